This is an optimization exercise on Yosys and OpenROAD, whose aim is small area and a short achievable clock period, not a production implementation. At most, simulation tests tie the RTL to the original design; equivalence was not proved. Order is by start time. A run may have started before the one above it ended, and the first run may already hold edits. The series may have gaps, and a smaller design here may also do less where the tests do not look. For runs 2 to 19, 23, 25, 27, 29, 31 to 33, 40, 53 and 60 to 62, only the layout was checked, not whether the RTL still works. Power is estimated from default activity; no workload was simulated.

==> design/flow/design.v <==
`timescale 1ns / 1ps
module FP16_mcl(
    input [15:0] data1,
    input [15:0] data2,
    input rst,
    input input_valid,
    input clk,
    output reg [15:0] datanew,
    output reg output_update
    );
    reg sign_1;           
    reg sign_2;
    reg [6:0]exp1;
    reg [6:0]exp2;
    reg [11:0]rm1;
    reg [11:0]rm2;
    reg overflow1;
    reg check_over;
    reg cal_over;        
    reg overflow2;
    reg [21:0]rmcache;
    reg [6:0]expcache;
    reg sign;
    reg carry1_over;     
    reg overflow3;
    reg [21:0]rmcache2;
    reg [6:0]expcache2;
    reg sign2;
    reg round_over;       
    reg overflow4;
    reg sign3;
    reg [6:0]expcache3;
    reg [11:0]rmcache3;
    reg carry2_over;     
    reg overflow5;
    reg [11:0]rmcache4;
    reg [6:0]expcache4;
    reg sign4;    
    always@(posedge clk or posedge rst) begin
        if(rst) begin
            sign_1 <= 1'b0;
            sign_2 <= 1'b0;
            exp1 <= 7'd0;
            exp2 <= 7'd0;
            rm1 <= 12'd0;
            rm2 <= 12'd0;
            overflow1 <= 1'b0;
            check_over <= 1'b0;
        end
        else if(input_valid)    begin
            check_over <= 1'b1;
            sign_1 <= data1[15];
            sign_2 <= data2[15];
            exp1 <= {2'b00,data1[14:10]};
            exp2 <= {2'b00,data2[14:10]};
            if((&data1[14:10]) || (&data2[14:10]))  begin    
                overflow1 <= 1'b1;
                rm1 <= rm1;
                rm2 <= rm2;
            end
            else if((~(|data1[14:0])) || (~(|data2[14:0]))) begin    
                overflow1 <= 1'b0;
                rm1 <= 12'd0;
                rm2 <= rm2;
                exp1 <= 7'd0;
                exp2 <= 7'd0;
            end
            else    begin
                overflow1 <= 1'b0;
                rm1 <= {2'b01,data1[9:0]};
                rm2 <= {2'b01,data2[9:0]};
            end
        end
        else begin
            sign_1 <= sign_1;
            sign_2 <= sign_2;
            exp1 <= exp1;
            exp2 <= exp2;
            rm1 <= rm1;
            rm2 <= rm2;
            overflow1 <= overflow1;
            check_over <= 1'b0;
        end
    end
    always@(posedge clk or posedge rst) begin
        if(rst) begin
            cal_over <= 1'b0;
            overflow2 <= 1'b0;
            rmcache <= 22'd0;
            expcache <= 7'd0;
            sign <= 1'b0;
        end
        else if(check_over) begin
            cal_over <= 1'b1;
            overflow2 <= overflow1;
            sign <= sign_1 ^ sign_2;
            if(overflow1)   begin
                rmcache <= rmcache;
                expcache <= expcache;
            end
            else    begin
                rmcache <= rm1 * rm2;
                expcache <= exp1 + exp2 - 7'd15;
            end
        end
        else    begin
            cal_over <= 1'b0;
            overflow2 <= overflow2;
            rmcache <= rmcache;
            expcache <= expcache;
            sign <= sign;
        end
    end
    always @(posedge clk or posedge rst)    begin
        if(rst) begin
            carry1_over <= 1'b0;
            overflow3 <= 1'b0;
            sign2 <= 1'b0;
            expcache2 <= 7'd0;
            rmcache2 <= 22'd0;
        end
        else if(cal_over)   begin
            carry1_over <=1'b1;
            sign2 <= sign;
            if(overflow2)   begin
                overflow3 <= overflow2;
                rmcache2 <= rmcache2;
                expcache2 <= expcache2;
            end
            else    begin
                if(rmcache[21]) begin
                    rmcache2 <= {1'b0, rmcache[21:2], rmcache[1] | rmcache[0]};
                    if(expcache == 7'd30)   begin
                        overflow3 <= 1'b1;
                        expcache2 <= expcache2;
                    end   
                    else begin
                        overflow3 <= overflow2 ;
                        expcache2 <= expcache + 7'd1;
                    end
                end
                else    begin
                    rmcache2 <= rmcache;
                    expcache2 <= expcache;
                    overflow3 <= overflow2;
                end
            end
        end
        else    begin
            carry1_over <= 1'b0;
            overflow3 <= overflow2;
            rmcache2 <= rmcache2;
            sign2 <= sign2;
            expcache2 <= expcache2;
        end
    end
    always@(posedge clk or posedge rst) begin
        if(rst) begin
            round_over <= 1'b0;
            overflow4 <= 1'b0;
            sign3 <= 1'b0;
            expcache3 <= 7'd0;
            rmcache3 <= 12'd0;
        end
        else if(carry1_over)    begin
            round_over <= 1'b1;
            overflow4 <= overflow3;
            sign3 <= sign2;
            if(overflow3)   begin
                expcache3 <= expcache3;
                rmcache3 <= rmcache3;
            end
            else    begin
                expcache3 <= expcache2;
                if(rmcache2[9] && (rmcache2[10] || (|rmcache2[8:0])))
                    rmcache3 <= rmcache2[21:10] + 12'd1;
                else
                    rmcache3 <= rmcache2[21:10];
            end
        end
        else    begin
            round_over <= 1'b0;
            overflow4 <= overflow4;
            sign3 <= sign3;
            expcache3 <= expcache3;
            rmcache3 <= rmcache3;
        end
    end
    always@(posedge clk or posedge rst) begin
        if(rst) begin
            carry2_over <= 1'b0;
            overflow5 <= 1'b0;
            sign4 <= 1'b0;
            expcache4 <= 7'd0;
            rmcache4 <= 12'd0;
        end
        else if(round_over)   begin
            carry2_over <=1'b1;
            sign4 <= sign3;
            if(overflow4)   begin
                overflow5 <= overflow4;
                rmcache4 <= rmcache4;
                expcache4 <= expcache4;
            end
            else    begin
                if(rmcache3[11]) begin
                    rmcache4 <= rmcache3 >> 1;
                    if((expcache3 >= 7'd30) && ~expcache3[6])  begin
                        overflow5 <= 1'b1;
                        expcache4 <= expcache4;
                    end
                    else begin
                        overflow5 <= overflow4;
                        expcache4 <= expcache3 + 7'd1;
                    end
                end
                else    begin
                    rmcache4 <= rmcache3;
                    expcache4 <= expcache3;
                    overflow5 <= overflow4;
                end
            end
        end
        else    begin
            carry2_over <= 1'b0;
            overflow5 <= overflow5;
            rmcache4 <= rmcache4;
            sign4 <= sign4;
            expcache4 <= expcache4;
        end
    end
    always@(posedge clk or posedge rst) begin
        if(rst) begin
            datanew <= 16'd0;
            output_update <= 1'b0;
        end
        else if(carry2_over)    begin
            output_update <= 1'b1;
            if(((expcache4 > 7'd30) && ~expcache4[6]) || overflow5)
                datanew <= {sign4,15'h7fff};
            else if(expcache4[6] || ~(|expcache4))
                datanew <= 16'h0000;
            else
                datanew <= {sign4,expcache4[4:0],rmcache4[9:0]};
        end
        else begin
            datanew <= datanew;
            output_update <= 1'b0;
        end
    end
endmodule
==> design/flow/run.sh <==
#!/bin/bash
# synth_recipe.tcl (not shown) runs the flow's synth.tcl, then flattens the netlist and writes it again
# the make line also repeats each setting of config.mk as NAME=value (left out here)
make -C /OpenROAD-flow-scripts/flow DESIGN_CONFIG=/design/flow/config.mk WORK_HOME=/design/flow/orfs CLKGATE_MAP_FILE= SYNTH_SCRIPT=/design/flow/synth_recipe.tcl finish
==> design/flow/config.mk <==
export PLATFORM = sky130hd
export DESIGN_NAME = FP16_mcl
export DESIGN_NICKNAME = FP16_mcl
export VERILOG_FILES = /design/flow/design.v
export SDC_FILE = /design/flow/constraint.sdc
export NUM_CORES = 4
export LEC_CHECK = 0
export CAP_MARGIN = 20
export CORE_MARGIN = 2
export CORE_UTILIZATION = 40
export SLEW_MARGIN = 20
==> design/flow/constraint.sdc <==
create_clock -name core_clock -period 5.5 [get_ports {clk}]
set_input_delay 1.1000 -clock core_clock [delete_from_list [all_inputs] [get_ports {clk}]]
set_output_delay 1.1000 -clock core_clock [all_outputs]
set_load 0.01 [all_outputs]
==> results of run 1 <==
[cell usage after synthesis (all sizes together)]
library cell    n
nand2         183
dfrtp         158
inv           127
o21ai          94
fa             81
ha             74
and2           69
a21oi          53
clkbuf         46
nor2           35
mux2i          31
mux2           24
nand4          21
xor2           21
xnor2          18
a21o           14
buf            12
a22o           10
nor4            9
nand2b          8
nand3           8
and3            7
a31oi           5
o211ai          4
a31o            3
nor3            3
o2111ai         3
or2             3
a211oi          2
nand3b          2
nor2b           2
nor4b           2
o21a            2
o21bai          2
or3             2
a2111o          1
a211o           1
a21boi          1
and2b           1
o2bb2ai         1
o311ai          1
o31ai           1
[final timing paths]
path | start | end | slack (ps) | depth (start not counted)
max | rm1[1]$_DFFE_PP0P_ | rmcache[18]$_DFFE_PP0P_ | 310 | 15
min | cal_over$_DFF_PP0_ | carry1_over$_DFF_PP0_ | 430 | 0
max reg2reg | rm1[1]$_DFFE_PP0P_ | rmcache[18]$_DFFE_PP0P_ | 310 | 15
min reg2reg | cal_over$_DFF_PP0_ | carry1_over$_DFF_PP0_ | 430 | 0
max in group asynchronous | rst | rmcache[1]$_DFFE_PP0P_ | 3290 | 3
min in group asynchronous | rst | rm2[0]$_DFFE_PP0P_ | 1220 | 2
[cells by family (layout without fill, tap and decap cells)]
family | after synthesis | count (layout) | synth area share, %
AOI/OAI and AO/OA | 198 | 198 | 10.6
xor gates and xnor gates | 39 | 39 | 3.11
DFF | 158 | 158 | 36.0
buffers and inverters | 185 | 219 | 6.48
and+or+nand+nor | 355 | 355 | 15.3
muxes | 55 | 55 | 5.29
adders and majority gates | 155 | 155 | 23.2
[state kept, by name, indices dropped and copies added, names as in the netlist, 10 cells and up]
| signal | flops |
|---|---|
| rm1 | 11 |
| rmcache2 | 21 |
| rmcache3 | 12 |
| rmcache4 | 10 |
| datanew | 16 |
| rm2 | 11 |
| rmcache | 22 |
[layer usage]
metal | routed length, um | share of wire (%) | track usage [%] | vias to the layer above
met4 | 397 | 1.9 | 5.09 | 0
met3 | 496 | 2.3 | 2.89 | 20
li1 | - | - | - | 3806
met5 | 0 | 0 | 0 | -
met2 | 9830 | 46 | 26.0 | 102
met1 | 10500 | 49 | 21.8 | 3475
[critical path, stage by stage (launching register included)]
cell       delay [ps]
dfrtp_1           540
and2_1            240
fa_1              500
fa_1              520
fa_1              530
fa_1              540
inv_1              50
fa_1              530
inv_1              40
ha_1              370
a21o_1            200
a31o_2            250
o2bb2ai_1         130
a211oi_1          340
xor2_1            180
o21ai_0            80
[power by group]
group	total (mW)	internal (mW)	switching (mW)
Sequential	1.88	1.54	0.336
Clock	1.20	0.666	0.532
Combinational	3.94	1.73	2.21
[layout make-up]
type	instances	area, um^2
Multi-Input combinational cell	802	6310
Inverter	127	482
Tap cell	341	427
Clock buffer	19	453
Clock inverter	13	144
Sequential cell	158	3950
Timing Repair Buffer	60	578
Fill cell	2569	14600
[metrics by stage]
stage | setup WS (ps) | hold WS (ps) | util (%) | cell area [um^2]
detailed placement | 381 | 422 | 43.6 | 11700
global placement | 467 | 424 | 43.6 | 11700
finish | 311 | 433 | 45.8 | 12300
floorplan | 137 | 403 | - | 11000
global route | 53.3 | 453 | 45.8 | 12300
CTS | 352 | 437 | 45.8 | 12300
==> impl_results.md, run 1 <==
- Hold Crit Class: flip-flop to flip-flop
- Netlist cell types: 50
- Post-Synthesis Cell Area: 11000 um^2
- Row cnt: 60
- Register area share after synthesis: 36.0%
- Fin. Hold Viols: 0
- Post-Syn Nets: 1335
- Final TNS setup: 0 ps
- DR iter-0 viols: 375
- Clock latency on the worst-skew pair: 420 ps
- Tcrit/Tclk final: 94.3%
- Initial antenna violation count: 0
- # Post-CTS Setup Buffers: 0
- Max-slew headroom: 27.1%
- Worst Skew: 10.3 ps
- CTS tree: done
- Placed cell count: 1488
- CP Launch Type: flip-flop
- Area of the die: 28800 um^2
- Tot GR Track Use: 16.0%
- Final Instance Count excl. Fillers: 1520
- Via/cell ratio: 4.87
- Power, Total: 7.02 mW
- CP max FO: 12
- Die height: 170 um
- Layout cells sized above 1: 6.79%
- Hpwl dp: 15900 um
- Drt first pass iters: 4
- Area delta synth->final: 12.5%
- GPL Wtd Cong: 0.838
- Worst Setup Path Type: flip-flop to flip-flop
- Syn avg cell area: 9.58 um^2
- Synth warn: 1
- Endpoint class of the critical path: flip-flop
- Commonest non-fill, non-tap cells in the layout: 183 x nand2_1, 158 x dfrtp_1, 126 x inv_1
- Register bit total from synthesis: 158
- Unrepaired setup endpoints after global routing: false
- First-pass GRT wire length: 37500 um
- Number of clock sinks: 158
- Min Tclk post-route: 5190 ps
- Top-area cell type share of the netlist area: 36.0%
- Grt total ovfl: 0
- Port bufs: 51
- TritonCTS buffer count: 17
- WL final: 21200 um
- DRC Markers: 0
- # diodes: 0
- Post-route ant nets: 0
- Cell accounting for the most synthesized area: dfrtp_1
- Nets: 1356
- Synth top area cells: dfrtp_1 36%, fa_1 15%, ha_1 8.4%
- CTS hold repair buffers: 0
- Total number of vias: 7403
- Largest net degree at the start of global routing: 98
- Die width: 170 um
- Commonest non-fill, non-tap cell in the layout: nand2_1
- CTS resizes: 0
- Clock transition at path regs: 70 ps
- Max-cap violations: 0
- Leak pwr: 5.75 nW
- Longest Clk Path Bufs: 2
- H-tree Lvls: 4
- CTS Root Cell: clkbuf_16
- Final Max Slew Viols: 0
- Critical path arrival: 5480 ps
- Worst EP required: 5790 ps
- Worst Tran Pin Value: 1090 ps
- Maximum vdd drop: 426 uV
- Cells after Synth: 1145
- Power density over cell area: 569 nW/um^2
- Status: timing/DRC/antenna clean
- F_max: 0.193 GHz
- Endpoints failing setup: 0
- Core area: 27000 um^2
- Initial Util: 40.7%
- WL/cell: 14.0 um
- Vias in the first global route: 7488
- Num ports: 52
==> run 2, diff against run 1 <==
==> design/flow/design.v (replaced) <==
module FP16_mcl(
    input [15:0] data1,
    input [15:0] data2,
    input rst,
    input input_valid,
    input clk,
    output reg [15:0] datanew,
    output reg output_update
    );
    wire        s    = data1[15] ^ data2[15];
    wire        inf  = (&data1[14:10]) | (&data2[14:10]);
    wire        zero = ~(|data1[14:0]) | ~(|data2[14:0]);
    wire [5:0]  esum = data1[14:10] + data2[14:10];
    wire [21:0] p    = {1'b1, data1[9:0]} * {1'b1, data2[9:0]};
    wire        h    = p[21];
    wire [10:0] sig  = h ? p[21:11] : p[20:10];
    wire        rb   = h ? p[10] : p[9];
    wire        st   = h ? (|p[9:0]) : (|p[8:0]);
    wire        up   = rb & (sig[0] | st);
    wire [11:0] sr   = {1'b0, sig} + {11'd0, up};
    wire [6:0]  ef   = {1'b0, esum} + {6'd0, h} + {6'd0, sr[11]};
    wire        sat  = inf | (ef >= 7'd46);
    wire        flz  = zero | (ef <= 7'd15);
    wire [4:0]  eo   = ef[4:0] + 5'd17;
    wire [15:0] res  = sat ? {s, 15'h7fff} : flz ? 16'h0000 : {s, eo, sr[9:0]};
    always @(posedge clk or posedge rst)
        if (rst) output_update <= 1'b0;
        else     output_update <= input_valid;
    always @(posedge clk)
        datanew <= res;
endmodule
==> impl_results.md, run 2 <==
- Commonest non-fill, non-tap cells in the layout: 169 x buf_4, 106 x inv_1, 74 x fa_1
- Setup WS post-layout: -2660 ps
- Worst Setup Path Type: input port to flip-flop
- Post-synth EDFFs: 0
- Initial antenna violation count: 0
- CP Launch Type: input port
- Most frequent cells after synthesis: 124 x inv_1, 82 x fa_1, 81 x nand2_1
- Port bufs: 51
- Worst Tran Pin Value: 443 ps
- Die width: 121 um
- Tcrit/Tclk final: 148%
- # diodes: 0
- TritonCTS buffer count: 3
- Cell accounting for the most synthesized area: fa_1
- Unrepaired setup endpoints after global routing: true
- Register bit total from synthesis: 17
- H-tree Lvls: 1
- Final Max Slew Viols: 0
- Fin. Hold Viols: 0
- Area of the die: 14700 um^2
- Total number of vias: 5203
- Register area share after synthesis: 6.27%
- Max-slew headroom: 70.2%
- SO Viols: negative setup slack
- F_max: 0.123 GHz
- DR iter-0 viols: 220
- Layout cells sized above 1: 36.6%
- CP max FO: 5
- Die height: 121 um
- Grt total ovfl: 0
- Commonest non-fill, non-tap cell in the layout: buf_4
- Crit path buffers/inverters: 10
- CTS tree: done
- Num ports: 52
- Syn avg cell area: 8.40 um^2
- Largest regs: datanew x16, output_update x1
- Synth top area cells: fa_1 30%, ha_1 16%, inv_1 8.4%
- WL final: 15300 um
- Most common cell in the synthesized netlist: inv_1
- CTS Root Cell: clkbuf_16
- Ys async rst share: 5.88%
- Fill count: 1170
- Area delta synth->final: 47.8%
- Hpwl dp: 12400 um
- CTS hold repair buffers: 0
- Drt first pass iters: 4
- Hold Crit Class: input port to async pin
- Tot GR Track Use: 21.4%
- Netlist cell types: 62
- Nets: 1058
- First-pass GRT wire length: 25500 um
- Crit-path leading delay family: adder cells
- Max reg flops: 16
- Largest net degree at the start of global routing: 16
- Primary FF master, synth: dfxtp_1
- Endpoint class of the critical path: flip-flop
- Initial Util: 41.3%
- Vias in the first global route: 5571
- Fin area: 8140 um^2
- Critical-path top delay cell: fa_2
- GPL Wtd Cong: 0.889
- Slowest Stage Delay on Critical Path: 540 ps
- Largest Register: datanew
- Cells after Synth: 656
- Endpoints failing setup: 16
- Max-cap violations: 0
- Post-Syn Nets: 844
- Min Tclk post-route: 8160 ps
- Row cnt: 42
- Longest Clk Path Bufs: 2
- Area after DPL: 7440 um^2
- Status: finished with violations
- Post-Synthesis Cell Area: 5510 um^2
- DRC Markers: 0
- Worst EP required: 5670 ps
- Critical path arrival: 8320 ps
- Core area: 13300 um^2
- Number of clock sinks: 17
- Synth warn: 1
- Top-area cell type share of the netlist area: 29.8%
- Via/cell ratio: 4.98
- Clock transition at path regs: 50 ps
- Post-route ant nets: 0
- WL/cell: 14.7 um
## run 2: cell families after synthesis
family | share of synthesized area (%)
xor gates and xnor gates | 6.61
adders and majority gates | 45.9
and+or+nand+nor | 18.1
DFF | 6.27
muxes | 0.931
AOI/OAI and AO/OA | 11.8
buffers and inverters | 10.4
## run 2: path summary, 6_finish.rpt
path | startpoint | to | slack [ps] | depth (start not counted)
min in group core_clock | input_valid | output_update$_DFF_PP0_ | 1290 | 1
max | data2[4] | datanew[5]$_SDFF_PP1_ | -2660 | 34
min | rst | output_update$_DFF_PP0_ | 980 | 2
max in group asynchronous | rst | output_update$_DFF_PP0_ | 4430 | 2
## run 2: final cells by class
class	count	area, um^2	area share, %
Timing Repair Buffer	237	1980	24.3
Inverter	124	468	5.75
Sequential cell	17	345	4.24
Clock buffer	4	78.8	0.968
Multi-Input combinational cell	487	5050	62.0
Tap cell	176	220	2.70
## run 2: per-stage QoR
step                TNS (ps)  worst slack, ps  util (%)  std cells  hold WS, ps
global route          -47070            -2970      61.0       1045         1020
floorplan             -43360            -2820         -        656          829
global placement      -53150            -3420      55.8       1004         1240
finish                -41580            -2660      61.0       1045          980
detailed placement    -53480            -3510      55.8       1004         1240
CTS                   -40810            -2600      60.3       1045          979
## run 2: per-layer routing
layer  GRT usage [%]  up-vias  share of wire, %
met2            39.4       82                52
li1                -     2513                 -
met5               0        -                 0
met1            28.0     2594                43
met4            2.30        0              0.89
met3            1.97       14               3.5
## run 2: repair_timing
item                       in CTS  in global routing
cloned                          3                  0
resized for setup             121                 61
pin swaps                      56                 53
setup endpoints to repair      16                 16
buffers inserted               34                  5
Power of run 2 is left out: the tool's default activity adds up to more than one toggle a clock period on the data nets, which glitch-free logic cannot reach.
==> run 3, diff against run 2 <==
==> design/flow/design.v (replaced) <==
module FP16_mcl(
    input [15:0] data1,
    input [15:0] data2,
    input rst,
    input input_valid,
    input clk,
    output reg [15:0] datanew,
    output reg output_update
    );
    reg        v1;
    reg        s1, inf1, zero1;
    reg [5:0]  esum1;
    reg [21:0] p;
    always @(posedge clk or posedge rst)
        if (rst) begin
            v1 <= 1'b0;
            output_update <= 1'b0;
        end else begin
            v1 <= input_valid;
            output_update <= v1;
        end
    always @(posedge clk) begin
        s1    <= data1[15] ^ data2[15];
        inf1  <= (&data1[14:10]) | (&data2[14:10]);
        zero1 <= ~(|data1[14:0]) | ~(|data2[14:0]);
        esum1 <= data1[14:10] + data2[14:10];
        p     <= {1'b1, data1[9:0]} * {1'b1, data2[9:0]};
    end
    wire        h    = p[21];
    wire [10:0] sig  = h ? p[21:11] : p[20:10];
    wire        rb   = h ? p[10] : p[9];
    wire        st   = h ? (|p[9:0]) : (|p[8:0]);
    wire        up   = rb & (sig[0] | st);
    wire [11:0] sr   = {1'b0, sig} + {11'd0, up};
    wire [6:0]  ef   = {1'b0, esum1} + {6'd0, h} + {6'd0, sr[11]};
    wire        sat  = inf1 | (ef >= 7'd46);
    wire        flz  = zero1 | (ef <= 7'd15);
    wire [4:0]  eo   = ef[4:0] + 5'd17;
    wire [15:0] res  = sat ? {s1, 15'h7fff} : flz ? 16'h0000 : {s1, eo, sr[9:0]};
    always @(posedge clk)
        datanew <= res;
endmodule
==> impl_results.md, run 3 <==
- Status: timing/DRC/antenna clean
- Hold_ws: 350 ps
- Largest family of logic cells by synthesized area: adder cells
- Register area share after synthesis: 16.2%
- Hpwl dp: 12200 um
- Top-area cell type share of the netlist area: 26.8%
- Slowest Stage Delay on Critical Path: 550 ps
- Vias in the first global route: 5196
- Endpoint class of the critical path: flip-flop
- Longest Clk Path Bufs: 2
- Grt total ovfl: 0
- Commonest non-fill, non-tap cell in the layout: inv_1
- Sequential cell area: 991 um^2
- Synth warn: 1
- Area of the die: 16300 um^2
- Most common cell in the synthesized netlist: inv_1
- F_max: 0.186 GHz
- Compound-cell area share of the yosys netlist: 9.02%
- Simple logic cell fraction of the synthesized area: 15.5%
- Post-Synthesis Cell Area: 6110 um^2
- Worst EP required: 5680 ps
- Power density over cell area: 571 nW/um^2
- CP Cell Sequence: buf_2 -> and2_4 -> fa_1 -> inv_1 -> fa_1 -> inv_2 -> fa_2 -> fa_1 -> inv_2 -> fa_1 -> inv_2 -> ha_4 -> a21o_1 -> a221o_1 -> a31o_4 -> a2bb2oi_4 -> a41oi_2 -> o31ai_1
- Ys async rst share: 4.08%
- Drt first pass iters: 4
- CP Launch Type: input port
- Number of clock sinks: 49
- Cell accounting for the most synthesized area: fa_1
- Xor/xnor share of the synthesized area: 5.42%
- Fill count: 1409
- Critical Path Sink: p[18]$_DFF_P_
- Commonest non-fill, non-tap cells in the layout: 135 x inv_1, 80 x fa_1, 80 x buf_4
- Critical path arrival: 5560 ps
- DR iter-0 viols: 303
- Fin area: 7640 um^2
- Clock latency on the worst-skew pair: 290 ps
- Core area: 15100 um^2
- Tcrit/Tclk final: 97.8%
- WL final: 14200 um
- Max-slew headroom: 52.1%
- CP most frequent cell: fa_1
- CTS Root Cell: clkbuf_16
- Cells after Synth: 704
- Initial Util: 40.5%
- CTS tree: done
- GPL Wtd Cong: 0.916
- Nets: 998
- Port bufs: 51
- Synth Area in Adders: 40.8%
- Leak pwr: 3.78 nW
- DRC Markers: 0
- Worst R2R End: datanew[5]$_SDFF_PP1_
- Layout cells sized above 1: 18.1%
- Worst R2R Path Depth: 11
- Mux contribution to synthesized area: 2.19%
- Min Tclk post-route: 5380 ps
- Largest regs: p x22, datanew x16, esum1 x6
- Total number of vias: 4913
- Post-Syn Nets: 889
- Hold Crit Class: flip-flop to flip-flop
- Row cnt: 45
- # diodes: 0
- Post-synth EDFFs: 0
- Netlist cell types: 50
- Register bit total from synthesis: 49
- Initial antenna violation count: 0
- Worst Tran Pin Value: 711 ps
- Primary FF master, synth: dfxtp_1
- Largest Register: p
- Setup slack, reg-to-reg: 1720 ps
- Crit-path leading delay family: adder cells
- Syn avg cell area: 8.69 um^2
- Critical-path top delay cell: fa_1
- Most frequent cells after synthesis: 143 x inv_1, 82 x fa_1, 77 x nand2_1
- First-pass GRT wire length: 24300 um
- Area delta synth->final: 25.0%
- Via/cell ratio: 4.90
- TritonCTS buffer count: 5
- Die height: 128 um
- WL/cell: 14.1 um
- Final Max Slew Viols: 0
- Crit path buffers/inverters: 5
- Maximum vdd drop: 346 uV
- Multi-input gate area: 4600 um^2
- Crit path from: data2[8]
- Critical R2R Launch: p[21]$_DFF_P_
- Post-route ant nets: 0
- Max reg flops: 22
- Worst Skew: 6.20 ps
- Worst Setup Path Type: input port to flip-flop
- Num ports: 52
- Endpoints failing setup: 0
- Hold Path End: output_update$_DFF_PP0_
- Synth top area cells: fa_1 27%, dfxtp_1 15%, ha_1 14%
- Clock transition at path regs: 60 ps
- Die width: 128 um
- Cells on Worst Hold Path: 0
- CP max FO: 5
- Min-delay src: v1$_DFF_PP0_
- Max-cap violations: 0
- H-tree Lvls: 2
- Largest net degree at the start of global routing: 17
- Cell depth of the worst setup path: 18
- Area after DPL: 7400 um^2
- CTS hold repair buffers: 0
- Fin. Hold Viols: 0
- Tot GR Track Use: 18.4%
run 3: metal layers:
layer / wire (um) / global-route usage (%) / share of wire (%) / up-vias
li1: - / - / - / 2435
met1: 6220 / 23.2 / 44 / 2333
met2: 6870 / 31.9 / 48 / 113
met3: 613 / 2.64 / 4.3 / 32
met4: 473 / 7.05 / 3.3 / 0
met5: 0 / 0 / 0 / -
run 3: cell type report:
| cell class | count | share of cell area (%) |
|---|---|---|
| multi-input combinational | 482 | 60.2 |
| timing repair buffer | 132 | 14.2 |
| sequential | 49 | 13.0 |
| inverter | 143 | 7.06 |
| tap | 188 | 3.08 |
| clock buffer | 5 | 1.64 |
| clock inverter | 3 | 0.900 |
run 3: through the flow:
step | util (%) | total power, mW | setup slack [ps] | instances | setup TNS, ps
final | 50.7 | 4.36 | 124 | 1002 | 0
after global routing | 50.7 | 4.87 | -12.8 | 1002 | -12.8
after CTS | 50.5 | 4.25 | 1.27 | 1000 | 0
after detailed placement | 49.0 | 3.82 | -651 | 992 | -7200
after global placement | 49.0 | 3.75 | -619 | 992 | -6450
after floorplan | - | 2.71 | -14.2 | 704 | -14.2
run 3: kinds of logic after synthesis:
kind of cell | after synthesis
buffers and inverters | 173
adders and majority gates | 150
DFF | 49
AOI/OAI and AO/OA | 89
muxes | 13
and+or+nand+nor | 193
xor gates and xnor gates | 37
run 3: what timing repair did:
action / 4_1_cts / 5_1_grt
buffers inserted: 0 / 2
gates cloned: 0 / 1
pin swaps: 3 / 15
setup endpoints to repair: 12 / 12
gates resized for setup: 43 / 58
run 3: worst register-to-register path, delay by kind of cell, from the launching register on:
family                   cells  cell delay, ps
flip-flops                   1             500
AO/OA/AOI/OAI                3            1130
AND/OR/NAND/NOR              5            1190
adder cells (fa/ha/maj)      2             700
XOR/XNOR                     1             200
run 3: power breakdown:
group | switching (mW) | internal, mW | total, mW
clock | 0.132 | 0.262 | 0.394
sequential | 0.102 | 0.533 | 0.635
combinational | 1.64 | 1.70 | 3.33
==> run 4, diff against run 3 <==
--- a/design/flow/design.v
+++ b/design/flow/design.v
@@ -11,5 +11,5 @@
     reg        s1, inf1, zero1;
     reg [5:0]  esum1;
-    reg [21:0] p;
+    reg [9:0]  f1, f2;
     always @(posedge clk or posedge rst)
         if (rst) begin
@@ -25,6 +25,8 @@
         zero1 <= ~(|data1[14:0]) | ~(|data2[14:0]);
         esum1 <= data1[14:10] + data2[14:10];
-        p     <= {1'b1, data1[9:0]} * {1'b1, data2[9:0]};
+        f1    <= data1[9:0];
+        f2    <= data2[9:0];
     end
+    wire [21:0] p    = {1'b1, f1} * {1'b1, f2};
     wire        h    = p[21];
     wire [10:0] sig  = h ? p[21:11] : p[20:10];
==> impl_results.md, run 4 <==
- Cell accounting for the most synthesized area: fa_1
- Netlist cell types: 57
- Most frequent cells after synthesis: 131 x inv_1, 82 x fa_1, 77 x nand2_1
- Via/cell ratio: 4.97
- Grt total ovfl: 0
- Hold_ws: 356 ps
- Drt first pass iters: 4
- Crit path from: f1[5]$_DFF_P_
- Port bufs: 51
- TritonCTS buffer count: 5
- Critical Path Sink: datanew[7]$_SDFF_PP1_
- Post-Syn Nets: 868
- Tot GR Track Use: 20.3%
- Worst R2R Path Depth: 29
- Top-area cell type share of the netlist area: 27.3%
- Min-delay src: v1$_DFF_PP0_
- DRC Markers: 0
- Post-synth EDFFs: 0
- H-tree Lvls: 2
- Initial Util: 41.2%
- Synth top area cells: fa_1 27%, dfxtp_1 15%, ha_1 14%
- Vias in the first global route: 5789
- Max-cap violations: 0
- Worst Setup Path Type: flip-flop to flip-flop
- Worst R2R End: datanew[7]$_SDFF_PP1_
- Post-Synthesis Cell Area: 6010 um^2
- Fin. Hold Viols: 0
- Post-route ant nets: 0
- Tcrit/Tclk final: 127%
- Die height: 127 um
- Initial antenna violation count: 0
- Synth warn: 1
- Unrepaired setup endpoints after global routing: true
- Die width: 127 um
- WL final: 15200 um
- Met3 Track Usage GR: 3.04%
- Endpoints failing setup: 16
- Primary FF master, synth: dfxtp_1
- Clock transition at path regs: 70 ps
- Busiest layer in global routing: met2
- Fill count: 1277
- # diodes: 0
- Endpoint class of the critical path: flip-flop
- CTS Root Cell: clkbuf_16
- Slowest Stage Delay on Critical Path: 550 ps
- Largest regs: datanew x16, f1 x10, f2 x10
- SO Viols: negative setup slack
- Total number of vias: 5239
- Setup WS post-layout: -1490 ps
- Hold Crit Class: flip-flop to flip-flop
- CP max FO: 8
- GPL Wtd Cong: 0.944
- Register area share after synthesis: 15.8%
- Crit-path leading delay family: adder cells
- Critical-path top delay cell: fa_1
- Cells after Synth: 683
- Largest net degree at the start of global routing: 17
- GR Util met2: 37.5%
- Area delta synth->final: 42.8%
- Max-slew headroom: 46.8%
- DR iter-0 viols: 168
- Number of clock sinks: 47
- Commonest non-fill, non-tap cell in the layout: buf_4
- Ys async rst share: 4.26%
- F_max: 0.143 GHz
- Worst Skew: 9.72 ps
- Clock latency on the worst-skew pair: 300 ps
- Met1 Usage GRT: 24.4%
- Nets: 1055
- Cell depth of the worst setup path: 29
- Critical R2R Launch: f1[5]$_DFF_P_
- Longest Clk Path Bufs: 2
- WL/cell: 14.4 um
- CTS tree: done
- Commonest non-fill, non-tap cells in the layout: 138 x buf_4, 119 x inv_1, 76 x fa_1
- Most common cell in the synthesized netlist: inv_1
- Hold Path End: output_update$_DFF_PP0_
- Critical path arrival: 7200 ps
- Layout cells sized above 1: 32.5%
- CTS hold repair buffers: 0
- Min Tclk post-route: 6990 ps
- Setup slack, reg-to-reg: -1490 ps
- Core area: 14600 um^2
- Max reg flops: 16
- Worst EP required: 5710 ps
- CP Launch Type: flip-flop
- Num ports: 52
- Hpwl dp: 12700 um
- Status: finished with violations
- Largest Register: datanew
- First-pass GRT wire length: 26300 um
- Worst Tran Pin Value: 790 ps
- Cells on Worst Hold Path: 0
- Register bit total from synthesis: 47
- Syn avg cell area: 8.80 um^2
- Crit path buffers/inverters: 7
- Area of the die: 16000 um^2
- Final Max Slew Viols: 0
- Row cnt: 44
- CP most frequent cell: fa_1
run 4: through the flow:
| stage | cell area (um^2) | TNS [ps] | setup slack, ps | util, % | instances |
|---|---|---|---|---|---|
| floorplan | 6360 | -21830 | -1430 | - | 683 |
| global placement | 7900 | -24940 | -1640 | 54.2 | 1027 |
| detailed placement | 7900 | -26040 | -1770 | 54.2 | 1027 |
| CTS | 8340 | -22530 | -1530 | 57.1 | 1050 |
| global route | 8590 | -26480 | -1780 | 58.9 | 1055 |
| finish | 8590 | -22110 | -1490 | 58.9 | 1055 |
run 4: routing by layer:
metal  vias to the layer above  wire length [um]
li1                       2551                 -
met5                         -                 0
met2                        94              7930
met1                      2573              6280
met3                        21               609
met4                         0               344
run 4: layout make-up:
type	count	area [um^2]	share of cell area (%)
multi-input cells	483	4960	57.8
repair buffers	201	1730	20.2
flip-flops and latches	47	987	11.5
inverters	132	495	5.77
well taps	184	230	2.68
clock buffers	6	139	1.62
clock inverters	2	38.8	0.452
run 4: what timing repair did:
| item | in CTS | in global routing |
|---|---|---|
| buffers inserted | 15 | 5 |
| endpoints found under the setup margin | 16 | 16 |
| resized for setup | 50 | 55 |
| gates cloned | 0 | 1 |
| pin swaps | 37 | 27 |
run 4: logic make-up (layout without fill, tap and decap cells):
kind of cell / Yosys count / count (layout) / share of synthesized area (%)
AND/OR/NAND/NOR: 201 / 201 / 17.0
AO/OA/AOI/OAI: 94 / 94 / 10.3
buffers and inverters: 153 / 341 / 9.86
flip-flops: 47 / 47 / 15.8
adder cells (fa/ha/maj): 150 / 150 / 41.4
multiplexers: 3 / 3 / 0.499
XOR/XNOR: 35 / 35 / 5.10
Power of run 4 is not shown: the default activity estimate is doubtful for this run.
==> run 5, diff against run 4 <==
--- a/design/flow/design.v
+++ b/design/flow/design.v
@@ -11,5 +11,5 @@
     reg        s1, inf1, zero1;
     reg [5:0]  esum1;
-    reg [9:0]  f1, f2;
+    reg [21:0] p;
     always @(posedge clk or posedge rst)
         if (rst) begin
@@ -25,8 +25,6 @@
         zero1 <= ~(|data1[14:0]) | ~(|data2[14:0]);
         esum1 <= data1[14:10] + data2[14:10];
-        f1    <= data1[9:0];
-        f2    <= data2[9:0];
+        p     <= {1'b1, data1[9:0]} * {1'b1, data2[9:0]};
     end
-    wire [21:0] p    = {1'b1, f1} * {1'b1, f2};
     wire        h    = p[21];
     wire [10:0] sig  = h ? p[21:11] : p[20:10];
--- a/design/flow/config.mk
+++ b/design/flow/config.mk
@@ -9,3 +9,4 @@
 export CORE_MARGIN = 2
 export CORE_UTILIZATION = 40
+export GPL_TIMING_DRIVEN = 0
 export SLEW_MARGIN = 20
==> impl_results.md, run 5 <==
- Status: timing/DRC/antenna clean
- Setup slack, reg-to-reg: 1730 ps
- Power density over cell area: 561 nW/um^2
- Cell accounting for the most synthesized area: fa_1
- CTS Root Cell: clkbuf_16
- Critical-path top delay cell: fa_1
- Critical R2R Launch: p[21]$_DFF_P_
- Row cnt: 45
- Crit-path leading delay family: adder cells
- Largest net degree at the start of global routing: 15
- Register area share after synthesis: 16.2%
- Nets: 983
- Layout cells sized above 1: 18.3%
- Final TNS setup: 0 ps
- F_max: 0.186 GHz
- Min-delay src: v1$_DFF_PP0_
- Clock transition at path regs: 60 ps
- Xor/xnor share of the synthesized area: 5.42%
- WL/cell: 14.3 um
- First-pass GRT wire length: 23700 um
- Multi-input gate area: 4720 um^2
- Ys async rst share: 4.08%
- H-tree Lvls: 2
- Core area: 15100 um^2
- Vias in the first global route: 5086
- Largest Register: p
- Setup WS post-layout: 136 ps
- CP most frequent cell: fa_1
- CTS tree: done
- Hold_ws: 349 ps
- Commonest non-fill, non-tap cell in the layout: inv_1
- Drt first pass iters: 4
- DRC Markers: 0
- Worst EP required: 5670 ps
- Compound-cell area share of the yosys netlist: 9.02%
- Worst Skew: 2.60 ps
- Post-Synthesis Cell Area: 6110 um^2
- Area delta synth->final: 26.4%
- # Post-CTS Setup Buffers: 32
- Post-synth EDFFs: 0
- Largest regs: p x22, datanew x16, esum1 x6
- Most frequent cells after synthesis: 143 x inv_1, 82 x fa_1, 77 x nand2_1
- Area of the die: 16300 um^2
- DR iter-0 viols: 195
- Most common cell in the synthesized netlist: inv_1
- Die width: 128 um
- Synth top area cells: fa_1 27%, dfxtp_1 15%, ha_1 14%
- CP max FO: 8
- Critical path arrival: 5530 ps
- Worst Setup Path Type: input port to flip-flop
- Register bit total from synthesis: 49
- Power, Total: 4.34 mW
- Crit path from: data2[4]
- Hpwl dp: 11300 um
- Endpoint class of the critical path: flip-flop
- Max reg flops: 22
- Hold Crit Class: flip-flop to flip-flop
- CTS resizes: 82
- # diodes: 0
- Min Tclk post-route: 5360 ps
- Simple logic cell fraction of the synthesized area: 15.5%
- Endpoints failing setup: 0
- Fin. Hold Viols: 0
- Commonest non-fill, non-tap cells in the layout: 130 x inv_1, 80 x fa_1, 70 x nand2_1
- Synth Area in Adders: 40.8%
- Port bufs: 47
- Via/cell ratio: 4.97
- Tcrit/Tclk final: 97.5%
- Worst Tran Pin Value: 583 ps
- Netlist cell types: 50
- Cells after Synth: 704
- CP Cell Sequence: buf_6 -> clkbuf_16 -> nand2_4 -> fa_1 -> inv_2 -> fa_1 -> inv_2 -> fa_1 -> inv_2 -> fa_1 -> inv_1 -> fa_1 -> inv_2 -> ha_4 -> and3_4 -> a221o_1 -> a31o_4 -> a2bb2oi_4 -> a41oi_2 -> o31ai_2
- Synth warn: 1
- Syn avg cell area: 8.69 um^2
- GPL Wtd Cong: 0.914
- Post-Syn Nets: 889
- Primary FF master, synth: dfxtp_1
- Number of clock sinks: 49
- Leak pwr: 3.73 nW
- Grt total ovfl: 0
- Longest Clk Path Bufs: 2
- Sequential cell area: 991 um^2
- Post-route ant nets: 0
- Tot GR Track Use: 18.0%
- Largest family of logic cells by synthesized area: adder cells
- Num ports: 52
- Total number of vias: 4902
- Crit path buffers/inverters: 7
- Slowest Stage Delay on Critical Path: 540 ps
- Max-slew headroom: 60.8%
- Mux contribution to synthesized area: 2.19%
- Die height: 128 um
- Maximum vdd drop: 329 uV
- Initial antenna violation count: 0
- Top-area cell type share of the netlist area: 26.8%
- Max-cap violations: 0
- Initial Util: 40.5%
- WL final: 14100 um
- Place WS: -1070 ps
- CP Launch Type: input port
- CTS hold repair buffers: 0
- TritonCTS buffer count: 5
- Final Max Slew Viols: 0
- Fill count: 1409
- Clock latency on the worst-skew pair: 290 ps
## run 5: changes by cell type after synthesis, sizes merged, moves of 5 or more
cell	before	now
inv	132	143
a21oi	29	23
xor2	19	14
clkbuf	17	26
xnor2	16	23
nor3	13	5
o22ai	1	6
mux2i	3	10
## run 5: where the power goes
part | switching [mW] | internal, mW
Sequential | 0.0857 | 0.533
Clock | 0.120 | 0.178
Combinational | 1.76 | 1.66
## run 5: per-layer routing
| layer | wire length [um] | vias up | global-route usage, % |
|---|---|---|---|
| met2 | 7090 | 99 | 32.8 |
| met4 | 311 | 0 | 5.62 |
| met1 | 6270 | 2372 | 22.4 |
| met3 | 413 | 25 | 1.84 |
| met5 | 0 | - | 0 |
| li1 | - | 2406 | - |
## run 5: path summary, 6_finish.rpt
path	end	cells after the start
worst min-delay path	output_update$_DFF_PP0_	0
worst min register to register	output_update$_DFF_PP0_	0
max in group asynchronous	v1$_DFF_PP0_	2
min in group asynchronous	output_update$_DFF_PP0_	2
worst max-delay path	p[18]$_DFF_P_	20
worst max register to register	datanew[12]$_SDFF_PP1_	12
## run 5: kinds of logic (layout without fill, tap and decap cells)
logic type                 Yosys count  after routing
buffers and inverters              173            267
adders and majority gates          150            150
and+or+nand+nor                    193            193
muxes                               13             13
AOI/OAI and AO/OA                   89             89
xor gates and xnor gates            37             37
DFF                                 49             49
## run 5: cell type report
type                    count  area share [%]
clock buffers               6            1.80
flip-flops and latches     49            12.8
repair buffers             95            10.8
inverters                 143            7.01
clock inverters             1          0.0972
multi-input cells         482            61.1
plain buffers              22            3.30
well taps                 188            3.04
## run 5: per-stage QoR
stage | utilization, % | area (um^2) | instances
after detailed placement | 46.8 | 7060 | 939
after global routing | 51.2 | 7730 | 986
after CTS | 49.9 | 7520 | 975
after floorplan | - | 6350 | 704
final | 51.2 | 7730 | 986
after global placement | 46.8 | 7060 | 939
==> run 6, diff against run 5 <==
--- a/design/flow/config.mk
+++ b/design/flow/config.mk
@@ -8,5 +8,6 @@
 export CAP_MARGIN = 20
 export CORE_MARGIN = 2
-export CORE_UTILIZATION = 40
+export CORE_UTILIZATION = 60
+export CTS_BUF_LIST = sky130_fd_sc_hd__clkbuf_4 sky130_fd_sc_hd__clkbuf_8
 export GPL_TIMING_DRIVEN = 0
 export SLEW_MARGIN = 20
==> impl_results.md, run 6 <==
- DR iter-0 viols: 210
- Max-cap violations: 0
- Area after DPL: 6990 um^2
- Primary FF master, synth: dfxtp_1
- Clock transition at path regs: 80 ps
- WL/cell: 14.8 um
- Met3 routed WL: 705 um
- DRC Markers: 0
- Post-route ant nets: 0
- Crit path buffers/inverters: 7
- Post-Synthesis Cell Area: 6110 um^2
- CP max FO: 6
- CP Launch Type: input port
- Leak pwr: 3.58 nW
- Nets: 964
- Fin area: 7350 um^2
- CP most frequent cell: fa_1
- Area of the die: 11000 um^2
- Area delta synth->final: 20.3%
- Register area share after synthesis: 16.2%
- Worst R2R End: datanew[4]$_SDFF_PP1_
- Met1 Routed Length: 5790 um
- # diodes: 0
- Grt total ovfl: 0
- Slowest Stage Delay on Critical Path: 530 ps
- H-tree Lvls: 2
- Drt first pass iters: 5
- Critical-path top delay cell: fa_1
- Min-delay src: v1$_DFF_PP0_
- Worst Tran Pin Value: 589 ps
- Row cnt: 36
- Hold_ws: 370 ps
- Most frequent cells after synthesis: 143 x inv_1, 82 x fa_1, 77 x nand2_1
- Status: timing/DRC/antenna clean
- Synth warn: 1
- Maximum vdd drop: 288 uV
- Power density over cell area: 538 nW/um^2
- Clock latency on the worst-skew pair: 290 ps
- Crit-path leading delay family: adder cells
- Metal2 WL: 6700 um
- Worst Skew: 6.34 ps
- Cells on Worst Hold Path: 0
- DR top layer: met4
- Tot GR Track Use: 26.4%
- TritonCTS buffer count: 5
- Unrepaired setup endpoints after global routing: true
- Critical R2R Launch: p[21]$_DFF_P_
- Critical path arrival: 5580 ps
- Most common cell in the synthesized netlist: inv_1
- Cells after Synth: 704
- Port bufs: 47
- Layout cells sized above 1: 14.7%
- Die width: 105 um
- Ys async rst share: 4.08%
- Met3 Track Usage GR: 2.99%
- Hold Crit Class: flip-flop to flip-flop
- Endpoints failing setup: 0
- Longest Clk Path Bufs: 2
- Synth top area cells: fa_1 27%, dfxtp_1 15%, ha_1 14%
- Min Tclk post-route: 5400 ps
- F_max: 0.185 GHz
- Commonest non-fill, non-tap cells in the layout: 134 x inv_1, 79 x fa_1, 72 x nand2_1
- Via/cell ratio: 5.35
- Tcrit/Tclk final: 98.2%
- Initial Util: 62.3%
- Final Max Slew Viols: 0
- Num ports: 52
- Hpwl dp: 11100 um
- Largest net degree at the start of global routing: 16
- Top-area cell type share of the netlist area: 26.8%
- Vias in the first global route: 4971
- Endpoint class of the critical path: flip-flop
- Setup slack, reg-to-reg: 1770 ps
- Total number of vias: 4880
- Worst Setup Path Type: input port to flip-flop
- Busiest layer in global routing: met2
- Power, Total: 3.96 mW
- Commonest non-fill, non-tap cell in the layout: inv_1
- CTS tree: done
- Final TNS setup: 0 ps
- Largest Register: p
- Cell depth of the worst setup path: 20
- Post-Syn Nets: 889
- CP Cell Sequence: buf_2 -> clkbuf_16 -> nand2_2 -> fa_1 -> inv_1 -> fa_1 -> inv_1 -> fa_1 -> inv_1 -> fa_1 -> inv_1 -> fa_1 -> inv_2 -> ha_4 -> and3_4 -> a221o_1 -> a31o_4 -> a2bb2oi_4 -> a41oi_2 -> o31ai_2
- Fin. Hold Viols: 0
- Register bit total from synthesis: 49
- Cell accounting for the most synthesized area: fa_1
- CTS Root Cell: clkbuf_8
- Max-slew headroom: 60.4%
- Post-synth EDFFs: 0
- Largest regs: p x22, datanew x16, esum1 x6
- Syn avg cell area: 8.69 um^2
- Number of clock sinks: 49
- Max reg flops: 22
- Core area: 9820 um^2
- Netlist cell types: 50
- GPL Wtd Cong: 0.901
- CTS hold repair buffers: 0
- Worst EP required: 5680 ps
- WL final: 13500 um
- Die height: 105 um
- Initial antenna violation count: 0
- Worst R2R Path Depth: 12
- Hold Path End: output_update$_DFF_PP0_
- GR Util met2: 45.7%
- First-pass GRT wire length: 23500 um
- Met1 Usage GRT: 34.6%
run 6: cell counts after synthesis:
No cell type changed its count.
run 6: logic make-up after synthesis:
logic type | Yosys count | share of synthesized area, %
flops | 49 | 16.2
mux | 13 | 2.19
buf+inv | 173 | 10.9
compound gates | 89 | 9.02
xor+xnor | 37 | 5.42
simple gates | 193 | 15.5
fa+ha+maj | 150 | 40.8
run 6: worst max path at each step:
stage / from / end / slack, ps
floorplan: data1[7] / p[18]$_DFF_P_ / -10
global placement: data1[0] / p[18]$_DFF_P_ / -1000
detailed placement: data1[0] / p[18]$_DFF_P_ / -1040
CTS: data2[9] / p[18]$_DFF_P_ / -30
global route: data1[5] / p[19]$_DFF_P_ / -40
finish: data2[4] / p[18]$_DFF_P_ / 100
run 6: per-stage QoR:
stage | cells | setup slack (ps) | util [%]
floorplan | 704 | -14.2 | -
global placement | 884 | -1000 | 71.2
detailed placement | 884 | -1040 | 71.2
CTS | 904 | -31.5 | 73.9
global route | 913 | -37.5 | 74.9
finish | 913 | 101 | 74.9
run 6: final cells by class:
| type | count | area (um^2) |
|---|---|---|
| Sequential cell | 49 | 991 |
| Timing Repair Buffer | 76 | 653 |
| Buffer | 22 | 255 |
| Tap cell | 133 | 166 |
| Multi-Input combinational cell | 482 | 4650 |
| Inverter | 143 | 539 |
| Clock buffer | 6 | 82.6 |
| Fill cell | 745 | 2470 |
| Clock inverter | 2 | 13.8 |
run 6: timing repair:
action	4_1_cts	5_1_grt
cloned	1	1
endpoints found under the setup margin	13	9
buffers inserted	14	13
pin swaps	8	23
gates resized for setup	61	59
run 6: where the power goes:
| part | switching, mW | internal, mW | leakage, nW |
|---|---|---|---|
| logic | 1.65 | 1.48 | 3.11 |
| clock network | 0.107 | 0.102 | 0.0512 |
| registers | 0.0879 | 0.532 | 0.419 |
--- run 7: outline of the changes from run 6 ---
design/flow/design.v: 42 -> 580 lines; modules unchanged: 0
  FP16_mcl: edited, 42 -> 580 lines, shown in part
==> module FP16_mcl, changes in run 7, first 39 of 599 lines <==
@@ -8,35 +8,573 @@
     output reg output_update
     );
-    reg        v1;
-    reg        s1, inf1, zero1;
-    reg [5:0]  esum1;
-    reg [21:0] p;
+    wire bm5_0;
+    wire bm5_1;
+    wire bm5_10;
+    wire bm5_11;
+    wire bm5_2;
+    wire bm5_3;
+    wire bm5_4;
+    wire bm5_5;
+    wire bm5_6;
+    wire bm5_7;
+    wire bm5_8;
+    wire bm5_9;
+    wire bp0_0;
+    wire bp0_1;
+    wire bp0_10;
+    wire bp0_11;
+    wire bp0_2;
+    wire bp0_3;
+    wire bp0_4;
+    wire bp0_5;
+    wire bp0_6;
+    wire bp0_7;
+    wire bp0_8;
+    wire bp0_9;
+    wire bp1_0;
+    wire bp1_1;
+    wire bp1_10;
+    wire bp1_11;
+    wire bp1_2;
+    wire bp1_3;
+    wire bp1_4;
+    wire bp1_5;
--- a/design/flow/config.mk
+++ b/design/flow/config.mk
@@ -8,6 +8,4 @@
 export CAP_MARGIN = 20
 export CORE_MARGIN = 2
-export CORE_UTILIZATION = 60
-export CTS_BUF_LIST = sky130_fd_sc_hd__clkbuf_4 sky130_fd_sc_hd__clkbuf_8
-export GPL_TIMING_DRIVEN = 0
+export CORE_UTILIZATION = 40
 export SLEW_MARGIN = 20
==> impl_results.md, run 7 <==
- Status: timing/DRC/antenna clean
- Post-Syn Nets: 756
- Sequential cell area share: 20.1%
- Worst Tran Pin Value: 727 ps
- Worst R2R Path Depth: 23
- Largest Register: datanew
- Initial Util: 40.7%
- Critical-path top delay cell: fa_1
- Multi-input combinational area share: 59.7%
- Register area share after synthesis: 23.7%
- CP max FO: 5
- Die height: 125 um
- Placed cell count: 844
- Area after DPL: 6560 um^2
- Leak pwr: 2.92 nW
- CP Launch Type: flip-flop
- Multi-input gate count: 472
- DRC Markers: 0
- Row cnt: 44
- Grt total ovfl: 0
- WL final: 13700 um
- Buffers outside the clock class: 68
- Critical R2R Launch: hs_3_2_6_r1$_DFF_P_
- Endpoint class of the critical path: flip-flop
- Reg power frac: 18.1%
- Worst Setup Path Type: flip-flop to flip-flop
- Net Sw Frac: 45.3%
- Final Instance Count excl. Fillers: 863
- Worst R2R End: datanew[14]$_SDFF_PP1_
- Fin. Hold Viols: 0
- Worst Skew: 7.78 ps
- Clock transition at path regs: 50 ps
- CTS hold repair buffers: 0
- Worst EP required: 5710 ps
- Initial antenna violation count: 0
- DR iter-0 viols: 239
- Endpoints failing setup: 0
- Clock latency on the worst-skew pair: 340 ps
- Die width: 125 um
- Nets: 796
- Final TNS setup: 0 ps
- F_max: 0.197 GHz
- Comb pwr share: 67.6%
- Place WS: 272 ps
- Buffering overhead: 9.22%
- Via/cell ratio: 5.45
- Hpwl dp: 10600 um
- Power, Total: 4.30 mW
- Primary FF master, synth: dfxtp_1
- Cells after Synth: 635
- Tot GR Track Use: 18.3%
- WL/cell: 15.8 um
- Top-area cell type share of the netlist area: 22.8%
- Cell accounting for the most synthesized area: dfxtp_1
- Max-cap violations: 0
- CTS Root Cell: clkbuf_16
- Number of clock sinks: 69
- Hold_ws: 356 ps
- Slowest Stage Delay on Critical Path: 460 ps
- Largest net degree at the start of global routing: 22
- Ys async rst share: 2.90%
- Area of the die: 15700 um^2
- Maximum vdd drop: 271 uV
- Num ports: 52
- Tap cells: 184
- Core area: 14400 um^2
- Crit path buffers/inverters: 1
- # diodes: 0
- Final clock-cell share: 4.68%
- Critical path arrival: 5290 ps
- Port bufs: 51
- Power density over cell area: 622 nW/um^2
- Commonest non-fill, non-tap cells in the layout: 67 x dfxtp_1, 53 x inv_1, 51 x clkdlybuf4s50_1
- Max-slew headroom: 51.1%
- Hold Crit Class: flip-flop to flip-flop
- Most common cell in the synthesized netlist: dfxtp_1
- Critical Path Sink: datanew[14]$_SDFF_PP1_
- Crit path from: hs_3_2_6_r1$_DFF_P_
- CTS tree: done
- Layout clock buffers: 10
- Area delta synth->final: 17.8%
- Net Sw Power: 1.95 mW
- CP most frequent cell: a21o_1
- Max reg flops: 16
- Cell depth of the worst setup path: 23
- Final Util: 48.0%
- TritonCTS buffer count: 9
- Final Max Slew Viols: 0
- Layout cells sized above 1: 7.81%
- Post-route ant nets: 0
- Int Pwr: 2.35 mW
- Netlist cell types: 65
- CP Cell Sequence: ha_1 -> a41o_1 -> a21o_1 -> a21o_1 -> a21o_1 -> a21oi_1 -> nor2b_1 -> o21ai_0 -> nand2b_1 -> fa_1 -> a21o_1 -> a21oi_1 -> xnor2_1 -> ha_1 -> nand3_1 -> nor2_1 -> nand2b_1 -> o31ai_4 -> inv_1 -> fa_1 -> nor2_1 -> mux2i_1 -> o211ai_1
- Longest Clk Path Bufs: 2
- Invs w/o clock: 55
- Vias in the first global route: 4729
- Post-synth EDFFs: 0
- Sequential cell area: 1390 um^2
- First-pass GRT wire length: 23700 um
- Setup slack, reg-to-reg: 420 ps
- Synth warn: 1
- Commonest non-fill, non-tap cell in the layout: dfxtp_1
run 7: changes by cell type after synthesis, moves of 29 or more:
cell     change
ha_1        -29
and2_1      -40
fa_1        -35
inv_1       -90
a22oi_1     +38
nand2_1     -46
run 7: layer usage:
layer	up-vias	share of wire [%]	GRT usage, %
li1	2310	-	-
met1	2242	47	24.2
met2	131	47	30.2
met3	19	4.5	3.21
met4	0	1.9	6.73
met5	-	0	0
run 7: worst min path at each step:
| stage | startpoint | end | slack, ps | depth (start not counted) |
|---|---|---|---|---|
| global route | vld$_DFF_PP0_ | output_update$_DFF_PP0_ | 370 | 0 |
| CTS | vld$_DFF_PP0_ | output_update$_DFF_PP0_ | 370 | 0 |
| global placement | vld$_DFF_PP0_ | output_update$_DFF_PP0_ | 340 | 0 |
| finish | vld$_DFF_PP0_ | output_update$_DFF_PP0_ | 360 | 0 |
| floorplan | vld$_DFF_PP0_ | output_update$_DFF_PP0_ | 330 | 0 |
| detailed placement | vld$_DFF_PP0_ | output_update$_DFF_PP0_ | 350 | 0 |
run 7: cells by family (layout without fill, tap and decap cells):
| group | count (synthesis) | after routing | share of synthesized area [%] |
|---|---|---|---|
| AOI/OAI and AO/OA | 160 | 160 | 19.9 |
| and+or+nand+nor | 136 | 136 | 11.9 |
| buffers and inverters | 94 | 138 | 6.24 |
| adders and majority gates | 86 | 86 | 24.3 |
| DFF | 69 | 69 | 23.7 |
| xor gates and xnor gates | 67 | 67 | 9.99 |
| muxes | 23 | 23 | 4.04 |
run 7: power groups by stage:
stage | logic [mW] | registers, mW | clock network [mW]
2_1_floorplan | 2.12 | 0.805 | 0
3_5_place_dp | 2.82 | 0.788 | 0
3_3_place_gp | 2.75 | 0.784 | 0
4_1_cts | 2.84 | 0.780 | 0.634
6_report | 2.91 | 0.777 | 0.618
5_1_grt | 3.29 | 0.799 | 0.656
run 7: what timing repair did:
action	CTS	global route
gates resized for setup	0	1
endpoints found under the setup margin	0	3
buffers inserted	0	4
==> run 8: too many edits to list; what changed since run 7 <==
design/flow/design.v: 580 -> 648 lines; modules unchanged: 0
  FP16_mcl: edited, 580 -> 648 lines, not shown
==> impl_results.md, run 8 <==
- Status: timing/DRC/antenna clean
- Max reg flops: 16
- Largest Register: datanew
- Ys async rst share: 2.88%
- Worst Tran Pin Value: 870 ps
- Initial Util: 41.3%
- Largest regs: datanew x16, vld x2
- Endpoint class of the critical path: flip-flop
- Netlist cell types: 61
- Worst Skew: 7.21 ps
- DR iter-0 viols: 380
- Fill count: 1560
- Unrepaired setup endpoints after global routing: false
- Critical R2R Launch: hs_3_2_6_r2$_DFF_P_
- Synth warn: 1
- Core area: 16000 um^2
- Row cnt: 46
- DRC Markers: 0
- CP most frequent cell: o21ai_0
- Min-delay src: sg0_r1$_DFF_P_
- Die width: 132 um
- Most common cell in the synthesized netlist: dfxtp_1
- Via/cell ratio: 5.28
- Endpoints failing setup: 0
- Drt first pass iters: 5
- Min Tclk post-route: 5020 ps
- Commonest non-fill, non-tap cells in the layout: 101 x dfxtp_1, 55 x inv_1, 51 x clkdlybuf4s50_1
- CTS Root Cell: clkbuf_16
- CTS resizes: 0
- Mux contribution to synthesized area: 1.93%
- Initial antenna violation count: 0
- # diodes: 0
- Worst EP required: 5780 ps
- F_max: 0.199 GHz
- Top-area cell type share of the netlist area: 30.6%
- WL/cell: 14.9 um
- Fin. Hold Viols: 0
- Nets: 821
- H-tree Lvls: 3
- Final Max Slew Viols: 0
- WL final: 13700 um
- Compound-cell area share of the yosys netlist: 16.8%
- Slowest Stage Delay on Critical Path: 460 ps
- CTS tree: done
- Register area share after synthesis: 31.8%
- Die height: 132 um
- Area of the die: 17500 um^2
- Hpwl dp: 10500 um
- Xor/xnor share of the synthesized area: 11.3%
- Number of clock sinks: 104
- Crit path buffers/inverters: 1
- Most frequent cells after synthesis: 101 x dfxtp_1, 55 x inv_1, 51 x xnor2_1
- Post-route ant nets: 0
- Simple logic cell fraction of the synthesized area: 11.0%
- Register bit total from synthesis: 104
- Post-synth EDFFs: 0
- Crit-path leading delay family: compound AO/OA/AOI/OAI gates
- Max-slew headroom: 41.9%
- Synth Area in Adders: 21.6%
- Total number of vias: 4860
- Critical-path top delay cell: fa_1
- Area delta synth->final: 15.0%
- GPL Wtd Cong: 0.867
- CP max FO: 5
- First-pass GRT wire length: 23200 um
- TritonCTS buffer count: 9
- Syn avg cell area: 9.94 um^2
- CTS hold repair buffers: 0
- Crit path from: hs_3_2_6_r2$_DFF_P_
- Critical path arrival: 5300 ps
- # Post-CTS Setup Buffers: 0
- Vias in the first global route: 4840
- Largest family of logic cells by synthesized area: adder cells
- Cells after Synth: 664
- Tcrit/Tclk final: 91.3%
- CP Cell Sequence: ha_1 -> a41o_1 -> a21oi_1 -> nor2b_1 -> o21ai_0 -> nand2b_1 -> a21oi_1 -> nor2b_1 -> o21ai_0 -> nand2b_1 -> fa_1 -> a211oi_4 -> nor2_1 -> xnor2_2 -> inv_1 -> ha_1 -> nand3_1 -> or3_4 -> nor3_4 -> a31oi_4 -> fa_1 -> o21ai_0 -> o31ai_1 -> a31oi_1
- Sequential cell area: 2100 um^2
- Largest net degree at the start of global routing: 26
- Post-Synthesis Cell Area: 6600 um^2
- Hold Crit Class: flip-flop to flip-flop
- Multi-input gate area: 4160 um^2
- CP Launch Type: flip-flop
- Longest Clk Path Bufs: 2
- Clock transition at path regs: 70 ps
- Synth top area cells: dfxtp_1 31%, fa_1 14%, ha_1 7.4%
- Primary FF master, synth: dfxtp_1
- Num ports: 52
- Grt total ovfl: 0
- Port bufs: 51
- Layout cells sized above 1: 7.52%
- Tot GR Track Use: 16.2%
- Clock latency on the worst-skew pair: 350 ps
- Max-cap violations: 0
- Cell accounting for the most synthesized area: dfxtp_1
- Commonest non-fill, non-tap cell in the layout: dfxtp_1
- Final TNS setup: 0 ps
- Worst Setup Path Type: flip-flop to flip-flop
- Post-Syn Nets: 785
[run 8: cell count changes in the layout (fill, tap and decap cells not counted), moves of 10 or more]
cell and delta:
dfxtp_1 +34, xor2_1 +10, a21oi_2 +10, nand2_1 -11
mux2i_1 -11, nor2_1 -16
[run 8: cells by family after synthesis]
kind of cell    count (synthesis)
compound gates                155
fa+ha+maj                      86
simple gates                  131
xor+xnor                       85
buf+inv                        91
mux                            12
flops                         104
[run 8: metrics by stage]
| step | area (um^2) | hold WS (ps) | setup slack [ps] | cells | util (%) |
|---|---|---|---|---|---|
| 2_1_floorplan | 6600 | 310 | 856 | 664 | - |
| 3_3_place_gp | 7250 | 311 | 390 | 899 | 45.3 |
| 3_5_place_dp | 7250 | 312 | 253 | 899 | 45.3 |
| 4_1_cts | 7520 | 328 | 217 | 915 | 47.0 |
| 5_1_grt | 7590 | 333 | 12.4 | 921 | 47.4 |
| 6_report | 7590 | 327 | 479 | 921 | 47.4 |
[run 8: cell type report]
cell class / count / share of cell area (%)
well taps: 216 / 3.56
clock inverters: 6 / 0.577
inverters: 56 / 2.77
multi-input cells: 469 / 54.8
repair buffers: 60 / 7.61
clock buffers: 10 / 3.02
flip-flops and latches: 104 / 27.6
[run 8: path summary, 6_finish.rpt]
path,endpoint,slack (ps),cells past startpoint
max,datanew[14]$_SDFF_PP1_,480,24
min in group asynchronous,output_update$_DFF_PP0_,920,2
max in group asynchronous,vld[0]$_DFF_PP0_,4460,2
min reg2reg,sg0_r2$_DFF_P_,330,0
max reg2reg,datanew[14]$_SDFF_PP1_,480,24
min,sg0_r2$_DFF_P_,330,0
[run 8: layer usage]
| layer | vias to the layer above | track usage, % | routed length, um |
|---|---|---|---|
| li1 | 2382 | - | - |
| met1 | 2341 | 21.6 | 6440 |
| met2 | 121 | 26.5 | 6510 |
| met3 | 16 | 3.07 | 548 |
| met4 | 0 | 5.85 | 224 |
| met5 | - | 0 | 0 |
Power of run 8 is not shown: the default activity estimate is doubtful for this run.
==> run 9, diff against run 8 <==
==> design/flow/design.v: back to that of run 7 <==
--- a/design/flow/config.mk
+++ b/design/flow/config.mk
@@ -6,6 +6,9 @@
 export NUM_CORES = 4
 export LEC_CHECK = 0
+export ABC_CLOCK_PERIOD_IN_PS = 3500
 export CAP_MARGIN = 20
 export CORE_MARGIN = 2
-export CORE_UTILIZATION = 40
+export CORE_UTILIZATION = 60
+export CTS_BUF_LIST = sky130_fd_sc_hd__clkbuf_4 sky130_fd_sc_hd__clkbuf_8
+export SETUP_SLACK_MARGIN = 2.0
 export SLEW_MARGIN = 20
==> impl_results.md, run 9 <==
- CP max FO: 3
- Primary FF master, synth: dfxtp_1
- Min Tclk post-route: 4450 ps
- Max-slew headroom: 53.8%
- Number of clock sinks: 69
- Layout cells sized above 1: 23.5%
- Syn avg cell area: 9.25 um^2
- Post-synth EDFFs: 0
- Clock latency on the worst-skew pair: 350 ps
- Cell accounting for the most synthesized area: dfxtp_1
- Commonest non-fill, non-tap cell in the layout: dfxtp_1
- Total number of vias: 5063
- Max reg flops: 16
- Drt first pass iters: 6
- Crit-path leading delay family: compound AO/OA/AOI/OAI gates
- Register area share after synthesis: 23.7%
- Post-route ant nets: 0
- Register bit total from synthesis: 69
- Longest Clk Path Bufs: 2
- Synth warn: 1
- Die height: 103 um
- Critical-path top delay cell: o31ai_4
- Cells after Synth: 635
- Place WS: 537 ps
- Post-Synthesis Cell Area: 5880 um^2
- CTS tree: done
- WL final: 14800 um
- F_max: 0.225 GHz
- Hpwl dp: 10200 um
- Status: timing/DRC/antenna clean
- WL/cell: 17.3 um
- Row cnt: 36
- Cell depth of the worst setup path: 23
- Tot GR Track Use: 28.5%
- Worst Tran Pin Value: 687 ps
- CP Launch Type: flip-flop
- # Post-CTS Setup Buffers: 36
- H-tree Lvls: 3
- Power density over cell area: 624 nW/um^2
- Via/cell ratio: 5.94
- First-pass GRT wire length: 23600 um
- Port bufs: 51
- Initial antenna violation count: 0
- TritonCTS buffer count: 9
- Worst R2R Path Depth: 23
- Worst EP required: 5760 ps
- Most frequent cells after synthesis: 67 x dfxtp_1, 53 x inv_1, 47 x fa_1
- CP most frequent cell: a21o_1
- Post-Syn Nets: 756
- Max-cap violations: 0
- Most common cell in the synthesized netlist: dfxtp_1
- CTS hold repair buffers: 0
- Grt total ovfl: 0
- CP Cell Sequence: ha_4 -> a41o_1 -> a21o_1 -> a21o_1 -> a21o_1 -> a21oi_2 -> nor2b_1 -> o21ai_1 -> nand2b_1 -> fa_2 -> a21o_1 -> nand4_1 -> a21oi_1 -> o41ai_2 -> xor2_2 -> o31ai_4 -> buf_6 -> ha_4 -> a21oi_2 -> nor2b_2 -> nand2_2 -> nor2_1 -> nor4_1
- Netlist cell types: 65
- Setup WS post-layout: 1050 ps
- Largest net degree at the start of global routing: 20
- Fin. Hold Viols: 0
- Core area: 9640 um^2
- Worst Skew: 15.9 ps
- Clock transition at path regs: 80 ps
- Synth top area cells: dfxtp_1 23%, fa_1 16%, ha_1 8.3%
- Maximum vdd drop: 341 uV
- Area delta synth->final: 27.3%
- Top-area cell type share of the netlist area: 22.8%
- Die width: 103 um
- Critical path arrival: 4710 ps
- Worst Setup Path Type: flip-flop to flip-flop
- Cells on Worst Hold Path: 0
- DR iter-0 viols: 229
- Endpoints failing setup: 0
- DRC Markers: 0
- Largest Register: datanew
- Vias in the first global route: 4933
- Tcrit/Tclk final: 80.8%
- # diodes: 0
- Endpoint class of the critical path: flip-flop
- CTS resizes: 74
- Hold Crit Class: flip-flop to flip-flop
- Commonest non-fill, non-tap cells in the layout: 65 x dfxtp_1, 47 x inv_1, 46 x buf_4
- Leak pwr: 3.19 nW
- Slowest Stage Delay on Critical Path: 400 ps
- Unrepaired setup endpoints after global routing: true
- Nets: 835
- Initial Util: 61.0%
- Final Max Slew Viols: 0
- Ys async rst share: 2.90%
- GPL Wtd Cong: 0.902
- Final TNS setup: 0 ps
- Crit path buffers/inverters: 1
- Area of the die: 10600 um^2
- CTS Root Cell: clkbuf_8
- Num ports: 52
-- run 9: final cells by class --
cell class                      count  area (um^2)
Fill cell                         680         2160
Multi-Input combinational cell    472         4550
Sequential cell                    69         1390
Clock inverter                      4         32.5
Clock buffer                       12          153
Timing Repair Buffer              107          966
Inverter                           55          223
Tap cell                          133          166
-- run 9: per-stage QoR --
step / cell area, um^2 / hold WS (ps) / power [mW] / utilization (%) / std cells
after global routing: 7480 / 373 / 5.07 / 77.6 / 852
final: 7480 / 363 / 4.66 / 77.6 / 852
after detailed placement: 6600 / 342 / 3.61 / 68.4 / 791
after CTS: 7270 / 369 / 4.33 / 75.4 / 844
after global placement: 6600 / 339 / 3.52 / 68.4 / 791
after floorplan: 6080 / 331 / 2.98 / - / 635
-- run 9: where the power goes --
part	internal, mW	switching (mW)	total, mW
registers	0.709	0.0733	0.782
clock network	0.189	0.201	0.389
logic	1.59	1.90	3.49
-- run 9: routing by layer --
metal  global-route usage [%]  wire length (um)
met4                     14.0               497
met2                     46.6              7150
met3                     3.93               753
met1                     37.3              6360
met5                        0                 0
-- run 9: cell families after synthesis --
| family | after synthesis | synth area share (%) |
|---|---|---|
| buffers and inverters | 94 | 6.24 |
| XOR/XNOR | 67 | 9.99 |
| AND/OR/NAND/NOR | 136 | 11.9 |
| adder cells (fa/ha/maj) | 86 | 24.3 |
| flip-flops | 69 | 23.7 |
| AO/OA/AOI/OAI | 160 | 19.9 |
| multiplexers | 23 | 4.04 |
-- run 9: path summary, 6_finish.rpt --
kind                                 start  slack [ps]                      end
setup / recovery           neg1_r1$_DFF_P_        1050   datanew[13]$_SDFF_PP1_
hold / removal               vld$_DFF_PP0_         360  output_update$_DFF_PP0_
setup reg to reg           neg1_r1$_DFF_P_        1050   datanew[13]$_SDFF_PP1_
hold reg to reg              vld$_DFF_PP0_         360  output_update$_DFF_PP0_
max in group asynchronous              rst        4500  output_update$_DFF_PP0_
min in group asynchronous              rst         890            vld$_DFF_PP0_
==> run 10, diff against run 9 <==
==> design/flow/design.v: back to that of run 8 <==
--- a/design/flow/config.mk
+++ b/design/flow/config.mk
@@ -6,9 +6,9 @@
 export NUM_CORES = 4
 export LEC_CHECK = 0
-export ABC_CLOCK_PERIOD_IN_PS = 3500
+export ABC_CLOCK_PERIOD_IN_PS = 3000
 export CAP_MARGIN = 20
 export CORE_MARGIN = 2
 export CORE_UTILIZATION = 60
 export CTS_BUF_LIST = sky130_fd_sc_hd__clkbuf_4 sky130_fd_sc_hd__clkbuf_8
-export SETUP_SLACK_MARGIN = 2.0
+export SETUP_SLACK_MARGIN = 2.5
 export SLEW_MARGIN = 20
==> impl_results.md, run 10 <==
- Worst R2R End: datanew[13]$_SDFF_PP1_
- Final Max Slew Viols: 0
- Tcrit/Tclk final: 81.2%
- Post-Syn Nets: 785
- Post-synth EDFFs: 0
- Tot GR Track Use: 26.7%
- Post-route ant nets: 0
- Drt first pass iters: 5
- Most common cell in the synthesized netlist: dfxtp_1
- Compound-cell area share of the yosys netlist: 16.8%
- WL final: 15000 um
- Cell accounting for the most synthesized area: dfxtp_1
- Worst Setup Path Type: flip-flop to flip-flop
- CTS tree: done
- Worst R2R Path Depth: 26
- Max-slew headroom: 43.1%
- Post-Synthesis Cell Area: 6600 um^2
- Final TNS setup: 0 ps
- First-pass GRT wire length: 24600 um
- Worst EP required: 5760 ps
- Commonest non-fill, non-tap cells in the layout: 97 x dfxtp_1, 52 x inv_1, 51 x clkdlybuf4s50_1
- Worst Skew: 12.0 ps
- Largest regs: datanew x16, vld x2
- Top-area cell type share of the netlist area: 30.6%
- Vias in the first global route: 5226
- Primary FF master, synth: dfxtp_1
- WL/cell: 17.4 um
- CP max FO: 4
- Crit-path leading delay family: adder cells
- DRC Markers: 0
- Total number of vias: 5150
- Xor/xnor share of the synthesized area: 11.3%
- Longest Clk Path Bufs: 2
- Synth warn: 1
- Synth top area cells: dfxtp_1 31%, fa_1 14%, ha_1 7.4%
- Via/cell ratio: 5.98
- Min-delay src: es0_2_r1$_SDFF_PP1_
- Nets: 837
- Most frequent cells after synthesis: 101 x dfxtp_1, 55 x inv_1, 51 x xnor2_1
- GPL Wtd Cong: 0.937
- Status: timing/DRC/antenna clean
- Largest Register: datanew
- Setup slack, reg-to-reg: 1030 ps
- Largest net degree at the start of global routing: 19
- Endpoints failing setup: 0
- CTS hold repair buffers: 0
- Simple logic cell fraction of the synthesized area: 11.0%
- Syn avg cell area: 9.94 um^2
- Max-cap violations: 0
- Synth Area in Adders: 21.6%
- Worst Tran Pin Value: 852 ps
- Critical R2R Launch: hs_3_2_6_r2$_DFF_P_
- # diodes: 0
- Critical-path top delay cell: fa_2
- Min Tclk post-route: 4470 ps
- Mux contribution to synthesized area: 1.93%
- Hold Crit Class: flip-flop to flip-flop
- Critical path arrival: 4730 ps
- Fin. Hold Viols: 0
- Hold Path End: es0_2_r2$_DFF_P_
- Register area share after synthesis: 31.8%
- Cells after Synth: 664
- Area delta synth->final: 19.2%
- Largest family of logic cells by synthesized area: adder cells
- DR iter-0 viols: 339
- Num ports: 52
- Clock latency on the worst-skew pair: 380 ps
- F_max: 0.224 GHz
- Die width: 109 um
- Grt total ovfl: 0
- Row cnt: 38
- Port bufs: 51
- Area of the die: 11900 um^2
- Clock transition at path regs: 100 ps
- Unrepaired setup endpoints after global routing: true
- Die height: 109 um
- Ys async rst share: 2.88%
- Fill count: 789
- Slowest Stage Delay on Critical Path: 400 ps
- H-tree Lvls: 3
- Register bit total from synthesis: 104
- Initial Util: 61.2%
- Cells on Worst Hold Path: 0
- Commonest non-fill, non-tap cell in the layout: dfxtp_1
- Core area: 10800 um^2
- Max reg flops: 16
- TritonCTS buffer count: 9
- Netlist cell types: 61
- Crit path buffers/inverters: 3
- Initial antenna violation count: 0
- Layout cells sized above 1: 15.8%
- Crit path from: hs_3_2_6_r2$_DFF_P_
- CP Launch Type: flip-flop
- Number of clock sinks: 104
- CTS Root Cell: clkbuf_8
- Endpoint class of the critical path: flip-flop
- Hpwl dp: 10800 um
==> run 10: timing repair <==
action	4_1_cts	5_1_grt
gates cloned	1	0
buffers inserted	20	3
resized for setup	27	24
hold endpoints to repair	0	0
endpoints found under the setup margin	22	28
pin swaps	25	20
==> run 10: cell families after synthesis <==
group,Yosys count
compound gates,155
simple gates,131
flops,104
buf+inv,91
fa+ha+maj,86
xor+xnor,85
mux,12
==> run 10: worst max path at each step <==
stage          depth (start not counted)                      to
6_report                              26  datanew[13]$_SDFF_PP1_
5_1_grt                               25  datanew[13]$_SDFF_PP1_
4_1_cts                               26  datanew[10]$_SDFF_PP1_
3_5_place_dp                          22     datanew[15]$_DFF_P_
3_3_place_gp                          22     datanew[15]$_DFF_P_
2_1_floorplan                         23  datanew[11]$_SDFF_PP1_
==> run 10: metrics by stage <==
stage	setup WS, ps	cells	util (%)	area [um^2]	hold slack [ps]
finish	1030	861	72.9	7870	333
global route	694	861	72.9	7870	342
CTS	1050	858	71.6	7730	336
detailed placement	630	821	66.6	7190	313
global placement	788	821	66.6	7190	311
floorplan	1200	664	-	6650	310
==> run 10: metal layers <==
metal / vias up / global-route usage [%] / wire length, um / part of all wire, %
met4: 0 / 8.52 / 268 / 1.8
met2: 191 / 45.2 / 7320 / 49
met5: - / 0 / 0 / 0
met3: 27 / 5.80 / 894 / 6.0
li1: 2408 / - / - / -
met1: 2524 / 34.0 / 6480 / 43
==> run 10: area by class of cell <==
cell class	count	area [um^2]	area share, %
Multi-Input combinational cell	469	4440	56.5
Sequential cell	104	2100	26.7
Timing Repair Buffer	76	756	9.61
Inverter	56	210	2.67
Tap cell	140	175	2.23
Clock buffer	10	131	1.67
Clock inverter	6	50.0	0.636
Power of run 10 is not shown: the default activity estimate is doubtful for this run.
--- run 11: outline of the changes from run 10 ---
design/flow/design.v: 648 -> 933 lines; modules unchanged: 0
  FP16_mcl: edited, 648 -> 933 lines, shown in part
==> module FP16_mcl, changes in run 11, first 67 of 507 lines <==
@@ -8,4 +8,82 @@
     output reg output_update
     );
+    wire G1;
+    wire G10;
+    wire G11;
+    wire G12;
+    wire G13;
+    wire G14;
+    wire G15;
+    wire G16;
+    wire G17;
+    wire G18;
+    wire G19;
+    wire G2;
+    wire G20;
+    wire G21;
+    wire G22;
+    wire G23;
+    wire G24;
+    wire G25;
+    wire G26;
+    wire G27;
+    wire G28;
+    wire G29;
+    wire G3;
+    wire G30;
+    wire G31;
+    wire G32;
+    wire G33;
+    wire G34;
+    wire G35;
+    wire G36;
+    wire G37;
+    wire G38;
+    wire G39;
+    wire G4;
+    wire G40;
+    wire G41;
+    wire G42;
+    wire G43;
+    wire G44;
+    wire G45;
+    wire G5;
+    wire G6;
+    wire G7;
+    wire G8;
+    wire G9;
+    wire P1;
+    wire P10;
+    wire P11;
+    wire P12;
+    wire P13;
+    wire P14;
+    wire P15;
+    wire P16;
+    wire P17;
+    wire P18;
+    wire P19;
+    wire P2;
+    wire P20;
+    wire P21;
+    wire P22;
+    wire P23;
+    wire P24;
+    wire P25;
+    wire P26;
==> impl_results.md, run 11 <==
- # diodes: 0
- Die width: 110 um
- Top-area cell type share of the netlist area: 30.2%
- Setup WS post-layout: 1660 ps
- Max-slew headroom: 48.8%
- Fin. Hold Viols: 0
- Hpwl dp: 10800 um
- Slowest Stage Delay on Critical Path: 490 ps
- Commonest non-fill, non-tap cells in the layout: 94 x dfxtp_1, 51 x clkdlybuf4s50_1, 49 x inv_1
- Cell accounting for the most synthesized area: dfxtp_1
- Synth warn: 1
- DRC Markers: 0
- Place WS: 1260 ps
- Clock transition at path regs: 120 ps
- Worst EP required: 5800 ps
- Worst Setup Path Type: flip-flop to flip-flop
- Post-synth EDFFs: 0
- Total number of vias: 5173
- Largest regs: datanew x16, vld x2
- Final Max Slew Viols: 0
- Crit-path leading delay family: adder cells
- CTS Root Cell: clkbuf_8
- H-tree Lvls: 3
- Critical-path top delay cell: fa_2
- F_max: 0.261 GHz
- TritonCTS buffer count: 9
- Clock latency on the worst-skew pair: 400 ps
- Post-Synthesis Cell Area: 6700 um^2
- Initial Util: 61.5%
- GPL Wtd Cong: 0.850
- Hold_ws: 337 ps
- Unrepaired setup endpoints after global routing: true
- Critical path arrival: 4140 ps
- Commonest non-fill, non-tap cell in the layout: dfxtp_1
- Fill count: 761
- DR iter-0 viols: 306
- Synth top area cells: dfxtp_1 30%, fa_1 14%, ha_1 8.6%
- CP max FO: 7
- Initial antenna violation count: 0
- Die height: 110 um
- Final TNS setup: 0 ps
- Port bufs: 51
- Number of clock sinks: 104
- Post-Syn Nets: 802
- Worst Skew: 21.5 ps
- Most frequent cells after synthesis: 101 x dfxtp_1, 53 x inv_1, 47 x xnor2_1
- Post-route ant nets: 0
- Ys async rst share: 2.88%
- Most common cell in the synthesized netlist: dfxtp_1
- Syn avg cell area: 9.93 um^2
- Area of the die: 12000 um^2
- WL final: 15100 um
- Core area: 10900 um^2
- Max reg flops: 16
- Endpoints failing setup: 0
- First-pass GRT wire length: 24000 um
- Min Tclk post-route: 3840 ps
- Register area share after synthesis: 31.3%
- Area delta synth->final: 22.7%
- Largest net degree at the start of global routing: 23
- CP Launch Type: flip-flop
- WL/cell: 17.0 um
- Layout cells sized above 1: 18.4%
- Worst Tran Pin Value: 767 ps
- Cells after Synth: 675
- Crit path buffers/inverters: 4
- Max-cap violations: 0
- Status: timing/DRC/antenna clean
- Hold Crit Class: flip-flop to flip-flop
- Num ports: 52
- Longest Clk Path Bufs: 2
- Primary FF master, synth: dfxtp_1
- Endpoint class of the critical path: flip-flop
- CTS tree: done
- Nets: 870
- Grt total ovfl: 0
- Vias in the first global route: 5147
- Drt first pass iters: 5
- Largest Register: datanew
- Via/cell ratio: 5.83
- Row cnt: 38
- Register bit total from synthesis: 104
- Netlist cell types: 67
- Tcrit/Tclk final: 69.8%
- CTS hold repair buffers: 0
- CP Cell Sequence: ha_4 -> a21oi_4 -> o21ai_4 -> a221o_2 -> inv_2 -> fa_2 -> a21oi_2 -> buf_4 -> nor2b_4 -> and4b_1 -> nand4_4 -> o21ai_4 -> inv_2 -> buf_6 -> fa_2 -> nor2_4 -> xor2_1 -> o21ai_1
- Tot GR Track Use: 25.7%
==> run 11: final timing paths <==
check / cells after the start / slack (ps) / start / end
worst max register to register: 18 / 1660 / fc_3_6_29_r2$_DFF_P_ / datanew[14]$_SDFF_PP1_
min in group asynchronous: 2 / 880 / rst / vld[0]$_DFF_PP0_
worst min-delay path: 0 / 340 / es0_5_r1$_SDFF_PP1_ / es0_5_r2$_DFF_P_
max in group asynchronous: 2 / 4500 / rst / output_update$_DFF_PP0_
worst min register to register: 0 / 340 / es0_5_r1$_SDFF_PP1_ / es0_5_r2$_DFF_P_
worst max-delay path: 18 / 1660 / fc_3_6_29_r2$_DFF_P_ / datanew[14]$_SDFF_PP1_
==> run 11: area by class of cell <==
class	instances	area [um^2]	share of cell area [%]
inverter	55	211	2.57
tap	140	175	2.13
sequential	104	2110	25.6
clock buffer	9	124	1.51
multi-input combinational	483	4640	56.5
clock inverter	7	62.6	0.761
timing repair buffer	90	898	10.9
==> run 11: metal layers <==
metal | GRT usage (%) | vias up | wire length (um)
met2 | 44.1 | 170 | 7400
met1 | 32.3 | 2499 | 6690
met4 | 9.22 | 0 | 355
li1 | - | 2476 | -
met5 | 0 | - | 0
met3 | 5.04 | 28 | 684
==> run 11: kinds of logic (layout without fill, tap and decap cells) <==
group	count (synthesis)	count (layout)	synth area share (%)
compound gates	152	152	15.4
xor+xnor	85	85	11.1
fa+ha+maj	92	92	22.3
buf+inv	88	161	5.38
flops	104	104	31.3
mux	21	21	3.29
simple gates	133	133	11.2
==> run 11: timing repair <==
item	4_1_cts	5_1_grt
pin swaps	25	20
buffers inserted	27	8
endpoints found under the setup margin	22	26
gates cloned	0	2
gates resized for setup	28	38
==> run 11: through the flow <==
stage	instance area, um^2	util, %	std cells
2_1_floorplan	6790	-	675
3_3_place_gp	7340	67.5	835
3_5_place_dp	7340	67.5	835
4_1_cts	7910	72.7	878
5_1_grt	8220	75.5	888
6_report	8220	75.5	888
Power of run 11 is not shown: the default activity estimate is doubtful for this run.
--- run 12: outline of the changes from run 11 ---
design/flow/design.v: 933 -> 865 lines; modules unchanged: 0
  FP16_mcl: edited, 933 -> 865 lines, not shown
--- a/design/flow/config.mk
+++ b/design/flow/config.mk
@@ -6,9 +6,9 @@
 export NUM_CORES = 4
 export LEC_CHECK = 0
-export ABC_CLOCK_PERIOD_IN_PS = 3000
+export ABC_CLOCK_PERIOD_IN_PS = 3500
 export CAP_MARGIN = 20
 export CORE_MARGIN = 2
 export CORE_UTILIZATION = 60
 export CTS_BUF_LIST = sky130_fd_sc_hd__clkbuf_4 sky130_fd_sc_hd__clkbuf_8
-export SETUP_SLACK_MARGIN = 2.5
+export SETUP_SLACK_MARGIN = 2.0
 export SLEW_MARGIN = 20
==> impl_results.md, run 12 <==
- Status: timing/DRC/antenna clean
- WL final: 15500 um
- TritonCTS buffer count: 9
- Largest net degree at the start of global routing: 23
- Worst Skew: 10.6 ps
- Total number of vias: 5159
- Cells on Worst Hold Path: 0
- Area after DPL: 6800 um^2
- Crit path from: fs_3_7_30_r1$_DFF_P_
- Port bufs: 51
- Final Max Slew Viols: 0
- Max reg flops: 16
- Worst Setup Path Type: flip-flop to flip-flop
- Max-slew headroom: 52.4%
- Die height: 104 um
- CTS tree: done
- Via/cell ratio: 5.91
- Endpoint class of the critical path: flip-flop
- Post-Syn Nets: 775
- Hold Crit Class: flip-flop to flip-flop
- Tot GR Track Use: 28.5%
- CP Launch Type: flip-flop
- Longest Clk Path Bufs: 2
- Critical path arrival: 4120 ps
- Syn avg cell area: 9.32 um^2
- WL/cell: 17.8 um
- Placed cell count: 805
- GPL Wtd Cong: 0.885
- Endpoints failing setup: 0
- Die width: 104 um
- H-tree Lvls: 3
- Register area share after synthesis: 23.0%
- Unrepaired setup endpoints after global routing: true
- Final Instance Count excl. Fillers: 873
- CP max FO: 4
- Netlist cell types: 64
- Final Util: 79.1%
- Worst R2R End: datanew[14]$_SDFF_PP1_
- Number of clock sinks: 69
- Clock latency on the worst-skew pair: 370 ps
- Ys async rst share: 2.90%
- Area delta synth->final: 28.0%
- Hold Path End: output_update$_DFF_PP0_
- # diodes: 0
- Row cnt: 36
- Register bit total from synthesis: 69
- Synth top area cells: dfxtp_1 22%, fa_1 15%, ha_1 9.5%
- Initial antenna violation count: 0
- Top-area cell type share of the netlist area: 22.2%
- Primary FF master, synth: dfxtp_1
- Drt first pass iters: 4
- Post-Synthesis Cell Area: 6040 um^2
- Min Tclk post-route: 3820 ps
- Initial Util: 61.8%
- Largest Register: datanew
- Hpwl dp: 10700 um
- Max-cap violations: 0
- Post-route ant nets: 0
- Setup slack, reg-to-reg: 1680 ps
- Commonest non-fill, non-tap cell in the layout: dfxtp_1
- Worst Tran Pin Value: 712 ps
- Final TNS setup: 0 ps
- Fin. Hold Viols: 0
- Area of the die: 10900 um^2
- Fin area: 7730 um^2
- DR iter-0 viols: 235
- Grt total ovfl: 0
- Most common cell in the synthesized netlist: dfxtp_1
- Min-delay src: vld$_DFF_PP0_
- Post-synth EDFFs: 0
- Num ports: 52
- Critical R2R Launch: fs_3_7_30_r1$_DFF_P_
- Tcrit/Tclk final: 69.5%
- Commonest non-fill, non-tap cells in the layout: 62 x dfxtp_1, 53 x buf_4, 44 x inv_1, 44 x fa_1, 40 x xnor2_1
- Cell accounting for the most synthesized area: dfxtp_1
- First-pass GRT wire length: 24800 um
- Vias in the first global route: 5067
- Nets: 863
- Worst R2R Path Depth: 20
- DRC Markers: 0
- Core area: 9770 um^2
- Cells after Synth: 648
- F_max: 0.262 GHz
- Worst EP required: 5800 ps
- Critical Path Sink: datanew[14]$_SDFF_PP1_
- CTS Root Cell: clkbuf_8
- Layout cells sized above 1: 27.4%
- Synth warn: 1
- Most frequent cells after synthesis: 67 x dfxtp_1, 50 x inv_1, 46 x fa_1, 46 x ha_1, 46 x xnor2_1
- Clock transition at path regs: 70 ps
## run 12: worst max-delay path, cell delays in order (launching register included)
cell and delay, ps:
dfxtp_2 330, ha_4 250, and4_4 200, and2_4 130, a221o_2 380, inv_2 100, fa_2 260, xor2_4 180
inv_2 70, ha_4 170, nand2_2 50, mux2i_1 70, and4_1 220, a41o_4 290, inv_6 80, ha_4 130
inv_2 40, fa_2 410, nor3b_2 240, a21oi_2 50, nand3_1 100
## run 12: area by class of cell
class                           instances  area (um^2)
Fill cell                             642         2040
Multi-Input combinational cell        488         4780
Clock buffer                            9          124
Inverter                               55          226
Clock inverter                          6         65.1
Timing Repair Buffer                  113          975
Sequential cell                        69         1400
Tap cell                              133          166
## run 12: what timing repair did
action | 4_1_cts | 5_1_grt
buffers inserted | 36 | 14
gates resized for setup | 70 | 71
pin swaps | 24 | 36
setup endpoints to repair | 41 | 33
cloned | 2 | 1
hold buffers | 0 | 0
## run 12: per-layer routing
layer / wire (um) / vias up / global-route usage (%)
met2: 7690 / 218 / 49.1
met1: 6210 / 2461 / 34.5
li1: - / 2437 / -
met3: 1150 / 43 / 7.02
met4: 469 / 0 / 10.0
met5: 0 / - / 0
## run 12: cell families after synthesis
kind of cell / after synthesis / share of synthesized area (%)
DFF: 69 / 23.0
and+or+nand+nor: 135 / 11.7
AOI/OAI and AO/OA: 156 / 18.4
xor gates and xnor gates: 75 / 11.1
muxes: 29 / 4.97
adders and majority gates: 92 / 24.8
buffers and inverters: 92 / 6.01
## run 12: metrics by stage
step	hold WS, ps	setup WS, ps
finish	363	1680
global route	383	1560
CTS	372	1760
detailed placement	348	846
global placement	343	951
floorplan	331	1830
Power of run 12 is not shown: the default activity estimate is doubtful for this run.
--- run 13: outline of the changes from run 12 ---
design/flow/design.v: 865 -> 944 lines; modules unchanged: 0
  FP16_mcl: edited, 865 -> 944 lines, shown in part
==> module FP16_mcl, changes in run 13, first 34 of 379 lines <==
@@ -48,4 +48,6 @@
     wire G44;
     wire G45;
+    wire G46;
+    wire G47;
     wire G5;
     wire G6;
@@ -77,7 +79,4 @@
     wire P3;
     wire P30;
-    wire P31;
-    wire P32;
-    wire P33;
     wire P4;
     wire P5;
@@ -275,4 +274,25 @@
     wire hc_3_2_6;
     wire hc_3_3_7;
+    wire hrc12;
+    wire hrc13;
+    wire hrc14;
+    wire hrc15;
+    wire hrc16;
+    wire hrc17;
+    wire hrc18;
+    wire hrc19;
+    wire hrc20;
+    wire hrc21;
+    wire hrs11;
+    wire hrs12;
+    wire hrs13;
+    wire hrs14;
+    wire hrs15;
+    wire hrs16;
--- a/design/flow/config.mk
+++ b/design/flow/config.mk
@@ -6,9 +6,9 @@
 export NUM_CORES = 4
 export LEC_CHECK = 0
-export ABC_CLOCK_PERIOD_IN_PS = 3500
+export ABC_CLOCK_PERIOD_IN_PS = 3000
 export CAP_MARGIN = 20
 export CORE_MARGIN = 2
 export CORE_UTILIZATION = 60
 export CTS_BUF_LIST = sky130_fd_sc_hd__clkbuf_4 sky130_fd_sc_hd__clkbuf_8
-export SETUP_SLACK_MARGIN = 2.0
+export SETUP_SLACK_MARGIN = 2.5
 export SLEW_MARGIN = 20
==> impl_results.md, run 13 <==
- Max reg flops: 16
- Grt total ovfl: 0
- Min Tclk post-route: 4060 ps
- H-tree Lvls: 3
- Int Pwr: 2.49 mW
- F_max: 0.247 GHz
- Compound-cell area share of the yosys netlist: 15.2%
- Core area: 9110 um^2
- Post-synth EDFFs: 0
- DR iter-0 viols: 279
- Final Util: 79.8%
- Leak pwr: 3.13 nW
- Power, Total: 4.36 mW
- CP Launch Type: flip-flop
- Register bit total from synthesis: 69
- Critical path arrival: 4280 ps
- Hold Crit Class: flip-flop to flip-flop
- Mux contribution to synthesized area: 3.25%
- Clock transition at path regs: 90 ps
- Most common cell in the synthesized netlist: dfxtp_1
- Longest Clk Path Bufs: 2
- TritonCTS buffer count: 9
- Synth Area in Adders: 28.6%
- Nets: 782
- Commonest non-fill, non-tap cell in the layout: dfxtp_1
- Reg power frac: 18.1%
- Top-area cell type share of the netlist area: 24.1%
- Most frequent cells after synthesis: 67 x dfxtp_1, 56 x inv_1, 49 x fa_1, 49 x ha_1, 42 x xor2_1
- Final TNS setup: 0 ps
- Fill count: 592
- Simple logic cell fraction of the synthesized area: 7.09%
- First-pass GRT wire length: 23800 um
- Tot GR Track Use: 30.9%
- Busiest layer in global routing: met2
- CP max FO: 4
- GPL Wtd Cong: 0.879
- Post-route ant nets: 0
- CP Cell Sequence: ha_4 -> a41o_1 -> a21oi_2 -> nor2_1 -> o22a_1 -> a21oi_2 -> xor2_2 -> inv_1 -> ha_2 -> inv_2 -> fa_2 -> nor2b_4 -> o21bai_4 -> a21boi_2 -> o41a_4 -> xnor2_4 -> inv_8 -> ha_4 -> buf_4 -> a21oi_1 -> nor2b_1 -> xnor2_1 -> o21ai_0
- Worst EP required: 5730 ps
- Netlist cell types: 55
- Slowest Stage Delay on Critical Path: 400 ps
- Synth top area cells: dfxtp_1 24%, fa_1 18%, ha_1 11%
- Place WS: 866 ps
- Fin area: 7270 um^2
- # diodes: 0
- Die width: 100 um
- Total number of vias: 4549
- GR Util met2: 52.8%
- Register area share after synthesis: 25.0%
- Clk pwr share: 9.9%
- Max-cap violations: 0
- Port bufs: 51
- Net Sw Power: 1.87 mW
- Largest family of logic cells by synthesized area: adder cells
- Area after DPL: 6320 um^2
- Tcrit/Tclk final: 73.7%
- Worst Tran Pin Value: 650 ps
- Initial antenna violation count: 0
- Area of the die: 10100 um^2
- Largest Register: datanew
- Maximum vdd drop: 453 uV
- CTS Root Cell: clkbuf_8
- Primary FF master, synth: dfxtp_1
- Cell accounting for the most synthesized area: dfxtp_1
- Num ports: 52
- Xor/xnor share of the synthesized area: 13.9%
- CTS tree: done
- Hpwl dp: 10000 um
- Drt first pass iters: 5
- Post-Syn Nets: 704
- Ys async rst share: 2.90%
- Initial Util: 61.2%
- Largest net degree at the start of global routing: 25
- Post-Synthesis Cell Area: 5570 um^2
- Crit path buffers/inverters: 4
- Status: timing/DRC/antenna clean
- Number of clock sinks: 69
- Unrepaired setup endpoints after global routing: true
- Crit-path leading delay family: compound AO/OA/AOI/OAI gates
- Endpoint class of the critical path: flip-flop
- Critical-path top delay cell: o41a_4
- WL final: 14800 um
- WL/cell: 19.4 um
- Sequential cell area: 1390 um^2
- Worst Skew: 18.7 ps
- Row cnt: 35
- Die height: 100 um
- Vias in the first global route: 4795
- Via/cell ratio: 5.95
- Worst Setup Path Type: flip-flop to flip-flop
- Met1 Usage GRT: 39.6%
- Met3 Track Usage GR: 5.36%
- Synth warn: 1
- Multi-input gate area: 4290 um^2
- Setup WS post-layout: 1440 ps
- DRC Markers: 0
- Max-slew headroom: 56.7%
- Commonest non-fill, non-tap cells in the layout: 66 x dfxtp_1, 44 x inv_1, 41 x ha_1
- Clock latency on the worst-skew pair: 350 ps
- Fin. Hold Viols: 0
- Power density over cell area: 600 nW/um^2
- Layout cells sized above 1: 30.1%
[run 13: kinds of logic (layout without fill, tap and decap cells)]
family / after synthesis / after routing
mux: 17 / 17
flops: 69 / 69
compound gates: 127 / 128
simple gates: 82 / 82
xor+xnor: 84 / 84
fa+ha+maj: 98 / 98
buf+inv: 94 / 176
[run 13: repair_timing]
item / 4_1_cts / 5_1_grt
pin swaps: 50 / 29
endpoints found under the setup margin: 53 / 49
resized for setup: 167 / 24
cloned: 4 / 0
setup buffers: 34 / 5
hold buffers: 0 / 0
[run 13: metal layers]
metal	vias to the layer above	part of all wire [%]
li1	2089	-
met4	0	2.7
met5	-	0
met3	33	6.8
met1	2236	41
met2	191	50
[run 13: final cells by class]
type                    count  share of cell area [%]
repair buffers            101                    13.8
flip-flops and latches     69                    19.2
inverters                  59                    3.27
multi-input cells         409                    59.0
clock inverters             5                   0.827
clock buffers              11                    2.00
well taps                 111                    1.91
[run 13: power groups by stage]
stage / Combinational, mW / Clock, mW / Sequential, mW
final: 3.14 / 0.432 / 0.788
after floorplan: 1.99 / 0 / 0.810
after global placement: 2.58 / 0 / 0.788
after detailed placement: 2.64 / 0 / 0.798
after CTS: 2.97 / 0.438 / 0.790
after global routing: 3.48 / 0.452 / 0.804
[run 13: final timing paths]
check                                         start                 endpoint  slack (ps)  cells past startpoint
worst max-delay path            hs_3_2_6_r1$_DFF_P_   datanew[13]$_SDFF_PP1_        1440                     23
worst min-delay path                  vld$_DFF_PP0_  output_update$_DFF_PP0_         360                      0
worst max register to register  hs_3_2_6_r1$_DFF_P_   datanew[13]$_SDFF_PP1_        1440                     23
worst min register to register        vld$_DFF_PP0_  output_update$_DFF_PP0_         360                      0
max in group asynchronous                       rst            vld$_DFF_PP0_        4490                      2
min in group asynchronous                       rst  output_update$_DFF_PP0_         900                      2
[run 13: stage by stage]
step	hold slack, ps	instances
floorplan	331	571
global placement	332	706
detailed placement	340	706
CTS	359	760
global route	367	765
finish	358	765
==> run 14, diff against run 13 <==
--- a/design/flow/design.v
+++ b/design/flow/design.v
@@ -442,4 +442,25 @@
     reg fc_3_20_43_r1;
     reg bp0_1_r1;
+    reg hrs12_r1;
+    reg hrc12_r1;
+    reg hrs13_r1;
+    reg hrc13_r1;
+    reg hrs14_r1;
+    reg hrc14_r1;
+    reg hrs15_r1;
+    reg hrc15_r1;
+    reg hrs16_r1;
+    reg hrc16_r1;
+    reg hrs17_r1;
+    reg hrc17_r1;
+    reg hrs18_r1;
+    reg hrc18_r1;
+    reg hrs19_r1;
+    reg hrc19_r1;
+    reg hrs20_r1;
+    reg hrc20_r1;
+    reg hrs21_r1;
+    reg hrc21_r1;
+    reg hrs11_r1;
     reg z9_0_r1;
     reg es0_5_r1;
@@ -759,45 +780,45 @@
     assign l9 = p9 ^ G15;
     assign l10 = p10 ^ G16;
-    assign hrs11 = fs_3_11_34_r1 ^ fc_3_10_33_r1;
-    assign hrc12 = fs_3_11_34_r1 & fc_3_10_33_r1;
-    assign hrs12 = fs_3_12_35_r1 ^ fc_3_11_34_r1;
-    assign hrc13 = fs_3_12_35_r1 & fc_3_11_34_r1;
-    assign hrs13 = fs_3_13_36_r1 ^ fc_3_12_35_r1;
-    assign hrc14 = fs_3_13_36_r1 & fc_3_12_35_r1;
-    assign hrs14 = fs_3_14_37_r1 ^ fc_3_13_36_r1;
-    assign hrc15 = fs_3_14_37_r1 & fc_3_13_36_r1;
-    assign hrs15 = fs_3_15_38_r1 ^ fc_3_14_37_r1;
-    assign hrc16 = fs_3_15_38_r1 & fc_3_14_37_r1;
-    assign hrs16 = fs_3_16_39_r1 ^ fc_3_15_38_r1;
-    assign hrc17 = fs_3_16_39_r1 & fc_3_15_38_r1;
-    assign hrs17 = fs_3_17_40_r1 ^ fc_3_16_39_r1;
-    assign hrc18 = fs_3_17_40_r1 & fc_3_16_39_r1;
-    assign hrs18 = fs_3_18_41_r1 ^ fc_3_17_40_r1;
-    assign hrc19 = fs_3_18_41_r1 & fc_3_17_40_r1;
-    assign hrs19 = fs_3_19_42_r1 ^ fc_3_18_41_r1;
-    assign hrc20 = fs_3_19_42_r1 & fc_3_18_41_r1;
-    assign hrs20 = fs_3_20_43_r1 ^ fc_3_19_42_r1;
-    assign hrc21 = fs_3_20_43_r1 & fc_3_19_42_r1;
-    assign hrs21 = n_bm5_11_c21_r1 ^ fc_3_20_43_r1;
-    assign ug12 = hrs12 & hrc12;
-    assign up12 = hrs12 ^ hrc12;
-    assign ug13 = hrs13 & hrc13;
-    assign up13 = hrs13 ^ hrc13;
-    assign ug14 = hrs14 & hrc14;
-    assign up14 = hrs14 ^ hrc14;
-    assign ug15 = hrs15 & hrc15;
-    assign up15 = hrs15 ^ hrc15;
-    assign ug16 = hrs16 & hrc16;
-    assign up16 = hrs16 ^ hrc16;
-    assign ug17 = hrs17 & hrc17;
-    assign up17 = hrs17 ^ hrc17;
-    assign ug18 = hrs18 & hrc18;
-    assign up18 = hrs18 ^ hrc18;
-    assign ug19 = hrs19 & hrc19;
-    assign up19 = hrs19 ^ hrc19;
-    assign ug20 = hrs20 & hrc20;
-    assign up20 = hrs20 ^ hrc20;
-    assign ug21 = hrs21 & hrc21;
-    assign up21 = hrs21 ^ hrc21;
+    assign hrs11 = fs_3_11_34 ^ fc_3_10_33;
+    assign hrc12 = fs_3_11_34 & fc_3_10_33;
+    assign hrs12 = fs_3_12_35 ^ fc_3_11_34;
+    assign hrc13 = fs_3_12_35 & fc_3_11_34;
+    assign hrs13 = fs_3_13_36 ^ fc_3_12_35;
+    assign hrc14 = fs_3_13_36 & fc_3_12_35;
+    assign hrs14 = fs_3_14_37 ^ fc_3_13_36;
+    assign hrc15 = fs_3_14_37 & fc_3_13_36;
+    assign hrs15 = fs_3_15_38 ^ fc_3_14_37;
+    assign hrc16 = fs_3_15_38 & fc_3_14_37;
+    assign hrs16 = fs_3_16_39 ^ fc_3_15_38;
+    assign hrc17 = fs_3_16_39 & fc_3_15_38;
+    assign hrs17 = fs_3_17_40 ^ fc_3_16_39;
+    assign hrc18 = fs_3_17_40 & fc_3_16_39;
+    assign hrs18 = fs_3_18_41 ^ fc_3_17_40;
+    assign hrc19 = fs_3_18_41 & fc_3_17_40;
+    assign hrs19 = fs_3_19_42 ^ fc_3_18_41;
+    assign hrc20 = fs_3_19_42 & fc_3_18_41;
+    assign hrs20 = fs_3_20_43 ^ fc_3_19_42;
+    assign hrc21 = fs_3_20_43 & fc_3_19_42;
+    assign hrs21 = n_bm5_11_c21 ^ fc_3_20_43;
+    assign ug12 = hrs12_r1 & hrc12_r1;
+    assign up12 = hrs12_r1 ^ hrc12_r1;
+    assign ug13 = hrs13_r1 & hrc13_r1;
+    assign up13 = hrs13_r1 ^ hrc13_r1;
+    assign ug14 = hrs14_r1 & hrc14_r1;
+    assign up14 = hrs14_r1 ^ hrc14_r1;
+    assign ug15 = hrs15_r1 & hrc15_r1;
+    assign up15 = hrs15_r1 ^ hrc15_r1;
+    assign ug16 = hrs16_r1 & hrc16_r1;
+    assign up16 = hrs16_r1 ^ hrc16_r1;
+    assign ug17 = hrs17_r1 & hrc17_r1;
+    assign up17 = hrs17_r1 ^ hrc17_r1;
+    assign ug18 = hrs18_r1 & hrc18_r1;
+    assign up18 = hrs18_r1 ^ hrc18_r1;
+    assign ug19 = hrs19_r1 & hrc19_r1;
+    assign up19 = hrs19_r1 ^ hrc19_r1;
+    assign ug20 = hrs20_r1 & hrc20_r1;
+    assign up20 = hrs20_r1 ^ hrc20_r1;
+    assign ug21 = hrs21_r1 & hrc21_r1;
+    assign up21 = hrs21_r1 ^ hrc21_r1;
     assign G18 = ug13 | (up13 & ug12);
     assign P18 = up13 & up12;
@@ -828,6 +849,6 @@
     assign r0 = l10 & l9;
     assign q0_10 = l10 ^ l9;
-    assign q0_c12 = (G17 & r0) | ((G17 ^ r0) & hrs11);
-    assign q0_11 = hrs11 ^ G17 ^ r0;
+    assign q0_c12 = (G17 & r0) | ((G17 ^ r0) & hrs11_r1);
+    assign q0_11 = hrs11_r1 ^ G17 ^ r0;
     assign q0_12 = up12 ^ q0_c12;
     assign G31 = ug12 | (up12 & q0_c12);
@@ -849,6 +870,6 @@
     assign G39 = G30 | (P30 & q0_c12);
     assign q0_21 = up21 ^ G39;
-    assign q1_c12 = (G17 & l10) | ((G17 ^ l10) & hrs11);
-    assign q1_11 = hrs11 ^ G17 ^ l10;
+    assign q1_c12 = (G17 & l10) | ((G17 ^ l10) & hrs11_r1);
+    assign q1_11 = hrs11_r1 ^ G17 ^ l10;
     assign q1_12 = up12 ^ q1_c12;
     assign G40 = ug12 | (up12 & q1_c12);
@@ -932,4 +953,25 @@
         fc_3_20_43_r1 <= fc_3_20_43;
         bp0_1_r1 <= bp0_1;
+        hrs12_r1 <= hrs12;
+        hrc12_r1 <= hrc12;
+        hrs13_r1 <= hrs13;
+        hrc13_r1 <= hrc13;
+        hrs14_r1 <= hrs14;
+        hrc14_r1 <= hrc14;
+        hrs15_r1 <= hrs15;
+        hrc15_r1 <= hrc15;
+        hrs16_r1 <= hrs16;
+        hrc16_r1 <= hrc16;
+        hrs17_r1 <= hrs17;
+        hrc17_r1 <= hrc17;
+        hrs18_r1 <= hrs18;
+        hrc18_r1 <= hrc18;
+        hrs19_r1 <= hrs19;
+        hrc19_r1 <= hrc19;
+        hrs20_r1 <= hrs20;
+        hrc20_r1 <= hrc20;
+        hrs21_r1 <= hrs21;
+        hrc21_r1 <= hrc21;
+        hrs11_r1 <= hrs11;
         z9_0_r1 <= z9_0;
         es0_5_r1 <= es0[5];
==> impl_results.md, run 14 <==
- Status: timing/DRC/antenna clean
- Sequential cell area share: 16.6%
- Setup WS post-layout: 944 ps
- CP max FO: 10
- Met1 Routed Length: 7170 um
- Tot GR Track Use: 36.4%
- TritonCTS buffer count: 9
- Primary FF master, synth: dfxtp_1
- Power density over cell area: 611 nW/um^2
- Port bufs: 51
- Min Tclk post-route: 4560 ps
- Invs w/o clock: 57
- H-tree Lvls: 3
- Row cnt: 35
- WL/cell: 24.9 um
- Seq Cell Count: 68
- Total number of vias: 5598
- Post-synth EDFFs: 0
- Area delta synth->final: 46.9%
- GPL Wtd Cong: 0.862
- Fin. Hold Viols: 0
- CTS Root Cell: clkbuf_8
- Buffers outside the clock class: 175
- Critical-path top delay cell: fa_2
- Post-Synthesis Cell Area: 5650 um^2
- Syn avg cell area: 9.46 um^2
- Sequential cell area: 1380 um^2
- Num ports: 52
- Final clock-cell share: 2.65%
- Net Sw Frac: 44.4%
- Net Sw Power: 2.25 mW
- Worst Skew: 4.92 ps
- Most frequent cells after synthesis: 66 x dfxtp_1, 56 x inv_1, 49 x fa_1, 49 x ha_1, 47 x xor2_1
- Worst EP required: 5720 ps
- CTS hold repair buffers: 0
- Slowest Stage Delay on Critical Path: 420 ps
- Unrepaired setup endpoints after global routing: true
- Max-slew headroom: 55.9%
- Register area share after synthesis: 24.3%
- Comb pwr share: 74.8%
- Initial antenna violation count: 0
- Metal2 WL: 10600 um
- Multi-input gate area: 4680 um^2
- Reg power frac: 15.7%
- Commonest non-fill, non-tap cells in the layout: 86 x buf_4, 63 x dfxtp_1, 39 x xor2_1
- Clk pwr share: 9.5%
- DRC Markers: 0
- Place WS: 789 ps
- Die width: 101 um
- Top class by area: multi-input combinational cells
- CP Cell Sequence: ha_1 -> a21oi_2 -> o21ai_1 -> and2_4 -> o31a_1 -> buf_4 -> o21ai_4 -> nand2b_1 -> fa_2 -> a21o_4 -> a221oi_4 -> buf_4 -> nor4_4 -> nor3_4 -> buf_6 -> inv_4 -> fa_2 -> nor2b_2 -> xor2_1 -> o21ai_1
- Post-Syn Nets: 730
- Grt total ovfl: 0
- Multi-input gate count: 433
- Leak pwr: 3.57 nW
- Final Max Slew Viols: 0
- Multi-input combinational area share: 56.4%
- Crit-path leading delay family: compound AO/OA/AOI/OAI gates
- Synth top area cells: dfxtp_1 23%, fa_1 17%, ha_1 11%
- Hold Crit Class: flip-flop to flip-flop
- Crit path buffers/inverters: 4
- Core area: 9200 um^2
- Initial Util: 61.4%
- Worst Tran Pin Value: 662 ps
- Tcrit/Tclk final: 82.8%
- CTS tree: done
- Hpwl dp: 9250 um
- Area of the die: 10200 um^2
- Vias in the first global route: 5493
- DR top layer: met4
- Ys async rst share: 2.94%
- Cells after Synth: 597
- Clock transition at path regs: 80 ps
- F_max: 0.220 GHz
- WL final: 21400 um
- Max-cap violations: 0
- Met3 routed WL: 1850 um
- Worst Setup Path Type: flip-flop to flip-flop
- Largest Register: datanew
- Clock latency on the worst-skew pair: 360 ps
- Synth warn: 1
- Layout clock buffers: 10
- Fill count: 369
- Final TNS setup: 0 ps
- Endpoint class of the critical path: flip-flop
- Buffering overhead: 20.1%
- Drt first pass iters: 5
- Maximum vdd drop: 315 uV
- Endpoints failing setup: 0
- Commonest non-fill, non-tap cell in the layout: buf_4
- Top-area cell type share of the netlist area: 23.4%
- Via/cell ratio: 6.51
- Int Pwr: 2.82 mW
- Max reg flops: 16
- Register bit total from synthesis: 68
- Die height: 101 um
- Longest Clk Path Bufs: 2
- Tap cells: 111
- CP Launch Type: flip-flop
- # diodes: 0
- Most common cell in the synthesized netlist: dfxtp_1
- Number of clock sinks: 68
run 14: power groups by stage:
stage	clock, mW	combinational, mW	sequential (mW)
floorplan	0	1.65	0.800
global placement	0	2.13	0.783
detailed placement	0	2.19	0.787
CTS	0.470	2.96	0.780
global route	0.502	4.01	0.807
finish	0.483	3.79	0.797
run 14: per-stage QoR:
stage | hold slack, ps | power [mW] | cells | instance area, um^2 | util (%)
finish | 367 | 5.07 | 860 | 8300 | 90.2
global route | 372 | 5.32 | 860 | 8300 | 90.2
CTS | 369 | 4.21 | 843 | 7900 | 85.9
detailed placement | 350 | 2.98 | 731 | 6450 | 70.2
global placement | 343 | 2.91 | 731 | 6450 | 70.2
floorplan | 331 | 2.45 | 597 | 6020 | -
run 14: cell families after synthesis:
kind of cell             after synthesis  share of synthesized area [%]
buffers and inverters                 96                           6.64
adder cells (fa/ha/maj)               98                           28.2
XOR/XNOR                              78                           12.2
multiplexers                          14                           2.52
AO/OA/AOI/OAI                        136                           16.2
AND/OR/NAND/NOR                      107                           9.94
flip-flops                            68                           24.3
run 14: timing repair:
item	4_1_cts	5_1_grt
setup buffers	93	17
endpoints found under the setup margin	54	48
cloned	3	0
resized for setup	184	61
pin swaps	85	59
run 14: routing by layer:
metal	GRT usage, %	vias to the layer above
met5	0	-
met4	20.4	0
met3	7.07	157
met2	63.8	431
met1	41.4	2691
li1	-	2319
run 14: worst paths after layout:
path | end | from | slack, ps | cells past startpoint
worst max-delay path | datanew[14]$_SDFF_PP1_ | fs_3_5_28_r1$_DFF_P_ | 940 | 20
worst min-delay path | output_update$_DFF_PP0_ | vld$_DFF_PP0_ | 370 | 0
worst max register to register | datanew[14]$_SDFF_PP1_ | fs_3_5_28_r1$_DFF_P_ | 940 | 20
worst min register to register | output_update$_DFF_PP0_ | vld$_DFF_PP0_ | 370 | 0
max in group asynchronous | output_update$_DFF_PP0_ | rst | 4510 | 2
min in group asynchronous | vld$_DFF_PP0_ | rst | 890 | 2
==> run 15: too many edits to list; what changed since run 14 <==
design/flow/design.v: 986 -> 970 lines; modules unchanged: 0
  FP16_mcl: edited, 986 -> 970 lines, shown in part
==> module FP16_mcl, changes in run 15, first 57 of 430 lines <==
@@ -46,8 +46,4 @@
     wire G42;
     wire G43;
-    wire G44;
-    wire G45;
-    wire G46;
-    wire G47;
     wire G5;
     wire G6;
@@ -74,9 +70,5 @@
     wire P25;
     wire P26;
-    wire P27;
-    wire P28;
-    wire P29;
     wire P3;
-    wire P30;
     wire P4;
     wire P5;
@@ -157,4 +149,11 @@
     wire bp4_8;
     wire bp4_9;
+    wire c10_k1;
+    wire c11_k0;
+    wire c11_k1;
+    wire c12_0_k0;
+    wire c12_0_k1;
+    wire c12_1_k0;
+    wire c12_1_k1;
     wire fc_1_10_2;
     wire fc_1_10_3;
@@ -303,6 +302,8 @@
     wire hs_3_2_6;
     wire hs_3_3_7;
-    wire l10;
-    wire l9;
+    wire l10_k0;
+    wire l10_k1;
+    wire l9_k0;
+    wire l9_k1;
     wire n_bm5_11_c21;
     wire n_bm5_2_c12;
@@ -347,4 +348,6 @@
     wire p8;
     wire p9;
+    wire pl10;
+    wire pl9;
     wire q0_10;
     wire q0_11;
@@ -360,4 +363,10 @@
     wire q0_21;
     wire q0_c12;
+    wire q10_k0;
+    wire q10_k1;
+    wire q11_0_k0;
+    wire q11_0_k1;
+    wire q11_1_k0;
==> impl_results.md, run 15 <==
- Die height: 105 um
- Critical-path top delay cell: fa_2
- Register bit total from synthesis: 69
- Netlist cell types: 65
- CP Cell Sequence: buf_12 -> buf_4 -> nand2_2 -> o21ai_4 -> buf_6 -> buf_12 -> a22oi_1 -> xnor2_1 -> fa_1 -> fa_1 -> inv_1 -> fa_2
- Xor/xnor share of the synthesized area: 12.3%
- Port bufs: 51
- Compound-cell area share of the yosys netlist: 18.1%
- Unrepaired setup endpoints after global routing: true
- Fin area: 7890 um^2
- Primary FF master, synth: dfxtp_1
- Mux contribution to synthesized area: 4.29%
- Net Sw Power: 2.17 mW
- Worst R2R Path Depth: 13
- Power, Total: 4.67 mW
- Net Sw Frac: 46.3%
- Layout cells sized above 1: 25.9%
- Final Instance Count excl. Fillers: 880
- Synth warn: 1
- Post-Syn Nets: 803
- WL final: 16900 um
- Hold Path End: output_update$_DFF_PP0_
- Critical R2R Launch: fs_3_9_32_r1$_DFF_P_
- Fin. Hold Viols: 0
- Total number of vias: 5247
- Tcrit/Tclk final: 62.8%
- Cell accounting for the most synthesized area: dfxtp_1
- Core area: 10100 um^2
- Worst R2R End: datanew[11]$_DFF_P_
- Comb power: 3.50 mW
- Min-delay src: vld$_DFF_PP0_
- Drt first pass iters: 7
- Maximum vdd drop: 416 uV
- Worst Skew: 13.8 ps
- Number of clock sinks: 69
- Endpoint class of the critical path: flip-flop
- Commonest non-fill, non-tap cells in the layout: 66 x dfxtp_1, 59 x inv_1, 46 x ha_1
- Area of the die: 11100 um^2
- Post-Synthesis Cell Area: 6180 um^2
- Status: timing/DRC/antenna clean
- Worst Tran Pin Value: 823 ps
- Grt total ovfl: 0
- Area after DPL: 6850 um^2
- Area delta synth->final: 27.6%
- CTS tree: done
- P_clk: 0.377 mW
- Row cnt: 37
- Post-synth EDFFs: 0
- Max reg flops: 16
- Endpoints failing setup: 0
- Register area share after synthesis: 22.5%
- Vias in the first global route: 5359
- Via/cell ratio: 5.96
- Tot GR Track Use: 30.5%
- Setup slack, reg-to-reg: 2370 ps
- Num ports: 52
- Most common cell in the synthesized netlist: inv_1
- CTS Root Cell: clkbuf_8
- Slowest Stage Delay on Critical Path: 520 ps
- Hold_ws: 360 ps
- Nets: 878
- Setup WS post-layout: 2050 ps
- Cells after Synth: 664
- Final Max Slew Viols: 0
- Reg power frac: 17.0%
- Fill count: 657
- Top-area cell type share of the netlist area: 21.7%
- Worst EP required: 5810 ps
- Simple logic cell fraction of the synthesized area: 8.49%
- Ys async rst share: 2.90%
- Main power group: combinational logic
- Int Pwr: 2.51 mW
- Crit path from: data2[7]
- TritonCTS buffer count: 9
- Placed cell count: 821
- Cells on Worst Hold Path: 0
- F_max: 0.290 GHz
- Die width: 105 um
- Final TNS setup: 0 ps
- CP Launch Type: input port
- First-pass GRT wire length: 26800 um
- Worst Setup Path Type: input port to flip-flop
- Initial antenna violation count: 0
- Commonest non-fill, non-tap cell in the layout: dfxtp_1
- Critical path arrival: 3760 ps
- # diodes: 0
- Max-cap violations: 0
- Most frequent cells after synthesis: 68 x inv_1, 67 x dfxtp_1, 52 x fa_1, 52 x ha_1, 46 x xnor2_1
- DR iter-0 viols: 299
- Largest family of logic cells by synthesized area: adder cells
- Clk pwr share: 8.1%
- GPL Wtd Cong: 0.911
- Longest Clk Path Bufs: 2
- Hpwl dp: 11300 um
- Place WS: 776 ps
- H-tree Lvls: 3
- Final Util: 77.8%
- Initial Util: 60.9%
- Power density over cell area: 592 nW/um^2
- Clock transition at path regs: 80 ps
- Total sequential power: 0.794 mW
- Post-route ant nets: 0
run 15: cell count changes after synthesis, sizes merged, moves of 4 or more:
cell | before | now
nor2 | 14 | 32
or3 | 5 | 1
nor2b | 12 | 2
mux2i | 12 | 22
inv | 57 | 71
o21ai | 30 | 38
xnor2 | 31 | 47
o31ai | 5 | 11
xor2 | 47 | 37
run 15: cell type report:
class / count / area, um^2 / area share [%]
Clock buffer: 10 / 131 / 1.67
Clock inverter: 6 / 40.0 / 0.508
Inverter: 71 / 284 / 3.60
Multi-Input combinational cell: 487 / 4830 / 61.3
Sequential cell: 69 / 1390 / 17.7
Tap cell: 136 / 170 / 2.16
Timing Repair Buffer: 101 / 1040 / 13.2
run 15: worst max-delay path by stage:
| stage | to | slack, ps |
|---|---|---|
| floorplan | fs_3_13_36_r1$_DFF_P_ | 1930 |
| global placement | fs_3_12_35_r1$_DFF_P_ | 900 |
| detailed placement | fs_3_10_33_r1$_DFF_P_ | 780 |
| CTS | fs_3_11_34_r1$_DFF_P_ | 2200 |
| global route | fs_3_12_35_r1$_DFF_P_ | 2050 |
| finish | fs_3_12_35_r1$_DFF_P_ | 2050 |
run 15: critical path: cells and delay by family:
| family | cells | cell delay [ps] |
|---|---|---|
| compound gates | 2 | 300 |
| simple gates | 1 | 90 |
| fa+ha+maj | 3 | 1510 |
| buf+inv | 5 | 580 |
| xor+xnor | 1 | 180 |
run 15: layer usage:
layer / up-vias / track usage (%) / share of wire (%)
li1: 2422 / - / -
met1: 2490 / 36.4 / 38
met2: 262 / 53.9 / 50
met3: 73 / 4.08 / 7.0
met4: 0 / 15.0 / 4.5
met5: - / 0 / 0
run 15: timing repair:
action | in CTS | in global routing
hold buffers | 0 | 0
pin swaps | 64 | 21
gates cloned | 4 | 0
gates resized for setup | 177 | 28
setup buffers | 35 | 4
endpoints found under the setup margin | 54 | 42
==> run 16, diff against run 15 <==
--- a/design/flow/design.v
+++ b/design/flow/design.v
@@ -452,4 +452,25 @@
     reg fc_3_20_43_r1;
     reg bp0_1_r1;
+    reg hrs12_r1;
+    reg hrc12_r1;
+    reg hrs13_r1;
+    reg hrc13_r1;
+    reg hrs14_r1;
+    reg hrc14_r1;
+    reg hrs15_r1;
+    reg hrc15_r1;
+    reg hrs16_r1;
+    reg hrc16_r1;
+    reg hrs17_r1;
+    reg hrc17_r1;
+    reg hrs18_r1;
+    reg hrc18_r1;
+    reg hrs19_r1;
+    reg hrc19_r1;
+    reg hrs20_r1;
+    reg hrc20_r1;
+    reg hrs21_r1;
+    reg hrc21_r1;
+    reg hrs11_r1;
     reg z9_0_r1;
     reg es0_5_r1;
@@ -759,45 +780,45 @@
     assign G13 = g8 | (p8 & G12);
     assign P13 = p8 & P12;
-    assign hrs11 = fs_3_11_34_r1 ^ fc_3_10_33_r1;
-    assign hrc12 = fs_3_11_34_r1 & fc_3_10_33_r1;
-    assign hrs12 = fs_3_12_35_r1 ^ fc_3_11_34_r1;
-    assign hrc13 = fs_3_12_35_r1 & fc_3_11_34_r1;
-    assign hrs13 = fs_3_13_36_r1 ^ fc_3_12_35_r1;
-    assign hrc14 = fs_3_13_36_r1 & fc_3_12_35_r1;
-    assign hrs14 = fs_3_14_37_r1 ^ fc_3_13_36_r1;
-    assign hrc15 = fs_3_14_37_r1 & fc_3_13_36_r1;
-    assign hrs15 = fs_3_15_38_r1 ^ fc_3_14_37_r1;
-    assign hrc16 = fs_3_15_38_r1 & fc_3_14_37_r1;
-    assign hrs16 = fs_3_16_39_r1 ^ fc_3_15_38_r1;
-    assign hrc17 = fs_3_16_39_r1 & fc_3_15_38_r1;
-    assign hrs17 = fs_3_17_40_r1 ^ fc_3_16_39_r1;
-    assign hrc18 = fs_3_17_40_r1 & fc_3_16_39_r1;
-    assign hrs18 = fs_3_18_41_r1 ^ fc_3_17_40_r1;
-    assign hrc19 = fs_3_18_41_r1 & fc_3_17_40_r1;
-    assign hrs19 = fs_3_19_42_r1 ^ fc_3_18_41_r1;
-    assign hrc20 = fs_3_19_42_r1 & fc_3_18_41_r1;
-    assign hrs20 = fs_3_20_43_r1 ^ fc_3_19_42_r1;
-    assign hrc21 = fs_3_20_43_r1 & fc_3_19_42_r1;
-    assign hrs21 = n_bm5_11_c21_r1 ^ fc_3_20_43_r1;
-    assign ug12 = hrs12 & hrc12;
-    assign up12 = hrs12 ^ hrc12;
-    assign ug13 = hrs13 & hrc13;
-    assign up13 = hrs13 ^ hrc13;
-    assign ug14 = hrs14 & hrc14;
-    assign up14 = hrs14 ^ hrc14;
-    assign ug15 = hrs15 & hrc15;
-    assign up15 = hrs15 ^ hrc15;
-    assign ug16 = hrs16 & hrc16;
-    assign up16 = hrs16 ^ hrc16;
-    assign ug17 = hrs17 & hrc17;
-    assign up17 = hrs17 ^ hrc17;
-    assign ug18 = hrs18 & hrc18;
-    assign up18 = hrs18 ^ hrc18;
-    assign ug19 = hrs19 & hrc19;
-    assign up19 = hrs19 ^ hrc19;
-    assign ug20 = hrs20 & hrc20;
-    assign up20 = hrs20 ^ hrc20;
-    assign ug21 = hrs21 & hrc21;
-    assign up21 = hrs21 ^ hrc21;
+    assign hrs11 = fs_3_11_34 ^ fc_3_10_33;
+    assign hrc12 = fs_3_11_34 & fc_3_10_33;
+    assign hrs12 = fs_3_12_35 ^ fc_3_11_34;
+    assign hrc13 = fs_3_12_35 & fc_3_11_34;
+    assign hrs13 = fs_3_13_36 ^ fc_3_12_35;
+    assign hrc14 = fs_3_13_36 & fc_3_12_35;
+    assign hrs14 = fs_3_14_37 ^ fc_3_13_36;
+    assign hrc15 = fs_3_14_37 & fc_3_13_36;
+    assign hrs15 = fs_3_15_38 ^ fc_3_14_37;
+    assign hrc16 = fs_3_15_38 & fc_3_14_37;
+    assign hrs16 = fs_3_16_39 ^ fc_3_15_38;
+    assign hrc17 = fs_3_16_39 & fc_3_15_38;
+    assign hrs17 = fs_3_17_40 ^ fc_3_16_39;
+    assign hrc18 = fs_3_17_40 & fc_3_16_39;
+    assign hrs18 = fs_3_18_41 ^ fc_3_17_40;
+    assign hrc19 = fs_3_18_41 & fc_3_17_40;
+    assign hrs19 = fs_3_19_42 ^ fc_3_18_41;
+    assign hrc20 = fs_3_19_42 & fc_3_18_41;
+    assign hrs20 = fs_3_20_43 ^ fc_3_19_42;
+    assign hrc21 = fs_3_20_43 & fc_3_19_42;
+    assign hrs21 = n_bm5_11_c21 ^ fc_3_20_43;
+    assign ug12 = hrs12_r1 & hrc12_r1;
+    assign up12 = hrs12_r1 ^ hrc12_r1;
+    assign ug13 = hrs13_r1 & hrc13_r1;
+    assign up13 = hrs13_r1 ^ hrc13_r1;
+    assign ug14 = hrs14_r1 & hrc14_r1;
+    assign up14 = hrs14_r1 ^ hrc14_r1;
+    assign ug15 = hrs15_r1 & hrc15_r1;
+    assign up15 = hrs15_r1 ^ hrc15_r1;
+    assign ug16 = hrs16_r1 & hrc16_r1;
+    assign up16 = hrs16_r1 ^ hrc16_r1;
+    assign ug17 = hrs17_r1 & hrc17_r1;
+    assign up17 = hrs17_r1 ^ hrc17_r1;
+    assign ug18 = hrs18_r1 & hrc18_r1;
+    assign up18 = hrs18_r1 ^ hrc18_r1;
+    assign ug19 = hrs19_r1 & hrc19_r1;
+    assign up19 = hrs19_r1 ^ hrc19_r1;
+    assign ug20 = hrs20_r1 & hrc20_r1;
+    assign up20 = hrs20_r1 ^ hrc20_r1;
+    assign ug21 = hrs21_r1 & hrc21_r1;
+    assign up21 = hrs21_r1 ^ hrc21_r1;
     assign G14 = ug13 | (up13 & ug12);
     assign P14 = up13 & up12;
@@ -830,8 +851,8 @@
     assign c11_k0 = g10 | (p10 & g9);
     assign r0_k0 = l10_k0 & l9_k0;
-    assign c12_0_k0 = (hrs11 & c11_k0) | (hrs11 & r0_k0) | (c11_k0 & r0_k0);
-    assign q11_0_k0 = hrs11 ^ c11_k0 ^ r0_k0;
-    assign c12_1_k0 = (hrs11 & c11_k0) | (hrs11 & l10_k0) | (c11_k0 & l10_k0);
-    assign q11_1_k0 = hrs11 ^ c11_k0 ^ l10_k0;
+    assign c12_0_k0 = (hrs11_r1 & c11_k0) | (hrs11_r1 & r0_k0) | (c11_k0 & r0_k0);
+    assign q11_0_k0 = hrs11_r1 ^ c11_k0 ^ r0_k0;
+    assign c12_1_k0 = (hrs11_r1 & c11_k0) | (hrs11_r1 & l10_k0) | (c11_k0 & l10_k0);
+    assign q11_1_k0 = hrs11_r1 ^ c11_k0 ^ l10_k0;
     assign q10_k0 = l10_k0 ^ l9_k0;
     assign l9_k1 = ~p9;
@@ -840,8 +861,8 @@
     assign c11_k1 = g10 | (p10 & c10_k1);
     assign r0_k1 = l10_k1 & l9_k1;
-    assign c12_0_k1 = (hrs11 & c11_k1) | (hrs11 & r0_k1) | (c11_k1 & r0_k1);
-    assign q11_0_k1 = hrs11 ^ c11_k1 ^ r0_k1;
-    assign c12_1_k1 = (hrs11 & c11_k1) | (hrs11 & l10_k1) | (c11_k1 & l10_k1);
-    assign q11_1_k1 = hrs11 ^ c11_k1 ^ l10_k1;
+    assign c12_0_k1 = (hrs11_r1 & c11_k1) | (hrs11_r1 & r0_k1) | (c11_k1 & r0_k1);
+    assign q11_0_k1 = hrs11_r1 ^ c11_k1 ^ r0_k1;
+    assign c12_1_k1 = (hrs11_r1 & c11_k1) | (hrs11_r1 & l10_k1) | (c11_k1 & l10_k1);
+    assign q11_1_k1 = hrs11_r1 ^ c11_k1 ^ l10_k1;
     assign q10_k1 = l10_k1 ^ l9_k1;
     assign pl9 = G13 ? l9_k1 : l9_k0;
@@ -958,4 +979,25 @@
         fc_3_20_43_r1 <= fc_3_20_43;
         bp0_1_r1 <= bp0_1;
+        hrs12_r1 <= hrs12;
+        hrc12_r1 <= hrc12;
+        hrs13_r1 <= hrs13;
+        hrc13_r1 <= hrc13;
+        hrs14_r1 <= hrs14;
+        hrc14_r1 <= hrc14;
+        hrs15_r1 <= hrs15;
+        hrc15_r1 <= hrc15;
+        hrs16_r1 <= hrs16;
+        hrc16_r1 <= hrc16;
+        hrs17_r1 <= hrs17;
+        hrc17_r1 <= hrc17;
+        hrs18_r1 <= hrs18;
+        hrc18_r1 <= hrc18;
+        hrs19_r1 <= hrs19;
+        hrc19_r1 <= hrc19;
+        hrs20_r1 <= hrs20;
+        hrc20_r1 <= hrc20;
+        hrs21_r1 <= hrs21;
+        hrc21_r1 <= hrc21;
+        hrs11_r1 <= hrs11;
         z9_0_r1 <= z9_0;
         es0_5_r1 <= es0[5];
==> impl_results.md, run 16 <==
- F_max: 0.275 GHz
- Placed cell count: 799
- Cells after Synth: 649
- Worst EP required: 5750 ps
- Leak pwr: 3.41 nW
- Drt first pass iters: 4
- Slowest Stage Delay on Critical Path: 590 ps
- CP Launch Type: input port
- Total number of vias: 5101
- Longest Clk Path Bufs: 2
- Area of the die: 10800 um^2
- Final Max Slew Viols: 0
- Critical R2R Launch: fc_3_8_31_r1$_DFF_P_
- Worst R2R Path Depth: 14
- Grt total ovfl: 0
- Status: timing/DRC/antenna clean
- CP most frequent cell: fa_2
- Tcrit/Tclk final: 66.1%
- Fin. Hold Viols: 0
- Post-synth EDFFs: 0
- Power, Total: 4.37 mW
- Hpwl dp: 9780 um
- CTS tree: done
- Place WS: 497 ps
- Unrepaired setup endpoints after global routing: true
- Critical path arrival: 3890 ps
- Final TNS setup: 0 ps
- Clock transition at path regs: 80 ps
- Netlist cell types: 57
- Commonest non-fill, non-tap cell in the layout: dfxtp_1
- Initial Util: 61.5%
- Worst Setup Path Type: input port to flip-flop
- Power density over cell area: 538 nW/um^2
- DR iter-0 viols: 276
- Register area share after synthesis: 22.8%
- Ys async rst share: 2.94%
- Maximum vdd drop: 334 uV
- GPL Wtd Cong: 0.911
- CP max FO: 5
- Crit-path leading delay family: adder cells
- Fin area: 8120 um^2
- Initial antenna violation count: 0
- Largest net degree at the start of global routing: 17
- WL final: 15300 um
- Port bufs: 51
- Final Instance Count excl. Fillers: 876
- Clock latency on the worst-skew pair: 360 ps
- CTS hold repair buffers: 0
- Fill count: 587
- Num ports: 52
- Endpoints failing setup: 0
- Register bit total from synthesis: 68
- Row cnt: 36
- Worst Skew: 13.1 ps
- Vias in the first global route: 5130
- Critical-path top delay cell: fa_1
- Max-slew headroom: 32.5%
- Min-delay src: vld$_DFF_PP0_
- Layout cells sized above 1: 33.5%
- Nets: 877
- CTS Root Cell: clkbuf_8
- Crit path buffers/inverters: 4
- Setup slack, reg-to-reg: 2150 ps
- Post-route ant nets: 0
- CP Cell Sequence: buf_8 -> buf_6 -> nand3b_1 -> o21ai_4 -> buf_12 -> a22oi_2 -> xor2_2 -> fa_1 -> fa_2 -> fa_2 -> inv_2 -> ha_4
- Tot GR Track Use: 28.6%
- Synth top area cells: dfxtp_1 22%, fa_1 17%, ha_1 11%
- # diodes: 0
- Cell depth of the worst setup path: 12
- H-tree Lvls: 3
- TritonCTS buffer count: 9
- First-pass GRT wire length: 24800 um
- Synth warn: 1
- Die height: 104 um
- Syn avg cell area: 9.27 um^2
- Commonest non-fill, non-tap cells in the layout: 64 x dfxtp_1, 46 x inv_1, 35 x xor2_1, 35 x buf_4, 34 x ha_1
- Cells on Worst Hold Path: 0
- Largest Register: datanew
- Post-Synthesis Cell Area: 6020 um^2
- Most common cell in the synthesized netlist: inv_1
- Number of clock sinks: 68
- Hold_ws: 353 ps
- Min Tclk post-route: 3640 ps
- Post-Syn Nets: 788
- Top-area cell type share of the netlist area: 22.0%
- Worst R2R End: datanew[11]$_DFF_P_
- Max-cap violations: 0
- Via/cell ratio: 5.82
- Area delta synth->final: 34.9%
- Setup WS post-layout: 1860 ps
- Cell accounting for the most synthesized area: dfxtp_1
- Final Util: 83.1%
- WL/cell: 17.5 um
- Primary FF master, synth: dfxtp_1
- DRC Markers: 0
- Most frequent cells after synthesis: 67 x inv_1, 66 x dfxtp_1, 52 x fa_1, 52 x ha_1, 39 x xor2_1
- Worst Tran Pin Value: 1000 ps
- Hold Crit Class: flip-flop to flip-flop
- Endpoint class of the critical path: flip-flop
- Hold Path End: output_update$_DFF_PP0_
- Area after DPL: 6750 um^2
- Max reg flops: 16
- Core area: 9770 um^2
- Die width: 104 um
run 16: cells by family (layout without fill, tap and decap cells):
logic type	count (synthesis)	in the layout	synth area share, %
simple gates	122	123	10.5
fa+ha+maj	104	104	28.1
xor+xnor	73	73	10.6
buf+inv	112	205	7.47
flops	68	68	22.8
mux	20	20	3.47
compound gates	150	150	17.0
run 16: timing repair:
item                                   in CTS  in global routing
setup endpoints to repair                  55                 51
resized for setup                         197                 40
endpoints found under the hold margin       0                  0
buffers inserted                           47                 10
gates cloned                                4                  0
pin swaps                                  75                 37
run 16: final cells by class:
class / instances / area [um^2] / share of cell area, %
clock buffers: 9 / 124 / 1.53
clock inverters: 7 / 60.1 / 0.740
inverters: 68 / 260 / 3.21
multi-input cells: 470 / 4850 / 59.8
flip-flops and latches: 68 / 1370 / 16.9
well taps: 133 / 166 / 2.05
repair buffers: 121 / 1280 / 15.8
run 16: metal layers:
| metal | part of all wire, % | track usage, % | up-vias |
|---|---|---|---|
| met1 | 42 | 35.8 | 2486 |
| met3 | 5.5 | 5.58 | 39 |
| met5 | 0 | 0 | - |
| li1 | - | - | 2380 |
| met2 | 50 | 49.3 | 196 |
| met4 | 2.5 | 9.85 | 0 |
run 16: where the power goes:
part           internal (mW)  switching, mW  total (mW)
clock network          0.169          0.215       0.384
registers              0.708         0.0788       0.787
logic                   1.54           1.66        3.20
total                   2.42           1.95        4.37
run 16: worst max-delay path by stage:
stage,start,endpoint,slack (ps)
floorplan,data2[9],hrs14_r1$_DFF_P_,1720
global placement,data2[7],hrs16_r1$_DFF_P_,550
detailed placement,data2[7],hrs11_r1$_DFF_P_,500
CTS,data2[9],hrs11_r1$_DFF_P_,1930
global route,data2[9],hrs13_r1$_DFF_P_,1790
finish,data2[9],hrs14_r1$_DFF_P_,1860
==> run 17, diff against run 16 <==
==> design/flow/design.v: back to that of run 15 <==
--- a/design/flow/config.mk
+++ b/design/flow/config.mk
@@ -6,9 +6,9 @@
 export NUM_CORES = 4
 export LEC_CHECK = 0
-export ABC_CLOCK_PERIOD_IN_PS = 3000
+export ABC_CLOCK_PERIOD_IN_PS = 4000
 export CAP_MARGIN = 20
 export CORE_MARGIN = 2
 export CORE_UTILIZATION = 60
 export CTS_BUF_LIST = sky130_fd_sc_hd__clkbuf_4 sky130_fd_sc_hd__clkbuf_8
-export SETUP_SLACK_MARGIN = 2.5
+export SETUP_SLACK_MARGIN = 1.5
 export SLEW_MARGIN = 20
==> impl_results.md, run 17 <==
- Status: timing/DRC/antenna clean
- Area delta synth->final: 15.2%
- Nets: 842
- # diodes: 0
- Synth warn: 1
- CP max FO: 11
- Netlist cell types: 65
- Drt first pass iters: 5
- Post-synth EDFFs: 0
- Slowest Stage Delay on Critical Path: 550 ps
- WL/cell: 16.7 um
- Unrepaired setup endpoints after global routing: false
- Post-Synthesis Cell Area: 6180 um^2
- Worst R2R Path Depth: 12
- Via/cell ratio: 5.72
- CP most frequent cell: fa_1
- Tot GR Track Use: 26.6%
- Hpwl dp: 11000 um
- Tcrit/Tclk final: 70.3%
- Critical-path top delay cell: fa_1
- Ys async rst share: 2.90%
- Leak pwr: 3.20 nW
- DRC Markers: 0
- GPL Wtd Cong: 0.925
- Cell accounting for the most synthesized area: dfxtp_1
- Setup slack, reg-to-reg: 2260 ps
- Crit path buffers/inverters: 2
- Most frequent cells after synthesis: 68 x inv_1, 67 x dfxtp_1, 52 x fa_1, 52 x ha_1, 46 x xnor2_1
- Cells on Worst Hold Path: 0
- Clock transition at path regs: 70 ps
- Hold Crit Class: flip-flop to flip-flop
- Crit path from: data2[2]
- Total number of vias: 4824
- Post-Syn Nets: 803
- Endpoints failing setup: 0
- Post-route ant nets: 0
- Worst Tran Pin Value: 931 ps
- Hold Path End: output_update$_DFF_PP0_
- CTS Root Cell: clkbuf_8
- Commonest non-fill, non-tap cells in the layout: 67 x inv_1, 67 x dfxtp_1, 52 x fa_1
- DR iter-0 viols: 239
- Power density over cell area: 610 nW/um^2
- Critical R2R Launch: fs_3_9_32_r1$_DFF_P_
- CTS tree: done
- Layout cells sized above 1: 8.62%
- Max reg flops: 16
- Top-area cell type share of the netlist area: 21.7%
- Most common cell in the synthesized netlist: inv_1
- Min Tclk post-route: 3870 ps
- First-pass GRT wire length: 23500 um
- Min-delay src: vld$_DFF_PP0_
- Net Sw Frac: 45.2%
- Register bit total from synthesis: 69
- Cell depth of the worst setup path: 8
- Final Max Slew Viols: 0
- Area of the die: 11100 um^2
- Crit-path leading delay family: adder cells
- Worst EP required: 5730 ps
- Power, Total: 4.34 mW
- Row cnt: 37
- WL final: 14100 um
- Port bufs: 51
- Core area: 10100 um^2
- Cells after Synth: 664
- Final TNS setup: 0 ps
- Die width: 105 um
- Initial antenna violation count: 0
- Clock latency on the worst-skew pair: 360 ps
- Largest net degree at the start of global routing: 25
- TritonCTS buffer count: 9
- Number of clock sinks: 69
- Max-slew headroom: 37.2%
- Critical path arrival: 4100 ps
- H-tree Lvls: 3
- Die height: 105 um
- Maximum vdd drop: 335 uV
- Register area share after synthesis: 22.5%
- F_max: 0.259 GHz
- Max-cap violations: 0
- Area after DPL: 6770 um^2
- Num ports: 52
- Critical Path Sink: fs_3_9_32_r1$_DFF_P_
- Clk pwr share: 11.5%
- Int Pwr: 2.38 mW
- CP Cell Sequence: clkdlybuf4s50_1 -> ha_1 -> a22oi_1 -> xnor2_1 -> fa_1 -> fa_1 -> inv_1 -> fa_1
- Worst Setup Path Type: input port to flip-flop
- Worst R2R End: datanew[11]$_DFF_P_
- Synth top area cells: dfxtp_1 22%, fa_1 17%, ha_1 11%
- Primary FF master, synth: dfxtp_1
- Initial Util: 60.9%
- Worst Skew: 9.65 ps
- Syn avg cell area: 9.30 um^2
- CP Launch Type: input port
- Comb pwr share: 70.2%
- Vias in the first global route: 4825
- Net Sw Power: 1.96 mW
- Largest Register: datanew
- Fin. Hold Viols: 0
- Reg power frac: 18.3%
- Grt total ovfl: 0
- Endpoint class of the critical path: flip-flop
- Longest Clk Path Bufs: 2
- Fin area: 7120 um^2
-- run 17: area by class of cell --
class                      count  area, um^2
tap                          136         170
multi-input combinational    485        4380
fill                         783        3020
sequential                    69        1390
clock buffer                  10         131
timing repair buffer          67         659
clock inverter                 6         111
inverter                      71         269
-- run 17: layer usage --
layer / vias up / wire length (um) / global-route usage, % / share of wire (%)
met5: - / 0 / 0 / 0
met2: 171 / 6990 / 46.4 / 50
li1: 2342 / - / - / -
met4: 0 / 336 / 10.9 / 2.4
met1: 2284 / 6000 / 33.3 / 43
met3: 27 / 748 / 3.40 / 5.3
-- run 17: per-stage QoR --
stage / setup WS, ps / instances / util [%] / hold slack [ps]
after floorplan: 1580 / 664 / - / 331
after global placement: 1100 / 822 / 66.8 / 340
after detailed placement: 1050 / 822 / 66.8 / 349
after CTS: 1480 / 841 / 69.5 / 364
after global routing: 1500 / 844 / 70.2 / 370
final: 1630 / 844 / 70.2 / 358
-- run 17: kinds of logic after synthesis --
group	after synthesis	share of synthesized area, %
flops	69	22.5
xor+xnor	84	12.3
compound gates	161	18.1
buf+inv	110	6.91
fa+ha+maj	104	27.4
simple gates	110	8.49
mux	26	4.29
-- run 17: timing repair --
item	in CTS	in global routing
gates cloned	1	1
pin swaps	0	3
hold buffers	0	0
gates resized for setup	5	16
setup buffers	2	2
setup endpoints to repair	5	18
-- run 17: worst reg2reg max path, delay by kind of cell (launching register included) --
kind,cells,cell delay [ps]
simple gates,3,400
xor+xnor,1,250
compound gates,3,1050
flops,1,310
buf+inv,1,60
fa+ha+maj,4,1060
-- run 17: power by group through the flow --
stage,clock network (mW),registers (mW),logic (mW)
after floorplan,0,0.820,2.29
after global placement,0,0.801,2.98
after detailed placement,0,0.806,3.02
after CTS,0.511,0.796,3.05
after global routing,0.532,0.814,3.42
final,0.499,0.795,3.05
==> run 18, diff against run 17 <==
--- a/design/flow/config.mk
+++ b/design/flow/config.mk
@@ -6,9 +6,9 @@
 export NUM_CORES = 4
 export LEC_CHECK = 0
-export ABC_CLOCK_PERIOD_IN_PS = 4000
+export ABC_CLOCK_PERIOD_IN_PS = 3500
 export CAP_MARGIN = 20
 export CORE_MARGIN = 2
 export CORE_UTILIZATION = 60
 export CTS_BUF_LIST = sky130_fd_sc_hd__clkbuf_4 sky130_fd_sc_hd__clkbuf_8
-export SETUP_SLACK_MARGIN = 1.5
+export SETUP_SLACK_MARGIN = 2.0
 export SLEW_MARGIN = 20
==> impl_results.md, run 18 <==
- Vias in the first global route: 5076
- Core area: 10100 um^2
- Nets: 860
- H-tree Lvls: 3
- Hold_ws: 357 ps
- Commonest non-fill, non-tap cells in the layout: 67 x dfxtp_1, 62 x inv_1, 52 x fa_1
- Power, Total: 4.33 mW
- Clock transition at path regs: 80 ps
- Ys async rst share: 2.90%
- Critical path arrival: 3740 ps
- Post-synth EDFFs: 0
- Synth Area in Adders: 27.4%
- Primary FF master, synth: dfxtp_1
- Tcrit/Tclk final: 64.2%
- Critical-path top delay cell: fa_1
- Drt first pass iters: 5
- F_max: 0.283 GHz
- Hold Path End: output_update$_DFF_PP0_
- Fin area: 7360 um^2
- TritonCTS buffer count: 9
- Via/cell ratio: 5.74
- Commonest non-fill, non-tap cell in the layout: dfxtp_1
- Min Tclk post-route: 3530 ps
- Largest family of logic cells by synthesized area: adder cells
- Die width: 105 um
- Crit path from: data2[9]
- Register bit total from synthesis: 69
- Hpwl dp: 10900 um
- Worst Setup Path Type: input port to flip-flop
- CTS Root Cell: clkbuf_8
- Critical Path Sink: fs_3_13_36_r1$_DFF_P_
- Port bufs: 51
- Worst R2R End: datanew[15]$_DFF_P_
- CTS hold repair buffers: 0
- Max-slew headroom: 34.2%
- Worst R2R Path Depth: 12
- Initial Util: 60.9%
- Post-route ant nets: 0
- Final Instance Count excl. Fillers: 861
- Setup slack, reg-to-reg: 2270 ps
- Most common cell in the synthesized netlist: inv_1
- CTS tree: done
- Area after DPL: 6810 um^2
- # diodes: 0
- Xor/xnor share of the synthesized area: 12.3%
- Cells on Worst Hold Path: 0
- Netlist cell types: 65
- Num ports: 52
- Placed cell count: 821
- Max-cap violations: 0
- GPL Wtd Cong: 0.920
- Top-area cell type share of the netlist area: 21.7%
- Longest Clk Path Bufs: 2
- Clock latency on the worst-skew pair: 350 ps
- Fill count: 745
- Leak pwr: 3.28 nW
- Register area share after synthesis: 22.5%
- Number of clock sinks: 69
- Initial antenna violation count: 0
- WL final: 14600 um
- Grt total ovfl: 0
- Critical R2R Launch: fs_3_9_32_r1$_DFF_P_
- Row cnt: 37
- DR iter-0 viols: 231
- DRC Markers: 0
- Maximum vdd drop: 308 uV
- Total number of vias: 4938
- Synth warn: 1
- First-pass GRT wire length: 24800 um
- Fin. Hold Viols: 0
- Area delta synth->final: 19.1%
- Cells after Synth: 664
- CP max FO: 7
- CP Launch Type: input port
- Die height: 105 um
- Endpoint class of the critical path: flip-flop
- Worst Skew: 11.5 ps
- Hold Crit Class: flip-flop to flip-flop
- Post-Synthesis Cell Area: 6180 um^2
- Cell accounting for the most synthesized area: dfxtp_1
- Tot GR Track Use: 28.0%
- Worst Tran Pin Value: 980 ps
- CP most frequent cell: fa_1
- Power density over cell area: 589 nW/um^2
- Syn avg cell area: 9.30 um^2
- Layout cells sized above 1: 16.3%
- WL/cell: 17.0 um
- Unrepaired setup endpoints after global routing: true
- Post-Syn Nets: 803
- Endpoints failing setup: 0
- Largest net degree at the start of global routing: 25
- Simple logic cell fraction of the synthesized area: 8.49%
- Worst EP required: 5710 ps
- CP Cell Sequence: buf_6 -> buf_8 -> inv_8 -> or3_4 -> o21ai_4 -> buf_6 -> a22oi_2 -> xnor2_2 -> fa_1 -> inv_1 -> fa_1 -> inv_2 -> fa_1
- Final TNS setup: 0 ps
- Status: timing/DRC/antenna clean
- Mux contribution to synthesized area: 4.29%
- Area of the die: 11100 um^2
- Synth top area cells: dfxtp_1 22%, fa_1 17%, ha_1 11%
- Min-delay src: vld$_DFF_PP0_
- Compound-cell area share of the yosys netlist: 18.1%
- Final Max Slew Viols: 0
- Slowest Stage Delay on Critical Path: 500 ps
- Most frequent cells after synthesis: 68 x inv_1, 67 x dfxtp_1, 52 x fa_1, 52 x ha_1, 46 x xnor2_1
- Largest Register: datanew
- Max reg flops: 16
[run 18: metrics by stage]
step	utilization, %	setup WS, ps
floorplan	-	1930
global placement	67.2	987
detailed placement	67.2	893
CTS	71.4	1990
global route	72.6	1880
finish	72.6	1970
[run 18: per-layer routing]
| layer | share of wire, % | vias to the layer above | GRT usage, % | wire [um] |
|---|---|---|---|---|
| met5 | 0 | - | 0 | 0 |
| met4 | 3.3 | 0 | 12.5 | 487 |
| met3 | 6.3 | 35 | 4.70 | 924 |
| met2 | 48 | 182 | 46.7 | 7050 |
| met1 | 42 | 2352 | 35.6 | 6150 |
| li1 | - | 2369 | - | - |
[run 18: logic make-up after synthesis]
family,Yosys count
AOI/OAI and AO/OA,161
xor gates and xnor gates,84
adders and majority gates,104
buffers and inverters,110
DFF,69
muxes,26
and+or+nand+nor,110
[run 18: power by group]
group / switching, mW / internal (mW) / leakage, nW
clock network: 0.197 / 0.252 / 0.101
logic: 1.71 / 1.38 / 2.59
registers: 0.0749 / 0.720 / 0.587
total: 1.98 / 2.35 / 3.28
[run 18: layout make-up]
cell class                      count  area (um^2)  share of cell area [%]
Multi-Input combinational cell    485         4550                    61.8
Sequential cell                    69         1390                    18.9
Timing Repair Buffer               85          758                    10.3
Inverter                           71          279                    3.79
Tap cell                          136          170                    2.31
Clock buffer                        9          124                    1.68
Clock inverter                      6         88.8                    1.21
[run 18: what timing repair did]
item                                    in CTS  in global routing
gates cloned                                 2                  0
endpoints found under the setup margin      26                 19
gates resized for setup                     74                 43
buffers inserted                            12                 11
hold endpoints to repair                     0                  0
pin swaps                                   13                 31
[run 18: worst max-delay path, delay by kind of cell]
kind	cells	cell delay (ps)
compound gates	2	210
xor+xnor	1	200
fa+ha+maj	3	1450
buf+inv	6	450
simple gates	1	330
--- run 19: outline of the changes from run 18 ---
design/flow/design.v: 970 -> 1004 lines; modules unchanged: 0
  FP16_mcl: edited, 970 -> 1004 lines, not shown
--- a/design/flow/config.mk
+++ b/design/flow/config.mk
@@ -6,9 +6,9 @@
 export NUM_CORES = 4
 export LEC_CHECK = 0
-export ABC_CLOCK_PERIOD_IN_PS = 3500
+export ABC_CLOCK_PERIOD_IN_PS = 3300
 export CAP_MARGIN = 20
 export CORE_MARGIN = 2
 export CORE_UTILIZATION = 60
 export CTS_BUF_LIST = sky130_fd_sc_hd__clkbuf_4 sky130_fd_sc_hd__clkbuf_8
-export SETUP_SLACK_MARGIN = 2.0
+export SETUP_SLACK_MARGIN = 1.9
 export SLEW_MARGIN = 20
==> impl_results.md, run 19 <==
- Final Max Slew Viols: 0
- Metal2 WL: 6990 um
- Max reg flops: 16
- Met3 Track Usage GR: 7.45%
- Final TNS setup: 0 ps
- Top-area cell type share of the netlist area: 26.2%
- CP Launch Type: input port
- F_max: 0.284 GHz
- Fin. Hold Viols: 0
- Met3 routed WL: 1030 um
- Largest Register: datanew
- Nets: 830
- Grt total ovfl: 0
- Busiest layer in global routing: met2
- Netlist cell types: 63
- H-tree Lvls: 3
- CTS hold repair buffers: 0
- Cells after Synth: 651
- CP Cell Sequence: clkdlybuf4s50_1 -> ha_1 -> nand2b_1 -> inv_2 -> xnor2_1 -> fa_1 -> inv_1 -> fa_1 -> inv_1
- CP max FO: 10
- Crit path buffers/inverters: 4
- Register area share after synthesis: 26.9%
- Register bit total from synthesis: 86
- Worst R2R Path Depth: 12
- Worst Skew: 14.4 ps
- Largest net degree at the start of global routing: 21
- Via/cell ratio: 5.86
- Tot GR Track Use: 27.2%
- Cells on Worst Hold Path: 0
- Critical path arrival: 3790 ps
- Initial Util: 62.0%
- Die width: 107 um
- Unrepaired setup endpoints after global routing: true
- Row cnt: 37
- Hpwl dp: 11200 um
- TritonCTS buffer count: 9
- # Post-CTS Setup Buffers: 2
- # diodes: 0
- Longest Clk Path Bufs: 2
- Port bufs: 51
- Ys async rst share: 2.33%
- Initial antenna violation count: 0
- GR Util met2: 45.7%
- Critical-path top delay cell: fa_1
- Met1 Routed Length: 6090 um
- Total number of vias: 4871
- Num ports: 52
- Syn avg cell area: 9.87 um^2
- Min Tclk post-route: 3520 ps
- Worst Setup Path Type: input port to flip-flop
- Post-Syn Nets: 791
- CTS tree: done
- CTS resizes: 3
- Most frequent cells after synthesis: 84 x dfxtp_1, 71 x inv_1, 54 x xnor2_1
- CTS Root Cell: clkbuf_8
- Crit-path leading delay family: adder cells
- WL/cell: 17.7 um
- Primary FF master, synth: dfxtp_1
- Vias in the first global route: 4997
- Area of the die: 11600 um^2
- Most common cell in the synthesized netlist: dfxtp_1
- Endpoint class of the critical path: flip-flop
- Drt first pass iters: 6
- First-pass GRT wire length: 24200 um
- Worst Tran Pin Value: 909 ps
- Cell depth of the worst setup path: 9
- Commonest non-fill, non-tap cells in the layout: 84 x dfxtp_1, 69 x inv_1, 54 x xnor2_1
- Setup slack, reg-to-reg: 2000 ps
- Met1 Usage GRT: 32.7%
- Synth top area cells: dfxtp_1 26%, fa_1 17%, ha_1 10%
- Endpoints failing setup: 0
- Clock transition at path regs: 80 ps
- GPL Wtd Cong: 0.911
- Commonest non-fill, non-tap cell in the layout: dfxtp_1
- Tcrit/Tclk final: 64.0%
- Core area: 10400 um^2
- DR iter-0 viols: 230
- Max-cap violations: 0
- Slowest Stage Delay on Critical Path: 540 ps
- Synth warn: 1
- Post-synth EDFFs: 0
- WL final: 14700 um
- Hold Crit Class: flip-flop to flip-flop
- Layout cells sized above 1: 9.21%
- Clock latency on the worst-skew pair: 370 ps
- Die height: 107 um
- Post-route ant nets: 0
- Worst EP required: 5770 ps
- Area delta synth->final: 13.3%
- Max-slew headroom: 39.0%
- Post-Synthesis Cell Area: 6430 um^2
- Cell accounting for the most synthesized area: dfxtp_1
- DR top layer: met4
- Number of clock sinks: 86
- DRC Markers: 0
- Status: timing/DRC/antenna clean
-- run 19: changes by cell type after synthesis, moves of 6 or more --
cell | previous run | this run
nand2_1 | 37 | 11
xor2_1 | 36 | 12
o21ai_0 | 37 | 14
dfxtp_1 | 67 | 84
nor2_1 | 31 | 21
o31ai_1 | 11 | 1
o21ai_1 | 1 | 10
a22o_1 | 0 | 8
xnor2_1 | 46 | 54
buf_1 | 8 | 1
clkbuf_1 | 25 | 32
nand2b_1 | 4 | 11
a21oi_1 | 32 | 26
mux2i_1 | 22 | 28
-- run 19: worst paths after layout --
path	endpoint	startpoint
max	fs_2_16_24_r1$_DFF_P_	data2[5]
min in group asynchronous	vld$_DFF_PP0_	rst
max reg2reg	datanew[3]$_DFF_P_	fc_2_8_16_r1$_DFF_P_
min	output_update$_DFF_PP0_	vld$_DFF_PP0_
max in group asynchronous	output_update$_DFF_PP0_	rst
min reg2reg	output_update$_DFF_PP0_	vld$_DFF_PP0_
-- run 19: cell type report --
cell class	instances	area [um^2]
Clock inverter	5	35.0
Sequential cell	86	1730
Fill cell	858	3090
Tap cell	136	170
Multi-Input combinational cell	456	4330
Inverter	74	282
Timing Repair Buffer	63	596
Clock buffer	11	139
-- run 19: logic make-up after synthesis --
group | Yosys count | synth area share, %
AO/OA/AOI/OAI | 146 | 16.1
XOR/XNOR | 66 | 9.00
adder cells (fa/ha/maj) | 105 | 26.6
buffers and inverters | 109 | 6.54
flip-flops | 86 | 26.9
multiplexers | 36 | 5.76
AND/OR/NAND/NOR | 103 | 9.03
-- run 19: metrics by stage --
stage          hold WS, ps  area (um^2)  instances  utilization, %  setup slack (ps)
4_1_cts                364         7210        827            69.5              1910
5_1_grt                370         7280        831            70.2              1840
3_3_place_gp           342         7010        809            67.6              1510
3_5_place_dp           340         7010        809            67.6              1350
6_report               362         7280        831            70.2              1980
2_1_floorplan          331         6430        651               -              2050
Power of run 19 is not shown: the default activity estimate is doubtful for this run.
## Run 20: large edit since run 19, in outline
design/flow/design.v: 1004 -> 1038 lines; modules unchanged: 0
  FP16_mcl: edited, 1004 -> 1038 lines, not shown
--- a/design/flow/config.mk
+++ b/design/flow/config.mk
@@ -6,9 +6,9 @@
 export NUM_CORES = 4
 export LEC_CHECK = 0
-export ABC_CLOCK_PERIOD_IN_PS = 3300
+export ABC_CLOCK_PERIOD_IN_PS = 2900
 export CAP_MARGIN = 20
 export CORE_MARGIN = 2
 export CORE_UTILIZATION = 60
 export CTS_BUF_LIST = sky130_fd_sc_hd__clkbuf_4 sky130_fd_sc_hd__clkbuf_8
-export SETUP_SLACK_MARGIN = 1.9
+export SETUP_SLACK_MARGIN = 2.3
 export SLEW_MARGIN = 20
==> impl_results.md, run 20 <==
- Status: timing/DRC/antenna clean
- Hold Path End: sg0_r2$_DFF_P_
- Clock latency on the worst-skew pair: 390 ps
- Net Sw Frac: 42.7%
- Register bit total from synthesis: 104
- Initial antenna violation count: 0
- GPL Wtd Cong: 0.885
- Crit path from: fs_3_9_32_r2$_DFF_P_
- Critical R2R Launch: fs_3_9_32_r2$_DFF_P_
- Post-route ant nets: 0
- WL/cell: 15.9 um
- Via/cell ratio: 5.61
- Reg power frac: 24.5%
- CTS tree: done
- CP max FO: 4
- Clk pwr share: 11.5%
- DRC Markers: 0
- Largest Register: datanew
- Min Tclk post-route: 3140 ps
- Cell accounting for the most synthesized area: dfxtp_1
- Worst Skew: 11.3 ps
- Leak pwr: 3.28 nW
- Critical Path Sink: datanew[1]$_DFF_P_
- Power, Total: 4.59 mW
- Maximum vdd drop: 551 uV
- Net Sw Power: 1.96 mW
- Fin area: 7600 um^2
- Layout cells sized above 1: 6.85%
- DR iter-0 viols: 249
- Area delta synth->final: 13.3%
- Unrepaired setup endpoints after global routing: true
- Setup WS post-layout: 2360 ps
- Worst R2R End: datanew[1]$_DFF_P_
- Endpoint class of the critical path: flip-flop
- Tot GR Track Use: 24.1%
- Final Max Slew Viols: 0
- Post-Syn Nets: 799
- Syn avg cell area: 10.2 um^2
- Ys async rst share: 2.88%
- Worst Setup Path Type: flip-flop to flip-flop
- F_max: 0.318 GHz
- Setup slack, reg-to-reg: 2360 ps
- Cells on Worst Hold Path: 0
- Most frequent cells after synthesis: 101 x dfxtp_1, 71 x inv_1, 54 x xnor2_1
- Hpwl dp: 10400 um
- Post-Synthesis Cell Area: 6700 um^2
- Largest regs: datanew x16, vld x2
- Number of clock sinks: 104
- Drt first pass iters: 5
- Place WS: 2090 ps
- Primary FF master, synth: dfxtp_1
- Post-synth EDFFs: 0
- Top-area cell type share of the netlist area: 30.2%
- Max reg flops: 16
- Endpoints failing setup: 0
- Max-slew headroom: 31.6%
- H-tree Lvls: 3
- WL final: 13400 um
- Worst Tran Pin Value: 1020 ps
- Final TNS setup: 0 ps
- Total number of vias: 4717
- Row cnt: 38
- Initial Util: 61.6%
- CTS Root Cell: clkbuf_8
- Core area: 10900 um^2
- Clock transition at path regs: 100 ps
- Worst R2R Path Depth: 14
- First-pass GRT wire length: 22300 um
- Port bufs: 51
- TritonCTS buffer count: 9
- Critical path arrival: 3400 ps
- Comb pwr share: 64.0%
- CP Launch Type: flip-flop
- Area after DPL: 7270 um^2
- Longest Clk Path Bufs: 2
- Int Pwr: 2.63 mW
- Fin. Hold Viols: 0
- Nets: 835
- Final Instance Count excl. Fillers: 841
- Netlist cell types: 51
- Grt total ovfl: 0
- Commonest non-fill, non-tap cell in the layout: dfxtp_1
- Commonest non-fill, non-tap cells in the layout: 101 x dfxtp_1, 71 x inv_1, 54 x xnor2_1
- Worst EP required: 5760 ps
- Final Util: 69.8%
- Die width: 110 um
- Synth top area cells: dfxtp_1 30%, fa_1 16%, ha_1 9.7%
- Die height: 110 um
- Area of the die: 12000 um^2
- Min-delay src: sg0_r1$_DFF_P_
- Synth warn: 1
- Tcrit/Tclk final: 57.1%
- Power density over cell area: 604 nW/um^2
- Register area share after synthesis: 31.3%
- Most common cell in the synthesized netlist: dfxtp_1
- Hold_ws: 336 ps
- Max-cap violations: 0
- # diodes: 0
- Cells after Synth: 660
- Placed cell count: 820
- Num ports: 52
- Hold Crit Class: flip-flop to flip-flop
- Vias in the first global route: 4644
- Largest net degree at the start of global routing: 19
run 20: power by group through the flow:
| stage | clock network, mW | registers (mW) | logic [mW] |
|---|---|---|---|
| after global placement | 0 | 1.14 | 2.67 |
| after floorplan | 0 | 1.11 | 2.11 |
| after CTS | 0.540 | 1.12 | 2.84 |
| after detailed placement | 0 | 1.14 | 2.74 |
| after global routing | 0.570 | 1.15 | 3.31 |
| final | 0.529 | 1.12 | 2.93 |
run 20: cell families after synthesis:
family | Yosys count | share of synthesized area (%)
DFF | 104 | 31.3
AOI/OAI and AO/OA | 146 | 15.0
muxes | 31 | 4.96
and+or+nand+nor | 90 | 6.87
adders and majority gates | 104 | 25.2
buffers and inverters | 106 | 6.08
xor gates and xnor gates | 79 | 10.6
run 20: layer usage:
layer,wire (um),share of wire (%),global-route usage (%)
met2,6660,50,41.8
met1,5930,44,30.1
met3,633,4.7,5.28
met4,155,1.2,7.41
met5,0,0,0
run 20: critical path, stage by stage, from the launching register on:
cell	delay, ps
dfxtp_1	340
ha_2	190
fa_1	590
inv_1	70
fa_2	340
nor3b_1	140
o21ai_1	110
o32ai_2	110
buf_4	180
nor2_4	90
inv_1	60
fa_2	510
inv_1	40
o21ai_1	140
mux2i_1	100
run 20: repair_timing:
action                                  CTS  global route
hold buffers                              0             0
pin swaps                                 3             1
resized for setup                         1             9
endpoints found under the setup margin   15            13
buffers inserted                          2             2
endpoints found under the hold margin     0             0
gates cloned                              1             0
run 20: layout make-up:
class,instances,area [um^2]
Clock buffer,9,124
Timing Repair Buffer,57,568
Tap cell,140,175
Multi-Input combinational cell,451,4260
Clock inverter,7,101
Sequential cell,104,2100
Inverter,73,277
Fill cell,834,3290
==> run 21, diff against run 20 <==
--- a/design/flow/config.mk
+++ b/design/flow/config.mk
@@ -6,9 +6,9 @@
 export NUM_CORES = 4
 export LEC_CHECK = 0
-export ABC_CLOCK_PERIOD_IN_PS = 2900
+export ABC_CLOCK_PERIOD_IN_PS = 2700
 export CAP_MARGIN = 20
 export CORE_MARGIN = 2
 export CORE_UTILIZATION = 60
 export CTS_BUF_LIST = sky130_fd_sc_hd__clkbuf_4 sky130_fd_sc_hd__clkbuf_8
-export SETUP_SLACK_MARGIN = 2.3
+export SETUP_SLACK_MARGIN = 2.6
 export SLEW_MARGIN = 20
==> impl_results.md, run 21 <==
- Simple logic cell fraction of the synthesized area: 6.87%
- Area of the die: 12000 um^2
- Total number of vias: 4808
- Critical-path top delay cell: fa_1
- Post-Synthesis Cell Area: 6700 um^2
- CTS hold repair buffers: 0
- Status: timing/DRC/antenna clean
- Syn avg cell area: 10.2 um^2
- Worst Setup Path Type: flip-flop to flip-flop
- Min Tclk post-route: 2920 ps
- Power density over cell area: 625 nW/um^2
- Crit path buffers/inverters: 4
- Worst R2R End: datanew[7]$_DFF_P_
- Die height: 110 um
- F_max: 0.342 GHz
- CP max FO: 8
- Cells after Synth: 660
- Final Max Slew Viols: 0
- Leak pwr: 3.32 nW
- Unrepaired setup endpoints after global routing: true
- Synth Area in Adders: 25.2%
- Endpoints failing setup: 0
- Num ports: 52
- Fin. Hold Viols: 0
- Initial Util: 61.6%
- Netlist cell types: 51
- Post-Syn Nets: 799
- Crit-path leading delay family: adder cells
- Primary FF master, synth: dfxtp_1
- Critical path arrival: 3230 ps
- Final Util: 71.1%
- Hpwl dp: 10500 um
- Grt total ovfl: 0
- Most common cell in the synthesized netlist: dfxtp_1
- Nets: 847
- Largest regs: datanew x16, vld x2
- Clock transition at path regs: 100 ps
- Largest family of logic cells by synthesized area: adder cells
- Synth top area cells: dfxtp_1 30%, fa_1 16%, ha_1 9.7%
- Tot GR Track Use: 24.5%
- DRC Markers: 0
- Setup slack, reg-to-reg: 2580 ps
- Core area: 10900 um^2
- CP Cell Sequence: ha_2 -> fa_1 -> buf_4 -> ha_2 -> fa_2 -> mux2i_4 -> inv_4 -> a211oi_4 -> buf_6 -> xnor2_4 -> buf_12 -> mux2i_1
- Worst R2R Path Depth: 12
- Most frequent cells after synthesis: 101 x dfxtp_1, 71 x inv_1, 54 x xnor2_1
- WL final: 13700 um
- DR iter-0 viols: 231
- Metal2 WL: 6840 um
- Critical R2R Launch: fs_3_9_32_r2$_DFF_P_
- Top-area cell type share of the netlist area: 30.2%
- CP most frequent cell: ha_2
- Worst Skew: 10.0 ps
- Place WS: 2100 ps
- Initial antenna violation count: 0
- Hold Path End: sg0_r2$_DFF_P_
- Longest Clk Path Bufs: 2
- Endpoint class of the critical path: flip-flop
- Clock latency on the worst-skew pair: 380 ps
- CP Launch Type: flip-flop
- Layout cells sized above 1: 11.9%
- Tcrit/Tclk final: 53.2%
- Final TNS setup: 0 ps
- Met3 routed WL: 556 um
- Drt first pass iters: 5
- Worst EP required: 5800 ps
- Post-route ant nets: 0
- H-tree Lvls: 3
- Min-delay src: sg0_r1$_DFF_P_
- Commonest non-fill, non-tap cells in the layout: 93 x dfxtp_1, 67 x inv_1, 54 x xnor2_1
- TritonCTS buffer count: 9
- Max-slew headroom: 23.2%
- Synth warn: 1
- Largest net degree at the start of global routing: 19
- Number of clock sinks: 104
- Max reg flops: 16
- Row cnt: 38
- Port bufs: 51
- Max-cap violations: 0
- # diodes: 0
- CTS tree: done
- Maximum vdd drop: 501 uV
- First-pass GRT wire length: 22700 um
- Met1 Routed Length: 6090 um
- Xor/xnor share of the synthesized area: 10.6%
- WL/cell: 16.1 um
- Hold Crit Class: flip-flop to flip-flop
- Area delta synth->final: 15.5%
- CTS Root Cell: clkbuf_8
- Hold_ws: 339 ps
- Power, Total: 4.84 mW
- Compound-cell area share of the yosys netlist: 15.0%
- Register bit total from synthesis: 104
- Setup WS post-layout: 2580 ps
- Vias in the first global route: 4794
- Post-synth EDFFs: 0
- Cells on Worst Hold Path: 0
- Register area share after synthesis: 31.3%
- Die width: 110 um
- Fill count: 861
- Commonest non-fill, non-tap cell in the layout: dfxtp_1
- Mux contribution to synthesized area: 4.96%
- Cell accounting for the most synthesized area: dfxtp_1
- Slowest Stage Delay on Critical Path: 470 ps
- GPL Wtd Cong: 0.914
- Ys async rst share: 2.88%
- Via/cell ratio: 5.64
- Worst Tran Pin Value: 1140 ps
- Largest Register: datanew
- DR top layer: met4
[run 21: cell counts after synthesis]
Identical to the previous run, type by type.
[run 21: worst max path at each step]
stage / start / end / slack, ps / depth (start not counted)
6_report: fs_3_9_32_r2$_DFF_P_ / datanew[7]$_DFF_P_ / 2580 / 12
5_1_grt: fs_3_9_32_r2$_DFF_P_ / datanew[2]$_DFF_P_ / 2460 / 13
4_1_cts: fs_3_9_32_r2$_DFF_P_ / datanew[1]$_DFF_P_ / 2560 / 13
3_5_place_dp: data1[1] / es0_3_r1$_SDFF_PP1_ / 2100 / 6
3_3_place_gp: data1[1] / es0_4_r1$_SDFF_PP1_ / 2220 / 6
2_1_floorplan: fc_3_8_31_r2$_DFF_P_ / datanew[12]$_DFF_P_ / 2550 / 12
[run 21: what timing repair did]
item	CTS	global route
setup endpoints to repair	22	26
resized for setup	11	22
setup buffers	10	7
cloned	1	0
endpoints found under the hold margin	0	0
pin swaps	8	12
[run 21: report_power, final]
part           switching, mW  internal, mW
Clock                  0.271         0.178
Combinational           1.65          1.61
Sequential             0.131         0.998
Total                   2.06          2.78
[run 21: routing by layer]
metal | vias up | GRT usage, %
li1 | 2333 | -
met4 | 0 | 8.77
met1 | 2344 | 31.2
met3 | 12 | 3.62
met2 | 119 | 42.2
met5 | - | 0
[run 21: layout make-up]
cell class / instances / area [um^2] / share of cell area (%)
repair buffers: 69 / 677 / 8.74
clock inverters: 6 / 52.6 / 0.678
multi-input cells: 451 / 4330 / 55.9
inverters: 73 / 277 / 3.57
flip-flops and latches: 104 / 2110 / 27.2
well taps: 140 / 175 / 2.26
clock buffers: 10 / 131 / 1.70
[run 21: stage by stage]
step / instances / cell area, um^2
global route: 853 / 7750
CTS: 846 / 7620
detailed placement: 819 / 7290
finish: 853 / 7750
floorplan: 660 / 6730
global placement: 819 / 7290
==> run 22, diff against run 21 <==
==> design/flow/flow/run.sh (new file) <==
#!/bin/bash
# The standard layout, with the port buffers made from the smallest buffer cell.
bash standard.sh 'BUFFER_PORTS_ARGS=-buffer_cell sky130_fd_sc_hd__buf_1' finish > standard.log 2>&1
==> design/flow/standard.sh (new file) <==
#!/bin/bash
# synth_recipe.tcl (not shown) runs the flow's synth.tcl, then flattens the netlist and writes it again
# the make line also repeats each setting of config.mk as NAME=value (left out here)
make -C /OpenROAD-flow-scripts/flow DESIGN_CONFIG=/design/flow/config.mk WORK_HOME=/design/flow/orfs CLKGATE_MAP_FILE= SYNTH_SCRIPT=/design/flow/synth_recipe.tcl "${@:-finish}"
--- a/design/flow/config.mk
+++ b/design/flow/config.mk
@@ -6,9 +6,9 @@
 export NUM_CORES = 4
 export LEC_CHECK = 0
-export ABC_CLOCK_PERIOD_IN_PS = 2700
+export ABC_CLOCK_PERIOD_IN_PS = 2900
 export CAP_MARGIN = 20
 export CORE_MARGIN = 2
 export CORE_UTILIZATION = 60
 export CTS_BUF_LIST = sky130_fd_sc_hd__clkbuf_4 sky130_fd_sc_hd__clkbuf_8
-export SETUP_SLACK_MARGIN = 2.6
+export SETUP_SLACK_MARGIN = 2.3
 export SLEW_MARGIN = 20
removed: design/flow/run.sh
==> impl_results.md, run 22 <==
- Status: timing/DRC/antenna clean
- Worst Setup Path Type: flip-flop to flip-flop
- Synth warn: 1
- Commonest non-fill, non-tap cell in the layout: dfxtp_1
- Net Sw Frac: 43.9%
- Endpoints failing setup: 0
- Longest Clk Path Bufs: 2
- Post-Synthesis Cell Area: 6700 um^2
- WL final: 13700 um
- Metal2 WL: 6600 um
- Busiest layer in global routing: met2
- Final TNS setup: 0 ps
- Fin area: 7250 um^2
- Synth Area in Adders: 25.2%
- Max reg flops: 16
- Hold Crit Class: flip-flop to flip-flop
- Worst Skew: 16.6 ps
- TritonCTS buffer count: 9
- Mux contribution to synthesized area: 4.96%
- Simple logic cell fraction of the synthesized area: 6.87%
- CTS tree: done
- Drt first pass iters: 5
- GPL Wtd Cong: 0.895
- Most frequent cells after synthesis: 101 x dfxtp_1, 71 x inv_1, 54 x xnor2_1
- Register area share after synthesis: 31.3%
- Nets: 836
- Register bit total from synthesis: 104
- Tot GR Track Use: 24.7%
- Synth top area cells: dfxtp_1 30%, fa_1 16%, ha_1 9.7%
- Clock latency on the worst-skew pair: 400 ps
- F_max: 0.331 GHz
- Critical-path top delay cell: fa_1
- CP Launch Type: flip-flop
- Hold_ws: 337 ps
- Worst EP required: 5830 ps
- Grt total ovfl: 0
- # Post-CTS Setup Buffers: 3
- Fin. Hold Viols: 0
- Area after DPL: 6950 um^2
- Unrepaired setup endpoints after global routing: false
- DRC Markers: 0
- Most common cell in the synthesized netlist: dfxtp_1
- H-tree Lvls: 3
- Area delta synth->final: 8.17%
- Slowest Stage Delay on Critical Path: 540 ps
- Largest regs: datanew x16, vld x2
- Cell accounting for the most synthesized area: dfxtp_1
- Int Pwr: 2.52 mW
- Final Max Slew Viols: 0
- Maximum vdd drop: 436 uV
- Hpwl dp: 10300 um
- CTS Root Cell: clkbuf_8
- Power, Total: 4.49 mW
- Initial Util: 61.6%
- First-pass GRT wire length: 22600 um
- Leak pwr: 3.13 nW
- Total number of vias: 4681
- Clock transition at path regs: 110 ps
- Initial antenna violation count: 0
- Via/cell ratio: 5.56
- Port bufs: 51
- Min Tclk post-route: 3020 ps
- Final Util: 66.6%
- Met3 routed WL: 727 um
- Largest Register: datanew
- Ys async rst share: 2.88%
- Post-Syn Nets: 799
- Met3 Track Usage GR: 5.63%
- Primary FF master, synth: dfxtp_1
- CTS resizes: 2
- Area of the die: 12000 um^2
- Die height: 110 um
- Placed cell count: 819
- Compound-cell area share of the yosys netlist: 15.0%
- Final Instance Count excl. Fillers: 842
- Net Sw Power: 1.97 mW
- CTS hold repair buffers: 0
- CP Cell Sequence: inv_1 -> ha_1 -> fa_1 -> inv_1 -> ha_1 -> fa_1 -> mux2i_4 -> inv_4 -> a211oi_4 -> buf_4 -> xnor2_4 -> mux2i_1
- CP max FO: 8
- Worst Tran Pin Value: 1080 ps
- Largest net degree at the start of global routing: 18
- Netlist cell types: 51
- Core area: 10900 um^2
- DR iter-0 viols: 284
- Num ports: 52
- Post-route ant nets: 0
- Setup WS post-layout: 2480 ps
- # diodes: 0
- Critical path arrival: 3350 ps
- Vias in the first global route: 4598
- Syn avg cell area: 10.2 um^2
- Commonest non-fill, non-tap cells in the layout: 100 x dfxtp_1, 71 x inv_1, 54 x xnor2_1
- Row cnt: 38
- Layout cells sized above 1: 6.70%
- Die width: 110 um
- Power density over cell area: 619 nW/um^2
- Top-area cell type share of the netlist area: 30.2%
- Reg power frac: 25.0%
- Number of clock sinks: 104
- Endpoint class of the critical path: flip-flop
- Max-cap violations: 0
- Crit path buffers/inverters: 4
[run 22: cell types whose count changed in the layout (fill, tap and decap cells not counted), sizes merged]
cell	delta
clkinv	-1
clkinvlp	-1
clkdlybuf4s50	-51
bufinv	+1
buf	+40
clkbuf	+1
[run 22: logic make-up (layout without fill, tap and decap cells)]
kind of cell | after synthesis | in the layout
simple gates | 90 | 90
flops | 104 | 104
fa+ha+maj | 104 | 104
mux | 31 | 31
buf+inv | 106 | 147
compound gates | 146 | 146
xor+xnor | 79 | 80
[run 22: path summary, 6_finish.rpt]
| path | start | end | cells after the start | slack, ps |
|---|---|---|---|---|
| worst min-delay path | sg0_r1$_DFF_P_ | sg0_r2$_DFF_P_ | 0 | 340 |
| worst min register to register | sg0_r1$_DFF_P_ | sg0_r2$_DFF_P_ | 0 | 340 |
| min in group asynchronous | rst | vld[1]$_DFF_PP0_ | 2 | 520 |
| worst max register to register | fs_3_9_32_r2$_DFF_P_ | datanew[13]$_DFF_P_ | 12 | 2480 |
| worst max-delay path | fs_3_9_32_r2$_DFF_P_ | datanew[13]$_DFF_P_ | 12 | 2480 |
| max in group asynchronous | rst | vld[0]$_DFF_PP0_ | 2 | 4850 |
[run 22: power by group through the flow]
stage | clock network, mW | logic (mW) | registers, mW
CTS | 0.514 | 2.77 | 1.12
finish | 0.503 | 2.86 | 1.12
detailed placement | 0 | 2.66 | 1.14
floorplan | 0 | 2.11 | 1.11
global route | 0.539 | 3.26 | 1.15
global placement | 0 | 2.60 | 1.13
[run 22: area by class of cell]
class | count | area [um^2] | area share (%)
clock buffer | 11 | 145 | 2.00
clock inverter | 5 | 62.6 | 0.863
inverter | 73 | 277 | 3.81
multi-input combinational | 451 | 4250 | 58.6
sequential | 104 | 2100 | 28.9
tap | 140 | 175 | 2.42
timing repair buffer | 58 | 244 | 3.36
--- run 23: outline of the changes from run 22 ---
design/flow/design.v: 1038 -> 1176 lines; modules unchanged: 0
  FP16_mcl: edited, 1038 -> 1176 lines, not shown
--- a/design/flow/config.mk
+++ b/design/flow/config.mk
@@ -6,9 +6,9 @@
 export NUM_CORES = 4
 export LEC_CHECK = 0
-export ABC_CLOCK_PERIOD_IN_PS = 2900
+export ABC_CLOCK_PERIOD_IN_PS = 2400
 export CAP_MARGIN = 20
 export CORE_MARGIN = 2
 export CORE_UTILIZATION = 60
 export CTS_BUF_LIST = sky130_fd_sc_hd__clkbuf_4 sky130_fd_sc_hd__clkbuf_8
-export SETUP_SLACK_MARGIN = 2.3
+export SETUP_SLACK_MARGIN = 2.9
 export SLEW_MARGIN = 20
==> impl_results.md, run 23 <==
- Status: timing/DRC/antenna clean
- Placed cell count: 877
- Netlist cell types: 55
- Register bit total from synthesis: 167
- First-pass GRT wire length: 24400 um
- Slowest Stage Delay on Critical Path: 300 ps
- H-tree Lvls: 4
- GPL Wtd Cong: 0.860
- Compound-cell area share of the yosys netlist: 13.7%
- Num ports: 52
- P_clk: 0.957 mW
- Vias in the first global route: 5058
- Min Tclk post-route: 2530 ps
- Cell accounting for the most synthesized area: dfxtp_1
- DRC Markers: 0
- Primary FF master, synth: dfxtp_1
- Hold Crit Class: flip-flop to flip-flop
- Final Instance Count excl. Fillers: 928
- Crit-path leading delay family: simple AND/OR/NAND/NOR gates
- Area of the die: 13900 um^2
- Net Sw Frac: 35.3%
- Syn avg cell area: 11.3 um^2
- Via/cell ratio: 5.37
- Synth warn: 1
- F_max: 0.395 GHz
- Final TNS setup: 0 ps
- Post-Syn Nets: 826
- Tcrit/Tclk final: 46.1%
- Post-synth EDFFs: 0
- CTS tree: done
- Area delta synth->final: 13.4%
- Fill count: 983
- Int Pwr: 3.29 mW
- Power, Total: 5.09 mW
- Largest net degree at the start of global routing: 17
- Ys async rst share: 2.40%
- Endpoints failing setup: 0
- Fin. Hold Viols: 0
- Number of clock sinks: 167
- Largest regs: datanew x16, vld x3
- TritonCTS buffer count: 17
- CP max FO: 6
- Crit path buffers/inverters: 3
- Tot GR Track Use: 22.1%
- Main power group: combinational logic
- Largest family of logic cells by synthesized area: adder cells
- Layout cells sized above 1: 10.6%
- Post-Synthesis Cell Area: 7810 um^2
- Place WS: 2380 ps
- Final Util: 69.9%
- WL final: 14700 um
- Core area: 12700 um^2
- Xor/xnor share of the synthesized area: 9.87%
- Worst Tran Pin Value: 663 ps
- Endpoint class of the critical path: flip-flop
- Die width: 118 um
- CTS Root Cell: clkbuf_8
- Top-area cell type share of the netlist area: 41.8%
- Post-route ant nets: 0
- Worst Setup Path Type: flip-flop to flip-flop
- Worst Skew: 11.8 ps
- DR iter-0 viols: 246
- Die height: 118 um
- Hpwl dp: 10700 um
- Max-slew headroom: 55.3%
- Longest Clk Path Bufs: 2
- Nets: 881
- Mux contribution to synthesized area: 2.66%
- Synth top area cells: dfxtp_1 42%, fa_1 12%, ha_1 9.0%
- Reg power frac: 35.8%
- Grt total ovfl: 0
- Net Sw Power: 1.80 mW
- Row cnt: 41
- Total sequential power: 1.82 mW
- Cells after Synth: 688
- Drt first pass iters: 5
- CTS hold repair buffers: 0
- Port bufs: 51
- CP Launch Type: flip-flop
- Register area share after synthesis: 43.1%
- Synth Area in Adders: 21.0%
- Simple logic cell fraction of the synthesized area: 5.88%
- Most frequent cells after synthesis: 163 x dfxtp_1, 80 x xnor2_1, 56 x ha_1
- Most common cell in the synthesized netlist: dfxtp_1
- Maximum vdd drop: 221 uV
- Clock transition at path regs: 90 ps
- Clock latency on the worst-skew pair: 450 ps
- # diodes: 0
- Max reg flops: 16
- Final Max Slew Viols: 0
- Clk pwr share: 18.8%
- Largest Register: datanew
- Comb power: 2.31 mW
- Critical path arrival: 2910 ps
- Commonest non-fill, non-tap cells in the layout: 161 x dfxtp_1, 80 x xnor2_1, 53 x ha_1
- Worst EP required: 5880 ps
- Setup WS post-layout: 2970 ps
- Commonest non-fill, non-tap cell in the layout: dfxtp_1
- Initial antenna violation count: 0
- Total number of vias: 4983
- Initial Util: 61.6%
- Leak pwr: 3.72 nW
- WL/cell: 15.8 um
- Power density over cell area: 575 nW/um^2
- Comb pwr share: 45.4%
- Max-cap violations: 0
- Unrepaired setup endpoints after global routing: true
- CP Cell Sequence: or2_4 -> ha_4 -> or2_4 -> ha_4 -> o21ba_4 -> nand3_4 -> a211oi_4 -> buf_6 -> a311oi_4 -> buf_4 -> buf_12 -> nand2b_4 -> a21boi_1
- Critical-path top delay cell: dfxtp_1
run 23: layout make-up:
type | count | area [um^2] | share of cell area (%)
Timing Repair Buffer | 70 | 407 | 4.59
Clock inverter | 13 | 196 | 2.22
Sequential cell | 167 | 3370 | 38.0
Inverter | 36 | 135 | 1.53
Clock buffer | 19 | 255 | 2.88
Multi-Input combinational cell | 451 | 4280 | 48.3
Tap cell | 172 | 215 | 2.43
run 23: routing by layer:
metal | vias up | part of all wire [%] | track usage, %
met5 | - | 0 | 0
li1 | 2474 | - | -
met2 | 116 | 49 | 38.2
met1 | 2364 | 44 | 26.6
met3 | 29 | 4.0 | 5.18
met4 | 0 | 2.5 | 8.43
run 23: worst paths after layout:
check	from	cells past startpoint	slack, ps	to
min in group asynchronous	rst	2	480	vld[0]$_DFF_PP0_
min reg2reg	es0_4_r2$_DFF_P_	0	320	es0_4_r3$_DFF_P_
max in group asynchronous	rst	2	4880	output_update$_DFF_PP0_
max reg2reg	fs_3_9_32_r3$_DFF_P_	13	2970	datanew[15]$_DFF_P_
max	fs_3_9_32_r3$_DFF_P_	13	2970	datanew[15]$_DFF_P_
min	es0_4_r2$_DFF_P_	0	320	es0_4_r3$_DFF_P_
run 23: cells by family (layout without fill, tap and decap cells):
kind of cell | count (synthesis) | in the layout
flip-flops | 167 | 167
AO/OA/AOI/OAI | 156 | 157
adder cells (fa/ha/maj) | 103 | 103
XOR/XNOR | 88 | 88
AND/OR/NAND/NOR | 83 | 83
buffers and inverters | 71 | 138
multiplexers | 20 | 20
run 23: per-stage QoR:
stage               hold slack, ps  cell area [um^2]
floorplan                      310              7810
global placement               310              8060
detailed placement             312              8060
CTS                            327              8740
global route                   334              8850
finish                         324              8850
run 23: repair_timing:
item                                    CTS  global route
endpoints found under the setup margin   16            16
buffers inserted                          9             8
cloned                                    2             0
endpoints found under the hold margin     0             0
pin swaps                                 6             3
gates resized for setup                  16            10
==> run 24, diff against run 23 <==
==> design/flow/design.v: back to that of run 20 <==
--- a/design/flow/config.mk
+++ b/design/flow/config.mk
@@ -6,9 +6,9 @@
 export NUM_CORES = 4
 export LEC_CHECK = 0
-export ABC_CLOCK_PERIOD_IN_PS = 2400
+export ABC_CLOCK_PERIOD_IN_PS = 2700
 export CAP_MARGIN = 20
 export CORE_MARGIN = 2
 export CORE_UTILIZATION = 60
 export CTS_BUF_LIST = sky130_fd_sc_hd__clkbuf_4 sky130_fd_sc_hd__clkbuf_8
-export SETUP_SLACK_MARGIN = 2.9
+export SETUP_SLACK_MARGIN = 2.6
 export SLEW_MARGIN = 20
==> impl_results.md, run 24 <==
- Status: timing/DRC/antenna clean
- Largest Register: datanew
- Hold_ws: 342 ps
- Placed cell count: 819
- Largest regs: datanew x16, vld x2
- CP most frequent cell: buf_4
- Clock latency on the worst-skew pair: 390 ps
- Hold Crit Class: flip-flop to flip-flop
- CTS Root Cell: clkbuf_8
- Commonest non-fill, non-tap cells in the layout: 91 x dfxtp_1, 68 x inv_1, 54 x xnor2_1
- Slowest Stage Delay on Critical Path: 440 ps
- Drt first pass iters: 5
- GPL Wtd Cong: 0.885
- Synth warn: 1
- Area after DPL: 6970 um^2
- Cells after Synth: 660
- F_max: 0.342 GHz
- Final TNS setup: 0 ps
- Syn avg cell area: 10.2 um^2
- Max reg flops: 16
- Post-Syn Nets: 799
- Vias in the first global route: 4843
- Worst EP required: 5770 ps
- Place WS: 2320 ps
- H-tree Lvls: 3
- Tot GR Track Use: 25.2%
- Primary FF master, synth: dfxtp_1
- Register area share after synthesis: 31.3%
- Initial Util: 61.6%
- Area of the die: 12000 um^2
- Unrepaired setup endpoints after global routing: true
- Final Util: 68.7%
- Largest net degree at the start of global routing: 20
- Multi-input gate area: 4340 um^2
- Most frequent cells after synthesis: 101 x dfxtp_1, 71 x inv_1, 54 x xnor2_1
- Critical-path top delay cell: fa_2
- Hpwl dp: 10600 um
- Min Tclk post-route: 2920 ps
- Port bufs: 51
- Commonest non-fill, non-tap cell in the layout: dfxtp_1
- Post-synth EDFFs: 0
- Top-area cell type share of the netlist area: 30.2%
- Post-route ant nets: 0
- Fill count: 879
- Ys async rst share: 2.88%
- Die width: 110 um
- Clock transition at path regs: 110 ps
- Post-Synthesis Cell Area: 6700 um^2
- DRC Markers: 0
- Most common cell in the synthesized netlist: dfxtp_1
- First-pass GRT wire length: 23300 um
- CP max FO: 2
- Cell accounting for the most synthesized area: dfxtp_1
- CTS tree: done
- Worst Skew: 12.2 ps
- Met1 Routed Length: 6540 um
- Nets: 849
- Final Instance Count excl. Fillers: 855
- CP Launch Type: flip-flop
- Worst Tran Pin Value: 1060 ps
- DR top layer: met4
- Area delta synth->final: 11.6%
- TritonCTS buffer count: 9
- Initial antenna violation count: 0
- Worst Setup Path Type: flip-flop to flip-flop
- Sequential cell area: 2110 um^2
- Netlist cell types: 51
- Max-slew headroom: 29.0%
- Longest Clk Path Bufs: 2
- Core area: 10900 um^2
- Row cnt: 38
- Synth top area cells: dfxtp_1 30%, fa_1 16%, ha_1 9.7%
- Fin. Hold Viols: 0
- Total number of vias: 4824
- Endpoints failing setup: 0
- Max-cap violations: 0
- Setup WS post-layout: 2580 ps
- Via/cell ratio: 5.64
- WL final: 14100 um
- CP Cell Sequence: ha_4 -> fa_2 -> inv_2 -> fa_2 -> buf_4 -> inv_1 -> o32ai_4 -> nor2_2 -> buf_4 -> buf_4 -> buf_4 -> a2111o_1 -> o211ai_1 -> mux2i_1
- Grt total ovfl: 0
- Endpoint class of the critical path: flip-flop
- DR iter-0 viols: 223
- Metal2 WL: 6870 um
- Num ports: 52
- Met3 routed WL: 466 um
- Die height: 110 um
- WL/cell: 16.5 um
- Tcrit/Tclk final: 53.1%
- Fin area: 7480 um^2
- Final Max Slew Viols: 0
- Layout cells sized above 1: 11.9%
- # diodes: 0
- Number of clock sinks: 104
- Register bit total from synthesis: 104
- Critical path arrival: 3200 ps
## run 24: area by class of cell
cell class / count / area share, %
inverter: 73 / 3.70
timing repair buffer: 71 / 5.00
clock inverter: 7 / 1.19
clock buffer: 9 / 1.66
sequential: 104 / 28.2
multi-input combinational: 451 / 57.9
tap: 140 / 2.34
## run 24: path summary, 6_finish.rpt
path / start / endpoint / slack [ps] / cells after the start
max in group asynchronous: rst / vld[0]$_DFF_PP0_ / 4820 / 2
max: fs_3_9_32_r2$_DFF_P_ / datanew[7]$_DFF_P_ / 2580 / 14
min in group asynchronous: rst / vld[1]$_DFF_PP0_ / 530 / 2
min: sg0_r1$_DFF_P_ / sg0_r2$_DFF_P_ / 340 / 0
max reg2reg: fs_3_9_32_r2$_DFF_P_ / datanew[7]$_DFF_P_ / 2580 / 14
min reg2reg: sg0_r1$_DFF_P_ / sg0_r2$_DFF_P_ / 340 / 0
## run 24: metal layers
| layer | GRT usage, % | vias up |
|---|---|---|
| met5 | 0 | - |
| met4 | 10.3 | 0 |
| met1 | 33.2 | 2344 |
| li1 | - | 2339 |
| met2 | 41.9 | 119 |
| met3 | 3.56 | 22 |
## run 24: kinds of logic after synthesis
kind of cell | count (synthesis) | synth area share, %
AOI/OAI and AO/OA | 146 | 15.0
xor gates and xnor gates | 79 | 10.6
adders and majority gates | 104 | 25.2
buffers and inverters | 106 | 6.08
DFF | 104 | 31.3
muxes | 31 | 4.96
and+or+nand+nor | 90 | 6.87
## run 24: what timing repair did
action,in CTS,in global routing
setup endpoints to repair,16,29
hold buffers,0,0
buffers inserted,10,9
cloned,1,0
pin swaps,8,9
gates resized for setup,10,22
endpoints found under the hold margin,0,0
## run 24: worst max-delay path, delay by kind of cell, from the launching register on
| family | cells | cell delay, ps |
|---|---|---|
| buf+inv | 6 | 600 |
| mux | 1 | 110 |
| fa+ha+maj | 3 | 790 |
| compound gates | 3 | 840 |
| flops | 1 | 380 |
| simple gates | 1 | 80 |
Power of run 24 is not shown: the default activity estimate is doubtful for this run.
==> run 25, diff against run 24 <==
--- a/design/flow/design.v
+++ b/design/flow/design.v
@@ -77,4 +77,8 @@
     wire P8;
     wire P9;
+    wire all_k0;
+    wire all_k1;
+    wire any_k0;
+    wire any_k1;
     wire bm5_0;
     wire bm5_1;
@@ -150,10 +154,12 @@
     wire bp4_9;
     wire c10_k1;
-    wire c11_k0;
-    wire c11_k1;
     wire c12_0_k0;
     wire c12_0_k1;
     wire c12_1_k0;
     wire c12_1_k1;
+    wire ex1_k0;
+    wire ex1_k1;
+    wire ex2_k0;
+    wire ex2_k1;
     wire fc_1_10_2;
     wire fc_1_10_3;
@@ -302,4 +308,6 @@
     wire hs_3_2_6;
     wire hs_3_3_7;
+    wire k1_k0;
+    wire k1_k1;
     wire l10_k0;
     wire l10_k1;
@@ -380,6 +388,4 @@
     wire q1_20;
     wire q1_c12;
-    wire r0_k0;
-    wire r0_k1;
     wire sg0;
     wire two0;
@@ -861,21 +867,27 @@
     assign P26 = up20 & P25;
     assign l9_k0 = p9;
-    assign l10_k0 = p10 ^ g9;
-    assign c11_k0 = g10 | (p10 & g9);
-    assign r0_k0 = l10_k0 & l9_k0;
-    assign c12_0_k0 = (hrs11 & c11_k0) | (hrs11 & r0_k0) | (c11_k0 & r0_k0);
-    assign q11_0_k0 = hrs11 ^ c11_k0 ^ r0_k0;
-    assign c12_1_k0 = (hrs11 & c11_k0) | (hrs11 & l10_k0) | (c11_k0 & l10_k0);
-    assign q11_1_k0 = hrs11 ^ c11_k0 ^ l10_k0;
+    assign all_k0 = fs_3_10_33_r2 & fc_3_9_32_r2 & g9;
+    assign any_k0 = fs_3_10_33_r2 | fc_3_9_32_r2 | g9;
+    assign ex2_k0 = (fs_3_10_33_r2 & fc_3_9_32_r2 & ~g9) | (fs_3_10_33_r2 & ~fc_3_9_32_r2 & g9) | (~fs_3_10_33_r2 & fc_3_9_32_r2 & g9);
+    assign ex1_k0 = (fs_3_10_33_r2 & ~fc_3_9_32_r2 & ~g9) | (~fs_3_10_33_r2 & fc_3_9_32_r2 & ~g9) | (~fs_3_10_33_r2 & ~fc_3_9_32_r2 & g9);
+    assign l10_k0 = ex1_k0 | all_k0;
+    assign c12_1_k0 = all_k0 | (hrs11 & any_k0);
+    assign q11_1_k0 = hrs11 ^ (any_k0 & ~all_k0);
+    assign k1_k0 = ex2_k0 | (all_k0 & ~l9_k0) | (ex1_k0 & l9_k0);
+    assign c12_0_k0 = (all_k0 & l9_k0) | (k1_k0 & hrs11);
+    assign q11_0_k0 = hrs11 ^ k1_k0;
     assign q10_k0 = l10_k0 ^ l9_k0;
     assign l9_k1 = ~p9;
     assign c10_k1 = fs_3_9_32_r2 | fc_3_8_31_r2;
-    assign l10_k1 = p10 ^ c10_k1;
-    assign c11_k1 = g10 | (p10 & c10_k1);
-    assign r0_k1 = l10_k1 & l9_k1;
-    assign c12_0_k1 = (hrs11 & c11_k1) | (hrs11 & r0_k1) | (c11_k1 & r0_k1);
-    assign q11_0_k1 = hrs11 ^ c11_k1 ^ r0_k1;
-    assign c12_1_k1 = (hrs11 & c11_k1) | (hrs11 & l10_k1) | (c11_k1 & l10_k1);
-    assign q11_1_k1 = hrs11 ^ c11_k1 ^ l10_k1;
+    assign all_k1 = fs_3_10_33_r2 & fc_3_9_32_r2 & c10_k1;
+    assign any_k1 = fs_3_10_33_r2 | fc_3_9_32_r2 | c10_k1;
+    assign ex2_k1 = (fs_3_10_33_r2 & fc_3_9_32_r2 & ~c10_k1) | (fs_3_10_33_r2 & ~fc_3_9_32_r2 & c10_k1) | (~fs_3_10_33_r2 & fc_3_9_32_r2 & c10_k1);
+    assign ex1_k1 = (fs_3_10_33_r2 & ~fc_3_9_32_r2 & ~c10_k1) | (~fs_3_10_33_r2 & fc_3_9_32_r2 & ~c10_k1) | (~fs_3_10_33_r2 & ~fc_3_9_32_r2 & c10_k1);
+    assign l10_k1 = ex1_k1 | all_k1;
+    assign c12_1_k1 = all_k1 | (hrs11 & any_k1);
+    assign q11_1_k1 = hrs11 ^ (any_k1 & ~all_k1);
+    assign k1_k1 = ex2_k1 | (all_k1 & ~l9_k1) | (ex1_k1 & l9_k1);
+    assign c12_0_k1 = (all_k1 & l9_k1) | (k1_k1 & hrs11);
+    assign q11_0_k1 = hrs11 ^ k1_k1;
     assign q10_k1 = l10_k1 ^ l9_k1;
     assign pl9 = G13 ? l9_k1 : l9_k0;
--- a/design/flow/config.mk
+++ b/design/flow/config.mk
@@ -6,9 +6,9 @@
 export NUM_CORES = 4
 export LEC_CHECK = 0
-export ABC_CLOCK_PERIOD_IN_PS = 2700
+export ABC_AREA = 1
 export CAP_MARGIN = 20
 export CORE_MARGIN = 2
 export CORE_UTILIZATION = 60
 export CTS_BUF_LIST = sky130_fd_sc_hd__clkbuf_4 sky130_fd_sc_hd__clkbuf_8
-export SETUP_SLACK_MARGIN = 2.6
+export SETUP_SLACK_MARGIN = 2.7
 export SLEW_MARGIN = 20
==> impl_results.md, run 25 <==
- Status: timing/DRC/antenna clean
- Final Instance Count excl. Fillers: 1031
- WL/cell: 14.2 um
- CTS hold repair buffers: 0
- Total number of vias: 5510
- Min Tclk post-route: 2740 ps
- Initial antenna violation count: 0
- Commonest non-fill, non-tap cells in the layout: 165 x nand2_1, 107 x inv_1, 89 x dfxtp_1
- Syn avg cell area: 8.20 um^2
- Synth warn: 1
- Power density over cell area: 548 nW/um^2
- Met1 Usage GRT: 34.1%
- Netlist cell types: 35
- DRC Markers: 0
- DR top layer: met4
- Critical path arrival: 3070 ps
- Met1 Routed Length: 6790 um
- Tot GR Track Use: 25.5%
- Max-slew headroom: 50.7%
- Worst Skew: 15.1 ps
- First-pass GRT wire length: 23800 um
- Layout cells sized above 1: 9.65%
- Most common cell in the synthesized netlist: nand2_1
- Leak pwr: 3.65 nW
- Clock latency on the worst-skew pair: 390 ps
- Area of the die: 12100 um^2
- Port bufs: 51
- Placed cell count: 999
- Post-synth EDFFs: 0
- Max reg flops: 16
- Post-Syn Nets: 956
- Register bit total from synthesis: 104
- Area after DPL: 7060 um^2
- Post-Synthesis Cell Area: 6750 um^2
- Final TNS setup: 0 ps
- Endpoints failing setup: 0
- WL final: 14600 um
- Fin area: 7460 um^2
- Largest Register: datanew
- Longest Clk Path Bufs: 2
- Initial Util: 62.0%
- Max-cap violations: 0
- Die width: 110 um
- GR Util met2: 41.8%
- CP Launch Type: flip-flop
- Cell accounting for the most synthesized area: dfxtp_1
- Drt first pass iters: 7
- GPL Wtd Cong: 0.937
- Hold Crit Class: flip-flop to flip-flop
- Most frequent cells after synthesis: 166 x nand2_1, 108 x inv_1, 101 x dfxtp_1
- Endpoint class of the critical path: flip-flop
- Cells after Synth: 823
- Via/cell ratio: 5.34
- Nets: 1019
- Largest regs: datanew x16, vld x2
- Number of clock sinks: 104
- Fill count: 926
- Worst Setup Path Type: flip-flop to flip-flop
- Metal2 WL: 6630 um
- F_max: 0.365 GHz
- Worst EP required: 5830 ps
- Place WS: 2500 ps
- Unrepaired setup endpoints after global routing: false
- Clock transition at path regs: 100 ps
- Commonest non-fill, non-tap cell in the layout: nand2_1
- DR iter-0 viols: 404
- Primary FF master, synth: dfxtp_1
- # diodes: 0
- Setup WS post-layout: 2760 ps
- Area delta synth->final: 10.5%
- Met3 Track Usage GR: 5.17%
- Num ports: 52
- H-tree Lvls: 3
- Row cnt: 38
- Post-route ant nets: 0
- Busiest layer in global routing: met2
- Vias in the first global route: 5135
- Largest net degree at the start of global routing: 21
- CP max FO: 8
- Register area share after synthesis: 31.1%
- Hold_ws: 342 ps
- Worst Tran Pin Value: 739 ps
- Final Util: 68.5%
- Power, Total: 4.09 mW
- CTS tree: done
- CTS Root Cell: clkbuf_8
- Fin. Hold Viols: 0
- Core area: 10900 um^2
- Met3 routed WL: 869 um
- Maximum vdd drop: 349 uV
- Top-area cell type share of the netlist area: 30.0%
- TritonCTS buffer count: 9
- Grt total ovfl: 0
- Synth top area cells: dfxtp_1 30%, fa_1 14%, ha_1 9.6%
- Ys async rst share: 2.88%
- Hpwl dp: 11500 um
- Tcrit/Tclk final: 49.8%
- Final Max Slew Viols: 0
- Die height: 110 um
## run 25: cells by family after synthesis
| kind of cell | share of synthesized area (%) |
|---|---|
| buf+inv | 8.01 |
| flops | 31.1 |
| compound gates | 10.9 |
| fa+ha+maj | 23.3 |
| xor+xnor | 8.82 |
| simple gates | 17.9 |
## run 25: final timing paths
kind,from,endpoint,slack (ps),depth (start not counted)
worst max-delay path,one2_r1$_DFF_P_,fs_3_13_36_r2$_DFF_P_,2760,8
worst min-delay path,es0_3_r1$_SDFF_PP1_,es0_3_r2$_DFF_P_,340,0
worst max register to register,one2_r1$_DFF_P_,fs_3_13_36_r2$_DFF_P_,2760,8
worst min register to register,es0_3_r1$_SDFF_PP1_,es0_3_r2$_DFF_P_,340,0
max in group asynchronous,rst,vld[1]$_DFF_PP0_,4850,2
min in group asynchronous,rst,vld[0]$_DFF_PP0_,530,2
## run 25: final cells by class
cell class	count	area [um^2]	share of cell area, %
clock inverter	7	83.8	1.12
timing repair inverter	2	10.0	0.134
sequential	104	2110	28.3
inverter	126	526	7.04
clock buffer	9	124	1.66
timing repair buffer	66	304	4.08
tap	140	175	2.35
multi-input combinational	577	4120	55.3
## run 25: repair_timing
| item | 4_1_cts | 5_1_grt |
|---|---|---|
| hold endpoints to repair | 0 | 0 |
| cloned | 0 | 2 |
| resized for setup | 6 | 25 |
| setup buffers | 0 | 14 |
| pin swaps | 0 | 0 |
| endpoints found under the setup margin | 14 | 20 |
## run 25: where the power goes
part	switching (mW)	leakage [nW]	internal [mW]	total [mW]
Sequential	0.0984	0.886	0.990	1.09
Clock	0.276	0.103	0.219	0.495
Combinational	1.57	2.66	0.935	2.51
## run 25: critical path: stages, from the launching register on
cell        delay, ps
dfxtp_1           410
clkinvlp_4        210
o22ai_1           250
xor2_1            120
fa_1              510
inv_1              60
fa_1              550
inv_1              60
fa_1              520
==> run 26: too many edits to list; what changed since run 25 <==
design/flow/design.v: 1050 -> 1188 lines; modules unchanged: 0
  FP16_mcl: edited, 1050 -> 1188 lines, not shown
--- a/design/flow/config.mk
+++ b/design/flow/config.mk
@@ -11,4 +11,4 @@
 export CORE_UTILIZATION = 60
 export CTS_BUF_LIST = sky130_fd_sc_hd__clkbuf_4 sky130_fd_sc_hd__clkbuf_8
-export SETUP_SLACK_MARGIN = 2.7
+export SETUP_SLACK_MARGIN = 3.0
 export SLEW_MARGIN = 20
==> impl_results.md, run 26 <==
- Tot GR Track Use: 22.2%
- Status: timing/DRC/antenna clean
- Fin. Hold Viols: 0
- Sequential cell area share: 38.6%
- Commonest non-fill, non-tap cell in the layout: nand2_1
- Crit path buffers/inverters: 1
- Int Pwr: 2.76 mW
- # diodes: 0
- Critical R2R Launch: data2_9_r1$_DFF_P_
- Tap cells: 176
- F_max: 0.424 GHz
- Via/cell ratio: 4.99
- Cell accounting for the most synthesized area: dfxtp_1
- Row cnt: 42
- # Post-CTS Setup Buffers: 0
- Die width: 119 um
- Nets: 1052
- Clk pwr share: 19.2%
- Worst Skew: 11.6 ps
- Final TNS setup: 0 ps
- Grt total ovfl: 0
- Comb pwr share: 41.9%
- Post-Synthesis Cell Area: 7980 um^2
- Worst EP required: 5810 ps
- Initial antenna violation count: 0
- Layout cells sized above 1: 6.32%
- Core area: 13100 um^2
- Die height: 119 um
- Hold Path End: es0_5_r2$_DFF_P_
- Crit-path leading delay family: adder cells
- Max-slew headroom: 57.4%
- Multi-input gate area: 4090 um^2
- Largest Register: datanew
- Largest regs: datanew x16, vld x3
- Endpoints failing setup: 0
- TritonCTS buffer count: 17
- Num ports: 52
- Vias in the first global route: 5462
- CP most frequent cell: fa_1
- Worst R2R End: fs_2_13_21_r2$_DFF_P_
- Netlist cell types: 35
- Final Max Slew Viols: 0
- Ys async rst share: 2.40%
- Area delta synth->final: 9.32%
- CP Launch Type: flip-flop
- Multi-input gate count: 564
- Worst Tran Pin Value: 633 ps
- Synth top area cells: dfxtp_1 41%, fa_1 11%, ha_1 8.0%
- Worst Setup Path Type: flip-flop to flip-flop
- Synth warn: 1
- Syn avg cell area: 9.20 um^2
- Total sequential power: 1.76 mW
- First-pass GRT wire length: 25100 um
- CTS hold repair buffers: 0
- Register area share after synthesis: 42.2%
- CP Cell Sequence: o21ai_0 -> fa_1 -> inv_1 -> fa_1
- Critical-path top delay cell: dfxtp_1
- Cells after Synth: 867
- Maximum vdd drop: 255 uV
- DRC Markers: 0
- Hold Crit Class: flip-flop to flip-flop
- Min-delay src: es0_5_r1$_SDFF_PP1_
- Buffers outside the clock class: 51
- Invs w/o clock: 120
- Clock latency on the worst-skew pair: 440 ps
- Top class by area: multi-input combinational cells
- Drt first pass iters: 5
- Seq Cell Count: 167
- Total number of vias: 5543
- Area of the die: 14200 um^2
- Cells on Worst Hold Path: 0
- CTS tree: done
- Most common cell in the synthesized netlist: nand2_1
- Slowest Stage Delay on Critical Path: 720 ps
- Unrepaired setup endpoints after global routing: false
- Post-Syn Nets: 998
- Post-synth EDFFs: 0
- Multi-input combinational area share: 46.9%
- WL/cell: 13.3 um
- Net Sw Power: 1.77 mW
- Worst R2R Path Depth: 4
- Commonest non-fill, non-tap cells in the layout: 164 x nand2_1, 162 x dfxtp_1, 105 x inv_1
- Endpoint class of the critical path: flip-flop
- Power density over cell area: 520 nW/um^2
- DR iter-0 viols: 270
- Leak pwr: 4.20 nW
- Initial Util: 60.7%
- Register bit total from synthesis: 167
- Tcrit/Tclk final: 42.9%
- Setup slack, reg-to-reg: 3140 ps
- Placed cell count: 1078
- Max reg flops: 16
- Min Tclk post-route: 2360 ps
- Buffering overhead: 2.20%
- Primary FF master, synth: dfxtp_1
- Largest net degree at the start of global routing: 22
- P_clk: 0.872 mW
- Power, Total: 4.53 mW
- Sequential cell area: 3360 um^2
- Clock transition at path regs: 80 ps
- CTS Root Cell: clkbuf_8
- Layout clock buffers: 19
## run 26: cell count changes after synthesis, sizes merged, moves of 2 or more
cell / previous run / this run
xnor2: 5 / 7
nand4: 6 / 3
a21oi: 28 / 24
inv: 112 / 106
dfxtp: 101 / 163
nor2: 54 / 44
o211ai: 4 / 1
xor2: 63 / 67
o21ai: 40 / 44
o21bai: 0 / 2
## run 26: worst max-delay path by stage
stage               cells past startpoint  slack, ps               endpoint          startpoint
floorplan                               7       3190  fs_2_16_24_r2$_DFF_P_     neg3_r1$_DFF_P_
global placement                        7       3070    es0_4_r1$_SDFF_PP1_           data1[10]
detailed placement                      9       3010    es0_0_r1$_SDFF_PP1_            data1[1]
CTS                                     6       3120  fs_2_16_24_r2$_DFF_P_     neg3_r1$_DFF_P_
global route                            4       3030  fs_2_13_21_r2$_DFF_P_  data2_9_r1$_DFF_P_
finish                                  4       3140  fs_2_13_21_r2$_DFF_P_  data2_9_r1$_DFF_P_
## run 26: timing repair
action                     CTS  global route
hold endpoints to repair     0             0
setup endpoints to repair    0             2
resized for setup            0             1
## run 26: per-layer routing
layer	wire length (um)	part of all wire [%]	track usage, %	vias up
met5	0	0	0	-
met1	6900	47	27.9	2490
met2	6950	47	37.2	144
met4	293	2.0	8.46	0
met3	641	4.3	5.27	20
li1	-	-	-	2889
## run 26: metrics by stage
| step | worst slack [ps] | util [%] | hold slack (ps) | area [um^2] |
|---|---|---|---|---|
| 6_report | 3140 | 66.4 | 324 | 8720 |
| 5_1_grt | 3030 | 66.4 | 327 | 8720 |
| 4_1_cts | 3120 | 66.4 | 321 | 8720 |
| 3_5_place_dp | 3010 | 63.3 | 313 | 8310 |
| 3_3_place_gp | 3070 | 63.3 | 316 | 8310 |
| 2_1_floorplan | 3190 | - | 310 | 7980 |
## run 26: kinds of logic after synthesis
logic type | share of synthesized area (%)
flops | 42.2
buf+inv | 6.62
xor+xnor | 8.12
simple gates | 14.9
fa+ha+maj | 19.3
compound gates | 8.96
==> run 27, diff against run 26 <==
==> design/flow/design.v: back to that of run 25 <==
--- a/design/flow/config.mk
+++ b/design/flow/config.mk
@@ -11,4 +11,4 @@
 export CORE_UTILIZATION = 60
 export CTS_BUF_LIST = sky130_fd_sc_hd__clkbuf_4 sky130_fd_sc_hd__clkbuf_8
-export SETUP_SLACK_MARGIN = 3.0
+export SETUP_SLACK_MARGIN = 2.95
 export SLEW_MARGIN = 20
==> impl_results.md, run 27 <==
- Status: timing/DRC/antenna clean
- WL/cell: 14.7 um
- Multi-input gate area: 4360 um^2
- Hold Crit Class: flip-flop to flip-flop
- Int Pwr: 2.18 mW
- Number of clock sinks: 104
- Clk pwr share: 10.5%
- Largest Register: datanew
- Total number of vias: 5544
- Hpwl dp: 11500 um
- Min-delay src: es0_5_r1$_SDFF_PP1_
- TritonCTS buffer count: 9
- Critical path arrival: 2930 ps
- Endpoints failing setup: 0
- Setup slack, reg-to-reg: 2830 ps
- Netlist cell types: 35
- CP max FO: 8
- Post-synth EDFFs: 0
- Via/cell ratio: 5.38
- Fill count: 863
- Simple logic cell fraction of the synthesized area: 17.9%
- Most common cell in the synthesized netlist: nand2_1
- Final Util: 71.0%
- Clock transition at path regs: 100 ps
- Top-area cell type share of the netlist area: 30.0%
- Critical Path Sink: fs_3_8_31_r2$_DFF_P_
- Leak pwr: 3.72 nW
- Post-Syn Nets: 956
- First-pass GRT wire length: 24900 um
- Register area share after synthesis: 31.1%
- Port bufs: 51
- Met3 Track Usage GR: 5.23%
- Nets: 1018
- Reg power frac: 26.1%
- Endpoint class of the critical path: flip-flop
- Synth Area in Adders: 23.3%
- CTS hold repair buffers: 0
- Fin. Hold Viols: 0
- Unrepaired setup endpoints after global routing: true
- Tcrit/Tclk final: 48.5%
- Final Instance Count excl. Fillers: 1030
- Syn avg cell area: 8.20 um^2
- Worst Skew: 12.6 ps
- Busiest layer in global routing: met2
- Worst R2R Path Depth: 8
- Num ports: 52
- Sequential cell area: 2140 um^2
- Min Tclk post-route: 2670 ps
- Placed cell count: 998
- Initial Util: 62.0%
- Synth top area cells: dfxtp_1 30%, fa_1 14%, ha_1 9.6%
- GPL Wtd Cong: 0.997
- Longest Clk Path Bufs: 2
- WL final: 15200 um
- Die width: 110 um
- Post-route ant nets: 0
- CTS Root Cell: clkbuf_8
- Final TNS setup: 0 ps
- Power, Total: 4.18 mW
- Met1 Usage GRT: 34.6%
- Commonest non-fill, non-tap cells in the layout: 161 x nand2_1, 100 x inv_1, 82 x dfxtp_1
- Area after DPL: 7050 um^2
- DR iter-0 viols: 428
- Cells after Synth: 823
- Initial antenna violation count: 0
- H-tree Lvls: 3
- Comb pwr share: 63.4%
- Final Max Slew Viols: 0
- Ys async rst share: 2.88%
- Max reg flops: 16
- Worst Setup Path Type: flip-flop to flip-flop
- Commonest non-fill, non-tap cell in the layout: nand2_1
- Max-slew headroom: 61.7%
- Worst R2R End: fs_3_8_31_r2$_DFF_P_
- Largest family of logic cells by synthesized area: adder cells
- Net Sw Power: 2.00 mW
- Vias in the first global route: 5383
- Critical R2R Launch: data1_4_r1$_DFF_P_
- Maximum vdd drop: 430 uV
- Largest regs: datanew x16, vld x2
- Area of the die: 12100 um^2
- Post-Synthesis Cell Area: 6750 um^2
- Tot GR Track Use: 26.7%
- Mux contribution to synthesized area: 0%
- Worst Tran Pin Value: 568 ps
- Register bit total from synthesis: 104
- F_max: 0.375 GHz
- Max-cap violations: 0
- Largest net degree at the start of global routing: 21
- Layout cells sized above 1: 14.9%
- Area delta synth->final: 14.5%
- Primary FF master, synth: dfxtp_1
- Worst EP required: 5770 ps
- Cell accounting for the most synthesized area: dfxtp_1
- Most frequent cells after synthesis: 166 x nand2_1, 108 x inv_1, 101 x dfxtp_1
- Hold_ws: 336 ps
- CP Launch Type: flip-flop
- Die height: 110 um
- Clock latency on the worst-skew pair: 390 ps
- Drt first pass iters: 7
- Setup WS post-layout: 2830 ps
- GR Util met2: 42.6%
- Net Sw Frac: 47.9%
- # diodes: 0
- Compound-cell area share of the yosys netlist: 10.9%
- Place WS: 2580 ps
- Fin area: 7730 um^2
- CTS tree: done
- Cells on Worst Hold Path: 0
- Xor/xnor share of the synthesized area: 8.82%
- Row cnt: 38
- Core area: 10900 um^2
- Grt total ovfl: 0
- Crit path from: data1_4_r1$_DFF_P_
- Power density over cell area: 540 nW/um^2
- DRC Markers: 0
- Synth warn: 1
## run 27: changes by cell type after synthesis, sizes merged, moves of 3 or more
cell,previous run,this run
nand4,3,6
inv,106,112
o211ai,1,4
o21ai,44,40
a21oi,24,28
xor2,67,63
dfxtp,163,101
nor2,44,54
## run 27: how the worst min path moves through the flow
stage / to / slack, ps
3_3_place_gp: sg0_r2$_DFF_P_ / 310
2_1_floorplan: es0_0_r2$_DFF_P_ / 310
3_5_place_dp: es0_3_r2$_DFF_P_ / 310
6_report: es0_5_r2$_DFF_P_ / 340
4_1_cts: es0_5_r2$_DFF_P_ / 340
5_1_grt: es0_3_r2$_DFF_P_ / 340
## run 27: critical path: stages, from the launching register on
cell	delay, ps
dfxtp_2	360
clkinvlp_4	220
buf_4	220
o22ai_4	120
xor2_2	200
fa_1	440
inv_1	80
fa_1	440
fa_1	480
## run 27: final cells by class
type                    count  share of cell area [%]
clock buffers              11                    1.88
clock inverters             5                   0.437
inverters                 126                    6.85
multi-input cells         577                    56.4
flip-flops and latches    104                    27.7
well taps                 140                    2.27
repair buffers             66                    4.36
repair inverters            1                  0.0972
## run 27: metal layers
metal  share of wire, %  vias up
met1                 45     2542
li1                   -     2767
met3                5.6       42
met5                  0        -
met2                 46      193
met4                3.3        0
## run 27: power by group through the flow
| stage | sequential [mW] | combinational [mW] | clock [mW] |
|---|---|---|---|
| 6_report | 1.09 | 2.65 | 0.438 |
| 4_1_cts | 1.09 | 2.54 | 0.446 |
| 5_1_grt | 1.12 | 3.03 | 0.480 |
| 3_3_place_gp | 1.10 | 2.42 | 0 |
| 2_1_floorplan | 1.11 | 1.90 | 0 |
| 3_5_place_dp | 1.10 | 2.49 | 0 |
## run 27: timing repair
item | CTS | global route
gates resized for setup | 68 | 39
pin swaps | 14 | 19
cloned | 1 | 0
setup buffers | 10 | 5
setup endpoints to repair | 26 | 36
==> run 28, diff against run 27 <==
==> design/flow/design.v: back to that of run 26 <==
--- a/design/flow/config.mk
+++ b/design/flow/config.mk
@@ -11,4 +11,4 @@
 export CORE_UTILIZATION = 60
 export CTS_BUF_LIST = sky130_fd_sc_hd__clkbuf_4 sky130_fd_sc_hd__clkbuf_8
-export SETUP_SLACK_MARGIN = 2.95
+export SETUP_SLACK_MARGIN = 3.25
 export SLEW_MARGIN = 20
==> impl_results.md, run 28 <==
- Setup slack, reg-to-reg: 3310 ps
- CP Launch Type: flip-flop
- Tap cells: 176
- Cell accounting for the most synthesized area: dfxtp_1
- Crit-path leading delay family: adder cells
- Ys async rst share: 2.40%
- Largest regs: datanew x16, vld x3
- Top-area cell type share of the netlist area: 40.9%
- DRC Markers: 0
- Multi-input gate count: 564
- GPL Wtd Cong: 0.937
- Min Tclk post-route: 2190 ps
- Fin. Hold Viols: 0
- Post-Synthesis Cell Area: 7980 um^2
- Multi-input gate area: 4100 um^2
- # diodes: 0
- H-tree Lvls: 4
- Buffering overhead: 3.18%
- TritonCTS buffer count: 17
- Fill count: 1089
- Row cnt: 42
- Endpoint class of the critical path: flip-flop
- Tot GR Track Use: 22.6%
- Worst Tran Pin Value: 475 ps
- Post-route ant nets: 0
- Critical-path top delay cell: fa_1
- Post-Syn Nets: 998
- Largest Register: datanew
- Met3 routed WL: 750 um
- Area of the die: 14200 um^2
- Commonest non-fill, non-tap cell in the layout: nand2_1
- Post-synth EDFFs: 0
- Worst R2R Path Depth: 6
- DR iter-0 viols: 415
- Synth warn: 1
- DR top layer: met4
- Core area: 13100 um^2
- Register bit total from synthesis: 167
- Met1 Usage GRT: 28.6%
- Register area share after synthesis: 42.2%
- Clk pwr share: 18.4%
- F_max: 0.457 GHz
- Net Sw Power: 1.81 mW
- Met1 Routed Length: 7030 um
- Clock latency on the worst-skew pair: 470 ps
- Layout clock buffers: 17
- Layout cells sized above 1: 10.2%
- Power density over cell area: 511 nW/um^2
- Tcrit/Tclk final: 39.8%
- Maximum vdd drop: 241 uV
- WL/cell: 13.8 um
- Max reg flops: 16
- Vias in the first global route: 5443
- Worst EP required: 5900 ps
- Commonest non-fill, non-tap cells in the layout: 164 x nand2_1, 151 x dfxtp_1, 105 x inv_1
- Min-delay src: es0_3_r2$_DFF_P_
- Initial Util: 60.7%
- Syn avg cell area: 9.20 um^2
- Sequential cell area share: 38.2%
- Drt first pass iters: 5
- Netlist cell types: 35
- Comb power: 1.92 mW
- CP most frequent cell: fa_1
- Clock transition at path regs: 90 ps
- Hpwl dp: 11900 um
- Placed cell count: 1078
- Hold_ws: 331 ps
- Invs w/o clock: 121
- Cells after Synth: 867
- P_clk: 0.832 mW
- Hold Crit Class: flip-flop to flip-flop
- Fin area: 8850 um^2
- Synth top area cells: dfxtp_1 41%, fa_1 11%, ha_1 8.0%
- GR Util met2: 35.8%
- Crit path buffers/inverters: 2
- WL final: 15500 um
- Busiest layer in global routing: met2
- Largest net degree at the start of global routing: 22
- Final clock-cell share: 4.25%
- Via/cell ratio: 5.15
- Metal2 WL: 7070 um
- Slowest Stage Delay on Critical Path: 540 ps
- Number of clock sinks: 167
- Critical R2R Launch: two3_r1$_DFF_P_
- Endpoints failing setup: 0
- Max-slew headroom: 68.0%
- Worst R2R End: fs_2_13_21_r2$_DFF_P_
- Die width: 119 um
- Area after DPL: 8310 um^2
- Worst Skew: 18.5 ps
- Die height: 119 um
- Max-cap violations: 0
- Primary FF master, synth: dfxtp_1
- Worst Setup Path Type: flip-flop to flip-flop
- Int Pwr: 2.71 mW
- Total sequential power: 1.77 mW
- Status: timing/DRC/antenna clean
- CP Cell Sequence: clkinvlp_4 -> buf_4 -> o22ai_1 -> xor2_1 -> fa_1 -> fa_1
- Grt total ovfl: 0
- Final Instance Count excl. Fillers: 1123
- Main power group: combinational logic
- Initial antenna violation count: 0
[run 28: changes by cell type in the layout (fill, tap and decap cells not counted), sizes merged, moves of 6 or more]
cell and change:
clkbuf +6, clkinv -6, clkinvlp +6, dfxtp +62
nor2 -10
[run 28: through the flow]
stage / worst slack, ps / utilization [%] / total power, mW
2_1_floorplan: 3260 / - / 3.24
3_3_place_gp: 3080 / 63.3 / 3.64
3_5_place_dp: 3000 / 63.3 / 3.69
4_1_cts: 3210 / 66.2 / 4.54
5_1_grt: 3240 / 67.4 / 4.99
6_report: 3310 / 67.4 / 4.52
[run 28: how the worst max path moves through the flow]
stage                             from  slack [ps]                    end  cells past startpoint
global placement             data1[10]        3080    es0_4_r1$_SDFF_PP1_                      7
global route        data1_7_r1$_DFF_P_        3240  fs_2_15_23_r2$_DFF_P_                      6
finish                 two3_r1$_DFF_P_        3310  fs_2_13_21_r2$_DFF_P_                      6
floorplan              neg1_r1$_DFF_P_        3260   fs_2_8_16_r2$_DFF_P_                      6
detailed placement           data1[10]        3000    es0_4_r1$_SDFF_PP1_                      7
CTS                    one3_r1$_DFF_P_        3210  fs_2_15_23_r2$_DFF_P_                      6
[run 28: cell families after synthesis]
| logic type | after synthesis | synth area share (%) |
|---|---|---|
| simple gates | 273 | 14.9 |
| xor+xnor | 74 | 8.12 |
| compound gates | 121 | 8.96 |
| flops | 167 | 42.2 |
| buf+inv | 136 | 6.62 |
| fa+ha+maj | 96 | 19.3 |
[run 28: timing repair]
action,in CTS,in global routing
hold endpoints to repair,0,0
gates resized for setup,8,22
cloned,0,1
endpoints found under the setup margin,14,16
buffers inserted,0,12
[run 28: worst reg2reg max path: cells and delay by family (launching register included)]
family | cells | cell delay, ps
AOI/OAI and AO/OA | 1 | 170
xor gates and xnor gates | 1 | 210
adders and majority gates | 2 | 1000
buffers and inverters | 2 | 320
DFF | 1 | 440
## Run 29: large edit since run 28, in outline
design/flow/design.v: 1188 -> 1176 lines; modules unchanged: 0
  FP16_mcl: edited, 1188 -> 1176 lines, shown in part
==> module FP16_mcl, changes in run 29, first 40 of 270 lines <==
@@ -415,9 +415,8 @@
     wire up21;
     wire z9_0;
-    reg one0_r1;
+    reg data2_1_r1;
+    reg data2_0_r1;
     reg data1_0_r1;
-    reg neg0_r1;
     reg data1_1_r1;
-    reg two0_r1;
     reg data1_2_r1;
     reg data1_3_r1;
@@ -428,17 +427,12 @@
     reg data1_8_r1;
     reg data1_9_r1;
-    reg one1_r1;
-    reg neg1_r1;
-    reg two1_r1;
-    reg one2_r1;
-    reg neg2_r1;
-    reg two2_r1;
-    reg one3_r1;
-    reg neg3_r1;
-    reg two3_r1;
-    reg one4_r1;
-    reg neg4_r1;
-    reg two4_r1;
+    reg data2_3_r1;
+    reg data2_2_r1;
+    reg data2_5_r1;
+    reg data2_4_r1;
+    reg data2_7_r1;
+    reg data2_6_r1;
     reg data2_9_r1;
+    reg data2_8_r1;
     reg bp0_2_r2;
     reg bp1_0_r2;
@@ -598,84 +592,84 @@
     assign t2[10] = ~(|data2[9:0]);
     assign z9_0 = (t1[0] & t2[9]) | (t1[1] & t2[8]) | (t1[2] & t2[7]) | (t1[3] & t2[6]) | (t1[4] & t2[5]) | (t1[5] & t2[4]) | (t1[6] & t2[3]) | (t1[7] & t2[2]) | (t1[8] & t2[1]) | (t1[9] & t2[0]);
==> impl_results.md, run 29 <==
- Post-synth EDFFs: 0
- Setup WS post-layout: 3190 ps
- Cells on Worst Hold Path: 0
- Hold Path End: es0_2_r3$_DFF_P_
- Primary FF master, synth: dfxtp_1
- P_clk: 0.895 mW
- Cell accounting for the most synthesized area: dfxtp_1
- Net Sw Frac: 40.2%
- Synth Area in Adders: 19.8%
- Largest family of logic cells by synthesized area: adder cells
- Largest Register: datanew
- Layout cells sized above 1: 17.8%
- Final Util: 73.8%
- Area delta synth->final: 19.7%
- Status: timing/DRC/antenna clean
- Fin area: 9320 um^2
- Min-delay src: es0_2_r2$_DFF_P_
- Final TNS setup: 0 ps
- Endpoints failing setup: 0
- Initial Util: 61.7%
- Multi-input gate area: 4460 um^2
- Worst Skew: 13.9 ps
- Number of clock sinks: 161
- Max-cap violations: 0
- Post-Synthesis Cell Area: 7780 um^2
- Max-slew headroom: 59.4%
- Worst EP required: 5920 ps
- Register area share after synthesis: 41.7%
- Num ports: 52
- Top-area cell type share of the netlist area: 40.4%
- Port bufs: 51
- Die width: 118 um
- Tcrit/Tclk final: 42.0%
- Worst Setup Path Type: flip-flop to flip-flop
- Most frequent cells after synthesis: 162 x nand2_1, 157 x dfxtp_1, 100 x inv_1
- Compound-cell area share of the yosys netlist: 10.2%
- Slowest Stage Delay on Critical Path: 540 ps
- DRC Markers: 0
- Hpwl dp: 12000 um
- F_max: 0.433 GHz
- Sequential cell area: 3280 um^2
- DR iter-0 viols: 470
- Longest Clk Path Bufs: 2
- GPL Wtd Cong: 0.878
- Nets: 1066
- Endpoint class of the critical path: flip-flop
- Grt total ovfl: 0
- Fin. Hold Viols: 0
- H-tree Lvls: 4
- CP Launch Type: flip-flop
- Placed cell count: 1057
- Hold Crit Class: flip-flop to flip-flop
- Final Max Slew Viols: 0
- Critical R2R Launch: data2_3_r1$_DFF_P_
- Largest net degree at the start of global routing: 17
- Int Pwr: 2.76 mW
- Drt first pass iters: 5
- Vias in the first global route: 5872
- Synth warn: 1
- Largest regs: datanew x16, vld x3
- Crit-path leading delay family: adder cells
- Tot GR Track Use: 24.9%
- Die height: 118 um
- Row cnt: 41
- Comb power: 2.01 mW
- TritonCTS buffer count: 17
- Worst Tran Pin Value: 603 ps
- Unrepaired setup endpoints after global routing: true
- CP Cell Sequence: inv_4 -> o21ai_4 -> o21ai_4 -> o21ai_2 -> xor2_1 -> fa_1 -> fa_1
- Total number of vias: 6040
- Xor/xnor share of the synthesized area: 7.77%
- Final Instance Count excl. Fillers: 1120
- Setup slack, reg-to-reg: 3190 ps
- Commonest non-fill, non-tap cell in the layout: nand2_1
- Area after DPL: 8150 um^2
- Critical-path top delay cell: fa_1
- Clock latency on the worst-skew pair: 470 ps
- Area of the die: 13900 um^2
- Power, Total: 4.62 mW
- Clock transition at path regs: 90 ps
- Ys async rst share: 2.48%
- Total sequential power: 1.72 mW
- WL/cell: 15.5 um
- Worst R2R Path Depth: 7
- Core area: 12600 um^2
- Max reg flops: 16
- Post-Syn Nets: 980
- Commonest non-fill, non-tap cells in the layout: 160 x nand2_1, 144 x dfxtp_1, 90 x inv_1
- Clk pwr share: 19.4%
- Crit path buffers/inverters: 1
- Most common cell in the synthesized netlist: nand2_1
- Critical path arrival: 2720 ps
- Register bit total from synthesis: 161
- Post-route ant nets: 0
- Cells after Synth: 849
- Power density over cell area: 496 nW/um^2
- Synth top area cells: dfxtp_1 40%, fa_1 12%, ha_1 8.2%
- Hold_ws: 325 ps
- First-pass GRT wire length: 27600 um
- Fill count: 925
- Mux contribution to synthesized area: 0%
- Syn avg cell area: 9.17 um^2
run 29: cell count changes after synthesis, moves of 3 or more:
cell / before / now
buf_2: 0 / 3
clkinv_1: 14 / 10
dfxtp_1: 163 / 157
inv_1: 105 / 100
nand2_2: 7 / 4
nand3_1: 42 / 32
nor2_1: 39 / 42
o21ai_0: 37 / 47
xnor2_1: 7 / 10
xor2_1: 67 / 59
run 29: layout make-up:
cell class / count / area share [%]
Multi-Input combinational cell: 562 / 47.9
Sequential cell: 161 / 35.2
Inverter: 111 / 5.10
Timing Repair inverter: 1 / 0.0537
Clock buffer: 18 / 2.66
Clock inverter: 14 / 1.87
Tap cell: 172 / 2.31
Timing Repair Buffer: 81 / 4.98
run 29: routing by layer:
metal | up-vias | track usage [%] | part of all wire (%)
met3 | 53 | 6.78 | 6.1
li1 | 2916 | - | -
met5 | - | 0 | 0
met1 | 2821 | 30.5 | 42
met4 | 0 | 12.4 | 3.5
met2 | 250 | 40.5 | 49
run 29: what timing repair did:
item                       4_1_cts  5_1_grt
setup buffers                   20        7
setup endpoints to repair       34       24
pin swaps                       25       34
gates resized for setup         73       54
hold buffers                     0        0
gates cloned                     3        1
run 29: how the worst max path moves through the flow:
stage | from | end | slack (ps) | cells after the start
2_1_floorplan | data2_5_r1$_DFF_P_ | fs_2_13_21_r2$_DFF_P_ | 3250 | 8
3_3_place_gp | data2_9_r1$_DFF_P_ | fs_2_16_24_r2$_DFF_P_ | 2360 | 9
3_5_place_dp | data2_9_r1$_DFF_P_ | fs_2_16_24_r2$_DFF_P_ | 2250 | 9
4_1_cts | data2_5_r1$_DFF_P_ | fs_2_16_24_r2$_DFF_P_ | 3250 | 9
5_1_grt | data2_3_r1$_DFF_P_ | fs_2_14_22_r2$_DFF_P_ | 3120 | 7
6_report | data2_3_r1$_DFF_P_ | fs_2_14_22_r2$_DFF_P_ | 3190 | 7
==> run 30, diff against run 29 <==
==> design/flow/design.v: back to that of run 26 <==
--- a/design/flow/config.mk
+++ b/design/flow/config.mk
@@ -9,5 +9,5 @@
 export CAP_MARGIN = 20
 export CORE_MARGIN = 2
-export CORE_UTILIZATION = 60
+export CORE_UTILIZATION = 75
 export CTS_BUF_LIST = sky130_fd_sc_hd__clkbuf_4 sky130_fd_sc_hd__clkbuf_8
 export SETUP_SLACK_MARGIN = 3.25
==> impl_results.md, run 30 <==
- Status: timing/DRC/antenna clean
- Netlist cell types: 35
- Cells on Worst Hold Path: 0
- CTS hold repair buffers: 0
- Clk pwr share: 19.8%
- Setup WS post-layout: 3120 ps
- Initial Util: 77.3%
- CTS resizes: 14
- Max-cap violations: 0
- Hold_ws: 335 ps
- Layout cells sized above 1: 10.5%
- Vias in the first global route: 6442
- Max-slew headroom: 67.3%
- Min Tclk post-route: 2380 ps
- CP Launch Type: flip-flop
- Worst Setup Path Type: flip-flop to flip-flop
- Final Max Slew Viols: 0
- Initial antenna violation count: 0
- Min-delay src: es0_5_r2$_DFF_P_
- Int Pwr: 2.86 mW
- Ys async rst share: 2.40%
- Net Sw Power: 1.98 mW
- Commonest non-fill, non-tap cell in the layout: nand2_1
- Post-route ant nets: 0
- Final TNS setup: 0 ps
- Endpoint class of the critical path: flip-flop
- H-tree Lvls: 4
- Tot GR Track Use: 33.5%
- First-pass GRT wire length: 29400 um
- Critical R2R Launch: one3_r1$_DFF_P_
- Num ports: 52
- Area after DPL: 8260 um^2
- Worst R2R Path Depth: 6
- Power, Total: 4.83 mW
- CTS tree: done
- Number of clock sinks: 167
- Clock transition at path regs: 90 ps
- Hold Path End: es0_5_r3$_DFF_P_
- Worst R2R End: fs_2_15_23_r2$_DFF_P_
- Area delta synth->final: 11.1%
- Tcrit/Tclk final: 43.3%
- Final Util: 85.9%
- Largest net degree at the start of global routing: 22
- Register area share after synthesis: 42.2%
- Cell accounting for the most synthesized area: dfxtp_1
- Grt total ovfl: 0
- Syn avg cell area: 9.20 um^2
- Die height: 107 um
- TritonCTS buffer count: 17
- Max reg flops: 16
- Largest regs: datanew x16, vld x3
- Maximum vdd drop: 258 uV
- Largest Register: datanew
- Longest Clk Path Bufs: 2
- DR iter-0 viols: 502
- Row cnt: 37
- Die width: 107 um
- Port bufs: 51
- Final Instance Count excl. Fillers: 1082
- Power density over cell area: 545 nW/um^2
- Placed cell count: 1038
- Post-Synthesis Cell Area: 7980 um^2
- Hold Crit Class: flip-flop to flip-flop
- Fin area: 8860 um^2
- CTS Root Cell: clkbuf_8
- Worst Tran Pin Value: 485 ps
- Commonest non-fill, non-tap cells in the layout: 164 x nand2_1, 152 x dfxtp_1, 102 x inv_1
- Fin. Hold Viols: 0
- Most frequent cells after synthesis: 164 x nand2_1, 163 x dfxtp_1, 105 x inv_1
- Most common cell in the synthesized netlist: nand2_1
- Clock latency on the worst-skew pair: 480 ps
- # diodes: 0
- DRC Markers: 0
- Via/cell ratio: 5.84
- WL/cell: 17.4 um
- Post-Syn Nets: 998
- Register bit total from synthesis: 167
- Drt first pass iters: 6
- Cells after Synth: 867
- Area of the die: 11500 um^2
- Top-area cell type share of the netlist area: 40.9%
- Reg power frac: 36.9%
- Critical path arrival: 2750 ps
- Synth top area cells: dfxtp_1 41%, fa_1 11%, ha_1 8.0%
- Fill count: 519
- Hpwl dp: 13200 um
- F_max: 0.420 GHz
- Post-synth EDFFs: 0
- Worst Skew: 12.6 ps
- Setup slack, reg-to-reg: 3120 ps
- Leak pwr: 4.28 nW
- Total number of vias: 6321
- Core area: 10300 um^2
- Place WS: 2940 ps
- WL final: 18800 um
- CP max FO: 9
- Endpoints failing setup: 0
- GPL Wtd Cong: 0.955
- Synth warn: 1
- # Post-CTS Setup Buffers: 0
- Primary FF master, synth: dfxtp_1
- Net Sw Frac: 40.9%
- Worst EP required: 5870 ps
- Comb pwr share: 43.3%
- Unrepaired setup endpoints after global routing: true
- Nets: 1064
==> run 30: power groups by stage <==
stage | Combinational [mW] | Sequential (mW) | Clock, mW
2_1_floorplan | 1.47 | 1.77 | 0
3_3_place_gp | 1.83 | 1.78 | 0
3_5_place_dp | 1.99 | 1.80 | 0
4_1_cts | 2.04 | 1.78 | 0.959
5_1_grt | 2.36 | 1.82 | 1.01
6_report | 2.09 | 1.78 | 0.958
==> run 30: logic make-up after synthesis <==
logic type,share of synthesized area [%]
compound gates,8.96
xor+xnor,8.12
fa+ha+maj,19.3
buf+inv,6.62
flops,42.2
simple gates,14.9
==> run 30: worst max-delay path by stage <==
stage                               start               endpoint  slack, ps  cells after the start
after global placement          data1[10]    es0_4_r1$_SDFF_PP1_       3080                      7
after floorplan           neg1_r1$_DFF_P_   fs_2_8_16_r2$_DFF_P_       3260                      6
after CTS                 neg4_r1$_DFF_P_  fs_2_15_23_r2$_DFF_P_       3200                      5
after detailed placement        data1[10]    es0_4_r1$_SDFF_PP1_       2940                      7
final                     one3_r1$_DFF_P_  fs_2_15_23_r2$_DFF_P_       3120                      6
after global routing      one3_r1$_DFF_P_  fs_2_15_23_r2$_DFF_P_       3110                      6
==> run 30: layer usage <==
layer | vias to the layer above | GRT usage [%] | routed length (um)
met5 | - | 0 | 0
met4 | 0 | 17.1 | 916
met3 | 113 | 7.90 | 1320
met2 | 354 | 61.0 | 9600
met1 | 2933 | 36.0 | 6970
li1 | 2921 | - | -
==> run 30: layout make-up <==
cell class	count	area, um^2	area share (%)
clock buffers	19	249	2.81
repair buffers	61	267	3.01
clock inverters	13	193	2.17
multi-input cells	564	4110	46.3
well taps	136	170	1.92
repair inverters	2	10.0	0.113
flip-flops and latches	167	3380	38.1
inverters	120	492	5.55
==> run 30: critical path, stage by stage, from the launching register on <==
cell and delay, ps:
dfxtp_1 410, clkinv_2 180, o22ai_1 340, xor2_1 240, fa_1 480, fa_1 560
inv_1 70
--- run 31: outline of the changes from run 30 ---
design/flow/design.v: 1188 -> 1236 lines; modules unchanged: 0
  FP16_mcl: edited, 1188 -> 1236 lines, shown in part
==> module FP16_mcl, changes in run 31, first 35 of 741 lines <==
@@ -158,4 +158,10 @@
     wire c12_1_k0;
     wire c12_1_k1;
+    wire es0;
+    wire es1;
+    wire es2;
+    wire es3;
+    wire es4;
+    wire es5;
     wire ex1_k0;
     wire ex1_k1;
@@ -308,4 +314,5 @@
     wire hs_3_2_6;
     wire hs_3_3_7;
+    wire inf0;
     wire k1_k0;
     wire k1_k1;
@@ -415,4 +422,17 @@
     wire up21;
     wire z9_0;
+    wire zero0;
+    reg data1_10_r1;
+    reg data2_10_r1;
+    reg data1_11_r1;
+    reg data2_11_r1;
+    reg data1_12_r1;
+    reg data2_12_r1;
+    reg data1_13_r1;
+    reg data2_13_r1;
+    reg data1_14_r1;
+    reg data2_14_r1;
+    reg inf0_r1;
+    reg zero0_r1;
     reg one0_r1;
     reg data1_0_r1;
--- a/design/flow/config.mk
+++ b/design/flow/config.mk
@@ -9,6 +9,6 @@
 export CAP_MARGIN = 20
 export CORE_MARGIN = 2
-export CORE_UTILIZATION = 75
+export CORE_UTILIZATION = 60
 export CTS_BUF_LIST = sky130_fd_sc_hd__clkbuf_4 sky130_fd_sc_hd__clkbuf_8
-export SETUP_SLACK_MARGIN = 3.25
+export SETUP_SLACK_MARGIN = 3.4
 export SLEW_MARGIN = 20
==> impl_results.md, run 31 <==
- Nets: 1099
- Endpoint class of the critical path: output port
- Hpwl dp: 13100 um
- Cell accounting for the most synthesized area: dfxtp_1
- Most frequent cells after synthesis: 187 x dfxtp_1, 160 x nand2_1, 114 x inv_1
- Synth warn: 1
- Most common cell in the synthesized netlist: dfxtp_1
- Row cnt: 43
- Setup slack, reg-to-reg: 3470 ps
- Largest regs: datanew x16, vld x3
- Net Sw Power: 1.94 mW
- Vias in the first global route: 6007
- Die width: 123 um
- Longest Clk Path Bufs: 2
- Total number of vias: 6076
- CP max FO: 1
- Area of the die: 15100 um^2
- Maximum vdd drop: 236 uV
- Post-Synthesis Cell Area: 8480 um^2
- Clk pwr share: 17.3%
- Int Pwr: 2.93 mW
- Port bufs: 51
- Worst Skew: 14.7 ps
- Syn avg cell area: 9.36 um^2
- Unrepaired setup endpoints after global routing: true
- First-pass GRT wire length: 28100 um
- Worst EP required: 4400 ps
- F_max: 0.486 GHz
- Register bit total from synthesis: 191
- Crit-path leading delay family: flip-flops
- Slowest Stage Delay on Critical Path: 380 ps
- WL final: 17000 um
- DRC Markers: 0
- Num ports: 52
- Area delta synth->final: 10.8%
- Multi-input gate area: 4180 um^2
- Number of clock sinks: 191
- Worst Tran Pin Value: 833 ps
- Primary FF master, synth: dfxtp_1
- Tot GR Track Use: 24.1%
- Fill count: 1143
- Initial Util: 61.3%
- Crit path buffers/inverters: 1
- Hold Crit Class: flip-flop to flip-flop
- Final TNS setup: 0 ps
- Endpoints failing setup: 0
- Tcrit/Tclk final: 37.4%
- Max reg flops: 16
- Core area: 13800 um^2
- Netlist cell types: 39
- Commonest non-fill, non-tap cell in the layout: dfxtp_1
- Final Max Slew Viols: 0
- Initial antenna violation count: 0
- Drt first pass iters: 5
- Final Instance Count excl. Fillers: 1161
- CP Cell Sequence: buf_6
- Reg power frac: 40.7%
- Largest Register: datanew
- Post-Syn Nets: 1037
- Critical path arrival: 960 ps
- DR iter-0 viols: 346
- Power density over cell area: 519 nW/um^2
- Register area share after synthesis: 45.3%
- Post-synth EDFFs: 0
- Critical R2R Launch: fs_1_13_8_r2$_DFF_P_
- Max-cap violations: 0
- Cells on Worst Hold Path: 0
- Max-slew headroom: 44.4%
- Worst R2R Path Depth: 4
- Net Sw Frac: 39.8%
- TritonCTS buffer count: 17
- CTS Root Cell: clkbuf_8
- Hold_ws: 332 ps
- Largest net degree at the start of global routing: 22
- Grt total ovfl: 0
- Commonest non-fill, non-tap cells in the layout: 181 x dfxtp_1, 149 x nand2_1, 113 x inv_1
- Critical-path top delay cell: dfrtp_1
- GPL Wtd Cong: 0.882
- Clock transition at path regs: 90 ps
- Place WS: 3320 ps
- Via/cell ratio: 5.23
- Final Util: 67.9%
- Min-delay src: z9_0_r2$_DFF_P_
- Synth top area cells: dfxtp_1 44%, fa_1 11%, ha_1 7.5%
- Hold Path End: z9_0_r3$_DFF_P_
- Die height: 123 um
- Post-route ant nets: 0
- Setup WS post-layout: 3440 ps
- Status: timing/DRC/antenna clean
- CP Launch Type: flip-flop
- Placed cell count: 1119
- Fin area: 9390 um^2
- Leak pwr: 4.50 nW
- Min Tclk post-route: 2060 ps
- # diodes: 0
- Power, Total: 4.87 mW
- Fin. Hold Viols: 0
- Top-area cell type share of the netlist area: 44.1%
- WL/cell: 14.7 um
- Sequential cell area: 3860 um^2
- Clock latency on the worst-skew pair: 470 ps
- Comb pwr share: 42.0%
- Area after DPL: 8820 um^2
- Worst Setup Path Type: flip-flop to output port
- CTS tree: done
- Layout cells sized above 1: 9.48%
- Cells after Synth: 906
- Ys async rst share: 2.09%
- Worst R2R End: up13_r3$_DFF_P_
- H-tree Lvls: 4
==> run 31: layout make-up <==
type,instances,share of cell area [%]
Multi-Input combinational cell,569,44.5
Clock inverter,13,1.32
Timing Repair Buffer,61,3.01
Sequential cell,191,41.0
Clock buffer,19,2.65
Inverter,128,5.11
Tap cell,180,2.40
==> run 31: timing repair <==
item	in CTS	in global routing
pin swaps	0	15
endpoints found under the setup margin	13	20
hold buffers	0	0
gates resized for setup	5	38
buffers inserted	1	9
==> run 31: how the worst max path moves through the flow <==
stage / from / endpoint / slack (ps) / cells past startpoint
2_1_floorplan: fs_1_12_6_r2$_DFF_P_ / up12_r3$_DFF_P_ / 3540 / 4
3_3_place_gp: es5_r3$_DFF_P_ / datanew[10]$_DFF_P_ / 3330 / 6
3_5_place_dp: es5_r3$_DFF_P_ / datanew[10]$_DFF_P_ / 3320 / 6
4_1_cts: p3_r3$_DFF_P_ / datanew[2]$_DFF_P_ / 3400 / 17
5_1_grt: fs_3_10_33_r3$_DFF_P_ / datanew[3]$_DFF_P_ / 3370 / 15
6_report: output_update$_DFF_PP0_ / output_update / 3440 / 1
==> run 31: kinds of logic (layout without fill, tap and decap cells) <==
logic type / Yosys count / count (layout) / synth area share, %
simple gates: 287 / 287 / 14.7
flops: 191 / 191 / 45.3
buf+inv: 146 / 221 / 6.64
compound gates: 116 / 116 / 7.95
fa+ha+maj: 96 / 96 / 18.1
xor+xnor: 70 / 70 / 7.23
==> run 31: power groups by stage <==
stage                     combinational (mW)  clock [mW]  sequential [mW]
after floorplan                         1.39           0             1.96
after global placement                  1.81           0             1.98
after CTS                               1.92       0.866             1.96
after detailed placement                1.87           0             1.99
after global routing                    2.38       0.923             2.03
final                                   2.05       0.844             1.98
==> run 31: routing by layer <==
metal	part of all wire, %	global-route usage, %	vias up
li1	-	-	3023
met1	44	30.2	2805
met2	47	39.2	193
met3	4.5	5.26	55
met4	4.4	12.2	0
met5	0	0	-
==> run 32, diff against run 31 <==
--- a/design/flow/config.mk
+++ b/design/flow/config.mk
@@ -11,4 +11,4 @@
 export CORE_UTILIZATION = 60
 export CTS_BUF_LIST = sky130_fd_sc_hd__clkbuf_4 sky130_fd_sc_hd__clkbuf_8
-export SETUP_SLACK_MARGIN = 3.4
+export SETUP_SLACK_MARGIN = 3.25
 export SLEW_MARGIN = 20
==> impl_results.md, run 32 <==
- Status: timing/DRC/antenna clean
- Die width: 123 um
- Max-slew headroom: 44.7%
- Num ports: 52
- CTS resizes: 0
- Net Sw Frac: 39.6%
- Endpoints failing setup: 0
- Final TNS setup: 0 ps
- Synth warn: 1
- Power density over cell area: 512 nW/um^2
- Largest Register: datanew
- CTS tree: done
- Net Sw Power: 1.87 mW
- Most common cell in the synthesized netlist: dfxtp_1
- Layout cells sized above 1: 6.57%
- Commonest non-fill, non-tap cells in the layout: 187 x dfxtp_1, 156 x nand2_1, 114 x inv_1
- Grt total ovfl: 0
- # Post-CTS Setup Buffers: 0
- GPL Wtd Cong: 0.882
- Slowest Stage Delay on Critical Path: 350 ps
- CTS Root Cell: clkbuf_8
- Area delta synth->final: 8.87%
- F_max: 0.477 GHz
- Ys async rst share: 2.09%
- Cell accounting for the most synthesized area: dfxtp_1
- Primary FF master, synth: dfxtp_1
- Critical path arrival: 2450 ps
- Worst Setup Path Type: flip-flop to flip-flop
- WL final: 16700 um
- Leak pwr: 4.44 nW
- Crit path buffers/inverters: 2
- Unrepaired setup endpoints after global routing: true
- Critical R2R Launch: p3_r3$_DFF_P_
- Number of clock sinks: 191
- Max-cap violations: 0
- Synth top area cells: dfxtp_1 44%, fa_1 11%, ha_1 7.5%
- Cells after Synth: 906
- H-tree Lvls: 4
- Int Pwr: 2.85 mW
- Most frequent cells after synthesis: 187 x dfxtp_1, 160 x nand2_1, 114 x inv_1
- Port bufs: 51
- Core area: 13800 um^2
- Nets: 1092
- CTS hold repair buffers: 0
- Endpoint class of the critical path: flip-flop
- Critical-path top delay cell: dfxtp_1
- Reg power frac: 41.3%
- GR Util met2: 38.9%
- Vias in the first global route: 5940
- Met1 Routed Length: 7290 um
- Hold_ws: 333 ps
- DRC Markers: 0
- Initial Util: 61.3%
- Hpwl dp: 13100 um
- Tot GR Track Use: 23.9%
- Maximum vdd drop: 233 uV
- Max reg flops: 16
- Min Tclk post-route: 2100 ps
- Crit-path leading delay family: simple AND/OR/NAND/NOR gates
- Area of the die: 15100 um^2
- Via/cell ratio: 5.26
- WL/cell: 14.5 um
- Worst Skew: 13.2 ps
- Clk pwr share: 17.8%
- Met3 routed WL: 909 um
- Metal2 WL: 7830 um
- Crit path from: p3_r3$_DFF_P_
- Final Max Slew Viols: 0
- Clock latency on the worst-skew pair: 460 ps
- Comb pwr share: 40.8%
- # diodes: 0
- Largest regs: datanew x16, vld x3
- Largest net degree at the start of global routing: 22
- Total number of vias: 6065
- Post-route ant nets: 0
- CP most frequent cell: nand2_1
- Worst EP required: 5850 ps
- Top-area cell type share of the netlist area: 44.1%
- Met1 Usage GRT: 30.2%
- TritonCTS buffer count: 17
- Clock transition at path regs: 100 ps
- Commonest non-fill, non-tap cell in the layout: dfxtp_1
- CP Launch Type: flip-flop
- Post-Syn Nets: 1037
- Min-delay src: z9_0_r2$_DFF_P_
- Worst Tran Pin Value: 828 ps
- DR top layer: met4
- Busiest layer in global routing: met2
- Hold Crit Class: flip-flop to flip-flop
- Syn avg cell area: 9.36 um^2
- Row cnt: 43
- Met3 Track Usage GR: 5.21%
- Tcrit/Tclk final: 38.2%
- Post-Synthesis Cell Area: 8480 um^2
- CP max FO: 7
- Register bit total from synthesis: 191
- Initial antenna violation count: 0
- Fin. Hold Viols: 0
- First-pass GRT wire length: 27900 um
- Netlist cell types: 39
- Longest Clk Path Bufs: 2
- CP Cell Sequence: nand2_1 -> inv_1 -> nand2_1 -> nand2_1 -> nand2_1 -> nand2_1 -> nand2_1 -> nand2_4 -> nand3_4 -> nand2_2 -> inv_1 -> ha_1 -> nor2_1 -> xor2_1 -> o21ai_0 -> nand2_1 -> nand2_1
- Register area share after synthesis: 45.3%
- Post-synth EDFFs: 0
- Die height: 123 um
- DR iter-0 viols: 366
- Drt first pass iters: 5
## run 32: cell counts after synthesis
Identical to the previous run, type by type.
## run 32: worst paths after layout
check | endpoint | cells past startpoint | slack, ps
max | datanew[3]$_DFF_P_ | 17 | 3400
min | z9_0_r3$_DFF_P_ | 0 | 330
max reg2reg | datanew[3]$_DFF_P_ | 17 | 3400
min reg2reg | z9_0_r3$_DFF_P_ | 0 | 330
max in group asynchronous | vld[1]$_DFF_PP0_ | 2 | 4880
min in group asynchronous | output_update$_DFF_PP0_ | 2 | 480
## run 32: kinds of logic after synthesis
| logic type | share of synthesized area (%) |
|---|---|
| adders and majority gates | 18.1 |
| DFF | 45.3 |
| AOI/OAI and AO/OA | 7.95 |
| xor gates and xnor gates | 7.23 |
| buffers and inverters | 6.64 |
| and+or+nand+nor | 14.7 |
## run 32: layout make-up
class | instances | area (um^2)
fillers | 1161 | 4590
multi-input cells | 569 | 4100
flip-flops and latches | 191 | 3840
inverters | 128 | 480
clock buffers | 19 | 249
well taps | 180 | 225
repair buffers | 54 | 214
clock inverters | 13 | 124
## run 32: power groups by stage
stage          logic (mW)  clock network (mW)  registers [mW]
6_report             1.93               0.843            1.95
5_1_grt              2.26               0.923            2.00
3_5_place_dp         1.87                   0            1.99
4_1_cts              1.89               0.866            1.95
3_3_place_gp         1.81                   0            1.98
2_1_floorplan        1.39                   0            1.96
## run 32: through the flow
| step | utilization [%] | power [mW] | cells | setup WS, ps | cell area [um^2] |
|---|---|---|---|---|---|
| global placement | 63.8 | 3.78 | 1119 | 3330 | 8820 |
| detailed placement | 63.8 | 3.86 | 1119 | 3320 | 8820 |
| CTS | 66.5 | 4.72 | 1151 | 3310 | 9190 |
| finish | 66.8 | 4.72 | 1154 | 3400 | 9230 |
| floorplan | - | 3.34 | 906 | 3540 | 8480 |
| global route | 66.8 | 5.18 | 1154 | 3180 | 9230 |
==> run 33: too many edits to list; what changed since run 32 <==
design/flow/design.v: 1236 -> 1185 lines; modules unchanged: 0
  FP16_mcl: edited, 1236 -> 1185 lines, shown in part
==> module FP16_mcl as of run 33, first 48 of 1185 lines <==
module FP16_mcl(
    input [15:0] data1,
    input [15:0] data2,
    input rst,
    input input_valid,
    input clk,
    output reg [15:0] datanew,
    output reg output_update
    );
    wire G1;
    wire G10;
    wire G11;
    wire G12;
    wire G13;
    wire G14;
    wire G15;
    wire G16;
    wire G17;
    wire G18;
    wire G19;
    wire G20;
    wire G21;
    wire G22;
    wire G23;
    wire G24;
    wire G25;
    wire G26;
    wire G27;
    wire G28;
    wire G29;
    wire G3;
    wire G30;
    wire G31;
    wire G32;
    wire G33;
    wire G34;
    wire G35;
    wire G36;
    wire G37;
    wire G38;
    wire G39;
    wire G4;
    wire G40;
    wire G41;
    wire G42;
    wire G43;
    wire G5;
    wire G6;
--- a/design/flow/config.mk
+++ b/design/flow/config.mk
@@ -11,4 +11,4 @@
 export CORE_UTILIZATION = 60
 export CTS_BUF_LIST = sky130_fd_sc_hd__clkbuf_4 sky130_fd_sc_hd__clkbuf_8
-export SETUP_SLACK_MARGIN = 3.25
+export SETUP_SLACK_MARGIN = 3.4
 export SLEW_MARGIN = 20
==> impl_results.md, run 33 <==
- Register bit total from synthesis: 174
- Tcrit/Tclk final: 37.0%
- Final TNS setup: 0 ps
- Cell accounting for the most synthesized area: dfxtp_1
- Die height: 121 um
- GR Util met2: 38.0%
- DR iter-0 viols: 418
- Longest Clk Path Bufs: 2
- Num ports: 52
- Largest regs: datanew x16, vld x3
- Slowest Stage Delay on Critical Path: 370 ps
- Critical R2R Launch: fs_1_15_16_r2$_DFF_P_
- DRC Markers: 0
- Endpoints failing setup: 0
- Cell depth of the worst setup path: 1
- Post-Synthesis Cell Area: 8170 um^2
- Commonest non-fill, non-tap cell in the layout: dfxtp_1
- Most frequent cells after synthesis: 170 x dfxtp_1, 158 x nand2_1, 112 x inv_1
- Xor/xnor share of the synthesized area: 7.18%
- Leak pwr: 4.37 nW
- Primary FF master, synth: dfxtp_1
- Critical path arrival: 940 ps
- Post-Syn Nets: 1025
- WL/cell: 14.6 um
- Number of clock sinks: 174
- Final Max Slew Viols: 0
- Crit-path leading delay family: flip-flops
- CTS Root Cell: clkbuf_8
- Register area share after synthesis: 42.9%
- Commonest non-fill, non-tap cells in the layout: 163 x dfxtp_1, 148 x nand2_1, 109 x inv_1
- Initial antenna violation count: 0
- Vias in the first global route: 5826
- Cells after Synth: 890
- First-pass GRT wire length: 27600 um
- Critical Path Sink: output_update
- Initial Util: 61.5%
- Hpwl dp: 12500 um
- Min Tclk post-route: 2040 ps
- Fin. Hold Viols: 0
- H-tree Lvls: 4
- Area after DPL: 8510 um^2
- Simple logic cell fraction of the synthesized area: 14.6%
- Core area: 13300 um^2
- Worst Tran Pin Value: 527 ps
- # diodes: 0
- Top-area cell type share of the netlist area: 41.7%
- Crit path from: output_update$_DFF_PP0_
- Mux contribution to synthesized area: 0%
- Die width: 121 um
- Hold Crit Class: flip-flop to flip-flop
- Power, Total: 4.65 mW
- Row cnt: 42
- Crit path buffers/inverters: 1
- Final Util: 69.0%
- Critical-path top delay cell: dfrtp_1
- Unrepaired setup endpoints after global routing: true
- CP Launch Type: flip-flop
- Grt total ovfl: 0
- Area of the die: 14600 um^2
- Setup slack, reg-to-reg: 3470 ps
- Busiest layer in global routing: met2
- Total number of vias: 5964
- CP Cell Sequence: buf_1
- Clock latency on the worst-skew pair: 450 ps
- Clock transition at path regs: 90 ps
- Tot GR Track Use: 24.3%
- Placed cell count: 1099
- Area delta synth->final: 12.2%
- F_max: 0.491 GHz
- Final Instance Count excl. Fillers: 1146
- Largest Register: datanew
- WL final: 16800 um
- Syn avg cell area: 9.18 um^2
- Worst R2R Path Depth: 4
- Max reg flops: 16
- Netlist cell types: 41
- GPL Wtd Cong: 0.964
- Compound-cell area share of the yosys netlist: 9.17%
- Maximum vdd drop: 270 uV
- Met1 Usage GRT: 32.9%
- Worst Skew: 12.6 ps
- Drt first pass iters: 5
- Most common cell in the synthesized netlist: dfxtp_1
- Met3 Track Usage GR: 5.42%
- Largest family of logic cells by synthesized area: adder cells
- Synth top area cells: dfxtp_1 42%, fa_1 11%, ha_1 8.4%
- Synth Area in Adders: 19.4%
- Nets: 1092
- Port bufs: 51
- Power density over cell area: 507 nW/um^2
- Worst Setup Path Type: flip-flop to output port
- Status: timing/DRC/antenna clean
- Post-route ant nets: 0
- CTS tree: done
- Fin area: 9170 um^2
- CP max FO: 1
- Layout cells sized above 1: 11.3%
- Ys async rst share: 2.30%
- Place WS: 2810 ps
- Worst EP required: 4400 ps
- Max-slew headroom: 64.8%
- Hold_ws: 332 ps
- Largest net degree at the start of global routing: 23
- Via/cell ratio: 5.20
- Post-synth EDFFs: 0
- Max-cap violations: 0
- Fill count: 1065
- TritonCTS buffer count: 17
- Worst R2R End: up15_r3$_DFF_P_
- Synth warn: 1
- Setup WS post-layout: 3460 ps
- Endpoint class of the critical path: output port
## run 33: cell families after synthesis
| logic type | Yosys count |
|---|---|
| fa+ha+maj | 100 |
| flops | 174 |
| compound gates | 130 |
| xor+xnor | 67 |
| buf+inv | 141 |
| simple gates | 278 |
## run 33: what timing repair did
item                                    CTS  global route
endpoints found under the setup margin   56            41
gates cloned                              0             1
pin swaps                                 1            10
hold buffers                              0             0
resized for setup                        17            40
setup buffers                             3            11
## run 33: report_power, final
| group | internal [mW] | switching [mW] |
|---|---|---|
| registers | 1.63 | 0.206 |
| clock network | 0.385 | 0.464 |
| logic | 0.772 | 1.19 |
| total | 2.79 | 1.86 |
## run 33: worst min path at each step
stage / from / end / slack (ps) / depth (start not counted)
floorplan: bp0_1_r2$_DFF_P_ / bp0_1_r3$_DFF_P_ / 310 / 0
global placement: sg0_r1$_DFF_P_ / sg0_r2$_DFF_P_ / 310 / 0
detailed placement: es1_r2$_DFF_P_ / es1_r3$_DFF_P_ / 310 / 0
CTS: bp0_1_r2$_DFF_P_ / bp0_1_r3$_DFF_P_ / 330 / 0
global route: bp0_1_r2$_DFF_P_ / bp0_1_r3$_DFF_P_ / 340 / 0
finish: bp0_1_r2$_DFF_P_ / bp0_1_r3$_DFF_P_ / 330 / 0
## run 33: area by class of cell
class	instances	area, um^2	area share, %
Sequential cell	174	3520	38.4
Timing Repair inverter	1	3.75	0.0409
Clock inverter	13	126	1.38
Tap cell	176	220	2.40
Multi-Input combinational cell	575	4250	46.4
Timing Repair Buffer	67	312	3.40
Inverter	121	477	5.20
Clock buffer	19	255	2.78
## run 33: routing by layer
layer | share of wire (%) | wire length [um]
met3 | 5.4 | 911
met4 | 2.4 | 399
met1 | 47 | 7800
met2 | 46 | 7650
met5 | 0 | 0
## Run 34: large edit since run 33, in outline
design/flow/design.v: 1185 -> 1226 lines; modules unchanged: 0
  FP16_mcl: edited, 1185 -> 1226 lines, shown in part
==> module FP16_mcl, changes in run 34, first 48 of 393 lines <==
@@ -426,34 +426,42 @@
     wire z9_0;
     wire zero0;
-    reg data1_14_r1;
-    reg data1_13_r1;
-    reg data1_12_r1;
-    reg data1_11_r1;
     reg data1_10_r1;
-    reg data2_14_r1;
-    reg data2_13_r1;
-    reg data2_12_r1;
-    reg data2_11_r1;
     reg data2_10_r1;
-    reg data1_9_r1;
-    reg data1_8_r1;
-    reg data1_7_r1;
-    reg data1_6_r1;
-    reg data1_5_r1;
-    reg data1_4_r1;
-    reg data1_3_r1;
-    reg data1_2_r1;
-    reg data1_1_r1;
+    reg data1_11_r1;
+    reg data2_11_r1;
+    reg data1_12_r1;
+    reg data2_12_r1;
+    reg data1_13_r1;
+    reg data2_13_r1;
+    reg data1_14_r1;
+    reg data2_14_r1;
+    reg inf0_r1;
+    reg zero0_r1;
+    reg one0_r1;
     reg data1_0_r1;
+    reg neg0_r1;
+    reg data1_1_r1;
+    reg two0_r1;
+    reg data1_2_r1;
+    reg data1_3_r1;
+    reg data1_4_r1;
+    reg data1_5_r1;
+    reg data1_6_r1;
+    reg data1_7_r1;
+    reg data1_8_r1;
+    reg data1_9_r1;
+    reg one1_r1;
+    reg neg1_r1;
+    reg two1_r1;
==> impl_results.md, run 34 <==
- Status: timing/DRC/antenna clean
- Initial Util: 60.8%
- Post-Syn Nets: 1033
- Post-route ant nets: 0
- Die width: 122 um
- Total number of vias: 5929
- Final Util: 67.1%
- Tcrit/Tclk final: 37.1%
- Clock transition at path regs: 110 ps
- First-pass GRT wire length: 27200 um
- Endpoint class of the critical path: output port
- Crit path from: datanew[2]$_DFF_P_
- Area after DPL: 8680 um^2
- Core area: 13700 um^2
- Final Instance Count excl. Fillers: 1152
- Final Max Slew Viols: 0
- TritonCTS buffer count: 17
- Netlist cell types: 39
- Most common cell in the synthesized netlist: dfxtp_1
- Num ports: 52
- Port bufs: 51
- Commonest non-fill, non-tap cell in the layout: dfxtp_1
- Layout cells sized above 1: 7.72%
- Min-delay src: es3_r2$_DFF_P_
- Worst R2R Path Depth: 4
- Longest Clk Path Bufs: 2
- Crit path buffers/inverters: 1
- Register bit total from synthesis: 183
- Cells on Worst Hold Path: 0
- Setup WS post-layout: 3460 ps
- Number of clock sinks: 183
- Initial antenna violation count: 1
- Placed cell count: 1117
- Net Sw Frac: 39.8%
- Synth top area cells: dfxtp_1 43%, fa_1 11%, nand2_1 7.7%
- Most frequent cells after synthesis: 179 x dfxtp_1, 172 x nand2_1, 117 x inv_1
- Clk pwr share: 19.5%
- Worst Tran Pin Value: 851 ps
- Hold Path End: es3_r3$_DFF_P_
- Min Tclk post-route: 2040 ps
- Max-cap violations: 0
- Row cnt: 43
- Area delta synth->final: 10.4%
- Cell accounting for the most synthesized area: dfxtp_1
- Critical R2R Launch: fs_1_15_16_r2$_DFF_P_
- Unrepaired setup endpoints after global routing: true
- Post-Synthesis Cell Area: 8340 um^2
- CP Cell Sequence: buf_2
- Critical path arrival: 940 ps
- CP max FO: 1
- Int Pwr: 2.87 mW
- Fin area: 9210 um^2
- Worst Skew: 20.2 ps
- Setup slack, reg-to-reg: 3470 ps
- Maximum vdd drop: 284 uV
- WL/cell: 14.2 um
- DR iter-0 viols: 389
- CP Launch Type: flip-flop
- Commonest non-fill, non-tap cells in the layout: 175 x dfxtp_1, 168 x nand2_1, 117 x inv_1
- Largest Register: datanew
- F_max: 0.490 GHz
- Ys async rst share: 2.19%
- Synth warn: 1
- Tot GR Track Use: 23.6%
- Final TNS setup: 0 ps
- Leak pwr: 4.47 nW
- Crit-path leading delay family: flip-flops
- Slowest Stage Delay on Critical Path: 360 ps
- Via/cell ratio: 5.15
- Net Sw Power: 1.89 mW
- Die height: 122 um
- Largest net degree at the start of global routing: 22
- Hpwl dp: 12600 um
- Comb pwr share: 40.5%
- Register area share after synthesis: 44.2%
- Post-synth EDFFs: 0
- Power density over cell area: 517 nW/um^2
- Worst R2R End: up15_r3$_DFF_P_
- Critical Path Sink: datanew[2]
- Nets: 1089
- Area of the die: 14900 um^2
- Drt first pass iters: 5
- Primary FF master, synth: dfxtp_1
- Cell depth of the worst setup path: 1
- CTS tree: done
- Cells after Synth: 902
- Reg power frac: 40.0%
- Hold_ws: 339 ps
- Worst Setup Path Type: flip-flop to output port
- Largest regs: datanew x16, vld x3
- Max-slew headroom: 43.2%
- H-tree Lvls: 4
- WL final: 16400 um
- Fin. Hold Viols: 0
- Hold Crit Class: flip-flop to flip-flop
- Max reg flops: 16
- Grt total ovfl: 0
- Endpoints failing setup: 0
- Top-area cell type share of the netlist area: 43.0%
- Worst EP required: 4400 ps
- Power, Total: 4.76 mW
- Syn avg cell area: 9.24 um^2
- Place WS: 3130 ps
- Critical-path top delay cell: dfxtp_2
- CTS Root Cell: clkbuf_8
- Vias in the first global route: 5867
- CTS hold repair buffers: 0
- DRC Markers: 0
- GPL Wtd Cong: 0.932
- Clock latency on the worst-skew pair: 460 ps
-- run 34: changes by cell type after synthesis, moves of 6 or more --
cell | previous run | this run
nand2_1 | 158 | 172
dfxtp_1 | 170 | 179
xor2_1 | 59 | 66
nor2_1 | 50 | 41
nand3_1 | 42 | 50
clkinv_1 | 6 | 12
o21ai_0 | 51 | 29
-- run 34: repair_timing --
| item | 4_1_cts | 5_1_grt |
|---|---|---|
| buffers inserted | 0 | 2 |
| pin swaps | 0 | 4 |
| setup endpoints to repair | 12 | 21 |
| resized for setup | 4 | 22 |
-- run 34: final cells by class --
class | count | area, um^2
diodes | 1 | 2.50
clock buffers | 17 | 234
clock inverters | 15 | 189
fillers | 1155 | 4510
inverters | 129 | 484
multi-input cells | 573 | 4160
flip-flops and latches | 183 | 3690
well taps | 180 | 225
repair buffers | 54 | 221
-- run 34: logic make-up (layout without fill, tap and decap cells) --
| group | Yosys count | in the layout | synth area share [%] |
|---|---|---|---|
| adders and majority gates | 96 | 96 | 18.5 |
| and+or+nand+nor | 293 | 293 | 15.2 |
| other | 0 | 1 | 0 |
| xor gates and xnor gates | 70 | 70 | 7.35 |
| AOI/OAI and AO/OA | 114 | 114 | 8.06 |
| buffers and inverters | 146 | 215 | 6.75 |
| DFF | 183 | 183 | 44.2 |
-- run 34: power by group through the flow --
stage / Clock [mW] / Combinational [mW] / Sequential, mW
after detailed placement: 0 / 1.85 / 1.93
final: 0.926 / 1.93 / 1.90
after global placement: 0 / 1.79 / 1.92
after global routing: 1.01 / 2.29 / 1.95
after floorplan: 0 / 1.39 / 1.90
after CTS: 0.947 / 1.89 / 1.90
-- run 34: layer usage --
| layer | up-vias | track usage [%] | wire length, um |
|---|---|---|---|
| met4 | 0 | 10.9 | 498 |
| met2 | 169 | 39.6 | 7980 |
| met5 | - | 0 | 0 |
| li1 | 2994 | - | - |
| met1 | 2734 | 29.1 | 7170 |
| met3 | 32 | 5.10 | 710 |
==> run 35, diff against run 34 <==
--- a/design/flow/config.mk
+++ b/design/flow/config.mk
@@ -10,5 +10,7 @@
 export CORE_MARGIN = 2
 export CORE_UTILIZATION = 60
-export CTS_BUF_LIST = sky130_fd_sc_hd__clkbuf_4 sky130_fd_sc_hd__clkbuf_8
+export CTS_BUF_LIST = sky130_fd_sc_hd__clkbuf_8 sky130_fd_sc_hd__clkbuf_16
+export CTS_CLUSTER_DIAMETER = 60
+export CTS_CLUSTER_SIZE = 24
 export SETUP_SLACK_MARGIN = 3.4
 export SLEW_MARGIN = 20
==> impl_results.md, run 35 <==
- Status: timing/DRC/antenna clean
- TritonCTS buffer count: 17
- Met1 Usage GRT: 29.6%
- WL final: 16600 um
- Tcrit/Tclk final: 37.3%
- Min Tclk post-route: 2050 ps
- Commonest non-fill, non-tap cell in the layout: dfxtp_1
- Post-Syn Nets: 1033
- Slowest Stage Delay on Critical Path: 360 ps
- First-pass GRT wire length: 27700 um
- Post-Synthesis Cell Area: 8340 um^2
- Core area: 13700 um^2
- H-tree Lvls: 4
- Longest Clk Path Bufs: 2
- Layout cells sized above 1: 6.90%
- Busiest layer in global routing: met2
- Worst Skew: 11.5 ps
- Nets: 1089
- Initial antenna violation count: 0
- Ys async rst share: 2.19%
- GR Util met2: 40.5%
- Port bufs: 51
- Cells on Worst Hold Path: 0
- CP max FO: 1
- Worst Tran Pin Value: 871 ps
- Cells after Synth: 902
- Power density over cell area: 538 nW/um^2
- Max reg flops: 16
- Worst EP required: 4400 ps
- Crit-path leading delay family: flip-flops
- Clock transition at path regs: 70 ps
- Cell accounting for the most synthesized area: dfxtp_1
- Tot GR Track Use: 24.0%
- Primary FF master, synth: dfxtp_1
- DR top layer: met4
- Maximum vdd drop: 256 uV
- Synth top area cells: dfxtp_1 43%, fa_1 11%, nand2_1 7.7%
- Netlist cell types: 39
- Top-area cell type share of the netlist area: 43.0%
- Largest Register: datanew
- Final TNS setup: 0 ps
- CP Cell Sequence: buf_1
- CTS tree: done
- Drt first pass iters: 5
- Initial Util: 60.8%
- Worst Setup Path Type: flip-flop to output port
- WL/cell: 14.5 um
- Post-route ant nets: 0
- CP Launch Type: flip-flop
- # diodes: 0
- Hold Crit Class: flip-flop to flip-flop
- Met3 Track Usage GR: 4.87%
- Most frequent cells after synthesis: 179 x dfxtp_1, 172 x nand2_1, 117 x inv_1
- Commonest non-fill, non-tap cells in the layout: 176 x dfxtp_1, 169 x nand2_1, 117 x inv_1
- F_max: 0.487 GHz
- Synth warn: 1
- CTS hold repair buffers: 0
- Leak pwr: 4.53 nW
- Vias in the first global route: 5926
- Power, Total: 5.04 mW
- CTS Root Cell: clkbuf_16
- DRC Markers: 0
- Final Max Slew Viols: 0
- Final Util: 68.3%
- Die height: 122 um
- Fin. Hold Viols: 0
- Endpoint class of the critical path: output port
- Register bit total from synthesis: 183
- Endpoints failing setup: 0
- Cell depth of the worst setup path: 1
- Worst R2R Path Depth: 4
- Hpwl dp: 12600 um
- Met1 Routed Length: 7230 um
- Crit path buffers/inverters: 1
- Unrepaired setup endpoints after global routing: true
- GPL Wtd Cong: 0.932
- Row cnt: 43
- Area of the die: 14900 um^2
- Area delta synth->final: 12.5%
- Max-slew headroom: 41.9%
- Via/cell ratio: 5.24
- Syn avg cell area: 9.24 um^2
- Largest net degree at the start of global routing: 22
- Register area share after synthesis: 44.2%
- Critical path arrival: 950 ps
- Clock latency on the worst-skew pair: 430 ps
- Largest regs: datanew x16, vld x3
- Max-cap violations: 0
- Total number of vias: 6034
- Critical-path top delay cell: dfxtp_1
- Number of clock sinks: 183
- Most common cell in the synthesized netlist: dfxtp_1
- Grt total ovfl: 0
- Metal2 WL: 8150 um
- DR iter-0 viols: 453
- Met3 routed WL: 747 um
- Num ports: 52
- Die width: 122 um
- Post-synth EDFFs: 0
==> run 35: cell types whose count changed in the layout (fill, tap and decap cells not counted), sizes merged <==
cell and delta:
clkbuf -5, buf +5, diode -1
==> run 35: cell type report <==
cell class / instances / area, um^2
Clock buffer: 17 / 425
Clock inverter: 15 / 189
Fill cell: 1121 / 4340
Inverter: 129 / 484
Multi-Input combinational cell: 573 / 4150
Sequential cell: 183 / 3690
Tap cell: 180 / 225
Timing Repair Buffer: 54 / 214
==> run 35: power by group <==
| part | internal, mW | switching [mW] |
|---|---|---|
| Combinational | 0.764 | 1.15 |
| Sequential | 1.70 | 0.206 |
| Clock | 0.654 | 0.571 |
==> run 35: path summary, 6_finish.rpt <==
check | endpoint | slack (ps) | from
max in group asynchronous | vld[0]$_DFF_PP0_ | 4850 | rst
hold reg to reg | es3_r3$_DFF_P_ | 330 | es3_r2$_DFF_P_
min in group asynchronous | vld[1]$_DFF_PP0_ | 510 | rst
hold / removal | es3_r3$_DFF_P_ | 330 | es3_r2$_DFF_P_
setup / recovery | datanew[2] | 3450 | datanew[2]$_DFF_P_
setup reg to reg | up15_r3$_DFF_P_ | 3480 | fs_1_15_16_r2$_DFF_P_
==> run 35: stage by stage <==
stage               instances  hold WS (ps)  setup slack (ps)  cell area [um^2]
detailed placement       1117           312              3130              8680
global placement         1117           314              3270              8680
global route             1151           335              3320              9380
floorplan                 902           310              3470              8340
finish                   1151           331              3450              9380
CTS                      1149           330              3410              9310
==> run 35: repair_timing <==
action,4_1_cts,5_1_grt
buffers inserted,0,2
resized for setup,2,15
pin swaps,0,2
endpoints found under the setup margin,11,16
==> run 35: logic make-up after synthesis <==
| logic type | after synthesis | share of synthesized area [%] |
|---|---|---|
| AOI/OAI and AO/OA | 114 | 8.06 |
| xor gates and xnor gates | 70 | 7.35 |
| adders and majority gates | 96 | 18.5 |
| buffers and inverters | 146 | 6.75 |
| DFF | 183 | 44.2 |
| and+or+nand+nor | 293 | 15.2 |
==> run 36, diff against run 35 <==
--- a/design/flow/config.mk
+++ b/design/flow/config.mk
@@ -10,7 +10,6 @@
 export CORE_MARGIN = 2
 export CORE_UTILIZATION = 60
-export CTS_BUF_LIST = sky130_fd_sc_hd__clkbuf_8 sky130_fd_sc_hd__clkbuf_16
-export CTS_CLUSTER_DIAMETER = 60
-export CTS_CLUSTER_SIZE = 24
+export CTS_BUF_LIST = sky130_fd_sc_hd__clkbuf_4 sky130_fd_sc_hd__clkbuf_8
 export SETUP_SLACK_MARGIN = 3.4
 export SLEW_MARGIN = 20
+export TNS_END_PERCENT = 10
==> impl_results.md, run 36 <==
- CTS Root Cell: clkbuf_8
- Most common cell in the synthesized netlist: dfxtp_1
- Max reg flops: 16
- Number of clock sinks: 183
- Vias in the first global route: 5854
- First-pass GRT wire length: 27200 um
- Reg power frac: 40.3%
- Post-route ant nets: 0
- Die width: 122 um
- Port bufs: 51
- Area of the die: 14900 um^2
- Worst R2R Path Depth: 4
- Unrepaired setup endpoints after global routing: true
- Crit path buffers/inverters: 1
- Multi-input gate area: 4140 um^2
- Cell accounting for the most synthesized area: dfxtp_1
- WL final: 16300 um
- Hpwl dp: 12600 um
- Placed cell count: 1117
- Row cnt: 43
- DR iter-0 viols: 373
- Slowest Stage Delay on Critical Path: 380 ps
- Drt first pass iters: 6
- Power density over cell area: 515 nW/um^2
- Worst Tran Pin Value: 865 ps
- Ys async rst share: 2.19%
- Setup slack, reg-to-reg: 3470 ps
- Net Sw Frac: 39.8%
- Commonest non-fill, non-tap cell in the layout: dfxtp_1
- Synth warn: 1
- WL/cell: 14.2 um
- Worst EP required: 4400 ps
- Total number of vias: 5935
- Cell depth of the worst setup path: 1
- Final TNS setup: 0 ps
- Largest Register: datanew
- Register bit total from synthesis: 183
- Critical path arrival: 1010 ps
- Fin. Hold Viols: 0
- Largest regs: datanew x16, vld x3
- Final Max Slew Viols: 0
- Min-delay src: es3_r2$_DFF_P_
- Cells after Synth: 902
- CTS tree: done
- Sequential cell area: 3690 um^2
- Worst R2R End: up15_r3$_DFF_P_
- Core area: 13700 um^2
- Netlist cell types: 39
- Final Util: 66.8%
- Max-slew headroom: 42.2%
- GPL Wtd Cong: 0.932
- Layout cells sized above 1: 6.50%
- Largest net degree at the start of global routing: 22
- Nets: 1087
- Fill count: 1161
- H-tree Lvls: 4
- Hold Path End: es3_r3$_DFF_P_
- Final Instance Count excl. Fillers: 1150
- Worst Skew: 18.8 ps
- Critical R2R Launch: fs_1_15_16_r2$_DFF_P_
- Comb pwr share: 40.1%
- Critical-path top delay cell: dfxtp_1
- CP Launch Type: flip-flop
- Min Tclk post-route: 2110 ps
- Hold Crit Class: flip-flop to flip-flop
- Initial Util: 60.8%
- Num ports: 52
- Worst Setup Path Type: flip-flop to output port
- Power, Total: 4.72 mW
- Tcrit/Tclk final: 38.3%
- Post-Syn Nets: 1033
- Leak pwr: 4.43 nW
- Syn avg cell area: 9.24 um^2
- Via/cell ratio: 5.16
- Commonest non-fill, non-tap cells in the layout: 177 x dfxtp_1, 169 x nand2_1, 117 x inv_1
- TritonCTS buffer count: 17
- Synth top area cells: dfxtp_1 43%, fa_1 11%, nand2_1 7.7%
- Top-area cell type share of the netlist area: 43.0%
- Post-synth EDFFs: 0
- CTS hold repair buffers: 0
- Fin area: 9170 um^2
- Initial antenna violation count: 1
- Int Pwr: 2.84 mW
- Clock transition at path regs: 110 ps
- Clk pwr share: 19.6%
- DRC Markers: 0
- CP max FO: 1
- Die height: 122 um
- Grt total ovfl: 0
- Endpoints failing setup: 0
- Register area share after synthesis: 44.2%
- Status: timing/DRC/antenna clean
- CP Cell Sequence: buf_1
- # Post-CTS Setup Buffers: 0
- Area delta synth->final: 9.93%
- Tot GR Track Use: 23.6%
- Endpoint class of the critical path: output port
- Most frequent cells after synthesis: 179 x dfxtp_1, 172 x nand2_1, 117 x inv_1
- Max-cap violations: 0
- F_max: 0.475 GHz
- Crit-path leading delay family: flip-flops
- Area after DPL: 8680 um^2
- Clock latency on the worst-skew pair: 460 ps
- Primary FF master, synth: dfxtp_1
- Longest Clk Path Bufs: 2
- Maximum vdd drop: 284 uV
- Post-Synthesis Cell Area: 8340 um^2
- Net Sw Power: 1.88 mW
- Cells on Worst Hold Path: 0
run 36: final cells by class:
class | count | area share, %
Multi-Input combinational cell | 573 | 45.2
Clock inverter | 15 | 2.06
Clock buffer | 17 | 2.55
Inverter | 129 | 5.28
Sequential cell | 183 | 40.2
Timing Repair Buffer | 52 | 2.17
Antenna cell | 1 | 0.0273
Tap cell | 180 | 2.46
run 36: worst reg2reg max path, stage by stage (launching register included):
cell     delay, ps
dfxtp_1        330
fa_1           560
fa_1           430
ha_1           310
ha_1           290
run 36: timing repair:
item	CTS	global route
resized for setup	1	14
pin swaps	0	1
setup endpoints to repair	12	22
run 36: power by group through the flow:
stage               clock, mW  combinational, mW  sequential, mW
global route             1.01               2.25            1.95
global placement            0               1.79            1.92
CTS                     0.947               1.89            1.90
finish                  0.925               1.89            1.90
floorplan                   0               1.39            1.90
detailed placement          0               1.85            1.93
run 36: cells by family after synthesis:
| group | synth area share (%) |
|---|---|
| and+or+nand+nor | 15.2 |
| DFF | 44.2 |
| buffers and inverters | 6.75 |
| AOI/OAI and AO/OA | 8.06 |
| adders and majority gates | 18.5 |
| xor gates and xnor gates | 7.35 |
run 36: worst max path at each step:
stage / startpoint / endpoint
2_1_floorplan: data2[1] / z9_0_r1$_DFF_P_
3_3_place_gp: data2[1] / z9_0_r1$_DFF_P_
3_5_place_dp: data2[1] / z9_0_r1$_DFF_P_
4_1_cts: datanew[2]$_DFF_P_ / datanew[2]
5_1_grt: fc_3_9_34_r3$_DFF_P_ / datanew[3]$_DFF_P_
6_report: datanew[2]$_DFF_P_ / datanew[2]
run 36: routing by layer:
metal,vias up,GRT usage [%],wire length (um)
li1,2993,-,-
met4,0,10.9,448
met5,-,0,0
met1,2735,29.1,7120
met3,29,5.10,720
met2,178,39.5,8010
run 36: stage by stage:
stage	hold slack, ps	setup slack (ps)
global route	344	3320
finish	339	3390
global placement	314	3270
floorplan	310	3470
CTS	337	3340
detailed placement	312	3130
==> run 37, diff against run 36 <==
--- a/design/flow/config.mk
+++ b/design/flow/config.mk
@@ -11,5 +11,4 @@
 export CORE_UTILIZATION = 60
 export CTS_BUF_LIST = sky130_fd_sc_hd__clkbuf_4 sky130_fd_sc_hd__clkbuf_8
-export SETUP_SLACK_MARGIN = 3.4
+export SETUP_SLACK_MARGIN = 3.45
 export SLEW_MARGIN = 20
-export TNS_END_PERCENT = 10
==> impl_results.md, run 37 <==
- Status: timing/DRC/antenna clean
- Seq Cell Count: 183
- Largest regs: datanew x16, vld x3
- Commonest non-fill, non-tap cells in the layout: 165 x dfxtp_1, 164 x nand2_1, 115 x inv_1
- Nets: 1091
- Crit path buffers/inverters: 1
- CTS resizes: 19
- Area after DPL: 8680 um^2
- TritonCTS buffer count: 17
- Min Tclk post-route: 2040 ps
- Via/cell ratio: 5.16
- Post-route ant nets: 0
- Area delta synth->final: 11.8%
- Tcrit/Tclk final: 37.0%
- Die height: 122 um
- Drt first pass iters: 6
- Area of the die: 14900 um^2
- Initial antenna violation count: 1
- First-pass GRT wire length: 27200 um
- Fin area: 9320 um^2
- Synth warn: 1
- Clk pwr share: 19.0%
- Most frequent cells after synthesis: 179 x dfxtp_1, 172 x nand2_1, 117 x inv_1
- Post-Synthesis Cell Area: 8340 um^2
- Layout clock buffers: 17
- Hpwl dp: 12600 um
- Endpoint class of the critical path: output port
- Max-slew headroom: 41.7%
- Clock transition at path regs: 110 ps
- Largest Register: datanew
- Port bufs: 51
- Clock latency on the worst-skew pair: 460 ps
- # Post-CTS Setup Buffers: 0
- Layout cells sized above 1: 11.2%
- Primary FF master, synth: dfxtp_1
- Net Sw Power: 1.91 mW
- DR iter-0 viols: 422
- Cells after Synth: 902
- Netlist cell types: 39
- Cell accounting for the most synthesized area: dfxtp_1
- F_max: 0.491 GHz
- Row cnt: 43
- Tap cells: 180
- Worst Tran Pin Value: 873 ps
- Net Sw Frac: 39.5%
- Buffering overhead: 3.09%
- Ys async rst share: 2.19%
- # diodes: 1
- Vias in the first global route: 5867
- Num ports: 52
- Commonest non-fill, non-tap cell in the layout: dfxtp_1
- Multi-input combinational area share: 45.0%
- Largest net degree at the start of global routing: 22
- Post-synth EDFFs: 0
- Invs w/o clock: 129
- Grt total ovfl: 0
- Top class by area: multi-input combinational cells
- Core area: 13700 um^2
- Max-cap violations: 0
- Die width: 122 um
- Initial Util: 60.8%
- Slowest Stage Delay on Critical Path: 370 ps
- Most common cell in the synthesized netlist: dfxtp_1
- Fill count: 1145
- CTS tree: done
- Max reg flops: 16
- Final TNS setup: 0 ps
- Worst EP required: 4400 ps
- Sequential cell area: 3700 um^2
- Synth top area cells: dfxtp_1 43%, fa_1 11%, nand2_1 7.7%
- Unrepaired setup endpoints after global routing: true
- Post-Syn Nets: 1033
- Longest Clk Path Bufs: 2
- Total number of vias: 5955
- Sequential cell area share: 39.7%
- H-tree Lvls: 4
- CP Launch Type: flip-flop
- CTS Root Cell: clkbuf_8
- Critical path arrival: 940 ps
- Worst Skew: 19.9 ps
- Final Max Slew Viols: 0
- Comb pwr share: 41.4%
- Top-area cell type share of the netlist area: 43.0%
- Maximum vdd drop: 284 uV
- Power density over cell area: 520 nW/um^2
- DRC Markers: 0
- Register bit total from synthesis: 183
- Multi-input gate area: 4200 um^2
- Buffers outside the clock class: 56
- GPL Wtd Cong: 0.932
- CP Cell Sequence: clkbuf_2
- Tot GR Track Use: 23.6%
- WL final: 16300 um
- Place WS: 3130 ps
- WL/cell: 14.2 um
- Endpoints failing setup: 0
- Register area share after synthesis: 44.2%
- Multi-input gate count: 573
- Syn avg cell area: 9.24 um^2
- CTS hold repair buffers: 0
- Power, Total: 4.85 mW
- Worst Setup Path Type: flip-flop to output port
- Number of clock sinks: 183
- Setup WS post-layout: 3460 ps
- Final clock-cell share: 4.54%
- Crit-path leading delay family: flip-flops
- Reg power frac: 39.6%
- CP max FO: 1
- Int Pwr: 2.94 mW
- Hold Crit Class: flip-flop to flip-flop
- Fin. Hold Viols: 0
- Leak pwr: 4.53 nW
- Critical-path top delay cell: dfrtp_1
## run 37: changes by cell type in the layout (fill, tap and decap cells not counted), moves of 4 or more
cell     previous run  this run
buf_1              51        34
dfxtp_1           177       165
dfxtp_2             1        13
buf_2               0        10
buf_6               0         6
nand2_1           169       164
buf_4               1         5
## run 37: routing by layer
metal / global-route usage (%) / up-vias / share of wire [%]
li1: - / 2998 / -
met1: 29.1 / 2748 / 44
met2: 39.6 / 173 / 49
met3: 5.10 / 36 / 4.4
met4: 10.9 / 0 / 3.0
met5: 0 / - / 0
## run 37: cell families (layout without fill, tap and decap cells)
family | Yosys count | count (layout) | share of synthesized area, %
XOR/XNOR | 70 | 70 | 7.35
buffers and inverters | 146 | 217 | 6.75
AO/OA/AOI/OAI | 114 | 114 | 8.06
other | 0 | 1 | 0
adder cells (fa/ha/maj) | 96 | 96 | 18.5
flip-flops | 183 | 183 | 44.2
AND/OR/NAND/NOR | 293 | 293 | 15.2
## run 37: worst paths after layout
kind                                              start          endpoint  slack [ps]  cells past startpoint
min in group asynchronous                           rst  vld[1]$_DFF_PP0_         470                      2
worst min register to register           es3_r2$_DFF_P_    es3_r3$_DFF_P_         340                      0
max in group asynchronous                           rst  vld[2]$_DFF_PP0_        4880                      2
worst min-delay path                     es3_r2$_DFF_P_    es3_r3$_DFF_P_         340                      0
worst max-delay path            output_update$_DFF_PP0_     output_update        3460                      1
worst max register to register    fc_1_12_10_r2$_DFF_P_   up13_r3$_DFF_P_        3480                      4
## run 37: power groups by stage
stage	clock network (mW)	registers, mW	logic [mW]
floorplan	0	1.90	1.39
global placement	0	1.92	1.79
detailed placement	0	1.93	1.85
CTS	0.947	1.90	1.91
global route	1.01	1.96	2.37
finish	0.922	1.92	2.01
## run 37: metrics by stage
step	std cells	util (%)	hold slack, ps
floorplan	902	-	310
global placement	1117	63.3	314
finish	1154	67.9	338
global route	1153	67.9	344
detailed placement	1117	63.3	312
CTS	1149	66.6	337
==> run 38, diff against run 37 <==
--- a/design/flow/config.mk
+++ b/design/flow/config.mk
@@ -6,9 +6,9 @@
 export NUM_CORES = 4
 export LEC_CHECK = 0
-export ABC_AREA = 1
+export ABC_AREA = 0
 export CAP_MARGIN = 20
 export CORE_MARGIN = 2
 export CORE_UTILIZATION = 60
 export CTS_BUF_LIST = sky130_fd_sc_hd__clkbuf_4 sky130_fd_sc_hd__clkbuf_8
-export SETUP_SLACK_MARGIN = 3.45
+export SETUP_SLACK_MARGIN = 3.4
 export SLEW_MARGIN = 20
==> impl_results.md, run 38 <==
- Worst R2R End: datanew[2]$_DFF_P_
- H-tree Lvls: 4
- Worst Setup Path Type: flip-flop to flip-flop
- Largest net degree at the start of global routing: 17
- Min Tclk post-route: 2330 ps
- Longest Clk Path Bufs: 2
- Worst R2R Path Depth: 10
- Net Sw Frac: 36.9%
- Clk pwr share: 17.2%
- Largest Register: datanew
- Placed cell count: 953
- Comb pwr share: 43.4%
- Fin. Hold Viols: 0
- Simple logic cell fraction of the synthesized area: 7.71%
- Hpwl dp: 11700 um
- # diodes: 0
- Total number of vias: 5553
- DR iter-0 viols: 334
- Most frequent cells after synthesis: 179 x dfxtp_1, 64 x xnor2_1, 61 x inv_1
- Worst Tran Pin Value: 913 ps
- Endpoint class of the critical path: flip-flop
- F_max: 0.430 GHz
- Comb power: 2.22 mW
- Final Max Slew Viols: 0
- Core area: 13800 um^2
- Endpoints failing setup: 0
- Mux contribution to synthesized area: 3.05%
- Unrepaired setup endpoints after global routing: true
- Sequential cell area: 3690 um^2
- Maximum vdd drop: 194 uV
- Largest regs: datanew x16, vld x3
- Tot GR Track Use: 23.7%
- Cells after Synth: 763
- Commonest non-fill, non-tap cells in the layout: 173 x dfxtp_1, 64 x xnor2_1, 60 x inv_1
- CP max FO: 5
- Net Sw Power: 1.88 mW
- GPL Wtd Cong: 0.881
- Setup WS post-layout: 3170 ps
- Cell depth of the worst setup path: 10
- Synth Area in Adders: 18.5%
- DRC Markers: 0
- Max reg flops: 16
- Crit path from: g6_r3$_DFF_P_
- Initial Util: 60.8%
- Final Instance Count excl. Fillers: 1000
- Setup slack, reg-to-reg: 3170 ps
- Final Util: 68.1%
- Post-synth EDFFs: 0
- Primary FF master, synth: dfxtp_1
- Critical path arrival: 2700 ps
- Int Pwr: 3.22 mW
- Via/cell ratio: 5.55
- Largest family of logic cells by synthesized area: adder cells
- Number of clock sinks: 183
- Multi-input gate area: 4490 um^2
- Area after DPL: 8610 um^2
- Netlist cell types: 64
- Num ports: 52
- Critical-path top delay cell: or4_4
- Area of the die: 14900 um^2
- Total sequential power: 2.02 mW
- Worst Skew: 10.3 ps
- Post-route ant nets: 0
- First-pass GRT wire length: 27400 um
- Die height: 122 um
- Fill count: 1085
- Power density over cell area: 545 nW/um^2
- Layout cells sized above 1: 12.4%
- Commonest non-fill, non-tap cell in the layout: dfxtp_1
- WL/cell: 16.3 um
- Hold_ws: 332 ps
- WL final: 16300 um
- Worst EP required: 5870 ps
- Ys async rst share: 2.19%
- Synth top area cells: dfxtp_1 43%, fa_1 11%, ha_1 7.6%
- Status: timing/DRC/antenna clean
- Clock transition at path regs: 90 ps
- Reg power frac: 39.5%
- Clock latency on the worst-skew pair: 450 ps
- Post-Synthesis Cell Area: 8370 um^2
- TritonCTS buffer count: 17
- Vias in the first global route: 5699
- Xor/xnor share of the synthesized area: 8.79%
- CP Launch Type: flip-flop
- Final TNS setup: 0 ps
- Tcrit/Tclk final: 42.3%
- P_clk: 0.877 mW
- Port bufs: 51
- Synth warn: 1
- Row cnt: 43
- Post-Syn Nets: 894
- Grt total ovfl: 0
- Max-cap violations: 0
- Main power group: combinational logic
- Drt first pass iters: 5
- Nets: 938
- Area delta synth->final: 12.0%
- Die width: 122 um
- Most common cell in the synthesized netlist: dfxtp_1
- CTS Root Cell: clkbuf_8
- Initial antenna violation count: 0
- Register area share after synthesis: 44.0%
==> run 38: changes by cell type in the layout (fill, tap and decap cells not counted), moves of 10 or more <==
| cell | before | now |
|---|---|---|
| nor2_1 | 38 | 27 |
| nand2_1 | 164 | 17 |
| buf_2 | 10 | 0 |
| xor2_1 | 66 | 20 |
| xnor2_1 | 4 | 64 |
| a22oi_1 | 1 | 47 |
| buf_1 | 34 | 48 |
| o21bai_1 | 0 | 10 |
| inv_1 | 115 | 60 |
| nand3_1 | 48 | 6 |
| o22ai_1 | 45 | 0 |
| mux2i_1 | 0 | 12 |
| clkinv_1 | 12 | 0 |
==> run 38: layout make-up <==
cell class                      count  area share (%)
Tap cell                          180            2.40
Inverter                           61            2.44
Multi-Input combinational cell    478            47.8
Clock buffer                       20            2.80
Timing Repair Buffer               66            3.79
Clock inverter                     12            1.37
Sequential cell                   183            39.4
==> run 38: how the worst min path moves through the flow <==
| stage | slack, ps | startpoint | to | depth (start not counted) |
|---|---|---|---|---|
| after floorplan | 310 | bp0_1_r2$_DFF_P_ | bp0_1_r3$_DFF_P_ | 0 |
| after global placement | 310 | sg0_r1$_DFF_P_ | sg0_r2$_DFF_P_ | 0 |
| after detailed placement | 310 | bp0_1_r2$_DFF_P_ | bp0_1_r3$_DFF_P_ | 0 |
| after CTS | 330 | fs_1_2_0_r2$_DFF_P_ | fs_1_2_0_r3$_DFF_P_ | 0 |
| after global routing | 340 | bp0_1_r2$_DFF_P_ | bp0_1_r3$_DFF_P_ | 0 |
| final | 330 | fs_1_2_0_r2$_DFF_P_ | fs_1_2_0_r3$_DFF_P_ | 0 |
==> run 38: routing by layer <==
layer | global-route usage [%] | wire length [um] | vias up
met5 | 0 | 0 | -
met4 | 8.98 | 285 | 0
met3 | 5.20 | 730 | 31
met2 | 39.0 | 7820 | 172
met1 | 30.6 | 7420 | 2649
li1 | - | - | 2701
==> run 39, diff against run 38 <==
--- a/design/flow/config.mk
+++ b/design/flow/config.mk
@@ -6,9 +6,10 @@
 export NUM_CORES = 4
 export LEC_CHECK = 0
-export ABC_AREA = 0
+export ABC_AREA = 1
 export CAP_MARGIN = 20
 export CORE_MARGIN = 2
 export CORE_UTILIZATION = 60
-export CTS_BUF_LIST = sky130_fd_sc_hd__clkbuf_4 sky130_fd_sc_hd__clkbuf_8
+export CTS_BUF_LIST = sky130_fd_sc_hd__clkbuf_8
+export CTS_CLUSTER_SIZE = 24
 export SETUP_SLACK_MARGIN = 3.4
 export SLEW_MARGIN = 20
==> impl_results.md, run 39 <==
- Status: timing/DRC/antenna clean
- Commonest non-fill, non-tap cell in the layout: dfxtp_1
- Place WS: 3130 ps
- Initial antenna violation count: 1
- Most frequent cells after synthesis: 179 x dfxtp_1, 172 x nand2_1, 117 x inv_1
- Register bit total from synthesis: 183
- H-tree Lvls: 4
- DRC Markers: 0
- Worst Skew: 20.2 ps
- WL/cell: 14.2 um
- GPL Wtd Cong: 0.932
- Metal2 WL: 7980 um
- DR top layer: met4
- Comb pwr share: 40.5%
- CP max FO: 1
- Int Pwr: 2.87 mW
- Synth warn: 1
- Met3 routed WL: 710 um
- Tot GR Track Use: 23.6%
- Critical-path top delay cell: dfxtp_2
- Main power group: combinational logic
- CTS hold repair buffers: 0
- Total number of vias: 5929
- CP Cell Sequence: buf_2
- Fill count: 1155
- Leak pwr: 4.47 nW
- DR iter-0 viols: 389
- Nets: 1089
- Largest Register: datanew
- Commonest non-fill, non-tap cells in the layout: 175 x dfxtp_1, 168 x nand2_1, 117 x inv_1
- Fin. Hold Viols: 0
- Tcrit/Tclk final: 37.1%
- Synth top area cells: dfxtp_1 43%, fa_1 11%, nand2_1 7.7%
- Top-area cell type share of the netlist area: 43.0%
- TritonCTS buffer count: 17
- Max reg flops: 16
- F_max: 0.490 GHz
- First-pass GRT wire length: 27200 um
- Number of clock sinks: 183
- Drt first pass iters: 5
- Hold Crit Class: flip-flop to flip-flop
- Primary FF master, synth: dfxtp_1
- CP Launch Type: flip-flop
- Layout cells sized above 1: 7.72%
- Endpoints failing setup: 0
- Area delta synth->final: 10.4%
- Clock transition at path regs: 110 ps
- Hpwl dp: 12600 um
- Netlist cell types: 39
- Endpoint class of the critical path: output port
- Final Max Slew Viols: 0
- Clock latency on the worst-skew pair: 460 ps
- CTS resizes: 4
- Net Sw Frac: 39.8%
- Maximum vdd drop: 284 uV
- Reg power frac: 40.0%
- Die width: 122 um
- Worst Setup Path Type: flip-flop to output port
- Post-route ant nets: 0
- Met1 Usage GRT: 29.1%
- Power density over cell area: 517 nW/um^2
- Grt total ovfl: 0
- Via/cell ratio: 5.15
- Crit path buffers/inverters: 1
- Max-slew headroom: 43.2%
- Core area: 13700 um^2
- Crit-path leading delay family: flip-flops
- Critical path arrival: 940 ps
- Min Tclk post-route: 2040 ps
- Longest Clk Path Bufs: 2
- Met3 Track Usage GR: 5.10%
- # Post-CTS Setup Buffers: 0
- Comb power: 1.93 mW
- CTS tree: done
- Net Sw Power: 1.89 mW
- Most common cell in the synthesized netlist: dfxtp_1
- Port bufs: 51
- Post-Synthesis Cell Area: 8340 um^2
- Post-Syn Nets: 1033
- Ys async rst share: 2.19%
- Post-synth EDFFs: 0
- Busiest layer in global routing: met2
- Total sequential power: 1.90 mW
- Row cnt: 43
- Largest net degree at the start of global routing: 22
- Initial Util: 60.8%
- Syn avg cell area: 9.24 um^2
- WL final: 16400 um
- Register area share after synthesis: 44.2%
- Cell accounting for the most synthesized area: dfxtp_1
- Unrepaired setup endpoints after global routing: true
- Die height: 122 um
- Final TNS setup: 0 ps
- P_clk: 0.926 mW
- Area of the die: 14900 um^2
- Vias in the first global route: 5867
- GR Util met2: 39.6%
- Slowest Stage Delay on Critical Path: 360 ps
- Largest regs: datanew x16, vld x3
- Max-cap violations: 0
- Met1 Routed Length: 7170 um
- Cells after Synth: 902
- Setup slack, reg-to-reg: 3470 ps
- Worst Tran Pin Value: 851 ps
- Num ports: 52
- Clk pwr share: 19.5%
- CTS Root Cell: clkbuf_8
- Setup WS post-layout: 3460 ps
- Worst EP required: 4400 ps
## run 39: changes by cell type after synthesis, sizes merged, moves of 13 or more
cell    previous run  this run
nand2             17       179
xnor2             64         4
inv               61       117
a22oi             47         1
xor2              20        66
nand3              9        53
o22ai              1        45
nor2              27        46
clkbuf            29        12
mux2i             13         0
## run 39: worst paths after layout
| kind | start | endpoint | cells past startpoint |
|---|---|---|---|
| setup / recovery | datanew[2]$_DFF_P_ | datanew[2] | 1 |
| hold / removal | es3_r2$_DFF_P_ | es3_r3$_DFF_P_ | 0 |
| setup reg to reg | fs_1_15_16_r2$_DFF_P_ | up15_r3$_DFF_P_ | 4 |
| hold reg to reg | es3_r2$_DFF_P_ | es3_r3$_DFF_P_ | 0 |
| max in group asynchronous | rst | vld[2]$_DFF_PP0_ | 2 |
| min in group asynchronous | rst | vld[1]$_DFF_PP0_ | 2 |
## run 39: logic make-up after synthesis
logic type	share of synthesized area, %
buf+inv	6.75
xor+xnor	7.35
compound gates	8.06
fa+ha+maj	18.5
simple gates	15.2
flops	44.2
## run 39: area by class of cell
| cell class | count | area [um^2] | area share, % |
|---|---|---|---|
| diodes | 1 | 2.50 | 0.0272 |
| clock buffers | 17 | 234 | 2.54 |
| clock inverters | 15 | 189 | 2.05 |
| inverters | 129 | 484 | 5.26 |
| multi-input cells | 573 | 4160 | 45.2 |
| flip-flops and latches | 183 | 3690 | 40.1 |
| well taps | 180 | 225 | 2.45 |
| repair buffers | 54 | 221 | 2.41 |
## run 39: per-stage QoR
step | total power, mW | instances | util (%) | hold slack (ps) | instance area (um^2)
finish | 4.76 | 1152 | 67.1 | 339 | 9210
global route | 5.25 | 1151 | 67.1 | 344 | 9210
CTS | 4.74 | 1149 | 66.4 | 337 | 9120
detailed placement | 3.78 | 1117 | 63.3 | 312 | 8680
global placement | 3.71 | 1117 | 63.3 | 314 | 8680
floorplan | 3.29 | 902 | - | 310 | 8340
## Run 40: large edit since run 39, in outline
design/flow/design.v: 1226 -> 1159 lines; modules unchanged: 0
  FP16_mcl: edited, 1226 -> 1159 lines, shown in part
==> module FP16_mcl, changes in run 40, first 33 of 482 lines <==
@@ -54,5 +54,4 @@
     wire P11;
     wire P12;
-    wire P13;
     wire P14;
     wire P15;
@@ -426,42 +425,34 @@
     wire z9_0;
     wire zero0;
-    reg data1_10_r1;
-    reg data2_10_r1;
-    reg data1_11_r1;
-    reg data2_11_r1;
-    reg data1_12_r1;
-    reg data2_12_r1;
-    reg data1_13_r1;
-    reg data2_13_r1;
     reg data1_14_r1;
+    reg data1_13_r1;
+    reg data1_12_r1;
+    reg data1_11_r1;
+    reg data1_10_r1;
     reg data2_14_r1;
-    reg inf0_r1;
-    reg zero0_r1;
-    reg one0_r1;
-    reg data1_0_r1;
-    reg neg0_r1;
-    reg data1_1_r1;
-    reg two0_r1;
-    reg data1_2_r1;
-    reg data1_3_r1;
-    reg data1_4_r1;
--- a/design/flow/config.mk
+++ b/design/flow/config.mk
@@ -10,6 +10,5 @@
 export CORE_MARGIN = 2
 export CORE_UTILIZATION = 60
-export CTS_BUF_LIST = sky130_fd_sc_hd__clkbuf_8
-export CTS_CLUSTER_SIZE = 24
+export CTS_BUF_LIST = sky130_fd_sc_hd__clkbuf_4 sky130_fd_sc_hd__clkbuf_8
 export SETUP_SLACK_MARGIN = 3.4
 export SLEW_MARGIN = 20
==> impl_results.md, run 40 <==
- Critical R2R Launch: fs_1_12_10_r2$_DFF_P_
- Xor/xnor share of the synthesized area: 7.33%
- Ys async rst share: 2.45%
- Grt total ovfl: 0
- Largest regs: datanew x16, vld x3
- Slowest Stage Delay on Critical Path: 370 ps
- Power density over cell area: 503 nW/um^2
- Mux contribution to synthesized area: 0%
- Final TNS setup: 0 ps
- Min Tclk post-route: 2030 ps
- Power, Total: 4.48 mW
- Crit-path leading delay family: flip-flops
- Worst Tran Pin Value: 514 ps
- Largest net degree at the start of global routing: 23
- Hold_ws: 330 ps
- Initial Util: 61.0%
- Via/cell ratio: 5.23
- Int Pwr: 2.71 mW
- Final Max Slew Viols: 0
- Post-Synthesis Cell Area: 8010 um^2
- Max-slew headroom: 65.7%
- Critical path arrival: 930 ps
- Critical-path top delay cell: dfrtp_1
- TritonCTS buffer count: 17
- CTS tree: done
- Synth top area cells: dfxtp_1 40%, fa_1 11%, ha_1 8.6%
- DRC Markers: 0
- Vias in the first global route: 5700
- Net Sw Frac: 39.7%
- Area of the die: 14300 um^2
- Core area: 13100 um^2
- Crit path buffers/inverters: 1
- Hpwl dp: 11900 um
- Die width: 120 um
- Max reg flops: 16
- Longest Clk Path Bufs: 2
- GPL Wtd Cong: 0.881
- Cells after Synth: 885
- Crit path from: output_update$_DFF_PP0_
- Initial antenna violation count: 0
- Worst Setup Path Type: flip-flop to output port
- Largest family of logic cells by synthesized area: adder cells
- Register area share after synthesis: 41.0%
- Most frequent cells after synthesis: 175 x nand2_1, 159 x dfxtp_1, 115 x inv_1
- CP max FO: 1
- Layout cells sized above 1: 10.4%
- Comb pwr share: 42.1%
- Row cnt: 42
- CP Cell Sequence: buf_1
- Endpoints failing setup: 0
- Endpoint class of the critical path: output port
- CP Launch Type: flip-flop
- F_max: 0.492 GHz
- Commonest non-fill, non-tap cell in the layout: nand2_1
- Worst EP required: 4400 ps
- WL final: 15900 um
- Tot GR Track Use: 23.3%
- Leak pwr: 4.31 nW
- Max-cap violations: 0
- Post-Syn Nets: 1020
- Cell accounting for the most synthesized area: dfxtp_1
- Most common cell in the synthesized netlist: nand2_1
- Reg power frac: 38.4%
- Drt first pass iters: 6
- Netlist cell types: 42
- Primary FF master, synth: dfxtp_1
- Compound-cell area share of the yosys netlist: 9.13%
- Clock transition at path regs: 80 ps
- Place WS: 2750 ps
- Clk pwr share: 19.5%
- Post-synth EDFFs: 0
- Maximum vdd drop: 238 uV
- Area delta synth->final: 11.3%
- DR iter-0 viols: 439
- H-tree Lvls: 4
- Num ports: 52
- Nets: 1080
- Largest Register: datanew
- Top-area cell type share of the netlist area: 39.8%
- Die height: 120 um
- Clock latency on the worst-skew pair: 450 ps
- First-pass GRT wire length: 26400 um
- Min-delay src: es0_r2$_DFF_P_
- Tcrit/Tclk final: 37.0%
- Hold Crit Class: flip-flop to flip-flop
- Setup WS post-layout: 3470 ps
- Register bit total from synthesis: 163
- Post-route ant nets: 0
- Port bufs: 51
- Simple logic cell fraction of the synthesized area: 15.7%
- Setup slack, reg-to-reg: 3470 ps
- # diodes: 0
- CTS Root Cell: clkbuf_8
- Worst Skew: 10.7 ps
- Commonest non-fill, non-tap cells in the layout: 172 x nand2_1, 152 x dfxtp_1, 114 x inv_1
- CTS hold repair buffers: 0
- Status: timing/DRC/antenna clean
- Number of clock sinks: 163
- Synth warn: 1
- Syn avg cell area: 9.05 um^2
- Synth Area in Adders: 19.8%
- Net Sw Power: 1.78 mW
- Total number of vias: 5933
- WL/cell: 14.0 um
- Unrepaired setup endpoints after global routing: false
- Fin. Hold Viols: 0
-- run 40: final timing paths --
| check | end | cells past startpoint |
|---|---|---|
| max reg2reg | up12_r3$_DFF_P_ | 4 |
| min | es0_r3$_DFF_P_ | 0 |
| max | output_update | 1 |
| min in group asynchronous | vld[0]$_DFF_PP0_ | 2 |
| min reg2reg | es0_r3$_DFF_P_ | 0 |
| max in group asynchronous | output_update$_DFF_PP0_ | 2 |
-- run 40: final cells by class --
class                           instances  area [um^2]
Inverter                              123          477
Tap cell                              176          220
Sequential cell                       163         3300
Clock inverter                         13          150
Timing Repair inverter                  1         3.75
Fill cell                            1099         4230
Timing Repair Buffer                   62          274
Multi-Input combinational cell        577         4230
Clock buffer                           19          255
-- run 40: logic make-up after synthesis --
logic type | count (synthesis)
AOI/OAI and AO/OA | 123
adders and majority gates | 100
xor gates and xnor gates | 67
DFF | 163
and+or+nand+nor | 287
buffers and inverters | 145
-- run 40: per-layer routing --
layer | global-route usage [%] | routed length (um)
met5 | 0 | 0
met4 | 11.4 | 487
met3 | 4.33 | 797
met2 | 38.3 | 7620
met1 | 29.7 | 6990
-- run 40: timing repair --
item / in CTS / in global routing
resized for setup: 14 / 24
pin swaps: 0 / 8
endpoints found under the setup margin: 47 / 36
buffers inserted: 2 / 7
gates cloned: 0 / 1
hold endpoints to repair: 0 / 0
-- run 40: through the flow --
step                cells  util [%]  area, um^2
global placement     1092      63.4        8330
detailed placement   1092      63.4        8330
floorplan             885         -        8010
finish               1134      67.8        8910
CTS                  1126      66.9        8790
global route         1134      67.8        8910
-- run 40: power by group through the flow --
stage          combinational (mW)  sequential, mW  clock (mW)
2_1_floorplan                1.42            1.73           0
3_3_place_gp                 1.78            1.74           0
3_5_place_dp                 1.85            1.74           0
4_1_cts                      1.88            1.71       0.897
5_1_grt                      2.22            1.76       0.939
6_report                     1.89            1.72       0.873
## Run 41: large edit since run 40, in outline
design/flow/design.v: 1159 -> 1189 lines; modules unchanged: 0
  FP16_mcl: edited, 1159 -> 1189 lines, shown in part
==> module FP16_mcl, changes in run 41, first 22 of 239 lines <==
@@ -455,4 +455,19 @@
     reg data2_1_r1;
     reg data2_0_r1;
+    reg one0_r1;
+    reg neg0_r1;
+    reg two0_r1;
+    reg one1_r1;
+    reg neg1_r1;
+    reg two1_r1;
+    reg one2_r1;
+    reg neg2_r1;
+    reg two2_r1;
+    reg one3_r1;
+    reg neg3_r1;
+    reg two3_r1;
+    reg one4_r1;
+    reg neg4_r1;
+    reg two4_r1;
     reg bp0_3_r2;
     reg bp1_1_r2;
@@ -578,84 +593,84 @@
     assign sg0 = data1[15] ^ data2[15];
==> impl_results.md, run 41 <==
- Synth top area cells: dfxtp_1 42%, fa_1 11%, nand2_1 8.0%
- Layout cells sized above 1: 7.36%
- GR Util met2: 37.6%
- Multi-input gate count: 574
- Via/cell ratio: 5.21
- Top class by area: multi-input combinational cells
- Crit path from: output_update$_DFF_PP0_
- Unrepaired setup endpoints after global routing: false
- Post-synth EDFFs: 0
- Largest Register: datanew
- H-tree Lvls: 4
- Slowest Stage Delay on Critical Path: 370 ps
- Cell depth of the worst setup path: 1
- Fill count: 1104
- Row cnt: 42
- Register bit total from synthesis: 176
- Worst EP required: 4400 ps
- CTS Root Cell: clkbuf_8
- DRC Markers: 0
- GPL Wtd Cong: 0.893
- Cell accounting for the most synthesized area: dfxtp_1
- TritonCTS buffer count: 17
- Hpwl dp: 11900 um
- Crit-path leading delay family: flip-flops
- Layout clock buffers: 20
- Min Tclk post-route: 2040 ps
- Endpoints failing setup: 0
- Register area share after synthesis: 43.2%
- Multi-input gate area: 4170 um^2
- Total number of vias: 5867
- Clock transition at path regs: 80 ps
- # Post-CTS Setup Buffers: 0
- Buffering overhead: 2.13%
- Initial Util: 61.7%
- Met3 routed WL: 868 um
- Sequential cell area: 3550 um^2
- Grt total ovfl: 0
- Synth warn: 1
- Syn avg cell area: 9.21 um^2
- Multi-input combinational area share: 46.4%
- Vias in the first global route: 5757
- CP Launch Type: flip-flop
- Number of clock sinks: 176
- CTS tree: done
- Leak pwr: 4.34 nW
- Core area: 13300 um^2
- Final Max Slew Viols: 0
- Top-area cell type share of the netlist area: 42.0%
- Sequential cell area share: 39.4%
- Die height: 121 um
- Placed cell count: 1098
- Post-Synthesis Cell Area: 8210 um^2
- Hold_ws: 332 ps
- Drt first pass iters: 6
- Maximum vdd drop: 285 uV
- Critical Path Sink: output_update
- Port bufs: 51
- First-pass GRT wire length: 26700 um
- Seq Cell Count: 176
- Min-delay src: sg0_r2$_DFF_P_
- Met3 Track Usage GR: 4.51%
- Crit path buffers/inverters: 1
- Status: timing/DRC/antenna clean
- Max-slew headroom: 37.8%
- Worst R2R End: up16_r3$_DFF_P_
- Busiest layer in global routing: met2
- Num ports: 52
- Most frequent cells after synthesis: 174 x nand2_1, 172 x dfxtp_1, 108 x inv_1
- Setup WS post-layout: 3460 ps
- # diodes: 0
- Post-Syn Nets: 1022
- Invs w/o clock: 121
- Most common cell in the synthesized netlist: nand2_1
- Met1 Routed Length: 7030 um
- Clock latency on the worst-skew pair: 450 ps
- Nets: 1072
- Metal2 WL: 7340 um
- Fin. Hold Viols: 0
- Power, Total: 4.58 mW
- CP max FO: 1
- Worst R2R Path Depth: 4
- Die width: 121 um
- DR top layer: met4
- Hold Crit Class: flip-flop to flip-flop
- Post-route ant nets: 0
- Max-cap violations: 0
- Cells after Synth: 891
- Final Instance Count excl. Fillers: 1127
- Primary FF master, synth: dfxtp_1
- Critical path arrival: 940 ps
- Largest net degree at the start of global routing: 23
- Setup slack, reg-to-reg: 3480 ps
- Tap cells: 176
- CP Cell Sequence: buf_1
- Final clock-cell share: 4.48%
- Met1 Usage GRT: 30.1%
- Netlist cell types: 39
- Ys async rst share: 2.27%
- Power density over cell area: 509 nW/um^2
- F_max: 0.491 GHz
- DR iter-0 viols: 427
- Worst Skew: 6.90 ps
run 41: changes by cell type after synthesis, moves of 6 or more:
| cell | delta |
|---|---|
| clkinv_1 | +6 |
| o21ai_0 | -12 |
| xor2_1 | +6 |
| dfxtp_1 | +13 |
| inv_1 | -7 |
| a21oi_1 | +6 |
run 41: how the worst min path moves through the flow:
stage	endpoint	slack, ps	cells after the start
floorplan	es0_r3$_DFF_P_	310	0
global placement	sg0_r3$_DFF_P_	310	0
detailed placement	sg0_r3$_DFF_P_	310	0
CTS	sg0_r3$_DFF_P_	330	0
global route	z9_0_r3$_DFF_P_	340	0
finish	sg0_r3$_DFF_P_	330	0
run 41: through the flow:
step / cell area [um^2] / util [%]
2_1_floorplan: 8210 / -
3_3_place_gp: 8530 / 64.2
3_5_place_dp: 8530 / 64.2
4_1_cts: 8940 / 67.2
5_1_grt: 9000 / 67.7
6_report: 9000 / 67.7
run 41: worst reg2reg max path: stages, from the launching register on:
cell and delay, ps:
dfxtp_1 330, fa_1 560, fa_1 430, ha_1 310, ha_1 290
run 41: what timing repair did:
| action | 4_1_cts | 5_1_grt |
|---|---|---|
| endpoints found under the hold margin | 0 | 0 |
| resized for setup | 3 | 18 |
| hold buffers | 0 | 0 |
| pin swaps | 0 | 3 |
| cloned | 0 | 0 |
| setup endpoints to repair | 19 | 17 |
run 41: logic make-up after synthesis:
| family | Yosys count | share of synthesized area [%] |
|---|---|---|
| AO/OA/AOI/OAI | 119 | 8.61 |
| AND/OR/NAND/NOR | 288 | 15.2 |
| multiplexers | 1 | 0.137 |
| buffers and inverters | 141 | 6.63 |
| adder cells (fa/ha/maj) | 96 | 18.7 |
| flip-flops | 176 | 43.2 |
| XOR/XNOR | 70 | 7.47 |
run 41: where the power goes:
group | switching [mW] | internal (mW)
sequential | 0.209 | 1.62
clock | 0.436 | 0.472
combinational | 1.10 | 0.743
total | 1.74 | 2.84
==> run 42, diff against run 41 <==
--- a/design/flow/design.v
+++ b/design/flow/design.v
@@ -425,37 +425,29 @@
     wire z9_0;
     wire zero0;
-    reg data1_14_r1;
-    reg data1_13_r1;
-    reg data1_12_r1;
-    reg data1_11_r1;
     reg data1_10_r1;
-    reg data2_14_r1;
-    reg data2_13_r1;
-    reg data2_12_r1;
-    reg data2_11_r1;
     reg data2_10_r1;
-    reg data1_9_r1;
-    reg data1_8_r1;
-    reg data1_7_r1;
-    reg data1_6_r1;
-    reg data1_5_r1;
-    reg data1_4_r1;
-    reg data1_3_r1;
-    reg data1_2_r1;
-    reg data1_1_r1;
-    reg data1_0_r1;
-    reg data2_9_r1;
-    reg data2_8_r1;
-    reg data2_7_r1;
-    reg data2_6_r1;
-    reg data2_5_r1;
-    reg data2_4_r1;
-    reg data2_3_r1;
-    reg data2_2_r1;
-    reg data2_1_r1;
-    reg data2_0_r1;
+    reg data1_11_r1;
+    reg data2_11_r1;
+    reg data1_12_r1;
+    reg data2_12_r1;
+    reg data1_13_r1;
+    reg data2_13_r1;
+    reg data1_14_r1;
+    reg data2_14_r1;
+    reg inf0_r1;
+    reg zero0_r1;
     reg one0_r1;
+    reg data1_0_r1;
     reg neg0_r1;
+    reg data1_1_r1;
     reg two0_r1;
+    reg data1_2_r1;
+    reg data1_3_r1;
+    reg data1_4_r1;
+    reg data1_5_r1;
+    reg data1_6_r1;
+    reg data1_7_r1;
+    reg data1_8_r1;
+    reg data1_9_r1;
     reg one1_r1;
     reg neg1_r1;
@@ -470,4 +462,5 @@
     reg neg4_r1;
     reg two4_r1;
+    reg data2_9_r1;
     reg bp0_3_r2;
     reg bp1_1_r2;
@@ -566,4 +559,5 @@
     reg fc_3_8_33_r3;
     reg up21_r3;
+    reg z9_0_r1;
     reg z9_0_r2;
     reg z9_0_r3;
@@ -583,14 +577,14 @@
     reg sg0_r2;
     reg sg0_r3;
-    assign inf0 = (&{data1_14_r1, data1_13_r1, data1_12_r1, data1_11_r1, data1_10_r1}) | (&{data2_14_r1, data2_13_r1, data2_12_r1, data2_11_r1, data2_10_r1});
-    assign zero0 = ~(|{data1_14_r1, data1_13_r1, data1_12_r1, data1_11_r1, data1_10_r1, data1_9_r1, data1_8_r1, data1_7_r1, data1_6_r1, data1_5_r1, data1_4_r1, data1_3_r1, data1_2_r1, data1_1_r1, data1_0_r1}) | ~(|{data2_14_r1, data2_13_r1, data2_12_r1, data2_11_r1, data2_10_r1, data2_9_r1, data2_8_r1, data2_7_r1, data2_6_r1, data2_5_r1, data2_4_r1, data2_3_r1, data2_2_r1, data2_1_r1, data2_0_r1});
-    assign es0 = inf0 | (~zero0 & ((data1_10_r1 ^ data2_10_r1)));
-    assign es1 = inf0 | (~zero0 & ((data1_11_r1 ^ data2_11_r1) ^ (((data1_10_r1 & data2_10_r1)))));
-    assign es2 = inf0 | (~zero0 & ((data1_12_r1 ^ data2_12_r1) ^ (((data1_11_r1 ^ data2_11_r1) & (data1_10_r1 & data2_10_r1)) | ((data1_11_r1 & data2_11_r1)))));
-    assign es3 = inf0 | (~zero0 & ((data1_13_r1 ^ data2_13_r1) ^ (((data1_11_r1 ^ data2_11_r1) & (data1_12_r1 ^ data2_12_r1) & (data1_10_r1 & data2_10_r1)) | ((data1_12_r1 ^ data2_12_r1) & (data1_11_r1 & data2_11_r1)) | ((data1_12_r1 & data2_12_r1)))));
-    assign es4 = inf0 | (~zero0 & ((data1_14_r1 ^ data2_14_r1) ^ (((data1_11_r1 ^ data2_11_r1) & (data1_12_r1 ^ data2_12_r1) & (data1_13_r1 ^ data2_13_r1) & (data1_10_r1 & data2_10_r1)) | ((data1_12_r1 ^ data2_12_r1) & (data1_13_r1 ^ data2_13_r1) & (data1_11_r1 & data2_11_r1)) | ((data1_13_r1 ^ data2_13_r1) & (data1_12_r1 & data2_12_r1)) | ((data1_13_r1 & data2_13_r1)))));
-    assign es5 = inf0 | (~zero0 & ((((data1_11_r1 ^ data2_11_r1) & (data1_12_r1 ^ data2_12_r1) & (data1_13_r1 ^ data2_13_r1) & (data1_14_r1 ^ data2_14_r1) & (data1_10_r1 & data2_10_r1)) | ((data1_12_r1 ^ data2_12_r1) & (data1_13_r1 ^ data2_13_r1) & (data1_14_r1 ^ data2_14_r1) & (data1_11_r1 & data2_11_r1)) | ((data1_13_r1 ^ data2_13_r1) & (data1_14_r1 ^ data2_14_r1) & (data1_12_r1 & data2_12_r1)) | ((data1_14_r1 ^ data2_14_r1) & (data1_13_r1 & data2_13_r1)) | ((data1_14_r1 & data2_14_r1)))));
+    assign inf0 = (&{data1[14], data1[13], data1[12], data1[11], data1[10]}) | (&{data2[14], data2[13], data2[12], data2[11], data2[10]});
+    assign zero0 = ~(|{data1[14], data1[13], data1[12], data1[11], data1[10], data1[9], data1[8], data1[7], data1[6], data1[5], data1[4], data1[3], data1[2], data1[1], data1[0]}) | ~(|{data2[14], data2[13], data2[12], data2[11], data2[10], data2[9], data2[8], data2[7], data2[6], data2[5], data2[4], data2[3], data2[2], data2[1], data2[0]});
+    assign es0 = inf0_r1 | (~zero0_r1 & ((data1_10_r1 ^ data2_10_r1)));
+    assign es1 = inf0_r1 | (~zero0_r1 & ((data1_11_r1 ^ data2_11_r1) ^ (((data1_10_r1 & data2_10_r1)))));
+    assign es2 = inf0_r1 | (~zero0_r1 & ((data1_12_r1 ^ data2_12_r1) ^ (((data1_11_r1 ^ data2_11_r1) & (data1_10_r1 & data2_10_r1)) | ((data1_11_r1 & data2_11_r1)))));
+    assign es3 = inf0_r1 | (~zero0_r1 & ((data1_13_r1 ^ data2_13_r1) ^ (((data1_11_r1 ^ data2_11_r1) & (data1_12_r1 ^ data2_12_r1) & (data1_10_r1 & data2_10_r1)) | ((data1_12_r1 ^ data2_12_r1) & (data1_11_r1 & data2_11_r1)) | ((data1_12_r1 & data2_12_r1)))));
+    assign es4 = inf0_r1 | (~zero0_r1 & ((data1_14_r1 ^ data2_14_r1) ^ (((data1_11_r1 ^ data2_11_r1) & (data1_12_r1 ^ data2_12_r1) & (data1_13_r1 ^ data2_13_r1) & (data1_10_r1 & data2_10_r1)) | ((data1_12_r1 ^ data2_12_r1) & (data1_13_r1 ^ data2_13_r1) & (data1_11_r1 & data2_11_r1)) | ((data1_13_r1 ^ data2_13_r1) & (data1_12_r1 & data2_12_r1)) | ((data1_13_r1 & data2_13_r1)))));
+    assign es5 = inf0_r1 | (~zero0_r1 & ((((data1_11_r1 ^ data2_11_r1) & (data1_12_r1 ^ data2_12_r1) & (data1_13_r1 ^ data2_13_r1) & (data1_14_r1 ^ data2_14_r1) & (data1_10_r1 & data2_10_r1)) | ((data1_12_r1 ^ data2_12_r1) & (data1_13_r1 ^ data2_13_r1) & (data1_14_r1 ^ data2_14_r1) & (data1_11_r1 & data2_11_r1)) | ((data1_13_r1 ^ data2_13_r1) & (data1_14_r1 ^ data2_14_r1) & (data1_12_r1 & data2_12_r1)) | ((data1_14_r1 ^ data2_14_r1) & (data1_13_r1 & data2_13_r1)) | ((data1_14_r1 & data2_14_r1)))));
     assign sg0 = data1[15] ^ data2[15];
-    assign z9_0 = (1'b1 & ~(|{data2_8_r1, data2_7_r1, data2_6_r1, data2_5_r1, data2_4_r1, data2_3_r1, data2_2_r1, data2_1_r1, data2_0_r1})) | (~(|{data1_0_r1}) & ~(|{data2_7_r1, data2_6_r1, data2_5_r1, data2_4_r1, data2_3_r1, data2_2_r1, data2_1_r1, data2_0_r1})) | (~(|{data1_1_r1, data1_0_r1}) & ~(|{data2_6_r1, data2_5_r1, data2_4_r1, data2_3_r1, data2_2_r1, data2_1_r1, data2_0_r1})) | (~(|{data1_2_r1, data1_1_r1, data1_0_r1}) & ~(|{data2_5_r1, data2_4_r1, data2_3_r1, data2_2_r1, data2_1_r1, data2_0_r1})) | (~(|{data1_3_r1, data1_2_r1, data1_1_r1, data1_0_r1}) & ~(|{data2_4_r1, data2_3_r1, data2_2_r1, data2_1_r1, data2_0_r1})) | (~(|{data1_4_r1, data1_3_r1, data1_2_r1, data1_1_r1, data1_0_r1}) & ~(|{data2_3_r1, data2_2_r1, data2_1_r1, data2_0_r1})) | (~(|{data1_5_r1, data1_4_r1, data1_3_r1, data1_2_r1, data1_1_r1, data1_0_r1}) & ~(|{data2_2_r1, data2_1_r1, data2_0_r1})) | (~(|{data1_6_r1, data1_5_r1, data1_4_r1, data1_3_r1, data1_2_r1, data1_1_r1, data1_0_r1}) & ~(|{data2_1_r1, data2_0_r1})) | (~(|{data1_7_r1, data1_6_r1, data1_5_r1, data1_4_r1, data1_3_r1, data1_2_r1, data1_1_r1, data1_0_r1}) & ~(|{data2_0_r1})) | (~(|{data1_8_r1, data1_7_r1, data1_6_r1, data1_5_r1, data1_4_r1, data1_3_r1, data1_2_r1, data1_1_r1, data1_0_r1}) & 1'b1);
+    assign z9_0 = (1'b1 & ~(|{data2[8], data2[7], data2[6], data2[5], data2[4], data2[3], data2[2], data2[1], data2[0]})) | (~(|{data1[0]}) & ~(|{data2[7], data2[6], data2[5], data2[4], data2[3], data2[2], data2[1], data2[0]})) | (~(|{data1[1], data1[0]}) & ~(|{data2[6], data2[5], data2[4], data2[3], data2[2], data2[1], data2[0]})) | (~(|{data1[2], data1[1], data1[0]}) & ~(|{data2[5], data2[4], data2[3], data2[2], data2[1], data2[0]})) | (~(|{data1[3], data1[2], data1[1], data1[0]}) & ~(|{data2[4], data2[3], data2[2], data2[1], data2[0]})) | (~(|{data1[4], data1[3], data1[2], data1[1], data1[0]}) & ~(|{data2[3], data2[2], data2[1], data2[0]})) | (~(|{data1[5], data1[4], data1[3], data1[2], data1[1], data1[0]}) & ~(|{data2[2], data2[1], data2[0]})) | (~(|{data1[6], data1[5], data1[4], data1[3], data1[2], data1[1], data1[0]}) & ~(|{data2[1], data2[0]})) | (~(|{data1[7], data1[6], data1[5], data1[4], data1[3], data1[2], data1[1], data1[0]}) & ~(|{data2[0]})) | (~(|{data1[8], data1[7], data1[6], data1[5], data1[4], data1[3], data1[2], data1[1], data1[0]}) & 1'b1);
     assign neg0 = data2[1] & ~(data2[0] & 1'b0);
     assign one0 = data2[0] ^ 1'b0;
@@ -1027,37 +1021,29 @@
         end
     always @(posedge clk) begin
-        data1_14_r1 <= data1[14];
-        data1_13_r1 <= data1[13];
-        data1_12_r1 <= data1[12];
-        data1_11_r1 <= data1[11];
         data1_10_r1 <= data1[10];
-        data2_14_r1 <= data2[14];
-        data2_13_r1 <= data2[13];
-        data2_12_r1 <= data2[12];
-        data2_11_r1 <= data2[11];
         data2_10_r1 <= data2[10];
-        data1_9_r1 <= data1[9];
-        data1_8_r1 <= data1[8];
-        data1_7_r1 <= data1[7];
-        data1_6_r1 <= data1[6];
-        data1_5_r1 <= data1[5];
-        data1_4_r1 <= data1[4];
-        data1_3_r1 <= data1[3];
-        data1_2_r1 <= data1[2];
-        data1_1_r1 <= data1[1];
-        data1_0_r1 <= data1[0];
-        data2_9_r1 <= data2[9];
-        data2_8_r1 <= data2[8];
-        data2_7_r1 <= data2[7];
-        data2_6_r1 <= data2[6];
-        data2_5_r1 <= data2[5];
-        data2_4_r1 <= data2[4];
-        data2_3_r1 <= data2[3];
-        data2_2_r1 <= data2[2];
-        data2_1_r1 <= data2[1];
-        data2_0_r1 <= data2[0];
+        data1_11_r1 <= data1[11];
+        data2_11_r1 <= data2[11];
+        data1_12_r1 <= data1[12];
+        data2_12_r1 <= data2[12];
+        data1_13_r1 <= data1[13];
+        data2_13_r1 <= data2[13];
+        data1_14_r1 <= data1[14];
+        data2_14_r1 <= data2[14];
+        inf0_r1 <= inf0;
+        zero0_r1 <= zero0;
         one0_r1 <= one0;
+        data1_0_r1 <= data1[0];
         neg0_r1 <= neg0;
+        data1_1_r1 <= data1[1];
         two0_r1 <= two0;
+        data1_2_r1 <= data1[2];
+        data1_3_r1 <= data1[3];
+        data1_4_r1 <= data1[4];
+        data1_5_r1 <= data1[5];
+        data1_6_r1 <= data1[6];
+        data1_7_r1 <= data1[7];
+        data1_8_r1 <= data1[8];
+        data1_9_r1 <= data1[9];
         one1_r1 <= one1;
         neg1_r1 <= neg1;
@@ -1072,4 +1058,5 @@
         neg4_r1 <= neg4;
         two4_r1 <= two4;
+        data2_9_r1 <= data2[9];
         bp0_3_r2 <= bp0_3;
         bp1_1_r2 <= bp1_1;
@@ -1168,5 +1155,6 @@
         fc_3_8_33_r3 <= fc_3_8_33;
         up21_r3 <= up21;
-        z9_0_r2 <= z9_0;
+        z9_0_r1 <= z9_0;
+        z9_0_r2 <= z9_0_r1;
         z9_0_r3 <= z9_0_r2;
         es5_r2 <= es5;
==> impl_results.md, run 42 <==
- Status: timing/DRC/antenna clean
- Area delta synth->final: 9.32%
- Crit-path leading delay family: flip-flops
- Layout cells sized above 1: 7.57%
- GPL Wtd Cong: 0.908
- Clock transition at path regs: 100 ps
- Hold Path End: sg0_r3$_DFF_P_
- Final Instance Count excl. Fillers: 1114
- Setup WS post-layout: 3450 ps
- Largest Register: datanew
- CTS tree: done
- Ys async rst share: 2.33%
- Setup slack, reg-to-reg: 3470 ps
- Place WS: 3270 ps
- Number of clock sinks: 172
- Clock latency on the worst-skew pair: 460 ps
- Crit path from: output_update$_DFF_PP0_
- DRC Markers: 0
- Fin. Hold Viols: 0
- Initial Util: 61.4%
- Worst R2R Path Depth: 4
- Final Util: 67.1%
- Max-cap violations: 0
- Final TNS setup: 0 ps
- Cell accounting for the most synthesized area: dfxtp_1
- Cells after Synth: 871
- Hold_ws: 326 ps
- Area after DPL: 8470 um^2
- Worst Setup Path Type: flip-flop to output port
- Fin area: 8890 um^2
- Synth Area in Adders: 18.9%
- Mux contribution to synthesized area: 0%
- WL final: 15900 um
- Xor/xnor share of the synthesized area: 7.97%
- Worst Tran Pin Value: 859 ps
- Num ports: 52
- CTS hold repair buffers: 0
- DR iter-0 viols: 355
- Maximum vdd drop: 206 uV
- Register bit total from synthesis: 172
- F_max: 0.488 GHz
- Die width: 120 um
- Top-area cell type share of the netlist area: 41.3%
- WL/cell: 14.3 um
- Syn avg cell area: 9.34 um^2
- TritonCTS buffer count: 17
- CP Launch Type: flip-flop
- Synth top area cells: dfxtp_1 41%, fa_1 11%, ha_1 7.8%
- Longest Clk Path Bufs: 2
- Endpoints failing setup: 0
- Commonest non-fill, non-tap cells in the layout: 166 x dfxtp_1, 145 x nand2_1, 119 x inv_1
- Critical-path top delay cell: dfrtp_1
- Most common cell in the synthesized netlist: dfxtp_1
- Fill count: 1129
- Critical R2R Launch: fs_1_13_12_r2$_DFF_P_
- Min Tclk post-route: 2050 ps
- Post-synth EDFFs: 0
- Area of the die: 14500 um^2
- Largest net degree at the start of global routing: 22
- Tot GR Track Use: 23.1%
- Slowest Stage Delay on Critical Path: 370 ps
- Largest regs: datanew x16, vld x3
- Max-slew headroom: 42.7%
- Total number of vias: 5771
- Worst R2R End: up13_r3$_DFF_P_
- Via/cell ratio: 5.18
- Max reg flops: 16
- Commonest non-fill, non-tap cell in the layout: dfxtp_1
- Row cnt: 42
- Final Max Slew Viols: 0
- Worst EP required: 4400 ps
- Drt first pass iters: 6
- Power, Total: 4.52 mW
- Nets: 1056
- Min-delay src: sg0_r2$_DFF_P_
- Cells on Worst Hold Path: 0
- Primary FF master, synth: dfxtp_1
- Critical path arrival: 950 ps
- # diodes: 0
- H-tree Lvls: 4
- Synth warn: 1
- Netlist cell types: 43
- Worst Skew: 10.5 ps
- Endpoint class of the critical path: output port
- Most frequent cells after synthesis: 168 x dfxtp_1, 147 x nand2_1, 119 x inv_1
- Core area: 13200 um^2
- Compound-cell area share of the yosys netlist: 9.37%
- Crit path buffers/inverters: 1
- Placed cell count: 1081
- Post-Syn Nets: 1002
- Hold Crit Class: flip-flop to flip-flop
- Vias in the first global route: 5580
- CP Cell Sequence: clkbuf_2
- Die height: 120 um
- Post-route ant nets: 0
- Hpwl dp: 12300 um
- CP max FO: 1
- Tcrit/Tclk final: 37.3%
- Largest family of logic cells by synthesized area: adder cells
- Initial antenna violation count: 0
- Grt total ovfl: 0
- First-pass GRT wire length: 26200 um
- Leak pwr: 4.27 nW
- Port bufs: 51
- Simple logic cell fraction of the synthesized area: 14.0%
- Post-Synthesis Cell Area: 8130 um^2
- Register area share after synthesis: 42.6%
- Power density over cell area: 508 nW/um^2
- Unrepaired setup endpoints after global routing: true
- CTS Root Cell: clkbuf_8
-- run 42: cell types whose count changed after synthesis, moves of 6 or more --
cell     delta
o21ai_0     +8
nand2_1    -27
nor2_1      -9
a21oi_1     +6
inv_1      +11
-- run 42: cell families (layout without fill, tap and decap cells) --
logic type	after synthesis	after routing
adder cells (fa/ha/maj)	96	96
XOR/XNOR	74	74
flip-flops	172	172
AO/OA/AOI/OAI	130	130
buffers and inverters	149	216
AND/OR/NAND/NOR	250	250
-- run 42: cell type report --
class	count	area, um^2	area share (%)
sequential	172	3470	39.0
inverter	131	492	5.53
clock inverter	15	153	1.72
clock buffer	17	234	2.63
timing repair buffer	53	210	2.36
tap	176	220	2.48
multi-input combinational	550	4120	46.3
-- run 42: worst max-delay path by stage --
stage,to,slack [ps],cells after the start
after global placement,z9_0_r1$_DFF_P_,3310,10
after CTS,datanew[4],3410,1
after detailed placement,z9_0_r1$_DFF_P_,3270,10
after floorplan,up12_r3$_DFF_P_,3540,4
after global routing,datanew[3]$_DFF_P_,3300,14
final,output_update,3450,1
-- run 42: timing repair --
action	in CTS	in global routing
resized for setup	1	11
setup buffers	0	1
setup endpoints to repair	1	8
endpoints found under the hold margin	0	0
pin swaps	0	5
-- run 42: report_power, final --
group          leakage [nW]  total (mW)  switching, mW  internal [mW]
Combinational          2.61        1.88           1.14          0.744
Clock                 0.199       0.845          0.509          0.336
Sequential             1.46        1.79          0.204           1.59
-- run 42: metal layers --
layer | wire, um | up-vias | global-route usage, %
met5 | 0 | - | 0
met1 | 7500 | 2673 | 30.7
li1 | - | 2898 | -
met4 | 337 | 0 | 9.81
met3 | 753 | 31 | 4.81
met2 | 7320 | 169 | 36.8
==> run 43, diff against run 42 <==
--- a/design/flow/config.mk
+++ b/design/flow/config.mk
@@ -11,4 +11,4 @@
 export CORE_UTILIZATION = 60
 export CTS_BUF_LIST = sky130_fd_sc_hd__clkbuf_4 sky130_fd_sc_hd__clkbuf_8
-export SETUP_SLACK_MARGIN = 3.4
+export SETUP_SLACK_MARGIN = 3.5
 export SLEW_MARGIN = 20
==> impl_results.md, run 43 <==
- WL final: 16000 um
- Max reg flops: 16
- TritonCTS buffer count: 17
- Unrepaired setup endpoints after global routing: true
- Max-slew headroom: 43.4%
- Total number of vias: 5767
- WL/cell: 14.4 um
- Synth warn: 1
- Multi-input gate count: 550
- Vias in the first global route: 5623
- Fin area: 9000 um^2
- Commonest non-fill, non-tap cell in the layout: dfxtp_1
- DRC Markers: 0
- # diodes: 0
- Clock latency on the worst-skew pair: 470 ps
- Critical-path top delay cell: dfrtp_1
- CTS Root Cell: clkbuf_8
- Post-Synthesis Cell Area: 8130 um^2
- Busiest layer in global routing: met2
- Slowest Stage Delay on Critical Path: 370 ps
- Die height: 120 um
- Min-delay src: sg0_r2$_DFF_P_
- Largest Register: datanew
- CP Launch Type: flip-flop
- Fill count: 1113
- Buffering overhead: 2.96%
- Met3 Track Usage GR: 4.81%
- Die width: 120 um
- Min Tclk post-route: 2050 ps
- Syn avg cell area: 9.34 um^2
- Area delta synth->final: 10.6%
- First-pass GRT wire length: 26300 um
- Initial Util: 61.4%
- Core area: 13200 um^2
- Area after DPL: 8470 um^2
- Setup slack, reg-to-reg: 3510 ps
- Layout clock buffers: 17
- F_max: 0.487 GHz
- Top class by area: multi-input combinational cells
- CP Cell Sequence: clkbuf_2
- Leak pwr: 4.32 nW
- Fin. Hold Viols: 0
- Final TNS setup: 0 ps
- Tcrit/Tclk final: 37.3%
- Via/cell ratio: 5.17
- Register area share after synthesis: 42.6%
- Worst Tran Pin Value: 847 ps
- CTS hold repair buffers: 0
- Cells on Worst Hold Path: 0
- Worst Setup Path Type: flip-flop to output port
- Crit path buffers/inverters: 1
- Final clock-cell share: 4.30%
- Worst EP required: 4400 ps
- Final Max Slew Viols: 0
- CTS tree: done
- Worst R2R End: up13_r3$_DFF_P_
- Most common cell in the synthesized netlist: dfxtp_1
- Multi-input gate area: 4140 um^2
- Cells after Synth: 871
- Ys async rst share: 2.33%
- Register bit total from synthesis: 172
- Sequential cell area share: 38.8%
- Netlist cell types: 43
- Post-Syn Nets: 1002
- Seq Cell Count: 172
- Cell accounting for the most synthesized area: dfxtp_1
- Most frequent cells after synthesis: 168 x dfxtp_1, 147 x nand2_1, 119 x inv_1
- Grt total ovfl: 0
- Critical R2R Launch: fc_1_12_10_r2$_DFF_P_
- Invs w/o clock: 131
- GR Util met2: 36.9%
- Drt first pass iters: 5
- H-tree Lvls: 4
- Nets: 1057
- Maximum vdd drop: 207 uV
- Status: timing/DRC/antenna clean
- Met1 Usage GRT: 30.7%
- Hold Crit Class: flip-flop to flip-flop
- Layout cells sized above 1: 11.5%
- Largest net degree at the start of global routing: 22
- Endpoint class of the critical path: output port
- Buffers outside the clock class: 54
- DR iter-0 viols: 341
- Initial antenna violation count: 0
- Power, Total: 4.60 mW
- Endpoints failing setup: 0
- Power density over cell area: 512 nW/um^2
- Tap cells: 176
- CP max FO: 1
- Hold Path End: sg0_r3$_DFF_P_
- Multi-input combinational area share: 46.1%
- Critical path arrival: 950 ps
- Commonest non-fill, non-tap cells in the layout: 151 x dfxtp_1, 141 x nand2_1, 117 x inv_1
- Worst R2R Path Depth: 4
- Primary FF master, synth: dfxtp_1
- Max-cap violations: 0
- Worst Skew: 12.2 ps
- Num ports: 52
- Longest Clk Path Bufs: 2
- Synth top area cells: dfxtp_1 41%, fa_1 11%, ha_1 7.8%
- Post-synth EDFFs: 0
- Area of the die: 14500 um^2
- Clock transition at path regs: 100 ps
- Tot GR Track Use: 23.2%
- Row cnt: 42
- GPL Wtd Cong: 0.908
- Top-area cell type share of the netlist area: 41.3%
- Hpwl dp: 12300 um
- Sequential cell area: 3490 um^2
- Crit-path leading delay family: flip-flops
- Port bufs: 51
- Number of clock sinks: 172
- Largest regs: datanew x16, vld x3
- Post-route ant nets: 0
==> run 43: stage by stage <==
stage               hold WS [ps]  setup slack [ps]  utilization (%)  instances
finish                       326              3450             68.0       1115
global route                 349              3400             68.0       1115
CTS                          331              3410             67.3       1113
detailed placement           313              3270             63.9       1081
global placement             311              3310             63.9       1081
floorplan                    310              3540                -        871
==> run 43: power breakdown <==
part           switching (mW)  total, mW  internal [mW]  leakage (nW)
sequential              0.215       1.82           1.60          1.46
clock                   0.509      0.845          0.336         0.199
combinational            1.15       1.94          0.793          2.66
==> run 43: worst max-delay path by stage <==
| stage | startpoint | to | slack (ps) | cells after the start |
|---|---|---|---|---|
| floorplan | fs_1_12_10_r2$_DFF_P_ | up12_r3$_DFF_P_ | 3540 | 4 |
| global placement | data2[1] | z9_0_r1$_DFF_P_ | 3310 | 10 |
| detailed placement | data2[1] | z9_0_r1$_DFF_P_ | 3270 | 10 |
| CTS | output_update$_DFF_PP0_ | output_update | 3410 | 1 |
| global route | fs_3_10_35_r3$_DFF_P_ | datanew[3]$_DFF_P_ | 3400 | 16 |
| finish | output_update$_DFF_PP0_ | output_update | 3450 | 1 |
==> run 43: kinds of logic after synthesis <==
family / synth area share [%]
fa+ha+maj: 18.9
simple gates: 14.0
buf+inv: 7.12
compound gates: 9.37
flops: 42.6
xor+xnor: 7.97
==> run 43: per-layer routing <==
| metal | routed length (um) | part of all wire [%] |
|---|---|---|
| met5 | 0 | 0 |
| met1 | 7470 | 47 |
| met3 | 799 | 5.0 |
| met4 | 367 | 2.3 |
| met2 | 7380 | 46 |
==> run 43: timing repair <==
item	in CTS	in global routing
pin swaps	10	10
buffers inserted	0	2
resized for setup	31	30
setup endpoints to repair	24	38
==> run 44, diff against run 43 <==
--- a/design/flow/config.mk
+++ b/design/flow/config.mk
@@ -10,5 +10,5 @@
 export CORE_MARGIN = 2
 export CORE_UTILIZATION = 60
-export CTS_BUF_LIST = sky130_fd_sc_hd__clkbuf_4 sky130_fd_sc_hd__clkbuf_8
-export SETUP_SLACK_MARGIN = 3.5
+export CTS_BUF_LIST = sky130_fd_sc_hd__clkbuf_16
+export SETUP_SLACK_MARGIN = 3.45
 export SLEW_MARGIN = 20
==> impl_results.md, run 44 <==
- Synth Area in Adders: 18.9%
- Clock transition at path regs: 70 ps
- Syn avg cell area: 9.34 um^2
- Met1 Routed Length: 7260 um
- Min Tclk post-route: 2010 ps
- Reg power frac: 37.2%
- Netlist cell types: 43
- Total number of vias: 5809
- TritonCTS buffer count: 17
- Worst Skew: 12.4 ps
- Unrepaired setup endpoints after global routing: true
- CP max FO: 1
- Net Sw Power: 1.89 mW
- Hold Crit Class: flip-flop to flip-flop
- Initial antenna violation count: 0
- # diodes: 0
- DRC Markers: 0
- Row cnt: 42
- Crit path buffers/inverters: 0
- Mux contribution to synthesized area: 0%
- Grt total ovfl: 0
- Xor/xnor share of the synthesized area: 7.97%
- Top-area cell type share of the netlist area: 41.3%
- Placed cell count: 1081
- CTS Root Cell: clkbuf_16
- Hpwl dp: 12300 um
- Synth warn: 1
- Largest regs: datanew x16, vld x3
- Synth top area cells: dfxtp_1 41%, fa_1 11%, ha_1 7.8%
- Largest family of logic cells by synthesized area: adder cells
- Place WS: 3270 ps
- Via/cell ratio: 5.21
- Metal2 WL: 7470 um
- Vias in the first global route: 5592
- Area after DPL: 8470 um^2
- Fin area: 9090 um^2
- CTS hold repair buffers: 0
- Final TNS setup: 0 ps
- Max reg flops: 16
- Post-Syn Nets: 1002
- Comb pwr share: 39.2%
- Power density over cell area: 532 nW/um^2
- Worst EP required: 5810 ps
- Register area share after synthesis: 42.6%
- Post-synth EDFFs: 0
- Multi-input gate area: 4120 um^2
- Cells after Synth: 871
- Fin. Hold Viols: 0
- Sequential cell area: 3470 um^2
- H-tree Lvls: 4
- Largest Register: datanew
- Leak pwr: 4.35 nW
- Critical-path top delay cell: fa_1
- Area delta synth->final: 11.7%
- WL final: 16000 um
- Core area: 13200 um^2
- Net Sw Frac: 39.1%
- Commonest non-fill, non-tap cell in the layout: dfxtp_1
- Fill count: 1111
- WL/cell: 14.4 um
- Initial Util: 61.4%
- Final Max Slew Viols: 0
- CP Launch Type: flip-flop
- Nets: 1056
- Status: timing/DRC/antenna clean
- Crit-path leading delay family: adder cells
- Slowest Stage Delay on Critical Path: 570 ps
- Endpoint class of the critical path: flip-flop
- DR iter-0 viols: 323
- Max-cap violations: 0
- Register bit total from synthesis: 172
- Port bufs: 51
- Commonest non-fill, non-tap cells in the layout: 165 x dfxtp_1, 143 x nand2_1, 119 x inv_1
- Clk pwr share: 23.6%
- Power, Total: 4.84 mW
- Int Pwr: 2.94 mW
- Number of clock sinks: 172
- Critical path arrival: 2320 ps
- GPL Wtd Cong: 0.908
- Max-slew headroom: 43.9%
- Worst Setup Path Type: flip-flop to flip-flop
- Area of the die: 14500 um^2
- Post-Synthesis Cell Area: 8130 um^2
- Cell accounting for the most synthesized area: dfxtp_1
- First-pass GRT wire length: 26200 um
- Compound-cell area share of the yosys netlist: 9.37%
- Tot GR Track Use: 23.1%
- Most frequent cells after synthesis: 168 x dfxtp_1, 147 x nand2_1, 119 x inv_1
- Die width: 120 um
- Final Instance Count excl. Fillers: 1114
- Endpoints failing setup: 0
- Met3 routed WL: 912 um
- Largest net degree at the start of global routing: 22
- Num ports: 52
- Simple logic cell fraction of the synthesized area: 14.0%
- Primary FF master, synth: dfxtp_1
- Hold_ws: 321 ps
- Setup WS post-layout: 3490 ps
- Worst Tran Pin Value: 840 ps
- Ys async rst share: 2.33%
- Most common cell in the synthesized netlist: dfxtp_1
- Die height: 120 um
- Tcrit/Tclk final: 36.6%
- Maximum vdd drop: 266 uV
- Post-route ant nets: 0
- Layout cells sized above 1: 7.78%
- Final Util: 68.6%
- Drt first pass iters: 5
- F_max: 0.497 GHz
- Longest Clk Path Bufs: 2
- Clock latency on the worst-skew pair: 430 ps
- CP Cell Sequence: fa_1 -> fa_1 -> ha_1 -> ha_1
- DR top layer: met4
- CTS tree: done
-- run 44: cell type report --
class	instances	share of cell area, %
multi-input cells	550	45.4
flip-flops and latches	172	38.1
inverters	131	5.41
clock buffers	17	4.68
well taps	176	2.42
repair buffers	53	2.30
clock inverters	15	1.68
-- run 44: what timing repair did --
item | in CTS | in global routing
endpoints found under the setup margin | 2 | 17
setup buffers | 0 | 1
resized for setup | 2 | 12
pin swaps | 0 | 16
endpoints found under the hold margin | 0 | 0
-- run 44: logic make-up after synthesis --
kind of cell             after synthesis
AND/OR/NAND/NOR                      250
flip-flops                           172
buffers and inverters                149
AO/OA/AOI/OAI                        130
adder cells (fa/ha/maj)               96
XOR/XNOR                              74
-- run 44: worst paths after layout --
path / start / to / slack, ps / cells after the start
hold / removal: sg0_r2$_DFF_P_ / sg0_r3$_DFF_P_ / 320 / 0
max in group asynchronous: rst / vld[1]$_DFF_PP0_ / 4830 / 2
min in group asynchronous: rst / output_update$_DFF_PP0_ / 520 / 2
hold reg to reg: sg0_r2$_DFF_P_ / sg0_r3$_DFF_P_ / 320 / 0
setup reg to reg: fc_1_12_10_r2$_DFF_P_ / up13_r3$_DFF_P_ / 3490 / 4
setup / recovery: fc_1_12_10_r2$_DFF_P_ / up13_r3$_DFF_P_ / 3490 / 4
-- run 44: power groups by stage --
stage | clock network [mW] | logic (mW) | registers [mW]
after detailed placement | 0 | 1.86 | 1.82
after global placement | 0 | 1.80 | 1.81
final | 1.14 | 1.90 | 1.80
after CTS | 1.17 | 1.91 | 1.79
after floorplan | 0 | 1.41 | 1.79
after global routing | 1.21 | 2.21 | 1.83
-- run 44: per-layer routing --
layer  global-route usage, %  vias up
met5                       0        -
li1                        -     2902
met2                    37.3      215
met1                    30.6     2663
met4                    9.88        0
met3                    4.39       29
==> run 45, diff against run 44 <==
--- a/design/flow/config.mk
+++ b/design/flow/config.mk
@@ -9,6 +9,6 @@
 export CAP_MARGIN = 20
 export CORE_MARGIN = 2
-export CORE_UTILIZATION = 60
-export CTS_BUF_LIST = sky130_fd_sc_hd__clkbuf_16
+export CORE_UTILIZATION = 75
+export CTS_BUF_LIST = sky130_fd_sc_hd__clkbuf_4 sky130_fd_sc_hd__clkbuf_8
 export SETUP_SLACK_MARGIN = 3.45
 export SLEW_MARGIN = 20
==> impl_results.md, run 45 <==
- Status: timing/DRC/antenna clean
- Commonest non-fill, non-tap cell in the layout: dfxtp_1
- Cell accounting for the most synthesized area: dfxtp_1
- Max-cap violations: 0
- Maximum vdd drop: 337 uV
- Final Max Slew Viols: 0
- Most frequent cells after synthesis: 168 x dfxtp_1, 147 x nand2_1, 119 x inv_1
- Fill count: 645
- Setup WS post-layout: 3440 ps
- Commonest non-fill, non-tap cells in the layout: 157 x dfxtp_1, 143 x nand2_1, 117 x inv_1
- Cells after Synth: 871
- Min Tclk post-route: 2060 ps
- Tot GR Track Use: 32.2%
- Drt first pass iters: 5
- Endpoints failing setup: 0
- Hpwl dp: 12900 um
- F_max: 0.486 GHz
- Syn avg cell area: 9.34 um^2
- CP max FO: 1
- WL final: 17800 um
- Largest regs: datanew x16, vld x3
- Area delta synth->final: 10.0%
- Final TNS setup: 0 ps
- GPL Wtd Cong: 0.945
- Post-Syn Nets: 1002
- Most common cell in the synthesized netlist: dfxtp_1
- Fin area: 8950 um^2
- Met3 routed WL: 1120 um
- Post-route ant nets: 0
- Tcrit/Tclk final: 37.4%
- Hold_ws: 331 ps
- CP Launch Type: flip-flop
- Nets: 1058
- Initial antenna violation count: 0
- Ys async rst share: 2.33%
- Num ports: 52
- Number of clock sinks: 172
- H-tree Lvls: 4
- Worst Tran Pin Value: 869 ps
- Die width: 108 um
- Hold Crit Class: flip-flop to flip-flop
- Register area share after synthesis: 42.6%
- Power, Total: 4.80 mW
- Worst Skew: 13.5 ps
- Layout cells sized above 1: 10.7%
- Core area: 10700 um^2
- Metal2 WL: 9120 um
- Vias in the first global route: 6062
- Place WS: 3210 ps
- Grt total ovfl: 0
- Clock latency on the worst-skew pair: 460 ps
- Primary FF master, synth: dfxtp_1
- Longest Clk Path Bufs: 2
- CTS Root Cell: clkbuf_8
- Max reg flops: 16
- Critical R2R Launch: bm5_5_r2$_DFF_P_
- Leak pwr: 4.30 nW
- Die height: 108 um
- Unrepaired setup endpoints after global routing: true
- Register bit total from synthesis: 172
- Area after DPL: 8420 um^2
- Via/cell ratio: 5.70
- DR iter-0 viols: 448
- CTS hold repair buffers: 0
- Crit path from: bm5_5_r2$_DFF_P_
- Met1 Routed Length: 6840 um
- Endpoint class of the critical path: flip-flop
- CTS tree: done
- Post-synth EDFFs: 0
- Netlist cell types: 43
- First-pass GRT wire length: 28500 um
- Area of the die: 11700 um^2
- Max-slew headroom: 42.0%
- Worst Setup Path Type: flip-flop to flip-flop
- Top-area cell type share of the netlist area: 41.3%
- TritonCTS buffer count: 17
- Largest net degree at the start of global routing: 22
- Min-delay src: z9_0_r2$_DFF_P_
- DR top layer: met4
- Synth warn: 1
- Power density over cell area: 537 nW/um^2
- Fin. Hold Viols: 0
- Clock transition at path regs: 80 ps
- Initial Util: 76.0%
- Total number of vias: 6144
- Critical path arrival: 2400 ps
- Worst EP required: 5840 ps
- Synth top area cells: dfxtp_1 41%, fa_1 11%, ha_1 7.8%
- Row cnt: 38
- Post-Synthesis Cell Area: 8130 um^2
- WL/cell: 16.5 um
- Largest Register: datanew
- Port bufs: 51
- # diodes: 0
- DRC Markers: 0
[run 45: worst paths after layout]
path	to	slack, ps	cells after the start
max	up16_r3$_DFF_P_	3440	4
min in group asynchronous	vld[2]$_DFF_PP0_	480	2
max in group asynchronous	output_update$_DFF_PP0_	4880	2
min reg2reg	z9_0_r3$_DFF_P_	330	0
max reg2reg	up16_r3$_DFF_P_	3440	4
min	z9_0_r3$_DFF_P_	330	0
[run 45: layout make-up]
class                   instances  area (um^2)  share of cell area, %
clock buffers                  21          283                   3.16
clock inverters                 9          115                   1.29
inverters                     131          492                   5.49
multi-input cells             550         4150                   46.4
flip-flops and latches        172         3480                   38.9
well taps                     140          175                   1.96
repair buffers                 55          254                   2.84
[run 45: report_power, final]
part	switching [mW]	internal (mW)	leakage (nW)
registers	0.226	1.60	1.46
logic	1.25	0.844	2.65
clock network	0.444	0.440	0.186
total	1.92	2.89	4.30
[run 45: what timing repair did]
action	4_1_cts	5_1_grt
gates resized for setup	12	38
pin swaps	5	10
buffers inserted	0	3
endpoints found under the setup margin	11	28
hold endpoints to repair	0	0
[run 45: cell families (layout without fill, tap and decap cells)]
group / Yosys count / in the layout / synth area share (%)
compound gates: 130 / 130 / 9.37
xor+xnor: 74 / 74 / 7.97
fa+ha+maj: 96 / 96 / 18.9
buf+inv: 149 / 216 / 7.12
flops: 172 / 172 / 42.6
simple gates: 250 / 250 / 14.0
[run 45: worst max-delay path, cell delays in order, from the launching register on]
cell and delay, ps:
dfxtp_2 340, fa_2 580, fa_1 440, ha_1 300
ha_1 280
[run 45: metal layers]
layer  global-route usage [%]  up-vias
li1                         -     2901
met1                     35.7     2887
met2                     56.9      292
met3                     7.78       64
met4                     17.1        0
met5                        0        -
[run 45: per-stage QoR]
stage,cells,util (%)
floorplan,871,-
global placement,1045,78.7
detailed placement,1045,78.7
CTS,1075,82.7
global route,1078,83.7
finish,1078,83.7
==> run 46, diff against run 45 <==
==> design/flow/flow/run.sh (replaced) <==
#!/bin/bash
# The standard layout, with the port buffers made from the smallest buffer
# cell and a clock tree built without dummy loads.
bash standard.sh 'BUFFER_PORTS_ARGS=-buffer_cell sky130_fd_sc_hd__buf_1' \
  'CTS_ARGS=-sink_clustering_enable -repair_clock_nets -buf_list {sky130_fd_sc_hd__clkbuf_4 sky130_fd_sc_hd__clkbuf_8} -dont_use_dummy_load' \
  finish > standard.log 2>&1
--- a/design/flow/config.mk
+++ b/design/flow/config.mk
@@ -9,6 +9,6 @@
 export CAP_MARGIN = 20
 export CORE_MARGIN = 2
-export CORE_UTILIZATION = 75
+export CORE_UTILIZATION = 60
 export CTS_BUF_LIST = sky130_fd_sc_hd__clkbuf_4 sky130_fd_sc_hd__clkbuf_8
-export SETUP_SLACK_MARGIN = 3.45
+export SETUP_SLACK_MARGIN = 3.5
 export SLEW_MARGIN = 20
==> impl_results.md, run 46 <==
- Final Util: 66.6%
- CTS tree: done
- Worst EP required: 4400 ps
- Endpoints failing setup: 0
- Final Instance Count excl. Fillers: 1100
- Post-route ant nets: 0
- Cell accounting for the most synthesized area: dfxtp_1
- Initial Util: 61.4%
- Core area: 13200 um^2
- Place WS: 3270 ps
- Commonest non-fill, non-tap cell in the layout: dfxtp_1
- GPL Wtd Cong: 0.908
- CP max FO: 1
- Area delta synth->final: 8.51%
- Compound-cell area share of the yosys netlist: 9.37%
- Layout cells sized above 1: 9.74%
- Tot GR Track Use: 22.9%
- Number of clock sinks: 172
- Top-area cell type share of the netlist area: 41.3%
- # diodes: 0
- Simple logic cell fraction of the synthesized area: 14.0%
- Slowest Stage Delay on Critical Path: 360 ps
- Max-slew headroom: 44.7%
- Total number of vias: 5717
- Register area share after synthesis: 42.6%
- Power density over cell area: 497 nW/um^2
- Longest Clk Path Bufs: 2
- Setup WS post-layout: 3470 ps
- DR iter-0 viols: 316
- Max reg flops: 16
- Initial antenna violation count: 0
- Post-synth EDFFs: 0
- Ys async rst share: 2.33%
- First-pass GRT wire length: 25900 um
- Leak pwr: 4.25 nW
- Critical path arrival: 930 ps
- Fin area: 8830 um^2
- Status: timing/DRC/antenna clean
- Final TNS setup: 0 ps
- Register bit total from synthesis: 172
- Worst Skew: 30.8 ps
- Power, Total: 4.39 mW
- WL final: 15700 um
- Max-cap violations: 0
- Xor/xnor share of the synthesized area: 7.97%
- Hold_ws: 329 ps
- DRC Markers: 0
- Fill count: 1130
- CP Cell Sequence: clkbuf_2
- Crit-path leading delay family: flip-flops
- # Post-CTS Setup Buffers: 0
- Mux contribution to synthesized area: 0%
- Netlist cell types: 43
- Port bufs: 51
- Syn avg cell area: 9.34 um^2
- H-tree Lvls: 4
- Cells after Synth: 871
- Vias in the first global route: 5534
- Row cnt: 42
- Drt first pass iters: 7
- Synth Area in Adders: 18.9%
- Largest family of logic cells by synthesized area: adder cells
- Worst Tran Pin Value: 829 ps
- Commonest non-fill, non-tap cells in the layout: 154 x dfxtp_1, 141 x nand2_1, 117 x inv_1
- Tcrit/Tclk final: 36.9%
- Unrepaired setup endpoints after global routing: true
- Hold Crit Class: flip-flop to flip-flop
- Min Tclk post-route: 2030 ps
- Min-delay src: sg0_r1$_DFF_P_
- Largest regs: datanew x16, vld x3
- Clock latency on the worst-skew pair: 460 ps
- CP Launch Type: flip-flop
- Num ports: 52
- Clock transition at path regs: 80 ps
- TritonCTS buffer count: 17
- Placed cell count: 1081
- Die height: 120 um
- WL/cell: 14.3 um
- Hpwl dp: 12300 um
- Most frequent cells after synthesis: 168 x dfxtp_1, 147 x nand2_1, 119 x inv_1
- Critical-path top delay cell: dfrtp_1
- Via/cell ratio: 5.20
- CTS hold repair buffers: 0
- Largest Register: datanew
- Grt total ovfl: 0
- Die width: 120 um
- Maximum vdd drop: 212 uV
- Crit path buffers/inverters: 1
- Nets: 1057
- Primary FF master, synth: dfxtp_1
- Area of the die: 14500 um^2
- Synth top area cells: dfxtp_1 41%, fa_1 11%, ha_1 7.8%
- CTS resizes: 25
- CTS Root Cell: clkbuf_8
- Crit path from: output_update$_DFF_PP0_
- Area after DPL: 8470 um^2
- F_max: 0.493 GHz
- Most common cell in the synthesized netlist: dfxtp_1
- Largest net degree at the start of global routing: 22
- Synth warn: 1
- Worst Setup Path Type: flip-flop to output port
- Fin. Hold Viols: 0
- Endpoint class of the critical path: output port
- Post-Syn Nets: 1002
- Final Max Slew Viols: 0
- Post-Synthesis Cell Area: 8130 um^2
- Critical R2R Launch: fc_1_12_10_r2$_DFF_P_
-- run 46: cell count changes in the layout (fill, tap and decap cells not counted), sizes merged --
cell      previous run  this run
buf                 48        52
bufinv               2         0
clkbuf              28        19
clkinv              14        12
clkinvlp             5         0
-- run 46: layout make-up --
| type | instances | area, um^2 | share of cell area [%] |
|---|---|---|---|
| clock buffers | 17 | 234 | 2.65 |
| inverters | 131 | 492 | 5.57 |
| multi-input cells | 550 | 4130 | 46.8 |
| flip-flops and latches | 172 | 3480 | 39.5 |
| well taps | 176 | 220 | 2.50 |
| repair buffers | 54 | 267 | 3.02 |
-- run 46: routing by layer --
| layer | global-route usage [%] | vias to the layer above | routed length, um |
|---|---|---|---|
| li1 | - | 2886 | - |
| met1 | 30.6 | 2633 | 7380 |
| met2 | 35.8 | 161 | 7160 |
| met3 | 4.72 | 37 | 741 |
| met4 | 10.5 | 0 | 442 |
| met5 | 0 | - | 0 |
-- run 46: power by group --
part | switching, mW | leakage, nW | total, mW | internal, mW
sequential | 0.208 | 1.46 | 1.81 | 1.60
combinational | 1.14 | 2.66 | 1.93 | 0.789
clock | 0.372 | 0.122 | 0.645 | 0.273
total | 1.72 | 4.25 | 4.39 | 2.66
-- run 46: path summary, 6_finish.rpt --
kind | endpoint | slack (ps) | cells past startpoint
worst max-delay path | output_update | 3470 | 1
worst min-delay path | sg0_r2$_DFF_P_ | 330 | 0
worst max register to register | up13_r3$_DFF_P_ | 3500 | 4
worst min register to register | sg0_r2$_DFF_P_ | 330 | 0
max in group asynchronous | vld[2]$_DFF_PP0_ | 4860 | 2
min in group asynchronous | vld[0]$_DFF_PP0_ | 490 | 2
-- run 46: cells by family (layout without fill, tap and decap cells) --
| group | Yosys count | after routing |
|---|---|---|
| compound gates | 130 | 130 |
| xor+xnor | 74 | 74 |
| fa+ha+maj | 96 | 96 |
| buf+inv | 149 | 202 |
| flops | 172 | 172 |
| simple gates | 250 | 250 |
==> run 47, diff against run 46 <==
==> design/flow/flow/run.sh (replaced) <==
#!/bin/bash
# The standard layout, with the port buffers made from the smallest buffer cell.
bash standard.sh 'BUFFER_PORTS_ARGS=-buffer_cell sky130_fd_sc_hd__buf_1' finish > standard.log 2>&1
--- a/design/flow/config.mk
+++ b/design/flow/config.mk
@@ -11,4 +11,4 @@
 export CORE_UTILIZATION = 60
 export CTS_BUF_LIST = sky130_fd_sc_hd__clkbuf_4 sky130_fd_sc_hd__clkbuf_8
-export SETUP_SLACK_MARGIN = 3.5
+export SETUP_SLACK_MARGIN = 3.3
 export SLEW_MARGIN = 20
==> impl_results.md, run 47 <==
- Status: timing/DRC/antenna clean
- Max-cap violations: 0
- Setup WS post-layout: 3430 ps
- CP Cell Sequence: buf_1
- DRC Markers: 0
- Fill count: 1125
- CP max FO: 1
- Clock transition at path regs: 100 ps
- # Post-CTS Setup Buffers: 0
- WL/cell: 14.3 um
- Post-synth EDFFs: 0
- Post-Synthesis Cell Area: 8130 um^2
- CTS hold repair buffers: 0
- Crit-path leading delay family: flip-flops
- Vias in the first global route: 5580
- CTS resizes: 0
- WL final: 15900 um
- Cell accounting for the most synthesized area: dfxtp_1
- Worst Setup Path Type: flip-flop to output port
- Hold_ws: 326 ps
- Synth warn: 1
- Worst Skew: 11.5 ps
- Hpwl dp: 12300 um
- Largest Register: datanew
- Maximum vdd drop: 207 uV
- Nets: 1055
- Slowest Stage Delay on Critical Path: 330 ps
- # diodes: 0
- GPL Wtd Cong: 0.908
- Synth top area cells: dfxtp_1 41%, fa_1 11%, ha_1 7.8%
- Endpoints failing setup: 0
- Unrepaired setup endpoints after global routing: true
- Worst R2R Path Depth: 14
- Initial Util: 61.4%
- Critical-path top delay cell: dfxtp_1
- Max-slew headroom: 42.9%
- Min Tclk post-route: 2070 ps
- Most frequent cells after synthesis: 168 x dfxtp_1, 147 x nand2_1, 119 x inv_1
- Ys async rst share: 2.33%
- Final Util: 66.9%
- Final Instance Count excl. Fillers: 1113
- Area delta synth->final: 8.98%
- Crit path buffers/inverters: 1
- Cell depth of the worst setup path: 1
- Hold Crit Class: flip-flop to flip-flop
- Max reg flops: 16
- Fin. Hold Viols: 0
- CTS tree: done
- First-pass GRT wire length: 26200 um
- Total number of vias: 5756
- Area of the die: 14500 um^2
- Core area: 13200 um^2
- Tcrit/Tclk final: 37.6%
- Register bit total from synthesis: 172
- Leak pwr: 4.25 nW
- Area after DPL: 8470 um^2
- Die height: 120 um
- Fin area: 8860 um^2
- Worst Tran Pin Value: 856 ps
- Most common cell in the synthesized netlist: dfxtp_1
- Die width: 120 um
- F_max: 0.483 GHz
- CTS Root Cell: clkbuf_8
- Initial antenna violation count: 0
- Endpoint class of the critical path: output port
- Cells on Worst Hold Path: 0
- Via/cell ratio: 5.17
- Largest net degree at the start of global routing: 22
- Post-route ant nets: 0
- Top-area cell type share of the netlist area: 41.3%
- Critical path arrival: 970 ps
- Register area share after synthesis: 42.6%
- Longest Clk Path Bufs: 2
- Worst EP required: 4400 ps
- Grt total ovfl: 0
- Cells after Synth: 871
- Clock latency on the worst-skew pair: 460 ps
- Final Max Slew Viols: 0
- Num ports: 52
- Final TNS setup: 0 ps
- Placed cell count: 1081
- TritonCTS buffer count: 17
- DR iter-0 viols: 350
- Netlist cell types: 43
- Commonest non-fill, non-tap cell in the layout: dfxtp_1
- CP Launch Type: flip-flop
- Power density over cell area: 507 nW/um^2
- H-tree Lvls: 4
- Post-Syn Nets: 1002
- Row cnt: 42
- Tot GR Track Use: 23.1%
- Power, Total: 4.50 mW
- Layout cells sized above 1: 6.83%
- Port bufs: 51
- Largest regs: datanew x16, vld x3
- Commonest non-fill, non-tap cells in the layout: 167 x dfxtp_1, 146 x nand2_1, 119 x inv_1
- Number of clock sinks: 172
- Primary FF master, synth: dfxtp_1
- Syn avg cell area: 9.34 um^2
- Drt first pass iters: 6
- Place WS: 3270 ps
run 47: cell types whose count changed in the layout (fill, tap and decap cells not counted), moves of 4 or more:
cell,previous run,this run
buf_1,34,51
dfxtp_1,154,167
dfxtp_2,13,1
buf_2,10,0
inv_6,0,6
buf_6,5,0
nand2_1,141,146
nand2_2,11,6
clkinv_8,0,4
run 47: worst paths after layout:
path                                 startpoint                      end  slack [ps]
max in group asynchronous                   rst         vld[2]$_DFF_PP0_        4880
setup reg to reg           fc_3_9_34_r3$_DFF_P_       datanew[3]$_DFF_P_        3460
setup / recovery             datanew[0]$_DFF_P_               datanew[0]        3430
min in group asynchronous                   rst  output_update$_DFF_PP0_         470
hold reg to reg                  sg0_r2$_DFF_P_           sg0_r3$_DFF_P_         330
hold / removal                   sg0_r2$_DFF_P_           sg0_r3$_DFF_P_         330
run 47: final cells by class:
type                    count  area, um^2  share of cell area, %
clock buffers              17         234                   2.64
flip-flops and latches    172        3460                   39.1
multi-input cells         550        4100                   46.3
well taps                 176         220                   2.48
clock inverters            15         153                   1.72
inverters                 131         492                   5.55
repair buffers             52         199                   2.24
run 47: logic make-up (layout without fill, tap and decap cells):
kind of cell	after synthesis	count (layout)	synth area share, %
DFF	172	172	42.6
adders and majority gates	96	96	18.9
AOI/OAI and AO/OA	130	130	9.37
buffers and inverters	149	215	7.12
xor gates and xnor gates	74	74	7.97
and+or+nand+nor	250	250	14.0
run 47: power breakdown:
part	internal, mW	switching (mW)	leakage, nW	total (mW)
registers	1.59	0.201	1.46	1.79
logic	0.730	1.13	2.59	1.86
clock network	0.336	0.509	0.199	0.845
run 47: routing by layer:
metal / wire, um / up-vias / global-route usage [%] / part of all wire, %
li1: - / 2892 / - / -
met1: 7410 / 2651 / 30.7 / 47
met2: 7350 / 182 / 36.8 / 46
met3: 826 / 31 / 4.81 / 5.2
met4: 341 / 0 / 9.81 / 2.1
met5: 0 / - / 0 / 0
==> run 48, diff against run 47 <==
--- a/design/flow/config.mk
+++ b/design/flow/config.mk
@@ -11,4 +11,4 @@
 export CORE_UTILIZATION = 60
 export CTS_BUF_LIST = sky130_fd_sc_hd__clkbuf_4 sky130_fd_sc_hd__clkbuf_8
-export SETUP_SLACK_MARGIN = 3.3
+export SETUP_SLACK_MARGIN = 3.35
 export SLEW_MARGIN = 20
==> impl_results.md, run 48 <==
- Top-area cell type share of the netlist area: 41.3%
- Tot GR Track Use: 23.1%
- First-pass GRT wire length: 26200 um
- CP Cell Sequence: buf_1
- Total number of vias: 5768
- Primary FF master, synth: dfxtp_1
- Ys async rst share: 2.33%
- Initial antenna violation count: 0
- Number of clock sinks: 172
- Min Tclk post-route: 2070 ps
- F_max: 0.483 GHz
- Largest net degree at the start of global routing: 22
- Netlist cell types: 43
- WL/cell: 14.3 um
- Post-Synthesis Cell Area: 8130 um^2
- Cell accounting for the most synthesized area: dfxtp_1
- Endpoint class of the critical path: output port
- Area of the die: 14500 um^2
- Sequential cell area: 3470 um^2
- Crit path buffers/inverters: 1
- Endpoints failing setup: 0
- Largest regs: datanew x16, vld x3
- Grt total ovfl: 0
- Num ports: 52
- Register bit total from synthesis: 172
- Tcrit/Tclk final: 37.7%
- CTS tree: done
- Critical path arrival: 970 ps
- Leak pwr: 4.25 nW
- CP max FO: 1
- Die width: 120 um
- Power density over cell area: 507 nW/um^2
- Fill count: 1124
- # diodes: 0
- Register area share after synthesis: 42.6%
- WL final: 15900 um
- Post-route ant nets: 0
- H-tree Lvls: 4
- Port bufs: 51
- Unrepaired setup endpoints after global routing: true
- Final Max Slew Viols: 0
- Crit-path leading delay family: flip-flops
- Multi-input gate area: 4110 um^2
- Vias in the first global route: 5580
- Worst Tran Pin Value: 859 ps
- Row cnt: 42
- CTS resizes: 0
- Synth warn: 1
- Place WS: 3270 ps
- CTS hold repair buffers: 0
- Worst Skew: 11.6 ps
- Clock latency on the worst-skew pair: 470 ps
- GPL Wtd Cong: 0.908
- Layout cells sized above 1: 7.15%
- Via/cell ratio: 5.18
- CTS Root Cell: clkbuf_8
- Status: timing/DRC/antenna clean
- Commonest non-fill, non-tap cell in the layout: dfxtp_1
- Nets: 1055
- TritonCTS buffer count: 17
- Initial Util: 61.4%
- DR iter-0 viols: 366
- Fin. Hold Viols: 0
- Maximum vdd drop: 207 uV
- Hold Crit Class: flip-flop to flip-flop
- Max-cap violations: 0
- Core area: 13200 um^2
- Final TNS setup: 0 ps
- Post-synth EDFFs: 0
- Area delta synth->final: 9.12%
- Commonest non-fill, non-tap cells in the layout: 166 x dfxtp_1, 145 x nand2_1, 119 x inv_1
- Slowest Stage Delay on Critical Path: 330 ps
- CP Launch Type: flip-flop
- Hpwl dp: 12300 um
- DRC Markers: 0
- Power, Total: 4.50 mW
- Largest Register: datanew
- Setup WS post-layout: 3430 ps
- Post-Syn Nets: 1002
- Worst EP required: 4400 ps
- Drt first pass iters: 5
- Clock transition at path regs: 100 ps
- Critical-path top delay cell: dfxtp_1
- Longest Clk Path Bufs: 2
- Synth top area cells: dfxtp_1 41%, fa_1 11%, ha_1 7.8%
- Cells after Synth: 871
- Syn avg cell area: 9.34 um^2
- Max-slew headroom: 42.7%
- Die height: 120 um
- Worst Setup Path Type: flip-flop to output port
- Hold_ws: 326 ps
- Most common cell in the synthesized netlist: dfxtp_1
- Max reg flops: 16
- # Post-CTS Setup Buffers: 0
- Most frequent cells after synthesis: 168 x dfxtp_1, 147 x nand2_1, 119 x inv_1
run 48: path summary, 6_finish.rpt:
path / start / end / slack (ps) / cells past startpoint
worst max-delay path: datanew[0]$_DFF_P_ / datanew[0] / 3430 / 1
worst min-delay path: sg0_r2$_DFF_P_ / sg0_r3$_DFF_P_ / 330 / 0
worst max register to register: fs_1_15_16_r2$_DFF_P_ / up15_r3$_DFF_P_ / 3470 / 4
worst min register to register: sg0_r2$_DFF_P_ / sg0_r3$_DFF_P_ / 330 / 0
max in group asynchronous: rst / vld[2]$_DFF_PP0_ / 4880 / 2
min in group asynchronous: rst / output_update$_DFF_PP0_ / 470 / 2
run 48: power by group:
part	total (mW)	switching, mW	internal [mW]
combinational	1.87	1.13	0.732
sequential	1.79	0.203	1.59
clock	0.845	0.509	0.336
run 48: layer usage:
layer  GRT usage [%]  routed length [um]  up-vias
met5               0                   0        -
met2            36.8                7350      178
li1                -                   -     2892
met3            4.81                 793       31
met4            9.81                 342        0
met1            30.7                7450     2667
run 48: cells by family after synthesis:
family          share of synthesized area [%]
compound gates                           9.37
xor+xnor                                 7.97
fa+ha+maj                                18.9
buf+inv                                  7.12
flops                                    42.6
simple gates                             14.0
run 48: layout make-up:
type / instances / area share, %
Tap cell: 176 / 2.48
Sequential cell: 172 / 39.0
Timing Repair Buffer: 52 / 2.24
Clock inverter: 15 / 1.72
Inverter: 131 / 5.54
Clock buffer: 17 / 2.64
Multi-Input combinational cell: 550 / 46.3
run 48: per-stage QoR:
stage	std cells	instance area [um^2]	util, %
6_report	1113	8880	67.0
5_1_grt	1113	8880	67.0
4_1_cts	1113	8850	66.8
3_5_place_dp	1081	8470	63.9
3_3_place_gp	1081	8470	63.9
2_1_floorplan	871	8130	-
==> run 49, diff against run 48 <==
--- a/design/flow/config.mk
+++ b/design/flow/config.mk
@@ -11,4 +11,5 @@
 export CORE_UTILIZATION = 60
 export CTS_BUF_LIST = sky130_fd_sc_hd__clkbuf_4 sky130_fd_sc_hd__clkbuf_8
-export SETUP_SLACK_MARGIN = 3.35
+export PLACE_DENSITY = 0.92
+export SETUP_SLACK_MARGIN = 3.4
 export SLEW_MARGIN = 20
==> impl_results.md, run 49 <==
- Commonest non-fill, non-tap cells in the layout: 167 x dfxtp_1, 146 x nand2_1, 119 x inv_1
- Top-area cell type share of the netlist area: 41.3%
- Initial antenna violation count: 0
- Endpoint class of the critical path: flip-flop
- Register bit total from synthesis: 172
- H-tree Lvls: 4
- Cell accounting for the most synthesized area: dfxtp_1
- CTS tree: done
- Cells after Synth: 871
- Synth warn: 1
- DR iter-0 viols: 556
- Int Pwr: 2.88 mW
- Tot GR Track Use: 25.3%
- Slowest Stage Delay on Critical Path: 580 ps
- Worst Skew: 11.2 ps
- Area delta synth->final: 9.86%
- Longest Clk Path Bufs: 2
- Area of the die: 14500 um^2
- Power density over cell area: 532 nW/um^2
- Initial Util: 61.4%
- Commonest non-fill, non-tap cell in the layout: dfxtp_1
- Fin. Hold Viols: 0
- Endpoints failing setup: 0
- Worst Tran Pin Value: 846 ps
- DR top layer: met4
- P_clk: 0.964 mW
- Worst Setup Path Type: flip-flop to flip-flop
- Core area: 13200 um^2
- Crit path buffers/inverters: 0
- Final TNS setup: 0 ps
- F_max: 0.483 GHz
- # diodes: 0
- Primary FF master, synth: dfxtp_1
- WL/cell: 15.8 um
- DRC Markers: 0
- Register area share after synthesis: 42.6%
- GPL Wtd Cong: 0.960
- Ys async rst share: 2.33%
- Hpwl dp: 13100 um
- Grt total ovfl: 0
- Clock latency on the worst-skew pair: 480 ps
- CTS hold repair buffers: 0
- CTS Root Cell: clkbuf_8
- Via/cell ratio: 5.45
- Drt first pass iters: 6
- Comb power: 1.98 mW
- Unrepaired setup endpoints after global routing: true
- First-pass GRT wire length: 28300 um
- Status: timing/DRC/antenna clean
- Layout cells sized above 1: 7.48%
- Main power group: combinational logic
- Clock transition at path regs: 80 ps
- Largest Register: datanew
- Synth top area cells: dfxtp_1 41%, fa_1 11%, ha_1 7.8%
- Net Sw Frac: 39.3%
- Min Tclk post-route: 2070 ps
- Die width: 120 um
- Maximum vdd drop: 214 uV
- Met3 Track Usage GR: 6.46%
- Met3 routed WL: 1030 um
- Total number of vias: 6056
- Vias in the first global route: 5874
- Metal2 WL: 9000 um
- CTS resizes: 4
- Final Max Slew Viols: 0
- Crit-path leading delay family: adder cells
- Comb pwr share: 41.7%
- Worst EP required: 5870 ps
- Leak pwr: 4.27 nW
- Num ports: 52
- Tcrit/Tclk final: 37.6%
- Post-Syn Nets: 1002
- Most frequent cells after synthesis: 168 x dfxtp_1, 147 x nand2_1, 119 x inv_1
- Max-slew headroom: 43.5%
- Nets: 1054
- Met1 Usage GRT: 28.3%
- Hold Crit Class: flip-flop to flip-flop
- Largest regs: datanew x16, vld x3
- Max-cap violations: 0
- Number of clock sinks: 172
- Netlist cell types: 43
- Syn avg cell area: 9.34 um^2
- WL final: 17600 um
- Reg power frac: 38.0%
- Post-Synthesis Cell Area: 8130 um^2
- TritonCTS buffer count: 17
- Busiest layer in global routing: met2
- Row cnt: 42
- Port bufs: 51
- Die height: 120 um
- Total sequential power: 1.81 mW
- CP Launch Type: flip-flop
- CP Cell Sequence: fa_1 -> fa_1 -> ha_1 -> ha_1
- GR Util met2: 44.7%
- Post-route ant nets: 0
- Met1 Routed Length: 6900 um
- # Post-CTS Setup Buffers: 0
- Most common cell in the synthesized netlist: dfxtp_1
- Clk pwr share: 20.3%
- Critical path arrival: 2440 ps
- Net Sw Power: 1.87 mW
- Post-synth EDFFs: 0
- Largest net degree at the start of global routing: 22
- Power, Total: 4.75 mW
- CP max FO: 1
- Max reg flops: 16
- Critical-path top delay cell: fa_1
==> run 49: cell counts after synthesis <==
Identical to the previous run, type by type.
==> run 49: layout make-up <==
| type | count | area, um^2 |
|---|---|---|
| repair buffers | 51 | 199 |
| inverters | 131 | 492 |
| well taps | 176 | 220 |
| multi-input cells | 550 | 4120 |
| flip-flops and latches | 172 | 3460 |
| clock buffers | 18 | 248 |
| fillers | 963 | 4310 |
| clock inverters | 14 | 193 |
==> run 49: cell families (layout without fill, tap and decap cells) <==
family	after synthesis	count (layout)	share of synthesized area, %
DFF	172	172	42.6
xor gates and xnor gates	74	74	7.97
adders and majority gates	96	96	18.9
AOI/OAI and AO/OA	130	130	9.37
and+or+nand+nor	250	250	14.0
buffers and inverters	149	214	7.12
==> run 49: worst reg2reg max path, cell delays in order, from the launching register on <==
cell,delay (ps)
dfxtp_1,330
fa_1,580
fa_1,450
ha_1,320
ha_1,290
==> run 49: per-stage QoR <==
| step | hold WS [ps] | instance area [um^2] | cells | utilization [%] | setup slack, ps |
|---|---|---|---|---|---|
| floorplan | 310 | 8130 | 871 | - | 3540 |
| global placement | 311 | 8460 | 1080 | 63.9 | 3260 |
| detailed placement | 313 | 8460 | 1080 | 63.9 | 3180 |
| CTS | 330 | 8900 | 1112 | 67.2 | 3400 |
| global route | 337 | 8940 | 1112 | 67.5 | 3290 |
| finish | 332 | 8940 | 1112 | 67.5 | 3430 |
==> run 49: path summary, 6_finish.rpt <==
check                                      start                 endpoint  slack [ps]  cells after the start
max                        fs_1_13_12_r2$_DFF_P_          up13_r3$_DFF_P_        3430                      4
min                               sg0_r2$_DFF_P_           sg0_r3$_DFF_P_         330                      0
max reg2reg                fs_1_13_12_r2$_DFF_P_          up13_r3$_DFF_P_        3430                      4
min reg2reg                       sg0_r2$_DFF_P_           sg0_r3$_DFF_P_         330                      0
max in group asynchronous                    rst         vld[1]$_DFF_PP0_        4900                      2
min in group asynchronous                    rst  output_update$_DFF_PP0_         460                      2
==> run 50, diff against run 49 <==
--- a/design/flow/config.mk
+++ b/design/flow/config.mk
@@ -11,5 +11,5 @@
 export CORE_UTILIZATION = 60
 export CTS_BUF_LIST = sky130_fd_sc_hd__clkbuf_4 sky130_fd_sc_hd__clkbuf_8
-export PLACE_DENSITY = 0.92
+export PLACE_DENSITY = 0.8
 export SETUP_SLACK_MARGIN = 3.4
 export SLEW_MARGIN = 20
==> impl_results.md, run 50 <==
- Worst Skew: 11.0 ps
- CTS hold repair buffers: 0
- Worst Tran Pin Value: 851 ps
- Worst EP required: 5860 ps
- Slowest Stage Delay on Critical Path: 560 ps
- Net Sw Frac: 38.6%
- Final Instance Count excl. Fillers: 1114
- Placed cell count: 1081
- Area after DPL: 8470 um^2
- Maximum vdd drop: 204 uV
- Post-Synthesis Cell Area: 8130 um^2
- Ys async rst share: 2.33%
- Netlist cell types: 43
- Setup WS post-layout: 3460 ps
- Status: timing/DRC/antenna clean
- Most frequent cells after synthesis: 168 x dfxtp_1, 147 x nand2_1, 119 x inv_1
- Reg power frac: 37.9%
- H-tree Lvls: 4
- Busiest layer in global routing: met2
- Hpwl dp: 11900 um
- Int Pwr: 2.92 mW
- Number of clock sinks: 172
- Hold Crit Class: flip-flop to flip-flop
- Worst Setup Path Type: flip-flop to flip-flop
- Syn avg cell area: 9.34 um^2
- CP Cell Sequence: fa_1 -> fa_1 -> ha_1 -> ha_1
- Core area: 13200 um^2
- Critical path arrival: 2400 ps
- Post-synth EDFFs: 0
- Longest Clk Path Bufs: 2
- Leak pwr: 4.31 nW
- Nets: 1056
- Hold_ws: 332 ps
- Grt total ovfl: 0
- Largest Register: datanew
- TritonCTS buffer count: 17
- Cell accounting for the most synthesized area: dfxtp_1
- Fin. Hold Viols: 0
- Initial antenna violation count: 0
- Net Sw Power: 1.84 mW
- Met1 Usage GRT: 29.3%
- F_max: 0.490 GHz
- Clock latency on the worst-skew pair: 470 ps
- CTS tree: done
- Drt first pass iters: 6
- Synth warn: 1
- Fill count: 1020
- Num ports: 52
- Fin area: 8990 um^2
- Final Max Slew Viols: 0
- Comb pwr share: 40.3%
- Multi-input gate area: 4110 um^2
- CP max FO: 1
- Most common cell in the synthesized netlist: dfxtp_1
- Register area share after synthesis: 42.6%
- Crit path from: fs_1_15_16_r2$_DFF_P_
- Critical-path top delay cell: fa_1
- Layout cells sized above 1: 8.00%
- Post-route ant nets: 0
- Power density over cell area: 529 nW/um^2
- GPL Wtd Cong: 0.895
- Primary FF master, synth: dfxtp_1
- Unrepaired setup endpoints after global routing: true
- Final TNS setup: 0 ps
- Die width: 120 um
- WL final: 15900 um
- Area delta synth->final: 10.5%
- Final Util: 67.9%
- Sequential cell area: 3470 um^2
- WL/cell: 14.3 um
- Min Tclk post-route: 2040 ps
- Endpoint class of the critical path: flip-flop
- Clk pwr share: 21.8%
- Power, Total: 4.76 mW
- Initial Util: 61.4%
- Largest regs: datanew x16, vld x3
- DRC Markers: 0
- Met3 Track Usage GR: 4.39%
- Row cnt: 42
- Critical R2R Launch: fs_1_15_16_r2$_DFF_P_
- CP Launch Type: flip-flop
- Cells on Worst Hold Path: 0
- GR Util met2: 40.1%
- Post-Syn Nets: 1002
- Area of the die: 14500 um^2
- Vias in the first global route: 5633
- Endpoints failing setup: 0
- Tot GR Track Use: 23.5%
- Via/cell ratio: 5.27
- Tcrit/Tclk final: 37.1%
- Register bit total from synthesis: 172
- Clock transition at path regs: 90 ps
- CTS Root Cell: clkbuf_8
- Worst R2R End: up15_r3$_DFF_P_
- # diodes: 0
- Synth top area cells: dfxtp_1 41%, fa_1 11%, ha_1 7.8%
- Worst R2R Path Depth: 4
- Die height: 120 um
- Commonest non-fill, non-tap cell in the layout: dfxtp_1
- First-pass GRT wire length: 26700 um
- Port bufs: 51
- DR iter-0 viols: 541
- Largest net degree at the start of global routing: 22
- Total number of vias: 5874
- Max reg flops: 16
- Cells after Synth: 871
- Setup slack, reg-to-reg: 3460 ps
- Critical Path Sink: up15_r3$_DFF_P_
- Max-cap violations: 0
- Commonest non-fill, non-tap cells in the layout: 164 x dfxtp_1, 143 x nand2_1, 119 x inv_1
- Max-slew headroom: 43.2%
- Place WS: 3290 ps
- Top-area cell type share of the netlist area: 41.3%
==> run 50: cell count changes in the layout (fill, tap and decap cells not counted), sizes merged <==
cell and change:
bufinv +1, inv +2, clkinv +2, buf +4, clkbuf -2, clkinvlp -5
==> run 50: cell type report <==
class                   instances  area share (%)
multi-input cells             550            45.7
clock buffers                  18            2.76
flip-flops and latches        172            38.6
clock inverters                14            2.60
well taps                     176            2.45
inverters                     131            5.47
repair buffers                 53            2.34
==> run 50: how the worst min path moves through the flow <==
stage	startpoint	end	slack (ps)
floorplan	es0_r2$_DFF_P_	es0_r3$_DFF_P_	310
finish	es5_r2$_DFF_P_	es5_r3$_DFF_P_	330
global route	es5_r2$_DFF_P_	es5_r3$_DFF_P_	340
global placement	z9_0_r2$_DFF_P_	z9_0_r3$_DFF_P_	310
detailed placement	es5_r2$_DFF_P_	es5_r3$_DFF_P_	310
CTS	es5_r2$_DFF_P_	es5_r3$_DFF_P_	330
==> run 50: cell families after synthesis <==
family | Yosys count | share of synthesized area [%]
xor+xnor | 74 | 7.97
flops | 172 | 42.6
simple gates | 250 | 14.0
buf+inv | 149 | 7.12
compound gates | 130 | 9.37
fa+ha+maj | 96 | 18.9
==> run 50: timing repair <==
action,4_1_cts,5_1_grt
gates resized for setup,2,15
buffers inserted,0,1
pin swaps,0,2
endpoints found under the setup margin,2,5
==> run 50: power by group through the flow <==
stage,Sequential (mW),Combinational (mW),Clock (mW)
after global placement,1.81,1.76,0
after floorplan,1.79,1.41,0
after detailed placement,1.82,1.87,0
after CTS,1.79,1.92,1.06
final,1.80,1.92,1.04
after global routing,1.83,2.23,1.11
==> run 50: layer usage <==
layer,up-vias,part of all wire [%]
met2,212,50
li1,2897,-
met1,2729,43
met5,-,0
met4,0,2.1
met3,36,5.4
==> run 50: worst max-delay path, delay by kind of cell (launching register included) <==
kind | cells | cell delay [ps]
flip-flops | 1 | 330
adder cells (fa/ha/maj) | 4 | 1600
==> run 51, diff against run 50 <==
--- a/design/flow/config.mk
+++ b/design/flow/config.mk
@@ -11,5 +11,5 @@
 export CORE_UTILIZATION = 60
 export CTS_BUF_LIST = sky130_fd_sc_hd__clkbuf_4 sky130_fd_sc_hd__clkbuf_8
-export PLACE_DENSITY = 0.8
+export CTS_CLUSTER_DIAMETER = 20
 export SETUP_SLACK_MARGIN = 3.4
 export SLEW_MARGIN = 20
==> impl_results.md, run 51 <==
- Unrepaired setup endpoints after global routing: true
- Multi-input gate area: 4120 um^2
- Largest net degree at the start of global routing: 22
- Sequential cell area: 3470 um^2
- Hpwl dp: 12300 um
- DRC Markers: 0
- Port bufs: 51
- Clock transition at path regs: 100 ps
- Tap cells: 176
- Min-delay src: sg0_r2$_DFF_P_
- CP Cell Sequence: clkbuf_2
- Initial antenna violation count: 0
- Die width: 120 um
- Setup WS post-layout: 3450 ps
- CTS Root Cell: clkbuf_8
- Multi-input combinational area share: 46.3%
- Fin. Hold Viols: 0
- F_max: 0.488 GHz
- Grt total ovfl: 0
- Tot GR Track Use: 23.1%
- GPL Wtd Cong: 0.908
- Tcrit/Tclk final: 37.3%
- First-pass GRT wire length: 26200 um
- Area delta synth->final: 9.32%
- Leak pwr: 4.27 nW
- Endpoints failing setup: 0
- Place WS: 3270 ps
- Worst Tran Pin Value: 859 ps
- Slowest Stage Delay on Critical Path: 370 ps
- Invs w/o clock: 131
- Core area: 13200 um^2
- Total number of vias: 5771
- Worst Setup Path Type: flip-flop to output port
- Max reg flops: 16
- Crit-path leading delay family: flip-flops
- Sequential cell area share: 39.0%
- Largest regs: datanew x16, vld x3
- Initial Util: 61.4%
- Critical R2R Launch: fs_1_13_12_r2$_DFF_P_
- Final Max Slew Viols: 0
- H-tree Lvls: 4
- WL final: 15900 um
- Longest Clk Path Bufs: 2
- Seq Cell Count: 172
- TritonCTS buffer count: 17
- Clock latency on the worst-skew pair: 460 ps
- Register bit total from synthesis: 172
- Layout cells sized above 1: 7.57%
- Drt first pass iters: 6
- Worst Skew: 10.5 ps
- Min Tclk post-route: 2050 ps
- Final TNS setup: 0 ps
- Buffers outside the clock class: 53
- Power density over cell area: 508 nW/um^2
- Critical-path top delay cell: dfrtp_1
- Setup slack, reg-to-reg: 3470 ps
- WL/cell: 14.3 um
- Register area share after synthesis: 42.6%
- Top-area cell type share of the netlist area: 41.3%
- Top class by area: multi-input combinational cells
- Crit path from: output_update$_DFF_PP0_
- Vias in the first global route: 5580
- Most common cell in the synthesized netlist: dfxtp_1
- Power, Total: 4.52 mW
- DR iter-0 viols: 355
- Endpoint class of the critical path: output port
- Critical path arrival: 950 ps
- CTS tree: done
- Most frequent cells after synthesis: 168 x dfxtp_1, 147 x nand2_1, 119 x inv_1
- Post-Syn Nets: 1002
- Syn avg cell area: 9.34 um^2
- Via/cell ratio: 5.18
- Max-cap violations: 0
- Worst EP required: 4400 ps
- Commonest non-fill, non-tap cells in the layout: 166 x dfxtp_1, 145 x nand2_1, 119 x inv_1
- Die height: 120 um
- Multi-input gate count: 550
- CP max FO: 1
- Hold Crit Class: flip-flop to flip-flop
- Commonest non-fill, non-tap cell in the layout: dfxtp_1
- Primary FF master, synth: dfxtp_1
- Nets: 1056
- Ys async rst share: 2.33%
- Status: timing/DRC/antenna clean
- Crit path buffers/inverters: 1
- Final clock-cell share: 4.35%
- Netlist cell types: 43
- # diodes: 0
- Maximum vdd drop: 206 uV
- Cells on Worst Hold Path: 0
- Cell accounting for the most synthesized area: dfxtp_1
- Synth warn: 1
- CP Launch Type: flip-flop
- Max-slew headroom: 42.7%
- Post-Synthesis Cell Area: 8130 um^2
- Fill count: 1129
- Post-route ant nets: 0
- Largest Register: datanew
- Hold Path End: sg0_r3$_DFF_P_
- CTS hold repair buffers: 0
- Area of the die: 14500 um^2
- Buffering overhead: 2.36%
- Post-synth EDFFs: 0
- Cells after Synth: 871
- Num ports: 52
- Layout clock buffers: 17
- Worst R2R Path Depth: 4
- Worst R2R End: up13_r3$_DFF_P_
- Hold_ws: 326 ps
- Row cnt: 42
- Number of clock sinks: 172
- Final Util: 67.1%
- Synth top area cells: dfxtp_1 41%, fa_1 11%, ha_1 7.8%
[run 51: cell counts after synthesis]
Identical to the previous run, type by type.
[run 51: metrics by stage]
stage	instances	area, um^2
2_1_floorplan	871	8130
3_3_place_gp	1081	8470
3_5_place_dp	1081	8470
4_1_cts	1113	8850
5_1_grt	1114	8890
6_report	1114	8890
[run 51: worst register-to-register path: stages, from the launching register on]
cell and delay [ps]:
dfxtp_1 330, fa_1 570, fa_1 430, ha_1 320, ha_1 280
[run 51: cell families (layout without fill, tap and decap cells)]
logic type	Yosys count	count (layout)	synth area share [%]
simple gates	250	250	14.0
flops	172	172	42.6
buf+inv	149	216	7.12
compound gates	130	130	9.37
fa+ha+maj	96	96	18.9
xor+xnor	74	74	7.97
[run 51: report_power, final]
group          switching [mW]  leakage, nW  internal (mW)  total (mW)
sequential              0.204         1.46           1.59        1.79
clock                   0.509        0.199          0.336       0.845
combinational            1.14         2.61          0.744        1.88
[run 51: worst max path at each step]
| stage | end | slack, ps | cells past startpoint |
|---|---|---|---|
| floorplan | up12_r3$_DFF_P_ | 3540 | 4 |
| global placement | z9_0_r1$_DFF_P_ | 3310 | 10 |
| detailed placement | z9_0_r1$_DFF_P_ | 3270 | 10 |
| CTS | datanew[4] | 3410 | 1 |
| global route | datanew[3]$_DFF_P_ | 3300 | 14 |
| finish | output_update | 3450 | 1 |
[run 51: layer usage]
| layer | up-vias | routed length [um] | track usage (%) |
|---|---|---|---|
| met1 | 2673 | 7500 | 30.7 |
| met2 | 169 | 7320 | 36.8 |
| met4 | 0 | 337 | 9.81 |
| met5 | - | 0 | 0 |
| li1 | 2898 | - | - |
| met3 | 31 | 753 | 4.81 |
[run 51: what timing repair did]
action                                 4_1_cts  5_1_grt
resized for setup                            1       11
endpoints found under the hold margin        0        0
setup endpoints to repair                    1        8
pin swaps                                    0        5
buffers inserted                             0        1
==> run 52, diff against run 51 <==
--- a/design/flow/config.mk
+++ b/design/flow/config.mk
@@ -11,5 +11,5 @@
 export CORE_UTILIZATION = 60
 export CTS_BUF_LIST = sky130_fd_sc_hd__clkbuf_4 sky130_fd_sc_hd__clkbuf_8
-export CTS_CLUSTER_DIAMETER = 20
+export CTS_CLUSTER_DIAMETER = 100
 export SETUP_SLACK_MARGIN = 3.4
 export SLEW_MARGIN = 20
==> impl_results.md, run 52 <==
- Post-route ant nets: 0
- Post-Syn Nets: 1002
- Crit-path leading delay family: flip-flops
- Most common cell in the synthesized netlist: dfxtp_1
- Largest Register: datanew
- Tot GR Track Use: 23.1%
- Worst Setup Path Type: flip-flop to output port
- Fin. Hold Viols: 0
- Netlist cell types: 43
- GR Util met2: 36.8%
- Endpoints failing setup: 0
- Number of clock sinks: 172
- Grt total ovfl: 0
- Ys async rst share: 2.33%
- Worst Tran Pin Value: 859 ps
- GPL Wtd Cong: 0.908
- Initial Util: 61.4%
- Min Tclk post-route: 2050 ps
- Worst Skew: 10.5 ps
- Core area: 13200 um^2
- Via/cell ratio: 5.18
- Maximum vdd drop: 206 uV
- Worst EP required: 4400 ps
- Cells after Synth: 871
- Slowest Stage Delay on Critical Path: 370 ps
- Metal2 WL: 7320 um
- Critical-path top delay cell: dfrtp_1
- Largest regs: datanew x16, vld x3
- Area delta synth->final: 9.32%
- Status: timing/DRC/antenna clean
- DR top layer: met4
- Endpoint class of the critical path: output port
- Die width: 120 um
- Register bit total from synthesis: 172
- Post-Synthesis Cell Area: 8130 um^2
- Layout cells sized above 1: 7.57%
- Power density over cell area: 508 nW/um^2
- Nets: 1056
- Area of the die: 14500 um^2
- CTS hold repair buffers: 0
- WL/cell: 14.3 um
- Final TNS setup: 0 ps
- Total number of vias: 5771
- Met1 Usage GRT: 30.7%
- Primary FF master, synth: dfxtp_1
- Longest Clk Path Bufs: 2
- Syn avg cell area: 9.34 um^2
- Vias in the first global route: 5580
- CTS tree: done
- Power, Total: 4.52 mW
- Top-area cell type share of the netlist area: 41.3%
- Initial antenna violation count: 0
- Final Util: 67.1%
- Die height: 120 um
- Synth top area cells: dfxtp_1 41%, fa_1 11%, ha_1 7.8%
- Setup slack, reg-to-reg: 3470 ps
- Commonest non-fill, non-tap cells in the layout: 166 x dfxtp_1, 145 x nand2_1, 119 x inv_1
- Clock transition at path regs: 100 ps
- Final Max Slew Viols: 0
- Synth warn: 1
- First-pass GRT wire length: 26200 um
- Met3 routed WL: 753 um
- Critical path arrival: 950 ps
- Most frequent cells after synthesis: 168 x dfxtp_1, 147 x nand2_1, 119 x inv_1
- Drt first pass iters: 6
- Met3 Track Usage GR: 4.81%
- CP Launch Type: flip-flop
- Hold Crit Class: flip-flop to flip-flop
- Clock latency on the worst-skew pair: 460 ps
- Hold_ws: 326 ps
- Setup WS post-layout: 3450 ps
- Cell accounting for the most synthesized area: dfxtp_1
- Max-slew headroom: 42.7%
- TritonCTS buffer count: 17
- CP max FO: 1
- F_max: 0.488 GHz
- Hpwl dp: 12300 um
- Row cnt: 42
- Max-cap violations: 0
- DR iter-0 viols: 355
- Max reg flops: 16
- Fill count: 1129
- # diodes: 0
- Place WS: 3270 ps
- Port bufs: 51
- Commonest non-fill, non-tap cell in the layout: dfxtp_1
- Leak pwr: 4.27 nW
- Met1 Routed Length: 7500 um
- Tcrit/Tclk final: 37.3%
- H-tree Lvls: 4
- Largest net degree at the start of global routing: 22
- Post-synth EDFFs: 0
- WL final: 15900 um
- CTS Root Cell: clkbuf_8
- Unrepaired setup endpoints after global routing: true
- CP Cell Sequence: clkbuf_2
- DRC Markers: 0
- Register area share after synthesis: 42.6%
- Num ports: 52
- Crit path buffers/inverters: 1
- Busiest layer in global routing: met2
[run 52: where the power goes]
group / leakage [nW] / internal, mW / switching, mW
sequential: 1.46 / 1.59 / 0.204
clock: 0.199 / 0.336 / 0.509
combinational: 2.61 / 0.744 / 1.14
[run 52: repair_timing]
action / CTS / global route
setup endpoints to repair: 1 / 8
cloned: 0 / 0
setup buffers: 0 / 1
pin swaps: 0 / 5
gates resized for setup: 1 / 11
[run 52: cell families (layout without fill, tap and decap cells)]
group | count (synthesis) | after routing | share of synthesized area [%]
adder cells (fa/ha/maj) | 96 | 96 | 18.9
AO/OA/AOI/OAI | 130 | 130 | 9.37
XOR/XNOR | 74 | 74 | 7.97
flip-flops | 172 | 172 | 42.6
AND/OR/NAND/NOR | 250 | 250 | 14.0
buffers and inverters | 149 | 216 | 7.12
[run 52: metrics by stage]
| stage | instances | instance area, um^2 |
|---|---|---|
| floorplan | 871 | 8130 |
| detailed placement | 1081 | 8470 |
| CTS | 1113 | 8850 |
| global route | 1114 | 8890 |
| global placement | 1081 | 8470 |
| finish | 1114 | 8890 |
[run 52: area by class of cell]
cell class                      count  area [um^2]  share of cell area [%]
Tap cell                          176          220                    2.48
Sequential cell                   172         3470                    39.0
Timing Repair Buffer               53          210                    2.36
Multi-Input combinational cell    550         4120                    46.3
Clock inverter                     15          153                    1.72
Inverter                          131          492                    5.53
Clock buffer                       17          234                    2.63
[run 52: final timing paths]
kind	start	to	cells past startpoint
setup / recovery	output_update$_DFF_PP0_	output_update	1
hold / removal	sg0_r2$_DFF_P_	sg0_r3$_DFF_P_	0
setup reg to reg	fs_1_13_12_r2$_DFF_P_	up13_r3$_DFF_P_	4
hold reg to reg	sg0_r2$_DFF_P_	sg0_r3$_DFF_P_	0
max in group asynchronous	rst	vld[2]$_DFF_PP0_	2
min in group asynchronous	rst	output_update$_DFF_PP0_	2
==> run 53, diff against run 52 <==
--- a/design/flow/design.v
+++ b/design/flow/design.v
@@ -19,4 +19,5 @@
     wire G18;
     wire G19;
+    wire G2;
     wire G20;
     wire G21;
@@ -29,5 +30,4 @@
     wire G28;
     wire G29;
-    wire G3;
     wire G30;
     wire G31;
@@ -43,6 +43,4 @@
     wire G40;
     wire G41;
-    wire G42;
-    wire G43;
     wire G5;
     wire G6;
@@ -51,7 +49,6 @@
     wire G9;
     wire P1;
-    wire P10;
-    wire P11;
     wire P12;
+    wire P13;
     wire P14;
     wire P15;
@@ -60,5 +57,4 @@
     wire P18;
     wire P19;
-    wire P2;
     wire P20;
     wire P21;
@@ -66,13 +62,7 @@
     wire P23;
     wire P24;
-    wire P25;
-    wire P26;
     wire P3;
     wire P4;
-    wire P5;
-    wire P6;
     wire P7;
-    wire P8;
-    wire P9;
     wire all_k0;
     wire all_k1;
@@ -257,4 +247,5 @@
     wire fs_3_9_34;
     wire g0;
+    wire g0_0;
     wire g10;
     wire g11;
@@ -347,4 +338,5 @@
     wire one4;
     wire p0;
+    wire p0_0;
     wire p10;
     wire p11;
@@ -528,9 +520,9 @@
     reg bp0_0_r2;
     reg neg0_r2;
-    reg bp0_1_r2;
     reg fs_1_2_0_r2;
+    reg G1_r2;
     reg g8_r3;
     reg p8_r3;
-    reg G12_r3;
+    reg G10_r3;
     reg ug13_r3;
     reg up13_r3;
@@ -835,28 +827,20 @@
     assign g21 = hs_3_21_10 & hc_3_20_9;
     assign p21 = hs_3_21_10 ^ hc_3_20_9;
-    assign G1 = bp0_1_r2 & g0;
-    assign P1 = bp0_1_r2 & p0;
-    assign P2 = fs_2_3_20 & fs_1_2_0_r2;
-    assign G3 = g5 | (p5 & g4);
-    assign P3 = p5 & p4;
-    assign G4 = g7 | (p7 & g6);
-    assign P4 = p7 & p6;
-    assign G5 = fs_1_2_0_r2 & G1;
-    assign P5 = fs_1_2_0_r2 & P1;
-    assign G6 = P2 & G1;
-    assign P6 = P2 & P1;
-    assign G7 = g6 | (p6 & G3);
-    assign P7 = p6 & P3;
-    assign G8 = G4 | (P4 & G3);
-    assign P8 = P4 & P3;
-    assign G9 = g4 | (p4 & G6);
-    assign P9 = p4 & P6;
-    assign G10 = G3 | (P3 & G6);
-    assign P10 = P3 & P6;
-    assign G11 = G7 | (P7 & G6);
-    assign P11 = P7 & P6;
-    assign G12 = G8 | (P8 & G6);
-    assign P12 = P8 & P6;
-    assign G13 = g8_r3 | (p8_r3 & G12_r3);
+    assign g0_0 = bp0_0 & neg0_r1;
+    assign p0_0 = bp0_0 ^ neg0_r1;
+    assign G1 = bp0_1 & g0_0;
+    assign P1 = bp0_1 & p0_0;
+    assign G2 = fs_1_2_0_r2 & G1_r2;
+    assign P3 = p4 & fs_2_3_20;
+    assign G4 = g6 | (p6 & g5);
+    assign P4 = p6 & p5;
+    assign G5 = fs_2_3_20 & G2;
+    assign G6 = g4 | (P3 & G2);
+    assign G7 = g7 | (p7 & G4);
+    assign P7 = p7 & P4;
+    assign G8 = g5 | (p5 & G6);
+    assign G9 = G4 | (P4 & G6);
+    assign G10 = G7 | (P7 & G6);
+    assign G11 = g8_r3 | (p8_r3 & G10_r3);
     assign hrs11 = fs_3_11_36 ^ fc_3_10_35;
     assign hrc12 = fs_3_11_36 & fc_3_10_35;
@@ -900,30 +884,30 @@
     assign ug21 = hrs21 & hrc21;
     assign up21 = hrs21 ^ hrc21;
-    assign G14 = ug13_r3 | (up13_r3 & ug12_r3);
-    assign P14 = up13_r3 & up12_r3;
-    assign G15 = ug15_r3 | (up15_r3 & ug14_r3);
-    assign P15 = up15_r3 & up14_r3;
-    assign G16 = ug17_r3 | (up17_r3 & ug16_r3);
-    assign P16 = up17_r3 & up16_r3;
-    assign G17 = ug19_r3 | (up19_r3 & ug18_r3);
-    assign P17 = up19_r3 & up18_r3;
-    assign G18 = ug14_r3 | (up14_r3 & G14);
-    assign P18 = up14_r3 & P14;
+    assign G12 = ug13_r3 | (up13_r3 & ug12_r3);
+    assign P12 = up13_r3 & up12_r3;
+    assign G13 = ug15_r3 | (up15_r3 & ug14_r3);
+    assign P13 = up15_r3 & up14_r3;
+    assign G14 = ug17_r3 | (up17_r3 & ug16_r3);
+    assign P14 = up17_r3 & up16_r3;
+    assign G15 = ug19_r3 | (up19_r3 & ug18_r3);
+    assign P15 = up19_r3 & up18_r3;
+    assign G16 = ug14_r3 | (up14_r3 & G12);
+    assign P16 = up14_r3 & P12;
+    assign G17 = G13 | (P13 & G12);
+    assign P17 = P13 & P12;
+    assign G18 = ug18_r3 | (up18_r3 & G14);
+    assign P18 = up18_r3 & P14;
     assign G19 = G15 | (P15 & G14);
     assign P19 = P15 & P14;
-    assign G20 = ug18_r3 | (up18_r3 & G16);
-    assign P20 = up18_r3 & P16;
-    assign G21 = G17 | (P17 & G16);
-    assign P21 = P17 & P16;
-    assign G22 = ug16_r3 | (up16_r3 & G19);
-    assign P22 = up16_r3 & P19;
-    assign G23 = G16 | (P16 & G19);
-    assign P23 = P16 & P19;
-    assign G24 = G20 | (P20 & G19);
-    assign P24 = P20 & P19;
-    assign G25 = G21 | (P21 & G19);
-    assign P25 = P21 & P19;
-    assign G26 = ug20_r3 | (up20_r3 & G25);
-    assign P26 = up20_r3 & P25;
+    assign G20 = ug16_r3 | (up16_r3 & G17);
+    assign P20 = up16_r3 & P17;
+    assign G21 = G14 | (P14 & G17);
+    assign P21 = P14 & P17;
+    assign G22 = G18 | (P18 & G17);
+    assign P22 = P18 & P17;
+    assign G23 = G19 | (P19 & G17);
+    assign P23 = P19 & P17;
+    assign G24 = ug20_r3 | (up20_r3 & G23);
+    assign P24 = up20_r3 & P23;
     assign l9_k0 = p9_r3;
     assign all_k0 = fs_3_10_35_r3 & fc_3_9_34_r3 & g9_r3;
@@ -951,47 +935,47 @@
     assign q11_0_k1 = hrs11_r3 ^ k1_k1;
     assign q10_k1 = l10_k1 ^ l9_k1;
-    assign pl9 = G13 ? l9_k1 : l9_k0;
-    assign pl10 = G13 ? l10_k1 : l10_k0;
-    assign q0_10 = G13 ? q10_k1 : q10_k0;
-    assign q0_c12 = G13 ? c12_0_k1 : c12_0_k0;
-    assign q0_11 = G13 ? q11_0_k1 : q11_0_k0;
+    assign pl9 = G11 ? l9_k1 : l9_k0;
+    assign pl10 = G11 ? l10_k1 : l10_k0;
+    assign q0_10 = G11 ? q10_k1 : q10_k0;
+    assign q0_c12 = G11 ? c12_0_k1 : c12_0_k0;
+    assign q0_11 = G11 ? q11_0_k1 : q11_0_k0;
     assign q0_12 = up12_r3 ^ q0_c12;
-    assign G27 = ug12_r3 | (up12_r3 & q0_c12);
-    assign q0_13 = up13_r3 ^ G27;
-    assign G28 = G14 | (P14 & q0_c12);
-    assign q0_14 = up14_r3 ^ G28;
-    assign G29 = G18 | (P18 & q0_c12);
-    assign q0_15 = up15_r3 ^ G29;
-    assign G30 = G19 | (P19 & q0_c12);
-    assign q0_16 = up16_r3 ^ G30;
+    assign G25 = ug12_r3 | (up12_r3 & q0_c12);
+    assign q0_13 = up13_r3 ^ G25;
+    assign G26 = G12 | (P12 & q0_c12);
+    assign q0_14 = up14_r3 ^ G26;
+    assign G27 = G16 | (P16 & q0_c12);
+    assign q0_15 = up15_r3 ^ G27;
+    assign G28 = G17 | (P17 & q0_c12);
+    assign q0_16 = up16_r3 ^ G28;
+    assign G29 = G20 | (P20 & q0_c12);
+    assign q0_17 = up17_r3 ^ G29;
+    assign G30 = G21 | (P21 & q0_c12);
+    assign q0_18 = up18_r3 ^ G30;
     assign G31 = G22 | (P22 & q0_c12);
-    assign q0_17 = up17_r3 ^ G31;
+    assign q0_19 = up19_r3 ^ G31;
     assign G32 = G23 | (P23 & q0_c12);
-    assign q0_18 = up18_r3 ^ G32;
+    assign q0_20 = up20_r3 ^ G32;
     assign G33 = G24 | (P24 & q0_c12);
-    assign q0_19 = up19_r3 ^ G33;
-    assign G34 = G25 | (P25 & q0_c12);
-    assign q0_20 = up20_r3 ^ G34;
-    assign G35 = G26 | (P26 & q0_c12);
-    assign q0_21 = up21_r3 ^ G35;
-    assign q1_c12 = G13 ? c12_1_k1 : c12_1_k0;
-    assign q1_11 = G13 ? q11_1_k1 : q11_1_k0;
+    assign q0_21 = up21_r3 ^ G33;
+    assign q1_c12 = G11 ? c12_1_k1 : c12_1_k0;
+    assign q1_11 = G11 ? q11_1_k1 : q11_1_k0;
     assign q1_12 = up12_r3 ^ q1_c12;
-    assign G36 = ug12_r3 | (up12_r3 & q1_c12);
-    assign q1_13 = up13_r3 ^ G36;
-    assign G37 = G14 | (P14 & q1_c12);
-    assign q1_14 = up14_r3 ^ G37;
-    assign G38 = G18 | (P18 & q1_c12);
-    assign q1_15 = up15_r3 ^ G38;
-    assign G39 = G19 | (P19 & q1_c12);
-    assign q1_16 = up16_r3 ^ G39;
+    assign G34 = ug12_r3 | (up12_r3 & q1_c12);
+    assign q1_13 = up13_r3 ^ G34;
+    assign G35 = G12 | (P12 & q1_c12);
+    assign q1_14 = up14_r3 ^ G35;
+    assign G36 = G16 | (P16 & q1_c12);
+    assign q1_15 = up15_r3 ^ G36;
+    assign G37 = G17 | (P17 & q1_c12);
+    assign q1_16 = up16_r3 ^ G37;
+    assign G38 = G20 | (P20 & q1_c12);
+    assign q1_17 = up17_r3 ^ G38;
+    assign G39 = G21 | (P21 & q1_c12);
+    assign q1_18 = up18_r3 ^ G39;
     assign G40 = G22 | (P22 & q1_c12);
-    assign q1_17 = up17_r3 ^ G40;
+    assign q1_19 = up19_r3 ^ G40;
     assign G41 = G23 | (P23 & q1_c12);
-    assign q1_18 = up18_r3 ^ G41;
-    assign G42 = G24 | (P24 & q1_c12);
-    assign q1_19 = up19_r3 ^ G42;
-    assign G43 = G25 | (P25 & q1_c12);
-    assign q1_20 = up20_r3 ^ G43;
+    assign q1_20 = up20_r3 ^ G41;
     wire z9 = z9_0_r3;
     wire k = q0_21;
@@ -1124,9 +1108,9 @@
         bp0_0_r2 <= bp0_0;
         neg0_r2 <= neg0_r1;
-        bp0_1_r2 <= bp0_1;
         fs_1_2_0_r2 <= fs_1_2_0;
+        G1_r2 <= G1;
         g8_r3 <= g8;
         p8_r3 <= p8;
-        G12_r3 <= G12;
+        G10_r3 <= G10;
         ug13_r3 <= ug13;
         up13_r3 <= up13;
--- a/design/flow/config.mk
+++ b/design/flow/config.mk
@@ -11,5 +11,4 @@
 export CORE_UTILIZATION = 60
 export CTS_BUF_LIST = sky130_fd_sc_hd__clkbuf_4 sky130_fd_sc_hd__clkbuf_8
-export CTS_CLUSTER_DIAMETER = 100
 export SETUP_SLACK_MARGIN = 3.4
 export SLEW_MARGIN = 20
==> impl_results.md, run 53 <==
- Status: timing/DRC/antenna clean
- Fill count: 1080
- Post-Syn Nets: 988
- Maximum vdd drop: 216 uV
- Post-Synthesis Cell Area: 8050 um^2
- Drt first pass iters: 5
- Top-area cell type share of the netlist area: 41.3%
- Netlist cell types: 45
- CP Cell Sequence: clkbuf_2
- Area delta synth->final: 9.91%
- Grt total ovfl: 0
- Final Util: 67.1%
- Worst Skew: 19.9 ps
- CTS hold repair buffers: 0
- Most common cell in the synthesized netlist: dfxtp_1
- CP Launch Type: flip-flop
- Synth top area cells: dfxtp_1 41%, fa_1 11%, ha_1 7.9%
- Endpoint class of the critical path: output port
- Crit path from: output_update$_DFF_PP0_
- Largest net degree at the start of global routing: 22
- Min Tclk post-route: 2050 ps
- Hpwl dp: 12400 um
- Hold Crit Class: flip-flop to flip-flop
- Die width: 120 um
- Final Max Slew Viols: 0
- Leak pwr: 4.20 nW
- Cells after Synth: 857
- Worst R2R Path Depth: 4
- Power density over cell area: 518 nW/um^2
- DRC Markers: 0
- Setup slack, reg-to-reg: 3460 ps
- Critical path arrival: 950 ps
- Critical R2R Launch: fs_1_15_16_r2$_DFF_P_
- CTS tree: done
- Initial antenna violation count: 0
- Most frequent cells after synthesis: 166 x dfxtp_1, 134 x nand2_1, 108 x inv_1
- Post-route ant nets: 0
- Worst Setup Path Type: flip-flop to output port
- WL/cell: 14.6 um
- Worst EP required: 4400 ps
- Area of the die: 14400 um^2
- Ys async rst share: 2.35%
- Port bufs: 51
- Largest Register: datanew
- Endpoints failing setup: 0
- Total number of vias: 5698
- Initial Util: 61.0%
- Clock latency on the worst-skew pair: 460 ps
- Critical-path top delay cell: dfrtp_1
- Vias in the first global route: 5851
- Crit path buffers/inverters: 1
- Unrepaired setup endpoints after global routing: true
- Primary FF master, synth: dfxtp_1
- Layout cells sized above 1: 9.74%
- Final TNS setup: 0 ps
- Nets: 1042
- DR iter-0 viols: 364
- Cells on Worst Hold Path: 0
- H-tree Lvls: 4
- Synth warn: 1
- CP max FO: 1
- Tcrit/Tclk final: 37.4%
- Largest regs: datanew x16, vld x3
- Num ports: 52
- GPL Wtd Cong: 0.880
- Cell accounting for the most synthesized area: dfxtp_1
- CTS Root Cell: clkbuf_8
- Commonest non-fill, non-tap cells in the layout: 157 x dfxtp_1, 132 x nand2_1, 108 x inv_1
- Cell depth of the worst setup path: 1
- Commonest non-fill, non-tap cell in the layout: dfxtp_1
- # diodes: 0
- Longest Clk Path Bufs: 2
- Fin. Hold Viols: 0
- Register area share after synthesis: 42.5%
- Via/cell ratio: 5.18
- Worst Tran Pin Value: 823 ps
- Number of clock sinks: 170
- Max-cap violations: 0
- TritonCTS buffer count: 17
- Slowest Stage Delay on Critical Path: 380 ps
- Worst R2R End: up15_r3$_DFF_P_
- Min-delay src: sg0_r1$_DFF_P_
- Syn avg cell area: 9.39 um^2
- Die height: 120 um
- Core area: 13200 um^2
- Post-synth EDFFs: 0
- Register bit total from synthesis: 170
- # Post-CTS Setup Buffers: 0
- WL final: 16000 um
- Critical Path Sink: output_update
- Max-slew headroom: 45.1%
- Max reg flops: 16
- Clock transition at path regs: 100 ps
- First-pass GRT wire length: 27200 um
- Tot GR Track Use: 24.0%
- Crit-path leading delay family: flip-flops
- Row cnt: 42
- F_max: 0.487 GHz
## run 53: how the worst min path moves through the flow
stage	end
floorplan	es0_r3$_DFF_P_
global placement	es5_r3$_DFF_P_
detailed placement	es2_r3$_DFF_P_
CTS	es2_r3$_DFF_P_
global route	z9_0_r3$_DFF_P_
finish	sg0_r2$_DFF_P_
## run 53: area by class of cell
cell class,instances,area (um^2),area share (%)
Clock buffer,18,241,2.73
Clock inverter,14,151,1.71
Inverter,124,465,5.26
Multi-Input combinational cell,547,4140,46.8
Sequential cell,170,3440,38.8
Tap cell,176,220,2.49
Timing Repair Buffer,51,196,2.22
## run 53: cells by family (layout without fill, tap and decap cells)
kind of cell               after synthesis  in the layout  share of synthesized area, %
buffers and inverters                  140            207                          6.71
xor gates and xnor gates                70             70                          7.61
and+or+nand+nor                        253            253                          14.6
adders and majority gates               96             96                          19.1
DFF                                    170            170                          42.5
AOI/OAI and AO/OA                      128            128                          9.46
## run 53: report_power, final
part           internal [mW]  switching, mW  leakage, nW
registers               1.58          0.206         1.44
logic                  0.777           1.18         2.55
clock network          0.345          0.501        0.202
total                   2.70           1.88         4.20
## run 53: per-stage QoR
stage	area [um^2]	setup slack, ps	hold WS, ps	cells	total power [mW]
floorplan	8050	3500	310	857	3.20
global placement	8390	3420	312	1068	3.64
detailed placement	8390	3300	312	1068	3.71
CTS	8780	3400	334	1100	4.58
global route	8850	3390	340	1100	5.02
finish	8850	3450	337	1100	4.58
## run 53: what timing repair did
item                       4_1_cts  5_1_grt
pin swaps                        0        8
resized for setup                1       25
setup endpoints to repair        1       19
## run 53: per-layer routing
layer / GRT usage (%) / up-vias / wire length [um] / share of wire [%]
li1: - / 2872 / - / -
met1: 28.8 / 2643 / 7000 / 44
met2: 41.7 / 152 / 7930 / 50
met3: 5.94 / 31 / 694 / 4.3
met4: 9.12 / 0 / 390 / 2.4
met5: 0 / - / 0 / 0
==> run 54, diff against run 53 <==
--- a/design/flow/design.v
+++ b/design/flow/design.v
@@ -30,4 +30,5 @@
     wire G28;
     wire G29;
+    wire G3;
     wire G30;
     wire G31;
@@ -42,5 +43,4 @@
     wire G4;
     wire G40;
-    wire G41;
     wire G5;
     wire G6;
@@ -49,4 +49,5 @@
     wire G9;
     wire P1;
+    wire P11;
     wire P12;
     wire P13;
@@ -57,12 +58,11 @@
     wire P18;
     wire P19;
+    wire P2;
     wire P20;
     wire P21;
     wire P22;
     wire P23;
-    wire P24;
-    wire P3;
     wire P4;
-    wire P7;
+    wire P5;
     wire all_k0;
     wire all_k1;
@@ -520,9 +520,8 @@
     reg bp0_0_r2;
     reg neg0_r2;
-    reg fs_1_2_0_r2;
-    reg G1_r2;
+    reg G2_r2;
     reg g8_r3;
     reg p8_r3;
-    reg G10_r3;
+    reg G9_r3;
     reg ug13_r3;
     reg up13_r3;
@@ -831,16 +830,16 @@
     assign G1 = bp0_1 & g0_0;
     assign P1 = bp0_1 & p0_0;
-    assign G2 = fs_1_2_0_r2 & G1_r2;
-    assign P3 = p4 & fs_2_3_20;
-    assign G4 = g6 | (p6 & g5);
-    assign P4 = p6 & p5;
-    assign G5 = fs_2_3_20 & G2;
-    assign G6 = g4 | (P3 & G2);
-    assign G7 = g7 | (p7 & G4);
-    assign P7 = p7 & P4;
-    assign G8 = g5 | (p5 & G6);
-    assign G9 = G4 | (P4 & G6);
-    assign G10 = G7 | (P7 & G6);
-    assign G11 = g8_r3 | (p8_r3 & G10_r3);
+    assign G2 = fs_1_2_0 & G1;
+    assign P2 = fs_1_2_0 & P1;
+    assign G3 = fs_2_3_20 & G2_r2;
+    assign G4 = g5 | (p5 & g4);
+    assign P4 = p5 & p4;
+    assign G5 = g7 | (p7 & g6);
+    assign P5 = p7 & p6;
+    assign G6 = g4 | (p4 & G3);
+    assign G7 = G4 | (P4 & G3);
+    assign G8 = g6 | (p6 & G7);
+    assign G9 = G5 | (P5 & G7);
+    assign G10 = g8_r3 | (p8_r3 & G9_r3);
     assign hrs11 = fs_3_11_36 ^ fc_3_10_35;
     assign hrc12 = fs_3_11_36 & fc_3_10_35;
@@ -884,30 +883,30 @@
     assign ug21 = hrs21 & hrc21;
     assign up21 = hrs21 ^ hrc21;
-    assign G12 = ug13_r3 | (up13_r3 & ug12_r3);
-    assign P12 = up13_r3 & up12_r3;
-    assign G13 = ug15_r3 | (up15_r3 & ug14_r3);
-    assign P13 = up15_r3 & up14_r3;
-    assign G14 = ug17_r3 | (up17_r3 & ug16_r3);
-    assign P14 = up17_r3 & up16_r3;
-    assign G15 = ug19_r3 | (up19_r3 & ug18_r3);
-    assign P15 = up19_r3 & up18_r3;
-    assign G16 = ug14_r3 | (up14_r3 & G12);
-    assign P16 = up14_r3 & P12;
-    assign G17 = G13 | (P13 & G12);
-    assign P17 = P13 & P12;
-    assign G18 = ug18_r3 | (up18_r3 & G14);
-    assign P18 = up18_r3 & P14;
-    assign G19 = G15 | (P15 & G14);
-    assign P19 = P15 & P14;
-    assign G20 = ug16_r3 | (up16_r3 & G17);
-    assign P20 = up16_r3 & P17;
-    assign G21 = G14 | (P14 & G17);
-    assign P21 = P14 & P17;
-    assign G22 = G18 | (P18 & G17);
-    assign P22 = P18 & P17;
-    assign G23 = G19 | (P19 & G17);
-    assign P23 = P19 & P17;
-    assign G24 = ug20_r3 | (up20_r3 & G23);
-    assign P24 = up20_r3 & P23;
+    assign G11 = ug13_r3 | (up13_r3 & ug12_r3);
+    assign P11 = up13_r3 & up12_r3;
+    assign G12 = ug15_r3 | (up15_r3 & ug14_r3);
+    assign P12 = up15_r3 & up14_r3;
+    assign G13 = ug17_r3 | (up17_r3 & ug16_r3);
+    assign P13 = up17_r3 & up16_r3;
+    assign G14 = ug19_r3 | (up19_r3 & ug18_r3);
+    assign P14 = up19_r3 & up18_r3;
+    assign G15 = ug14_r3 | (up14_r3 & G11);
+    assign P15 = up14_r3 & P11;
+    assign G16 = G12 | (P12 & G11);
+    assign P16 = P12 & P11;
+    assign G17 = ug18_r3 | (up18_r3 & G13);
+    assign P17 = up18_r3 & P13;
+    assign G18 = G14 | (P14 & G13);
+    assign P18 = P14 & P13;
+    assign G19 = ug16_r3 | (up16_r3 & G16);
+    assign P19 = up16_r3 & P16;
+    assign G20 = G13 | (P13 & G16);
+    assign P20 = P13 & P16;
+    assign G21 = G17 | (P17 & G16);
+    assign P21 = P17 & P16;
+    assign G22 = G18 | (P18 & G16);
+    assign P22 = P18 & P16;
+    assign G23 = ug20_r3 | (up20_r3 & G22);
+    assign P23 = up20_r3 & P22;
     assign l9_k0 = p9_r3;
     assign all_k0 = fs_3_10_35_r3 & fc_3_9_34_r3 & g9_r3;
@@ -935,47 +934,47 @@
     assign q11_0_k1 = hrs11_r3 ^ k1_k1;
     assign q10_k1 = l10_k1 ^ l9_k1;
-    assign pl9 = G11 ? l9_k1 : l9_k0;
-    assign pl10 = G11 ? l10_k1 : l10_k0;
-    assign q0_10 = G11 ? q10_k1 : q10_k0;
-    assign q0_c12 = G11 ? c12_0_k1 : c12_0_k0;
-    assign q0_11 = G11 ? q11_0_k1 : q11_0_k0;
+    assign pl9 = G10 ? l9_k1 : l9_k0;
+    assign pl10 = G10 ? l10_k1 : l10_k0;
+    assign q0_10 = G10 ? q10_k1 : q10_k0;
+    assign q0_c12 = G10 ? c12_0_k1 : c12_0_k0;
+    assign q0_11 = G10 ? q11_0_k1 : q11_0_k0;
     assign q0_12 = up12_r3 ^ q0_c12;
-    assign G25 = ug12_r3 | (up12_r3 & q0_c12);
-    assign q0_13 = up13_r3 ^ G25;
-    assign G26 = G12 | (P12 & q0_c12);
-    assign q0_14 = up14_r3 ^ G26;
+    assign G24 = ug12_r3 | (up12_r3 & q0_c12);
+    assign q0_13 = up13_r3 ^ G24;
+    assign G25 = G11 | (P11 & q0_c12);
+    assign q0_14 = up14_r3 ^ G25;
+    assign G26 = G15 | (P15 & q0_c12);
+    assign q0_15 = up15_r3 ^ G26;
     assign G27 = G16 | (P16 & q0_c12);
-    assign q0_15 = up15_r3 ^ G27;
-    assign G28 = G17 | (P17 & q0_c12);
-    assign q0_16 = up16_r3 ^ G28;
+    assign q0_16 = up16_r3 ^ G27;
+    assign G28 = G19 | (P19 & q0_c12);
+    assign q0_17 = up17_r3 ^ G28;
     assign G29 = G20 | (P20 & q0_c12);
-    assign q0_17 = up17_r3 ^ G29;
+    assign q0_18 = up18_r3 ^ G29;
     assign G30 = G21 | (P21 & q0_c12);
-    assign q0_18 = up18_r3 ^ G30;
+    assign q0_19 = up19_r3 ^ G30;
     assign G31 = G22 | (P22 & q0_c12);
-    assign q0_19 = up19_r3 ^ G31;
+    assign q0_20 = up20_r3 ^ G31;
     assign G32 = G23 | (P23 & q0_c12);
-    assign q0_20 = up20_r3 ^ G32;
-    assign G33 = G24 | (P24 & q0_c12);
-    assign q0_21 = up21_r3 ^ G33;
-    assign q1_c12 = G11 ? c12_1_k1 : c12_1_k0;
-    assign q1_11 = G11 ? q11_1_k1 : q11_1_k0;
+    assign q0_21 = up21_r3 ^ G32;
+    assign q1_c12 = G10 ? c12_1_k1 : c12_1_k0;
+    assign q1_11 = G10 ? q11_1_k1 : q11_1_k0;
     assign q1_12 = up12_r3 ^ q1_c12;
-    assign G34 = ug12_r3 | (up12_r3 & q1_c12);
-    assign q1_13 = up13_r3 ^ G34;
-    assign G35 = G12 | (P12 & q1_c12);
-    assign q1_14 = up14_r3 ^ G35;
+    assign G33 = ug12_r3 | (up12_r3 & q1_c12);
+    assign q1_13 = up13_r3 ^ G33;
+    assign G34 = G11 | (P11 & q1_c12);
+    assign q1_14 = up14_r3 ^ G34;
+    assign G35 = G15 | (P15 & q1_c12);
+    assign q1_15 = up15_r3 ^ G35;
     assign G36 = G16 | (P16 & q1_c12);
-    assign q1_15 = up15_r3 ^ G36;
-    assign G37 = G17 | (P17 & q1_c12);
-    assign q1_16 = up16_r3 ^ G37;
+    assign q1_16 = up16_r3 ^ G36;
+    assign G37 = G19 | (P19 & q1_c12);
+    assign q1_17 = up17_r3 ^ G37;
     assign G38 = G20 | (P20 & q1_c12);
-    assign q1_17 = up17_r3 ^ G38;
+    assign q1_18 = up18_r3 ^ G38;
     assign G39 = G21 | (P21 & q1_c12);
-    assign q1_18 = up18_r3 ^ G39;
+    assign q1_19 = up19_r3 ^ G39;
     assign G40 = G22 | (P22 & q1_c12);
-    assign q1_19 = up19_r3 ^ G40;
-    assign G41 = G23 | (P23 & q1_c12);
-    assign q1_20 = up20_r3 ^ G41;
+    assign q1_20 = up20_r3 ^ G40;
     wire z9 = z9_0_r3;
     wire k = q0_21;
@@ -1108,9 +1107,8 @@
         bp0_0_r2 <= bp0_0;
         neg0_r2 <= neg0_r1;
-        fs_1_2_0_r2 <= fs_1_2_0;
-        G1_r2 <= G1;
+        G2_r2 <= G2;
         g8_r3 <= g8;
         p8_r3 <= p8;
-        G10_r3 <= G10;
+        G9_r3 <= G9;
         ug13_r3 <= ug13;
         up13_r3 <= up13;
==> impl_results.md, run 54 <==
- Via/cell ratio: 5.14
- Longest Clk Path Bufs: 2
- Tcrit/Tclk final: 36.9%
- Layout cells sized above 1: 7.00%
- Max-cap violations: 0
- DRC Markers: 0
- Max-slew headroom: 46.2%
- Vias in the first global route: 5717
- Most common cell in the synthesized netlist: dfxtp_1
- Initial antenna violation count: 0
- Min Tclk post-route: 2030 ps
- Nets: 1047
- DR iter-0 viols: 315
- Cells after Synth: 862
- GPL Wtd Cong: 0.891
- Worst Skew: 9.22 ps
- Fill count: 1110
- Met3 Track Usage GR: 3.94%
- Net Sw Frac: 39.0%
- Commonest non-fill, non-tap cells in the layout: 164 x dfxtp_1, 154 x nand2_1, 113 x inv_1
- Synth warn: 1
- Endpoint class of the critical path: output port
- Worst Setup Path Type: flip-flop to output port
- Total sequential power: 1.76 mW
- Post-synth EDFFs: 0
- Critical path arrival: 930 ps
- Busiest layer in global routing: met2
- Net Sw Power: 1.76 mW
- CP max FO: 1
- Worst Tran Pin Value: 805 ps
- Syn avg cell area: 9.31 um^2
- Met1 Routed Length: 6790 um
- First-pass GRT wire length: 26400 um
- Clock latency on the worst-skew pair: 450 ps
- Met3 routed WL: 590 um
- Fin. Hold Viols: 0
- TritonCTS buffer count: 17
- Grt total ovfl: 0
- # diodes: 0
- CTS Root Cell: clkbuf_8
- Maximum vdd drop: 206 uV
- Worst EP required: 4400 ps
- H-tree Lvls: 4
- Unrepaired setup endpoints after global routing: true
- CP Cell Sequence: buf_1
- Drt first pass iters: 4
- Final Max Slew Viols: 0
- Netlist cell types: 45
- Post-route ant nets: 0
- Die width: 120 um
- Tot GR Track Use: 23.2%
- Area delta synth->final: 9.48%
- Power density over cell area: 513 nW/um^2
- Hold Crit Class: flip-flop to flip-flop
- Met1 Usage GRT: 28.1%
- Endpoints failing setup: 0
- Final Util: 66.9%
- Critical-path top delay cell: dfrtp_1
- CP Launch Type: flip-flop
- Comb pwr share: 41.3%
- Hpwl dp: 12300 um
- Crit-path leading delay family: flip-flops
- Largest Register: datanew
- Die height: 120 um
- Register bit total from synthesis: 169
- Synth top area cells: dfxtp_1 41%, fa_1 11%, ha_1 8.0%
- F_max: 0.492 GHz
- Main power group: combinational logic
- Slowest Stage Delay on Critical Path: 360 ps
- WL/cell: 13.9 um
- P_clk: 0.890 mW
- Crit path buffers/inverters: 1
- Register area share after synthesis: 42.4%
- Largest regs: datanew x16, vld x3
- Num ports: 52
- Clk pwr share: 19.7%
- Post-Syn Nets: 993
- Total number of vias: 5677
- Clock transition at path regs: 90 ps
- DR top layer: met4
- Area of the die: 14300 um^2
- Top-area cell type share of the netlist area: 41.2%
- Largest net degree at the start of global routing: 22
- Comb power: 1.86 mW
- Post-Synthesis Cell Area: 8030 um^2
- Primary FF master, synth: dfxtp_1
- Reg power frac: 39.0%
- Ys async rst share: 2.37%
- Cell accounting for the most synthesized area: dfxtp_1
- Initial Util: 61.1%
- Row cnt: 42
- Status: timing/DRC/antenna clean
- Int Pwr: 2.75 mW
- Most frequent cells after synthesis: 165 x dfxtp_1, 155 x nand2_1, 113 x inv_1
- WL final: 15400 um
- Port bufs: 51
- Number of clock sinks: 169
- CTS tree: done
- Metal2 WL: 7670 um
- Final TNS setup: 0 ps
- GR Util met2: 41.3%
- Commonest non-fill, non-tap cell in the layout: dfxtp_1
- Leak pwr: 4.21 nW
- # Post-CTS Setup Buffers: 0
- Core area: 13100 um^2
- Max reg flops: 16
==> run 54: worst reg2reg max path, delay by kind of cell, from the launching register on <==
kind / cells / cell delay [ps]
and+or+nand+nor: 1 / 60
AOI/OAI and AO/OA: 1 / 130
adders and majority gates: 3 / 1310
DFF: 1 / 330
buffers and inverters: 2 / 90
==> run 54: what timing repair did <==
action                                  in CTS  in global routing
hold buffers                                 0                  0
endpoints found under the setup margin       0                  5
resized for setup                            0                  3
==> run 54: layout make-up <==
class	count	area, um^2	area share, %
clock buffer	20	275	3.13
clock inverter	12	138	1.57
inverter	126	473	5.38
multi-input combinational	550	4080	46.4
sequential	169	3400	38.7
tap	176	220	2.51
timing repair buffer	52	199	2.26
==> run 54: worst paths after layout <==
check / start / to / slack [ps] / cells after the start
worst max-delay path: output_update$_DFF_PP0_ / output_update / 3470 / 1
worst min-delay path: es0_r2$_DFF_P_ / es0_r3$_DFF_P_ / 330 / 0
min in group asynchronous: rst / vld[0]$_DFF_PP0_ / 490 / 2
max in group asynchronous: rst / vld[1]$_DFF_PP0_ / 4870 / 2
worst min register to register: es0_r2$_DFF_P_ / es0_r3$_DFF_P_ / 330 / 0
worst max register to register: hs_1_7_0_r2$_DFF_P_ / G9_r3$_DFF_P_ / 3480 / 7
==> run 54: cells by family (layout without fill, tap and decap cells) <==
kind of cell,count (synthesis),after routing,share of synthesized area [%]
simple gates,257,257,14.4
flops,169,169,42.4
buf+inv,143,210,6.89
compound gates,126,126,9.42
fa+ha+maj,96,96,19.2
xor+xnor,71,71,7.75
==> run 54: per-stage QoR <==
step                      cells  setup slack, ps  total power, mW  hold slack (ps)  cell area, um^2
after floorplan             862             3480             3.17              310             8030
after global placement     1073             3280             3.58              313             8360
after detailed placement   1073             3180             3.65              312             8360
after CTS                  1105             3440             4.55              326             8780
after global routing       1105             3320             4.95              334             8790
final                      1105             3470             4.51              330             8790
==> run 55, diff against run 54 <==
==> design/flow/flow/run.sh (replaced) <==
#!/bin/bash
# The standard layout, with the port buffers made from the buf_2 cell.
bash standard.sh 'BUFFER_PORTS_ARGS=-buffer_cell sky130_fd_sc_hd__buf_2' finish > standard.log 2>&1
==> impl_results.md, run 55 <==
- Max reg flops: 16
- TritonCTS buffer count: 17
- Longest Clk Path Bufs: 2
- Max-cap violations: 0
- F_max: 0.490 GHz
- Slowest Stage Delay on Critical Path: 370 ps
- Setup WS post-layout: 3460 ps
- CTS Root Cell: clkbuf_8
- Register area share after synthesis: 42.4%
- Netlist cell types: 45
- Primary FF master, synth: dfxtp_1
- CP Launch Type: flip-flop
- # diodes: 0
- Grt total ovfl: 0
- Top-area cell type share of the netlist area: 41.2%
- Simple logic cell fraction of the synthesized area: 14.4%
- Tcrit/Tclk final: 37.1%
- Synth Area in Adders: 19.2%
- Place WS: 3180 ps
- Comb pwr share: 41.6%
- DRC Markers: 0
- Hpwl dp: 12100 um
- Power density over cell area: 517 nW/um^2
- Commonest non-fill, non-tap cell in the layout: dfxtp_1
- Leak pwr: 4.38 nW
- CP max FO: 1
- Post-route ant nets: 0
- Largest net degree at the start of global routing: 22
- Worst Tran Pin Value: 813 ps
- Post-Synthesis Cell Area: 8030 um^2
- Cell depth of the worst setup path: 1
- Hold Crit Class: flip-flop to flip-flop
- Row cnt: 42
- Final TNS setup: 0 ps
- Nets: 1048
- Layout cells sized above 1: 12.7%
- Area of the die: 14300 um^2
- Status: timing/DRC/antenna clean
- Cell accounting for the most synthesized area: dfxtp_1
- Final Util: 67.7%
- CTS tree: done
- Synth warn: 1
- CTS hold repair buffers: 0
- Drt first pass iters: 5
- Num ports: 52
- Area delta synth->final: 10.8%
- Xor/xnor share of the synthesized area: 7.75%
- Endpoints failing setup: 0
- Net Sw Power: 1.77 mW
- Total number of vias: 5673
- Commonest non-fill, non-tap cells in the layout: 165 x dfxtp_1, 154 x nand2_1, 113 x inv_1
- Int Pwr: 2.83 mW
- DR iter-0 viols: 352
- Most common cell in the synthesized netlist: dfxtp_1
- Final Max Slew Viols: 0
- Worst EP required: 4400 ps
- Min Tclk post-route: 2040 ps
- Die height: 120 um
- Area after DPL: 8430 um^2
- Via/cell ratio: 5.13
- Vias in the first global route: 5790
- Clock transition at path regs: 90 ps
- GPL Wtd Cong: 0.888
- WL/cell: 13.9 um
- Largest family of logic cells by synthesized area: adder cells
- Critical-path top delay cell: dfrtp_1
- Clk pwr share: 20.1%
- Reg power frac: 38.3%
- Power, Total: 4.60 mW
- Worst Setup Path Type: flip-flop to output port
- Net Sw Frac: 38.4%
- Syn avg cell area: 9.31 um^2
- Port bufs: 51
- Most frequent cells after synthesis: 165 x dfxtp_1, 155 x nand2_1, 113 x inv_1
- Worst R2R Path Depth: 4
- First-pass GRT wire length: 26200 um
- H-tree Lvls: 4
- Final Instance Count excl. Fillers: 1106
- Crit path buffers/inverters: 1
- Worst Skew: 10.9 ps
- Number of clock sinks: 169
- Synth top area cells: dfxtp_1 41%, fa_1 11%, ha_1 8.0%
- Clock latency on the worst-skew pair: 450 ps
- Max-slew headroom: 45.7%
- Post-synth EDFFs: 0
- Fin. Hold Viols: 0
- Mux contribution to synthesized area: 0%
- Endpoint class of the critical path: output port
- Crit-path leading delay family: flip-flops
- Initial Util: 61.1%
- WL final: 15300 um
- Cells on Worst Hold Path: 0
- Hold_ws: 332 ps
- Placed cell count: 1073
- Core area: 13100 um^2
- Post-Syn Nets: 993
- Critical path arrival: 940 ps
- Register bit total from synthesis: 169
- Unrepaired setup endpoints after global routing: true
- Ys async rst share: 2.37%
- Initial antenna violation count: 0
- Die width: 120 um
- Largest Register: datanew
- CP Cell Sequence: buf_2
- Cells after Synth: 862
- Compound-cell area share of the yosys netlist: 9.42%
- Fin area: 8890 um^2
- Largest regs: datanew x16, vld x3
- Tot GR Track Use: 23.2%
- Maximum vdd drop: 202 uV
[run 55: cell counts after synthesis]
No cell type changed its count.
[run 55: logic make-up (layout without fill, tap and decap cells)]
family,after synthesis,after routing
AO/OA/AOI/OAI,126,126
XOR/XNOR,71,71
adder cells (fa/ha/maj),96,96
buffers and inverters,143,211
flip-flops,169,169
AND/OR/NAND/NOR,257,257
[run 55: final timing paths]
path	slack (ps)	endpoint	from
max	3460	output_update	output_update$_DFF_PP0_
min	330	es5_r3$_DFF_P_	es5_r2$_DFF_P_
max reg2reg	3480	up12_r3$_DFF_P_	fs_1_12_10_r2$_DFF_P_
min reg2reg	330	es5_r3$_DFF_P_	es5_r2$_DFF_P_
max in group asynchronous	4830	output_update$_DFF_PP0_	rst
min in group asynchronous	520	vld[2]$_DFF_PP0_	rst
[run 55: layout make-up]
class                      instances  area [um^2]
fill                            1116         4240
multi-input combinational        550         4100
sequential                       169         3400
inverter                         126          473
clock buffer                      21          270
timing repair buffer              53          270
tap                              176          220
clock inverter                    11          160
[run 55: power groups by stage]
| stage | sequential, mW | clock (mW) | combinational (mW) |
|---|---|---|---|
| floorplan | 1.77 | 0 | 1.40 |
| global placement | 1.78 | 0 | 1.81 |
| detailed placement | 1.79 | 0 | 1.88 |
| CTS | 1.76 | 0.946 | 1.91 |
| global route | 1.80 | 1.01 | 2.25 |
| finish | 1.76 | 0.925 | 1.91 |
[run 55: timing repair]
item / CTS / global route
setup endpoints to repair: 0 / 8
resized for setup: 0 / 5
hold endpoints to repair: 0 / 0
buffers inserted: 0 / 1
[run 55: layer usage]
layer	share of wire (%)	global-route usage, %
met2	49	40.1
met3	4.3	5.28
met4	2.5	9.34
met5	0	0
met1	44	28.0
==> run 56, diff against run 55 <==
==> design/flow/flow/run.sh (replaced) <==
#!/bin/bash
# The standard layout, with the port buffers made from the smallest buffer cell.
bash standard.sh 'BUFFER_PORTS_ARGS=-buffer_cell sky130_fd_sc_hd__buf_1' finish > standard.log 2>&1
--- a/design/flow/config.mk
+++ b/design/flow/config.mk
@@ -9,6 +9,6 @@
 export CAP_MARGIN = 20
 export CORE_MARGIN = 2
-export CORE_UTILIZATION = 60
+export CORE_UTILIZATION = 50
 export CTS_BUF_LIST = sky130_fd_sc_hd__clkbuf_4 sky130_fd_sc_hd__clkbuf_8
-export SETUP_SLACK_MARGIN = 3.4
+export SETUP_SLACK_MARGIN = 3.45
 export SLEW_MARGIN = 20
==> impl_results.md, run 56 <==
- Largest regs: datanew x16, vld x3
- Tot GR Track Use: 19.9%
- Largest Register: datanew
- Multi-input gate area: 4150 um^2
- Simple logic cell fraction of the synthesized area: 14.4%
- Leak pwr: 4.28 nW
- H-tree Lvls: 4
- CP max FO: 1
- Hold Crit Class: flip-flop to flip-flop
- Clock latency on the worst-skew pair: 450 ps
- Final TNS setup: 0 ps
- Synth top area cells: dfxtp_1 41%, fa_1 11%, ha_1 8.0%
- Area delta synth->final: 11.4%
- Total number of vias: 5700
- Hold_ws: 331 ps
- Register area share after synthesis: 42.4%
- Nets: 1048
- Initial antenna violation count: 0
- Compound-cell area share of the yosys netlist: 9.42%
- Fin. Hold Viols: 0
- Post-synth EDFFs: 0
- Fill count: 1472
- Sequential cell area: 3420 um^2
- CTS tree: done
- First-pass GRT wire length: 26600 um
- Area of the die: 17100 um^2
- Cell accounting for the most synthesized area: dfxtp_1
- Tcrit/Tclk final: 37.1%
- Die width: 131 um
- Worst Skew: 18.2 ps
- Core area: 15800 um^2
- GR Util met2: 33.4%
- Max-slew headroom: 42.2%
- Largest family of logic cells by synthesized area: adder cells
- Endpoint class of the critical path: output port
- Post-Syn Nets: 993
- CTS hold repair buffers: 0
- Synth warn: 1
- Clock transition at path regs: 90 ps
- Max reg flops: 16
- CP Cell Sequence: clkbuf_2
- Layout cells sized above 1: 11.4%
- Xor/xnor share of the synthesized area: 7.75%
- Final Instance Count excl. Fillers: 1146
- Drt first pass iters: 6
- Via/cell ratio: 4.97
- CTS Root Cell: clkbuf_8
- Crit path buffers/inverters: 1
- GPL Wtd Cong: 0.857
- Slowest Stage Delay on Critical Path: 370 ps
- Syn avg cell area: 9.31 um^2
- Num ports: 52
- Post-route ant nets: 0
- Most frequent cells after synthesis: 165 x dfxtp_1, 155 x nand2_1, 113 x inv_1
- Power, Total: 4.58 mW
- Cells after Synth: 862
- WL final: 15800 um
- Netlist cell types: 45
- Synth Area in Adders: 19.2%
- Unrepaired setup endpoints after global routing: true
- TritonCTS buffer count: 17
- Critical-path top delay cell: dfrtp_1
- Register bit total from synthesis: 169
- DRC Markers: 0
- Post-Synthesis Cell Area: 8030 um^2
- Number of clock sinks: 169
- Initial Util: 50.9%
- Die height: 131 um
- WL/cell: 13.8 um
- DR iter-0 viols: 296
- Met3 Track Usage GR: 4.76%
- CP Launch Type: flip-flop
- Min Tclk post-route: 2040 ps
- Critical path arrival: 940 ps
- Status: timing/DRC/antenna clean
- Most common cell in the synthesized netlist: dfxtp_1
- Ys async rst share: 2.37%
- Primary FF master, synth: dfxtp_1
- Maximum vdd drop: 197 uV
- Power density over cell area: 512 nW/um^2
- Area after DPL: 8410 um^2
- Final Max Slew Viols: 0
- Longest Clk Path Bufs: 2
- Placed cell count: 1113
- Vias in the first global route: 5693
- Worst Tran Pin Value: 866 ps
- Mux contribution to synthesized area: 0%
- Crit-path leading delay family: flip-flops
- Largest net degree at the start of global routing: 22
- Setup WS post-layout: 3460 ps
- Final Util: 56.7%
- Worst Setup Path Type: flip-flop to output port
- Worst EP required: 4400 ps
- Fin area: 8940 um^2
- Met1 Usage GRT: 24.8%
- # diodes: 0
- Top-area cell type share of the netlist area: 41.2%
- Hpwl dp: 12400 um
- Row cnt: 46
- Endpoints failing setup: 0
- Max-cap violations: 0
- Grt total ovfl: 0
- Place WS: 3160 ps
- Busiest layer in global routing: met2
- F_max: 0.490 GHz
- Port bufs: 51
- Commonest non-fill, non-tap cells in the layout: 153 x dfxtp_1, 147 x nand2_1, 112 x inv_1
- Commonest non-fill, non-tap cell in the layout: dfxtp_1
-- run 56: final timing paths --
| path | slack [ps] | cells after the start | endpoint | from |
|---|---|---|---|---|
| worst min register to register | 330 | 0 | sg0_r2$_DFF_P_ | sg0_r1$_DFF_P_ |
| min in group asynchronous | 480 | 2 | output_update$_DFF_PP0_ | rst |
| max in group asynchronous | 4880 | 2 | vld[1]$_DFF_PP0_ | rst |
| worst max-delay path | 3460 | 1 | output_update | output_update$_DFF_PP0_ |
| worst min-delay path | 330 | 0 | sg0_r2$_DFF_P_ | sg0_r1$_DFF_P_ |
| worst max register to register | 3490 | 4 | up13_r3$_DFF_P_ | fs_1_13_12_r2$_DFF_P_ |
-- run 56: area by class of cell --
class	instances	share of cell area (%)
clock buffers	20	3.01
inverters	126	5.29
clock inverters	12	1.20
flip-flops and latches	169	38.3
multi-input cells	550	46.4
well taps	216	3.02
repair buffers	53	2.83
-- run 56: power breakdown --
group	switching [mW]	leakage, nW	total (mW)	internal (mW)
clock network	0.463	0.194	0.820	0.358
registers	0.220	1.43	1.80	1.58
logic	1.15	2.65	1.97	0.811
total	1.84	4.28	4.58	2.74
-- run 56: logic make-up (layout without fill, tap and decap cells) --
family	count (synthesis)	after routing
compound gates	126	126
flops	169	169
simple gates	257	257
xor+xnor	71	71
fa+ha+maj	96	96
buf+inv	143	211
-- run 56: repair_timing --
action,4_1_cts,5_1_grt
setup endpoints to repair,9,33
buffers inserted,0,1
gates resized for setup,9,51
pin swaps,3,12
-- run 56: per-layer routing --
layer,wire length [um],part of all wire (%),up-vias
met3,659,4.2,28
met4,413,2.6,0
met5,0,0,-
met2,7700,49,151
li1,-,-,2877
met1,7070,45,2644
==> run 57, diff against run 56 <==
--- a/design/flow/config.mk
+++ b/design/flow/config.mk
@@ -9,6 +9,7 @@
 export CAP_MARGIN = 20
 export CORE_MARGIN = 2
-export CORE_UTILIZATION = 50
+export CORE_UTILIZATION = 60
 export CTS_BUF_LIST = sky130_fd_sc_hd__clkbuf_4 sky130_fd_sc_hd__clkbuf_8
+export GPL_TIMING_DRIVEN = 0
 export SETUP_SLACK_MARGIN = 3.45
 export SLEW_MARGIN = 20
==> impl_results.md, run 57 <==
- DRC Markers: 0
- Final Instance Count excl. Fillers: 1120
- Hold_ws: 334 ps
- First-pass GRT wire length: 27300 um
- Largest net degree at the start of global routing: 17
- TritonCTS buffer count: 17
- Ys async rst share: 2.37%
- Area after DPL: 8440 um^2
- Post-route ant nets: 0
- WL final: 16300 um
- Placed cell count: 1089
- Max-cap violations: 0
- Cells after Synth: 862
- Clock transition at path regs: 90 ps
- Net Sw Power: 1.82 mW
- Largest Register: datanew
- CTS tree: done
- Synth top area cells: dfxtp_1 41%, fa_1 11%, ha_1 8.0%
- Fin area: 8940 um^2
- Setup WS post-layout: 3430 ps
- Syn avg cell area: 9.31 um^2
- Initial antenna violation count: 0
- Tcrit/Tclk final: 37.7%
- Int Pwr: 2.86 mW
- Register bit total from synthesis: 169
- Unrepaired setup endpoints after global routing: true
- Hold Crit Class: flip-flop to flip-flop
- Area delta synth->final: 11.5%
- Endpoint class of the critical path: flip-flop
- Area of the die: 14300 um^2
- Primary FF master, synth: dfxtp_1
- Most frequent cells after synthesis: 165 x dfxtp_1, 155 x nand2_1, 113 x inv_1
- Post-synth EDFFs: 0
- Min Tclk post-route: 2070 ps
- Reg power frac: 37.5%
- Endpoints failing setup: 0
- Initial Util: 61.1%
- Layout cells sized above 1: 10.4%
- Power density over cell area: 523 nW/um^2
- Net Sw Frac: 38.9%
- Nets: 1063
- F_max: 0.482 GHz
- Hpwl dp: 12900 um
- CP Cell Sequence: fa_1 -> fa_1 -> ha_1 -> ha_1
- Die height: 120 um
- Die width: 120 um
- Final TNS setup: 0 ps
- GPL Wtd Cong: 0.913
- Largest regs: datanew x16, vld x3
- DR iter-0 viols: 318
- Post-Synthesis Cell Area: 8030 um^2
- Clock latency on the worst-skew pair: 450 ps
- Port bufs: 51
- Final Util: 68.1%
- Worst Skew: 11.2 ps
- Max-slew headroom: 55.9%
- Sequential cell area: 3410 um^2
- Netlist cell types: 45
- Vias in the first global route: 5853
- Top-area cell type share of the netlist area: 41.2%
- Num ports: 52
- CTS hold repair buffers: 0
- Total number of vias: 5829
- Final Max Slew Viols: 0
- Row cnt: 42
- Critical-path top delay cell: fa_1
- Core area: 13100 um^2
- Drt first pass iters: 5
- Comb pwr share: 42.4%
- Place WS: 3120 ps
- Grt total ovfl: 0
- CP Launch Type: flip-flop
- Worst Tran Pin Value: 661 ps
- Fin. Hold Viols: 0
- Leak pwr: 4.32 nW
- Worst R2R Path Depth: 4
- Number of clock sinks: 169
- Commonest non-fill, non-tap cell in the layout: dfxtp_1
- Maximum vdd drop: 195 uV
- Multi-input gate area: 4110 um^2
- H-tree Lvls: 4
- Commonest non-fill, non-tap cells in the layout: 159 x dfxtp_1, 154 x nand2_1, 112 x inv_1
- CP max FO: 1
- Cells on Worst Hold Path: 0
- CTS resizes: 8
- # Post-CTS Setup Buffers: 0
- Post-Syn Nets: 993
- # diodes: 0
- Max reg flops: 16
- CTS Root Cell: clkbuf_8
- Cell accounting for the most synthesized area: dfxtp_1
- Register area share after synthesis: 42.4%
- Most common cell in the synthesized netlist: dfxtp_1
- Fill count: 1096
- Status: timing/DRC/antenna clean
- Tot GR Track Use: 24.4%
- Slowest Stage Delay on Critical Path: 600 ps
- Critical path arrival: 2410 ps
- Longest Clk Path Bufs: 2
- Power, Total: 4.68 mW
- Synth warn: 1
- Via/cell ratio: 5.20
- Worst Setup Path Type: flip-flop to flip-flop
- Worst EP required: 5840 ps
- Clk pwr share: 20.1%
- WL/cell: 14.5 um
run 57: cell counts after synthesis:
Identical to the previous run, type by type.
run 57: layer usage:
| layer | global-route usage (%) | part of all wire [%] |
|---|---|---|
| met2 | 41.0 | 48 |
| met5 | 0 | 0 |
| met4 | 13.8 | 4.0 |
| met3 | 4.52 | 4.4 |
| met1 | 29.5 | 44 |
run 57: power by group through the flow:
stage | Sequential [mW] | Combinational (mW) | Clock, mW
2_1_floorplan | 1.77 | 1.40 | 0
3_3_place_gp | 1.77 | 1.85 | 0
3_5_place_dp | 1.78 | 1.92 | 0
4_1_cts | 1.75 | 1.95 | 0.964
5_1_grt | 1.79 | 2.33 | 1.01
6_report | 1.75 | 1.99 | 0.940
run 57: final cells by class:
cell class                 instances  share of cell area (%)
buffer                            17                   0.965
clock buffer                      18                    2.77
clock inverter                    13                    2.01
inverter                         126                    5.29
multi-input combinational        550                    46.0
sequential                       169                    38.1
tap                              176                    2.46
timing repair buffer              51                    2.38
run 57: critical path, delay by kind of cell (launching register included):
family	cells	cell delay, ps
adders and majority gates	4	1620
DFF	1	340
run 57: cells by family after synthesis:
kind of cell,share of synthesized area [%]
buffers and inverters,6.89
adder cells (fa/ha/maj),19.2
AO/OA/AOI/OAI,9.42
XOR/XNOR,7.75
flip-flops,42.4
AND/OR/NAND/NOR,14.4
run 57: path summary, 6_finish.rpt:
| kind | from | slack [ps] | endpoint |
|---|---|---|---|
| worst max-delay path | bm5_5_r2$_DFF_P_ | 3430 | up16_r3$_DFF_P_ |
| worst max register to register | bm5_5_r2$_DFF_P_ | 3430 | up16_r3$_DFF_P_ |
| worst min register to register | es2_r2$_DFF_P_ | 330 | es2_r3$_DFF_P_ |
| min in group asynchronous | rst | 480 | vld[2]$_DFF_PP0_ |
| max in group asynchronous | rst | 4880 | vld[1]$_DFF_PP0_ |
| worst min-delay path | es2_r2$_DFF_P_ | 330 | es2_r3$_DFF_P_ |
==> run 58, diff against run 57 <==
--- a/design/flow/config.mk
+++ b/design/flow/config.mk
@@ -11,5 +11,4 @@
 export CORE_UTILIZATION = 60
 export CTS_BUF_LIST = sky130_fd_sc_hd__clkbuf_4 sky130_fd_sc_hd__clkbuf_8
-export GPL_TIMING_DRIVEN = 0
 export SETUP_SLACK_MARGIN = 3.45
 export SLEW_MARGIN = 20
==> impl_results.md, run 58 <==
- Hold_ws: 330 ps
- Longest Clk Path Bufs: 2
- Area of the die: 14300 um^2
- Most frequent cells after synthesis: 165 x dfxtp_1, 155 x nand2_1, 113 x inv_1
- Power density over cell area: 515 nW/um^2
- Worst Tran Pin Value: 802 ps
- Port bufs: 51
- Fin. Hold Viols: 0
- Unrepaired setup endpoints after global routing: true
- Crit-path leading delay family: flip-flops
- Fin area: 8850 um^2
- Register area share after synthesis: 42.4%
- Synth warn: 1
- CTS hold repair buffers: 0
- Row cnt: 42
- GPL Wtd Cong: 0.891
- DRC Markers: 0
- Min-delay src: es0_r2$_DFF_P_
- Primary FF master, synth: dfxtp_1
- Total number of vias: 5704
- Largest Register: datanew
- Tcrit/Tclk final: 36.9%
- Multi-input gate area: 4110 um^2
- Netlist cell types: 45
- Post-synth EDFFs: 0
- Crit path buffers/inverters: 1
- Final Max Slew Viols: 0
- Cell accounting for the most synthesized area: dfxtp_1
- Synth top area cells: dfxtp_1 41%, fa_1 11%, ha_1 8.0%
- Syn avg cell area: 9.31 um^2
- DR iter-0 viols: 312
- CP Cell Sequence: clkbuf_2
- WL final: 15400 um
- Die height: 120 um
- Worst Skew: 9.61 ps
- Clock transition at path regs: 90 ps
- CTS tree: done
- Post-route ant nets: 0
- Area delta synth->final: 10.2%
- Status: timing/DRC/antenna clean
- Final Instance Count excl. Fillers: 1106
- Setup slack, reg-to-reg: 3510 ps
- Endpoint class of the critical path: output port
- Commonest non-fill, non-tap cells in the layout: 158 x dfxtp_1, 153 x nand2_1, 112 x inv_1
- Min Tclk post-route: 2030 ps
- Power, Total: 4.56 mW
- Critical R2R Launch: fs_1_12_11_r2$_DFF_P_
- WL/cell: 13.9 um
- Sequential cell area: 3410 um^2
- Layout cells sized above 1: 9.14%
- Maximum vdd drop: 205 uV
- H-tree Lvls: 4
- Post-Syn Nets: 993
- Final TNS setup: 0 ps
- Via/cell ratio: 5.16
- Max reg flops: 16
- # diodes: 0
- CTS Root Cell: clkbuf_8
- F_max: 0.492 GHz
- Worst Setup Path Type: flip-flop to output port
- Critical path arrival: 930 ps
- TritonCTS buffer count: 17
- Vias in the first global route: 5717
- Leak pwr: 4.24 nW
- Core area: 13100 um^2
- Endpoints failing setup: 0
- Register bit total from synthesis: 169
- Commonest non-fill, non-tap cell in the layout: dfxtp_1
- Most common cell in the synthesized netlist: dfxtp_1
- CP max FO: 1
- Tot GR Track Use: 23.2%
- Nets: 1048
- Initial Util: 61.1%
- Largest regs: datanew x16, vld x3
- Largest net degree at the start of global routing: 22
- Top-area cell type share of the netlist area: 41.2%
- Hpwl dp: 12300 um
- Placed cell count: 1073
- Num ports: 52
- Clock latency on the worst-skew pair: 450 ps
- Post-Synthesis Cell Area: 8030 um^2
- Final Util: 67.3%
- Number of clock sinks: 169
- Hold Crit Class: flip-flop to flip-flop
- Setup WS post-layout: 3470 ps
- CP Launch Type: flip-flop
- Initial antenna violation count: 0
- Area after DPL: 8360 um^2
- Cells after Synth: 862
- Drt first pass iters: 6
- Critical-path top delay cell: dfrtp_1
- Die width: 120 um
- Crit path from: output_update$_DFF_PP0_
- Fill count: 1105
- Worst EP required: 4400 ps
- Place WS: 3180 ps
- First-pass GRT wire length: 26400 um
- Slowest Stage Delay on Critical Path: 370 ps
- Max-slew headroom: 46.5%
- Max-cap violations: 0
- Ys async rst share: 2.37%
- Grt total ovfl: 0
## run 58: cell counts after synthesis
No cell type changed its count.
## run 58: metal layers
| layer | global-route usage [%] | wire (um) | vias up |
|---|---|---|---|
| met5 | 0 | 0 | - |
| li1 | - | - | 2882 |
| met1 | 28.1 | 6800 | 2639 |
| met2 | 41.3 | 7670 | 155 |
| met4 | 8.68 | 337 | 0 |
| met3 | 3.94 | 595 | 28 |
## run 58: what timing repair did
item                       in CTS  in global routing
setup endpoints to repair       2                 19
pin swaps                       1                 15
setup buffers                   0                  1
resized for setup               0                 25
## run 58: worst paths after layout
| kind | cells after the start | to |
|---|---|---|
| worst max-delay path | 1 | output_update |
| worst min-delay path | 0 | es0_r3$_DFF_P_ |
| worst max register to register | 4 | up12_r3$_DFF_P_ |
| worst min register to register | 0 | es0_r3$_DFF_P_ |
| max in group asynchronous | 2 | vld[1]$_DFF_PP0_ |
| min in group asynchronous | 2 | vld[0]$_DFF_PP0_ |
## run 58: logic make-up (layout without fill, tap and decap cells)
kind of cell	count (synthesis)	count (layout)	synth area share (%)
adders and majority gates	96	96	19.2
xor gates and xnor gates	71	71	7.75
DFF	169	169	42.4
and+or+nand+nor	257	257	14.4
buffers and inverters	143	211	6.89
AOI/OAI and AO/OA	126	126	9.42
## run 58: layout make-up
| type | count | area share [%] |
|---|---|---|
| clock inverter | 12 | 1.56 |
| timing repair buffer | 53 | 2.42 |
| sequential | 169 | 38.6 |
| inverter | 126 | 5.35 |
| tap | 176 | 2.49 |
| clock buffer | 20 | 3.11 |
| multi-input combinational | 550 | 46.5 |
## run 58: where the power goes
group | switching [mW] | internal, mW
clock | 0.446 | 0.445
combinational | 1.14 | 0.766
sequential | 0.198 | 1.57
==> run 59, diff against run 58 <==
==> design/flow/flow/run.sh (replaced) <==
#!/bin/bash
# The standard layout, with the port buffers made from the smallest buffer
# cell and a strong buffer at the root of the clock tree.
bash standard.sh 'BUFFER_PORTS_ARGS=-buffer_cell sky130_fd_sc_hd__buf_1' \
  'CTS_ARGS=-sink_clustering_enable -repair_clock_nets -root_buf sky130_fd_sc_hd__clkbuf_16 -buf_list {sky130_fd_sc_hd__clkbuf_4 sky130_fd_sc_hd__clkbuf_8}' \
  finish > standard.log 2>&1
--- a/design/flow/config.mk
+++ b/design/flow/config.mk
@@ -11,4 +11,4 @@
 export CORE_UTILIZATION = 60
 export CTS_BUF_LIST = sky130_fd_sc_hd__clkbuf_4 sky130_fd_sc_hd__clkbuf_8
-export SETUP_SLACK_MARGIN = 3.45
+export SETUP_SLACK_MARGIN = 3.4
 export SLEW_MARGIN = 20
==> impl_results.md, run 59 <==
- Fin. Hold Viols: 0
- Drt first pass iters: 4
- Cells after Synth: 862
- Maximum vdd drop: 244 uV
- Power density over cell area: 514 nW/um^2
- DR iter-0 viols: 293
- Largest Register: datanew
- Num ports: 52
- Clock latency on the worst-skew pair: 370 ps
- Most frequent cells after synthesis: 165 x dfxtp_1, 155 x nand2_1, 113 x inv_1
- Grt total ovfl: 0
- Syn avg cell area: 9.31 um^2
- DRC Markers: 0
- F_max: 0.496 GHz
- Endpoint class of the critical path: flip-flop
- CTS Root Cell: clkbuf_16
- Die width: 120 um
- Worst Setup Path Type: flip-flop to flip-flop
- Post-Synthesis Cell Area: 8030 um^2
- Largest regs: datanew x16, vld x3
- Clk pwr share: 20.0%
- Critical path arrival: 2280 ps
- Comb pwr share: 41.1%
- Nets: 1047
- Post-Syn Nets: 993
- Top-area cell type share of the netlist area: 41.2%
- Power, Total: 4.52 mW
- Via/cell ratio: 5.15
- Area of the die: 14300 um^2
- Net Sw Power: 1.75 mW
- Core area: 13100 um^2
- Longest Clk Path Bufs: 2
- Max-cap violations: 0
- Endpoints failing setup: 0
- CTS hold repair buffers: 0
- Area delta synth->final: 9.60%
- Comb power: 1.86 mW
- WL/cell: 13.9 um
- CP Launch Type: flip-flop
- Hold Crit Class: flip-flop to flip-flop
- Register area share after synthesis: 42.4%
- GPL Wtd Cong: 0.891
- # Post-CTS Setup Buffers: 0
- Synth top area cells: dfxtp_1 41%, fa_1 11%, ha_1 8.0%
- Status: timing/DRC/antenna clean
- Most common cell in the synthesized netlist: dfxtp_1
- Layout cells sized above 1: 6.89%
- Min Tclk post-route: 2020 ps
- TritonCTS buffer count: 17
- # diodes: 0
- Final Util: 67.0%
- Total number of vias: 5690
- Net Sw Frac: 38.7%
- Fin area: 8800 um^2
- CTS resizes: 0
- Reg power frac: 38.9%
- Initial Util: 61.1%
- Main power group: combinational logic
- Synth warn: 1
- CP max FO: 2
- Cell accounting for the most synthesized area: dfxtp_1
- Area after DPL: 8360 um^2
- Die height: 120 um
- Max reg flops: 16
- Leak pwr: 4.22 nW
- Tcrit/Tclk final: 36.7%
- Worst EP required: 5770 ps
- Initial antenna violation count: 0
- Primary FF master, synth: dfxtp_1
- Int Pwr: 2.77 mW
- WL final: 15300 um
- Netlist cell types: 45
- Clock transition at path regs: 80 ps
- Largest net degree at the start of global routing: 22
- Final TNS setup: 0 ps
- Port bufs: 51
- Number of clock sinks: 169
- Row cnt: 42
- Hpwl dp: 12300 um
- Worst Skew: 9.52 ps
- H-tree Lvls: 4
- Unrepaired setup endpoints after global routing: true
- Vias in the first global route: 5704
- Commonest non-fill, non-tap cell in the layout: dfxtp_1
- P_clk: 0.905 mW
- Fill count: 1108
- Post-synth EDFFs: 0
- Ys async rst share: 2.37%
- Worst Tran Pin Value: 795 ps
- CTS tree: done
- Final Max Slew Viols: 0
- Tot GR Track Use: 23.2%
- Post-route ant nets: 0
- Total sequential power: 1.76 mW
- Register bit total from synthesis: 169
- Commonest non-fill, non-tap cells in the layout: 165 x dfxtp_1, 154 x nand2_1, 113 x inv_1
- Max-slew headroom: 46.9%
- First-pass GRT wire length: 26400 um
run 59: worst max-delay path, stage by stage, from the launching register on:
cell     delay, ps
dfxtp_1        320
fa_1           530
inv_1           50
fa_1           500
inv_1           40
ha_1           280
a21oi_1        130
nand2_1         60
run 59: layout make-up:
type                    instances  area [um^2]  share of cell area, %
repair buffers                 52          199                   2.26
multi-input cells             550         4080                   46.3
flip-flops and latches        169         3400                   38.7
well taps                     176          220                   2.50
clock inverters                12          138                   1.56
clock buffers                  20          287                   3.26
inverters                     126          473                   5.38
run 59: stage by stage:
stage          instances  setup slack [ps]  hold slack, ps
2_1_floorplan        862              3480             310
3_3_place_gp        1073              3280             313
3_5_place_dp        1073              3180             312
4_1_cts             1105              3450             326
5_1_grt             1105              3320             334
6_report            1105              3480             328
run 59: path summary, 6_finish.rpt:
path	startpoint	to	slack, ps	cells after the start
min reg2reg	es0_r2$_DFF_P_	es0_r3$_DFF_P_	330	0
max reg2reg	hs_1_7_0_r2$_DFF_P_	G9_r3$_DFF_P_	3480	7
max in group asynchronous	rst	vld[1]$_DFF_PP0_	4790	2
min	es0_r2$_DFF_P_	es0_r3$_DFF_P_	330	0
max	hs_1_7_0_r2$_DFF_P_	G9_r3$_DFF_P_	3480	7
min in group asynchronous	rst	vld[0]$_DFF_PP0_	570	2
run 59: routing by layer:
layer | share of wire (%) | global-route usage, % | wire length, um | vias to the layer above
met1 | 44 | 28.2 | 6800 | 2650
met3 | 3.7 | 3.94 | 573 | 20
met2 | 50 | 41.3 | 7710 | 143
met5 | 0 | 0 | 0 | -
met4 | 1.7 | 8.46 | 261 | 0
li1 | - | - | - | 2877
run 59: cells by family (layout without fill, tap and decap cells):
family          after synthesis  after routing  share of synthesized area [%]
fa+ha+maj                    96             96                           19.2
flops                       169            169                           42.4
simple gates                257            257                           14.4
buf+inv                     143            210                           6.89
compound gates              126            126                           9.42
xor+xnor                     71             71                           7.75
==> run 60: too many edits to list; what changed since run 59 <==
design/flow/design.v: 1159 -> 1205 lines; modules unchanged: 0
  FP16_mcl: edited, 1159 -> 1205 lines, not shown
==> design/flow/flow/run.sh (replaced) <==
#!/bin/bash
# The standard layout, with the port buffers made from the smallest buffer cell.
bash standard.sh 'BUFFER_PORTS_ARGS=-buffer_cell sky130_fd_sc_hd__buf_1' finish > standard.log 2>&1
--- a/design/flow/config.mk
+++ b/design/flow/config.mk
@@ -11,4 +11,4 @@
 export CORE_UTILIZATION = 60
 export CTS_BUF_LIST = sky130_fd_sc_hd__clkbuf_4 sky130_fd_sc_hd__clkbuf_8
-export SETUP_SLACK_MARGIN = 3.4
+export SETUP_SLACK_MARGIN = 3.45
 export SLEW_MARGIN = 20
==> impl_results.md, run 60 <==
- Grt total ovfl: 0
- Min-delay src: es2_r2$_DFF_P_
- Longest Clk Path Bufs: 2
- WL/cell: 13.7 um
- Drt first pass iters: 7
- Main power group: combinational logic
- Cell accounting for the most synthesized area: dfxtp_1
- Tot GR Track Use: 22.4%
- Comb pwr share: 44.9%
- Synth warn: 1
- Nets: 1052
- Unrepaired setup endpoints after global routing: true
- Clock latency on the worst-skew pair: 460 ps
- Fin. Hold Viols: 0
- Num ports: 52
- Crit path buffers/inverters: 1
- F_max: 0.490 GHz
- Vias in the first global route: 5673
- Worst EP required: 4400 ps
- Most common cell in the synthesized netlist: dfxtp_1
- CP Cell Sequence: clkbuf_2
- Setup WS post-layout: 3460 ps
- Area of the die: 14300 um^2
- CP max FO: 1
- Clock transition at path regs: 90 ps
- Net Sw Power: 1.94 mW
- Tcrit/Tclk final: 37.1%
- Largest Register: datanew
- Max-slew headroom: 44.9%
- Fill count: 1100
- Hpwl dp: 11800 um
- Netlist cell types: 40
- Max-cap violations: 0
- Largest regs: datanew x16, vld x3
- Largest net degree at the start of global routing: 22
- Sequential cell area: 3430 um^2
- Crit-path leading delay family: flip-flops
- # diodes: 0
- Comb power: 2.16 mW
- Commonest non-fill, non-tap cells in the layout: 161 x dfxtp_1, 149 x nand2_1, 113 x inv_1
- TritonCTS buffer count: 17
- DRC Markers: 0
- Worst R2R Path Depth: 4
- Register area share after synthesis: 42.7%
- CTS tree: done
- Cell depth of the worst setup path: 1
- First-pass GRT wire length: 25600 um
- Initial antenna violation count: 0
- Register bit total from synthesis: 170
- Number of clock sinks: 170
- H-tree Lvls: 4
- Multi-input gate area: 4200 um^2
- Worst Tran Pin Value: 826 ps
- Net Sw Frac: 40.3%
- Hold Crit Class: flip-flop to flip-flop
- Post-synth EDFFs: 0
- Syn avg cell area: 9.30 um^2
- Final Util: 68.3%
- Cells after Synth: 862
- Synth top area cells: dfxtp_1 41%, fa_1 12%, ha_1 7.6%
- Commonest non-fill, non-tap cell in the layout: dfxtp_1
- CP Launch Type: flip-flop
- Post-Synthesis Cell Area: 8020 um^2
- Core area: 13100 um^2
- Top-area cell type share of the netlist area: 41.5%
- Port bufs: 51
- Reg power frac: 36.3%
- Primary FF master, synth: dfxtp_1
- Critical path arrival: 940 ps
- Final Max Slew Viols: 0
- Worst R2R End: fs_1_12_11_r2$_DFF_P_
- Endpoint class of the critical path: output port
- Hold_ws: 334 ps
- Crit path from: output_update$_DFF_PP0_
- Place WS: 3430 ps
- Critical-path top delay cell: dfrtp_1
- Area after DPL: 8370 um^2
- Fin area: 8970 um^2
- Setup slack, reg-to-reg: 3520 ps
- Clk pwr share: 18.8%
- Die width: 120 um
- WL final: 15200 um
- Row cnt: 42
- P_clk: 0.904 mW
- Status: timing/DRC/antenna clean
- Max reg flops: 16
- DR iter-0 viols: 460
- Final Instance Count excl. Fillers: 1110
- Int Pwr: 2.88 mW
- Power density over cell area: 537 nW/um^2
- Post-Syn Nets: 993
- Maximum vdd drop: 217 uV
- GPL Wtd Cong: 0.879
- Ys async rst share: 2.35%
- Total sequential power: 1.75 mW
- Critical Path Sink: output_update
- Die height: 120 um
- Via/cell ratio: 5.18
- Most frequent cells after synthesis: 166 x dfxtp_1, 152 x nand2_1, 114 x inv_1
- CTS Root Cell: clkbuf_8
- Initial Util: 61.0%
- Layout cells sized above 1: 9.53%
- Worst Setup Path Type: flip-flop to output port
- Placed cell count: 1075
- Endpoints failing setup: 0
- Min Tclk post-route: 2040 ps
- Total number of vias: 5755
- Critical R2R Launch: neg3_r1$_DFF_P_
- Post-route ant nets: 0
- Final TNS setup: 0 ps
- Area delta synth->final: 12.0%
- Worst Skew: 9.82 ps
- Slowest Stage Delay on Critical Path: 370 ps
- Leak pwr: 4.27 nW
- Power, Total: 4.82 mW
-- run 60: cell types whose count changed after synthesis, sizes merged, moves of 2 or more --
cell,before,now
nor2,34,38
nand2,165,162
a21boi,2,0
buf,6,4
fa,45,47
ha,51,49
nand3,41,43
nand4,3,5
or2,3,1
-- run 60: worst min-delay path by stage --
stage	end	cells past startpoint
detailed placement	es2_r3$_DFF_P_	0
floorplan	es0_r3$_DFF_P_	0
global placement	z9_0_r3$_DFF_P_	0
finish	es2_r3$_DFF_P_	0
global route	es2_r3$_DFF_P_	0
CTS	es2_r3$_DFF_P_	0
-- run 60: worst reg2reg max path, cell delays in order, from the launching register on --
cell,delay [ps]
dfxtp_1,740
inv_1,280
xor2_1,250
fa_1,550
inv_1,50
-- run 60: area by class of cell --
cell class | instances | share of cell area [%]
Clock buffer | 17 | 2.61
Clock inverter | 15 | 1.95
Inverter | 127 | 5.31
Multi-Input combinational cell | 550 | 46.8
Sequential cell | 170 | 38.2
Tap cell | 176 | 2.45
Timing Repair Buffer | 55 | 2.61
-- run 60: repair_timing --
item / CTS / global route
gates resized for setup: 3 / 39
pin swaps: 3 / 11
gates cloned: 0 / 1
buffers inserted: 0 / 2
hold buffers: 0 / 0
endpoints found under the setup margin: 11 / 28
-- run 60: metal layers --
layer,global-route usage (%),share of wire (%),up-vias
met4,9.56,2.2,0
met1,28.2,45,2666
met5,0,0,-
li1,-,-,2885
met2,38.2,48,175
met3,3.80,4.0,29
-- run 60: kinds of logic (layout without fill, tap and decap cells) --
| family | count (synthesis) | in the layout | synth area share (%) |
|---|---|---|---|
| flip-flops | 170 | 170 | 42.7 |
| AO/OA/AOI/OAI | 121 | 121 | 8.73 |
| adder cells (fa/ha/maj) | 96 | 96 | 19.4 |
| buffers and inverters | 143 | 214 | 6.84 |
| AND/OR/NAND/NOR | 260 | 261 | 14.5 |
| XOR/XNOR | 72 | 72 | 7.87 |
==> run 61, diff against run 60 <==
--- a/design/flow/design.v
+++ b/design/flow/design.v
@@ -42,5 +42,4 @@
     wire G39;
     wire G4;
-    wire G40;
     wire G5;
     wire G6;
@@ -49,4 +48,5 @@
     wire G9;
     wire P1;
+    wire P10;
     wire P11;
     wire P12;
@@ -62,7 +62,5 @@
     wire P21;
     wire P22;
-    wire P23;
     wire P4;
-    wire P5;
     wire all_k0;
     wire all_k1;
@@ -543,7 +541,9 @@
     reg hc_3_20_9_r3;
     reg G2_r2;
+    reg g7_r3;
+    reg p7_r3;
+    reg G7_r3;
     reg g8_r3;
     reg p8_r3;
-    reg G9_r3;
     reg hrs12_r3;
     reg hrc12_r3;
@@ -858,11 +858,9 @@
     assign G4 = g5 | (p5 & g4);
     assign P4 = p5 & p4;
-    assign G5 = g7 | (p7 & g6);
-    assign P5 = p7 & p6;
-    assign G6 = g4 | (p4 & G3);
-    assign G7 = G4 | (P4 & G3);
-    assign G8 = g6 | (p6 & G7);
-    assign G9 = G5 | (P5 & G7);
-    assign G10 = g8_r3 | (p8_r3 & G9_r3);
+    assign G5 = g4 | (p4 & G3);
+    assign G6 = G4 | (P4 & G3);
+    assign G7 = g6 | (p6 & G6);
+    assign G8 = g7_r3 | (p7_r3 & G7_r3);
+    assign G9 = g8_r3 | (p8_r3 & G8);
     assign hrs11 = fs_3_11_36 ^ fc_3_10_35;
     assign hrc12 = fs_3_11_36 & fc_3_10_35;
@@ -906,30 +904,30 @@
     assign ug21 = hrs21_r3 & hrc21_r3;
     assign up21 = hrs21_r3 ^ hrc21_r3;
-    assign G11 = ug13 | (up13 & ug12);
-    assign P11 = up13 & up12;
-    assign G12 = ug15 | (up15 & ug14);
-    assign P12 = up15 & up14;
-    assign G13 = ug17 | (up17 & ug16);
-    assign P13 = up17 & up16;
-    assign G14 = ug19 | (up19 & ug18);
-    assign P14 = up19 & up18;
-    assign G15 = ug14 | (up14 & G11);
-    assign P15 = up14 & P11;
-    assign G16 = G12 | (P12 & G11);
-    assign P16 = P12 & P11;
-    assign G17 = ug18 | (up18 & G13);
-    assign P17 = up18 & P13;
-    assign G18 = G14 | (P14 & G13);
-    assign P18 = P14 & P13;
-    assign G19 = ug16 | (up16 & G16);
-    assign P19 = up16 & P16;
-    assign G20 = G13 | (P13 & G16);
-    assign P20 = P13 & P16;
-    assign G21 = G17 | (P17 & G16);
-    assign P21 = P17 & P16;
-    assign G22 = G18 | (P18 & G16);
-    assign P22 = P18 & P16;
-    assign G23 = ug20 | (up20 & G22);
-    assign P23 = up20 & P22;
+    assign G10 = ug13 | (up13 & ug12);
+    assign P10 = up13 & up12;
+    assign G11 = ug15 | (up15 & ug14);
+    assign P11 = up15 & up14;
+    assign G12 = ug17 | (up17 & ug16);
+    assign P12 = up17 & up16;
+    assign G13 = ug19 | (up19 & ug18);
+    assign P13 = up19 & up18;
+    assign G14 = ug14 | (up14 & G10);
+    assign P14 = up14 & P10;
+    assign G15 = G11 | (P11 & G10);
+    assign P15 = P11 & P10;
+    assign G16 = ug18 | (up18 & G12);
+    assign P16 = up18 & P12;
+    assign G17 = G13 | (P13 & G12);
+    assign P17 = P13 & P12;
+    assign G18 = ug16 | (up16 & G15);
+    assign P18 = up16 & P15;
+    assign G19 = G12 | (P12 & G15);
+    assign P19 = P12 & P15;
+    assign G20 = G16 | (P16 & G15);
+    assign P20 = P16 & P15;
+    assign G21 = G17 | (P17 & G15);
+    assign P21 = P17 & P15;
+    assign G22 = ug20 | (up20 & G21);
+    assign P22 = up20 & P21;
     assign l9_k0 = p9_r3;
     assign all_k0 = fs_3_10_35_r3 & fc_3_9_34_r3 & g9_r3;
@@ -957,47 +955,47 @@
     assign q11_0_k1 = hrs11_r3 ^ k1_k1;
     assign q10_k1 = l10_k1 ^ l9_k1;
-    assign pl9 = G10 ? l9_k1 : l9_k0;
-    assign pl10 = G10 ? l10_k1 : l10_k0;
-    assign q0_10 = G10 ? q10_k1 : q10_k0;
-    assign q0_c12 = G10 ? c12_0_k1 : c12_0_k0;
-    assign q0_11 = G10 ? q11_0_k1 : q11_0_k0;
+    assign pl9 = G9 ? l9_k1 : l9_k0;
+    assign pl10 = G9 ? l10_k1 : l10_k0;
+    assign q0_10 = G9 ? q10_k1 : q10_k0;
+    assign q0_c12 = G9 ? c12_0_k1 : c12_0_k0;
+    assign q0_11 = G9 ? q11_0_k1 : q11_0_k0;
     assign q0_12 = up12 ^ q0_c12;
-    assign G24 = ug12 | (up12 & q0_c12);
-    assign q0_13 = up13 ^ G24;
-    assign G25 = G11 | (P11 & q0_c12);
-    assign q0_14 = up14 ^ G25;
+    assign G23 = ug12 | (up12 & q0_c12);
+    assign q0_13 = up13 ^ G23;
+    assign G24 = G10 | (P10 & q0_c12);
+    assign q0_14 = up14 ^ G24;
+    assign G25 = G14 | (P14 & q0_c12);
+    assign q0_15 = up15 ^ G25;
     assign G26 = G15 | (P15 & q0_c12);
-    assign q0_15 = up15 ^ G26;
-    assign G27 = G16 | (P16 & q0_c12);
-    assign q0_16 = up16 ^ G27;
+    assign q0_16 = up16 ^ G26;
+    assign G27 = G18 | (P18 & q0_c12);
+    assign q0_17 = up17 ^ G27;
     assign G28 = G19 | (P19 & q0_c12);
-    assign q0_17 = up17 ^ G28;
+    assign q0_18 = up18 ^ G28;
     assign G29 = G20 | (P20 & q0_c12);
-    assign q0_18 = up18 ^ G29;
+    assign q0_19 = up19 ^ G29;
     assign G30 = G21 | (P21 & q0_c12);
-    assign q0_19 = up19 ^ G30;
+    assign q0_20 = up20 ^ G30;
     assign G31 = G22 | (P22 & q0_c12);
-    assign q0_20 = up20 ^ G31;
-    assign G32 = G23 | (P23 & q0_c12);
-    assign q0_21 = up21 ^ G32;
-    assign q1_c12 = G10 ? c12_1_k1 : c12_1_k0;
-    assign q1_11 = G10 ? q11_1_k1 : q11_1_k0;
+    assign q0_21 = up21 ^ G31;
+    assign q1_c12 = G9 ? c12_1_k1 : c12_1_k0;
+    assign q1_11 = G9 ? q11_1_k1 : q11_1_k0;
     assign q1_12 = up12 ^ q1_c12;
-    assign G33 = ug12 | (up12 & q1_c12);
-    assign q1_13 = up13 ^ G33;
-    assign G34 = G11 | (P11 & q1_c12);
-    assign q1_14 = up14 ^ G34;
+    assign G32 = ug12 | (up12 & q1_c12);
+    assign q1_13 = up13 ^ G32;
+    assign G33 = G10 | (P10 & q1_c12);
+    assign q1_14 = up14 ^ G33;
+    assign G34 = G14 | (P14 & q1_c12);
+    assign q1_15 = up15 ^ G34;
     assign G35 = G15 | (P15 & q1_c12);
-    assign q1_15 = up15 ^ G35;
-    assign G36 = G16 | (P16 & q1_c12);
-    assign q1_16 = up16 ^ G36;
+    assign q1_16 = up16 ^ G35;
+    assign G36 = G18 | (P18 & q1_c12);
+    assign q1_17 = up17 ^ G36;
     assign G37 = G19 | (P19 & q1_c12);
-    assign q1_17 = up17 ^ G37;
+    assign q1_18 = up18 ^ G37;
     assign G38 = G20 | (P20 & q1_c12);
-    assign q1_18 = up18 ^ G38;
+    assign q1_19 = up19 ^ G38;
     assign G39 = G21 | (P21 & q1_c12);
-    assign q1_19 = up19 ^ G39;
-    assign G40 = G22 | (P22 & q1_c12);
-    assign q1_20 = up20 ^ G40;
+    assign q1_20 = up20 ^ G39;
     wire z9 = z9_0_r3;
     wire k = q0_21;
@@ -1153,7 +1151,9 @@
         hc_3_20_9_r3 <= hc_3_20_9;
         G2_r2 <= G2;
+        g7_r3 <= g7;
+        p7_r3 <= p7;
+        G7_r3 <= G7;
         g8_r3 <= g8;
         p8_r3 <= p8;
-        G9_r3 <= G9;
         hrs12_r3 <= hrs12;
         hrc12_r3 <= hrc12;
==> impl_results.md, run 61 <==
- Fin. Hold Viols: 0
- Syn avg cell area: 9.19 um^2
- Area of the die: 14400 um^2
- Placed cell count: 1091
- Drt first pass iters: 4
- Crit path buffers/inverters: 1
- Met3 Track Usage GR: 4.56%
- Max reg flops: 16
- Most common cell in the synthesized netlist: dfxtp_1
- Num ports: 52
- Vias in the first global route: 5763
- Power density over cell area: 528 nW/um^2
- CTS resizes: 20
- Most frequent cells after synthesis: 168 x dfxtp_1, 163 x nand2_1, 115 x inv_1
- Final Max Slew Viols: 0
- CP max FO: 1
- Max-cap violations: 0
- Maximum vdd drop: 230 uV
- Met1 Usage GRT: 27.7%
- Area delta synth->final: 10.9%
- Primary FF master, synth: dfxtp_1
- Worst Tran Pin Value: 856 ps
- F_max: 0.486 GHz
- CTS tree: done
- Endpoint class of the critical path: output port
- Commonest non-fill, non-tap cell in the layout: dfxtp_1
- Nets: 1069
- Worst EP required: 4400 ps
- Number of clock sinks: 172
- H-tree Lvls: 4
- DR iter-0 viols: 291
- Core area: 13200 um^2
- Initial Util: 61.4%
- Via/cell ratio: 5.18
- Cells after Synth: 881
- Tot GR Track Use: 23.1%
- Crit-path leading delay family: flip-flops
- Endpoints failing setup: 0
- Area after DPL: 8430 um^2
- Setup slack, reg-to-reg: 3570 ps
- Hpwl dp: 11900 um
- DRC Markers: 0
- Initial antenna violation count: 0
- Grt total ovfl: 0
- Longest Clk Path Bufs: 2
- Ys async rst share: 2.33%
- Critical-path top delay cell: dfrtp_1
- Worst Skew: 15.1 ps
- CP Launch Type: flip-flop
- Fin area: 8980 um^2
- WL/cell: 14.0 um
- Top-area cell type share of the netlist area: 41.6%
- Post-route ant nets: 0
- Row cnt: 42
- Register bit total from synthesis: 172
- DR top layer: met4
- Met3 routed WL: 613 um
- Synth top area cells: dfxtp_1 42%, fa_1 12%, ha_1 7.6%
- Final TNS setup: 0 ps
- GR Util met2: 40.1%
- Port bufs: 51
- Synth warn: 1
- Met1 Routed Length: 7000 um
- Slowest Stage Delay on Critical Path: 370 ps
- Metal2 WL: 7620 um
- Tcrit/Tclk final: 37.4%
- TritonCTS buffer count: 17
- CTS Root Cell: clkbuf_8
- Netlist cell types: 42
- Layout cells sized above 1: 10.1%
- WL final: 15700 um
- # Post-CTS Setup Buffers: 3
- Clock transition at path regs: 90 ps
- Status: timing/DRC/antenna clean
- Unrepaired setup endpoints after global routing: true
- First-pass GRT wire length: 26000 um
- Final Util: 68.1%
- Hold Crit Class: flip-flop to flip-flop
- Largest regs: datanew x16, vld x3
- Post-Synthesis Cell Area: 8090 um^2
- Total number of vias: 5840
- Largest net degree at the start of global routing: 22
- Critical path arrival: 960 ps
- Register area share after synthesis: 42.8%
- Max-slew headroom: 42.9%
- # diodes: 0
- Hold_ws: 334 ps
- Busiest layer in global routing: met2
- Clock latency on the worst-skew pair: 470 ps
- Die height: 120 um
- GPL Wtd Cong: 0.898
- Leak pwr: 4.35 nW
- Post-Syn Nets: 1012
- Min Tclk post-route: 2060 ps
- Final Instance Count excl. Fillers: 1127
- Largest Register: datanew
- Post-synth EDFFs: 0
- Commonest non-fill, non-tap cells in the layout: 162 x dfxtp_1, 161 x nand2_1, 114 x inv_1
- Worst Setup Path Type: flip-flop to output port
- Die width: 120 um
- CP Cell Sequence: clkbuf_2
- CTS hold repair buffers: 0
- Cell accounting for the most synthesized area: dfxtp_1
[run 61: changes by cell type in the layout (fill, tap and decap cells not counted), sizes merged, moves of 4 or more]
| cell | before | now |
|---|---|---|
| nand3 | 43 | 58 |
| nand2 | 162 | 173 |
| buf | 45 | 53 |
| o21ai | 40 | 32 |
| inv | 123 | 118 |
| nor2 | 39 | 44 |
| clkinv | 15 | 19 |
| xor2 | 65 | 61 |
[run 61: through the flow]
stage	total power, mW	worst slack (ps)
floorplan	3.30	3650
global placement	3.71	3190
finish	4.74	3440
detailed placement	3.78	3000
global route	5.18	3390
CTS	4.67	3410
[run 61: final timing paths]
path                                          from                  to  cells past startpoint
max reg2reg                       hrs13_r3$_DFF_P_  datanew[3]$_DFF_P_                     12
max                        output_update$_DFF_PP0_       output_update                      1
min reg2reg                         sg0_r1$_DFF_P_      sg0_r2$_DFF_P_                      0
min                                 sg0_r1$_DFF_P_      sg0_r2$_DFF_P_                      0
max in group asynchronous                      rst    vld[0]$_DFF_PP0_                      2
min in group asynchronous                      rst    vld[2]$_DFF_PP0_                      2
[run 61: area by class of cell]
cell class / count / area [um^2]
Clock buffer: 21 / 283
Clock inverter: 11 / 86.3
Fill cell: 1075 / 4210
Inverter: 128 / 480
Multi-Input combinational cell: 563 / 4170
Sequential cell: 172 / 3470
Tap cell: 176 / 220
Timing Repair Buffer: 56 / 268
[run 61: where the power goes]
| part | internal, mW | switching (mW) | leakage [nW] |
|---|---|---|---|
| Clock | 0.357 | 0.450 | 0.186 |
| Sequential | 1.60 | 0.175 | 1.46 |
| Combinational | 0.883 | 1.27 | 2.71 |
| Total | 2.84 | 1.90 | 4.35 |
[run 61: kinds of logic after synthesis]
logic type                 share of synthesized area [%]
adders and majority gates                           19.2
DFF                                                 42.8
AOI/OAI and AO/OA                                   8.15
xor gates and xnor gates                            7.25
and+or+nand+nor                                     15.6
buffers and inverters                               6.99
==> run 62, diff against run 61 <==
--- a/design/flow/config.mk
+++ b/design/flow/config.mk
@@ -11,4 +11,4 @@
 export CORE_UTILIZATION = 60
 export CTS_BUF_LIST = sky130_fd_sc_hd__clkbuf_4 sky130_fd_sc_hd__clkbuf_8
-export SETUP_SLACK_MARGIN = 3.45
+export SETUP_SLACK_MARGIN = 3.55
 export SLEW_MARGIN = 20
==> impl_results.md, run 62 <==
- Clock transition at path regs: 90 ps
- Post-Syn Nets: 1012
- Compound-cell area share of the yosys netlist: 8.15%
- Fin. Hold Viols: 0
- Cells on Worst Hold Path: 0
- Crit path buffers/inverters: 1
- WL final: 16200 um
- Die height: 120 um
- Primary FF master, synth: dfxtp_1
- Drt first pass iters: 5
- Fin area: 9210 um^2
- Simple logic cell fraction of the synthesized area: 15.6%
- CTS tree: done
- Area delta synth->final: 13.8%
- Register bit total from synthesis: 172
- Worst EP required: 4400 ps
- Area after DPL: 8430 um^2
- Row cnt: 42
- Largest family of logic cells by synthesized area: adder cells
- Port bufs: 51
- Nets: 1076
- Register area share after synthesis: 42.8%
- Fill count: 1053
- Tcrit/Tclk final: 37.4%
- Num ports: 52
- Commonest non-fill, non-tap cells in the layout: 155 x dfxtp_1, 151 x nand2_1, 111 x inv_1
- CTS hold repair buffers: 0
- Post-synth EDFFs: 0
- F_max: 0.486 GHz
- Slowest Stage Delay on Critical Path: 370 ps
- Invs w/o clock: 128
- Critical-path top delay cell: dfrtp_1
- CTS Root Cell: clkbuf_8
- Cells after Synth: 881
- Hold Crit Class: flip-flop to flip-flop
- Multi-input gate area: 4300 um^2
- CP Cell Sequence: clkbuf_2
- Longest Clk Path Bufs: 2
- Multi-input gate count: 564
- Total number of vias: 5943
- Setup slack, reg-to-reg: 3460 ps
- Most common cell in the synthesized netlist: dfxtp_1
- Commonest non-fill, non-tap cell in the layout: dfxtp_1
- Worst R2R End: datanew[3]$_DFF_P_
- Worst Tran Pin Value: 846 ps
- Worst Skew: 14.9 ps
- Min Tclk post-route: 2060 ps
- Clock latency on the worst-skew pair: 470 ps
- Endpoints failing setup: 0
- CP Launch Type: flip-flop
- Largest Register: datanew
- Final TNS setup: 0 ps
- Crit-path leading delay family: flip-flops
- Power density over cell area: 543 nW/um^2
- Buffering overhead: 3.98%
- Vias in the first global route: 5772
- Max-slew headroom: 43.6%
- Placed cell count: 1091
- TritonCTS buffer count: 17
- Buffers outside the clock class: 62
- Synth warn: 1
- Netlist cell types: 42
- Layout clock buffers: 21
- Top-area cell type share of the netlist area: 41.6%
- Tot GR Track Use: 23.1%
- Layout cells sized above 1: 13.7%
- Core area: 13200 um^2
- Number of clock sinks: 172
- Sequential cell area share: 37.8%
- Sequential cell area: 3480 um^2
- Post-route ant nets: 0
- H-tree Lvls: 4
- Largest net degree at the start of global routing: 22
- Hpwl dp: 11900 um
- Multi-input combinational area share: 46.6%
- Largest regs: datanew x16, vld x3
- Via/cell ratio: 5.24
- Tap cells: 176
- First-pass GRT wire length: 26000 um
- Xor/xnor share of the synthesized area: 7.25%
- Final clock-cell share: 4.01%
- Status: timing/DRC/antenna clean
- Most frequent cells after synthesis: 168 x dfxtp_1, 163 x nand2_1, 115 x inv_1
- Cell accounting for the most synthesized area: dfxtp_1
- Max reg flops: 16
- Synth Area in Adders: 19.2%
- Worst Setup Path Type: flip-flop to output port
- Synth top area cells: dfxtp_1 42%, fa_1 12%, ha_1 7.6%
- Final Instance Count excl. Fillers: 1134
- GPL Wtd Cong: 0.898
- Min-delay src: sg0_r1$_DFF_P_
- Worst R2R Path Depth: 13
- Post-Synthesis Cell Area: 8090 um^2
- DRC Markers: 0
- Initial antenna violation count: 0
- Initial Util: 61.4%
- Leak pwr: 4.43 nW
- Die width: 120 um
- Final Max Slew Viols: 0
- Seq Cell Count: 172
- Critical path arrival: 960 ps
- Ys async rst share: 2.33%
==> run 62: how the worst max path moves through the flow <==
| stage | depth (start not counted) | end | slack (ps) | from |
|---|---|---|---|---|
| global placement | 10 | datanew[14]$_DFF_P_ | 3190 | es1_r3$_DFF_P_ |
| global route | 13 | datanew[3]$_DFF_P_ | 3330 | fs_3_10_35_r3$_DFF_P_ |
| CTS | 1 | output_update | 3410 | output_update$_DFF_PP0_ |
| detailed placement | 10 | datanew[14]$_DFF_P_ | 3000 | es1_r3$_DFF_P_ |
| floorplan | 10 | datanew[2]$_DFF_P_ | 3650 | fc_3_9_34_r3$_DFF_P_ |
| finish | 1 | output_update | 3440 | output_update$_DFF_PP0_ |
==> run 62: kinds of logic (layout without fill, tap and decap cells) <==
group	count (synthesis)	count (layout)
flip-flops	172	172
buffers and inverters	146	222
AO/OA/AOI/OAI	111	111
XOR/XNOR	67	67
adder cells (fa/ha/maj)	96	96
AND/OR/NAND/NOR	289	290
==> run 62: metal layers <==
metal  global-route usage [%]  share of wire [%]  routed length [um]
met4                     10.6                3.4                 546
met2                     40.2                 49                7910
met3                     4.56                4.3                 703
met5                        0                  0                   0
met1                     27.5                 43                7020
==> run 62: through the flow <==
stage               power [mW]  hold slack (ps)  setup slack (ps)  utilization (%)
finish                    5.00              333              3440             69.8
global route              5.46              340              3330             69.8
CTS                       4.73              334              3410             67.7
detailed placement        3.78              313              3000             63.9
global placement          3.71              311              3190             63.9
floorplan                 3.30              310              3650                -
==> run 62: where the power goes <==
group	switching [mW]	internal [mW]	total, mW
Sequential	0.190	1.60	1.79
Clock	0.448	0.357	0.806
Combinational	1.38	1.02	2.41
==> run 62: what timing repair did <==
| item | in CTS | in global routing |
|---|---|---|
| hold endpoints to repair | 0 | 0 |
| pin swaps | 3 | 17 |
| gates resized for setup | 36 | 49 |
| setup endpoints to repair | 35 | 35 |
| gates cloned | 0 | 2 |
| buffers inserted | 3 | 6 |
==> run 63, diff against run 62 <==
==> design/flow/design.v: back to that of run 54 <==
==> impl_results.md, run 63 <==
- Hold Path End: es0_r3$_DFF_P_
- Post-route ant nets: 0
- Number of clock sinks: 169
- Worst R2R End: up16_r3$_DFF_P_
- Status: timing/DRC/antenna clean
- Hpwl dp: 12100 um
- Nets: 1052
- Total number of vias: 5797
- Endpoints failing setup: 0
- Most common cell in the synthesized netlist: dfxtp_1
- CP Cell Sequence: clkbuf_2
- Initial antenna violation count: 0
- Port bufs: 51
- Critical-path top delay cell: dfrtp_1
- Register area share after synthesis: 42.4%
- Synth warn: 1
- Most frequent cells after synthesis: 165 x dfxtp_1, 155 x nand2_1, 113 x inv_1
- Initial Util: 61.1%
- Synth Area in Adders: 19.2%
- Fin. Hold Viols: 0
- Worst EP required: 4400 ps
- Simple logic cell fraction of the synthesized area: 14.4%
- Fin area: 8960 um^2
- Drt first pass iters: 6
- Worst Setup Path Type: flip-flop to output port
- Hold Crit Class: flip-flop to flip-flop
- Critical path arrival: 930 ps
- Primary FF master, synth: dfxtp_1
- Setup slack, reg-to-reg: 3520 ps
- Area delta synth->final: 11.7%
- Power density over cell area: 525 nW/um^2
- Area of the die: 14300 um^2
- Worst Skew: 14.7 ps
- Sequential cell area: 3430 um^2
- Met1 Routed Length: 6790 um
- Longest Clk Path Bufs: 2
- Max-slew headroom: 43.8%
- Largest family of logic cells by synthesized area: adder cells
- Endpoint class of the critical path: output port
- Layout cells sized above 1: 13.3%
- Post-synth EDFFs: 0
- CTS tree: done
- Unrepaired setup endpoints after global routing: true
- Largest regs: datanew x16, vld x3
- Post-Synthesis Cell Area: 8030 um^2
- Post-Syn Nets: 993
- CP Launch Type: flip-flop
- Min Tclk post-route: 2030 ps
- Row cnt: 42
- Vias in the first global route: 5763
- Grt total ovfl: 0
- CTS hold repair buffers: 0
- Leak pwr: 4.30 nW
- # diodes: 0
- Commonest non-fill, non-tap cell in the layout: nand2_1
- Worst R2R Path Depth: 4
- Cells on Worst Hold Path: 0
- Tcrit/Tclk final: 36.8%
- Min-delay src: es0_r2$_DFF_P_
- Core area: 13100 um^2
- Metal2 WL: 7630 um
- Die width: 120 um
- Syn avg cell area: 9.31 um^2
- Critical R2R Launch: fs_1_16_17_r2$_DFF_P_
- Top-area cell type share of the netlist area: 41.2%
- First-pass GRT wire length: 26300 um
- Clock latency on the worst-skew pair: 450 ps
- Clock transition at path regs: 90 ps
- Slowest Stage Delay on Critical Path: 370 ps
- Ys async rst share: 2.37%
- Largest Register: datanew
- Met3 routed WL: 736 um
- WL/cell: 14.0 um
- Final TNS setup: 0 ps
- Max reg flops: 16
- F_max: 0.493 GHz
- Multi-input gate area: 4160 um^2
- Worst Tran Pin Value: 842 ps
- Area after DPL: 8370 um^2
- GPL Wtd Cong: 0.905
- Netlist cell types: 45
- DR iter-0 viols: 326
- CP max FO: 1
- Largest net degree at the start of global routing: 22
- Xor/xnor share of the synthesized area: 7.75%
- DRC Markers: 0
- Compound-cell area share of the yosys netlist: 9.42%
- Num ports: 52
- H-tree Lvls: 4
- CTS Root Cell: clkbuf_8
- Crit path buffers/inverters: 1
- Register bit total from synthesis: 169
- Cell accounting for the most synthesized area: dfxtp_1
- Commonest non-fill, non-tap cells in the layout: 148 x nand2_1, 147 x dfxtp_1, 108 x inv_1
- Fill count: 1066
- Power, Total: 4.71 mW
- Maximum vdd drop: 198 uV
- Die height: 120 um
- Final Max Slew Viols: 0
- DR top layer: met4
- Crit path from: output_update$_DFF_PP0_
- Synth top area cells: dfxtp_1 41%, fa_1 11%, ha_1 8.0%
- Tot GR Track Use: 23.0%
- Cells after Synth: 862
- WL final: 15500 um
- Mux contribution to synthesized area: 0%
- Crit-path leading delay family: flip-flops
- Max-cap violations: 0
- Via/cell ratio: 5.22
- TritonCTS buffer count: 17
[run 63: changes by cell type after synthesis, sizes merged, moves of 4 or more]
cell and change:
xor2 +4, nand2 -8, nor2 -10, o21ai +9, nand3 -17
[run 63: worst max-delay path by stage]
stage	cells past startpoint	to
global route	16	datanew[3]$_DFF_P_
floorplan	6	z9_0_r1$_DFF_P_
CTS	1	output_update
finish	1	output_update
detailed placement	7	z9_0_r1$_DFF_P_
global placement	7	z9_0_r1$_DFF_P_
[run 63: cell families after synthesis]
family | after synthesis
and+or+nand+nor | 257
DFF | 169
buffers and inverters | 143
AOI/OAI and AO/OA | 126
adders and majority gates | 96
xor gates and xnor gates | 71
[run 63: layer usage]
| layer | global-route usage, % | vias to the layer above |
|---|---|---|
| li1 | - | 2889 |
| met1 | 27.9 | 2677 |
| met2 | 40.4 | 200 |
| met3 | 4.18 | 31 |
| met4 | 9.34 | 0 |
| met5 | 0 | - |
[run 63: power by group]
part / internal [mW] / total [mW] / switching [mW]
combinational: 0.848 / 2.03 / 1.18
clock: 0.465 / 0.910 / 0.444
sequential: 1.57 / 1.77 / 0.199
[run 63: cell type report]
class / instances / share of cell area, %
clock buffer: 19 / 2.78
clock inverter: 13 / 1.90
inverter: 126 / 5.28
multi-input combinational: 550 / 46.4
sequential: 169 / 38.3
tap: 176 / 2.46
timing repair buffer: 57 / 2.95
[run 63: through the flow]
| step | hold slack [ps] | util [%] | worst slack (ps) | instances |
|---|---|---|---|---|
| 2_1_floorplan | 310 | - | 3540 | 862 |
| 3_3_place_gp | 312 | 63.7 | 3360 | 1073 |
| 3_5_place_dp | 313 | 63.7 | 3220 | 1073 |
| 4_1_cts | 325 | 67.2 | 3440 | 1105 |
| 5_1_grt | 335 | 68.2 | 3410 | 1110 |
| 6_report | 329 | 68.2 | 3470 | 1110 |
[run 63: repair_timing]
item,in CTS,in global routing
endpoints found under the setup margin,25,42
setup buffers,0,5
resized for setup,24,38
pin swaps,17,18

==> afterwards: timing with drivers on the ports <==
How much do the figures lean on ideal ports? The routed layouts below were timed once more, with nothing changed but the port constraints. Step 1, drivers: a clkbuf_16 drives clk and a buf_2 each remaining input, both assumed. Step 2 moves the port delays by t, midway between the first and last clock arrival at a register: inputs arrive t later, outputs are due t later. That takes back most of the time a late clock gives input paths. a / b / c = no drivers / after step 1 / after step 2; a / b = the first two.
run | t (ns) | setup slack, ns | slew at the worst register clock pin (ns) | worst slew at a driven data input, ns | pins driven straight from the clock port
run 1 | 0.469 | 0.311 / 0.311 / 0.311 | 0.07 / 0.07 | 0.04 | 1
run 2 | 0.272 | -2.659 / -2.678 / -2.950 | 0.05 / 0.05 | 0.07 | 1
run 3 | 0.324 | 0.124 / 0.131 / -0.193 | 0.07 / 0.07 | 0.04 | 1
run 4 | 0.330 | -1.492 / -1.492 / -1.492 | 0.07 / 0.07 | 0.04 | 1
run 5 | 0.320 | 0.136 / 0.133 / -0.187 | 0.06 / 0.06 | 0.06 | 1
run 6 | 0.322 | 0.101 / 0.091 / -0.231 | 0.08 / 0.08 | 0.06 | 1
run 7 | 0.378 | 0.419 / 0.419 / 0.419 | 0.06 / 0.06 | 0.04 | 1
run 8 | 0.384 | 0.479 / 0.479 / 0.479 | 0.07 / 0.07 | 0.03 | 1
run 9 | 0.378 | 1.054 / 1.054 / 1.054 | 0.08 / 0.08 | 0.05 | 1
run 10 | 0.410 | 1.031 / 1.031 / 1.031 | 0.10 / 0.10 | 0.04 | 1
run 11 | 0.417 | 1.662 / 1.662 / 1.662 | 0.12 / 0.12 | 0.03 | 1
run 12 | 0.391 | 1.676 / 1.676 / 1.625 | 0.08 / 0.08 | 0.04 | 1
run 13 | 0.376 | 1.445 / 1.445 / 1.445 | 0.09 / 0.09 | 0.06 | 1
run 14 | 0.387 | 0.944 / 0.944 / 0.944 | 0.08 / 0.08 | 0.06 | 1
run 15 | 0.393 | 2.047 / 2.021 / 1.628 | 0.08 / 0.08 | 0.08 | 1
run 16 | 0.391 | 1.864 / 1.863 / 1.473 | 0.09 / 0.09 | 0.06 | 1
run 17 | 0.388 | 1.633 / 1.645 / 1.257 | 0.08 / 0.08 | 0.04 | 1
run 18 | 0.382 | 1.967 / 1.964 / 1.583 | 0.08 / 0.08 | 0.04 | 1
run 19 | 0.402 | 1.980 / 1.994 / 1.592 | 0.09 / 0.09 | 0.04 | 1
run 20 | 0.416 | 2.360 / 2.360 / 2.360 | 0.10 / 0.10 | 0.03 | 1
run 21 | 0.410 | 2.576 / 2.576 / 2.374 | 0.10 / 0.10 | 0.04 | 1
run 22 | 0.427 | 2.480 / 2.480 / 2.358 | 0.11 / 0.11 | 0.03 | 1
run 23 | 0.480 | 2.967 / 2.967 / 2.722 | 0.09 / 0.09 | 0.03 | 1
run 24 | 0.421 | 2.577 / 2.577 / 2.577 | 0.11 / 0.11 | 0.03 | 1
run 25 | 0.413 | 2.763 / 2.763 / 2.763 | 0.11 / 0.11 | 0.03 | 1
run 26 | 0.472 | 3.139 / 3.139 / 3.019 | 0.09 / 0.09 | 0.03 | 1
run 27 | 0.416 | 2.830 / 2.830 / 2.830 | 0.10 / 0.10 | 0.03 | 1
run 28 | 0.497 | 3.311 / 3.311 / 2.993 | 0.10 / 0.10 | 0.03 | 1
run 29 | 0.506 | 3.193 / 3.193 / 2.992 | 0.09 / 0.09 | 0.03 | 1
run 30 | 0.510 | 3.119 / 3.119 / 2.903 | 0.10 / 0.10 | 0.05 | 1
run 31 | 0.494 | 3.444 / 3.406 / 3.370 | 0.10 / 0.10 | 0.03 | 1
run 32 | 0.493 | 3.401 / 3.401 / 3.374 | 0.10 / 0.10 | 0.03 | 1
run 33 | 0.485 | 3.463 / 3.424 / 3.467 | 0.09 / 0.09 | 0.03 | 1
run 34 | 0.489 | 3.458 / 3.421 / 3.084 | 0.11 / 0.11 | 0.04 | 1
run 35 | 0.464 | 3.446 / 3.405 / 3.069 | 0.08 / 0.08 | 0.03 | 1
run 36 | 0.490 | 3.394 / 3.356 / 3.083 | 0.11 / 0.11 | 0.04 | 1
run 37 | 0.486 | 3.463 / 3.425 / 3.078 | 0.11 / 0.11 | 0.04 | 1
run 38 | 0.482 | 3.173 / 3.173 / 3.089 | 0.09 / 0.09 | 0.03 | 1
run 39 | 0.489 | 3.458 / 3.421 / 3.084 | 0.11 / 0.11 | 0.04 | 1
run 40 | 0.480 | 3.466 / 3.429 / 3.466 | 0.09 / 0.09 | 0.03 | 1
run 41 | 0.487 | 3.464 / 3.427 / 3.484 | 0.08 / 0.08 | 0.04 | 1
run 42 | 0.498 | 3.451 / 3.412 / 3.222 | 0.10 / 0.10 | 0.03 | 1
run 43 | 0.498 | 3.447 / 3.408 / 3.235 | 0.10 / 0.10 | 0.03 | 1
run 44 | 0.465 | 3.487 / 3.456 / 3.250 | 0.07 / 0.07 | 0.03 | 1
run 45 | 0.492 | 3.443 / 3.424 / 3.190 | 0.09 / 0.09 | 0.04 | 1
run 46 | 0.477 | 3.473 / 3.436 / 3.245 | 0.10 / 0.10 | 0.03 | 1
run 47 | 0.497 | 3.431 / 3.392 / 3.236 | 0.10 / 0.10 | 0.03 | 1
run 48 | 0.499 | 3.429 / 3.391 / 3.236 | 0.10 / 0.10 | 0.03 | 1
run 49 | 0.514 | 3.432 / 3.409 / 3.223 | 0.09 / 0.09 | 0.04 | 1
run 50 | 0.499 | 3.460 / 3.427 / 3.258 | 0.10 / 0.10 | 0.03 | 1
run 51 | 0.498 | 3.451 / 3.412 / 3.222 | 0.10 / 0.10 | 0.03 | 1
run 52 | 0.498 | 3.451 / 3.412 / 3.222 | 0.10 / 0.10 | 0.03 | 1
run 53 | 0.490 | 3.446 / 3.407 / 3.291 | 0.10 / 0.10 | 0.03 | 1
run 54 | 0.478 | 3.469 / 3.434 / 3.160 | 0.09 / 0.09 | 0.03 | 1
run 55 | 0.479 | 3.460 / 3.422 / 3.160 | 0.09 / 0.09 | 0.03 | 1
run 56 | 0.484 | 3.461 / 3.421 / 3.142 | 0.10 / 0.10 | 0.04 | 1
run 57 | 0.478 | 3.426 / 3.426 / 3.090 | 0.10 / 0.10 | 0.03 | 1
run 58 | 0.477 | 3.469 / 3.433 / 3.176 | 0.09 / 0.09 | 0.03 | 1
run 59 | 0.407 | 3.483 / 3.483 / 3.163 | 0.09 / 0.09 | 0.03 | 1
run 60 | 0.488 | 3.461 / 3.424 / 3.441 | 0.10 / 0.10 | 0.03 | 1
run 61 | 0.499 | 3.441 / 3.403 / 3.344 | 0.09 / 0.09 | 0.03 | 1
run 62 | 0.500 | 3.440 / 3.403 / 3.337 | 0.09 / 0.09 | 0.03 | 1
run 63 | 0.476 | 3.473 / 3.437 / 3.222 | 0.09 / 0.09 | 0.03 | 1
With both steps, setup timing fails in run 3, run 5 and run 6, where it was met with ideal ports. For run 15, which loses most, drivers alone change the setup slack by -0.026 ns; drivers and shift together by -0.419 ns.
